This is an optimization exercise on Yosys and OpenROAD, whose aim is small area and a short achievable clock period, not a production implementation.
At most, simulation tests tie the RTL to the original design; equivalence was not proved.
The runs stand in the order in which they began. Some may have run side by side, so a run need not build on the results above it, and the first need not be the original design.
Some runs may be left out. An edit can pass the tests and still lose a function that they never use.
No functional check of the RTL was part of runs 1, 4 and 6 to 11.

==> design.v <==
module n_bit_pipo #(
    parameter N = 8
) (
    input clk, clr_n, load,
    input [N-1:0] d,
    output reg [N-1:0] q
);
    always @(posedge clk or negedge clr_n) begin
        if(!clr_n)
            q <= 'b0;
        else if(load)
            q <= d;
        else
            q <= q;
    end
endmodule
module n_bit_adder 
#(
    parameter N = 8
) 
(
    input[N-1:0] a,b,
    input cin,
    output reg [N-1:0] sum,
    output reg cout
);
    always @(a or b or cin) begin
        {cout,sum} = a + b + cin;
    end
endmodule
module n_bit_array_mul 
#(
    parameter N = 32
)
(
    input[N-1:0] data_in,
    input clk, clr_n, load_a, load_b,
    output [2*N-1:0] product,
    output done
);
    wire[N-1:0] a,b;
    n_bit_pipo #(.N(N))  pipo_a (.clk(clk), .clr_n(clr_n), .load(load_a), .d(data_in), .q(a)),
                pipo_b(.clk(clk), .clr_n(clr_n), .load(load_b), .d(data_in), .q(b));
    assign done = 1'b1;
    wire[(N+1)*N-1:0] partial_prod;
    wire[2*N-1:0] product_d;
    n_bit_pipo #(.N(2*N))  pipo_out(.clk(clk), .clr_n(clr_n), .load(done), .d(product_d), .q(product));
    function [N-1:0] f_partial_product(input[N-1:0] a, input b);
        f_partial_product = b?a:{N{1'b0}};
    endfunction
    assign partial_prod[N:0] = {1'b0, f_partial_product(a, b[0])};
    assign product_d[0] = partial_prod[0];
    genvar gi;
    generate
        for (gi = 1; gi < N; gi = gi + 1) begin : gen_partial_prod
            n_bit_adder #(.N(N)) row_adder (
                .a(f_partial_product(a, b[gi])),
                .b(partial_prod[(N+1)*gi-1:(N+1)*(gi-1)+1]),
                .cin(1'b0),
                .sum(partial_prod[(N+1)*gi+N-1:(N+1)*gi]),
                .cout(partial_prod[(N+1)*gi+N])
            );
            assign product_d[gi] = partial_prod[(N+1)*gi];
        end
    endgenerate
    assign product_d[2*N-1:N] = partial_prod[(N+1)*N-1:(N+1)*(N-1)+1];
endmodule
==> run.sh <==
#!/bin/bash
# synth_recipe.tcl (not shown) runs the flow's synth.tcl, then flattens the netlist and writes it again
# the make line also repeats each setting of config.mk as NAME=value (left out here)
make -C /OpenROAD-flow-scripts/flow DESIGN_CONFIG=/design/flow/config.mk WORK_HOME=/design/flow/orfs CLKGATE_MAP_FILE= SYNTH_SCRIPT=/design/flow/synth_recipe.tcl finish
==> config.mk <==
export PLATFORM = sky130hd
export DESIGN_NAME = n_bit_array_mul
export DESIGN_NICKNAME = n_bit_array_mul
export VERILOG_FILES = /design/flow/design.v
export SDC_FILE = /design/flow/constraint.sdc
export NUM_CORES = 4
export LEC_CHECK = 0
export CAP_MARGIN = 20
export CORE_MARGIN = 2
export CORE_UTILIZATION = 40
export SLEW_MARGIN = 20
==> constraint.sdc <==
create_clock -name core_clock -period 38.0 [get_ports {clk}]
set_input_delay 7.6000 -clock core_clock [delete_from_list [all_inputs] [get_ports {clk}]]
set_output_delay 7.6000 -clock core_clock [all_outputs]
set_load 0.01 [all_outputs]
==> summary.txt, run 1 <==
Logic synthesis
  – Mux contribution to synthesized area: 1.327%
  – Largest family of logic cells by synthesized area: compound AO/OA/AOI/OAI gates
  – Synth Cell Area: 0.05590 sq mm
  – Top-area cell type share of the netlist area: 22.18%
  – Netlist cell types: 85
  – Compound-cell area share of the yosys netlist: 27.75%
  – Number of enable flip-flop cells after synthesis: 0
  – Ranking of synthesized cells by area: ha_1 (22%), and2_1 (11%), xnor2_1 (9.8%)
  – Top cells by count, synth: and2_1 (1023), ha_1 (991), a21oi_1 (766)
  – Ys flop type: dfrtp_1
  – Adder-cell share of the synthesized area: 23.29%
  – Synth warn: 4
  – Simple-Gate Fraction of Synth Area: 24.74%
  – XOR/XNOR Fraction of Synth Area: 13.55%
  – Post-synthesis sequential area ratio: 5.730%
  – Mean Syn Cell Area: 7.382 sq um
  – Fraction of registers with async set/reset: 100.0%
  – Yosys reg bits: 128
  – Largest area contributor in the netlist: ha_1
  – Syn Nets: 8630
  – Most frequent cell after synthesis: and2_1
  – Post-Synthesis Cells: 7572

Worst setup path
  – Slowest stage delay, CP: 540 ps
  – CP dominant cell by count: ha_1
  – Worst-path fanout max: 10
  – Class of the most critical setup path: flip-flop to flip-flop
  – Worst setup SP type: flip-flop
  – CP max stage cell: dfrtp_2
  – Worst Path Required: 38460 ps
  – CP Capture Type: flip-flop
  – Worst Path Arrival: 36610 ps
  – Worst R2R Path Depth: 178

Global route
  – Initial antenna violation count: 8
  – Vias in the first global route: 50481
  – GRT Util Overall: 22.05%
  – Global-route wire length before repair: 260100 um
  – Gr ovfl total: 0
  – Largest net degree at the start of global routing: 48

Layout
  – Layout cells sized above 1: 8.050%
  – P&R area growth vs syn: 10.23%
  – Finished Layout Cells: 9544
  – Layout Nets: 8710
  – Fill cells: 14453
  – Finished Cell Area: 0.06162 sq mm
  – Register Area: 0.003213 sq mm
  – Area of the multi-input gates: 0.05193 sq mm

Timing
  – Final min period: 36160 ps
  – Skew final: 25.81 ps
  – Max transition margin: 30.61%
  – Final hold vios: 0
  – Fin crit share: 95.15%
  – FMAX: 27.66 MHz
  – # setup viols final: 0
  – Worst-Margin Slew: 1041 ps
  – Final Slew Violations: 0

Clocking
  – CTS Root Cell: clkbuf_16
  – H-tree Lvls: 4
  – CTS clk-pin slew, worst paths: 70 ps
  – CTS tree: yes
  – Num CTS Buffers: 17
  – CTS Buffer Depth: 2
  – CTS sink count: 128
  – Clock Latency Late Sink: 550 ps

Detailed routing
  – 1st-iter DRT viols: 3065
  – DRC viols: 0
  – DRT antenna net count: 0
  – DRT Pass-1 Iters: 6
  – Total Routed Length: 162700 um
  – Wire per inst: 17.04 um
  – Vias/cell: 5.640
  – Via count: 53824

Flow run
  – Maxcap violations: 0

Place
  – Area post-placement: 0.05904 sq mm
  – IO buf count: 99
  – Final GP Congestion: 0.8865
  – Placed Instances: 9406
  – Dpl hpwl: 126900 um

Floorplanning
  – Chip width: 377.8 um
  – Starting Density: 40.16%
  – # rows: 137
  – Die Height: 377.8 um
  – Ports: 101
  – DIE AREA: 0.1428 sq mm
  – CORE AREA: 0.1392 sq mm

Status
  – Status: complete, no violations

Min path
  – HP Class: flip-flop to flip-flop
  – Hold Path Stages: 1
## flip-flops by register name, summed over array words and instances, names as in the netlist
signal,flops
pipo_a.q,32
pipo_b.q,32
pipo_out.q,64
## per-layer routing
metal  track usage, %  up-vias  share of wire [%]
met5                0        -                  0
li1                 -    27317                  -
met3            1.971      196                3.4
met4            5.194        0                2.3
met2            36.57      936                 45
met1            30.64    25375                 49
## layout make-up
type	count	share of cell area [%]
diodes	3	0.01218
clock buffers	18	0.6965
clock inverters	14	0.1909
inverters	305	1.858
multi-input cells	6908	84.28
flip-flops and latches	128	5.215
well taps	1876	3.809
repair buffers	292	3.941
## critical path, delay by kind of cell (launching register included)
kind	cells	cell delay (ps)
XOR/XNOR	27	4000
multiplexers	1	350
flip-flops	1	540
buffers and inverters	5	610
AND/OR/NAND/NOR	46	7650
adder cells (fa/ha/maj)	31	10200
AO/OA/AOI/OAI	68	12690
## what timing repair did
action | 4_1_cts | 5_1_grt
buffers inserted | 0 | 103
setup endpoints to repair | 6 | 17
resized for setup | 7 | 311
pin swaps | 0 | 124
hold buffers | 0 | 0
## kinds of logic after synthesis
logic type,Yosys count
and+or+nand+nor,2553
muxes,66
AOI/OAI and AO/OA,2401
buffers and inverters,536
other,1
DFF,128
xor gates and xnor gates,865
adders and majority gates,1022
## through the flow
stage	util [%]	hold WS [ps]	setup slack (ps)	setup TNS, ps
global placement	42.41	493.8	347.0	0
global route	44.26	524.7	-264.4	-1031
finish	44.27	509.7	1843	0
detailed placement	42.41	497.4	-311.6	-952.8
CTS	42.82	512.7	21.18	0
floorplan	-	526.2	3133	0
## cell usage in the layout, fill, tap and decap left out, drive strengths merged, types with 126 or more instances in the layout
master,count
a21o,489
a21oi,767
and2,1023
buf,196
dfrtp,128
ha,991
inv,313
nand2,367
nand3,129
nor2,436
nor2b,126
o21a,132
o21ai,387
xnor2,624
xor2,241
## final timing paths
path,start,to,slack (ps)
max,pipo_a.q[4]$_DFFE_PN0P_,pipo_out.q[60]$_DFF_PN0_,1840
min,pipo_b.q[5]$_DFFE_PN0P_,pipo_b.q[5]$_DFFE_PN0P_,510
max reg2reg,pipo_a.q[4]$_DFFE_PN0P_,pipo_out.q[60]$_DFF_PN0_,1840
min reg2reg,pipo_b.q[5]$_DFFE_PN0P_,pipo_b.q[5]$_DFFE_PN0P_,510
max in group asynchronous,clr_n,pipo_a.q[2]$_DFFE_PN0P_,29200
min in group asynchronous,clr_n,pipo_out.q[61]$_DFF_PN0_,7000
Power of run 1 is left out: the tool's default activity adds up to more than one toggle a clock period on the data nets, which glitch-free logic cannot reach.
==> run 2: changes to the inputs <==
==> design.v (replaced) <==
module n_bit_pipo #(
    parameter N = 8
) (
    input clk, clr_n, load,
    input [N-1:0] d,
    output reg [N-1:0] q
);
    always @(posedge clk or negedge clr_n) begin
        if(!clr_n)
            q <= 'b0;
        else if(load)
            q <= d;
        else
            q <= q;
    end
endmodule
module n_bit_adder
#(
    parameter N = 8
)
(
    input[N-1:0] a,b,
    input cin,
    output reg [N-1:0] sum,
    output reg cout
);
    always @(a or b or cin) begin
        {cout,sum} = a + b + cin;
    end
endmodule
module mul_fa (
    input a, b, c,
    output s, co
);
    assign s = a ^ b ^ c;
    assign co = (a & b) | (a & c) | (b & c);
endmodule
module mul_ha (
    input a, b,
    output s, co
);
    assign s = a ^ b;
    assign co = a & b;
endmodule
module mul_ha1 (
    input a, b,
    output s, co
);
    assign s = ~(a ^ b);
    assign co = a | b;
endmodule
module mul_and (
    input a, b,
    output y
);
    assign y = a & b;
endmodule
module booth_enc (
    input b2, b1, b0,
    output one, two, neg
);
    assign one = b1 ^ b0;
    assign two = (b2 & ~b1 & ~b0) | (~b2 & b1 & b0);
    assign neg = b2;
endmodule
module booth_enc0 (
    input b1, b0,
    output one, two, neg
);
    assign one = b0;
    assign two = b1 & ~b0;
    assign neg = b1;
endmodule
module booth_sel (
    input a, am1, one, two, neg,
    output pp
);
    assign pp = ((one & a) | (two & am1)) ^ neg;
endmodule
module booth_sel0 (
    input a, one, neg,
    output pp
);
    assign pp = (one & a) ^ neg;
endmodule
module booth_selt (
    input am1, two, neg,
    output pp
);
    assign pp = (two & am1) ^ neg;
endmodule
module booth_row (
    input [31:0] a,
    input one, two, neg,
    output [32:0] pp
);
    wire [33:0] ax = {1'b0, a, 1'b0};
    assign pp = (({33{one}} & ax[33:1]) | ({33{two}} & ax[32:0])) ^ {33{neg}};
endmodule
module prefix_g (
    input gh, ph, gl,
    output g
);
    assign g = gh | (ph & gl);
endmodule
module mul_final_add (
    input [63:0] a, b,
    output [63:0] s
);
    wire g0_0, p0_0, g0_1, p0_1, g0_2, p0_2, g0_3, p0_3, g0_4, p0_4, g0_5, p0_5, g0_6, p0_6, g0_7, p0_7, g0_8, p0_8, g0_9, p0_9, g0_10, p0_10, g0_11, p0_11, g0_12, p0_12, g0_13, p0_13, g0_14, p0_14, g0_15, p0_15, g0_16, p0_16, g0_17, p0_17, g0_18, p0_18, g0_19, p0_19, g0_20, p0_20, g0_21, p0_21, g0_22, p0_22, g0_23, p0_23, g0_24, p0_24, g0_25, p0_25, g0_26, p0_26, g0_27, p0_27, g0_28, p0_28, g0_29, p0_29, g0_30, p0_30, g0_31, p0_31, g0_32, p0_32, g0_33, p0_33, g0_34, p0_34, g0_35, p0_35, g0_36, p0_36, g0_37, p0_37, g0_38, p0_38, g0_39, p0_39, g0_40, p0_40, g0_41, p0_41, g0_42, p0_42, g0_43, p0_43, g0_44, p0_44, g0_45, p0_45, g0_46, p0_46, g0_47, p0_47, g0_48, p0_48, g0_49, p0_49, g0_50, p0_50, g0_51, p0_51, g0_52, p0_52, g0_53, p0_53, g0_54, p0_54, g0_55, p0_55, g0_56, p0_56, g0_57, p0_57, g0_58, p0_58, g0_59, p0_59, g0_60, p0_60, g0_61, p0_61, g0_62, p0_62, g0_63, p0_63, g1_1, p1_1, g1_3, p1_3, g1_5, p1_5, g1_7, p1_7, g1_9, p1_9, g1_11, p1_11, g1_13, p1_13, g1_15, p1_15, g1_17, p1_17, g1_19, p1_19, g1_21, p1_21, g1_23, p1_23, g1_25, p1_25, g1_27, p1_27, g1_29, p1_29, g1_31, p1_31, g1_33, p1_33, g1_35, p1_35, g1_37, p1_37, g1_39, p1_39, g1_41, p1_41, g1_43, p1_43, g1_45, p1_45, g1_47, p1_47, g1_49, p1_49, g1_51, p1_51, g1_53, p1_53, g1_55, p1_55, g1_57, p1_57, g1_59, p1_59, g1_61, p1_61, g1_63, p1_63, g2_3, p2_3, g2_7, p2_7, g2_11, p2_11, g2_15, p2_15, g2_19, p2_19, g2_23, p2_23, g2_27, p2_27, g2_31, p2_31, g2_35, p2_35, g2_39, p2_39, g2_43, p2_43, g2_47, p2_47, g2_51, p2_51, g2_55, p2_55, g2_59, p2_59, g2_63, p2_63, g3_7, p3_7, g3_15, p3_15, g3_23, p3_23, g3_31, p3_31, g3_39, p3_39, g3_47, p3_47, g3_55, p3_55, g3_63, p3_63, g4_15, p4_15, g4_31, p4_31, g4_47, p4_47, g4_63, p4_63, g5_31, p5_31, g5_63, p5_63, g6_63, p6_63, g7_47, p7_47, g8_23, p8_23, g8_39, p8_39, g8_55, p8_55, g9_11, p9_11, g9_19, p9_19, g9_27, p9_27, g9_35, p9_35, g9_43, p9_43, g9_51, p9_51, g9_59, p9_59, g10_5, p10_5, g10_9, p10_9, g10_13, p10_13, g10_17, p10_17, g10_21, p10_21, g10_25, p10_25, g10_29, p10_29, g10_33, p10_33, g10_37, p10_37, g10_41, p10_41, g10_45, p10_45, g10_49, p10_49, g10_53, p10_53, g10_57, p10_57, g10_61, p10_61, g11_2, p11_2, g11_4, p11_4, g11_6, p11_6, g11_8, p11_8, g11_10, p11_10, g11_12, p11_12, g11_14, p11_14, g11_16, p11_16, g11_18, p11_18, g11_20, p11_20, g11_22, p11_22, g11_24, p11_24, g11_26, p11_26, g11_28, p11_28, g11_30, p11_30, g11_32, p11_32, g11_34, p11_34, g11_36, p11_36, g11_38, p11_38, g11_40, p11_40, g11_42, p11_42, g11_44, p11_44, g11_46, p11_46, g11_48, p11_48, g11_50, p11_50, g11_52, p11_52, g11_54, p11_54, g11_56, p11_56, g11_58, p11_58, g11_60, p11_60, g11_62, p11_62;
    assign g0_0 = a[0] & b[0];
    assign p0_0 = a[0] ^ b[0];
    assign g0_1 = a[1] & b[1];
    assign p0_1 = a[1] ^ b[1];
    assign g0_2 = a[2] & b[2];
    assign p0_2 = a[2] ^ b[2];
    assign g0_3 = a[3] & b[3];
    assign p0_3 = a[3] ^ b[3];
    assign g0_4 = a[4] & b[4];
    assign p0_4 = a[4] ^ b[4];
    assign g0_5 = a[5] & b[5];
    assign p0_5 = a[5] ^ b[5];
    assign g0_6 = a[6] & b[6];
    assign p0_6 = a[6] ^ b[6];
    assign g0_7 = a[7] & b[7];
    assign p0_7 = a[7] ^ b[7];
    assign g0_8 = a[8] & b[8];
    assign p0_8 = a[8] ^ b[8];
    assign g0_9 = a[9] & b[9];
    assign p0_9 = a[9] ^ b[9];
    assign g0_10 = a[10] & b[10];
    assign p0_10 = a[10] ^ b[10];
    assign g0_11 = a[11] & b[11];
    assign p0_11 = a[11] ^ b[11];
    assign g0_12 = a[12] & b[12];
    assign p0_12 = a[12] ^ b[12];
    assign g0_13 = a[13] & b[13];
    assign p0_13 = a[13] ^ b[13];
    assign g0_14 = a[14] & b[14];
    assign p0_14 = a[14] ^ b[14];
    assign g0_15 = a[15] & b[15];
    assign p0_15 = a[15] ^ b[15];
    assign g0_16 = a[16] & b[16];
    assign p0_16 = a[16] ^ b[16];
    assign g0_17 = a[17] & b[17];
    assign p0_17 = a[17] ^ b[17];
    assign g0_18 = a[18] & b[18];
    assign p0_18 = a[18] ^ b[18];
    assign g0_19 = a[19] & b[19];
    assign p0_19 = a[19] ^ b[19];
    assign g0_20 = a[20] & b[20];
    assign p0_20 = a[20] ^ b[20];
    assign g0_21 = a[21] & b[21];
    assign p0_21 = a[21] ^ b[21];
    assign g0_22 = a[22] & b[22];
    assign p0_22 = a[22] ^ b[22];
    assign g0_23 = a[23] & b[23];
    assign p0_23 = a[23] ^ b[23];
    assign g0_24 = a[24] & b[24];
    assign p0_24 = a[24] ^ b[24];
    assign g0_25 = a[25] & b[25];
    assign p0_25 = a[25] ^ b[25];
    assign g0_26 = a[26] & b[26];
    assign p0_26 = a[26] ^ b[26];
    assign g0_27 = a[27] & b[27];
    assign p0_27 = a[27] ^ b[27];
    assign g0_28 = a[28] & b[28];
    assign p0_28 = a[28] ^ b[28];
    assign g0_29 = a[29] & b[29];
    assign p0_29 = a[29] ^ b[29];
    assign g0_30 = a[30] & b[30];
    assign p0_30 = a[30] ^ b[30];
    assign g0_31 = a[31] & b[31];
    assign p0_31 = a[31] ^ b[31];
    assign g0_32 = a[32] & b[32];
    assign p0_32 = a[32] ^ b[32];
    assign g0_33 = a[33] & b[33];
    assign p0_33 = a[33] ^ b[33];
    assign g0_34 = a[34] & b[34];
    assign p0_34 = a[34] ^ b[34];
    assign g0_35 = a[35] & b[35];
    assign p0_35 = a[35] ^ b[35];
    assign g0_36 = a[36] & b[36];
    assign p0_36 = a[36] ^ b[36];
    assign g0_37 = a[37] & b[37];
    assign p0_37 = a[37] ^ b[37];
    assign g0_38 = a[38] & b[38];
    assign p0_38 = a[38] ^ b[38];
    assign g0_39 = a[39] & b[39];
    assign p0_39 = a[39] ^ b[39];
    assign g0_40 = a[40] & b[40];
    assign p0_40 = a[40] ^ b[40];
    assign g0_41 = a[41] & b[41];
    assign p0_41 = a[41] ^ b[41];
    assign g0_42 = a[42] & b[42];
    assign p0_42 = a[42] ^ b[42];
    assign g0_43 = a[43] & b[43];
    assign p0_43 = a[43] ^ b[43];
    assign g0_44 = a[44] & b[44];
    assign p0_44 = a[44] ^ b[44];
    assign g0_45 = a[45] & b[45];
    assign p0_45 = a[45] ^ b[45];
    assign g0_46 = a[46] & b[46];
    assign p0_46 = a[46] ^ b[46];
    assign g0_47 = a[47] & b[47];
    assign p0_47 = a[47] ^ b[47];
    assign g0_48 = a[48] & b[48];
    assign p0_48 = a[48] ^ b[48];
    assign g0_49 = a[49] & b[49];
    assign p0_49 = a[49] ^ b[49];
    assign g0_50 = a[50] & b[50];
    assign p0_50 = a[50] ^ b[50];
    assign g0_51 = a[51] & b[51];
    assign p0_51 = a[51] ^ b[51];
    assign g0_52 = a[52] & b[52];
    assign p0_52 = a[52] ^ b[52];
    assign g0_53 = a[53] & b[53];
    assign p0_53 = a[53] ^ b[53];
    assign g0_54 = a[54] & b[54];
    assign p0_54 = a[54] ^ b[54];
    assign g0_55 = a[55] & b[55];
    assign p0_55 = a[55] ^ b[55];
    assign g0_56 = a[56] & b[56];
    assign p0_56 = a[56] ^ b[56];
    assign g0_57 = a[57] & b[57];
    assign p0_57 = a[57] ^ b[57];
    assign g0_58 = a[58] & b[58];
    assign p0_58 = a[58] ^ b[58];
    assign g0_59 = a[59] & b[59];
    assign p0_59 = a[59] ^ b[59];
    assign g0_60 = a[60] & b[60];
    assign p0_60 = a[60] ^ b[60];
    assign g0_61 = a[61] & b[61];
    assign p0_61 = a[61] ^ b[61];
    assign g0_62 = a[62] & b[62];
    assign p0_62 = a[62] ^ b[62];
    assign g0_63 = a[63] & b[63];
    assign p0_63 = a[63] ^ b[63];
    assign g1_1 = g0_1 | (p0_1 & g0_0);
    assign p1_1 = p0_1 & p0_0;
    assign g1_3 = g0_3 | (p0_3 & g0_2);
    assign p1_3 = p0_3 & p0_2;
    assign g1_5 = g0_5 | (p0_5 & g0_4);
    assign p1_5 = p0_5 & p0_4;
    assign g1_7 = g0_7 | (p0_7 & g0_6);
    assign p1_7 = p0_7 & p0_6;
    assign g1_9 = g0_9 | (p0_9 & g0_8);
    assign p1_9 = p0_9 & p0_8;
    assign g1_11 = g0_11 | (p0_11 & g0_10);
    assign p1_11 = p0_11 & p0_10;
    assign g1_13 = g0_13 | (p0_13 & g0_12);
    assign p1_13 = p0_13 & p0_12;
    assign g1_15 = g0_15 | (p0_15 & g0_14);
    assign p1_15 = p0_15 & p0_14;
    assign g1_17 = g0_17 | (p0_17 & g0_16);
    assign p1_17 = p0_17 & p0_16;
    assign g1_19 = g0_19 | (p0_19 & g0_18);
    assign p1_19 = p0_19 & p0_18;
    assign g1_21 = g0_21 | (p0_21 & g0_20);
    assign p1_21 = p0_21 & p0_20;
    assign g1_23 = g0_23 | (p0_23 & g0_22);
    assign p1_23 = p0_23 & p0_22;
    assign g1_25 = g0_25 | (p0_25 & g0_24);
    assign p1_25 = p0_25 & p0_24;
    assign g1_27 = g0_27 | (p0_27 & g0_26);
    assign p1_27 = p0_27 & p0_26;
    assign g1_29 = g0_29 | (p0_29 & g0_28);
    assign p1_29 = p0_29 & p0_28;
    assign g1_31 = g0_31 | (p0_31 & g0_30);
    assign p1_31 = p0_31 & p0_30;
    assign g1_33 = g0_33 | (p0_33 & g0_32);
    assign p1_33 = p0_33 & p0_32;
    assign g1_35 = g0_35 | (p0_35 & g0_34);
    assign p1_35 = p0_35 & p0_34;
    assign g1_37 = g0_37 | (p0_37 & g0_36);
    assign p1_37 = p0_37 & p0_36;
    assign g1_39 = g0_39 | (p0_39 & g0_38);
    assign p1_39 = p0_39 & p0_38;
    assign g1_41 = g0_41 | (p0_41 & g0_40);
    assign p1_41 = p0_41 & p0_40;
    assign g1_43 = g0_43 | (p0_43 & g0_42);
    assign p1_43 = p0_43 & p0_42;
    assign g1_45 = g0_45 | (p0_45 & g0_44);
    assign p1_45 = p0_45 & p0_44;
    assign g1_47 = g0_47 | (p0_47 & g0_46);
    assign p1_47 = p0_47 & p0_46;
    assign g1_49 = g0_49 | (p0_49 & g0_48);
    assign p1_49 = p0_49 & p0_48;
    assign g1_51 = g0_51 | (p0_51 & g0_50);
    assign p1_51 = p0_51 & p0_50;
    assign g1_53 = g0_53 | (p0_53 & g0_52);
    assign p1_53 = p0_53 & p0_52;
    assign g1_55 = g0_55 | (p0_55 & g0_54);
    assign p1_55 = p0_55 & p0_54;
    assign g1_57 = g0_57 | (p0_57 & g0_56);
    assign p1_57 = p0_57 & p0_56;
    assign g1_59 = g0_59 | (p0_59 & g0_58);
    assign p1_59 = p0_59 & p0_58;
    assign g1_61 = g0_61 | (p0_61 & g0_60);
    assign p1_61 = p0_61 & p0_60;
    assign g1_63 = g0_63 | (p0_63 & g0_62);
    assign p1_63 = p0_63 & p0_62;
    assign g2_3 = g1_3 | (p1_3 & g1_1);
    assign p2_3 = p1_3 & p1_1;
    assign g2_7 = g1_7 | (p1_7 & g1_5);
    assign p2_7 = p1_7 & p1_5;
    assign g2_11 = g1_11 | (p1_11 & g1_9);
    assign p2_11 = p1_11 & p1_9;
    assign g2_15 = g1_15 | (p1_15 & g1_13);
    assign p2_15 = p1_15 & p1_13;
    assign g2_19 = g1_19 | (p1_19 & g1_17);
    assign p2_19 = p1_19 & p1_17;
    assign g2_23 = g1_23 | (p1_23 & g1_21);
    assign p2_23 = p1_23 & p1_21;
    assign g2_27 = g1_27 | (p1_27 & g1_25);
    assign p2_27 = p1_27 & p1_25;
    assign g2_31 = g1_31 | (p1_31 & g1_29);
    assign p2_31 = p1_31 & p1_29;
    assign g2_35 = g1_35 | (p1_35 & g1_33);
    assign p2_35 = p1_35 & p1_33;
    assign g2_39 = g1_39 | (p1_39 & g1_37);
    assign p2_39 = p1_39 & p1_37;
    assign g2_43 = g1_43 | (p1_43 & g1_41);
    assign p2_43 = p1_43 & p1_41;
    assign g2_47 = g1_47 | (p1_47 & g1_45);
    assign p2_47 = p1_47 & p1_45;
    assign g2_51 = g1_51 | (p1_51 & g1_49);
    assign p2_51 = p1_51 & p1_49;
    assign g2_55 = g1_55 | (p1_55 & g1_53);
    assign p2_55 = p1_55 & p1_53;
    assign g2_59 = g1_59 | (p1_59 & g1_57);
    assign p2_59 = p1_59 & p1_57;
    assign g2_63 = g1_63 | (p1_63 & g1_61);
    assign p2_63 = p1_63 & p1_61;
    assign g3_7 = g2_7 | (p2_7 & g2_3);
    assign p3_7 = p2_7 & p2_3;
    assign g3_15 = g2_15 | (p2_15 & g2_11);
    assign p3_15 = p2_15 & p2_11;
    assign g3_23 = g2_23 | (p2_23 & g2_19);
    assign p3_23 = p2_23 & p2_19;
    assign g3_31 = g2_31 | (p2_31 & g2_27);
    assign p3_31 = p2_31 & p2_27;
    assign g3_39 = g2_39 | (p2_39 & g2_35);
    assign p3_39 = p2_39 & p2_35;
    assign g3_47 = g2_47 | (p2_47 & g2_43);
    assign p3_47 = p2_47 & p2_43;
    assign g3_55 = g2_55 | (p2_55 & g2_51);
    assign p3_55 = p2_55 & p2_51;
    assign g3_63 = g2_63 | (p2_63 & g2_59);
    assign p3_63 = p2_63 & p2_59;
    assign g4_15 = g3_15 | (p3_15 & g3_7);
    assign p4_15 = p3_15 & p3_7;
    assign g4_31 = g3_31 | (p3_31 & g3_23);
    assign p4_31 = p3_31 & p3_23;
    assign g4_47 = g3_47 | (p3_47 & g3_39);
    assign p4_47 = p3_47 & p3_39;
    assign g4_63 = g3_63 | (p3_63 & g3_55);
    assign p4_63 = p3_63 & p3_55;
    assign g5_31 = g4_31 | (p4_31 & g4_15);
    assign p5_31 = p4_31 & p4_15;
    assign g5_63 = g4_63 | (p4_63 & g4_47);
    assign p5_63 = p4_63 & p4_47;
    assign g6_63 = g5_63 | (p5_63 & g5_31);
    assign p6_63 = p5_63 & p5_31;
    assign g7_47 = g4_47 | (p4_47 & g5_31);
    assign p7_47 = p4_47 & p5_31;
    assign g8_23 = g3_23 | (p3_23 & g4_15);
    assign p8_23 = p3_23 & p4_15;
    assign g8_39 = g3_39 | (p3_39 & g5_31);
    assign p8_39 = p3_39 & p5_31;
    assign g8_55 = g3_55 | (p3_55 & g7_47);
    assign p8_55 = p3_55 & p7_47;
    assign g9_11 = g2_11 | (p2_11 & g3_7);
    assign p9_11 = p2_11 & p3_7;
    assign g9_19 = g2_19 | (p2_19 & g4_15);
    assign p9_19 = p2_19 & p4_15;
    assign g9_27 = g2_27 | (p2_27 & g8_23);
    assign p9_27 = p2_27 & p8_23;
    assign g9_35 = g2_35 | (p2_35 & g5_31);
    assign p9_35 = p2_35 & p5_31;
    assign g9_43 = g2_43 | (p2_43 & g8_39);
    assign p9_43 = p2_43 & p8_39;
    assign g9_51 = g2_51 | (p2_51 & g7_47);
    assign p9_51 = p2_51 & p7_47;
    assign g9_59 = g2_59 | (p2_59 & g8_55);
    assign p9_59 = p2_59 & p8_55;
    assign g10_5 = g1_5 | (p1_5 & g2_3);
    assign p10_5 = p1_5 & p2_3;
    assign g10_9 = g1_9 | (p1_9 & g3_7);
    assign p10_9 = p1_9 & p3_7;
    assign g10_13 = g1_13 | (p1_13 & g9_11);
    assign p10_13 = p1_13 & p9_11;
    assign g10_17 = g1_17 | (p1_17 & g4_15);
    assign p10_17 = p1_17 & p4_15;
    assign g10_21 = g1_21 | (p1_21 & g9_19);
    assign p10_21 = p1_21 & p9_19;
    assign g10_25 = g1_25 | (p1_25 & g8_23);
    assign p10_25 = p1_25 & p8_23;
    assign g10_29 = g1_29 | (p1_29 & g9_27);
    assign p10_29 = p1_29 & p9_27;
    assign g10_33 = g1_33 | (p1_33 & g5_31);
    assign p10_33 = p1_33 & p5_31;
    assign g10_37 = g1_37 | (p1_37 & g9_35);
    assign p10_37 = p1_37 & p9_35;
    assign g10_41 = g1_41 | (p1_41 & g8_39);
    assign p10_41 = p1_41 & p8_39;
    assign g10_45 = g1_45 | (p1_45 & g9_43);
    assign p10_45 = p1_45 & p9_43;
    assign g10_49 = g1_49 | (p1_49 & g7_47);
    assign p10_49 = p1_49 & p7_47;
    assign g10_53 = g1_53 | (p1_53 & g9_51);
    assign p10_53 = p1_53 & p9_51;
    assign g10_57 = g1_57 | (p1_57 & g8_55);
    assign p10_57 = p1_57 & p8_55;
    assign g10_61 = g1_61 | (p1_61 & g9_59);
    assign p10_61 = p1_61 & p9_59;
    assign g11_2 = g0_2 | (p0_2 & g1_1);
    assign p11_2 = p0_2 & p1_1;
    assign g11_4 = g0_4 | (p0_4 & g2_3);
    assign p11_4 = p0_4 & p2_3;
    assign g11_6 = g0_6 | (p0_6 & g10_5);
    assign p11_6 = p0_6 & p10_5;
    assign g11_8 = g0_8 | (p0_8 & g3_7);
    assign p11_8 = p0_8 & p3_7;
    assign g11_10 = g0_10 | (p0_10 & g10_9);
    assign p11_10 = p0_10 & p10_9;
    assign g11_12 = g0_12 | (p0_12 & g9_11);
    assign p11_12 = p0_12 & p9_11;
    assign g11_14 = g0_14 | (p0_14 & g10_13);
    assign p11_14 = p0_14 & p10_13;
    assign g11_16 = g0_16 | (p0_16 & g4_15);
    assign p11_16 = p0_16 & p4_15;
    assign g11_18 = g0_18 | (p0_18 & g10_17);
    assign p11_18 = p0_18 & p10_17;
    assign g11_20 = g0_20 | (p0_20 & g9_19);
    assign p11_20 = p0_20 & p9_19;
    assign g11_22 = g0_22 | (p0_22 & g10_21);
    assign p11_22 = p0_22 & p10_21;
    assign g11_24 = g0_24 | (p0_24 & g8_23);
    assign p11_24 = p0_24 & p8_23;
    assign g11_26 = g0_26 | (p0_26 & g10_25);
    assign p11_26 = p0_26 & p10_25;
    assign g11_28 = g0_28 | (p0_28 & g9_27);
    assign p11_28 = p0_28 & p9_27;
    assign g11_30 = g0_30 | (p0_30 & g10_29);
    assign p11_30 = p0_30 & p10_29;
    assign g11_32 = g0_32 | (p0_32 & g5_31);
    assign p11_32 = p0_32 & p5_31;
    assign g11_34 = g0_34 | (p0_34 & g10_33);
    assign p11_34 = p0_34 & p10_33;
    assign g11_36 = g0_36 | (p0_36 & g9_35);
    assign p11_36 = p0_36 & p9_35;
    assign g11_38 = g0_38 | (p0_38 & g10_37);
    assign p11_38 = p0_38 & p10_37;
    assign g11_40 = g0_40 | (p0_40 & g8_39);
    assign p11_40 = p0_40 & p8_39;
    assign g11_42 = g0_42 | (p0_42 & g10_41);
    assign p11_42 = p0_42 & p10_41;
    assign g11_44 = g0_44 | (p0_44 & g9_43);
    assign p11_44 = p0_44 & p9_43;
    assign g11_46 = g0_46 | (p0_46 & g10_45);
    assign p11_46 = p0_46 & p10_45;
    assign g11_48 = g0_48 | (p0_48 & g7_47);
    assign p11_48 = p0_48 & p7_47;
    assign g11_50 = g0_50 | (p0_50 & g10_49);
    assign p11_50 = p0_50 & p10_49;
    assign g11_52 = g0_52 | (p0_52 & g9_51);
    assign p11_52 = p0_52 & p9_51;
    assign g11_54 = g0_54 | (p0_54 & g10_53);
    assign p11_54 = p0_54 & p10_53;
    assign g11_56 = g0_56 | (p0_56 & g8_55);
    assign p11_56 = p0_56 & p8_55;
    assign g11_58 = g0_58 | (p0_58 & g10_57);
    assign p11_58 = p0_58 & p10_57;
    assign g11_60 = g0_60 | (p0_60 & g9_59);
    assign p11_60 = p0_60 & p9_59;
    assign g11_62 = g0_62 | (p0_62 & g10_61);
    assign p11_62 = p0_62 & p10_61;
    assign s[0] = p0_0;
    assign s[1] = p0_1 ^ g0_0;
    assign s[2] = p0_2 ^ g1_1;
    assign s[3] = p0_3 ^ g11_2;
    assign s[4] = p0_4 ^ g2_3;
    assign s[5] = p0_5 ^ g11_4;
    assign s[6] = p0_6 ^ g10_5;
    assign s[7] = p0_7 ^ g11_6;
    assign s[8] = p0_8 ^ g3_7;
    assign s[9] = p0_9 ^ g11_8;
    assign s[10] = p0_10 ^ g10_9;
    assign s[11] = p0_11 ^ g11_10;
    assign s[12] = p0_12 ^ g9_11;
    assign s[13] = p0_13 ^ g11_12;
    assign s[14] = p0_14 ^ g10_13;
    assign s[15] = p0_15 ^ g11_14;
    assign s[16] = p0_16 ^ g4_15;
    assign s[17] = p0_17 ^ g11_16;
    assign s[18] = p0_18 ^ g10_17;
    assign s[19] = p0_19 ^ g11_18;
    assign s[20] = p0_20 ^ g9_19;
    assign s[21] = p0_21 ^ g11_20;
    assign s[22] = p0_22 ^ g10_21;
    assign s[23] = p0_23 ^ g11_22;
    assign s[24] = p0_24 ^ g8_23;
    assign s[25] = p0_25 ^ g11_24;
    assign s[26] = p0_26 ^ g10_25;
    assign s[27] = p0_27 ^ g11_26;
    assign s[28] = p0_28 ^ g9_27;
    assign s[29] = p0_29 ^ g11_28;
    assign s[30] = p0_30 ^ g10_29;
    assign s[31] = p0_31 ^ g11_30;
    assign s[32] = p0_32 ^ g5_31;
    assign s[33] = p0_33 ^ g11_32;
    assign s[34] = p0_34 ^ g10_33;
    assign s[35] = p0_35 ^ g11_34;
    assign s[36] = p0_36 ^ g9_35;
    assign s[37] = p0_37 ^ g11_36;
    assign s[38] = p0_38 ^ g10_37;
    assign s[39] = p0_39 ^ g11_38;
    assign s[40] = p0_40 ^ g8_39;
    assign s[41] = p0_41 ^ g11_40;
    assign s[42] = p0_42 ^ g10_41;
    assign s[43] = p0_43 ^ g11_42;
    assign s[44] = p0_44 ^ g9_43;
    assign s[45] = p0_45 ^ g11_44;
    assign s[46] = p0_46 ^ g10_45;
    assign s[47] = p0_47 ^ g11_46;
    assign s[48] = p0_48 ^ g7_47;
    assign s[49] = p0_49 ^ g11_48;
    assign s[50] = p0_50 ^ g10_49;
    assign s[51] = p0_51 ^ g11_50;
    assign s[52] = p0_52 ^ g9_51;
    assign s[53] = p0_53 ^ g11_52;
    assign s[54] = p0_54 ^ g10_53;
    assign s[55] = p0_55 ^ g11_54;
    assign s[56] = p0_56 ^ g8_55;
    assign s[57] = p0_57 ^ g11_56;
    assign s[58] = p0_58 ^ g10_57;
    assign s[59] = p0_59 ^ g11_58;
    assign s[60] = p0_60 ^ g9_59;
    assign s[61] = p0_61 ^ g11_60;
    assign s[62] = p0_62 ^ g10_61;
    assign s[63] = p0_63 ^ g11_62;
endmodule
module n_bit_array_mul
#(
    parameter N = 32
)
(
    input[N-1:0] data_in,
    input clk, clr_n, load_a, load_b,
    output [2*N-1:0] product,
    output done
);
    reg [N-1:0] a_q, b_q;
    reg [2*N-1:0] p_q;
    wire [2*N-1:0] product_d;
    always @(posedge clk or negedge clr_n) begin
        if (!clr_n) begin
            a_q <= {N{1'b0}};
            b_q <= {N{1'b0}};
            p_q <= {(2*N){1'b0}};
        end else begin
            if (load_a) a_q <= data_in;
            if (load_b) b_q <= data_in;
            p_q <= product_d;
        end
    end
    assign product = p_q;
    assign done = 1'b1;
    wire [15:0] b_one, b_two, b_neg;
    wire [15:0] b_negn = ~b_neg;
    wire ppl_0, ppl_1, ppl_2, ppl_3, ppl_4, ppl_5, ppl_6, ppl_7, ppl_8, ppl_9, ppl_10, ppl_11, ppl_12, ppl_13, ppl_14, ppl_15, ppl_16, ppl_17, ppl_18, ppl_19, ppl_20, ppl_21, ppl_22, ppl_23, ppl_24, ppl_25, ppl_26, ppl_27, ppl_28, ppl_29, ppl_30, ppl_31, s1, c2, s3, c4, s5, c6, s7, c8, s9, c10, s11, c12, s13, c14, s15, c16, s17, c18, s19, c20, s21, c22, s23, c24, s25, c26, s27, c28, s29, c30, s31, c32, s33, c34, s35, c36, s37, c38, s39, c40, s41, c42, s43, c44, s45, c46, s47, c48, s49, c50, s51, c52, s53, c54, s55, c56, s57, c58, s59, c60, s61, c62, s63, c64, s65, c66, s67, c68, s69, c70, s71, c72, s73, c74, s75, c76, s77, c78, s79, c80, s81, c82, s83, c84, s85, c86, s87, c88, s89, c90, s91, c92, s93, c94, s95, c96, s97, c98, s99, c100, s101, c102, s103, c104, s105, c106, s107, c108, s109, c110, s111, c112, s113, c114, s115, c116, s117, c118, s119, c120, s121, c122, s123, c124, s125, c126, s127, c128, s129, c130, s131, c132, s133, c134, s135, c136, s137, c138, s139, c140, s141, c142, s143, c144, s145, c146, s147, c148, s149, c150, s151, c152, s153, c154, s155, c156, s157, c158, s159, c160, s161, c162, s163, c164, s165, c166, s167, c168, s169, c170, s171, c172, s173, c174, s175, c176, s177, c178, s179, c180, s181, c182, s183, c184, s185, c186, s187, c188, s189, c190, s191, c192, s193, c194, s195, c196, s197, c198, s199, c200, s201, c202, s203, c204, s205, c206, s207, c208, s209, c210, s211, c212, s213, c214, s215, c216, s217, c218, s219, c220, s221, c222, s223, c224, s225, c226, s227, c228, s229, c230, s231, c232, s233, c234, s235, c236, s237, c238, s239, c240, s241, c242, s243, c244, s245, c246, s247, c248, s249, c250, s251, c252, s253, c254, s255, c256, s257, c258, s259, c260, s261, c262, s263, c264, s265, c266, s267, c268, s269, c270, s271, c272, s273, c274, s275, c276, s277, c278, s279, c280, s281, c282, s283, c284, s285, c286, s287, c288, s289, c290, s291, c292, s293, c294, s295, c296, s297, c298, s299, c300, s301, c302, s303, c304, s305, c306, s307, c308, s309, c310, s311, c312, s313, c314, s315, c316, s317, c318, s319, c320, s321, c322, s323, c324, s325, c326, s327, c328, s329, c330, s331, c332, s333, c334, s335, c336, s337, c338, s339, c340, s341, c342, s343, c344, s345, c346, s347, c348, s349, c350, s351, c352, s353, c354, s355, c356, s357, c358, s359, c360, s361, c362, s363, c364, s365, c366, s367, c368, s369, c370, s371, c372, s373, c374, s375, c376, s377, c378, s379, c380, s381, c382, s383, c384, s385, c386, s387, c388, s389, c390, s391, c392, s393, c394, s395, c396, s397, c398, s399, c400, s401, c402, s403, c404, s405, c406, s407, c408, s409, c410, s411, c412, s413, c414, s415, c416, s417, c418, s419, c420, s421, c422, s423, c424, s425, c426, s427, c428, s429, c430, s431, c432, s433, c434, s435, c436, s437, c438, s439, c440, s441, c442, s443, c444, s445, c446, s447, c448, s449, c450, s451, c452, s453, c454, s455, c456, s457, c458, s459, c460, s461, c462, s463, c464, s465, c466, s467, c468, s469, c470, s471, c472, s473, c474, s475, c476, s477, c478, s479, c480, s481, c482, s483, c484, s485, c486, s487, c488, s489, c490, s491, c492, s493, c494, s495, c496, s497, c498, s499, c500, s501, c502, s503, c504, s505, c506, s507, c508, s509, c510, s511, c512, s513, c514, s515, c516, s517, c518, s519, c520, s521, c522, s523, c524, s525, c526, s527, c528, s529, c530, s531, c532, s533, c534, s535, c536, s537, c538, s539, c540, s541, c542, s543, c544, s545, c546, s547, c548, s549, c550, s551, c552, s553, c554, s555, c556, s557, c558, s559, c560, s561, c562, s563, c564, s565, c566, s567, c568, s569, c570, s571, c572, s573, c574, s575, c576, s577, c578, s579, c580, s581, c582, s583, c584, s585, c586, s587, c588, s589, c590, s591, c592, s593, c594, s595, c596, s597, c598, s599, c600, s601, c602, s603, c604, s605, c606, s607, c608, s609, c610, s611, c612, s613, c614, s615, c616, s617, c618, s619, c620, s621, c622, s623, c624, s625, c626, s627, c628, s629, c630, s631, c632, s633, c634, s635, c636, s637, c638, s639, c640, s641, c642, s643, c644, s645, c646, s647, c648, s649, c650, s651, c652, s653, c654, s655, c656, s657, c658, s659, c660, s661, c662, s663, c664, s665, c666, s667, c668, s669, c670, s671, c672, s673, c674, s675, c676, s677, c678, s679, c680, s681, c682, s683, c684, s685, c686, s687, c688, s689, c690, s691, c692, s693, c694, s695, c696, s697, c698, s699, c700, s701, c702, s703, c704, s705, c706, s707, c708, s709, c710, s711, c712, s713, c714, s715, c716, s717, c718, s719, c720, s721, c722, s723, c724, s725, c726, s727, c728, s729, c730, s731, c732, s733, c734, s735, c736, s737, c738, s739, c740, s741, c742, s743, c744, s745, c746, s747, c748, s749, c750, s751, c752, s753, c754, s755, c756, s757, c758, s759, c760, s761, c762, s763, c764, s765, c766, s767, c768, s769, c770, s771, c772, s773, c774, s775, c776, s777, c778, s779, c780, s781, c782, s783, c784, s785, c786, s787, c788, s789, c790, s791, c792, s793, c794, s795, c796, s797, c798, s799, c800, s801, c802, s803, c804, s805, c806, s807, c808, s809, c810, s811, c812, s813, c814, s815, c816, s817, c818, s819, c820, s821, c822, s823, c824, s825, c826, s827, c828, s829, c830, s831, c832, s833, c834, s835, c836, s837, c838, s839, c840, s841, c842, s843, c844, s845, c846, s847, c848, s849, c850, s851, c852, s853, c854, s855, c856, s857, c858, s859, c860, s861, c862, s863, c864, s865, c866, s867, c868, s869, c870, s871, c872, s873, c874, s875, c876, s877, c878, s879, c880, s881, c882, s883, c884, s885, c886, s887, c888, s889, c890, s891, c892, s893, c894, s895, c896, s897, c898, s899, c900, s901, c902, s903, c904, s905, c906, s907, c908, s909, c910, s911, c912, s913, c914, s915, c916, s917, c918, s919, c920, s921, c922, s923, c924, s925, c926, s927, c928, s929, c930, s931, c932, s933, c934, s935, c936, s937, c938, s939, c940, s941, c942, s943, c944, s945, c946, s947, c948, s949, c950, s951, c952, s953, c954, s955, c956, s957, c958, s959, c960, s961, c962, s963, c964, s965, c966, s967, c968, s969, c970, s971, c972, s973, c974, s975, c976, s977, c978, s979, c980, s981, c982, s983, c984, s985, c986, s987, c988, s989, c990, s991, c992, s993, c994, s995, c996, s997, c998, s999, c1000, s1001, c1002, s1003, c1004, s1005, c1006, s1007, c1008, s1009, c1010, s1011, c1012, s1013, c1014, s1015, c1016, s1017, c1018, s1019, c1020, s1021, c1022, s1023, c1024, s1025, c1026, s1027, c1028, s1029, c1030, s1031, c1032, s1033, c1034, s1035, c1036, s1037, c1038, s1039, c1040, s1041, c1042, s1043, c1044, s1045, c1046, s1047, c1048, s1049, c1050, s1051, c1052;
    booth_enc0 u_enc0 (.b1(b_q[1]), .b0(b_q[0]), .one(b_one[0]), .two(b_two[0]), .neg(b_neg[0]));
    wire [32:0] pp0;
    booth_row u_row0 (.a(a_q), .one(b_one[0]), .two(b_two[0]), .neg(b_neg[0]), .pp(pp0));
    booth_enc u_enc1 (.b2(b_q[3]), .b1(b_q[2]), .b0(b_q[1]), .one(b_one[1]), .two(b_two[1]), .neg(b_neg[1]));
    wire [32:0] pp1;
    booth_row u_row1 (.a(a_q), .one(b_one[1]), .two(b_two[1]), .neg(b_neg[1]), .pp(pp1));
    booth_enc u_enc2 (.b2(b_q[5]), .b1(b_q[4]), .b0(b_q[3]), .one(b_one[2]), .two(b_two[2]), .neg(b_neg[2]));
    wire [32:0] pp2;
    booth_row u_row2 (.a(a_q), .one(b_one[2]), .two(b_two[2]), .neg(b_neg[2]), .pp(pp2));
    booth_enc u_enc3 (.b2(b_q[7]), .b1(b_q[6]), .b0(b_q[5]), .one(b_one[3]), .two(b_two[3]), .neg(b_neg[3]));
    wire [32:0] pp3;
    booth_row u_row3 (.a(a_q), .one(b_one[3]), .two(b_two[3]), .neg(b_neg[3]), .pp(pp3));
    booth_enc u_enc4 (.b2(b_q[9]), .b1(b_q[8]), .b0(b_q[7]), .one(b_one[4]), .two(b_two[4]), .neg(b_neg[4]));
    wire [32:0] pp4;
    booth_row u_row4 (.a(a_q), .one(b_one[4]), .two(b_two[4]), .neg(b_neg[4]), .pp(pp4));
    booth_enc u_enc5 (.b2(b_q[11]), .b1(b_q[10]), .b0(b_q[9]), .one(b_one[5]), .two(b_two[5]), .neg(b_neg[5]));
    wire [32:0] pp5;
    booth_row u_row5 (.a(a_q), .one(b_one[5]), .two(b_two[5]), .neg(b_neg[5]), .pp(pp5));
    booth_enc u_enc6 (.b2(b_q[13]), .b1(b_q[12]), .b0(b_q[11]), .one(b_one[6]), .two(b_two[6]), .neg(b_neg[6]));
    wire [32:0] pp6;
    booth_row u_row6 (.a(a_q), .one(b_one[6]), .two(b_two[6]), .neg(b_neg[6]), .pp(pp6));
    booth_enc u_enc7 (.b2(b_q[15]), .b1(b_q[14]), .b0(b_q[13]), .one(b_one[7]), .two(b_two[7]), .neg(b_neg[7]));
    wire [32:0] pp7;
    booth_row u_row7 (.a(a_q), .one(b_one[7]), .two(b_two[7]), .neg(b_neg[7]), .pp(pp7));
    booth_enc u_enc8 (.b2(b_q[17]), .b1(b_q[16]), .b0(b_q[15]), .one(b_one[8]), .two(b_two[8]), .neg(b_neg[8]));
    wire [32:0] pp8;
    booth_row u_row8 (.a(a_q), .one(b_one[8]), .two(b_two[8]), .neg(b_neg[8]), .pp(pp8));
    booth_enc u_enc9 (.b2(b_q[19]), .b1(b_q[18]), .b0(b_q[17]), .one(b_one[9]), .two(b_two[9]), .neg(b_neg[9]));
    wire [32:0] pp9;
    booth_row u_row9 (.a(a_q), .one(b_one[9]), .two(b_two[9]), .neg(b_neg[9]), .pp(pp9));
    booth_enc u_enc10 (.b2(b_q[21]), .b1(b_q[20]), .b0(b_q[19]), .one(b_one[10]), .two(b_two[10]), .neg(b_neg[10]));
    wire [32:0] pp10;
    booth_row u_row10 (.a(a_q), .one(b_one[10]), .two(b_two[10]), .neg(b_neg[10]), .pp(pp10));
    booth_enc u_enc11 (.b2(b_q[23]), .b1(b_q[22]), .b0(b_q[21]), .one(b_one[11]), .two(b_two[11]), .neg(b_neg[11]));
    wire [32:0] pp11;
    booth_row u_row11 (.a(a_q), .one(b_one[11]), .two(b_two[11]), .neg(b_neg[11]), .pp(pp11));
    booth_enc u_enc12 (.b2(b_q[25]), .b1(b_q[24]), .b0(b_q[23]), .one(b_one[12]), .two(b_two[12]), .neg(b_neg[12]));
    wire [32:0] pp12;
    booth_row u_row12 (.a(a_q), .one(b_one[12]), .two(b_two[12]), .neg(b_neg[12]), .pp(pp12));
    booth_enc u_enc13 (.b2(b_q[27]), .b1(b_q[26]), .b0(b_q[25]), .one(b_one[13]), .two(b_two[13]), .neg(b_neg[13]));
    wire [32:0] pp13;
    booth_row u_row13 (.a(a_q), .one(b_one[13]), .two(b_two[13]), .neg(b_neg[13]), .pp(pp13));
    booth_enc u_enc14 (.b2(b_q[29]), .b1(b_q[28]), .b0(b_q[27]), .one(b_one[14]), .two(b_two[14]), .neg(b_neg[14]));
    wire [32:0] pp14;
    booth_row u_row14 (.a(a_q), .one(b_one[14]), .two(b_two[14]), .neg(b_neg[14]), .pp(pp14));
    booth_enc u_enc15 (.b2(b_q[31]), .b1(b_q[30]), .b0(b_q[29]), .one(b_one[15]), .two(b_two[15]), .neg(b_neg[15]));
    wire [32:0] pp15;
    booth_row u_row15 (.a(a_q), .one(b_one[15]), .two(b_two[15]), .neg(b_neg[15]), .pp(pp15));
    mul_and u_ppl0 (.a(a_q[0]), .b(b_q[31]), .y(ppl_0));
    mul_and u_ppl1 (.a(a_q[1]), .b(b_q[31]), .y(ppl_1));
    mul_and u_ppl2 (.a(a_q[2]), .b(b_q[31]), .y(ppl_2));
    mul_and u_ppl3 (.a(a_q[3]), .b(b_q[31]), .y(ppl_3));
    mul_and u_ppl4 (.a(a_q[4]), .b(b_q[31]), .y(ppl_4));
    mul_and u_ppl5 (.a(a_q[5]), .b(b_q[31]), .y(ppl_5));
    mul_and u_ppl6 (.a(a_q[6]), .b(b_q[31]), .y(ppl_6));
    mul_and u_ppl7 (.a(a_q[7]), .b(b_q[31]), .y(ppl_7));
    mul_and u_ppl8 (.a(a_q[8]), .b(b_q[31]), .y(ppl_8));
    mul_and u_ppl9 (.a(a_q[9]), .b(b_q[31]), .y(ppl_9));
    mul_and u_ppl10 (.a(a_q[10]), .b(b_q[31]), .y(ppl_10));
    mul_and u_ppl11 (.a(a_q[11]), .b(b_q[31]), .y(ppl_11));
    mul_and u_ppl12 (.a(a_q[12]), .b(b_q[31]), .y(ppl_12));
    mul_and u_ppl13 (.a(a_q[13]), .b(b_q[31]), .y(ppl_13));
    mul_and u_ppl14 (.a(a_q[14]), .b(b_q[31]), .y(ppl_14));
    mul_and u_ppl15 (.a(a_q[15]), .b(b_q[31]), .y(ppl_15));
    mul_and u_ppl16 (.a(a_q[16]), .b(b_q[31]), .y(ppl_16));
    mul_and u_ppl17 (.a(a_q[17]), .b(b_q[31]), .y(ppl_17));
    mul_and u_ppl18 (.a(a_q[18]), .b(b_q[31]), .y(ppl_18));
    mul_and u_ppl19 (.a(a_q[19]), .b(b_q[31]), .y(ppl_19));
    mul_and u_ppl20 (.a(a_q[20]), .b(b_q[31]), .y(ppl_20));
    mul_and u_ppl21 (.a(a_q[21]), .b(b_q[31]), .y(ppl_21));
    mul_and u_ppl22 (.a(a_q[22]), .b(b_q[31]), .y(ppl_22));
    mul_and u_ppl23 (.a(a_q[23]), .b(b_q[31]), .y(ppl_23));
    mul_and u_ppl24 (.a(a_q[24]), .b(b_q[31]), .y(ppl_24));
    mul_and u_ppl25 (.a(a_q[25]), .b(b_q[31]), .y(ppl_25));
    mul_and u_ppl26 (.a(a_q[26]), .b(b_q[31]), .y(ppl_26));
    mul_and u_ppl27 (.a(a_q[27]), .b(b_q[31]), .y(ppl_27));
    mul_and u_ppl28 (.a(a_q[28]), .b(b_q[31]), .y(ppl_28));
    mul_and u_ppl29 (.a(a_q[29]), .b(b_q[31]), .y(ppl_29));
    mul_and u_ppl30 (.a(a_q[30]), .b(b_q[31]), .y(ppl_30));
    mul_and u_ppl31 (.a(a_q[31]), .b(b_q[31]), .y(ppl_31));
    mul_ha1 u_s1 (.a(b_negn[0]), .b(ppl_1), .s(s1), .co(c2));
    mul_ha1 u_s3 (.a(ppl_2), .b(pp1[32]), .s(s3), .co(c4));
    mul_ha1 u_s5 (.a(ppl_4), .b(pp2[32]), .s(s5), .co(c6));
    mul_ha1 u_s7 (.a(ppl_6), .b(pp3[32]), .s(s7), .co(c8));
    mul_ha1 u_s9 (.a(ppl_8), .b(pp4[32]), .s(s9), .co(c10));
    mul_ha1 u_s11 (.a(ppl_10), .b(pp5[32]), .s(s11), .co(c12));
    mul_ha1 u_s13 (.a(ppl_12), .b(pp6[32]), .s(s13), .co(c14));
    mul_ha1 u_s15 (.a(ppl_14), .b(pp7[32]), .s(s15), .co(c16));
    mul_ha1 u_s17 (.a(ppl_16), .b(pp8[32]), .s(s17), .co(c18));
    mul_ha1 u_s19 (.a(ppl_18), .b(pp9[32]), .s(s19), .co(c20));
    mul_ha1 u_s21 (.a(ppl_20), .b(pp10[32]), .s(s21), .co(c22));
    mul_ha1 u_s23 (.a(ppl_22), .b(pp11[32]), .s(s23), .co(c24));
    mul_ha1 u_s25 (.a(ppl_24), .b(pp12[32]), .s(s25), .co(c26));
    mul_ha1 u_s27 (.a(ppl_26), .b(pp13[32]), .s(s27), .co(c28));
    mul_ha1 u_s29 (.a(ppl_28), .b(pp14[32]), .s(s29), .co(c30));
    mul_ha1 u_s31 (.a(ppl_30), .b(pp15[32]), .s(s31), .co(c32));
    mul_ha u_s33 (.a(b_neg[12]), .b(pp0[24]), .s(s33), .co(c34));
    mul_ha u_s35 (.a(pp0[25]), .b(pp1[23]), .s(s35), .co(c36));
    mul_fa u_s37 (.a(b_neg[13]), .b(pp0[26]), .c(pp1[24]), .s(s37), .co(c38));
    mul_ha u_s39 (.a(pp2[22]), .b(pp3[20]), .s(s39), .co(c40));
    mul_fa u_s41 (.a(pp0[27]), .b(pp1[25]), .c(pp2[23]), .s(s41), .co(c42));
    mul_ha u_s43 (.a(pp3[21]), .b(pp4[19]), .s(s43), .co(c44));
    mul_fa u_s45 (.a(b_neg[14]), .b(pp0[28]), .c(pp1[26]), .s(s45), .co(c46));
    mul_fa u_s47 (.a(pp2[24]), .b(pp3[22]), .c(pp4[20]), .s(s47), .co(c48));
    mul_ha u_s49 (.a(pp5[18]), .b(pp6[16]), .s(s49), .co(c50));
    mul_fa u_s51 (.a(pp0[29]), .b(pp1[27]), .c(pp2[25]), .s(s51), .co(c52));
    mul_fa u_s53 (.a(pp3[23]), .b(pp4[21]), .c(pp5[19]), .s(s53), .co(c54));
    mul_ha u_s55 (.a(pp6[17]), .b(pp7[15]), .s(s55), .co(c56));
    mul_fa u_s57 (.a(b_neg[15]), .b(pp0[30]), .c(pp1[28]), .s(s57), .co(c58));
    mul_fa u_s59 (.a(pp2[26]), .b(pp3[24]), .c(pp4[22]), .s(s59), .co(c60));
    mul_fa u_s61 (.a(pp5[20]), .b(pp6[18]), .c(pp7[16]), .s(s61), .co(c62));
    mul_ha u_s63 (.a(pp8[14]), .b(pp9[12]), .s(s63), .co(c64));
    mul_fa u_s65 (.a(pp0[31]), .b(pp1[29]), .c(pp2[27]), .s(s65), .co(c66));
    mul_fa u_s67 (.a(pp3[25]), .b(pp4[23]), .c(pp5[21]), .s(s67), .co(c68));
    mul_fa u_s69 (.a(pp6[19]), .b(pp7[17]), .c(pp8[15]), .s(s69), .co(c70));
    mul_ha u_s71 (.a(pp9[13]), .b(pp10[11]), .s(s71), .co(c72));
    mul_fa u_s73 (.a(ppl_0), .b(pp0[32]), .c(pp1[30]), .s(s73), .co(c74));
    mul_fa u_s75 (.a(pp2[28]), .b(pp3[26]), .c(pp4[24]), .s(s75), .co(c76));
    mul_fa u_s77 (.a(pp5[22]), .b(pp6[20]), .c(pp7[18]), .s(s77), .co(c78));
    mul_fa u_s79 (.a(pp8[16]), .b(pp9[14]), .c(pp10[12]), .s(s79), .co(c80));
    mul_fa u_s81 (.a(pp1[31]), .b(pp2[29]), .c(pp3[27]), .s(s81), .co(c82));
    mul_fa u_s83 (.a(pp4[25]), .b(pp5[23]), .c(pp6[21]), .s(s83), .co(c84));
    mul_fa u_s85 (.a(pp7[19]), .b(pp8[17]), .c(pp9[15]), .s(s85), .co(c86));
    mul_ha u_s87 (.a(pp10[13]), .b(pp11[11]), .s(s87), .co(c88));
    mul_fa u_s89 (.a(pp2[30]), .b(pp3[28]), .c(pp4[26]), .s(s89), .co(c90));
    mul_fa u_s91 (.a(pp5[24]), .b(pp6[22]), .c(pp7[20]), .s(s91), .co(c92));
    mul_fa u_s93 (.a(pp8[18]), .b(pp9[16]), .c(pp10[14]), .s(s93), .co(c94));
    mul_ha u_s95 (.a(pp11[12]), .b(pp12[10]), .s(s95), .co(c96));
    mul_fa u_s97 (.a(b_negn[1]), .b(ppl_3), .c(pp2[31]), .s(s97), .co(c98));
    mul_fa u_s99 (.a(pp3[29]), .b(pp4[27]), .c(pp5[25]), .s(s99), .co(c100));
    mul_fa u_s101 (.a(pp6[23]), .b(pp7[21]), .c(pp8[19]), .s(s101), .co(c102));
    mul_fa u_s103 (.a(pp9[17]), .b(pp10[15]), .c(pp11[13]), .s(s103), .co(c104));
    mul_fa u_s105 (.a(pp3[30]), .b(pp4[28]), .c(pp5[26]), .s(s105), .co(c106));
    mul_fa u_s107 (.a(pp6[24]), .b(pp7[22]), .c(pp8[20]), .s(s107), .co(c108));
    mul_ha u_s109 (.a(pp9[18]), .b(pp10[16]), .s(s109), .co(c110));
    mul_fa u_s111 (.a(b_negn[2]), .b(ppl_5), .c(pp3[31]), .s(s111), .co(c112));
    mul_fa u_s113 (.a(pp4[29]), .b(pp5[27]), .c(pp6[25]), .s(s113), .co(c114));
    mul_fa u_s115 (.a(pp7[23]), .b(pp8[21]), .c(pp9[19]), .s(s115), .co(c116));
    mul_fa u_s117 (.a(pp4[30]), .b(pp5[28]), .c(pp6[26]), .s(s117), .co(c118));
    mul_ha u_s119 (.a(pp7[24]), .b(pp8[22]), .s(s119), .co(c120));
    mul_fa u_s121 (.a(b_negn[3]), .b(ppl_7), .c(pp4[31]), .s(s121), .co(c122));
    mul_fa u_s123 (.a(pp5[29]), .b(pp6[27]), .c(pp7[25]), .s(s123), .co(c124));
    mul_ha u_s125 (.a(pp5[30]), .b(pp6[28]), .s(s125), .co(c126));
    mul_fa u_s127 (.a(b_negn[4]), .b(ppl_9), .c(pp5[31]), .s(s127), .co(c128));
    mul_ha u_s129 (.a(b_neg[8]), .b(pp0[16]), .s(s129), .co(c130));
    mul_ha u_s131 (.a(pp0[17]), .b(pp1[15]), .s(s131), .co(c132));
    mul_fa u_s133 (.a(b_neg[9]), .b(pp0[18]), .c(pp1[16]), .s(s133), .co(c134));
    mul_ha u_s135 (.a(pp2[14]), .b(pp3[12]), .s(s135), .co(c136));
    mul_fa u_s137 (.a(pp0[19]), .b(pp1[17]), .c(pp2[15]), .s(s137), .co(c138));
    mul_ha u_s139 (.a(pp3[13]), .b(pp4[11]), .s(s139), .co(c140));
    mul_fa u_s141 (.a(b_neg[10]), .b(pp0[20]), .c(pp1[18]), .s(s141), .co(c142));
    mul_fa u_s143 (.a(pp2[16]), .b(pp3[14]), .c(pp4[12]), .s(s143), .co(c144));
    mul_ha u_s145 (.a(pp5[10]), .b(pp6[8]), .s(s145), .co(c146));
    mul_fa u_s147 (.a(pp0[21]), .b(pp1[19]), .c(pp2[17]), .s(s147), .co(c148));
    mul_fa u_s149 (.a(pp3[15]), .b(pp4[13]), .c(pp5[11]), .s(s149), .co(c150));
    mul_ha u_s151 (.a(pp6[9]), .b(pp7[7]), .s(s151), .co(c152));
    mul_fa u_s153 (.a(b_neg[11]), .b(pp0[22]), .c(pp1[20]), .s(s153), .co(c154));
    mul_fa u_s155 (.a(pp2[18]), .b(pp3[16]), .c(pp4[14]), .s(s155), .co(c156));
    mul_fa u_s157 (.a(pp5[12]), .b(pp6[10]), .c(pp7[8]), .s(s157), .co(c158));
    mul_ha u_s159 (.a(pp8[6]), .b(pp9[4]), .s(s159), .co(c160));
    mul_fa u_s161 (.a(pp0[23]), .b(pp1[21]), .c(pp2[19]), .s(s161), .co(c162));
    mul_fa u_s163 (.a(pp3[17]), .b(pp4[15]), .c(pp5[13]), .s(s163), .co(c164));
    mul_fa u_s165 (.a(pp6[11]), .b(pp7[9]), .c(pp8[7]), .s(s165), .co(c166));
    mul_ha u_s167 (.a(pp9[5]), .b(pp10[3]), .s(s167), .co(c168));
    mul_fa u_s169 (.a(pp1[22]), .b(pp2[20]), .c(pp3[18]), .s(s169), .co(c170));
    mul_fa u_s171 (.a(pp4[16]), .b(pp5[14]), .c(pp6[12]), .s(s171), .co(c172));
    mul_fa u_s173 (.a(pp7[10]), .b(pp8[8]), .c(pp9[6]), .s(s173), .co(c174));
    mul_fa u_s175 (.a(pp10[4]), .b(pp11[2]), .c(pp12[0]), .s(s175), .co(c176));
    mul_fa u_s177 (.a(pp2[21]), .b(pp3[19]), .c(pp4[17]), .s(s177), .co(c178));
    mul_fa u_s179 (.a(pp5[15]), .b(pp6[13]), .c(pp7[11]), .s(s179), .co(c180));
    mul_fa u_s181 (.a(pp8[9]), .b(pp9[7]), .c(pp10[5]), .s(s181), .co(c182));
    mul_fa u_s183 (.a(pp11[3]), .b(pp12[1]), .c(c34), .s(s183), .co(c184));
    mul_fa u_s185 (.a(pp4[18]), .b(pp5[16]), .c(pp6[14]), .s(s185), .co(c186));
    mul_fa u_s187 (.a(pp7[12]), .b(pp8[10]), .c(pp9[8]), .s(s187), .co(c188));
    mul_fa u_s189 (.a(pp10[6]), .b(pp11[4]), .c(pp12[2]), .s(s189), .co(c190));
    mul_fa u_s191 (.a(pp13[0]), .b(c36), .c(s39), .s(s191), .co(c192));
    mul_fa u_s193 (.a(pp5[17]), .b(pp6[15]), .c(pp7[13]), .s(s193), .co(c194));
    mul_fa u_s195 (.a(pp8[11]), .b(pp9[9]), .c(pp10[7]), .s(s195), .co(c196));
    mul_fa u_s197 (.a(pp11[5]), .b(pp12[3]), .c(pp13[1]), .s(s197), .co(c198));
    mul_fa u_s199 (.a(c40), .b(s43), .c(c38), .s(s199), .co(c200));
    mul_fa u_s201 (.a(pp7[14]), .b(pp8[12]), .c(pp9[10]), .s(s201), .co(c202));
    mul_fa u_s203 (.a(pp10[8]), .b(pp11[6]), .c(pp12[4]), .s(s203), .co(c204));
    mul_fa u_s205 (.a(pp13[2]), .b(pp14[0]), .c(c44), .s(s205), .co(c206));
    mul_fa u_s207 (.a(s49), .b(c42), .c(s45), .s(s207), .co(c208));
    mul_fa u_s209 (.a(pp8[13]), .b(pp9[11]), .c(pp10[9]), .s(s209), .co(c210));
    mul_fa u_s211 (.a(pp11[7]), .b(pp12[5]), .c(pp13[3]), .s(s211), .co(c212));
    mul_fa u_s213 (.a(pp14[1]), .b(c50), .c(s55), .s(s213), .co(c214));
    mul_fa u_s215 (.a(c46), .b(c48), .c(s51), .s(s215), .co(c216));
    mul_fa u_s217 (.a(pp10[10]), .b(pp11[8]), .c(pp12[6]), .s(s217), .co(c218));
    mul_fa u_s219 (.a(pp13[4]), .b(pp14[2]), .c(pp15[0]), .s(s219), .co(c220));
    mul_fa u_s221 (.a(c56), .b(s63), .c(c52), .s(s221), .co(c222));
    mul_fa u_s223 (.a(c54), .b(s57), .c(s59), .s(s223), .co(c224));
    mul_fa u_s225 (.a(pp11[9]), .b(pp12[7]), .c(pp13[5]), .s(s225), .co(c226));
    mul_fa u_s227 (.a(pp14[3]), .b(pp15[1]), .c(c64), .s(s227), .co(c228));
    mul_fa u_s229 (.a(s71), .b(c58), .c(c60), .s(s229), .co(c230));
    mul_fa u_s231 (.a(c62), .b(s65), .c(s67), .s(s231), .co(c232));
    mul_fa u_s233 (.a(pp11[10]), .b(pp12[8]), .c(pp13[6]), .s(s233), .co(c234));
    mul_fa u_s235 (.a(pp14[4]), .b(pp15[2]), .c(c72), .s(s235), .co(c236));
    mul_fa u_s237 (.a(c66), .b(c68), .c(c70), .s(s237), .co(c238));
    mul_fa u_s239 (.a(s73), .b(s75), .c(s77), .s(s239), .co(c240));
    mul_fa u_s241 (.a(pp12[9]), .b(pp13[7]), .c(pp14[5]), .s(s241), .co(c242));
    mul_fa u_s243 (.a(pp15[3]), .b(s1), .c(s87), .s(s243), .co(c244));
    mul_fa u_s245 (.a(c74), .b(c76), .c(c78), .s(s245), .co(c246));
    mul_fa u_s247 (.a(c80), .b(s81), .c(s83), .s(s247), .co(c248));
    mul_fa u_s249 (.a(pp13[8]), .b(pp14[6]), .c(pp15[4]), .s(s249), .co(c250));
    mul_fa u_s251 (.a(c2), .b(c88), .c(s95), .s(s251), .co(c252));
    mul_fa u_s253 (.a(s3), .b(c82), .c(c84), .s(s253), .co(c254));
    mul_fa u_s255 (.a(c86), .b(s89), .c(s91), .s(s255), .co(c256));
    mul_fa u_s257 (.a(pp12[11]), .b(pp13[9]), .c(pp14[7]), .s(s257), .co(c258));
    mul_fa u_s259 (.a(pp15[5]), .b(c96), .c(c4), .s(s259), .co(c260));
    mul_fa u_s261 (.a(c90), .b(c92), .c(c94), .s(s261), .co(c262));
    mul_fa u_s263 (.a(s97), .b(s99), .c(s101), .s(s263), .co(c264));
    mul_fa u_s265 (.a(pp11[14]), .b(pp12[12]), .c(pp13[10]), .s(s265), .co(c266));
    mul_fa u_s267 (.a(pp14[8]), .b(pp15[6]), .c(s109), .s(s267), .co(c268));
    mul_fa u_s269 (.a(s5), .b(c98), .c(c100), .s(s269), .co(c270));
    mul_fa u_s271 (.a(c102), .b(c104), .c(s105), .s(s271), .co(c272));
    mul_fa u_s273 (.a(pp10[17]), .b(pp11[15]), .c(pp12[13]), .s(s273), .co(c274));
    mul_fa u_s275 (.a(pp13[11]), .b(pp14[9]), .c(pp15[7]), .s(s275), .co(c276));
    mul_fa u_s277 (.a(c110), .b(c6), .c(c106), .s(s277), .co(c278));
    mul_fa u_s279 (.a(c108), .b(s111), .c(s113), .s(s279), .co(c280));
    mul_fa u_s281 (.a(pp9[20]), .b(pp10[18]), .c(pp11[16]), .s(s281), .co(c282));
    mul_fa u_s283 (.a(pp12[14]), .b(pp13[12]), .c(pp14[10]), .s(s283), .co(c284));
    mul_fa u_s285 (.a(pp15[8]), .b(s119), .c(s7), .s(s285), .co(c286));
    mul_fa u_s287 (.a(c112), .b(c114), .c(c116), .s(s287), .co(c288));
    mul_fa u_s289 (.a(pp8[23]), .b(pp9[21]), .c(pp10[19]), .s(s289), .co(c290));
    mul_fa u_s291 (.a(pp11[17]), .b(pp12[15]), .c(pp13[13]), .s(s291), .co(c292));
    mul_fa u_s293 (.a(pp14[11]), .b(pp15[9]), .c(c120), .s(s293), .co(c294));
    mul_fa u_s295 (.a(c8), .b(c118), .c(s121), .s(s295), .co(c296));
    mul_fa u_s297 (.a(pp7[26]), .b(pp8[24]), .c(pp9[22]), .s(s297), .co(c298));
    mul_fa u_s299 (.a(pp10[20]), .b(pp11[18]), .c(pp12[16]), .s(s299), .co(c300));
    mul_fa u_s301 (.a(pp13[14]), .b(pp14[12]), .c(pp15[10]), .s(s301), .co(c302));
    mul_fa u_s303 (.a(s125), .b(s9), .c(c122), .s(s303), .co(c304));
    mul_fa u_s305 (.a(pp6[29]), .b(pp7[27]), .c(pp8[25]), .s(s305), .co(c306));
    mul_fa u_s307 (.a(pp9[23]), .b(pp10[21]), .c(pp11[19]), .s(s307), .co(c308));
    mul_fa u_s309 (.a(pp12[17]), .b(pp13[15]), .c(pp14[13]), .s(s309), .co(c310));
    mul_fa u_s311 (.a(pp15[11]), .b(c126), .c(c10), .s(s311), .co(c312));
    mul_fa u_s313 (.a(pp6[30]), .b(pp7[28]), .c(pp8[26]), .s(s313), .co(c314));
    mul_fa u_s315 (.a(pp9[24]), .b(pp10[22]), .c(pp11[20]), .s(s315), .co(c316));
    mul_fa u_s317 (.a(pp12[18]), .b(pp13[16]), .c(pp14[14]), .s(s317), .co(c318));
    mul_ha u_s319 (.a(pp15[12]), .b(s11), .s(s319), .co(c320));
    mul_fa u_s321 (.a(b_negn[5]), .b(ppl_11), .c(pp6[31]), .s(s321), .co(c322));
    mul_fa u_s323 (.a(pp7[29]), .b(pp8[27]), .c(pp9[25]), .s(s323), .co(c324));
    mul_fa u_s325 (.a(pp10[23]), .b(pp11[21]), .c(pp12[19]), .s(s325), .co(c326));
    mul_fa u_s327 (.a(pp13[17]), .b(pp14[15]), .c(pp15[13]), .s(s327), .co(c328));
    mul_fa u_s329 (.a(pp7[30]), .b(pp8[28]), .c(pp9[26]), .s(s329), .co(c330));
    mul_fa u_s331 (.a(pp10[24]), .b(pp11[22]), .c(pp12[20]), .s(s331), .co(c332));
    mul_ha u_s333 (.a(pp13[18]), .b(pp14[16]), .s(s333), .co(c334));
    mul_fa u_s335 (.a(b_negn[6]), .b(ppl_13), .c(pp7[31]), .s(s335), .co(c336));
    mul_fa u_s337 (.a(pp8[29]), .b(pp9[27]), .c(pp10[25]), .s(s337), .co(c338));
    mul_fa u_s339 (.a(pp11[23]), .b(pp12[21]), .c(pp13[19]), .s(s339), .co(c340));
    mul_fa u_s341 (.a(pp8[30]), .b(pp9[28]), .c(pp10[26]), .s(s341), .co(c342));
    mul_ha u_s343 (.a(pp11[24]), .b(pp12[22]), .s(s343), .co(c344));
    mul_fa u_s345 (.a(b_negn[7]), .b(ppl_15), .c(pp8[31]), .s(s345), .co(c346));
    mul_fa u_s347 (.a(pp9[29]), .b(pp10[27]), .c(pp11[25]), .s(s347), .co(c348));
    mul_ha u_s349 (.a(pp9[30]), .b(pp10[28]), .s(s349), .co(c350));
    mul_fa u_s351 (.a(b_negn[8]), .b(ppl_17), .c(pp9[31]), .s(s351), .co(c352));
    mul_ha u_s353 (.a(b_neg[5]), .b(pp0[10]), .s(s353), .co(c354));
    mul_ha u_s355 (.a(pp0[11]), .b(pp1[9]), .s(s355), .co(c356));
    mul_fa u_s357 (.a(b_neg[6]), .b(pp0[12]), .c(pp1[10]), .s(s357), .co(c358));
    mul_ha u_s359 (.a(pp2[8]), .b(pp3[6]), .s(s359), .co(c360));
    mul_fa u_s361 (.a(pp0[13]), .b(pp1[11]), .c(pp2[9]), .s(s361), .co(c362));
    mul_ha u_s363 (.a(pp3[7]), .b(pp4[5]), .s(s363), .co(c364));
    mul_fa u_s365 (.a(b_neg[7]), .b(pp0[14]), .c(pp1[12]), .s(s365), .co(c366));
    mul_fa u_s367 (.a(pp2[10]), .b(pp3[8]), .c(pp4[6]), .s(s367), .co(c368));
    mul_ha u_s369 (.a(pp5[4]), .b(pp6[2]), .s(s369), .co(c370));
    mul_fa u_s371 (.a(pp0[15]), .b(pp1[13]), .c(pp2[11]), .s(s371), .co(c372));
    mul_fa u_s373 (.a(pp3[9]), .b(pp4[7]), .c(pp5[5]), .s(s373), .co(c374));
    mul_ha u_s375 (.a(pp6[3]), .b(pp7[1]), .s(s375), .co(c376));
    mul_fa u_s377 (.a(pp1[14]), .b(pp2[12]), .c(pp3[10]), .s(s377), .co(c378));
    mul_fa u_s379 (.a(pp4[8]), .b(pp5[6]), .c(pp6[4]), .s(s379), .co(c380));
    mul_fa u_s381 (.a(pp7[2]), .b(pp8[0]), .c(s129), .s(s381), .co(c382));
    mul_fa u_s383 (.a(pp2[13]), .b(pp3[11]), .c(pp4[9]), .s(s383), .co(c384));
    mul_fa u_s385 (.a(pp5[7]), .b(pp6[5]), .c(pp7[3]), .s(s385), .co(c386));
    mul_fa u_s387 (.a(pp8[1]), .b(c130), .c(s131), .s(s387), .co(c388));
    mul_fa u_s389 (.a(pp4[10]), .b(pp5[8]), .c(pp6[6]), .s(s389), .co(c390));
    mul_fa u_s391 (.a(pp7[4]), .b(pp8[2]), .c(pp9[0]), .s(s391), .co(c392));
    mul_fa u_s393 (.a(c132), .b(s135), .c(s133), .s(s393), .co(c394));
    mul_fa u_s395 (.a(pp5[9]), .b(pp6[7]), .c(pp7[5]), .s(s395), .co(c396));
    mul_fa u_s397 (.a(pp8[3]), .b(pp9[1]), .c(c136), .s(s397), .co(c398));
    mul_fa u_s399 (.a(s139), .b(c134), .c(s137), .s(s399), .co(c400));
    mul_fa u_s401 (.a(pp7[6]), .b(pp8[4]), .c(pp9[2]), .s(s401), .co(c402));
    mul_fa u_s403 (.a(pp10[0]), .b(c140), .c(s145), .s(s403), .co(c404));
    mul_fa u_s405 (.a(c138), .b(s141), .c(s143), .s(s405), .co(c406));
    mul_fa u_s407 (.a(pp8[5]), .b(pp9[3]), .c(pp10[1]), .s(s407), .co(c408));
    mul_fa u_s409 (.a(c146), .b(s151), .c(c142), .s(s409), .co(c410));
    mul_fa u_s411 (.a(c144), .b(s147), .c(s149), .s(s411), .co(c412));
    mul_fa u_s413 (.a(pp10[2]), .b(pp11[0]), .c(c152), .s(s413), .co(c414));
    mul_fa u_s415 (.a(s159), .b(c148), .c(c150), .s(s415), .co(c416));
    mul_fa u_s417 (.a(s153), .b(s155), .c(s157), .s(s417), .co(c418));
    mul_fa u_s419 (.a(pp11[1]), .b(c160), .c(s167), .s(s419), .co(c420));
    mul_fa u_s421 (.a(c154), .b(c156), .c(c158), .s(s421), .co(c422));
    mul_fa u_s423 (.a(s161), .b(s163), .c(s165), .s(s423), .co(c424));
    mul_fa u_s425 (.a(c168), .b(s33), .c(c162), .s(s425), .co(c426));
    mul_fa u_s427 (.a(c164), .b(c166), .c(s169), .s(s427), .co(c428));
    mul_fa u_s429 (.a(s171), .b(s173), .c(s175), .s(s429), .co(c430));
    mul_fa u_s431 (.a(s35), .b(c170), .c(c172), .s(s431), .co(c432));
    mul_fa u_s433 (.a(c174), .b(c176), .c(s177), .s(s433), .co(c434));
    mul_fa u_s435 (.a(s179), .b(s181), .c(s183), .s(s435), .co(c436));
    mul_fa u_s437 (.a(c178), .b(c180), .c(c182), .s(s437), .co(c438));
    mul_fa u_s439 (.a(s185), .b(s187), .c(s189), .s(s439), .co(c440));
    mul_fa u_s441 (.a(s37), .b(c184), .c(s191), .s(s441), .co(c442));
    mul_fa u_s443 (.a(c186), .b(c188), .c(c190), .s(s443), .co(c444));
    mul_fa u_s445 (.a(s193), .b(s195), .c(s197), .s(s445), .co(c446));
    mul_fa u_s447 (.a(s41), .b(c192), .c(s199), .s(s447), .co(c448));
    mul_fa u_s449 (.a(c194), .b(c196), .c(c198), .s(s449), .co(c450));
    mul_fa u_s451 (.a(s201), .b(s203), .c(s47), .s(s451), .co(c452));
    mul_fa u_s453 (.a(c200), .b(s205), .c(s207), .s(s453), .co(c454));
    mul_fa u_s455 (.a(c202), .b(c204), .c(s209), .s(s455), .co(c456));
    mul_fa u_s457 (.a(s211), .b(s53), .c(c206), .s(s457), .co(c458));
    mul_fa u_s459 (.a(s213), .b(c208), .c(s215), .s(s459), .co(c460));
    mul_fa u_s461 (.a(c210), .b(c212), .c(s217), .s(s461), .co(c462));
    mul_fa u_s463 (.a(s219), .b(s61), .c(c214), .s(s463), .co(c464));
    mul_fa u_s465 (.a(c216), .b(s221), .c(s223), .s(s465), .co(c466));
    mul_fa u_s467 (.a(c218), .b(c220), .c(s225), .s(s467), .co(c468));
    mul_fa u_s469 (.a(s69), .b(c222), .c(s227), .s(s469), .co(c470));
    mul_fa u_s471 (.a(c224), .b(s229), .c(s231), .s(s471), .co(c472));
    mul_fa u_s473 (.a(c226), .b(s233), .c(s79), .s(s473), .co(c474));
    mul_fa u_s475 (.a(c228), .b(c230), .c(s235), .s(s475), .co(c476));
    mul_fa u_s477 (.a(c232), .b(s237), .c(s239), .s(s477), .co(c478));
    mul_fa u_s479 (.a(c234), .b(s241), .c(s85), .s(s479), .co(c480));
    mul_fa u_s481 (.a(c236), .b(c238), .c(s243), .s(s481), .co(c482));
    mul_fa u_s483 (.a(c240), .b(s245), .c(s247), .s(s483), .co(c484));
    mul_fa u_s485 (.a(c242), .b(s249), .c(s93), .s(s485), .co(c486));
    mul_fa u_s487 (.a(c244), .b(c246), .c(s251), .s(s487), .co(c488));
    mul_fa u_s489 (.a(c248), .b(s253), .c(s255), .s(s489), .co(c490));
    mul_fa u_s491 (.a(c250), .b(s257), .c(s103), .s(s491), .co(c492));
    mul_fa u_s493 (.a(c252), .b(c254), .c(s259), .s(s493), .co(c494));
    mul_fa u_s495 (.a(c256), .b(s261), .c(s263), .s(s495), .co(c496));
    mul_fa u_s497 (.a(c258), .b(s265), .c(s107), .s(s497), .co(c498));
    mul_fa u_s499 (.a(c260), .b(c262), .c(s267), .s(s499), .co(c500));
    mul_fa u_s501 (.a(c264), .b(s269), .c(s271), .s(s501), .co(c502));
    mul_fa u_s503 (.a(c266), .b(s273), .c(s275), .s(s503), .co(c504));
    mul_fa u_s505 (.a(s115), .b(c268), .c(c270), .s(s505), .co(c506));
    mul_fa u_s507 (.a(c272), .b(s277), .c(s279), .s(s507), .co(c508));
    mul_fa u_s509 (.a(c274), .b(c276), .c(s281), .s(s509), .co(c510));
    mul_fa u_s511 (.a(s283), .b(s117), .c(c278), .s(s511), .co(c512));
    mul_fa u_s513 (.a(s285), .b(c280), .c(s287), .s(s513), .co(c514));
    mul_fa u_s515 (.a(c282), .b(c284), .c(s289), .s(s515), .co(c516));
    mul_fa u_s517 (.a(s291), .b(s123), .c(c286), .s(s517), .co(c518));
    mul_fa u_s519 (.a(c288), .b(s293), .c(s295), .s(s519), .co(c520));
    mul_fa u_s521 (.a(c290), .b(c292), .c(c124), .s(s521), .co(c522));
    mul_fa u_s523 (.a(s297), .b(s299), .c(s301), .s(s523), .co(c524));
    mul_fa u_s525 (.a(c294), .b(c296), .c(s303), .s(s525), .co(c526));
    mul_fa u_s527 (.a(c298), .b(c300), .c(c302), .s(s527), .co(c528));
    mul_fa u_s529 (.a(s305), .b(s307), .c(s309), .s(s529), .co(c530));
    mul_fa u_s531 (.a(s127), .b(c304), .c(s311), .s(s531), .co(c532));
    mul_fa u_s533 (.a(c306), .b(c308), .c(c310), .s(s533), .co(c534));
    mul_fa u_s535 (.a(c128), .b(s313), .c(s315), .s(s535), .co(c536));
    mul_fa u_s537 (.a(s317), .b(c312), .c(s319), .s(s537), .co(c538));
    mul_fa u_s539 (.a(c12), .b(c314), .c(c316), .s(s539), .co(c540));
    mul_fa u_s541 (.a(c318), .b(s321), .c(s323), .s(s541), .co(c542));
    mul_fa u_s543 (.a(s325), .b(s327), .c(c320), .s(s543), .co(c544));
    mul_fa u_s545 (.a(pp15[14]), .b(s333), .c(s13), .s(s545), .co(c546));
    mul_fa u_s547 (.a(c322), .b(c324), .c(c326), .s(s547), .co(c548));
    mul_fa u_s549 (.a(c328), .b(s329), .c(s331), .s(s549), .co(c550));
    mul_fa u_s551 (.a(pp14[17]), .b(pp15[15]), .c(c334), .s(s551), .co(c552));
    mul_fa u_s553 (.a(c14), .b(c330), .c(c332), .s(s553), .co(c554));
    mul_fa u_s555 (.a(s335), .b(s337), .c(s339), .s(s555), .co(c556));
    mul_fa u_s557 (.a(pp13[20]), .b(pp14[18]), .c(pp15[16]), .s(s557), .co(c558));
    mul_fa u_s559 (.a(s343), .b(s15), .c(c336), .s(s559), .co(c560));
    mul_fa u_s561 (.a(c338), .b(c340), .c(s341), .s(s561), .co(c562));
    mul_fa u_s563 (.a(pp12[23]), .b(pp13[21]), .c(pp14[19]), .s(s563), .co(c564));
    mul_fa u_s565 (.a(pp15[17]), .b(c344), .c(c16), .s(s565), .co(c566));
    mul_fa u_s567 (.a(c342), .b(s345), .c(s347), .s(s567), .co(c568));
    mul_fa u_s569 (.a(pp11[26]), .b(pp12[24]), .c(pp13[22]), .s(s569), .co(c570));
    mul_fa u_s571 (.a(pp14[20]), .b(pp15[18]), .c(s349), .s(s571), .co(c572));
    mul_fa u_s573 (.a(s17), .b(c346), .c(c348), .s(s573), .co(c574));
    mul_fa u_s575 (.a(pp10[29]), .b(pp11[27]), .c(pp12[25]), .s(s575), .co(c576));
    mul_fa u_s577 (.a(pp13[23]), .b(pp14[21]), .c(pp15[19]), .s(s577), .co(c578));
    mul_fa u_s579 (.a(c350), .b(c18), .c(s351), .s(s579), .co(c580));
    mul_fa u_s581 (.a(pp10[30]), .b(pp11[28]), .c(pp12[26]), .s(s581), .co(c582));
    mul_fa u_s583 (.a(pp13[24]), .b(pp14[22]), .c(pp15[20]), .s(s583), .co(c584));
    mul_ha u_s585 (.a(s19), .b(c352), .s(s585), .co(c586));
    mul_fa u_s587 (.a(b_negn[9]), .b(ppl_19), .c(pp10[31]), .s(s587), .co(c588));
    mul_fa u_s589 (.a(pp11[29]), .b(pp12[27]), .c(pp13[25]), .s(s589), .co(c590));
    mul_fa u_s591 (.a(pp14[23]), .b(pp15[21]), .c(c20), .s(s591), .co(c592));
    mul_fa u_s593 (.a(pp11[30]), .b(pp12[28]), .c(pp13[26]), .s(s593), .co(c594));
    mul_ha u_s595 (.a(pp14[24]), .b(pp15[22]), .s(s595), .co(c596));
    mul_fa u_s597 (.a(b_negn[10]), .b(ppl_21), .c(pp11[31]), .s(s597), .co(c598));
    mul_fa u_s599 (.a(pp12[29]), .b(pp13[27]), .c(pp14[25]), .s(s599), .co(c600));
    mul_ha u_s601 (.a(pp12[30]), .b(pp13[28]), .s(s601), .co(c602));
    mul_fa u_s603 (.a(b_negn[11]), .b(ppl_23), .c(pp12[31]), .s(s603), .co(c604));
    mul_ha u_s605 (.a(b_neg[3]), .b(pp0[6]), .s(s605), .co(c606));
    mul_ha u_s607 (.a(pp0[7]), .b(pp1[5]), .s(s607), .co(c608));
    mul_fa u_s609 (.a(b_neg[4]), .b(pp0[8]), .c(pp1[6]), .s(s609), .co(c610));
    mul_ha u_s611 (.a(pp2[4]), .b(pp3[2]), .s(s611), .co(c612));
    mul_fa u_s613 (.a(pp0[9]), .b(pp1[7]), .c(pp2[5]), .s(s613), .co(c614));
    mul_ha u_s615 (.a(pp3[3]), .b(pp4[1]), .s(s615), .co(c616));
    mul_fa u_s617 (.a(pp1[8]), .b(pp2[6]), .c(pp3[4]), .s(s617), .co(c618));
    mul_fa u_s619 (.a(pp4[2]), .b(pp5[0]), .c(s353), .s(s619), .co(c620));
    mul_fa u_s621 (.a(pp2[7]), .b(pp3[5]), .c(pp4[3]), .s(s621), .co(c622));
    mul_fa u_s623 (.a(pp5[1]), .b(c354), .c(s355), .s(s623), .co(c624));
    mul_fa u_s625 (.a(pp4[4]), .b(pp5[2]), .c(pp6[0]), .s(s625), .co(c626));
    mul_fa u_s627 (.a(c356), .b(s359), .c(s357), .s(s627), .co(c628));
    mul_fa u_s629 (.a(pp5[3]), .b(pp6[1]), .c(c360), .s(s629), .co(c630));
    mul_fa u_s631 (.a(s363), .b(c358), .c(s361), .s(s631), .co(c632));
    mul_fa u_s633 (.a(pp7[0]), .b(c364), .c(s369), .s(s633), .co(c634));
    mul_fa u_s635 (.a(c362), .b(s365), .c(s367), .s(s635), .co(c636));
    mul_fa u_s637 (.a(c370), .b(s375), .c(c366), .s(s637), .co(c638));
    mul_fa u_s639 (.a(c368), .b(s371), .c(s373), .s(s639), .co(c640));
    mul_fa u_s641 (.a(c376), .b(c372), .c(c374), .s(s641), .co(c642));
    mul_fa u_s643 (.a(s377), .b(s379), .c(s381), .s(s643), .co(c644));
    mul_fa u_s645 (.a(c378), .b(c380), .c(s383), .s(s645), .co(c646));
    mul_fa u_s647 (.a(s385), .b(c382), .c(s387), .s(s647), .co(c648));
    mul_fa u_s649 (.a(c384), .b(c386), .c(s389), .s(s649), .co(c650));
    mul_fa u_s651 (.a(s391), .b(c388), .c(s393), .s(s651), .co(c652));
    mul_fa u_s653 (.a(c390), .b(c392), .c(s395), .s(s653), .co(c654));
    mul_fa u_s655 (.a(s397), .b(c394), .c(s399), .s(s655), .co(c656));
    mul_fa u_s657 (.a(c396), .b(s401), .c(c398), .s(s657), .co(c658));
    mul_fa u_s659 (.a(s403), .b(c400), .c(s405), .s(s659), .co(c660));
    mul_fa u_s661 (.a(c402), .b(s407), .c(c404), .s(s661), .co(c662));
    mul_fa u_s663 (.a(c406), .b(s409), .c(s411), .s(s663), .co(c664));
    mul_fa u_s665 (.a(c408), .b(c410), .c(s413), .s(s665), .co(c666));
    mul_fa u_s667 (.a(c412), .b(s415), .c(s417), .s(s667), .co(c668));
    mul_fa u_s669 (.a(c414), .b(c416), .c(s419), .s(s669), .co(c670));
    mul_fa u_s671 (.a(c418), .b(s421), .c(s423), .s(s671), .co(c672));
    mul_fa u_s673 (.a(c420), .b(c422), .c(c424), .s(s673), .co(c674));
    mul_fa u_s675 (.a(s425), .b(s427), .c(s429), .s(s675), .co(c676));
    mul_fa u_s677 (.a(c426), .b(c428), .c(c430), .s(s677), .co(c678));
    mul_fa u_s679 (.a(s431), .b(s433), .c(s435), .s(s679), .co(c680));
    mul_fa u_s681 (.a(c432), .b(c434), .c(s437), .s(s681), .co(c682));
    mul_fa u_s683 (.a(s439), .b(c436), .c(s441), .s(s683), .co(c684));
    mul_fa u_s685 (.a(c438), .b(c440), .c(s443), .s(s685), .co(c686));
    mul_fa u_s687 (.a(s445), .b(c442), .c(s447), .s(s687), .co(c688));
    mul_fa u_s689 (.a(c444), .b(c446), .c(s449), .s(s689), .co(c690));
    mul_fa u_s691 (.a(s451), .b(c448), .c(s453), .s(s691), .co(c692));
    mul_fa u_s693 (.a(c450), .b(c452), .c(s455), .s(s693), .co(c694));
    mul_fa u_s695 (.a(s457), .b(c454), .c(s459), .s(s695), .co(c696));
    mul_fa u_s697 (.a(c456), .b(s461), .c(c458), .s(s697), .co(c698));
    mul_fa u_s699 (.a(s463), .b(c460), .c(s465), .s(s699), .co(c700));
    mul_fa u_s701 (.a(c462), .b(s467), .c(c464), .s(s701), .co(c702));
    mul_fa u_s703 (.a(s469), .b(c466), .c(s471), .s(s703), .co(c704));
    mul_fa u_s705 (.a(c468), .b(s473), .c(c470), .s(s705), .co(c706));
    mul_fa u_s707 (.a(s475), .b(c472), .c(s477), .s(s707), .co(c708));
    mul_fa u_s709 (.a(c474), .b(s479), .c(c476), .s(s709), .co(c710));
    mul_fa u_s711 (.a(s481), .b(c478), .c(s483), .s(s711), .co(c712));
    mul_fa u_s713 (.a(c480), .b(s485), .c(c482), .s(s713), .co(c714));
    mul_fa u_s715 (.a(s487), .b(c484), .c(s489), .s(s715), .co(c716));
    mul_fa u_s717 (.a(c486), .b(s491), .c(c488), .s(s717), .co(c718));
    mul_fa u_s719 (.a(s493), .b(c490), .c(s495), .s(s719), .co(c720));
    mul_fa u_s721 (.a(c492), .b(s497), .c(c494), .s(s721), .co(c722));
    mul_fa u_s723 (.a(s499), .b(c496), .c(s501), .s(s723), .co(c724));
    mul_fa u_s725 (.a(c498), .b(s503), .c(c500), .s(s725), .co(c726));
    mul_fa u_s727 (.a(s505), .b(c502), .c(s507), .s(s727), .co(c728));
    mul_fa u_s729 (.a(c504), .b(s509), .c(c506), .s(s729), .co(c730));
    mul_fa u_s731 (.a(s511), .b(c508), .c(s513), .s(s731), .co(c732));
    mul_fa u_s733 (.a(c510), .b(s515), .c(c512), .s(s733), .co(c734));
    mul_fa u_s735 (.a(s517), .b(c514), .c(s519), .s(s735), .co(c736));
    mul_fa u_s737 (.a(c516), .b(s521), .c(s523), .s(s737), .co(c738));
    mul_fa u_s739 (.a(c518), .b(c520), .c(s525), .s(s739), .co(c740));
    mul_fa u_s741 (.a(c522), .b(c524), .c(s527), .s(s741), .co(c742));
    mul_fa u_s743 (.a(s529), .b(c526), .c(s531), .s(s743), .co(c744));
    mul_fa u_s745 (.a(c528), .b(c530), .c(s533), .s(s745), .co(c746));
    mul_fa u_s747 (.a(s535), .b(c532), .c(s537), .s(s747), .co(c748));
    mul_fa u_s749 (.a(c534), .b(c536), .c(s539), .s(s749), .co(c750));
    mul_fa u_s751 (.a(s541), .b(c538), .c(s543), .s(s751), .co(c752));
    mul_fa u_s753 (.a(c540), .b(s545), .c(c542), .s(s753), .co(c754));
    mul_fa u_s755 (.a(s547), .b(c544), .c(s549), .s(s755), .co(c756));
    mul_fa u_s757 (.a(c546), .b(c548), .c(s551), .s(s757), .co(c758));
    mul_fa u_s759 (.a(c550), .b(s553), .c(s555), .s(s759), .co(c760));
    mul_fa u_s761 (.a(s557), .b(c552), .c(c554), .s(s761), .co(c762));
    mul_fa u_s763 (.a(c556), .b(s559), .c(s561), .s(s763), .co(c764));
    mul_fa u_s765 (.a(c558), .b(s563), .c(c560), .s(s765), .co(c766));
    mul_fa u_s767 (.a(s565), .b(c562), .c(s567), .s(s767), .co(c768));
    mul_fa u_s769 (.a(c564), .b(s569), .c(c566), .s(s769), .co(c770));
    mul_fa u_s771 (.a(s571), .b(c568), .c(s573), .s(s771), .co(c772));
    mul_fa u_s773 (.a(c570), .b(s575), .c(s577), .s(s773), .co(c774));
    mul_fa u_s775 (.a(c572), .b(c574), .c(s579), .s(s775), .co(c776));
    mul_fa u_s777 (.a(c576), .b(c578), .c(s581), .s(s777), .co(c778));
    mul_fa u_s779 (.a(s583), .b(s585), .c(c580), .s(s779), .co(c780));
    mul_fa u_s781 (.a(c582), .b(c584), .c(s587), .s(s781), .co(c782));
    mul_fa u_s783 (.a(s589), .b(c586), .c(s591), .s(s783), .co(c784));
    mul_fa u_s785 (.a(s595), .b(s21), .c(c588), .s(s785), .co(c786));
    mul_fa u_s787 (.a(c590), .b(s593), .c(c592), .s(s787), .co(c788));
    mul_fa u_s789 (.a(pp15[23]), .b(c596), .c(c22), .s(s789), .co(c790));
    mul_fa u_s791 (.a(c594), .b(s597), .c(s599), .s(s791), .co(c792));
    mul_fa u_s793 (.a(pp14[26]), .b(pp15[24]), .c(s601), .s(s793), .co(c794));
    mul_fa u_s795 (.a(s23), .b(c598), .c(c600), .s(s795), .co(c796));
    mul_fa u_s797 (.a(pp13[29]), .b(pp14[27]), .c(pp15[25]), .s(s797), .co(c798));
    mul_fa u_s799 (.a(c602), .b(c24), .c(s603), .s(s799), .co(c800));
    mul_fa u_s801 (.a(pp13[30]), .b(pp14[28]), .c(pp15[26]), .s(s801), .co(c802));
    mul_ha u_s803 (.a(s25), .b(c604), .s(s803), .co(c804));
    mul_fa u_s805 (.a(b_negn[12]), .b(ppl_25), .c(pp13[31]), .s(s805), .co(c806));
    mul_fa u_s807 (.a(pp14[29]), .b(pp15[27]), .c(c26), .s(s807), .co(c808));
    mul_ha u_s809 (.a(pp14[30]), .b(pp15[28]), .s(s809), .co(c810));
    mul_fa u_s811 (.a(b_negn[13]), .b(ppl_27), .c(pp14[31]), .s(s811), .co(c812));
    mul_ha u_s813 (.a(b_neg[2]), .b(pp0[4]), .s(s813), .co(c814));
    mul_ha u_s815 (.a(pp0[5]), .b(pp1[3]), .s(s815), .co(c816));
    mul_fa u_s817 (.a(pp1[4]), .b(pp2[2]), .c(pp3[0]), .s(s817), .co(c818));
    mul_fa u_s819 (.a(pp2[3]), .b(pp3[1]), .c(c606), .s(s819), .co(c820));
    mul_fa u_s821 (.a(pp4[0]), .b(c608), .c(s611), .s(s821), .co(c822));
    mul_fa u_s823 (.a(c612), .b(s615), .c(c610), .s(s823), .co(c824));
    mul_fa u_s825 (.a(c616), .b(c614), .c(s617), .s(s825), .co(c826));
    mul_fa u_s827 (.a(c618), .b(s621), .c(c620), .s(s827), .co(c828));
    mul_fa u_s829 (.a(c622), .b(s625), .c(c624), .s(s829), .co(c830));
    mul_fa u_s831 (.a(c626), .b(s629), .c(c628), .s(s831), .co(c832));
    mul_fa u_s833 (.a(c630), .b(s633), .c(c632), .s(s833), .co(c834));
    mul_fa u_s835 (.a(c634), .b(c636), .c(s637), .s(s835), .co(c836));
    mul_fa u_s837 (.a(c638), .b(c640), .c(s641), .s(s837), .co(c838));
    mul_fa u_s839 (.a(c642), .b(s645), .c(c644), .s(s839), .co(c840));
    mul_fa u_s841 (.a(c646), .b(s649), .c(c648), .s(s841), .co(c842));
    mul_fa u_s843 (.a(c650), .b(s653), .c(c652), .s(s843), .co(c844));
    mul_fa u_s845 (.a(c654), .b(s657), .c(c656), .s(s845), .co(c846));
    mul_fa u_s847 (.a(c658), .b(s661), .c(c660), .s(s847), .co(c848));
    mul_fa u_s849 (.a(c662), .b(s665), .c(c664), .s(s849), .co(c850));
    mul_fa u_s851 (.a(c666), .b(s669), .c(c668), .s(s851), .co(c852));
    mul_fa u_s853 (.a(c670), .b(s673), .c(c672), .s(s853), .co(c854));
    mul_fa u_s855 (.a(c674), .b(s677), .c(c676), .s(s855), .co(c856));
    mul_fa u_s857 (.a(c678), .b(s681), .c(c680), .s(s857), .co(c858));
    mul_fa u_s859 (.a(c682), .b(s685), .c(c684), .s(s859), .co(c860));
    mul_fa u_s861 (.a(c686), .b(s689), .c(c688), .s(s861), .co(c862));
    mul_fa u_s863 (.a(c690), .b(s693), .c(c692), .s(s863), .co(c864));
    mul_fa u_s865 (.a(c694), .b(s697), .c(c696), .s(s865), .co(c866));
    mul_fa u_s867 (.a(c698), .b(s701), .c(c700), .s(s867), .co(c868));
    mul_fa u_s869 (.a(c702), .b(s705), .c(c704), .s(s869), .co(c870));
    mul_fa u_s871 (.a(c706), .b(s709), .c(c708), .s(s871), .co(c872));
    mul_fa u_s873 (.a(c710), .b(s713), .c(c712), .s(s873), .co(c874));
    mul_fa u_s875 (.a(c714), .b(s717), .c(c716), .s(s875), .co(c876));
    mul_fa u_s877 (.a(c718), .b(s721), .c(c720), .s(s877), .co(c878));
    mul_fa u_s879 (.a(c722), .b(s725), .c(c724), .s(s879), .co(c880));
    mul_fa u_s881 (.a(c726), .b(s729), .c(c728), .s(s881), .co(c882));
    mul_fa u_s883 (.a(c730), .b(s733), .c(c732), .s(s883), .co(c884));
    mul_fa u_s885 (.a(s737), .b(c734), .c(c736), .s(s885), .co(c886));
    mul_fa u_s887 (.a(c738), .b(s741), .c(c740), .s(s887), .co(c888));
    mul_fa u_s889 (.a(c742), .b(s745), .c(c744), .s(s889), .co(c890));
    mul_fa u_s891 (.a(c746), .b(s749), .c(c748), .s(s891), .co(c892));
    mul_fa u_s893 (.a(c750), .b(s753), .c(s755), .s(s893), .co(c894));
    mul_fa u_s895 (.a(c754), .b(s757), .c(c756), .s(s895), .co(c896));
    mul_fa u_s897 (.a(c758), .b(s761), .c(c760), .s(s897), .co(c898));
    mul_fa u_s899 (.a(c762), .b(s765), .c(c764), .s(s899), .co(c900));
    mul_fa u_s901 (.a(c766), .b(s769), .c(c768), .s(s901), .co(c902));
    mul_fa u_s903 (.a(s773), .b(c770), .c(c772), .s(s903), .co(c904));
    mul_fa u_s905 (.a(c774), .b(s777), .c(s779), .s(s905), .co(c906));
    mul_fa u_s907 (.a(c778), .b(s781), .c(c780), .s(s907), .co(c908));
    mul_fa u_s909 (.a(c782), .b(s785), .c(c784), .s(s909), .co(c910));
    mul_fa u_s911 (.a(c786), .b(s789), .c(s791), .s(s911), .co(c912));
    mul_fa u_s913 (.a(c790), .b(s793), .c(c792), .s(s913), .co(c914));
    mul_fa u_s915 (.a(s797), .b(c794), .c(c796), .s(s915), .co(c916));
    mul_fa u_s917 (.a(c798), .b(s801), .c(s803), .s(s917), .co(c918));
    mul_fa u_s919 (.a(c802), .b(s805), .c(c804), .s(s919), .co(c920));
    mul_fa u_s921 (.a(s809), .b(s27), .c(c806), .s(s921), .co(c922));
    mul_fa u_s923 (.a(pp15[29]), .b(c810), .c(c28), .s(s923), .co(c924));
    mul_ha u_s925 (.a(pp15[30]), .b(s29), .s(s925), .co(c926));
    mul_fa u_s927 (.a(b_negn[14]), .b(ppl_29), .c(pp15[31]), .s(s927), .co(c928));
    mul_ha u_s929 (.a(b_neg[1]), .b(pp0[2]), .s(s929), .co(c930));
    mul_ha u_s931 (.a(pp0[3]), .b(pp1[1]), .s(s931), .co(c932));
    mul_fa u_s933 (.a(pp1[2]), .b(pp2[0]), .c(s813), .s(s933), .co(c934));
    mul_fa u_s935 (.a(pp2[1]), .b(c814), .c(s815), .s(s935), .co(c936));
    mul_fa u_s937 (.a(c816), .b(s605), .c(s817), .s(s937), .co(c938));
    mul_fa u_s939 (.a(s607), .b(c818), .c(s819), .s(s939), .co(c940));
    mul_fa u_s941 (.a(s609), .b(c820), .c(s821), .s(s941), .co(c942));
    mul_fa u_s943 (.a(s613), .b(c822), .c(s823), .s(s943), .co(c944));
    mul_fa u_s945 (.a(c824), .b(s619), .c(s825), .s(s945), .co(c946));
    mul_fa u_s947 (.a(s623), .b(c826), .c(s827), .s(s947), .co(c948));
    mul_fa u_s949 (.a(s627), .b(c828), .c(s829), .s(s949), .co(c950));
    mul_fa u_s951 (.a(s631), .b(c830), .c(s831), .s(s951), .co(c952));
    mul_fa u_s953 (.a(s635), .b(c832), .c(s833), .s(s953), .co(c954));
    mul_fa u_s955 (.a(s639), .b(c834), .c(s835), .s(s955), .co(c956));
    mul_fa u_s957 (.a(c836), .b(s643), .c(s837), .s(s957), .co(c958));
    mul_fa u_s959 (.a(c838), .b(s647), .c(s839), .s(s959), .co(c960));
    mul_fa u_s961 (.a(s651), .b(c840), .c(s841), .s(s961), .co(c962));
    mul_fa u_s963 (.a(s655), .b(c842), .c(s843), .s(s963), .co(c964));
    mul_fa u_s965 (.a(s659), .b(c844), .c(s845), .s(s965), .co(c966));
    mul_fa u_s967 (.a(s663), .b(c846), .c(s847), .s(s967), .co(c968));
    mul_fa u_s969 (.a(s667), .b(c848), .c(s849), .s(s969), .co(c970));
    mul_fa u_s971 (.a(s671), .b(c850), .c(s851), .s(s971), .co(c972));
    mul_fa u_s973 (.a(s675), .b(c852), .c(s853), .s(s973), .co(c974));
    mul_fa u_s975 (.a(c854), .b(s679), .c(s855), .s(s975), .co(c976));
    mul_fa u_s977 (.a(c856), .b(s683), .c(s857), .s(s977), .co(c978));
    mul_fa u_s979 (.a(s687), .b(c858), .c(s859), .s(s979), .co(c980));
    mul_fa u_s981 (.a(s691), .b(c860), .c(s861), .s(s981), .co(c982));
    mul_fa u_s983 (.a(s695), .b(c862), .c(s863), .s(s983), .co(c984));
    mul_fa u_s985 (.a(s699), .b(c864), .c(s865), .s(s985), .co(c986));
    mul_fa u_s987 (.a(s703), .b(c866), .c(s867), .s(s987), .co(c988));
    mul_fa u_s989 (.a(s707), .b(c868), .c(s869), .s(s989), .co(c990));
    mul_fa u_s991 (.a(s711), .b(c870), .c(s871), .s(s991), .co(c992));
    mul_fa u_s993 (.a(s715), .b(c872), .c(s873), .s(s993), .co(c994));
    mul_fa u_s995 (.a(s719), .b(c874), .c(s875), .s(s995), .co(c996));
    mul_fa u_s997 (.a(s723), .b(c876), .c(s877), .s(s997), .co(c998));
    mul_fa u_s999 (.a(s727), .b(c878), .c(s879), .s(s999), .co(c1000));
    mul_fa u_s1001 (.a(s731), .b(c880), .c(s881), .s(s1001), .co(c1002));
    mul_fa u_s1003 (.a(s735), .b(c882), .c(s883), .s(s1003), .co(c1004));
    mul_fa u_s1005 (.a(s739), .b(c884), .c(s885), .s(s1005), .co(c1006));
    mul_fa u_s1007 (.a(s743), .b(c886), .c(s887), .s(s1007), .co(c1008));
    mul_fa u_s1009 (.a(s747), .b(c888), .c(s889), .s(s1009), .co(c1010));
    mul_fa u_s1011 (.a(s751), .b(c890), .c(s891), .s(s1011), .co(c1012));
    mul_fa u_s1013 (.a(c752), .b(c892), .c(s893), .s(s1013), .co(c1014));
    mul_fa u_s1015 (.a(s759), .b(c894), .c(s895), .s(s1015), .co(c1016));
    mul_fa u_s1017 (.a(s763), .b(c896), .c(s897), .s(s1017), .co(c1018));
    mul_fa u_s1019 (.a(s767), .b(c898), .c(s899), .s(s1019), .co(c1020));
    mul_fa u_s1021 (.a(s771), .b(c900), .c(s901), .s(s1021), .co(c1022));
    mul_fa u_s1023 (.a(s775), .b(c902), .c(s903), .s(s1023), .co(c1024));
    mul_fa u_s1025 (.a(c776), .b(c904), .c(s905), .s(s1025), .co(c1026));
    mul_fa u_s1027 (.a(s783), .b(c906), .c(s907), .s(s1027), .co(c1028));
    mul_fa u_s1029 (.a(s787), .b(s909), .c(c908), .s(s1029), .co(c1030));
    mul_fa u_s1031 (.a(c788), .b(s911), .c(c910), .s(s1031), .co(c1032));
    mul_fa u_s1033 (.a(s795), .b(s913), .c(c912), .s(s1033), .co(c1034));
    mul_fa u_s1035 (.a(s799), .b(c914), .c(s915), .s(s1035), .co(c1036));
    mul_fa u_s1037 (.a(c800), .b(c916), .c(s917), .s(s1037), .co(c1038));
    mul_fa u_s1039 (.a(s807), .b(c918), .c(s919), .s(s1039), .co(c1040));
    mul_fa u_s1041 (.a(c808), .b(s921), .c(c920), .s(s1041), .co(c1042));
    mul_fa u_s1043 (.a(s811), .b(c922), .c(s923), .s(s1043), .co(c1044));
    mul_fa u_s1045 (.a(c812), .b(c924), .c(s925), .s(s1045), .co(c1046));
    mul_fa u_s1047 (.a(c30), .b(s927), .c(c926), .s(s1047), .co(c1048));
    mul_ha u_s1049 (.a(s31), .b(c928), .s(s1049), .co(c1050));
    mul_fa u_s1051 (.a(b_negn[15]), .b(ppl_31), .c(c32), .s(s1051), .co(c1052));
    wire [2*N-1:0] row_a = {c1050, c1048, c1046, c1044, c1042, c1040, c1038, c1036, c1034, c1032, c1030, c1028, c1026, c1024, c1022, c1020, c1018, c1016, c1014, c1012, c1010, c1008, c1006, c1004, c1002, c1000, c998, c996, c994, c992, c990, c988, c986, c984, c982, c980, c978, c976, c974, c972, c970, c968, c966, c964, c962, c960, c958, c956, c954, c952, c950, c948, c946, c944, c942, c940, c938, c936, c934, c932, c930, s929, pp0[1], b_neg[0]};
    wire [2*N-1:0] row_b = {s1051, s1049, s1047, s1045, s1043, s1041, s1039, s1037, s1035, s1033, s1031, s1029, s1027, s1025, s1023, s1021, s1019, s1017, s1015, s1013, s1011, s1009, s1007, s1005, s1003, s1001, s999, s997, s995, s993, s991, s989, s987, s985, s983, s981, s979, s977, s975, s973, s971, s969, s967, s965, s963, s961, s959, s957, s955, s953, s951, s949, s947, s945, s943, s941, s939, s937, s935, s933, s931, pp1[0], 1'b0, pp0[0]};
    mul_final_add u_final (.a(row_a[2*N-1:0]), .b(row_b[2*N-1:0]), .s(product_d[2*N-1:0]));
endmodule
--- a/config.mk
+++ b/config.mk
@@ -9,3 +9,4 @@
 export CORE_MARGIN = 2
 export CORE_UTILIZATION = 40
 export SLEW_MARGIN = 20
+export SYNTH_HIERARCHICAL = 1
==> run 2 against run 1 <==
  * Utilization fell by 0.94 points
  * Die area fell by 50%
  * Non-clock buffer count fell by 126
  * Critical endpoint is now product[49]
  * Largest cell class unchanged
  * Final area fell by 52%
  * Clock skew rose by 4.5 ps
  * Synthesized area fell by 50%
  * Still clean on timing, DRC and antenna
  * Register-to-register slack improved by 27000 ps
  * Sequential cell count did not move
  * First-iteration DRC count fell by 16%
  * Hold slack improved by 9.2 ps
  * Final cell count fell by 65%
  * Via count fell by 61%
==> summary.txt, run 2 <==
Clocking
  – CTS tree: yes
  – H-tree Lvls: 4 (unchanged)
  – Resize count post-CTS: 0 (-7)
  – Clock Latency Late Sink: 520 ps (-30 ps)
  – Post-CTS Hold Fix Bufs: 0 (unchanged)
  – CTS sink count: 128 (unchanged)
  – Setup Fix Bufs, Post-CTS: 0 (unchanged)
  – CTS Root Cell: clkbuf_16
  – CTS Buffer Depth: 2 (unchanged)
  – CTS clk-pin slew, worst paths: 80 ps (about the same)
  – Num CTS Buffers: 17 (unchanged)

Global route
  – Vias in the first global route: 23198 (-54%)
  – Largest net degree at the start of global routing: 76 (+58%)
  – Global-route wire length before repair: 142700 um (-45%)
  – GRT Util Overall: 26.76% (+4.7 points)
  – Initial antenna violation count: 0 (-8)
  – Gr ovfl total: 0 (unchanged)

Logic synthesis
  – Synth warn: 7 (+3)
  – Yosys reg bits: 128 (unchanged)
  – Ranking of synthesized cells by area: fa_1 (36%), xnor2_1 (17%), a22oi_1 (13%)
  – Largest area contributor in the netlist: fa_1
  – Fraction of registers with async set/reset: 100.0% (unchanged)
  – Post-Synthesis Cells: 2445 (-68%)
  – Top-area cell type share of the netlist area: 35.64% (+13 points)
  – Netlist cell types: 50 (-41%)
  – Most frequent cell after synthesis: xnor2_1
  – Syn Nets: 3100 (-64%)
  – Mean Syn Cell Area: 11.39 sq um (+54%)
  – Synth Cell Area: 0.02786 sq mm (-50%)
  – Post-synthesis sequential area ratio: 11.50% (+5.8 points)
  – Top cells by count, synth: xnor2_1 (538), a22oi_1 (496), fa_1 (496)
  – Number of enable flip-flop cells after synthesis: 0 (unchanged)
  – Ys flop type: dfrtp_1

Timing
  – Fin crit share: 23.75% (-71 points)
  – Final hold vios: 0 (unchanged)
  – Final min period: 9027 ps (-27130 ps)
  – FMAX: 110.8 MHz (+300%)
  – Worst-Margin Slew: 1274 ps (+233.3 ps)
  – Final Slew Violations: 0 (unchanged)
  – RSZ-0062 raised after global routing: false
  – Skew final: 30.31 ps (+4.502 ps)
  – # setup viols final: 0 (unchanged)
  – Max transition margin: 15.06% (-16 points)
  – Setup_tns: 0 ps (unchanged)

Place
  – Final GP Congestion: 0.8601 (-3.0%)
  – Dpl hpwl: 57930 um (-54%)
  – IO buf count: 99 (unchanged)
  – Area post-placement: 0.02918 sq mm (-51%)

Floorplanning
  – Chip width: 267.9 um (-29%)
  – Starting Density: 40.47% (+0.31 points)
  – Die Height: 267.9 um (-29%)
  – DIE AREA: 0.07177 sq mm (-50%)
  – Ports: 101 (unchanged)
  – # rows: 96 (-30%)
  – CORE AREA: 0.06883 sq mm (-51%)

Worst setup path
  – Worst setup SP type: flip-flop
  – CP bufs+invs: 1 (-4)
  – Class of the most critical setup path: flip-flop to output pin
  – Worst-path fanout max: 1 (-9)
  – CP Capture Type: output pin
  – CP max stage cell: clkdlybuf4s50_1
  – Slowest stage delay, CP: 550 ps (about the same)
  – Top cell family by delay on the critical path: buffers and inverters
  – Worst Path Required: 30400 ps (-8060 ps)
  – Cell Chain, Critical Path: clkdlybuf4s50_1
  – Worst Path Arrival: 1430 ps (-35180 ps)

Detailed routing
  – Met2 wire len: 44660 um (-39%)
  – Highest routed layer: met4
  – DRT antenna net count: 0 (unchanged)
  – Vias/cell: 6.184 (+9.7%)
  – DRC viols: 0 (unchanged)
  – WL met1: 34520 um (-57%)
  – DRT Pass-1 Iters: 6 (unchanged)
  – Via count: 20946 (-61%)
  – Total Routed Length: 93340 um (-43%)
  – 1st-iter DRT viols: 2567 (-16%)
  – Wire per inst: 27.56 um (+62%)
  – Met3 wire length: 9160 um (+65%)

Status
  – Status: complete, no violations

Layout
  – Inserted Diodes: 0 (-3)
  – P&R area growth vs syn: 7.043%
  – Layout cells sized above 1: 9.487% (+1.4 points)
  – Finished Cell Area: 0.02982 sq mm (-52%)
  – Largest regs: p_q (64), a_q (32), b_q (32)
  – Commonest cells after routing, fill and taps aside: xnor2_1 (538), fa_1 (496), a22oi_1 (496)
  – Most common cell after layout, fill and taps aside: xnor2_1
  – Layout Nets: 3098 (-64%)
  – Max FFs per register: 64 (unchanged)
  – Largest register by flop count: p_q
  – Fin util: 43.32% (-0.94 points)

Flow run
  – Maxcap violations: 0 (unchanged)

Min path
  – HP Class: flip-flop to flip-flop
## run 2: cell count changes after synthesis, sizes merged, moves of 296 or more
| cell | change |
|---|---|
| a22oi | +493 |
| nand2 | -296 |
| a21oi | -737 |
| fa | +465 |
| nor2 | -424 |
| ha | -868 |
| and2 | -987 |
| a21o | -478 |
| o21ai | -364 |
## run 2: final cells by class
cell class,count,area [sq um]
inverter,115,431.7
tap,931,1165
fill,6417,39010
sequential,128,3248
timing repair buffer,166,1485
clock buffer,17,425.4
multi-input combinational,2015,22850
clock inverter,15,214.0
## run 2: path summary, 6_finish.rpt
path                               startpoint                   to  slack (ps)  cells past startpoint
max                         p_q[49]$_DFF_PN0_          product[49]       28970                      1
min in group asynchronous               clr_n    p_q[21]$_DFF_PN0_        7040                      1
min reg2reg                a_q[9]$_DFFE_PN0P_   a_q[9]$_DFFE_PN0P_         520                      1
max in group asynchronous               clr_n  b_q[19]$_DFFE_PN0P_       29430                      2
max reg2reg                b_q[9]$_DFFE_PN0P_    p_q[63]$_DFF_PN0_       29310                     23
min                        a_q[9]$_DFFE_PN0P_   a_q[9]$_DFFE_PN0P_         520                      1
## run 2: modules after synthesis (local to each module, per instance), a selection
module / area (sq um) / copies in the design / cells / flip-flops and latches
booth_enc: 38.79 / 15 / 5 / 0
booth_enc0: 28.78 / 1 / 3 / 0
booth_row: 606.8 / 16 / 76 / 0
mul_and: 6.256 / 32 / 1 / 0
mul_final_add: 2665 / 1 / 310 / 0
mul_ha: 12.51 / 46 / 1 / 0
mul_ha1: 27.53 / 16 / 5 / 0
n_bit_array_mul: 4367 / 1 / 219 / 128
## run 2: kinds of logic (layout without fill, tap and decap cells)
group | after synthesis | in the layout | synth area share (%)
flip-flops | 128 | 128 | 11.50
multiplexers | 64 | 64 | 3.396
AND/OR/NAND/NOR | 160 | 160 | 2.906
XOR/XNOR | 575 | 575 | 18.08
other | 2 | 2 | 0.02696
buffers and inverters | 302 | 313 | 7.029
adder cells (fa/ha/maj) | 619 | 619 | 41.17
AO/OA/AOI/OAI | 595 | 595 | 15.90
## run 2: metrics by stage
stage,hold slack (ps),setup WS [ps],cells
2_1_floorplan,537.5,29730,2445
4_1_cts,521.5,28920,3387
3_5_place_dp,504.0,28720,3355
6_report,518.9,28970,3387
5_1_grt,535.3,28920,3387
3_3_place_gp,503.5,28830,3355
## run 2: per-layer routing
| metal | vias to the layer above | track usage (%) |
|---|---|---|
| met5 | - | 0 |
| met4 | 0 | 14.87 |
| met3 | 318 | 7.147 |
| met2 | 1353 | 43.28 |
| met1 | 10887 | 32.49 |
| li1 | 8388 | - |
Power of run 2 is left out for the same reason.
==> run 3: changes to the inputs <==
--- a/config.mk
+++ b/config.mk
@@ -7,6 +7,6 @@
 export LEC_CHECK = 0
 export CAP_MARGIN = 20
 export CORE_MARGIN = 2
-export CORE_UTILIZATION = 40
+export CORE_UTILIZATION = 65
 export SLEW_MARGIN = 20
 export SYNTH_HIERARCHICAL = 1
==> run 3 against run 2 <==
  * Setup slack better by 41 ps
  * Sequential share of layout area rose by 0.12 points
  * Hold slack got worse by 2.1 ps
  * Clock skew is 14 ps lower
  * Via count rose by 1.7%
  * Final cell count decreased by 11%
  * Final area fell by 1.5%
==> summary.txt, run 3 <==
Status
  – Status: complete, no violations

Logic synthesis
  – Synth Cell Area: 0.02786 sq mm (unchanged)
  – Adder-cell share of the synthesized area: 41.17% (unchanged)
  – Ranking of synthesized cells by area: fa_1 (36%), xnor2_1 (17%), a22oi_1 (13%)
  – Most frequent cell after synthesis: xnor2_1
  – Largest area contributor in the netlist: fa_1
  – Fraction of registers with async set/reset: 100.0% (unchanged)
  – Mean Syn Cell Area: 11.39 sq um (unchanged)
  – Compound-cell area share of the yosys netlist: 15.90% (unchanged)
  – Simple-Gate Fraction of Synth Area: 2.906% (unchanged)
  – Synth warn: 7 (unchanged)
  – Syn Nets: 3100 (unchanged)
  – Netlist cell types: 50 (unchanged)
  – Yosys reg bits: 128 (unchanged)
  – Mux contribution to synthesized area: 3.396% (unchanged)
  – Top-area cell type share of the netlist area: 35.64% (unchanged)
  – Top cells by count, synth: xnor2_1 (538), a22oi_1 (496), fa_1 (496)
  – Largest family of logic cells by synthesized area: adder cells
  – Ys flop type: dfrtp_1
  – Number of enable flip-flop cells after synthesis: 0 (unchanged)
  – XOR/XNOR Fraction of Synth Area: 18.08% (unchanged)
  – Post-synthesis sequential area ratio: 11.50% (unchanged)
  – Post-Synthesis Cells: 2445 (unchanged)

Clocking
  – Setup Fix Bufs, Post-CTS: 0 (unchanged)
  – Clock Latency Late Sink: 490 ps (-30 ps)
  – Resize count post-CTS: 0 (unchanged)
  – H-tree Lvls: 4 (unchanged)
  – CTS Buffer Depth: 2 (unchanged)
  – CTS Root Cell: clkbuf_16
  – CTS tree: yes
  – CTS clk-pin slew, worst paths: 70 ps (about the same)
  – Post-CTS Hold Fix Bufs: 0 (unchanged)
  – Num CTS Buffers: 17 (unchanged)
  – CTS sink count: 128 (unchanged)

Floorplanning
  – Ports: 101 (unchanged)
  – CORE AREA: 0.04213 sq mm (-39%)
  – # rows: 75 (-22%)
  – DIE AREA: 0.04453 sq mm (-38%)
  – Die Height: 211.0 um (-21%)
  – Starting Density: 66.11% (+26 points)
  – Chip width: 211.0 um (-21%)

Global route
  – Largest net degree at the start of global routing: 66 (-13%)
  – Gr ovfl total: 0 (unchanged)
  – Vias in the first global route: 23140 (-0.25%)
  – Initial antenna violation count: 1 (+1)
  – Global-route wire length before repair: 138800 um (-2.7%)
  – GRT Util Overall: 42.12% (+15 points)

Layout
  – Layout Nets: 3111 (+0.42%)
  – Largest register by flop count: p_q
  – Fill cells: 3160 (-51%)
  – Finished Cell Area: 0.02936 sq mm (-1.5%)
  – Layout cells sized above 1: 9.599% (+0.11 points)
  – P&R area growth vs syn: 5.385%
  – Max FFs per register: 64 (unchanged)
  – Commonest cells after routing, fill and taps aside: xnor2_1 (538), fa_1 (496), a22oi_1 (496)
  – Most common cell after layout, fill and taps aside: xnor2_1
  – Area of the multi-input gates: 0.02281 sq mm (-0.18%)
  – Largest regs: p_q (64), a_q (32), b_q (32)
  – Register Area: 0.003232 sq mm (-0.50%)

Detailed routing
  – DRT Pass-1 Iters: 9 (+3)
  – Total Routed Length: 89920 um (-3.7%)
  – 1st-iter DRT viols: 2933 (+14%)
  – Vias/cell: 7.077 (+14%)
  – DRT antenna net count: 0 (unchanged)
  – DRC viols: 0 (unchanged)
  – Via count: 21301 (+1.7%)
  – Wire per inst: 29.87 um (+8.4%)

Timing
  – Skew final: 16.47 ps (-13.85 ps)
  – Final hold vios: 0 (unchanged)
  – Setup_tns: 0 ps (unchanged)
  – Worst-Margin Slew: 1216 ps (-57.82 ps)
  – Max transition margin: 18.91% (+3.9 points)
  – RSZ-0062 raised after global routing: false
  – Fin crit share: 23.65% (-0.11 points)
  – Final Slew Violations: 0 (unchanged)
  – FMAX: 111.3 MHz (+0.46%)
  – Final min period: 8986 ps (-41.00 ps)
  – # setup viols final: 0 (unchanged)

Worst setup path
  – Worst Path Arrival: 1390 ps (-40 ps)
  – Class of the most critical setup path: flip-flop to output pin
  – CP Capture Type: output pin
  – Cell Chain, Critical Path: clkdlybuf4s50_1
  – CP bufs+invs: 1 (unchanged)
  – Worst-path fanout max: 1 (unchanged)
  – CP max stage cell: clkdlybuf4s50_1
  – Top cell family by delay on the critical path: buffers and inverters
  – Slowest stage delay, CP: 540 ps (about the same)
  – Worst setup SP type: flip-flop
  – Worst Path Required: 30400 ps (about the same)

Place
  – IO buf count: 99 (unchanged)
  – Final GP Congestion: 0.9077 (+5.5%)
  – Area post-placement: 0.02873 sq mm (-1.5%)
  – Dpl hpwl: 55560 um (-4.1%)

Flow run
  – Maxcap violations: 0 (unchanged)

Min path
  – HP Class: flip-flop to flip-flop
[run 3: cell counts after synthesis]
Identical to the previous run, type by type.
[run 3: cells by family (layout without fill, tap and decap cells)]
family | Yosys count | after routing
compound gates | 595 | 595
xor+xnor | 575 | 575
fa+ha+maj | 619 | 619
buf+inv | 302 | 326
flops | 128 | 128
mux | 64 | 64
other cells | 2 | 4
simple gates | 160 | 160
[run 3: stage by stage]
step	hold slack, ps	worst slack [ps]	utilization, %	instances
final	516.8	29010	69.67	3010
after global routing	524.7	28940	69.66	3008
after CTS	515.6	28970	69.66	3008
after detailed placement	495.5	28930	68.18	2976
after global placement	500.8	29000	68.18	2976
after floorplan	537.5	29730	-	2445
[run 3: path summary, 6_finish.rpt]
path,slack [ps],from,endpoint,depth (start not counted)
max in group asynchronous,29540,clr_n,a_q[22]$_DFFE_PN0P_,2
min reg2reg,520,a_q[5]$_DFFE_PN0P_,a_q[5]$_DFFE_PN0P_,1
min in group asynchronous,7130,clr_n,p_q[23]$_DFF_PN0_,1
min,520,a_q[5]$_DFFE_PN0P_,a_q[5]$_DFFE_PN0P_,1
max,29010,p_q[53]$_DFF_PN0_,product[53],1
max reg2reg,29260,b_q[7]$_DFFE_PN0P_,p_q[63]$_DFF_PN0_,23
[run 3: metal layers]
metal,GRT usage (%),routed length [um],share of wire (%)
met1,53.44,32790,36
met2,64.79,40880,45
met3,10.79,10480,12
met4,26.40,5772,6.4
met5,0.3337,0,0
[run 3: per-module statistics from Yosys, one instance, submodules excluded]
module | times used | flip-flops and latches | cells inside | area (sq um)
mul_ha | 46 | 0 | 1 | 12.51
n_bit_array_mul | 1 | 128 | 219 | 4367
mul_and | 32 | 0 | 1 | 6.256
mul_ha1 | 16 | 0 | 5 | 27.53
booth_enc0 | 1 | 0 | 3 | 28.78
booth_enc | 15 | 0 | 5 | 38.79
booth_row | 16 | 0 | 76 | 606.8
mul_fa | 464 | 0 | 1 | 20.02
mul_final_add | 1 | 0 | 310 | 2665
[run 3: cell type report]
class	count	share of cell area, %
timing repair buffer	179	5.400
sequential	128	11.01
tap	539	2.297
clock buffer	19	1.543
antenna	2	0.01705
clock inverter	13	0.5711
multi-input combinational	2015	77.69
inverter	115	1.470
Power of run 3 is left out for the same reason.
==> run 4: changes to the inputs <==
--- a/design.v
+++ b/design.v
@@ -107,7 +107,7 @@
     input [63:0] a, b,
     output [63:0] s
 );
-    wire g0_0, p0_0, g0_1, p0_1, g0_2, p0_2, g0_3, p0_3, g0_4, p0_4, g0_5, p0_5, g0_6, p0_6, g0_7, p0_7, g0_8, p0_8, g0_9, p0_9, g0_10, p0_10, g0_11, p0_11, g0_12, p0_12, g0_13, p0_13, g0_14, p0_14, g0_15, p0_15, g0_16, p0_16, g0_17, p0_17, g0_18, p0_18, g0_19, p0_19, g0_20, p0_20, g0_21, p0_21, g0_22, p0_22, g0_23, p0_23, g0_24, p0_24, g0_25, p0_25, g0_26, p0_26, g0_27, p0_27, g0_28, p0_28, g0_29, p0_29, g0_30, p0_30, g0_31, p0_31, g0_32, p0_32, g0_33, p0_33, g0_34, p0_34, g0_35, p0_35, g0_36, p0_36, g0_37, p0_37, g0_38, p0_38, g0_39, p0_39, g0_40, p0_40, g0_41, p0_41, g0_42, p0_42, g0_43, p0_43, g0_44, p0_44, g0_45, p0_45, g0_46, p0_46, g0_47, p0_47, g0_48, p0_48, g0_49, p0_49, g0_50, p0_50, g0_51, p0_51, g0_52, p0_52, g0_53, p0_53, g0_54, p0_54, g0_55, p0_55, g0_56, p0_56, g0_57, p0_57, g0_58, p0_58, g0_59, p0_59, g0_60, p0_60, g0_61, p0_61, g0_62, p0_62, g0_63, p0_63, g1_1, p1_1, g1_3, p1_3, g1_5, p1_5, g1_7, p1_7, g1_9, p1_9, g1_11, p1_11, g1_13, p1_13, g1_15, p1_15, g1_17, p1_17, g1_19, p1_19, g1_21, p1_21, g1_23, p1_23, g1_25, p1_25, g1_27, p1_27, g1_29, p1_29, g1_31, p1_31, g1_33, p1_33, g1_35, p1_35, g1_37, p1_37, g1_39, p1_39, g1_41, p1_41, g1_43, p1_43, g1_45, p1_45, g1_47, p1_47, g1_49, p1_49, g1_51, p1_51, g1_53, p1_53, g1_55, p1_55, g1_57, p1_57, g1_59, p1_59, g1_61, p1_61, g1_63, p1_63, g2_3, p2_3, g2_7, p2_7, g2_11, p2_11, g2_15, p2_15, g2_19, p2_19, g2_23, p2_23, g2_27, p2_27, g2_31, p2_31, g2_35, p2_35, g2_39, p2_39, g2_43, p2_43, g2_47, p2_47, g2_51, p2_51, g2_55, p2_55, g2_59, p2_59, g2_63, p2_63, g3_7, p3_7, g3_15, p3_15, g3_23, p3_23, g3_31, p3_31, g3_39, p3_39, g3_47, p3_47, g3_55, p3_55, g3_63, p3_63, g4_15, p4_15, g4_31, p4_31, g4_47, p4_47, g4_63, p4_63, g5_31, p5_31, g5_63, p5_63, g6_63, p6_63, g7_47, p7_47, g8_23, p8_23, g8_39, p8_39, g8_55, p8_55, g9_11, p9_11, g9_19, p9_19, g9_27, p9_27, g9_35, p9_35, g9_43, p9_43, g9_51, p9_51, g9_59, p9_59, g10_5, p10_5, g10_9, p10_9, g10_13, p10_13, g10_17, p10_17, g10_21, p10_21, g10_25, p10_25, g10_29, p10_29, g10_33, p10_33, g10_37, p10_37, g10_41, p10_41, g10_45, p10_45, g10_49, p10_49, g10_53, p10_53, g10_57, p10_57, g10_61, p10_61, g11_2, p11_2, g11_4, p11_4, g11_6, p11_6, g11_8, p11_8, g11_10, p11_10, g11_12, p11_12, g11_14, p11_14, g11_16, p11_16, g11_18, p11_18, g11_20, p11_20, g11_22, p11_22, g11_24, p11_24, g11_26, p11_26, g11_28, p11_28, g11_30, p11_30, g11_32, p11_32, g11_34, p11_34, g11_36, p11_36, g11_38, p11_38, g11_40, p11_40, g11_42, p11_42, g11_44, p11_44, g11_46, p11_46, g11_48, p11_48, g11_50, p11_50, g11_52, p11_52, g11_54, p11_54, g11_56, p11_56, g11_58, p11_58, g11_60, p11_60, g11_62, p11_62;
+    wire g0_0, p0_0, g0_1, p0_1, g0_2, p0_2, g0_3, p0_3, g0_4, p0_4, g0_5, p0_5, g0_6, p0_6, g0_7, p0_7, g0_8, p0_8, g0_9, p0_9, g0_10, p0_10, g0_11, p0_11, g0_12, p0_12, g0_13, p0_13, g0_14, p0_14, g0_15, p0_15, g0_16, p0_16, g0_17, p0_17, g0_18, p0_18, g0_19, p0_19, g0_20, p0_20, g0_21, p0_21, g0_22, p0_22, g0_23, p0_23, g0_24, p0_24, g0_25, p0_25, g0_26, p0_26, g0_27, p0_27, g0_28, p0_28, g0_29, p0_29, g0_30, p0_30, g0_31, p0_31, g0_32, p0_32, g0_33, p0_33, g0_34, p0_34, g0_35, p0_35, g0_36, p0_36, g0_37, p0_37, g0_38, p0_38, g0_39, p0_39, g0_40, p0_40, g0_41, p0_41, g0_42, p0_42, g0_43, p0_43, g0_44, p0_44, g0_45, p0_45, g0_46, p0_46, g0_47, p0_47, g0_48, p0_48, g0_49, p0_49, g0_50, p0_50, g0_51, p0_51, g0_52, p0_52, g0_53, p0_53, g0_54, p0_54, g0_55, p0_55, g0_56, p0_56, g0_57, p0_57, g0_58, p0_58, g0_59, p0_59, g0_60, p0_60, g0_61, p0_61, g0_62, p0_62, g0_63, p0_63, g1_1, g1_3, p1_3, g1_5, p1_5, g1_7, p1_7, g1_9, p1_9, g1_11, p1_11, g1_13, p1_13, g1_15, p1_15, g1_17, p1_17, g1_19, p1_19, g1_21, p1_21, g1_23, p1_23, g1_25, p1_25, g1_27, p1_27, g1_29, p1_29, g1_31, p1_31, g1_33, p1_33, g1_35, p1_35, g1_37, p1_37, g1_39, p1_39, g1_41, p1_41, g1_43, p1_43, g1_45, p1_45, g1_47, p1_47, g1_49, p1_49, g1_51, p1_51, g1_53, p1_53, g1_55, p1_55, g1_57, p1_57, g1_59, p1_59, g1_61, p1_61, g1_63, p1_63, g2_2, g2_3, g2_6, p2_6, g2_7, p2_7, g2_10, p2_10, g2_11, p2_11, g2_14, p2_14, g2_15, p2_15, g2_18, p2_18, g2_19, p2_19, g2_22, p2_22, g2_23, p2_23, g2_26, p2_26, g2_27, p2_27, g2_30, p2_30, g2_31, p2_31, g2_34, p2_34, g2_35, p2_35, g2_38, p2_38, g2_39, p2_39, g2_42, p2_42, g2_43, p2_43, g2_46, p2_46, g2_47, p2_47, g2_50, p2_50, g2_51, p2_51, g2_54, p2_54, g2_55, p2_55, g2_58, p2_58, g2_59, p2_59, g2_62, p2_62, g2_63, p2_63, g3_4, g3_5, g3_6, g3_7, g3_12, p3_12, g3_13, p3_13, g3_14, p3_14, g3_15, p3_15, g3_20, p3_20, g3_21, p3_21, g3_22, p3_22, g3_23, p3_23, g3_28, p3_28, g3_29, p3_29, g3_30, p3_30, g3_31, p3_31, g3_36, p3_36, g3_37, p3_37, g3_38, p3_38, g3_39, p3_39, g3_44, p3_44, g3_45, p3_45, g3_46, p3_46, g3_47, p3_47, g3_52, p3_52, g3_53, p3_53, g3_54, p3_54, g3_55, p3_55, g3_60, p3_60, g3_61, p3_61, g3_62, p3_62, g3_63, p3_63, g4_8, g4_9, g4_10, g4_11, g4_12, g4_13, g4_14, g4_15, g4_24, p4_24, g4_25, p4_25, g4_26, p4_26, g4_27, p4_27, g4_28, p4_28, g4_29, p4_29, g4_30, p4_30, g4_31, p4_31, g4_40, p4_40, g4_41, p4_41, g4_42, p4_42, g4_43, p4_43, g4_44, p4_44, g4_45, p4_45, g4_46, p4_46, g4_47, p4_47, g4_56, p4_56, g4_57, p4_57, g4_58, p4_58, g4_59, p4_59, g4_60, p4_60, g4_61, p4_61, g4_62, p4_62, g4_63, p4_63, g5_16, g5_17, g5_18, g5_19, g5_20, g5_21, g5_22, g5_23, g5_24, g5_25, g5_26, g5_27, g5_28, g5_29, g5_30, g5_31, g5_48, p5_48, g5_49, p5_49, g5_50, p5_50, g5_51, p5_51, g5_52, p5_52, g5_53, p5_53, g5_54, p5_54, g5_55, p5_55, g5_56, p5_56, g5_57, p5_57, g5_58, p5_58, g5_59, p5_59, g5_60, p5_60, g5_61, p5_61, g5_62, p5_62, g5_63, p5_63, g6_32, g6_33, g6_34, g6_35, g6_36, g6_37, g6_38, g6_39, g6_40, g6_41, g6_42, g6_43, g6_44, g6_45, g6_46, g6_47, g6_48, g6_49, g6_50, g6_51, g6_52, g6_53, g6_54, g6_55, g6_56, g6_57, g6_58, g6_59, g6_60, g6_61, g6_62, g6_63;
     assign g0_0 = a[0] & b[0];
     assign p0_0 = a[0] ^ b[0];
     assign g0_1 = a[1] & b[1];
@@ -237,7 +237,6 @@
     assign g0_63 = a[63] & b[63];
     assign p0_63 = a[63] ^ b[63];
     assign g1_1 = g0_1 | (p0_1 & g0_0);
-    assign p1_1 = p0_1 & p0_0;
     assign g1_3 = g0_3 | (p0_3 & g0_2);
     assign p1_3 = p0_3 & p0_2;
     assign g1_5 = g0_5 | (p0_5 & g0_4);
@@ -300,246 +299,328 @@
     assign p1_61 = p0_61 & p0_60;
     assign g1_63 = g0_63 | (p0_63 & g0_62);
     assign p1_63 = p0_63 & p0_62;
+    assign g2_2 = g0_2 | (p0_2 & g1_1);
     assign g2_3 = g1_3 | (p1_3 & g1_1);
-    assign p2_3 = p1_3 & p1_1;
+    assign g2_6 = g0_6 | (p0_6 & g1_5);
+    assign p2_6 = p0_6 & p1_5;
     assign g2_7 = g1_7 | (p1_7 & g1_5);
     assign p2_7 = p1_7 & p1_5;
+    assign g2_10 = g0_10 | (p0_10 & g1_9);
+    assign p2_10 = p0_10 & p1_9;
     assign g2_11 = g1_11 | (p1_11 & g1_9);
     assign p2_11 = p1_11 & p1_9;
+    assign g2_14 = g0_14 | (p0_14 & g1_13);
+    assign p2_14 = p0_14 & p1_13;
     assign g2_15 = g1_15 | (p1_15 & g1_13);
     assign p2_15 = p1_15 & p1_13;
+    assign g2_18 = g0_18 | (p0_18 & g1_17);
+    assign p2_18 = p0_18 & p1_17;
     assign g2_19 = g1_19 | (p1_19 & g1_17);
     assign p2_19 = p1_19 & p1_17;
+    assign g2_22 = g0_22 | (p0_22 & g1_21);
+    assign p2_22 = p0_22 & p1_21;
     assign g2_23 = g1_23 | (p1_23 & g1_21);
     assign p2_23 = p1_23 & p1_21;
+    assign g2_26 = g0_26 | (p0_26 & g1_25);
+    assign p2_26 = p0_26 & p1_25;
     assign g2_27 = g1_27 | (p1_27 & g1_25);
     assign p2_27 = p1_27 & p1_25;
+    assign g2_30 = g0_30 | (p0_30 & g1_29);
+    assign p2_30 = p0_30 & p1_29;
     assign g2_31 = g1_31 | (p1_31 & g1_29);
     assign p2_31 = p1_31 & p1_29;
+    assign g2_34 = g0_34 | (p0_34 & g1_33);
+    assign p2_34 = p0_34 & p1_33;
     assign g2_35 = g1_35 | (p1_35 & g1_33);
     assign p2_35 = p1_35 & p1_33;
+    assign g2_38 = g0_38 | (p0_38 & g1_37);
+    assign p2_38 = p0_38 & p1_37;
     assign g2_39 = g1_39 | (p1_39 & g1_37);
     assign p2_39 = p1_39 & p1_37;
+    assign g2_42 = g0_42 | (p0_42 & g1_41);
+    assign p2_42 = p0_42 & p1_41;
     assign g2_43 = g1_43 | (p1_43 & g1_41);
     assign p2_43 = p1_43 & p1_41;
+    assign g2_46 = g0_46 | (p0_46 & g1_45);
+    assign p2_46 = p0_46 & p1_45;
     assign g2_47 = g1_47 | (p1_47 & g1_45);
     assign p2_47 = p1_47 & p1_45;
+    assign g2_50 = g0_50 | (p0_50 & g1_49);
+    assign p2_50 = p0_50 & p1_49;
     assign g2_51 = g1_51 | (p1_51 & g1_49);
     assign p2_51 = p1_51 & p1_49;
+    assign g2_54 = g0_54 | (p0_54 & g1_53);
+    assign p2_54 = p0_54 & p1_53;
     assign g2_55 = g1_55 | (p1_55 & g1_53);
     assign p2_55 = p1_55 & p1_53;
+    assign g2_58 = g0_58 | (p0_58 & g1_57);
+    assign p2_58 = p0_58 & p1_57;
     assign g2_59 = g1_59 | (p1_59 & g1_57);
     assign p2_59 = p1_59 & p1_57;
+    assign g2_62 = g0_62 | (p0_62 & g1_61);
+    assign p2_62 = p0_62 & p1_61;
     assign g2_63 = g1_63 | (p1_63 & g1_61);
     assign p2_63 = p1_63 & p1_61;
+    assign g3_4 = g0_4 | (p0_4 & g2_3);
+    assign g3_5 = g1_5 | (p1_5 & g2_3);
+    assign g3_6 = g2_6 | (p2_6 & g2_3);
     assign g3_7 = g2_7 | (p2_7 & g2_3);
-    assign p3_7 = p2_7 & p2_3;
+    assign g3_12 = g0_12 | (p0_12 & g2_11);
+    assign p3_12 = p0_12 & p2_11;
+    assign g3_13 = g1_13 | (p1_13 & g2_11);
+    assign p3_13 = p1_13 & p2_11;
+    assign g3_14 = g2_14 | (p2_14 & g2_11);
+    assign p3_14 = p2_14 & p2_11;
     assign g3_15 = g2_15 | (p2_15 & g2_11);
     assign p3_15 = p2_15 & p2_11;
+    assign g3_20 = g0_20 | (p0_20 & g2_19);
+    assign p3_20 = p0_20 & p2_19;
+    assign g3_21 = g1_21 | (p1_21 & g2_19);
+    assign p3_21 = p1_21 & p2_19;
+    assign g3_22 = g2_22 | (p2_22 & g2_19);
+    assign p3_22 = p2_22 & p2_19;
     assign g3_23 = g2_23 | (p2_23 & g2_19);
     assign p3_23 = p2_23 & p2_19;
+    assign g3_28 = g0_28 | (p0_28 & g2_27);
+    assign p3_28 = p0_28 & p2_27;
+    assign g3_29 = g1_29 | (p1_29 & g2_27);
+    assign p3_29 = p1_29 & p2_27;
+    assign g3_30 = g2_30 | (p2_30 & g2_27);
+    assign p3_30 = p2_30 & p2_27;
     assign g3_31 = g2_31 | (p2_31 & g2_27);
     assign p3_31 = p2_31 & p2_27;
+    assign g3_36 = g0_36 | (p0_36 & g2_35);
+    assign p3_36 = p0_36 & p2_35;
+    assign g3_37 = g1_37 | (p1_37 & g2_35);
+    assign p3_37 = p1_37 & p2_35;
+    assign g3_38 = g2_38 | (p2_38 & g2_35);
+    assign p3_38 = p2_38 & p2_35;
     assign g3_39 = g2_39 | (p2_39 & g2_35);
     assign p3_39 = p2_39 & p2_35;
+    assign g3_44 = g0_44 | (p0_44 & g2_43);
+    assign p3_44 = p0_44 & p2_43;
+    assign g3_45 = g1_45 | (p1_45 & g2_43);
+    assign p3_45 = p1_45 & p2_43;
+    assign g3_46 = g2_46 | (p2_46 & g2_43);
+    assign p3_46 = p2_46 & p2_43;
     assign g3_47 = g2_47 | (p2_47 & g2_43);
     assign p3_47 = p2_47 & p2_43;
+    assign g3_52 = g0_52 | (p0_52 & g2_51);
+    assign p3_52 = p0_52 & p2_51;
+    assign g3_53 = g1_53 | (p1_53 & g2_51);
+    assign p3_53 = p1_53 & p2_51;
+    assign g3_54 = g2_54 | (p2_54 & g2_51);
+    assign p3_54 = p2_54 & p2_51;
     assign g3_55 = g2_55 | (p2_55 & g2_51);
     assign p3_55 = p2_55 & p2_51;
+    assign g3_60 = g0_60 | (p0_60 & g2_59);
+    assign p3_60 = p0_60 & p2_59;
+    assign g3_61 = g1_61 | (p1_61 & g2_59);
+    assign p3_61 = p1_61 & p2_59;
+    assign g3_62 = g2_62 | (p2_62 & g2_59);
+    assign p3_62 = p2_62 & p2_59;
     assign g3_63 = g2_63 | (p2_63 & g2_59);
     assign p3_63 = p2_63 & p2_59;
+    assign g4_8 = g0_8 | (p0_8 & g3_7);
+    assign g4_9 = g1_9 | (p1_9 & g3_7);
+    assign g4_10 = g2_10 | (p2_10 & g3_7);
+    assign g4_11 = g2_11 | (p2_11 & g3_7);
+    assign g4_12 = g3_12 | (p3_12 & g3_7);
+    assign g4_13 = g3_13 | (p3_13 & g3_7);
+    assign g4_14 = g3_14 | (p3_14 & g3_7);
     assign g4_15 = g3_15 | (p3_15 & g3_7);
-    assign p4_15 = p3_15 & p3_7;
+    assign g4_24 = g0_24 | (p0_24 & g3_23);
+    assign p4_24 = p0_24 & p3_23;
+    assign g4_25 = g1_25 | (p1_25 & g3_23);
+    assign p4_25 = p1_25 & p3_23;
+    assign g4_26 = g2_26 | (p2_26 & g3_23);
+    assign p4_26 = p2_26 & p3_23;
+    assign g4_27 = g2_27 | (p2_27 & g3_23);
+    assign p4_27 = p2_27 & p3_23;
+    assign g4_28 = g3_28 | (p3_28 & g3_23);
+    assign p4_28 = p3_28 & p3_23;
+    assign g4_29 = g3_29 | (p3_29 & g3_23);
+    assign p4_29 = p3_29 & p3_23;
+    assign g4_30 = g3_30 | (p3_30 & g3_23);
+    assign p4_30 = p3_30 & p3_23;
     assign g4_31 = g3_31 | (p3_31 & g3_23);
     assign p4_31 = p3_31 & p3_23;
+    assign g4_40 = g0_40 | (p0_40 & g3_39);
+    assign p4_40 = p0_40 & p3_39;
+    assign g4_41 = g1_41 | (p1_41 & g3_39);
+    assign p4_41 = p1_41 & p3_39;
+    assign g4_42 = g2_42 | (p2_42 & g3_39);
+    assign p4_42 = p2_42 & p3_39;
+    assign g4_43 = g2_43 | (p2_43 & g3_39);
+    assign p4_43 = p2_43 & p3_39;
+    assign g4_44 = g3_44 | (p3_44 & g3_39);
+    assign p4_44 = p3_44 & p3_39;
+    assign g4_45 = g3_45 | (p3_45 & g3_39);
+    assign p4_45 = p3_45 & p3_39;
+    assign g4_46 = g3_46 | (p3_46 & g3_39);
+    assign p4_46 = p3_46 & p3_39;
     assign g4_47 = g3_47 | (p3_47 & g3_39);
     assign p4_47 = p3_47 & p3_39;
+    assign g4_56 = g0_56 | (p0_56 & g3_55);
+    assign p4_56 = p0_56 & p3_55;
+    assign g4_57 = g1_57 | (p1_57 & g3_55);
+    assign p4_57 = p1_57 & p3_55;
+    assign g4_58 = g2_58 | (p2_58 & g3_55);
+    assign p4_58 = p2_58 & p3_55;
+    assign g4_59 = g2_59 | (p2_59 & g3_55);
+    assign p4_59 = p2_59 & p3_55;
+    assign g4_60 = g3_60 | (p3_60 & g3_55);
+    assign p4_60 = p3_60 & p3_55;
+    assign g4_61 = g3_61 | (p3_61 & g3_55);
+    assign p4_61 = p3_61 & p3_55;
+    assign g4_62 = g3_62 | (p3_62 & g3_55);
+    assign p4_62 = p3_62 & p3_55;
     assign g4_63 = g3_63 | (p3_63 & g3_55);
     assign p4_63 = p3_63 & p3_55;
+    assign g5_16 = g0_16 | (p0_16 & g4_15);
+    assign g5_17 = g1_17 | (p1_17 & g4_15);
+    assign g5_18 = g2_18 | (p2_18 & g4_15);
+    assign g5_19 = g2_19 | (p2_19 & g4_15);
+    assign g5_20 = g3_20 | (p3_20 & g4_15);
+    assign g5_21 = g3_21 | (p3_21 & g4_15);
+    assign g5_22 = g3_22 | (p3_22 & g4_15);
+    assign g5_23 = g3_23 | (p3_23 & g4_15);
+    assign g5_24 = g4_24 | (p4_24 & g4_15);
+    assign g5_25 = g4_25 | (p4_25 & g4_15);
+    assign g5_26 = g4_26 | (p4_26 & g4_15);
+    assign g5_27 = g4_27 | (p4_27 & g4_15);
+    assign g5_28 = g4_28 | (p4_28 & g4_15);
+    assign g5_29 = g4_29 | (p4_29 & g4_15);
+    assign g5_30 = g4_30 | (p4_30 & g4_15);
     assign g5_31 = g4_31 | (p4_31 & g4_15);
-    assign p5_31 = p4_31 & p4_15;
+    assign g5_48 = g0_48 | (p0_48 & g4_47);
+    assign p5_48 = p0_48 & p4_47;
+    assign g5_49 = g1_49 | (p1_49 & g4_47);
+    assign p5_49 = p1_49 & p4_47;
+    assign g5_50 = g2_50 | (p2_50 & g4_47);
+    assign p5_50 = p2_50 & p4_47;
+    assign g5_51 = g2_51 | (p2_51 & g4_47);
+    assign p5_51 = p2_51 & p4_47;
+    assign g5_52 = g3_52 | (p3_52 & g4_47);
+    assign p5_52 = p3_52 & p4_47;
+    assign g5_53 = g3_53 | (p3_53 & g4_47);
+    assign p5_53 = p3_53 & p4_47;
+    assign g5_54 = g3_54 | (p3_54 & g4_47);
+    assign p5_54 = p3_54 & p4_47;
+    assign g5_55 = g3_55 | (p3_55 & g4_47);
+    assign p5_55 = p3_55 & p4_47;
+    assign g5_56 = g4_56 | (p4_56 & g4_47);
+    assign p5_56 = p4_56 & p4_47;
+    assign g5_57 = g4_57 | (p4_57 & g4_47);
+    assign p5_57 = p4_57 & p4_47;
+    assign g5_58 = g4_58 | (p4_58 & g4_47);
+    assign p5_58 = p4_58 & p4_47;
+    assign g5_59 = g4_59 | (p4_59 & g4_47);
+    assign p5_59 = p4_59 & p4_47;
+    assign g5_60 = g4_60 | (p4_60 & g4_47);
+    assign p5_60 = p4_60 & p4_47;
+    assign g5_61 = g4_61 | (p4_61 & g4_47);
+    assign p5_61 = p4_61 & p4_47;
+    assign g5_62 = g4_62 | (p4_62 & g4_47);
+    assign p5_62 = p4_62 & p4_47;
     assign g5_63 = g4_63 | (p4_63 & g4_47);
     assign p5_63 = p4_63 & p4_47;
+    assign g6_32 = g0_32 | (p0_32 & g5_31);
+    assign g6_33 = g1_33 | (p1_33 & g5_31);
+    assign g6_34 = g2_34 | (p2_34 & g5_31);
+    assign g6_35 = g2_35 | (p2_35 & g5_31);
+    assign g6_36 = g3_36 | (p3_36 & g5_31);
+    assign g6_37 = g3_37 | (p3_37 & g5_31);
+    assign g6_38 = g3_38 | (p3_38 & g5_31);
+    assign g6_39 = g3_39 | (p3_39 & g5_31);
+    assign g6_40 = g4_40 | (p4_40 & g5_31);
+    assign g6_41 = g4_41 | (p4_41 & g5_31);
+    assign g6_42 = g4_42 | (p4_42 & g5_31);
+    assign g6_43 = g4_43 | (p4_43 & g5_31);
+    assign g6_44 = g4_44 | (p4_44 & g5_31);
+    assign g6_45 = g4_45 | (p4_45 & g5_31);
+    assign g6_46 = g4_46 | (p4_46 & g5_31);
+    assign g6_47 = g4_47 | (p4_47 & g5_31);
+    assign g6_48 = g5_48 | (p5_48 & g5_31);
+    assign g6_49 = g5_49 | (p5_49 & g5_31);
+    assign g6_50 = g5_50 | (p5_50 & g5_31);
+    assign g6_51 = g5_51 | (p5_51 & g5_31);
+    assign g6_52 = g5_52 | (p5_52 & g5_31);
+    assign g6_53 = g5_53 | (p5_53 & g5_31);
+    assign g6_54 = g5_54 | (p5_54 & g5_31);
+    assign g6_55 = g5_55 | (p5_55 & g5_31);
+    assign g6_56 = g5_56 | (p5_56 & g5_31);
+    assign g6_57 = g5_57 | (p5_57 & g5_31);
+    assign g6_58 = g5_58 | (p5_58 & g5_31);
+    assign g6_59 = g5_59 | (p5_59 & g5_31);
+    assign g6_60 = g5_60 | (p5_60 & g5_31);
+    assign g6_61 = g5_61 | (p5_61 & g5_31);
+    assign g6_62 = g5_62 | (p5_62 & g5_31);
     assign g6_63 = g5_63 | (p5_63 & g5_31);
-    assign p6_63 = p5_63 & p5_31;
-    assign g7_47 = g4_47 | (p4_47 & g5_31);
-    assign p7_47 = p4_47 & p5_31;
-    assign g8_23 = g3_23 | (p3_23 & g4_15);
-    assign p8_23 = p3_23 & p4_15;
-    assign g8_39 = g3_39 | (p3_39 & g5_31);
-    assign p8_39 = p3_39 & p5_31;
-    assign g8_55 = g3_55 | (p3_55 & g7_47);
-    assign p8_55 = p3_55 & p7_47;
-    assign g9_11 = g2_11 | (p2_11 & g3_7);
-    assign p9_11 = p2_11 & p3_7;
-    assign g9_19 = g2_19 | (p2_19 & g4_15);
-    assign p9_19 = p2_19 & p4_15;
-    assign g9_27 = g2_27 | (p2_27 & g8_23);
-    assign p9_27 = p2_27 & p8_23;
-    assign g9_35 = g2_35 | (p2_35 & g5_31);
-    assign p9_35 = p2_35 & p5_31;
-    assign g9_43 = g2_43 | (p2_43 & g8_39);
-    assign p9_43 = p2_43 & p8_39;
-    assign g9_51 = g2_51 | (p2_51 & g7_47);
-    assign p9_51 = p2_51 & p7_47;
-    assign g9_59 = g2_59 | (p2_59 & g8_55);
-    assign p9_59 = p2_59 & p8_55;
-    assign g10_5 = g1_5 | (p1_5 & g2_3);
-    assign p10_5 = p1_5 & p2_3;
-    assign g10_9 = g1_9 | (p1_9 & g3_7);
-    assign p10_9 = p1_9 & p3_7;
-    assign g10_13 = g1_13 | (p1_13 & g9_11);
-    assign p10_13 = p1_13 & p9_11;
-    assign g10_17 = g1_17 | (p1_17 & g4_15);
-    assign p10_17 = p1_17 & p4_15;
-    assign g10_21 = g1_21 | (p1_21 & g9_19);
-    assign p10_21 = p1_21 & p9_19;
-    assign g10_25 = g1_25 | (p1_25 & g8_23);
-    assign p10_25 = p1_25 & p8_23;
-    assign g10_29 = g1_29 | (p1_29 & g9_27);
-    assign p10_29 = p1_29 & p9_27;
-    assign g10_33 = g1_33 | (p1_33 & g5_31);
-    assign p10_33 = p1_33 & p5_31;
-    assign g10_37 = g1_37 | (p1_37 & g9_35);
-    assign p10_37 = p1_37 & p9_35;
-    assign g10_41 = g1_41 | (p1_41 & g8_39);
-    assign p10_41 = p1_41 & p8_39;
-    assign g10_45 = g1_45 | (p1_45 & g9_43);
-    assign p10_45 = p1_45 & p9_43;
-    assign g10_49 = g1_49 | (p1_49 & g7_47);
-    assign p10_49 = p1_49 & p7_47;
-    assign g10_53 = g1_53 | (p1_53 & g9_51);
-    assign p10_53 = p1_53 & p9_51;
-    assign g10_57 = g1_57 | (p1_57 & g8_55);
-    assign p10_57 = p1_57 & p8_55;
-    assign g10_61 = g1_61 | (p1_61 & g9_59);
-    assign p10_61 = p1_61 & p9_59;
-    assign g11_2 = g0_2 | (p0_2 & g1_1);
-    assign p11_2 = p0_2 & p1_1;
-    assign g11_4 = g0_4 | (p0_4 & g2_3);
-    assign p11_4 = p0_4 & p2_3;
-    assign g11_6 = g0_6 | (p0_6 & g10_5);
-    assign p11_6 = p0_6 & p10_5;
-    assign g11_8 = g0_8 | (p0_8 & g3_7);
-    assign p11_8 = p0_8 & p3_7;
-    assign g11_10 = g0_10 | (p0_10 & g10_9);
-    assign p11_10 = p0_10 & p10_9;
-    assign g11_12 = g0_12 | (p0_12 & g9_11);
-    assign p11_12 = p0_12 & p9_11;
-    assign g11_14 = g0_14 | (p0_14 & g10_13);
-    assign p11_14 = p0_14 & p10_13;
-    assign g11_16 = g0_16 | (p0_16 & g4_15);
-    assign p11_16 = p0_16 & p4_15;
-    assign g11_18 = g0_18 | (p0_18 & g10_17);
-    assign p11_18 = p0_18 & p10_17;
-    assign g11_20 = g0_20 | (p0_20 & g9_19);
-    assign p11_20 = p0_20 & p9_19;
-    assign g11_22 = g0_22 | (p0_22 & g10_21);
-    assign p11_22 = p0_22 & p10_21;
-    assign g11_24 = g0_24 | (p0_24 & g8_23);
-    assign p11_24 = p0_24 & p8_23;
-    assign g11_26 = g0_26 | (p0_26 & g10_25);
-    assign p11_26 = p0_26 & p10_25;
-    assign g11_28 = g0_28 | (p0_28 & g9_27);
-    assign p11_28 = p0_28 & p9_27;
-    assign g11_30 = g0_30 | (p0_30 & g10_29);
-    assign p11_30 = p0_30 & p10_29;
-    assign g11_32 = g0_32 | (p0_32 & g5_31);
-    assign p11_32 = p0_32 & p5_31;
-    assign g11_34 = g0_34 | (p0_34 & g10_33);
-    assign p11_34 = p0_34 & p10_33;
-    assign g11_36 = g0_36 | (p0_36 & g9_35);
-    assign p11_36 = p0_36 & p9_35;
-    assign g11_38 = g0_38 | (p0_38 & g10_37);
-    assign p11_38 = p0_38 & p10_37;
-    assign g11_40 = g0_40 | (p0_40 & g8_39);
-    assign p11_40 = p0_40 & p8_39;
-    assign g11_42 = g0_42 | (p0_42 & g10_41);
-    assign p11_42 = p0_42 & p10_41;
-    assign g11_44 = g0_44 | (p0_44 & g9_43);
-    assign p11_44 = p0_44 & p9_43;
-    assign g11_46 = g0_46 | (p0_46 & g10_45);
-    assign p11_46 = p0_46 & p10_45;
-    assign g11_48 = g0_48 | (p0_48 & g7_47);
-    assign p11_48 = p0_48 & p7_47;
-    assign g11_50 = g0_50 | (p0_50 & g10_49);
-    assign p11_50 = p0_50 & p10_49;
-    assign g11_52 = g0_52 | (p0_52 & g9_51);
-    assign p11_52 = p0_52 & p9_51;
-    assign g11_54 = g0_54 | (p0_54 & g10_53);
-    assign p11_54 = p0_54 & p10_53;
-    assign g11_56 = g0_56 | (p0_56 & g8_55);
-    assign p11_56 = p0_56 & p8_55;
-    assign g11_58 = g0_58 | (p0_58 & g10_57);
-    assign p11_58 = p0_58 & p10_57;
-    assign g11_60 = g0_60 | (p0_60 & g9_59);
-    assign p11_60 = p0_60 & p9_59;
-    assign g11_62 = g0_62 | (p0_62 & g10_61);
-    assign p11_62 = p0_62 & p10_61;
     assign s[0] = p0_0;
     assign s[1] = p0_1 ^ g0_0;
     assign s[2] = p0_2 ^ g1_1;
-    assign s[3] = p0_3 ^ g11_2;
+    assign s[3] = p0_3 ^ g2_2;
     assign s[4] = p0_4 ^ g2_3;
-    assign s[5] = p0_5 ^ g11_4;
-    assign s[6] = p0_6 ^ g10_5;
-    assign s[7] = p0_7 ^ g11_6;
+    assign s[5] = p0_5 ^ g3_4;
+    assign s[6] = p0_6 ^ g3_5;
+    assign s[7] = p0_7 ^ g3_6;
     assign s[8] = p0_8 ^ g3_7;
-    assign s[9] = p0_9 ^ g11_8;
-    assign s[10] = p0_10 ^ g10_9;
-    assign s[11] = p0_11 ^ g11_10;
-    assign s[12] = p0_12 ^ g9_11;
-    assign s[13] = p0_13 ^ g11_12;
-    assign s[14] = p0_14 ^ g10_13;
-    assign s[15] = p0_15 ^ g11_14;
+    assign s[9] = p0_9 ^ g4_8;
+    assign s[10] = p0_10 ^ g4_9;
+    assign s[11] = p0_11 ^ g4_10;
+    assign s[12] = p0_12 ^ g4_11;
+    assign s[13] = p0_13 ^ g4_12;
+    assign s[14] = p0_14 ^ g4_13;
+    assign s[15] = p0_15 ^ g4_14;
     assign s[16] = p0_16 ^ g4_15;
-    assign s[17] = p0_17 ^ g11_16;
-    assign s[18] = p0_18 ^ g10_17;
-    assign s[19] = p0_19 ^ g11_18;
-    assign s[20] = p0_20 ^ g9_19;
-    assign s[21] = p0_21 ^ g11_20;
-    assign s[22] = p0_22 ^ g10_21;
-    assign s[23] = p0_23 ^ g11_22;
-    assign s[24] = p0_24 ^ g8_23;
-    assign s[25] = p0_25 ^ g11_24;
-    assign s[26] = p0_26 ^ g10_25;
-    assign s[27] = p0_27 ^ g11_26;
-    assign s[28] = p0_28 ^ g9_27;
-    assign s[29] = p0_29 ^ g11_28;
-    assign s[30] = p0_30 ^ g10_29;
-    assign s[31] = p0_31 ^ g11_30;
+    assign s[17] = p0_17 ^ g5_16;
+    assign s[18] = p0_18 ^ g5_17;
+    assign s[19] = p0_19 ^ g5_18;
+    assign s[20] = p0_20 ^ g5_19;
+    assign s[21] = p0_21 ^ g5_20;
+    assign s[22] = p0_22 ^ g5_21;
+    assign s[23] = p0_23 ^ g5_22;
+    assign s[24] = p0_24 ^ g5_23;
+    assign s[25] = p0_25 ^ g5_24;
+    assign s[26] = p0_26 ^ g5_25;
+    assign s[27] = p0_27 ^ g5_26;
+    assign s[28] = p0_28 ^ g5_27;
+    assign s[29] = p0_29 ^ g5_28;
+    assign s[30] = p0_30 ^ g5_29;
+    assign s[31] = p0_31 ^ g5_30;
     assign s[32] = p0_32 ^ g5_31;
-    assign s[33] = p0_33 ^ g11_32;
-    assign s[34] = p0_34 ^ g10_33;
-    assign s[35] = p0_35 ^ g11_34;
-    assign s[36] = p0_36 ^ g9_35;
-    assign s[37] = p0_37 ^ g11_36;
-    assign s[38] = p0_38 ^ g10_37;
-    assign s[39] = p0_39 ^ g11_38;
-    assign s[40] = p0_40 ^ g8_39;
-    assign s[41] = p0_41 ^ g11_40;
-    assign s[42] = p0_42 ^ g10_41;
-    assign s[43] = p0_43 ^ g11_42;
-    assign s[44] = p0_44 ^ g9_43;
-    assign s[45] = p0_45 ^ g11_44;
-    assign s[46] = p0_46 ^ g10_45;
-    assign s[47] = p0_47 ^ g11_46;
-    assign s[48] = p0_48 ^ g7_47;
-    assign s[49] = p0_49 ^ g11_48;
-    assign s[50] = p0_50 ^ g10_49;
-    assign s[51] = p0_51 ^ g11_50;
-    assign s[52] = p0_52 ^ g9_51;
-    assign s[53] = p0_53 ^ g11_52;
-    assign s[54] = p0_54 ^ g10_53;
-    assign s[55] = p0_55 ^ g11_54;
-    assign s[56] = p0_56 ^ g8_55;
-    assign s[57] = p0_57 ^ g11_56;
-    assign s[58] = p0_58 ^ g10_57;
-    assign s[59] = p0_59 ^ g11_58;
-    assign s[60] = p0_60 ^ g9_59;
-    assign s[61] = p0_61 ^ g11_60;
-    assign s[62] = p0_62 ^ g10_61;
-    assign s[63] = p0_63 ^ g11_62;
+    assign s[33] = p0_33 ^ g6_32;
+    assign s[34] = p0_34 ^ g6_33;
+    assign s[35] = p0_35 ^ g6_34;
+    assign s[36] = p0_36 ^ g6_35;
+    assign s[37] = p0_37 ^ g6_36;
+    assign s[38] = p0_38 ^ g6_37;
+    assign s[39] = p0_39 ^ g6_38;
+    assign s[40] = p0_40 ^ g6_39;
+    assign s[41] = p0_41 ^ g6_40;
+    assign s[42] = p0_42 ^ g6_41;
+    assign s[43] = p0_43 ^ g6_42;
+    assign s[44] = p0_44 ^ g6_43;
+    assign s[45] = p0_45 ^ g6_44;
+    assign s[46] = p0_46 ^ g6_45;
+    assign s[47] = p0_47 ^ g6_46;
+    assign s[48] = p0_48 ^ g6_47;
+    assign s[49] = p0_49 ^ g6_48;
+    assign s[50] = p0_50 ^ g6_49;
+    assign s[51] = p0_51 ^ g6_50;
+    assign s[52] = p0_52 ^ g6_51;
+    assign s[53] = p0_53 ^ g6_52;
+    assign s[54] = p0_54 ^ g6_53;
+    assign s[55] = p0_55 ^ g6_54;
+    assign s[56] = p0_56 ^ g6_55;
+    assign s[57] = p0_57 ^ g6_56;
+    assign s[58] = p0_58 ^ g6_57;
+    assign s[59] = p0_59 ^ g6_58;
+    assign s[60] = p0_60 ^ g6_59;
+    assign s[61] = p0_61 ^ g6_60;
+    assign s[62] = p0_62 ^ g6_61;
+    assign s[63] = p0_63 ^ g6_62;
 endmodule
 module n_bit_array_mul
 #(
==> flow/run.sh (new file) <==
#!/bin/bash
# Layout flow: the standard flow (standard.sh, unchanged synthesis and
# steps) with one difference: the buffers that placement puts on every input
# and output port are sky130_fd_sc_hd__buf_1 cells instead of the delay-cell
# buffers buffer_ports picks by default.  Each tool's full output stays in
# ORFS's own logs under orfs/logs/; this script's output goes to flow.log.
set -o pipefail
export BUFFER_PORTS_ARGS="-buffer_cell sky130_fd_sc_hd__buf_1"
bash standard.sh > flow.log 2>&1
==> standard.sh (new file) <==
#!/bin/bash
# synth_recipe.tcl (not shown) runs the flow's synth.tcl, then flattens the netlist and writes it again
# the make line also repeats each setting of config.mk as NAME=value (left out here)
make -C /OpenROAD-flow-scripts/flow DESIGN_CONFIG=/design/flow/config.mk WORK_HOME=/design/flow/orfs CLKGATE_MAP_FILE= SYNTH_SCRIPT=/design/flow/synth_recipe.tcl "${@:-finish}"
--- a/config.mk
+++ b/config.mk
@@ -7,6 +7,6 @@
 export LEC_CHECK = 0
 export CAP_MARGIN = 20
 export CORE_MARGIN = 2
-export CORE_UTILIZATION = 65
+export CORE_UTILIZATION = 45
 export SLEW_MARGIN = 20
 export SYNTH_HIERARCHICAL = 1
removed: run.sh
==> run 4 against run 3 <==
  * Setup slack improved by 19 ps
  * Utilization decreased by 22 points
  * Largest cell class unchanged
  * Synthesized area increased by 0.16%
  * Still clean
  * First-iteration DRC count is 24% lower
  * Global-route usage decreased by 13 points
  * Sequential cell count unchanged
==> summary.txt, run 4 <==
Worst setup path
  – Reg-to-reg setup timing slack: 29030 ps (-230 ps)
  – CP dominant cell by count: fa_1
  – R2R Path End: p_q[55]$_DFF_PN0_
  – Worst Path Arrival: 9380 ps (+7990 ps)
  – CP max stage cell: dfrtp_2
  – Worst Path Required: 38420 ps (+8020 ps)
  – Cell Chain, Critical Path: buf_4 -> nand2_1 -> o22ai_4 -> buf_4 -> a22oi_1 -> xnor2_1 -> ha_1 -> fa_1 -> fa_1 -> fa_1 -> fa_1 -> fa_1 -> ha_1 -> nand2_1 -> nor3_2 -> nand3_1 -> a211oi_1 -> o31ai_2 -> nor2_1 -> a21oi_1 -> o21bai_1 -> xor2_1
  – Worst Setup SP: b_q[17]$_DFFE_PN0P_
  – CP Capture Type: flip-flop
  – Slowest stage delay, CP: 930 ps (+390 ps)
  – Worst R2R Start: b_q[17]$_DFFE_PN0P_
  – Class of the most critical setup path: flip-flop to flip-flop
  – Worst-path fanout max: 32 (+31)
  – Worst setup SP type: flip-flop
  – Worst R2R Path Depth: 22 (-4.3%)

Min path
  – HP Start: a_q[27]$_DFFE_PN0P_
  – HP Class: flip-flop to flip-flop
  – Hold endpoint: a_q[27]$_DFFE_PN0P_
  – Hold Path Stages: 1 (unchanged)

Layout
  – Layout cells sized above 1: 10.13% (+0.53 points)
  – Commonest cells after routing, fill and taps aside: xnor2_1 (562), a22oi_1 (496), fa_1 (470)
  – Largest register by flop count: p_q
  – P&R area growth vs syn: 4.323%
  – Most common cell after layout, fill and taps aside: xnor2_1
  – Max FFs per register: 64 (unchanged)
  – Largest regs: p_q (64), a_q (32), b_q (32)
  – Inserted Diodes: 0 (-2)
  – Fill cells: 5654 (+79%)
  – Layout Nets: 3124 (+0.42%)

Flow run
  – Maxcap violations: 0 (unchanged)

Detailed routing
  – Vias/cell: 6.439 (-9.0%)
  – Via count: 21228 (-0.34%)
  – DRC viols: 0 (unchanged)
  – DRT antenna net count: 0 (unchanged)
  – Total Routed Length: 91630 um (+1.9%)
  – Wire per inst: 27.79 um (-7.0%)
  – 1st-iter DRT viols: 2225 (-24%)
  – DRT Pass-1 Iters: 6 (-3)

Floorplanning
  – CORE AREA: 0.06148 sq mm (+46%)
  – DIE AREA: 0.06401 sq mm (+44%)
  – Starting Density: 45.38% (-21 points)
  – Ports: 101 (unchanged)
  – Die Height: 253.0 um (+20%)
  – # rows: 91 (+21%)
  – Chip width: 253.0 um (+20%)

Logic synthesis
  – Ranking of synthesized cells by area: fa_1 (34%), xnor2_1 (18%), a22oi_1 (13%)
  – Ys flop type: dfrtp_1
  – Number of enable flip-flop cells after synthesis: 0 (unchanged)
  – Top cells by count, synth: xnor2_1 (562), a22oi_1 (496), fa_1 (470)
  – Fraction of registers with async set/reset: 100.0% (unchanged)
  – Syn Nets: 3120 (+0.65%)
  – Post-synthesis sequential area ratio: 11.48% (-0.019 points)
  – Synth warn: 7 (unchanged)
  – Most frequent cell after synthesis: xnor2_1
  – Largest area contributor in the netlist: fa_1
  – Synth Cell Area: 0.02790 sq mm (+0.16%)
  – Netlist cell types: 65 (+30%)
  – Top-area cell type share of the netlist area: 33.72% (-1.9 points)
  – Mean Syn Cell Area: 11.21 sq um (-1.6%)
  – Post-Synthesis Cells: 2490 (+1.8%)
  – Yosys reg bits: 128 (unchanged)

Timing
  – Max transition margin: 30.03% (+11 points)
  – FMAX: 111.5 MHz (+0.22%)
  – Skew final: 14.78 ps (-1.690 ps)
  – Final hold vios: 0 (unchanged)
  – Worst-Margin Slew: 1050 ps (-166.8 ps)
  – Final Slew Violations: 0 (unchanged)
  – Setup_tns: 0 ps (unchanged)
  – Fin crit share: 23.60% (-0.051 points)
  – # setup viols final: 0 (unchanged)
  – Final min period: 8966 ps (-19.40 ps)
  – RSZ-0062 raised after global routing: false

Clocking
  – CTS tree: yes
  – CTS clk-pin slew, worst paths: 70 ps (about the same)
  – H-tree Lvls: 4 (unchanged)
  – Resize count post-CTS: 0 (unchanged)
  – CTS sink count: 128 (unchanged)
  – CTS Root Cell: clkbuf_16
  – CTS Buffer Depth: 2 (unchanged)
  – Post-CTS Hold Fix Bufs: 0 (unchanged)
  – Setup Fix Bufs, Post-CTS: 0 (unchanged)
  – Num CTS Buffers: 17 (unchanged)
  – Clock Latency Late Sink: 500 ps (about the same)

Global route
  – Gr ovfl total: 0 (unchanged)
  – Vias in the first global route: 23425 (+1.2%)
  – Global-route wire length before repair: 140600 um (+1.3%)
  – Largest net degree at the start of global routing: 78 (+18%)
  – Initial antenna violation count: 2 (+1)
  – GRT Util Overall: 29.34% (-13 points)

Place
  – IO buf count: 99 (unchanged)
  – Final GP Congestion: 0.9107 (+0.33%)
  – Dpl hpwl: 57730 um (+3.9%)

Status
  – Status: complete, no violations
run 4: cell count changes after synthesis, moves of 4 or more:
cell	delta
fa_1	-26
xnor2_1	+24
nor2_1	+13
nor3_1	+8
nand3_1	+7
nand2_1	-6
a21oi_1	+5
a211oi_2	+4
a21o_1	-4
and3_1	+4
xor2_1	-4
run 4: metal layers:
| layer | track usage [%] | up-vias | routed length, um |
|---|---|---|---|
| met5 | 0 | - | 8 |
| met4 | 15.11 | 2 | 4396 |
| met3 | 8.008 | 292 | 9974 |
| met2 | 45.91 | 1431 | 41680 |
| met1 | 37.26 | 10903 | 35560 |
| li1 | - | 8600 | - |
run 4: worst max path at each step:
stage                                to
finish                p_q[55]$_DFF_PN0_
global route        b_q[21]$_DFFE_PN0P_
CTS                 b_q[21]$_DFFE_PN0P_
floorplan           a_q[30]$_DFFE_PN0P_
global placement    b_q[21]$_DFFE_PN0P_
detailed placement  b_q[21]$_DFFE_PN0P_
run 4: Yosys stat by module (local to each module, per instance):
module	area, sq um	times used	flops+latches
mul_fa	20.02	464	0
booth_enc	38.79	15	0
n_bit_array_mul	4367	1	128
mul_ha1	27.53	16	0
mul_ha	12.51	46	0
mul_and	6.256	32	0
booth_enc0	28.78	1	0
booth_row	606.8	16	0
mul_final_add	2710	1	0
run 4: critical path: cells and delay by family (launching register included):
kind	cells	cell delay, ps
adder cells (fa/ha/maj)	7	3070
AO/OA/AOI/OAI	6	1840
AND/OR/NAND/NOR	5	1660
buffers and inverters	2	990
XOR/XNOR	2	370
flip-flops	1	930
run 4: cells by family after synthesis:
family	Yosys count	share of synthesized area (%)
AOI/OAI and AO/OA	617	16.77
xor gates and xnor gates	595	18.68
adders and majority gates	594	39.28
buffers and inverters	306	7.076
DFF	128	11.48
muxes	64	3.390
other	2	0.02692
and+or+nand+nor	184	3.296
run 4: layout make-up:
class | instances | area (sq um) | area share (%)
clock buffers | 18 | 429.2 | 1.474
clock inverters | 14 | 152.6 | 0.5244
inverters | 118 | 442.9 | 1.522
multi-input cells | 2056 | 22920 | 78.73
flip-flops and latches | 128 | 3246 | 11.15
well taps | 790 | 988.4 | 3.396
repair buffers | 173 | 933.4 | 3.207
run 4: per-stage QoR:
stage	hold WS (ps)	utilization (%)	cells	setup WS [ps]	area (sq um)
after floorplan	537.5	-	2490	29730	27900
after global placement	499.6	46.40	3265	28580	28530
after detailed placement	502.7	46.40	3265	28500	28530
after CTS	519.2	47.34	3297	29050	29110
after global routing	536.5	47.34	3297	28830	29110
final	514.7	47.34	3297	29030	29110
Power of run 4 is left out for the same reason.
==> run 5: changes to the inputs <==
==> design.v: back to that of run 2 <==
==> flow/run.sh (replaced) <==
#!/bin/bash
# Layout flow: the standard flow (standard.sh, unchanged synthesis and
# steps) with one difference: the buffers that placement puts on every input
# and output port are sky130_fd_sc_hd__buf_2 cells instead of the delay-cell
# buffers buffer_ports picks by default.  Each tool's full output stays in
# ORFS's own logs under orfs/logs/; this script's output goes to flow.log.
set -o pipefail
export BUFFER_PORTS_ARGS="-buffer_cell sky130_fd_sc_hd__buf_2"
bash standard.sh > flow.log 2>&1
--- a/config.mk
+++ b/config.mk
@@ -7,6 +7,6 @@
 export LEC_CHECK = 0
 export CAP_MARGIN = 20
 export CORE_MARGIN = 2
-export CORE_UTILIZATION = 45
+export CORE_UTILIZATION = 65
 export SLEW_MARGIN = 20
 export SYNTH_HIERARCHICAL = 1
==> run 5 against run 4 <==
  * Critical path depth shrank 21
  * Register-to-register slack gained 390 ps
  * Hold slack gained 3.3 ps
  * Maximum frequency grew 4.3%
  * Critical path type is now flip-flop to output pin
==> summary.txt, run 5 <==
Status
  – Status: complete, no violations

Timing
  – Skew final: 17.03 ps (+2.250 ps)
  – # setup viols final: 0 (unchanged)
  – Max transition margin: 24.83% (-5.2 points)
  – Final Slew Violations: 0 (unchanged)
  – Final hold vios: 0 (unchanged)
  – Final min period: 8596 ps (-370.6 ps)
  – Setup_tns: 0 ps (unchanged)
  – Fin crit share: 22.62% (-0.98 points)
  – Hold WS: 518.0 ps (+3.294 ps)
  – Worst-Margin Slew: 1128 ps (+78.07 ps)
  – FMAX: 116.3 MHz (+4.3%)
  – RSZ-0062 raised after global routing: false

Worst setup path
  – Worst-path fanout max: 1 (-97%)
  – R2R Path End: p_q[63]$_DFF_PN0_
  – CP max stage cell: dfrtp_1
  – Worst setup SP type: flip-flop
  – Top cell family by delay on the critical path: flip-flops
  – Class of the most critical setup path: flip-flop to output pin
  – Worst Path Arrival: 1000 ps (-8380 ps)
  – Reg-to-reg setup timing slack: 29420 ps (+390 ps)
  – CP Capture Type: output pin
  – Worst Path Required: 30400 ps (-8020 ps)
  – Slowest stage delay, CP: 370 ps (-560 ps)
  – Cell Chain, Critical Path: buf_2
  – Worst R2R Start: b_q[21]$_DFFE_PN0P_
  – Worst R2R Path Depth: 24 (+9.1%)
  – CP bufs+invs: 1 (-1)

Place
  – Dpl hpwl: 56580 um (-2.0%)
  – Final GP Congestion: 0.8822 (-3.1%)
  – IO buf count: 99 (unchanged)

Layout
  – Layout Nets: 3113 (-0.35%)
  – Largest register by flop count: p_q
  – P&R area growth vs syn: 3.575%
  – Largest regs: p_q (64), a_q (32), b_q (32)
  – Max FFs per register: 64 (unchanged)
  – Area of the multi-input gates: 0.02282 sq mm (-0.42%)
  – Register Area: 0.003229 sq mm (-0.50%)
  – Inserted Diodes: 0 (unchanged)
  – Fill cells: 3265 (-42%)
  – Commonest cells after routing, fill and taps aside: xnor2_1 (538), fa_1 (496), a22oi_1 (496)
  – Most common cell after layout, fill and taps aside: xnor2_1
  – Layout cells sized above 1: 13.44% (+3.3 points)

Global route
  – Vias in the first global route: 23326 (-0.42%)
  – GRT Util Overall: 41.69% (+12 points)
  – Global-route wire length before repair: 138100 um (-1.7%)
  – Gr ovfl total: 0 (unchanged)
  – Largest net degree at the start of global routing: 82 (+5.1%)
  – Initial antenna violation count: 0 (-2)

Min path
  – Hold Path Stages: 1 (unchanged)
  – Hold endpoint: a_q[5]$_DFFE_PN0P_
  – HP Start: a_q[5]$_DFFE_PN0P_
  – HP Class: flip-flop to flip-flop

Detailed routing
  – DRT antenna net count: 0 (unchanged)
  – Via count: 21475 (+1.2%)
  – 1st-iter DRT viols: 2750 (+24%)
  – DRC viols: 0 (unchanged)
  – Vias/cell: 7.135 (+11%)
  – Wire per inst: 29.69 um (+6.8%)
  – Total Routed Length: 89360 um (-2.5%)
  – DRT Pass-1 Iters: 7 (+1)

Logic synthesis
  – Ys flop type: dfrtp_1
  – Top-area cell type share of the netlist area: 35.64% (+1.9 points)
  – Post-Synthesis Cells: 2445 (-1.8%)
  – Top cells by count, synth: xnor2_1 (538), a22oi_1 (496), fa_1 (496)
  – Synth warn: 7 (unchanged)
  – Netlist cell types: 50 (-23%)
  – Most frequent cell after synthesis: xnor2_1
  – Syn Nets: 3100 (-0.64%)
  – Fraction of registers with async set/reset: 100.0% (unchanged)
  – Ranking of synthesized cells by area: fa_1 (36%), xnor2_1 (17%), a22oi_1 (13%)
  – Mean Syn Cell Area: 11.39 sq um (+1.7%)
  – Yosys reg bits: 128 (unchanged)
  – Largest area contributor in the netlist: fa_1
  – Number of enable flip-flop cells after synthesis: 0 (unchanged)
  – Synth Cell Area: 0.02786 sq mm (-0.16%)
  – Post-synthesis sequential area ratio: 11.50% (+0.019 points)

Floorplanning
  – Die Height: 211.0 um (-17%)
  – # rows: 75 (-18%)
  – Ports: 101 (unchanged)
  – DIE AREA: 0.04453 sq mm (-30%)
  – Starting Density: 66.11% (+21 points)
  – Chip width: 211.0 um (-17%)
  – CORE AREA: 0.04213 sq mm (-31%)

Clocking
  – CTS Buffer Depth: 2 (unchanged)
  – H-tree Lvls: 4 (unchanged)
  – Post-CTS Hold Fix Bufs: 0 (unchanged)
  – CTS sink count: 128 (unchanged)
  – CTS tree: yes
  – Resize count post-CTS: 0 (unchanged)
  – Num CTS Buffers: 17 (unchanged)
  – CTS clk-pin slew, worst paths: 80 ps (about the same)
  – CTS Root Cell: clkbuf_16
  – Setup Fix Bufs, Post-CTS: 0 (unchanged)
  – Clock Latency Late Sink: 490 ps (about the same)

Flow run
  – Maxcap violations: 0 (unchanged)
## run 5: logic make-up (layout without fill, tap and decap cells)
family / count (synthesis) / in the layout / share of synthesized area, %
simple gates: 160 / 160 / 2.906
flops: 128 / 128 / 11.50
fa+ha+maj: 619 / 619 / 41.17
compound gates: 595 / 595 / 15.90
mux: 64 / 64 / 3.396
buf+inv: 302 / 328 / 7.029
xor+xnor: 575 / 575 / 18.08
other cells: 2 / 2 / 0.02696
## run 5: final cells by class
cell class | instances | share of cell area (%)
sequential | 128 | 11.19
multi-input combinational | 2015 | 79.09
timing repair buffer | 181 | 3.872
clock buffer | 18 | 1.487
inverter | 115 | 1.496
tap | 539 | 2.337
clock inverter | 14 | 0.5247
## run 5: worst max-delay path by stage
stage,end,cells past startpoint,slack [ps],start
2_1_floorplan,a_q[30]$_DFFE_PN0P_,3,29730,load_a
3_3_place_gp,b_q[0]$_DFFE_PN0P_,2,29020,load_b
3_5_place_dp,b_q[0]$_DFFE_PN0P_,2,29000,load_b
4_1_cts,product[43],1,29380,p_q[43]$_DFF_PN0_
5_1_grt,p_q[63]$_DFF_PN0_,24,29210,b_q[1]$_DFFE_PN0P_
6_report,product[43],1,29400,p_q[43]$_DFF_PN0_
## run 5: routing by layer
layer / part of all wire, % / track usage (%) / routed length, um / vias to the layer above
met5: 0 / 0 / 0 / -
met4: 7.0 / 25.04 / 6214 / 0
met3: 12 / 11.08 / 10700 / 472
met2: 45 / 63.77 / 40350 / 1692
met1: 36 / 53.44 / 32090 / 10887
li1: - / - / - / 8424
## run 5: Yosys stat by module, one instance, submodules excluded
module | cell area [sq um] | copies in the design | cells
booth_row | 606.8 | 16 | 76
booth_enc | 38.79 | 15 | 5
n_bit_array_mul | 4367 | 1 | 219
mul_fa | 20.02 | 464 | 1
mul_ha | 12.51 | 46 | 1
booth_enc0 | 28.78 | 1 | 3
mul_ha1 | 27.53 | 16 | 5
mul_and | 6.256 | 32 | 1
mul_final_add | 2665 | 1 | 310
## run 5: metrics by stage
stage / area (sq um) / util (%) / setup WS [ps] / std cells
floorplan: 27860 / - / 29730 / 2445
global placement: 28270 / 67.10 / 29020 / 2978
detailed placement: 28270 / 67.10 / 29000 / 2978
CTS: 28850 / 68.48 / 29380 / 3010
global route: 28850 / 68.48 / 29210 / 3010
finish: 28850 / 68.48 / 29400 / 3010
Power of run 5 is left out for the same reason.
==> run 6: changes to the inputs <==
--- a/design.v
+++ b/design.v
@@ -103,443 +103,374 @@
 );
     assign g = gh | (ph & gl);
 endmodule
+module mul_aoi21 (
+    input a, b, c,
+    output y
+);
+    assign y = ~(c | (a & b));
+endmodule
+module mul_inv (
+    input a,
+    output y
+);
+    assign y = ~a;
+endmodule
+module mul_nand2 (
+    input a, b,
+    output y
+);
+    assign y = ~(a & b);
+endmodule
+module mul_nor2 (
+    input a, b,
+    output y
+);
+    assign y = ~(a | b);
+endmodule
+module mul_oai21 (
+    input a, b, c,
+    output y
+);
+    assign y = ~(c & (a | b));
+endmodule
+module mul_xnor2 (
+    input a, b,
+    output y
+);
+    assign y = ~(a ^ b);
+endmodule
+module mul_xor2 (
+    input a, b,
+    output y
+);
+    assign y = a ^ b;
+endmodule
 module mul_final_add (
     input [63:0] a, b,
     output [63:0] s
 );
-    wire g0_0, p0_0, g0_1, p0_1, g0_2, p0_2, g0_3, p0_3, g0_4, p0_4, g0_5, p0_5, g0_6, p0_6, g0_7, p0_7, g0_8, p0_8, g0_9, p0_9, g0_10, p0_10, g0_11, p0_11, g0_12, p0_12, g0_13, p0_13, g0_14, p0_14, g0_15, p0_15, g0_16, p0_16, g0_17, p0_17, g0_18, p0_18, g0_19, p0_19, g0_20, p0_20, g0_21, p0_21, g0_22, p0_22, g0_23, p0_23, g0_24, p0_24, g0_25, p0_25, g0_26, p0_26, g0_27, p0_27, g0_28, p0_28, g0_29, p0_29, g0_30, p0_30, g0_31, p0_31, g0_32, p0_32, g0_33, p0_33, g0_34, p0_34, g0_35, p0_35, g0_36, p0_36, g0_37, p0_37, g0_38, p0_38, g0_39, p0_39, g0_40, p0_40, g0_41, p0_41, g0_42, p0_42, g0_43, p0_43, g0_44, p0_44, g0_45, p0_45, g0_46, p0_46, g0_47, p0_47, g0_48, p0_48, g0_49, p0_49, g0_50, p0_50, g0_51, p0_51, g0_52, p0_52, g0_53, p0_53, g0_54, p0_54, g0_55, p0_55, g0_56, p0_56, g0_57, p0_57, g0_58, p0_58, g0_59, p0_59, g0_60, p0_60, g0_61, p0_61, g0_62, p0_62, g0_63, p0_63, g1_1, p1_1, g1_3, p1_3, g1_5, p1_5, g1_7, p1_7, g1_9, p1_9, g1_11, p1_11, g1_13, p1_13, g1_15, p1_15, g1_17, p1_17, g1_19, p1_19, g1_21, p1_21, g1_23, p1_23, g1_25, p1_25, g1_27, p1_27, g1_29, p1_29, g1_31, p1_31, g1_33, p1_33, g1_35, p1_35, g1_37, p1_37, g1_39, p1_39, g1_41, p1_41, g1_43, p1_43, g1_45, p1_45, g1_47, p1_47, g1_49, p1_49, g1_51, p1_51, g1_53, p1_53, g1_55, p1_55, g1_57, p1_57, g1_59, p1_59, g1_61, p1_61, g1_63, p1_63, g2_3, p2_3, g2_7, p2_7, g2_11, p2_11, g2_15, p2_15, g2_19, p2_19, g2_23, p2_23, g2_27, p2_27, g2_31, p2_31, g2_35, p2_35, g2_39, p2_39, g2_43, p2_43, g2_47, p2_47, g2_51, p2_51, g2_55, p2_55, g2_59, p2_59, g2_63, p2_63, g3_7, p3_7, g3_15, p3_15, g3_23, p3_23, g3_31, p3_31, g3_39, p3_39, g3_47, p3_47, g3_55, p3_55, g3_63, p3_63, g4_15, p4_15, g4_31, p4_31, g4_47, p4_47, g4_63, p4_63, g5_31, p5_31, g5_63, p5_63, g6_63, p6_63, g7_47, p7_47, g8_23, p8_23, g8_39, p8_39, g8_55, p8_55, g9_11, p9_11, g9_19, p9_19, g9_27, p9_27, g9_35, p9_35, g9_43, p9_43, g9_51, p9_51, g9_59, p9_59, g10_5, p10_5, g10_9, p10_9, g10_13, p10_13, g10_17, p10_17, g10_21, p10_21, g10_25, p10_25, g10_29, p10_29, g10_33, p10_33, g10_37, p10_37, g10_41, p10_41, g10_45, p10_45, g10_49, p10_49, g10_53, p10_53, g10_57, p10_57, g10_61, p10_61, g11_2, p11_2, g11_4, p11_4, g11_6, p11_6, g11_8, p11_8, g11_10, p11_10, g11_12, p11_12, g11_14, p11_14, g11_16, p11_16, g11_18, p11_18, g11_20, p11_20, g11_22, p11_22, g11_24, p11_24, g11_26, p11_26, g11_28, p11_28, g11_30, p11_30, g11_32, p11_32, g11_34, p11_34, g11_36, p11_36, g11_38, p11_38, g11_40, p11_40, g11_42, p11_42, g11_44, p11_44, g11_46, p11_46, g11_48, p11_48, g11_50, p11_50, g11_52, p11_52, g11_54, p11_54, g11_56, p11_56, g11_58, p11_58, g11_60, p11_60, g11_62, p11_62;
-    assign g0_0 = a[0] & b[0];
-    assign p0_0 = a[0] ^ b[0];
-    assign g0_1 = a[1] & b[1];
-    assign p0_1 = a[1] ^ b[1];
-    assign g0_2 = a[2] & b[2];
-    assign p0_2 = a[2] ^ b[2];
-    assign g0_3 = a[3] & b[3];
-    assign p0_3 = a[3] ^ b[3];
-    assign g0_4 = a[4] & b[4];
-    assign p0_4 = a[4] ^ b[4];
-    assign g0_5 = a[5] & b[5];
-    assign p0_5 = a[5] ^ b[5];
-    assign g0_6 = a[6] & b[6];
-    assign p0_6 = a[6] ^ b[6];
-    assign g0_7 = a[7] & b[7];
-    assign p0_7 = a[7] ^ b[7];
-    assign g0_8 = a[8] & b[8];
-    assign p0_8 = a[8] ^ b[8];
-    assign g0_9 = a[9] & b[9];
-    assign p0_9 = a[9] ^ b[9];
-    assign g0_10 = a[10] & b[10];
-    assign p0_10 = a[10] ^ b[10];
-    assign g0_11 = a[11] & b[11];
-    assign p0_11 = a[11] ^ b[11];
-    assign g0_12 = a[12] & b[12];
-    assign p0_12 = a[12] ^ b[12];
-    assign g0_13 = a[13] & b[13];
-    assign p0_13 = a[13] ^ b[13];
-    assign g0_14 = a[14] & b[14];
-    assign p0_14 = a[14] ^ b[14];
-    assign g0_15 = a[15] & b[15];
-    assign p0_15 = a[15] ^ b[15];
-    assign g0_16 = a[16] & b[16];
-    assign p0_16 = a[16] ^ b[16];
-    assign g0_17 = a[17] & b[17];
-    assign p0_17 = a[17] ^ b[17];
-    assign g0_18 = a[18] & b[18];
-    assign p0_18 = a[18] ^ b[18];
-    assign g0_19 = a[19] & b[19];
-    assign p0_19 = a[19] ^ b[19];
-    assign g0_20 = a[20] & b[20];
-    assign p0_20 = a[20] ^ b[20];
-    assign g0_21 = a[21] & b[21];
-    assign p0_21 = a[21] ^ b[21];
-    assign g0_22 = a[22] & b[22];
-    assign p0_22 = a[22] ^ b[22];
-    assign g0_23 = a[23] & b[23];
-    assign p0_23 = a[23] ^ b[23];
-    assign g0_24 = a[24] & b[24];
-    assign p0_24 = a[24] ^ b[24];
-    assign g0_25 = a[25] & b[25];
-    assign p0_25 = a[25] ^ b[25];
-    assign g0_26 = a[26] & b[26];
-    assign p0_26 = a[26] ^ b[26];
-    assign g0_27 = a[27] & b[27];
-    assign p0_27 = a[27] ^ b[27];
-    assign g0_28 = a[28] & b[28];
-    assign p0_28 = a[28] ^ b[28];
-    assign g0_29 = a[29] & b[29];
-    assign p0_29 = a[29] ^ b[29];
-    assign g0_30 = a[30] & b[30];
-    assign p0_30 = a[30] ^ b[30];
-    assign g0_31 = a[31] & b[31];
-    assign p0_31 = a[31] ^ b[31];
-    assign g0_32 = a[32] & b[32];
-    assign p0_32 = a[32] ^ b[32];
-    assign g0_33 = a[33] & b[33];
-    assign p0_33 = a[33] ^ b[33];
-    assign g0_34 = a[34] & b[34];
-    assign p0_34 = a[34] ^ b[34];
-    assign g0_35 = a[35] & b[35];
-    assign p0_35 = a[35] ^ b[35];
-    assign g0_36 = a[36] & b[36];
-    assign p0_36 = a[36] ^ b[36];
-    assign g0_37 = a[37] & b[37];
-    assign p0_37 = a[37] ^ b[37];
-    assign g0_38 = a[38] & b[38];
-    assign p0_38 = a[38] ^ b[38];
-    assign g0_39 = a[39] & b[39];
-    assign p0_39 = a[39] ^ b[39];
-    assign g0_40 = a[40] & b[40];
-    assign p0_40 = a[40] ^ b[40];
-    assign g0_41 = a[41] & b[41];
-    assign p0_41 = a[41] ^ b[41];
-    assign g0_42 = a[42] & b[42];
-    assign p0_42 = a[42] ^ b[42];
-    assign g0_43 = a[43] & b[43];
-    assign p0_43 = a[43] ^ b[43];
-    assign g0_44 = a[44] & b[44];
-    assign p0_44 = a[44] ^ b[44];
-    assign g0_45 = a[45] & b[45];
-    assign p0_45 = a[45] ^ b[45];
-    assign g0_46 = a[46] & b[46];
-    assign p0_46 = a[46] ^ b[46];
-    assign g0_47 = a[47] & b[47];
-    assign p0_47 = a[47] ^ b[47];
-    assign g0_48 = a[48] & b[48];
-    assign p0_48 = a[48] ^ b[48];
-    assign g0_49 = a[49] & b[49];
-    assign p0_49 = a[49] ^ b[49];
-    assign g0_50 = a[50] & b[50];
-    assign p0_50 = a[50] ^ b[50];
-    assign g0_51 = a[51] & b[51];
-    assign p0_51 = a[51] ^ b[51];
-    assign g0_52 = a[52] & b[52];
-    assign p0_52 = a[52] ^ b[52];
-    assign g0_53 = a[53] & b[53];
-    assign p0_53 = a[53] ^ b[53];
-    assign g0_54 = a[54] & b[54];
-    assign p0_54 = a[54] ^ b[54];
-    assign g0_55 = a[55] & b[55];
-    assign p0_55 = a[55] ^ b[55];
-    assign g0_56 = a[56] & b[56];
-    assign p0_56 = a[56] ^ b[56];
-    assign g0_57 = a[57] & b[57];
-    assign p0_57 = a[57] ^ b[57];
-    assign g0_58 = a[58] & b[58];
-    assign p0_58 = a[58] ^ b[58];
-    assign g0_59 = a[59] & b[59];
-    assign p0_59 = a[59] ^ b[59];
-    assign g0_60 = a[60] & b[60];
-    assign p0_60 = a[60] ^ b[60];
-    assign g0_61 = a[61] & b[61];
-    assign p0_61 = a[61] ^ b[61];
-    assign g0_62 = a[62] & b[62];
-    assign p0_62 = a[62] ^ b[62];
-    assign g0_63 = a[63] & b[63];
-    assign p0_63 = a[63] ^ b[63];
-    assign g1_1 = g0_1 | (p0_1 & g0_0);
-    assign p1_1 = p0_1 & p0_0;
-    assign g1_3 = g0_3 | (p0_3 & g0_2);
-    assign p1_3 = p0_3 & p0_2;
-    assign g1_5 = g0_5 | (p0_5 & g0_4);
-    assign p1_5 = p0_5 & p0_4;
-    assign g1_7 = g0_7 | (p0_7 & g0_6);
-    assign p1_7 = p0_7 & p0_6;
-    assign g1_9 = g0_9 | (p0_9 & g0_8);
-    assign p1_9 = p0_9 & p0_8;
-    assign g1_11 = g0_11 | (p0_11 & g0_10);
-    assign p1_11 = p0_11 & p0_10;
-    assign g1_13 = g0_13 | (p0_13 & g0_12);
-    assign p1_13 = p0_13 & p0_12;
-    assign g1_15 = g0_15 | (p0_15 & g0_14);
-    assign p1_15 = p0_15 & p0_14;
-    assign g1_17 = g0_17 | (p0_17 & g0_16);
-    assign p1_17 = p0_17 & p0_16;
-    assign g1_19 = g0_19 | (p0_19 & g0_18);
-    assign p1_19 = p0_19 & p0_18;
-    assign g1_21 = g0_21 | (p0_21 & g0_20);
-    assign p1_21 = p0_21 & p0_20;
-    assign g1_23 = g0_23 | (p0_23 & g0_22);
-    assign p1_23 = p0_23 & p0_22;
-    assign g1_25 = g0_25 | (p0_25 & g0_24);
-    assign p1_25 = p0_25 & p0_24;
-    assign g1_27 = g0_27 | (p0_27 & g0_26);
-    assign p1_27 = p0_27 & p0_26;
-    assign g1_29 = g0_29 | (p0_29 & g0_28);
-    assign p1_29 = p0_29 & p0_28;
-    assign g1_31 = g0_31 | (p0_31 & g0_30);
-    assign p1_31 = p0_31 & p0_30;
-    assign g1_33 = g0_33 | (p0_33 & g0_32);
-    assign p1_33 = p0_33 & p0_32;
-    assign g1_35 = g0_35 | (p0_35 & g0_34);
-    assign p1_35 = p0_35 & p0_34;
-    assign g1_37 = g0_37 | (p0_37 & g0_36);
-    assign p1_37 = p0_37 & p0_36;
-    assign g1_39 = g0_39 | (p0_39 & g0_38);
-    assign p1_39 = p0_39 & p0_38;
-    assign g1_41 = g0_41 | (p0_41 & g0_40);
-    assign p1_41 = p0_41 & p0_40;
-    assign g1_43 = g0_43 | (p0_43 & g0_42);
-    assign p1_43 = p0_43 & p0_42;
-    assign g1_45 = g0_45 | (p0_45 & g0_44);
-    assign p1_45 = p0_45 & p0_44;
-    assign g1_47 = g0_47 | (p0_47 & g0_46);
-    assign p1_47 = p0_47 & p0_46;
-    assign g1_49 = g0_49 | (p0_49 & g0_48);
-    assign p1_49 = p0_49 & p0_48;
-    assign g1_51 = g0_51 | (p0_51 & g0_50);
-    assign p1_51 = p0_51 & p0_50;
-    assign g1_53 = g0_53 | (p0_53 & g0_52);
-    assign p1_53 = p0_53 & p0_52;
-    assign g1_55 = g0_55 | (p0_55 & g0_54);
-    assign p1_55 = p0_55 & p0_54;
-    assign g1_57 = g0_57 | (p0_57 & g0_56);
-    assign p1_57 = p0_57 & p0_56;
-    assign g1_59 = g0_59 | (p0_59 & g0_58);
-    assign p1_59 = p0_59 & p0_58;
-    assign g1_61 = g0_61 | (p0_61 & g0_60);
-    assign p1_61 = p0_61 & p0_60;
-    assign g1_63 = g0_63 | (p0_63 & g0_62);
-    assign p1_63 = p0_63 & p0_62;
-    assign g2_3 = g1_3 | (p1_3 & g1_1);
-    assign p2_3 = p1_3 & p1_1;
-    assign g2_7 = g1_7 | (p1_7 & g1_5);
-    assign p2_7 = p1_7 & p1_5;
-    assign g2_11 = g1_11 | (p1_11 & g1_9);
-    assign p2_11 = p1_11 & p1_9;
-    assign g2_15 = g1_15 | (p1_15 & g1_13);
-    assign p2_15 = p1_15 & p1_13;
-    assign g2_19 = g1_19 | (p1_19 & g1_17);
-    assign p2_19 = p1_19 & p1_17;
-    assign g2_23 = g1_23 | (p1_23 & g1_21);
-    assign p2_23 = p1_23 & p1_21;
-    assign g2_27 = g1_27 | (p1_27 & g1_25);
-    assign p2_27 = p1_27 & p1_25;
-    assign g2_31 = g1_31 | (p1_31 & g1_29);
-    assign p2_31 = p1_31 & p1_29;
-    assign g2_35 = g1_35 | (p1_35 & g1_33);
-    assign p2_35 = p1_35 & p1_33;
-    assign g2_39 = g1_39 | (p1_39 & g1_37);
-    assign p2_39 = p1_39 & p1_37;
-    assign g2_43 = g1_43 | (p1_43 & g1_41);
-    assign p2_43 = p1_43 & p1_41;
-    assign g2_47 = g1_47 | (p1_47 & g1_45);
-    assign p2_47 = p1_47 & p1_45;
-    assign g2_51 = g1_51 | (p1_51 & g1_49);
-    assign p2_51 = p1_51 & p1_49;
-    assign g2_55 = g1_55 | (p1_55 & g1_53);
-    assign p2_55 = p1_55 & p1_53;
-    assign g2_59 = g1_59 | (p1_59 & g1_57);
-    assign p2_59 = p1_59 & p1_57;
-    assign g2_63 = g1_63 | (p1_63 & g1_61);
-    assign p2_63 = p1_63 & p1_61;
-    assign g3_7 = g2_7 | (p2_7 & g2_3);
-    assign p3_7 = p2_7 & p2_3;
-    assign g3_15 = g2_15 | (p2_15 & g2_11);
-    assign p3_15 = p2_15 & p2_11;
-    assign g3_23 = g2_23 | (p2_23 & g2_19);
-    assign p3_23 = p2_23 & p2_19;
-    assign g3_31 = g2_31 | (p2_31 & g2_27);
-    assign p3_31 = p2_31 & p2_27;
-    assign g3_39 = g2_39 | (p2_39 & g2_35);
-    assign p3_39 = p2_39 & p2_35;
-    assign g3_47 = g2_47 | (p2_47 & g2_43);
-    assign p3_47 = p2_47 & p2_43;
-    assign g3_55 = g2_55 | (p2_55 & g2_51);
-    assign p3_55 = p2_55 & p2_51;
-    assign g3_63 = g2_63 | (p2_63 & g2_59);
-    assign p3_63 = p2_63 & p2_59;
-    assign g4_15 = g3_15 | (p3_15 & g3_7);
-    assign p4_15 = p3_15 & p3_7;
-    assign g4_31 = g3_31 | (p3_31 & g3_23);
-    assign p4_31 = p3_31 & p3_23;
-    assign g4_47 = g3_47 | (p3_47 & g3_39);
-    assign p4_47 = p3_47 & p3_39;
-    assign g4_63 = g3_63 | (p3_63 & g3_55);
-    assign p4_63 = p3_63 & p3_55;
-    assign g5_31 = g4_31 | (p4_31 & g4_15);
-    assign p5_31 = p4_31 & p4_15;
-    assign g5_63 = g4_63 | (p4_63 & g4_47);
-    assign p5_63 = p4_63 & p4_47;
-    assign g6_63 = g5_63 | (p5_63 & g5_31);
-    assign p6_63 = p5_63 & p5_31;
-    assign g7_47 = g4_47 | (p4_47 & g5_31);
-    assign p7_47 = p4_47 & p5_31;
-    assign g8_23 = g3_23 | (p3_23 & g4_15);
-    assign p8_23 = p3_23 & p4_15;
-    assign g8_39 = g3_39 | (p3_39 & g5_31);
-    assign p8_39 = p3_39 & p5_31;
-    assign g8_55 = g3_55 | (p3_55 & g7_47);
-    assign p8_55 = p3_55 & p7_47;
-    assign g9_11 = g2_11 | (p2_11 & g3_7);
-    assign p9_11 = p2_11 & p3_7;
-    assign g9_19 = g2_19 | (p2_19 & g4_15);
-    assign p9_19 = p2_19 & p4_15;
-    assign g9_27 = g2_27 | (p2_27 & g8_23);
-    assign p9_27 = p2_27 & p8_23;
-    assign g9_35 = g2_35 | (p2_35 & g5_31);
-    assign p9_35 = p2_35 & p5_31;
-    assign g9_43 = g2_43 | (p2_43 & g8_39);
-    assign p9_43 = p2_43 & p8_39;
-    assign g9_51 = g2_51 | (p2_51 & g7_47);
-    assign p9_51 = p2_51 & p7_47;
-    assign g9_59 = g2_59 | (p2_59 & g8_55);
-    assign p9_59 = p2_59 & p8_55;
-    assign g10_5 = g1_5 | (p1_5 & g2_3);
-    assign p10_5 = p1_5 & p2_3;
-    assign g10_9 = g1_9 | (p1_9 & g3_7);
-    assign p10_9 = p1_9 & p3_7;
-    assign g10_13 = g1_13 | (p1_13 & g9_11);
-    assign p10_13 = p1_13 & p9_11;
-    assign g10_17 = g1_17 | (p1_17 & g4_15);
-    assign p10_17 = p1_17 & p4_15;
-    assign g10_21 = g1_21 | (p1_21 & g9_19);
-    assign p10_21 = p1_21 & p9_19;
-    assign g10_25 = g1_25 | (p1_25 & g8_23);
-    assign p10_25 = p1_25 & p8_23;
-    assign g10_29 = g1_29 | (p1_29 & g9_27);
-    assign p10_29 = p1_29 & p9_27;
-    assign g10_33 = g1_33 | (p1_33 & g5_31);
-    assign p10_33 = p1_33 & p5_31;
-    assign g10_37 = g1_37 | (p1_37 & g9_35);
-    assign p10_37 = p1_37 & p9_35;
-    assign g10_41 = g1_41 | (p1_41 & g8_39);
-    assign p10_41 = p1_41 & p8_39;
-    assign g10_45 = g1_45 | (p1_45 & g9_43);
-    assign p10_45 = p1_45 & p9_43;
-    assign g10_49 = g1_49 | (p1_49 & g7_47);
-    assign p10_49 = p1_49 & p7_47;
-    assign g10_53 = g1_53 | (p1_53 & g9_51);
-    assign p10_53 = p1_53 & p9_51;
-    assign g10_57 = g1_57 | (p1_57 & g8_55);
-    assign p10_57 = p1_57 & p8_55;
-    assign g10_61 = g1_61 | (p1_61 & g9_59);
-    assign p10_61 = p1_61 & p9_59;
-    assign g11_2 = g0_2 | (p0_2 & g1_1);
-    assign p11_2 = p0_2 & p1_1;
-    assign g11_4 = g0_4 | (p0_4 & g2_3);
-    assign p11_4 = p0_4 & p2_3;
-    assign g11_6 = g0_6 | (p0_6 & g10_5);
-    assign p11_6 = p0_6 & p10_5;
-    assign g11_8 = g0_8 | (p0_8 & g3_7);
-    assign p11_8 = p0_8 & p3_7;
-    assign g11_10 = g0_10 | (p0_10 & g10_9);
-    assign p11_10 = p0_10 & p10_9;
-    assign g11_12 = g0_12 | (p0_12 & g9_11);
-    assign p11_12 = p0_12 & p9_11;
-    assign g11_14 = g0_14 | (p0_14 & g10_13);
-    assign p11_14 = p0_14 & p10_13;
-    assign g11_16 = g0_16 | (p0_16 & g4_15);
-    assign p11_16 = p0_16 & p4_15;
-    assign g11_18 = g0_18 | (p0_18 & g10_17);
-    assign p11_18 = p0_18 & p10_17;
-    assign g11_20 = g0_20 | (p0_20 & g9_19);
-    assign p11_20 = p0_20 & p9_19;
-    assign g11_22 = g0_22 | (p0_22 & g10_21);
-    assign p11_22 = p0_22 & p10_21;
-    assign g11_24 = g0_24 | (p0_24 & g8_23);
-    assign p11_24 = p0_24 & p8_23;
-    assign g11_26 = g0_26 | (p0_26 & g10_25);
-    assign p11_26 = p0_26 & p10_25;
-    assign g11_28 = g0_28 | (p0_28 & g9_27);
-    assign p11_28 = p0_28 & p9_27;
-    assign g11_30 = g0_30 | (p0_30 & g10_29);
-    assign p11_30 = p0_30 & p10_29;
-    assign g11_32 = g0_32 | (p0_32 & g5_31);
-    assign p11_32 = p0_32 & p5_31;
-    assign g11_34 = g0_34 | (p0_34 & g10_33);
-    assign p11_34 = p0_34 & p10_33;
-    assign g11_36 = g0_36 | (p0_36 & g9_35);
-    assign p11_36 = p0_36 & p9_35;
-    assign g11_38 = g0_38 | (p0_38 & g10_37);
-    assign p11_38 = p0_38 & p10_37;
-    assign g11_40 = g0_40 | (p0_40 & g8_39);
-    assign p11_40 = p0_40 & p8_39;
-    assign g11_42 = g0_42 | (p0_42 & g10_41);
-    assign p11_42 = p0_42 & p10_41;
-    assign g11_44 = g0_44 | (p0_44 & g9_43);
-    assign p11_44 = p0_44 & p9_43;
-    assign g11_46 = g0_46 | (p0_46 & g10_45);
-    assign p11_46 = p0_46 & p10_45;
-    assign g11_48 = g0_48 | (p0_48 & g7_47);
-    assign p11_48 = p0_48 & p7_47;
-    assign g11_50 = g0_50 | (p0_50 & g10_49);
-    assign p11_50 = p0_50 & p10_49;
-    assign g11_52 = g0_52 | (p0_52 & g9_51);
-    assign p11_52 = p0_52 & p9_51;
-    assign g11_54 = g0_54 | (p0_54 & g10_53);
-    assign p11_54 = p0_54 & p10_53;
-    assign g11_56 = g0_56 | (p0_56 & g8_55);
-    assign p11_56 = p0_56 & p8_55;
-    assign g11_58 = g0_58 | (p0_58 & g10_57);
-    assign p11_58 = p0_58 & p10_57;
-    assign g11_60 = g0_60 | (p0_60 & g9_59);
-    assign p11_60 = p0_60 & p9_59;
-    assign g11_62 = g0_62 | (p0_62 & g10_61);
-    assign p11_62 = p0_62 & p10_61;
-    assign s[0] = p0_0;
-    assign s[1] = p0_1 ^ g0_0;
-    assign s[2] = p0_2 ^ g1_1;
-    assign s[3] = p0_3 ^ g11_2;
-    assign s[4] = p0_4 ^ g2_3;
-    assign s[5] = p0_5 ^ g11_4;
-    assign s[6] = p0_6 ^ g10_5;
-    assign s[7] = p0_7 ^ g11_6;
-    assign s[8] = p0_8 ^ g3_7;
-    assign s[9] = p0_9 ^ g11_8;
-    assign s[10] = p0_10 ^ g10_9;
-    assign s[11] = p0_11 ^ g11_10;
-    assign s[12] = p0_12 ^ g9_11;
-    assign s[13] = p0_13 ^ g11_12;
-    assign s[14] = p0_14 ^ g10_13;
-    assign s[15] = p0_15 ^ g11_14;
-    assign s[16] = p0_16 ^ g4_15;
-    assign s[17] = p0_17 ^ g11_16;
-    assign s[18] = p0_18 ^ g10_17;
-    assign s[19] = p0_19 ^ g11_18;
-    assign s[20] = p0_20 ^ g9_19;
-    assign s[21] = p0_21 ^ g11_20;
-    assign s[22] = p0_22 ^ g10_21;
-    assign s[23] = p0_23 ^ g11_22;
-    assign s[24] = p0_24 ^ g8_23;
-    assign s[25] = p0_25 ^ g11_24;
-    assign s[26] = p0_26 ^ g10_25;
-    assign s[27] = p0_27 ^ g11_26;
-    assign s[28] = p0_28 ^ g9_27;
-    assign s[29] = p0_29 ^ g11_28;
-    assign s[30] = p0_30 ^ g10_29;
-    assign s[31] = p0_31 ^ g11_30;
-    assign s[32] = p0_32 ^ g5_31;
-    assign s[33] = p0_33 ^ g11_32;
-    assign s[34] = p0_34 ^ g10_33;
-    assign s[35] = p0_35 ^ g11_34;
-    assign s[36] = p0_36 ^ g9_35;
-    assign s[37] = p0_37 ^ g11_36;
-    assign s[38] = p0_38 ^ g10_37;
-    assign s[39] = p0_39 ^ g11_38;
-    assign s[40] = p0_40 ^ g8_39;
-    assign s[41] = p0_41 ^ g11_40;
-    assign s[42] = p0_42 ^ g10_41;
-    assign s[43] = p0_43 ^ g11_42;
-    assign s[44] = p0_44 ^ g9_43;
-    assign s[45] = p0_45 ^ g11_44;
-    assign s[46] = p0_46 ^ g10_45;
-    assign s[47] = p0_47 ^ g11_46;
-    assign s[48] = p0_48 ^ g7_47;
-    assign s[49] = p0_49 ^ g11_48;
-    assign s[50] = p0_50 ^ g10_49;
-    assign s[51] = p0_51 ^ g11_50;
-    assign s[52] = p0_52 ^ g9_51;
-    assign s[53] = p0_53 ^ g11_52;
-    assign s[54] = p0_54 ^ g10_53;
-    assign s[55] = p0_55 ^ g11_54;
-    assign s[56] = p0_56 ^ g8_55;
-    assign s[57] = p0_57 ^ g11_56;
-    assign s[58] = p0_58 ^ g10_57;
-    assign s[59] = p0_59 ^ g11_58;
-    assign s[60] = p0_60 ^ g9_59;
-    assign s[61] = p0_61 ^ g11_60;
-    assign s[62] = p0_62 ^ g10_61;
-    assign s[63] = p0_63 ^ g11_62;
+    wire g1, p2, g3, p4, g5, p6, g7, p8, g9, p10, g11, p12, g13, p14, g15, p16, g17, p18, g19, p20, g21, p22, g23, p24, g25, p26, g27, p28, g29, p30, g31, p32, g33, p34, g35, p36, g37, p38, g39, p40, g41, p42, g43, p44, g45, p46, g47, p48, g49, p50, g51, p52, g53, p54, g55, p56, g57, p58, g59, p60, g61, p62, g63, p64, g65, p66, g67, p68, g69, p70, g71, p72, g73, p74, g75, p76, g77, p78, g79, p80, g81, p82, g83, p84, g85, p86, g87, p88, g89, p90, g91, p92, g93, p94, g95, p96, g97, p98, g99, p100, g101, p102, g103, p104, g105, p106, g107, p108, g109, p110, g111, p112, g113, p114, g115, p116, g117, p118, g119, p120, g121, p122, g123, p124, g125, p126, g127, p128, g129, g130, p131, g132, p133, g134, p135, g136, p137, g138, p139, g140, p141, g142, p143, g144, p145, g146, p147, g148, p149, g150, p151, g152, p153, g154, p155, g156, p157, g158, p159, g160, p161, g162, p163, g164, p165, g166, p167, g168, p169, g170, p171, g172, p173, g174, p175, g176, p177, g178, p179, g180, p181, g182, p183, g184, p185, g186, p187, g188, p189, g190, p191, g192, g193, p194, g195, p196, g197, p198, g199, p200, g201, p202, g203, p204, g205, p206, g207, p208, g209, p210, g211, p212, g213, p214, g215, p216, g217, p218, g219, p220, g221, p222, g223, g224, p225, g226, p227, g228, p229, g230, p231, g232, p233, g234, p235, g236, p237, g238, g239, p240, g241, p242, g243, p244, g245, g246, p247, g248, n249, g250, n251, g252, g253, g254, n255, g256, g257, g258, g259, g260, n261, g262, g263, n264, g265, g266, g267, g268, g269, n270, g271, g272, g273, g274, n275, g276, g277, g278, g279, n280, g281, g282, n283, g284, g285, g286, g287, g288, n289, g290, g291, g292, g293, n294, g295, g296, g297, g298, n299, g300, g301, g302, g303, n304, g305, g306, g307, g308, n309, g310, g311, g312, g313, n314, g315, g316, g317, g318, n319, g320, g321;
+    mul_ha u_pg0 (.a(a[0]), .b(b[0]), .s(p2), .co(g1));
+    mul_ha u_pg1 (.a(a[1]), .b(b[1]), .s(p4), .co(g3));
+    mul_ha u_pg2 (.a(a[2]), .b(b[2]), .s(p6), .co(g5));
+    mul_ha u_pg3 (.a(a[3]), .b(b[3]), .s(p8), .co(g7));
+    mul_ha u_pg4 (.a(a[4]), .b(b[4]), .s(p10), .co(g9));
+    mul_ha u_pg5 (.a(a[5]), .b(b[5]), .s(p12), .co(g11));
+    mul_ha u_pg6 (.a(a[6]), .b(b[6]), .s(p14), .co(g13));
+    mul_ha u_pg7 (.a(a[7]), .b(b[7]), .s(p16), .co(g15));
+    mul_ha u_pg8 (.a(a[8]), .b(b[8]), .s(p18), .co(g17));
+    mul_ha u_pg9 (.a(a[9]), .b(b[9]), .s(p20), .co(g19));
+    mul_ha u_pg10 (.a(a[10]), .b(b[10]), .s(p22), .co(g21));
+    mul_ha u_pg11 (.a(a[11]), .b(b[11]), .s(p24), .co(g23));
+    mul_ha u_pg12 (.a(a[12]), .b(b[12]), .s(p26), .co(g25));
+    mul_ha u_pg13 (.a(a[13]), .b(b[13]), .s(p28), .co(g27));
+    mul_ha u_pg14 (.a(a[14]), .b(b[14]), .s(p30), .co(g29));
+    mul_ha u_pg15 (.a(a[15]), .b(b[15]), .s(p32), .co(g31));
+    mul_ha u_pg16 (.a(a[16]), .b(b[16]), .s(p34), .co(g33));
+    mul_ha u_pg17 (.a(a[17]), .b(b[17]), .s(p36), .co(g35));
+    mul_ha u_pg18 (.a(a[18]), .b(b[18]), .s(p38), .co(g37));
+    mul_ha u_pg19 (.a(a[19]), .b(b[19]), .s(p40), .co(g39));
+    mul_ha u_pg20 (.a(a[20]), .b(b[20]), .s(p42), .co(g41));
+    mul_ha u_pg21 (.a(a[21]), .b(b[21]), .s(p44), .co(g43));
+    mul_ha u_pg22 (.a(a[22]), .b(b[22]), .s(p46), .co(g45));
+    mul_ha u_pg23 (.a(a[23]), .b(b[23]), .s(p48), .co(g47));
+    mul_ha u_pg24 (.a(a[24]), .b(b[24]), .s(p50), .co(g49));
+    mul_ha u_pg25 (.a(a[25]), .b(b[25]), .s(p52), .co(g51));
+    mul_ha u_pg26 (.a(a[26]), .b(b[26]), .s(p54), .co(g53));
+    mul_ha u_pg27 (.a(a[27]), .b(b[27]), .s(p56), .co(g55));
+    mul_ha u_pg28 (.a(a[28]), .b(b[28]), .s(p58), .co(g57));
+    mul_ha u_pg29 (.a(a[29]), .b(b[29]), .s(p60), .co(g59));
+    mul_ha u_pg30 (.a(a[30]), .b(b[30]), .s(p62), .co(g61));
+    mul_ha u_pg31 (.a(a[31]), .b(b[31]), .s(p64), .co(g63));
+    mul_ha u_pg32 (.a(a[32]), .b(b[32]), .s(p66), .co(g65));
+    mul_ha u_pg33 (.a(a[33]), .b(b[33]), .s(p68), .co(g67));
+    mul_ha u_pg34 (.a(a[34]), .b(b[34]), .s(p70), .co(g69));
+    mul_ha u_pg35 (.a(a[35]), .b(b[35]), .s(p72), .co(g71));
+    mul_ha u_pg36 (.a(a[36]), .b(b[36]), .s(p74), .co(g73));
+    mul_ha u_pg37 (.a(a[37]), .b(b[37]), .s(p76), .co(g75));
+    mul_ha u_pg38 (.a(a[38]), .b(b[38]), .s(p78), .co(g77));
+    mul_ha u_pg39 (.a(a[39]), .b(b[39]), .s(p80), .co(g79));
+    mul_ha u_pg40 (.a(a[40]), .b(b[40]), .s(p82), .co(g81));
+    mul_ha u_pg41 (.a(a[41]), .b(b[41]), .s(p84), .co(g83));
+    mul_ha u_pg42 (.a(a[42]), .b(b[42]), .s(p86), .co(g85));
+    mul_ha u_pg43 (.a(a[43]), .b(b[43]), .s(p88), .co(g87));
+    mul_ha u_pg44 (.a(a[44]), .b(b[44]), .s(p90), .co(g89));
+    mul_ha u_pg45 (.a(a[45]), .b(b[45]), .s(p92), .co(g91));
+    mul_ha u_pg46 (.a(a[46]), .b(b[46]), .s(p94), .co(g93));
+    mul_ha u_pg47 (.a(a[47]), .b(b[47]), .s(p96), .co(g95));
+    mul_ha u_pg48 (.a(a[48]), .b(b[48]), .s(p98), .co(g97));
+    mul_ha u_pg49 (.a(a[49]), .b(b[49]), .s(p100), .co(g99));
+    mul_ha u_pg50 (.a(a[50]), .b(b[50]), .s(p102), .co(g101));
+    mul_ha u_pg51 (.a(a[51]), .b(b[51]), .s(p104), .co(g103));
+    mul_ha u_pg52 (.a(a[52]), .b(b[52]), .s(p106), .co(g105));
+    mul_ha u_pg53 (.a(a[53]), .b(b[53]), .s(p108), .co(g107));
+    mul_ha u_pg54 (.a(a[54]), .b(b[54]), .s(p110), .co(g109));
+    mul_ha u_pg55 (.a(a[55]), .b(b[55]), .s(p112), .co(g111));
+    mul_ha u_pg56 (.a(a[56]), .b(b[56]), .s(p114), .co(g113));
+    mul_ha u_pg57 (.a(a[57]), .b(b[57]), .s(p116), .co(g115));
+    mul_ha u_pg58 (.a(a[58]), .b(b[58]), .s(p118), .co(g117));
+    mul_ha u_pg59 (.a(a[59]), .b(b[59]), .s(p120), .co(g119));
+    mul_ha u_pg60 (.a(a[60]), .b(b[60]), .s(p122), .co(g121));
+    mul_ha u_pg61 (.a(a[61]), .b(b[61]), .s(p124), .co(g123));
+    mul_ha u_pg62 (.a(a[62]), .b(b[62]), .s(p126), .co(g125));
+    mul_ha u_pg63 (.a(a[63]), .b(b[63]), .s(p128), .co(g127));
+    mul_aoi21 u_g129 (.a(p4), .b(g1), .c(g3), .y(g129));
+    mul_aoi21 u_g130 (.a(p8), .b(g5), .c(g7), .y(g130));
+    mul_nand2 u_p131 (.a(p8), .b(p6), .y(p131));
+    mul_aoi21 u_g132 (.a(p12), .b(g9), .c(g11), .y(g132));
+    mul_nand2 u_p133 (.a(p12), .b(p10), .y(p133));
+    mul_aoi21 u_g134 (.a(p16), .b(g13), .c(g15), .y(g134));
+    mul_nand2 u_p135 (.a(p16), .b(p14), .y(p135));
+    mul_aoi21 u_g136 (.a(p20), .b(g17), .c(g19), .y(g136));
+    mul_nand2 u_p137 (.a(p20), .b(p18), .y(p137));
+    mul_aoi21 u_g138 (.a(p24), .b(g21), .c(g23), .y(g138));
+    mul_nand2 u_p139 (.a(p24), .b(p22), .y(p139));
+    mul_aoi21 u_g140 (.a(p28), .b(g25), .c(g27), .y(g140));
+    mul_nand2 u_p141 (.a(p28), .b(p26), .y(p141));
+    mul_aoi21 u_g142 (.a(p32), .b(g29), .c(g31), .y(g142));
+    mul_nand2 u_p143 (.a(p32), .b(p30), .y(p143));
+    mul_aoi21 u_g144 (.a(p36), .b(g33), .c(g35), .y(g144));
+    mul_nand2 u_p145 (.a(p36), .b(p34), .y(p145));
+    mul_aoi21 u_g146 (.a(p40), .b(g37), .c(g39), .y(g146));
+    mul_nand2 u_p147 (.a(p40), .b(p38), .y(p147));
+    mul_aoi21 u_g148 (.a(p44), .b(g41), .c(g43), .y(g148));
+    mul_nand2 u_p149 (.a(p44), .b(p42), .y(p149));
+    mul_aoi21 u_g150 (.a(p48), .b(g45), .c(g47), .y(g150));
+    mul_nand2 u_p151 (.a(p48), .b(p46), .y(p151));
+    mul_aoi21 u_g152 (.a(p52), .b(g49), .c(g51), .y(g152));
+    mul_nand2 u_p153 (.a(p52), .b(p50), .y(p153));
+    mul_aoi21 u_g154 (.a(p56), .b(g53), .c(g55), .y(g154));
+    mul_nand2 u_p155 (.a(p56), .b(p54), .y(p155));
+    mul_aoi21 u_g156 (.a(p60), .b(g57), .c(g59), .y(g156));
+    mul_nand2 u_p157 (.a(p60), .b(p58), .y(p157));
+    mul_aoi21 u_g158 (.a(p64), .b(g61), .c(g63), .y(g158));
+    mul_nand2 u_p159 (.a(p64), .b(p62), .y(p159));
+    mul_aoi21 u_g160 (.a(p68), .b(g65), .c(g67), .y(g160));
+    mul_nand2 u_p161 (.a(p68), .b(p66), .y(p161));
+    mul_aoi21 u_g162 (.a(p72), .b(g69), .c(g71), .y(g162));
+    mul_nand2 u_p163 (.a(p72), .b(p70), .y(p163));
+    mul_aoi21 u_g164 (.a(p76), .b(g73), .c(g75), .y(g164));
+    mul_nand2 u_p165 (.a(p76), .b(p74), .y(p165));
+    mul_aoi21 u_g166 (.a(p80), .b(g77), .c(g79), .y(g166));
+    mul_nand2 u_p167 (.a(p80), .b(p78), .y(p167));
+    mul_aoi21 u_g168 (.a(p84), .b(g81), .c(g83), .y(g168));
+    mul_nand2 u_p169 (.a(p84), .b(p82), .y(p169));
+    mul_aoi21 u_g170 (.a(p88), .b(g85), .c(g87), .y(g170));
+    mul_nand2 u_p171 (.a(p88), .b(p86), .y(p171));
+    mul_aoi21 u_g172 (.a(p92), .b(g89), .c(g91), .y(g172));
+    mul_nand2 u_p173 (.a(p92), .b(p90), .y(p173));
+    mul_aoi21 u_g174 (.a(p96), .b(g93), .c(g95), .y(g174));
+    mul_nand2 u_p175 (.a(p96), .b(p94), .y(p175));
+    mul_aoi21 u_g176 (.a(p100), .b(g97), .c(g99), .y(g176));
+    mul_nand2 u_p177 (.a(p100), .b(p98), .y(p177));
+    mul_aoi21 u_g178 (.a(p104), .b(g101), .c(g103), .y(g178));
+    mul_nand2 u_p179 (.a(p104), .b(p102), .y(p179));
+    mul_aoi21 u_g180 (.a(p108), .b(g105), .c(g107), .y(g180));
+    mul_nand2 u_p181 (.a(p108), .b(p106), .y(p181));
+    mul_aoi21 u_g182 (.a(p112), .b(g109), .c(g111), .y(g182));
+    mul_nand2 u_p183 (.a(p112), .b(p110), .y(p183));
+    mul_aoi21 u_g184 (.a(p116), .b(g113), .c(g115), .y(g184));
+    mul_nand2 u_p185 (.a(p116), .b(p114), .y(p185));
+    mul_aoi21 u_g186 (.a(p120), .b(g117), .c(g119), .y(g186));
+    mul_nand2 u_p187 (.a(p120), .b(p118), .y(p187));
+    mul_aoi21 u_g188 (.a(p124), .b(g121), .c(g123), .y(g188));
+    mul_nand2 u_p189 (.a(p124), .b(p122), .y(p189));
+    mul_aoi21 u_g190 (.a(p128), .b(g125), .c(g127), .y(g190));
+    mul_nand2 u_p191 (.a(p128), .b(p126), .y(p191));
+    mul_oai21 u_g192 (.a(p131), .b(g129), .c(g130), .y(g192));
+    mul_oai21 u_g193 (.a(p135), .b(g132), .c(g134), .y(g193));
+    mul_nor2 u_p194 (.a(p135), .b(p133), .y(p194));
+    mul_oai21 u_g195 (.a(p139), .b(g136), .c(g138), .y(g195));
+    mul_nor2 u_p196 (.a(p139), .b(p137), .y(p196));
+    mul_oai21 u_g197 (.a(p143), .b(g140), .c(g142), .y(g197));
+    mul_nor2 u_p198 (.a(p143), .b(p141), .y(p198));
+    mul_oai21 u_g199 (.a(p147), .b(g144), .c(g146), .y(g199));
+    mul_nor2 u_p200 (.a(p147), .b(p145), .y(p200));
+    mul_oai21 u_g201 (.a(p151), .b(g148), .c(g150), .y(g201));
+    mul_nor2 u_p202 (.a(p151), .b(p149), .y(p202));
+    mul_oai21 u_g203 (.a(p155), .b(g152), .c(g154), .y(g203));
+    mul_nor2 u_p204 (.a(p155), .b(p153), .y(p204));
+    mul_oai21 u_g205 (.a(p159), .b(g156), .c(g158), .y(g205));
+    mul_nor2 u_p206 (.a(p159), .b(p157), .y(p206));
+    mul_oai21 u_g207 (.a(p163), .b(g160), .c(g162), .y(g207));
+    mul_nor2 u_p208 (.a(p163), .b(p161), .y(p208));
+    mul_oai21 u_g209 (.a(p167), .b(g164), .c(g166), .y(g209));
+    mul_nor2 u_p210 (.a(p167), .b(p165), .y(p210));
+    mul_oai21 u_g211 (.a(p171), .b(g168), .c(g170), .y(g211));
+    mul_nor2 u_p212 (.a(p171), .b(p169), .y(p212));
+    mul_oai21 u_g213 (.a(p175), .b(g172), .c(g174), .y(g213));
+    mul_nor2 u_p214 (.a(p175), .b(p173), .y(p214));
+    mul_oai21 u_g215 (.a(p179), .b(g176), .c(g178), .y(g215));
+    mul_nor2 u_p216 (.a(p179), .b(p177), .y(p216));
+    mul_oai21 u_g217 (.a(p183), .b(g180), .c(g182), .y(g217));
+    mul_nor2 u_p218 (.a(p183), .b(p181), .y(p218));
+    mul_oai21 u_g219 (.a(p187), .b(g184), .c(g186), .y(g219));
+    mul_nor2 u_p220 (.a(p187), .b(p185), .y(p220));
+    mul_oai21 u_g221 (.a(p191), .b(g188), .c(g190), .y(g221));
+    mul_nor2 u_p222 (.a(p191), .b(p189), .y(p222));
+    mul_aoi21 u_g223 (.a(p194), .b(g192), .c(g193), .y(g223));
+    mul_aoi21 u_g224 (.a(p198), .b(g195), .c(g197), .y(g224));
+    mul_nand2 u_p225 (.a(p198), .b(p196), .y(p225));
+    mul_aoi21 u_g226 (.a(p202), .b(g199), .c(g201), .y(g226));
+    mul_nand2 u_p227 (.a(p202), .b(p200), .y(p227));
+    mul_aoi21 u_g228 (.a(p206), .b(g203), .c(g205), .y(g228));
+    mul_nand2 u_p229 (.a(p206), .b(p204), .y(p229));
+    mul_aoi21 u_g230 (.a(p210), .b(g207), .c(g209), .y(g230));
+    mul_nand2 u_p231 (.a(p210), .b(p208), .y(p231));
+    mul_aoi21 u_g232 (.a(p214), .b(g211), .c(g213), .y(g232));
+    mul_nand2 u_p233 (.a(p214), .b(p212), .y(p233));
+    mul_aoi21 u_g234 (.a(p218), .b(g215), .c(g217), .y(g234));
+    mul_nand2 u_p235 (.a(p218), .b(p216), .y(p235));
+    mul_aoi21 u_g236 (.a(p222), .b(g219), .c(g221), .y(g236));
+    mul_nand2 u_p237 (.a(p222), .b(p220), .y(p237));
+    mul_oai21 u_g238 (.a(p225), .b(g223), .c(g224), .y(g238));
+    mul_oai21 u_g239 (.a(p229), .b(g226), .c(g228), .y(g239));
+    mul_nor2 u_p240 (.a(p229), .b(p227), .y(p240));
+    mul_oai21 u_g241 (.a(p233), .b(g230), .c(g232), .y(g241));
+    mul_nor2 u_p242 (.a(p233), .b(p231), .y(p242));
+    mul_oai21 u_g243 (.a(p237), .b(g234), .c(g236), .y(g243));
+    mul_nor2 u_p244 (.a(p237), .b(p235), .y(p244));
+    mul_aoi21 u_g245 (.a(p240), .b(g238), .c(g239), .y(g245));
+    mul_aoi21 u_g246 (.a(p244), .b(g241), .c(g243), .y(g246));
+    mul_nand2 u_p247 (.a(p244), .b(p242), .y(p247));
+    mul_oai21 u_g248 (.a(p247), .b(g245), .c(g246), .y(g248));
+    mul_inv u_n249 (.a(g245), .y(n249));
+    mul_aoi21 u_g250 (.a(p242), .b(n249), .c(g241), .y(g250));
+    mul_inv u_n251 (.a(g238), .y(n251));
+    mul_oai21 u_g252 (.a(p227), .b(n251), .c(g226), .y(g252));
+    mul_oai21 u_g253 (.a(p231), .b(g245), .c(g230), .y(g253));
+    mul_oai21 u_g254 (.a(p235), .b(g250), .c(g234), .y(g254));
+    mul_inv u_n255 (.a(g223), .y(n255));
+    mul_aoi21 u_g256 (.a(p196), .b(n255), .c(g195), .y(g256));
+    mul_aoi21 u_g257 (.a(p200), .b(g238), .c(g199), .y(g257));
+    mul_aoi21 u_g258 (.a(p204), .b(g252), .c(g203), .y(g258));
+    mul_aoi21 u_g259 (.a(p208), .b(n249), .c(g207), .y(g259));
+    mul_aoi21 u_g260 (.a(p212), .b(g253), .c(g211), .y(g260));
+    mul_inv u_n261 (.a(g250), .y(n261));
+    mul_aoi21 u_g262 (.a(p216), .b(n261), .c(g215), .y(g262));
+    mul_aoi21 u_g263 (.a(p220), .b(g254), .c(g219), .y(g263));
+    mul_inv u_n264 (.a(g192), .y(n264));
+    mul_oai21 u_g265 (.a(p133), .b(n264), .c(g132), .y(g265));
+    mul_oai21 u_g266 (.a(p137), .b(g223), .c(g136), .y(g266));
+    mul_oai21 u_g267 (.a(p141), .b(g256), .c(g140), .y(g267));
+    mul_oai21 u_g268 (.a(p145), .b(n251), .c(g144), .y(g268));
+    mul_oai21 u_g269 (.a(p149), .b(g257), .c(g148), .y(g269));
+    mul_inv u_n270 (.a(g252), .y(n270));
+    mul_oai21 u_g271 (.a(p153), .b(n270), .c(g152), .y(g271));
+    mul_oai21 u_g272 (.a(p157), .b(g258), .c(g156), .y(g272));
+    mul_oai21 u_g273 (.a(p161), .b(g245), .c(g160), .y(g273));
+    mul_oai21 u_g274 (.a(p165), .b(g259), .c(g164), .y(g274));
+    mul_inv u_n275 (.a(g253), .y(n275));
+    mul_oai21 u_g276 (.a(p169), .b(n275), .c(g168), .y(g276));
+    mul_oai21 u_g277 (.a(p173), .b(g260), .c(g172), .y(g277));
+    mul_oai21 u_g278 (.a(p177), .b(g250), .c(g176), .y(g278));
+    mul_oai21 u_g279 (.a(p181), .b(g262), .c(g180), .y(g279));
+    mul_inv u_n280 (.a(g254), .y(n280));
+    mul_oai21 u_g281 (.a(p185), .b(n280), .c(g184), .y(g281));
+    mul_oai21 u_g282 (.a(p189), .b(g263), .c(g188), .y(g282));
+    mul_inv u_n283 (.a(g129), .y(n283));
+    mul_aoi21 u_g284 (.a(p6), .b(n283), .c(g5), .y(g284));
+    mul_aoi21 u_g285 (.a(p10), .b(g192), .c(g9), .y(g285));
+    mul_aoi21 u_g286 (.a(p14), .b(g265), .c(g13), .y(g286));
+    mul_aoi21 u_g287 (.a(p18), .b(n255), .c(g17), .y(g287));
+    mul_aoi21 u_g288 (.a(p22), .b(g266), .c(g21), .y(g288));
+    mul_inv u_n289 (.a(g256), .y(n289));
+    mul_aoi21 u_g290 (.a(p26), .b(n289), .c(g25), .y(g290));
+    mul_aoi21 u_g291 (.a(p30), .b(g267), .c(g29), .y(g291));
+    mul_aoi21 u_g292 (.a(p34), .b(g238), .c(g33), .y(g292));
+    mul_aoi21 u_g293 (.a(p38), .b(g268), .c(g37), .y(g293));
+    mul_inv u_n294 (.a(g257), .y(n294));
+    mul_aoi21 u_g295 (.a(p42), .b(n294), .c(g41), .y(g295));
+    mul_aoi21 u_g296 (.a(p46), .b(g269), .c(g45), .y(g296));
+    mul_aoi21 u_g297 (.a(p50), .b(g252), .c(g49), .y(g297));
+    mul_aoi21 u_g298 (.a(p54), .b(g271), .c(g53), .y(g298));
+    mul_inv u_n299 (.a(g258), .y(n299));
+    mul_aoi21 u_g300 (.a(p58), .b(n299), .c(g57), .y(g300));
+    mul_aoi21 u_g301 (.a(p62), .b(g272), .c(g61), .y(g301));
+    mul_aoi21 u_g302 (.a(p66), .b(n249), .c(g65), .y(g302));
+    mul_aoi21 u_g303 (.a(p70), .b(g273), .c(g69), .y(g303));
+    mul_inv u_n304 (.a(g259), .y(n304));
+    mul_aoi21 u_g305 (.a(p74), .b(n304), .c(g73), .y(g305));
+    mul_aoi21 u_g306 (.a(p78), .b(g274), .c(g77), .y(g306));
+    mul_aoi21 u_g307 (.a(p82), .b(g253), .c(g81), .y(g307));
+    mul_aoi21 u_g308 (.a(p86), .b(g276), .c(g85), .y(g308));
+    mul_inv u_n309 (.a(g260), .y(n309));
+    mul_aoi21 u_g310 (.a(p90), .b(n309), .c(g89), .y(g310));
+    mul_aoi21 u_g311 (.a(p94), .b(g277), .c(g93), .y(g311));
+    mul_aoi21 u_g312 (.a(p98), .b(n261), .c(g97), .y(g312));
+    mul_aoi21 u_g313 (.a(p102), .b(g278), .c(g101), .y(g313));
+    mul_inv u_n314 (.a(g262), .y(n314));
+    mul_aoi21 u_g315 (.a(p106), .b(n314), .c(g105), .y(g315));
+    mul_aoi21 u_g316 (.a(p110), .b(g279), .c(g109), .y(g316));
+    mul_aoi21 u_g317 (.a(p114), .b(g254), .c(g113), .y(g317));
+    mul_aoi21 u_g318 (.a(p118), .b(g281), .c(g117), .y(g318));
+    mul_inv u_n319 (.a(g263), .y(n319));
+    mul_aoi21 u_g320 (.a(p122), .b(n319), .c(g121), .y(g320));
+    mul_aoi21 u_g321 (.a(p126), .b(g282), .c(g125), .y(g321));
+    assign s[0] = p2;
+    mul_xor2 u_s1 (.a(p4), .b(g1), .y(s[1]));
+    mul_xnor2 u_s2 (.a(p6), .b(g129), .y(s[2]));
+    mul_xnor2 u_s3 (.a(p8), .b(g284), .y(s[3]));
+    mul_xor2 u_s4 (.a(p10), .b(g192), .y(s[4]));
+    mul_xnor2 u_s5 (.a(p12), .b(g285), .y(s[5]));
+    mul_xor2 u_s6 (.a(p14), .b(g265), .y(s[6]));
+    mul_xnor2 u_s7 (.a(p16), .b(g286), .y(s[7]));
+    mul_xnor2 u_s8 (.a(p18), .b(g223), .y(s[8]));
+    mul_xnor2 u_s9 (.a(p20), .b(g287), .y(s[9]));
+    mul_xor2 u_s10 (.a(p22), .b(g266), .y(s[10]));
+    mul_xnor2 u_s11 (.a(p24), .b(g288), .y(s[11]));
+    mul_xnor2 u_s12 (.a(p26), .b(g256), .y(s[12]));
+    mul_xnor2 u_s13 (.a(p28), .b(g290), .y(s[13]));
+    mul_xor2 u_s14 (.a(p30), .b(g267), .y(s[14]));
+    mul_xnor2 u_s15 (.a(p32), .b(g291), .y(s[15]));
+    mul_xor2 u_s16 (.a(p34), .b(g238), .y(s[16]));
+    mul_xnor2 u_s17 (.a(p36), .b(g292), .y(s[17]));
+    mul_xor2 u_s18 (.a(p38), .b(g268), .y(s[18]));
+    mul_xnor2 u_s19 (.a(p40), .b(g293), .y(s[19]));
+    mul_xnor2 u_s20 (.a(p42), .b(g257), .y(s[20]));
+    mul_xnor2 u_s21 (.a(p44), .b(g295), .y(s[21]));
+    mul_xor2 u_s22 (.a(p46), .b(g269), .y(s[22]));
+    mul_xnor2 u_s23 (.a(p48), .b(g296), .y(s[23]));
+    mul_xor2 u_s24 (.a(p50), .b(g252), .y(s[24]));
+    mul_xnor2 u_s25 (.a(p52), .b(g297), .y(s[25]));
+    mul_xor2 u_s26 (.a(p54), .b(g271), .y(s[26]));
+    mul_xnor2 u_s27 (.a(p56), .b(g298), .y(s[27]));
+    mul_xnor2 u_s28 (.a(p58), .b(g258), .y(s[28]));
+    mul_xnor2 u_s29 (.a(p60), .b(g300), .y(s[29]));
+    mul_xor2 u_s30 (.a(p62), .b(g272), .y(s[30]));
+    mul_xnor2 u_s31 (.a(p64), .b(g301), .y(s[31]));
+    mul_xnor2 u_s32 (.a(p66), .b(g245), .y(s[32]));
+    mul_xnor2 u_s33 (.a(p68), .b(g302), .y(s[33]));
+    mul_xor2 u_s34 (.a(p70), .b(g273), .y(s[34]));
+    mul_xnor2 u_s35 (.a(p72), .b(g303), .y(s[35]));
+    mul_xnor2 u_s36 (.a(p74), .b(g259), .y(s[36]));
+    mul_xnor2 u_s37 (.a(p76), .b(g305), .y(s[37]));
+    mul_xor2 u_s38 (.a(p78), .b(g274), .y(s[38]));
+    mul_xnor2 u_s39 (.a(p80), .b(g306), .y(s[39]));
+    mul_xor2 u_s40 (.a(p82), .b(g253), .y(s[40]));
+    mul_xnor2 u_s41 (.a(p84), .b(g307), .y(s[41]));
+    mul_xor2 u_s42 (.a(p86), .b(g276), .y(s[42]));
+    mul_xnor2 u_s43 (.a(p88), .b(g308), .y(s[43]));
+    mul_xnor2 u_s44 (.a(p90), .b(g260), .y(s[44]));
+    mul_xnor2 u_s45 (.a(p92), .b(g310), .y(s[45]));
+    mul_xor2 u_s46 (.a(p94), .b(g277), .y(s[46]));
+    mul_xnor2 u_s47 (.a(p96), .b(g311), .y(s[47]));
+    mul_xnor2 u_s48 (.a(p98), .b(g250), .y(s[48]));
+    mul_xnor2 u_s49 (.a(p100), .b(g312), .y(s[49]));
+    mul_xor2 u_s50 (.a(p102), .b(g278), .y(s[50]));
+    mul_xnor2 u_s51 (.a(p104), .b(g313), .y(s[51]));
+    mul_xnor2 u_s52 (.a(p106), .b(g262), .y(s[52]));
+    mul_xnor2 u_s53 (.a(p108), .b(g315), .y(s[53]));
+    mul_xor2 u_s54 (.a(p110), .b(g279), .y(s[54]));
+    mul_xnor2 u_s55 (.a(p112), .b(g316), .y(s[55]));
+    mul_xor2 u_s56 (.a(p114), .b(g254), .y(s[56]));
+    mul_xnor2 u_s57 (.a(p116), .b(g317), .y(s[57]));
+    mul_xor2 u_s58 (.a(p118), .b(g281), .y(s[58]));
+    mul_xnor2 u_s59 (.a(p120), .b(g318), .y(s[59]));
+    mul_xnor2 u_s60 (.a(p122), .b(g263), .y(s[60]));
+    mul_xnor2 u_s61 (.a(p124), .b(g320), .y(s[61]));
+    mul_xor2 u_s62 (.a(p126), .b(g282), .y(s[62]));
+    mul_xnor2 u_s63 (.a(p128), .b(g321), .y(s[63]));
 endmodule
 module n_bit_array_mul
 #(
==> flow/run.sh (replaced) <==
#!/bin/bash
# Layout flow: the standard flow (standard.sh: the standard synthesis and
# the ORFS steps, unchanged) with three layout choices of its own:
#  1. after synthesis, the a21oi_2 and mux2_4 cells that ABC sized up are set
#     back to their _1 size (same function and pins);
#  2. the buffers that placement puts on every port are buf_2 cells instead of
#     the delay-cell buffers that buffer_ports picks by default;
#  3. the port buffers of load_a, load_b and clr_n, which fan out to many
#     registers, are then made buf_8.
# Each step's full output goes to a log file of its own in this folder; ORFS
# also keeps its per-step logs under orfs/logs/.
set -euo pipefail
R=$PWD/orfs/results/$FLOW_PLATFORM/n_bit_array_mul/base
export BUFFER_PORTS_ARGS="-buffer_cell sky130_fd_sc_hd__buf_2"
bash standard.sh $R/1_2_yosys.v > flow_1_synth.log 2>&1
sed -i -e 's/sky130_fd_sc_hd__a21oi_2 /sky130_fd_sc_hd__a21oi_1 /' \
       -e 's/sky130_fd_sc_hd__mux2_4 /sky130_fd_sc_hd__mux2_1 /' $R/1_2_yosys.v
bash standard.sh $R/3_3_place_gp.odb > flow_2_place.log 2>&1
PORTS_ODB=$R/3_3_place_gp.odb openroad -no_init -exit flow/ports.tcl > flow_3_ports.log 2>&1
bash standard.sh > flow_4_finish.log 2>&1
==> flow/ports.tcl (new file) <==
# Give the input ports with a large fanout (operand loads, clear) a stronger
# port buffer than the other ports.  Runs on the global placement result,
# before the placement resizer and detailed placement.
set odb $::env(PORTS_ODB)
read_db $odb
set block [ord::get_db_block]
set big [[ord::get_db] findMaster sky130_fd_sc_hd__buf_8]
foreach p {load_a load_b clr_n} {
  set net [[$block findBTerm $p] getNet]
  foreach it [$net getITerms] {
    set inst [$it getInst]
    if {[string match "sky130_fd_sc_hd__buf_*" [[$inst getMaster] getName]]} {
      puts "port $p: [$inst getName] [[$inst getMaster] getName] -> sky130_fd_sc_hd__buf_8"
      $inst swapMaster $big
    }
  }
}
write_db $odb
--- a/config.mk
+++ b/config.mk
@@ -7,6 +7,6 @@
 export LEC_CHECK = 0
 export CAP_MARGIN = 20
 export CORE_MARGIN = 2
-export CORE_UTILIZATION = 65
+export CORE_UTILIZATION = 50
 export SLEW_MARGIN = 20
 export SYNTH_HIERARCHICAL = 1
==> run 6 against run 5 <==
  * Synthesized area fell by 2.5%
  * Non-clock buffer count rose by 4
  * Sequential cell count did not move
  * Die area rose by 26%
  * Final cell count rose by 5.3%
  * Final area fell by 1.6%
  * Critical path depth did not move
  * Global-route usage fell by 9.6 points
  * Critical path type unchanged
  * Highest routed layer is now met5
==> summary.txt, run 6 <==
Status
  – Status: complete, no violations

Min path
  – Hold Path Stages: 1 (unchanged)
  – Hold endpoint: a_q[12]$_DFFE_PN0P_
  – HP Class: flip-flop to flip-flop
  – HP Start: a_q[12]$_DFFE_PN0P_

Worst setup path
  – Worst Path Arrival: 1030 ps (+30 ps)
  – CP max stage cell: dfrtp_1
  – Slowest stage delay, CP: 400 ps (+30 ps)
  – Worst Path Required: 30400 ps (about the same)
  – CP Capture Type: output pin
  – R2R Path End: p_q[63]$_DFF_PN0_
  – Top cell family by delay on the critical path: flip-flops
  – Cell Chain, Critical Path: buf_2
  – Reg-to-reg setup timing slack: 29440 ps (+20 ps)
  – Worst-path fanout max: 1 (unchanged)
  – Class of the most critical setup path: flip-flop to output pin
  – Worst R2R Path Depth: 24 (unchanged)
  – CP bufs+invs: 1 (unchanged)
  – Worst setup SP type: flip-flop
  – Worst R2R Start: b_q[13]$_DFFE_PN0P_

Clocking
  – H-tree Lvls: 4 (unchanged)
  – CTS sink count: 128 (unchanged)
  – Num CTS Buffers: 17 (unchanged)
  – Setup Fix Bufs, Post-CTS: 0 (unchanged)
  – CTS Buffer Depth: 2 (unchanged)
  – CTS tree: yes
  – CTS Root Cell: clkbuf_16
  – Clock Latency Late Sink: 490 ps (about the same)
  – CTS clk-pin slew, worst paths: 70 ps (about the same)
  – Resize count post-CTS: 0 (unchanged)
  – Post-CTS Hold Fix Bufs: 0 (unchanged)

Detailed routing
  – DRT Pass-1 Iters: 6 (-1)
  – WL met1: 33690 um (+5.0%)
  – Total Routed Length: 87080 um (-2.5%)
  – 1st-iter DRT viols: 2306 (-16%)
  – Wire per inst: 27.46 um (-7.5%)
  – Via count: 20466 (-4.7%)
  – Vias/cell: 6.454 (-9.5%)
  – DRT antenna net count: 0 (unchanged)
  – Met3 wire length: 7544 um (-30%)
  – Met2 wire len: 41100 um (+1.9%)
  – DRC viols: 0 (unchanged)
  – Highest routed layer: met5

Layout
  – P&R area growth vs syn: 4.571%
  – Fill cells: 4756 (+46%)
  – Inserted Diodes: 0 (unchanged)
  – Most common cell after layout, fill and taps aside: xnor2_1
  – Largest register by flop count: p_q
  – Layout cells sized above 1: 10.99% (-2.4 points)
  – Max FFs per register: 64 (unchanged)
  – Layout Nets: 3088 (-0.80%)
  – Commonest cells after routing, fill and taps aside: xnor2_1 (570), a22oi_1 (496), fa_1 (464)
  – Area of the multi-input gates: 0.02218 sq mm (-2.8%)
  – Register Area: 0.003228 sq mm (about the same)
  – Largest regs: p_q (64), a_q (32), b_q (32)

Logic synthesis
  – Synth warn: 7 (unchanged)
  – Mean Syn Cell Area: 11.11 sq um (-2.5%)
  – Synth Cell Area: 0.02715 sq mm (-2.5%)
  – Syn Nets: 3071 (-0.94%)
  – Post-Synthesis Cells: 2445 (unchanged)

Timing
  – Fin worst setup slack: 29370 ps (-31.70 ps)
  – Worst-Margin Slew: 1173 ps (+45.71 ps)
  – Final Slew Violations: 0 (unchanged)
  – Final min period: 8628 ps (+31.70 ps)
  – # setup viols final: 0 (unchanged)
  – RSZ-0062 raised after global routing: false
  – Final hold vios: 0 (unchanged)
  – Fin crit share: 22.70% (+0.083 points)
  – Setup_tns: 0 ps (unchanged)
  – Skew final: 20.02 ps (+2.988 ps)
  – Max transition margin: 21.78% (-3.0 points)
  – FMAX: 115.9 MHz (-0.37%)

Global route
  – GRT Util Overall: 32.09% (-9.6 points)
  – Initial antenna violation count: 1 (+1)
  – Gr ovfl total: 0 (unchanged)
  – Global-route wire length before repair: 135200 um (-2.1%)
  – Largest net degree at the start of global routing: 80 (-2.4%)
  – Vias in the first global route: 21728 (-6.9%)

Floorplanning
  – # rows: 85 (+13%)
  – Starting Density: 50.56% (-16 points)
  – Ports: 101 (unchanged)
  – Die Height: 237.0 um (+12%)
  – DIE AREA: 0.05619 sq mm (+26%)
  – CORE AREA: 0.05371 sq mm (+27%)
  – Chip width: 237.0 um (+12%)

Place
  – Final GP Congestion: 0.9014 (+2.2%)
  – Dpl hpwl: 59200 um (+4.6%)
  – Place WS: 28890 ps (-113.9 ps)
  – IO buf count: 99 (unchanged)

Flow run
  – Maxcap violations: 0 (unchanged)
==> run 6: stage by stage <==
step           cells  hold slack, ps  cell area (sq um)  utilization [%]
2_1_floorplan   2445           514.3              27150                -
3_3_place_gp    3139           524.2              27790            51.74
3_5_place_dp    3139           527.2              27810            51.79
4_1_cts         3171           541.7              28390            52.86
5_1_grt         3171           558.3              28390            52.87
6_report        3171           537.8              28390            52.87
==> run 6: cell type report <==
type | count | area share, %
Clock buffer | 18 | 1.547
Clock inverter | 14 | 0.4847
Inverter | 96 | 1.269
Multi-Input combinational cell | 2034 | 78.13
Sequential cell | 128 | 11.37
Tap cell | 696 | 3.067
Timing Repair Buffer | 185 | 4.138
==> run 6: worst max-delay path by stage <==
| stage | startpoint | to | slack (ps) | cells past startpoint |
|---|---|---|---|---|
| floorplan | load_a | a_q[10]$_DFFE_PN0P_ | 29730 | 3 |
| global placement | clr_n | b_q[19]$_DFFE_PN0P_ | 28850 | 2 |
| detailed placement | clr_n | b_q[19]$_DFFE_PN0P_ | 28890 | 2 |
| CTS | b_q[17]$_DFFE_PN0P_ | p_q[63]$_DFF_PN0_ | 29300 | 25 |
| global route | b_q[11]$_DFFE_PN0P_ | p_q[63]$_DFF_PN0_ | 28880 | 25 |
| finish | p_q[49]$_DFF_PN0_ | product[49] | 29370 | 1 |
==> run 6: routing by layer <==
metal | track usage, % | vias up
met3 | 6.668 | 265
met4 | 16.63 | 2
met2 | 51.23 | 1211
met1 | 41.35 | 10551
met5 | 0 | -
li1 | - | 8437
Power of run 6 is left out for the same reason.
==> run 7: changes to the inputs <==
--- a/design.v
+++ b/design.v
@@ -149,7 +149,7 @@
     input [63:0] a, b,
     output [63:0] s
 );
-    wire g1, p2, g3, p4, g5, p6, g7, p8, g9, p10, g11, p12, g13, p14, g15, p16, g17, p18, g19, p20, g21, p22, g23, p24, g25, p26, g27, p28, g29, p30, g31, p32, g33, p34, g35, p36, g37, p38, g39, p40, g41, p42, g43, p44, g45, p46, g47, p48, g49, p50, g51, p52, g53, p54, g55, p56, g57, p58, g59, p60, g61, p62, g63, p64, g65, p66, g67, p68, g69, p70, g71, p72, g73, p74, g75, p76, g77, p78, g79, p80, g81, p82, g83, p84, g85, p86, g87, p88, g89, p90, g91, p92, g93, p94, g95, p96, g97, p98, g99, p100, g101, p102, g103, p104, g105, p106, g107, p108, g109, p110, g111, p112, g113, p114, g115, p116, g117, p118, g119, p120, g121, p122, g123, p124, g125, p126, g127, p128, g129, g130, p131, g132, p133, g134, p135, g136, p137, g138, p139, g140, p141, g142, p143, g144, p145, g146, p147, g148, p149, g150, p151, g152, p153, g154, p155, g156, p157, g158, p159, g160, p161, g162, p163, g164, p165, g166, p167, g168, p169, g170, p171, g172, p173, g174, p175, g176, p177, g178, p179, g180, p181, g182, p183, g184, p185, g186, p187, g188, p189, g190, p191, g192, g193, p194, g195, p196, g197, p198, g199, p200, g201, p202, g203, p204, g205, p206, g207, p208, g209, p210, g211, p212, g213, p214, g215, p216, g217, p218, g219, p220, g221, p222, g223, g224, p225, g226, p227, g228, p229, g230, p231, g232, p233, g234, p235, g236, p237, g238, g239, p240, g241, p242, g243, p244, g245, g246, p247, g248, n249, g250, n251, g252, g253, g254, n255, g256, g257, g258, g259, g260, n261, g262, g263, n264, g265, g266, g267, g268, g269, n270, g271, g272, g273, g274, n275, g276, g277, g278, g279, n280, g281, g282, n283, g284, g285, g286, g287, g288, n289, g290, g291, g292, g293, n294, g295, g296, g297, g298, n299, g300, g301, g302, g303, n304, g305, g306, g307, g308, n309, g310, g311, g312, g313, n314, g315, g316, g317, g318, n319, g320, g321;
+    wire g1, p2, g3, p4, g5, p6, g7, p8, g9, p10, g11, p12, g13, p14, g15, p16, g17, p18, g19, p20, g21, p22, g23, p24, g25, p26, g27, p28, g29, p30, g31, p32, g33, p34, g35, p36, g37, p38, g39, p40, g41, p42, g43, p44, g45, p46, g47, p48, g49, p50, g51, p52, g53, p54, g55, p56, g57, p58, g59, p60, g61, p62, g63, p64, g65, p66, g67, p68, g69, p70, g71, p72, g73, p74, g75, p76, g77, p78, g79, p80, g81, p82, g83, p84, g85, p86, g87, p88, g89, p90, g91, p92, g93, p94, g95, p96, g97, p98, g99, p100, g101, p102, g103, p104, g105, p106, g107, p108, g109, p110, g111, p112, g113, p114, g115, p116, g117, p118, g119, p120, g121, p122, g123, p124, g125, p126, g127, p128, g129, g130, p131, g132, p133, g134, p135, g136, p137, g138, p139, g140, p141, g142, p143, g144, p145, g146, p147, g148, p149, g150, p151, g152, p153, g154, p155, g156, p157, g158, p159, g160, p161, g162, p163, g164, p165, g166, p167, g168, p169, g170, p171, g172, p173, g174, p175, g176, p177, g178, p179, g180, p181, g182, p183, g184, p185, g186, p187, g188, p189, g190, p191, g192, g193, p194, g195, p196, g197, p198, g199, p200, g201, p202, g203, p204, g205, p206, g207, p208, g209, p210, g211, p212, g213, p214, g215, p216, g217, p218, g219, p220, g221, p222, g223, p224, g225, p226, g227, p228, g229, p230, g231, p232, g233, p234, g235, p236, g237, p238, g239, p240, g241, p242, g243, p244, g245, p246, g247, p248, g249, p250, g251, p252, n253, g254, g255, g256, p257, g258, p259, g260, p261, g262, p263, g264, p265, g266, p267, g268, p269, g270, p271, g272, p273, g274, p275, g276, p277, g278, p279, g280, p281, g282, p283, g284, p285, g286, p287, g288, p289, g290, p291, g292, p293, g294, p295, g296, p297, g298, p299, g300, p301, g302, p303, g304, p305, g306, p307, g308, p309, g310, p311, g312, n313, g314, g315, g316, g317, p318, g319, p320, g321, p322, g323, p324, g325, p326, g327, p328, g329, p330, g331, p332, g333, p334, g335, p336, g337, p338, g339, p340, g341, p342, g343, p344, g345, p346, g347, p348, g349, p350, g351, p352, g353, p354, g355, p356, g357, p358, g359, p360, g361, p362, g363, p364, g365, g366, n367, g368, n369, g370, g371, g372, g373, g374, g375, p376, g377, p378, g379, p380, g381, p382, g383, p384, g385, p386, g387, p388, g389, p390, g391, p392, g393, p394, g395, p396, g397, p398, g399, p400, g401, p402, g403, p404, g405, p406, g407, g408, g409, g410, n411, g412, n413, g414, n415, g416, n417, g418, g419, g420, g421, g422, g423, g424, g425, g426, g427, g428, g429, g430, g431, g432, g433, g434, n435, g436, n437, g438, n439, g440, n441, g442, n443, g444, n445, g446, n447, g448, n449, g450, g451, g452, g453, g454, g455, g456, g457, g458, g459, g460, g461, g462, g463, g464, g465;
     mul_ha u_pg0 (.a(a[0]), .b(b[0]), .s(p2), .co(g1));
     mul_ha u_pg1 (.a(a[1]), .b(b[1]), .s(p4), .co(g3));
     mul_ha u_pg2 (.a(a[2]), .b(b[2]), .s(p6), .co(g5));
@@ -278,199 +278,343 @@
     mul_aoi21 u_g190 (.a(p128), .b(g125), .c(g127), .y(g190));
     mul_nand2 u_p191 (.a(p128), .b(p126), .y(p191));
     mul_oai21 u_g192 (.a(p131), .b(g129), .c(g130), .y(g192));
-    mul_oai21 u_g193 (.a(p135), .b(g132), .c(g134), .y(g193));
-    mul_nor2 u_p194 (.a(p135), .b(p133), .y(p194));
-    mul_oai21 u_g195 (.a(p139), .b(g136), .c(g138), .y(g195));
-    mul_nor2 u_p196 (.a(p139), .b(p137), .y(p196));
-    mul_oai21 u_g197 (.a(p143), .b(g140), .c(g142), .y(g197));
-    mul_nor2 u_p198 (.a(p143), .b(p141), .y(p198));
-    mul_oai21 u_g199 (.a(p147), .b(g144), .c(g146), .y(g199));
-    mul_nor2 u_p200 (.a(p147), .b(p145), .y(p200));
-    mul_oai21 u_g201 (.a(p151), .b(g148), .c(g150), .y(g201));
-    mul_nor2 u_p202 (.a(p151), .b(p149), .y(p202));
-    mul_oai21 u_g203 (.a(p155), .b(g152), .c(g154), .y(g203));
-    mul_nor2 u_p204 (.a(p155), .b(p153), .y(p204));
-    mul_oai21 u_g205 (.a(p159), .b(g156), .c(g158), .y(g205));
-    mul_nor2 u_p206 (.a(p159), .b(p157), .y(p206));
-    mul_oai21 u_g207 (.a(p163), .b(g160), .c(g162), .y(g207));
-    mul_nor2 u_p208 (.a(p163), .b(p161), .y(p208));
-    mul_oai21 u_g209 (.a(p167), .b(g164), .c(g166), .y(g209));
-    mul_nor2 u_p210 (.a(p167), .b(p165), .y(p210));
-    mul_oai21 u_g211 (.a(p171), .b(g168), .c(g170), .y(g211));
-    mul_nor2 u_p212 (.a(p171), .b(p169), .y(p212));
-    mul_oai21 u_g213 (.a(p175), .b(g172), .c(g174), .y(g213));
-    mul_nor2 u_p214 (.a(p175), .b(p173), .y(p214));
-    mul_oai21 u_g215 (.a(p179), .b(g176), .c(g178), .y(g215));
-    mul_nor2 u_p216 (.a(p179), .b(p177), .y(p216));
-    mul_oai21 u_g217 (.a(p183), .b(g180), .c(g182), .y(g217));
-    mul_nor2 u_p218 (.a(p183), .b(p181), .y(p218));
-    mul_oai21 u_g219 (.a(p187), .b(g184), .c(g186), .y(g219));
-    mul_nor2 u_p220 (.a(p187), .b(p185), .y(p220));
-    mul_oai21 u_g221 (.a(p191), .b(g188), .c(g190), .y(g221));
-    mul_nor2 u_p222 (.a(p191), .b(p189), .y(p222));
-    mul_aoi21 u_g223 (.a(p194), .b(g192), .c(g193), .y(g223));
-    mul_aoi21 u_g224 (.a(p198), .b(g195), .c(g197), .y(g224));
-    mul_nand2 u_p225 (.a(p198), .b(p196), .y(p225));
-    mul_aoi21 u_g226 (.a(p202), .b(g199), .c(g201), .y(g226));
-    mul_nand2 u_p227 (.a(p202), .b(p200), .y(p227));
-    mul_aoi21 u_g228 (.a(p206), .b(g203), .c(g205), .y(g228));
-    mul_nand2 u_p229 (.a(p206), .b(p204), .y(p229));
-    mul_aoi21 u_g230 (.a(p210), .b(g207), .c(g209), .y(g230));
-    mul_nand2 u_p231 (.a(p210), .b(p208), .y(p231));
-    mul_aoi21 u_g232 (.a(p214), .b(g211), .c(g213), .y(g232));
-    mul_nand2 u_p233 (.a(p214), .b(p212), .y(p233));
-    mul_aoi21 u_g234 (.a(p218), .b(g215), .c(g217), .y(g234));
-    mul_nand2 u_p235 (.a(p218), .b(p216), .y(p235));
-    mul_aoi21 u_g236 (.a(p222), .b(g219), .c(g221), .y(g236));
-    mul_nand2 u_p237 (.a(p222), .b(p220), .y(p237));
-    mul_oai21 u_g238 (.a(p225), .b(g223), .c(g224), .y(g238));
-    mul_oai21 u_g239 (.a(p229), .b(g226), .c(g228), .y(g239));
-    mul_nor2 u_p240 (.a(p229), .b(p227), .y(p240));
-    mul_oai21 u_g241 (.a(p233), .b(g230), .c(g232), .y(g241));
-    mul_nor2 u_p242 (.a(p233), .b(p231), .y(p242));
-    mul_oai21 u_g243 (.a(p237), .b(g234), .c(g236), .y(g243));
-    mul_nor2 u_p244 (.a(p237), .b(p235), .y(p244));
-    mul_aoi21 u_g245 (.a(p240), .b(g238), .c(g239), .y(g245));
-    mul_aoi21 u_g246 (.a(p244), .b(g241), .c(g243), .y(g246));
-    mul_nand2 u_p247 (.a(p244), .b(p242), .y(p247));
-    mul_oai21 u_g248 (.a(p247), .b(g245), .c(g246), .y(g248));
-    mul_inv u_n249 (.a(g245), .y(n249));
-    mul_aoi21 u_g250 (.a(p242), .b(n249), .c(g241), .y(g250));
-    mul_inv u_n251 (.a(g238), .y(n251));
-    mul_oai21 u_g252 (.a(p227), .b(n251), .c(g226), .y(g252));
-    mul_oai21 u_g253 (.a(p231), .b(g245), .c(g230), .y(g253));
-    mul_oai21 u_g254 (.a(p235), .b(g250), .c(g234), .y(g254));
-    mul_inv u_n255 (.a(g223), .y(n255));
-    mul_aoi21 u_g256 (.a(p196), .b(n255), .c(g195), .y(g256));
-    mul_aoi21 u_g257 (.a(p200), .b(g238), .c(g199), .y(g257));
-    mul_aoi21 u_g258 (.a(p204), .b(g252), .c(g203), .y(g258));
-    mul_aoi21 u_g259 (.a(p208), .b(n249), .c(g207), .y(g259));
-    mul_aoi21 u_g260 (.a(p212), .b(g253), .c(g211), .y(g260));
-    mul_inv u_n261 (.a(g250), .y(n261));
-    mul_aoi21 u_g262 (.a(p216), .b(n261), .c(g215), .y(g262));
-    mul_aoi21 u_g263 (.a(p220), .b(g254), .c(g219), .y(g263));
-    mul_inv u_n264 (.a(g192), .y(n264));
-    mul_oai21 u_g265 (.a(p133), .b(n264), .c(g132), .y(g265));
-    mul_oai21 u_g266 (.a(p137), .b(g223), .c(g136), .y(g266));
-    mul_oai21 u_g267 (.a(p141), .b(g256), .c(g140), .y(g267));
-    mul_oai21 u_g268 (.a(p145), .b(n251), .c(g144), .y(g268));
-    mul_oai21 u_g269 (.a(p149), .b(g257), .c(g148), .y(g269));
-    mul_inv u_n270 (.a(g252), .y(n270));
-    mul_oai21 u_g271 (.a(p153), .b(n270), .c(g152), .y(g271));
-    mul_oai21 u_g272 (.a(p157), .b(g258), .c(g156), .y(g272));
-    mul_oai21 u_g273 (.a(p161), .b(g245), .c(g160), .y(g273));
-    mul_oai21 u_g274 (.a(p165), .b(g259), .c(g164), .y(g274));
-    mul_inv u_n275 (.a(g253), .y(n275));
-    mul_oai21 u_g276 (.a(p169), .b(n275), .c(g168), .y(g276));
-    mul_oai21 u_g277 (.a(p173), .b(g260), .c(g172), .y(g277));
-    mul_oai21 u_g278 (.a(p177), .b(g250), .c(g176), .y(g278));
-    mul_oai21 u_g279 (.a(p181), .b(g262), .c(g180), .y(g279));
-    mul_inv u_n280 (.a(g254), .y(n280));
-    mul_oai21 u_g281 (.a(p185), .b(n280), .c(g184), .y(g281));
-    mul_oai21 u_g282 (.a(p189), .b(g263), .c(g188), .y(g282));
-    mul_inv u_n283 (.a(g129), .y(n283));
-    mul_aoi21 u_g284 (.a(p6), .b(n283), .c(g5), .y(g284));
-    mul_aoi21 u_g285 (.a(p10), .b(g192), .c(g9), .y(g285));
-    mul_aoi21 u_g286 (.a(p14), .b(g265), .c(g13), .y(g286));
-    mul_aoi21 u_g287 (.a(p18), .b(n255), .c(g17), .y(g287));
-    mul_aoi21 u_g288 (.a(p22), .b(g266), .c(g21), .y(g288));
-    mul_inv u_n289 (.a(g256), .y(n289));
-    mul_aoi21 u_g290 (.a(p26), .b(n289), .c(g25), .y(g290));
-    mul_aoi21 u_g291 (.a(p30), .b(g267), .c(g29), .y(g291));
-    mul_aoi21 u_g292 (.a(p34), .b(g238), .c(g33), .y(g292));
-    mul_aoi21 u_g293 (.a(p38), .b(g268), .c(g37), .y(g293));
-    mul_inv u_n294 (.a(g257), .y(n294));
-    mul_aoi21 u_g295 (.a(p42), .b(n294), .c(g41), .y(g295));
-    mul_aoi21 u_g296 (.a(p46), .b(g269), .c(g45), .y(g296));
-    mul_aoi21 u_g297 (.a(p50), .b(g252), .c(g49), .y(g297));
-    mul_aoi21 u_g298 (.a(p54), .b(g271), .c(g53), .y(g298));
-    mul_inv u_n299 (.a(g258), .y(n299));
-    mul_aoi21 u_g300 (.a(p58), .b(n299), .c(g57), .y(g300));
-    mul_aoi21 u_g301 (.a(p62), .b(g272), .c(g61), .y(g301));
-    mul_aoi21 u_g302 (.a(p66), .b(n249), .c(g65), .y(g302));
-    mul_aoi21 u_g303 (.a(p70), .b(g273), .c(g69), .y(g303));
-    mul_inv u_n304 (.a(g259), .y(n304));
-    mul_aoi21 u_g305 (.a(p74), .b(n304), .c(g73), .y(g305));
-    mul_aoi21 u_g306 (.a(p78), .b(g274), .c(g77), .y(g306));
-    mul_aoi21 u_g307 (.a(p82), .b(g253), .c(g81), .y(g307));
-    mul_aoi21 u_g308 (.a(p86), .b(g276), .c(g85), .y(g308));
-    mul_inv u_n309 (.a(g260), .y(n309));
-    mul_aoi21 u_g310 (.a(p90), .b(n309), .c(g89), .y(g310));
-    mul_aoi21 u_g311 (.a(p94), .b(g277), .c(g93), .y(g311));
-    mul_aoi21 u_g312 (.a(p98), .b(n261), .c(g97), .y(g312));
-    mul_aoi21 u_g313 (.a(p102), .b(g278), .c(g101), .y(g313));
-    mul_inv u_n314 (.a(g262), .y(n314));
-    mul_aoi21 u_g315 (.a(p106), .b(n314), .c(g105), .y(g315));
-    mul_aoi21 u_g316 (.a(p110), .b(g279), .c(g109), .y(g316));
-    mul_aoi21 u_g317 (.a(p114), .b(g254), .c(g113), .y(g317));
-    mul_aoi21 u_g318 (.a(p118), .b(g281), .c(g117), .y(g318));
-    mul_inv u_n319 (.a(g263), .y(n319));
-    mul_aoi21 u_g320 (.a(p122), .b(n319), .c(g121), .y(g320));
-    mul_aoi21 u_g321 (.a(p126), .b(g282), .c(g125), .y(g321));
+    mul_oai21 u_g193 (.a(p133), .b(g130), .c(g132), .y(g193));
+    mul_nor2 u_p194 (.a(p133), .b(p131), .y(p194));
+    mul_oai21 u_g195 (.a(p135), .b(g132), .c(g134), .y(g195));
+    mul_nor2 u_p196 (.a(p135), .b(p133), .y(p196));
+    mul_oai21 u_g197 (.a(p137), .b(g134), .c(g136), .y(g197));
+    mul_nor2 u_p198 (.a(p137), .b(p135), .y(p198));
+    mul_oai21 u_g199 (.a(p139), .b(g136), .c(g138), .y(g199));
+    mul_nor2 u_p200 (.a(p139), .b(p137), .y(p200));
+    mul_oai21 u_g201 (.a(p141), .b(g138), .c(g140), .y(g201));
+    mul_nor2 u_p202 (.a(p141), .b(p139), .y(p202));
+    mul_oai21 u_g203 (.a(p143), .b(g140), .c(g142), .y(g203));
+    mul_nor2 u_p204 (.a(p143), .b(p141), .y(p204));
+    mul_oai21 u_g205 (.a(p145), .b(g142), .c(g144), .y(g205));
+    mul_nor2 u_p206 (.a(p145), .b(p143), .y(p206));
+    mul_oai21 u_g207 (.a(p147), .b(g144), .c(g146), .y(g207));
+    mul_nor2 u_p208 (.a(p147), .b(p145), .y(p208));
+    mul_oai21 u_g209 (.a(p149), .b(g146), .c(g148), .y(g209));
+    mul_nor2 u_p210 (.a(p149), .b(p147), .y(p210));
+    mul_oai21 u_g211 (.a(p151), .b(g148), .c(g150), .y(g211));
+    mul_nor2 u_p212 (.a(p151), .b(p149), .y(p212));
+    mul_oai21 u_g213 (.a(p153), .b(g150), .c(g152), .y(g213));
+    mul_nor2 u_p214 (.a(p153), .b(p151), .y(p214));
+    mul_oai21 u_g215 (.a(p155), .b(g152), .c(g154), .y(g215));
+    mul_nor2 u_p216 (.a(p155), .b(p153), .y(p216));
+    mul_oai21 u_g217 (.a(p157), .b(g154), .c(g156), .y(g217));
+    mul_nor2 u_p218 (.a(p157), .b(p155), .y(p218));
+    mul_oai21 u_g219 (.a(p159), .b(g156), .c(g158), .y(g219));
+    mul_nor2 u_p220 (.a(p159), .b(p157), .y(p220));
+    mul_oai21 u_g221 (.a(p161), .b(g158), .c(g160), .y(g221));
+    mul_nor2 u_p222 (.a(p161), .b(p159), .y(p222));
+    mul_oai21 u_g223 (.a(p163), .b(g160), .c(g162), .y(g223));
+    mul_nor2 u_p224 (.a(p163), .b(p161), .y(p224));
+    mul_oai21 u_g225 (.a(p165), .b(g162), .c(g164), .y(g225));
+    mul_nor2 u_p226 (.a(p165), .b(p163), .y(p226));
+    mul_oai21 u_g227 (.a(p167), .b(g164), .c(g166), .y(g227));
+    mul_nor2 u_p228 (.a(p167), .b(p165), .y(p228));
+    mul_oai21 u_g229 (.a(p169), .b(g166), .c(g168), .y(g229));
+    mul_nor2 u_p230 (.a(p169), .b(p167), .y(p230));
+    mul_oai21 u_g231 (.a(p171), .b(g168), .c(g170), .y(g231));
+    mul_nor2 u_p232 (.a(p171), .b(p169), .y(p232));
+    mul_oai21 u_g233 (.a(p173), .b(g170), .c(g172), .y(g233));
+    mul_nor2 u_p234 (.a(p173), .b(p171), .y(p234));
+    mul_oai21 u_g235 (.a(p175), .b(g172), .c(g174), .y(g235));
+    mul_nor2 u_p236 (.a(p175), .b(p173), .y(p236));
+    mul_oai21 u_g237 (.a(p177), .b(g174), .c(g176), .y(g237));
+    mul_nor2 u_p238 (.a(p177), .b(p175), .y(p238));
+    mul_oai21 u_g239 (.a(p179), .b(g176), .c(g178), .y(g239));
+    mul_nor2 u_p240 (.a(p179), .b(p177), .y(p240));
+    mul_oai21 u_g241 (.a(p181), .b(g178), .c(g180), .y(g241));
+    mul_nor2 u_p242 (.a(p181), .b(p179), .y(p242));
+    mul_oai21 u_g243 (.a(p183), .b(g180), .c(g182), .y(g243));
+    mul_nor2 u_p244 (.a(p183), .b(p181), .y(p244));
+    mul_oai21 u_g245 (.a(p185), .b(g182), .c(g184), .y(g245));
+    mul_nor2 u_p246 (.a(p185), .b(p183), .y(p246));
+    mul_oai21 u_g247 (.a(p187), .b(g184), .c(g186), .y(g247));
+    mul_nor2 u_p248 (.a(p187), .b(p185), .y(p248));
+    mul_oai21 u_g249 (.a(p189), .b(g186), .c(g188), .y(g249));
+    mul_nor2 u_p250 (.a(p189), .b(p187), .y(p250));
+    mul_oai21 u_g251 (.a(p191), .b(g188), .c(g190), .y(g251));
+    mul_nor2 u_p252 (.a(p191), .b(p189), .y(p252));
+    mul_inv u_n253 (.a(g129), .y(n253));
+    mul_aoi21 u_g254 (.a(p194), .b(n253), .c(g193), .y(g254));
+    mul_aoi21 u_g255 (.a(p196), .b(g192), .c(g195), .y(g255));
+    mul_aoi21 u_g256 (.a(p198), .b(g193), .c(g197), .y(g256));
+    mul_nand2 u_p257 (.a(p198), .b(p194), .y(p257));
+    mul_aoi21 u_g258 (.a(p200), .b(g195), .c(g199), .y(g258));
+    mul_nand2 u_p259 (.a(p200), .b(p196), .y(p259));
+    mul_aoi21 u_g260 (.a(p202), .b(g197), .c(g201), .y(g260));
+    mul_nand2 u_p261 (.a(p202), .b(p198), .y(p261));
+    mul_aoi21 u_g262 (.a(p204), .b(g199), .c(g203), .y(g262));
+    mul_nand2 u_p263 (.a(p204), .b(p200), .y(p263));
+    mul_aoi21 u_g264 (.a(p206), .b(g201), .c(g205), .y(g264));
+    mul_nand2 u_p265 (.a(p206), .b(p202), .y(p265));
+    mul_aoi21 u_g266 (.a(p208), .b(g203), .c(g207), .y(g266));
+    mul_nand2 u_p267 (.a(p208), .b(p204), .y(p267));
+    mul_aoi21 u_g268 (.a(p210), .b(g205), .c(g209), .y(g268));
+    mul_nand2 u_p269 (.a(p210), .b(p206), .y(p269));
+    mul_aoi21 u_g270 (.a(p212), .b(g207), .c(g211), .y(g270));
+    mul_nand2 u_p271 (.a(p212), .b(p208), .y(p271));
+    mul_aoi21 u_g272 (.a(p214), .b(g209), .c(g213), .y(g272));
+    mul_nand2 u_p273 (.a(p214), .b(p210), .y(p273));
+    mul_aoi21 u_g274 (.a(p216), .b(g211), .c(g215), .y(g274));
+    mul_nand2 u_p275 (.a(p216), .b(p212), .y(p275));
+    mul_aoi21 u_g276 (.a(p218), .b(g213), .c(g217), .y(g276));
+    mul_nand2 u_p277 (.a(p218), .b(p214), .y(p277));
+    mul_aoi21 u_g278 (.a(p220), .b(g215), .c(g219), .y(g278));
+    mul_nand2 u_p279 (.a(p220), .b(p216), .y(p279));
+    mul_aoi21 u_g280 (.a(p222), .b(g217), .c(g221), .y(g280));
+    mul_nand2 u_p281 (.a(p222), .b(p218), .y(p281));
+    mul_aoi21 u_g282 (.a(p224), .b(g219), .c(g223), .y(g282));
+    mul_nand2 u_p283 (.a(p224), .b(p220), .y(p283));
+    mul_aoi21 u_g284 (.a(p226), .b(g221), .c(g225), .y(g284));
+    mul_nand2 u_p285 (.a(p226), .b(p222), .y(p285));
+    mul_aoi21 u_g286 (.a(p228), .b(g223), .c(g227), .y(g286));
+    mul_nand2 u_p287 (.a(p228), .b(p224), .y(p287));
+    mul_aoi21 u_g288 (.a(p230), .b(g225), .c(g229), .y(g288));
+    mul_nand2 u_p289 (.a(p230), .b(p226), .y(p289));
+    mul_aoi21 u_g290 (.a(p232), .b(g227), .c(g231), .y(g290));
+    mul_nand2 u_p291 (.a(p232), .b(p228), .y(p291));
+    mul_aoi21 u_g292 (.a(p234), .b(g229), .c(g233), .y(g292));
+    mul_nand2 u_p293 (.a(p234), .b(p230), .y(p293));
+    mul_aoi21 u_g294 (.a(p236), .b(g231), .c(g235), .y(g294));
+    mul_nand2 u_p295 (.a(p236), .b(p232), .y(p295));
+    mul_aoi21 u_g296 (.a(p238), .b(g233), .c(g237), .y(g296));
+    mul_nand2 u_p297 (.a(p238), .b(p234), .y(p297));
+    mul_aoi21 u_g298 (.a(p240), .b(g235), .c(g239), .y(g298));
+    mul_nand2 u_p299 (.a(p240), .b(p236), .y(p299));
+    mul_aoi21 u_g300 (.a(p242), .b(g237), .c(g241), .y(g300));
+    mul_nand2 u_p301 (.a(p242), .b(p238), .y(p301));
+    mul_aoi21 u_g302 (.a(p244), .b(g239), .c(g243), .y(g302));
+    mul_nand2 u_p303 (.a(p244), .b(p240), .y(p303));
+    mul_aoi21 u_g304 (.a(p246), .b(g241), .c(g245), .y(g304));
+    mul_nand2 u_p305 (.a(p246), .b(p242), .y(p305));
+    mul_aoi21 u_g306 (.a(p248), .b(g243), .c(g247), .y(g306));
+    mul_nand2 u_p307 (.a(p248), .b(p244), .y(p307));
+    mul_aoi21 u_g308 (.a(p250), .b(g245), .c(g249), .y(g308));
+    mul_nand2 u_p309 (.a(p250), .b(p246), .y(p309));
+    mul_aoi21 u_g310 (.a(p252), .b(g247), .c(g251), .y(g310));
+    mul_nand2 u_p311 (.a(p252), .b(p248), .y(p311));
+    mul_oai21 u_g312 (.a(p257), .b(g129), .c(g256), .y(g312));
+    mul_inv u_n313 (.a(g192), .y(n313));
+    mul_oai21 u_g314 (.a(p259), .b(n313), .c(g258), .y(g314));
+    mul_oai21 u_g315 (.a(p261), .b(g254), .c(g260), .y(g315));
+    mul_oai21 u_g316 (.a(p263), .b(g255), .c(g262), .y(g316));
+    mul_oai21 u_g317 (.a(p265), .b(g256), .c(g264), .y(g317));
+    mul_nor2 u_p318 (.a(p265), .b(p257), .y(p318));
+    mul_oai21 u_g319 (.a(p267), .b(g258), .c(g266), .y(g319));
+    mul_nor2 u_p320 (.a(p267), .b(p259), .y(p320));
+    mul_oai21 u_g321 (.a(p269), .b(g260), .c(g268), .y(g321));
+    mul_nor2 u_p322 (.a(p269), .b(p261), .y(p322));
+    mul_oai21 u_g323 (.a(p271), .b(g262), .c(g270), .y(g323));
+    mul_nor2 u_p324 (.a(p271), .b(p263), .y(p324));
+    mul_oai21 u_g325 (.a(p273), .b(g264), .c(g272), .y(g325));
+    mul_nor2 u_p326 (.a(p273), .b(p265), .y(p326));
+    mul_oai21 u_g327 (.a(p275), .b(g266), .c(g274), .y(g327));
+    mul_nor2 u_p328 (.a(p275), .b(p267), .y(p328));
+    mul_oai21 u_g329 (.a(p277), .b(g268), .c(g276), .y(g329));
+    mul_nor2 u_p330 (.a(p277), .b(p269), .y(p330));
+    mul_oai21 u_g331 (.a(p279), .b(g270), .c(g278), .y(g331));
+    mul_nor2 u_p332 (.a(p279), .b(p271), .y(p332));
+    mul_oai21 u_g333 (.a(p281), .b(g272), .c(g280), .y(g333));
+    mul_nor2 u_p334 (.a(p281), .b(p273), .y(p334));
+    mul_oai21 u_g335 (.a(p283), .b(g274), .c(g282), .y(g335));
+    mul_nor2 u_p336 (.a(p283), .b(p275), .y(p336));
+    mul_oai21 u_g337 (.a(p285), .b(g276), .c(g284), .y(g337));
+    mul_nor2 u_p338 (.a(p285), .b(p277), .y(p338));
+    mul_oai21 u_g339 (.a(p287), .b(g278), .c(g286), .y(g339));
+    mul_nor2 u_p340 (.a(p287), .b(p279), .y(p340));
+    mul_oai21 u_g341 (.a(p289), .b(g280), .c(g288), .y(g341));
+    mul_nor2 u_p342 (.a(p289), .b(p281), .y(p342));
+    mul_oai21 u_g343 (.a(p291), .b(g282), .c(g290), .y(g343));
+    mul_nor2 u_p344 (.a(p291), .b(p283), .y(p344));
+    mul_oai21 u_g345 (.a(p293), .b(g284), .c(g292), .y(g345));
+    mul_nor2 u_p346 (.a(p293), .b(p285), .y(p346));
+    mul_oai21 u_g347 (.a(p295), .b(g286), .c(g294), .y(g347));
+    mul_nor2 u_p348 (.a(p295), .b(p287), .y(p348));
+    mul_oai21 u_g349 (.a(p297), .b(g288), .c(g296), .y(g349));
+    mul_nor2 u_p350 (.a(p297), .b(p289), .y(p350));
+    mul_oai21 u_g351 (.a(p299), .b(g290), .c(g298), .y(g351));
+    mul_nor2 u_p352 (.a(p299), .b(p291), .y(p352));
+    mul_oai21 u_g353 (.a(p301), .b(g292), .c(g300), .y(g353));
+    mul_nor2 u_p354 (.a(p301), .b(p293), .y(p354));
+    mul_oai21 u_g355 (.a(p303), .b(g294), .c(g302), .y(g355));
+    mul_nor2 u_p356 (.a(p303), .b(p295), .y(p356));
+    mul_oai21 u_g357 (.a(p305), .b(g296), .c(g304), .y(g357));
+    mul_nor2 u_p358 (.a(p305), .b(p297), .y(p358));
+    mul_oai21 u_g359 (.a(p307), .b(g298), .c(g306), .y(g359));
+    mul_nor2 u_p360 (.a(p307), .b(p299), .y(p360));
+    mul_oai21 u_g361 (.a(p309), .b(g300), .c(g308), .y(g361));
+    mul_nor2 u_p362 (.a(p309), .b(p301), .y(p362));
+    mul_oai21 u_g363 (.a(p311), .b(g302), .c(g310), .y(g363));
+    mul_nor2 u_p364 (.a(p311), .b(p303), .y(p364));
+    mul_aoi21 u_g365 (.a(p318), .b(n253), .c(g317), .y(g365));
+    mul_aoi21 u_g366 (.a(p320), .b(g192), .c(g319), .y(g366));
+    mul_inv u_n367 (.a(g254), .y(n367));
+    mul_aoi21 u_g368 (.a(p322), .b(n367), .c(g321), .y(g368));
+    mul_inv u_n369 (.a(g255), .y(n369));
+    mul_aoi21 u_g370 (.a(p324), .b(n369), .c(g323), .y(g370));
+    mul_aoi21 u_g371 (.a(p326), .b(g312), .c(g325), .y(g371));
+    mul_aoi21 u_g372 (.a(p328), .b(g314), .c(g327), .y(g372));
+    mul_aoi21 u_g373 (.a(p330), .b(g315), .c(g329), .y(g373));
+    mul_aoi21 u_g374 (.a(p332), .b(g316), .c(g331), .y(g374));
+    mul_aoi21 u_g375 (.a(p334), .b(g317), .c(g333), .y(g375));
+    mul_nand2 u_p376 (.a(p334), .b(p318), .y(p376));
+    mul_aoi21 u_g377 (.a(p336), .b(g319), .c(g335), .y(g377));
+    mul_nand2 u_p378 (.a(p336), .b(p320), .y(p378));
+    mul_aoi21 u_g379 (.a(p338), .b(g321), .c(g337), .y(g379));
+    mul_nand2 u_p380 (.a(p338), .b(p322), .y(p380));
+    mul_aoi21 u_g381 (.a(p340), .b(g323), .c(g339), .y(g381));
+    mul_nand2 u_p382 (.a(p340), .b(p324), .y(p382));
+    mul_aoi21 u_g383 (.a(p342), .b(g325), .c(g341), .y(g383));
+    mul_nand2 u_p384 (.a(p342), .b(p326), .y(p384));
+    mul_aoi21 u_g385 (.a(p344), .b(g327), .c(g343), .y(g385));
+    mul_nand2 u_p386 (.a(p344), .b(p328), .y(p386));
+    mul_aoi21 u_g387 (.a(p346), .b(g329), .c(g345), .y(g387));
+    mul_nand2 u_p388 (.a(p346), .b(p330), .y(p388));
+    mul_aoi21 u_g389 (.a(p348), .b(g331), .c(g347), .y(g389));
+    mul_nand2 u_p390 (.a(p348), .b(p332), .y(p390));
+    mul_aoi21 u_g391 (.a(p350), .b(g333), .c(g349), .y(g391));
+    mul_nand2 u_p392 (.a(p350), .b(p334), .y(p392));
+    mul_aoi21 u_g393 (.a(p352), .b(g335), .c(g351), .y(g393));
+    mul_nand2 u_p394 (.a(p352), .b(p336), .y(p394));
+    mul_aoi21 u_g395 (.a(p354), .b(g337), .c(g353), .y(g395));
+    mul_nand2 u_p396 (.a(p354), .b(p338), .y(p396));
+    mul_aoi21 u_g397 (.a(p356), .b(g339), .c(g355), .y(g397));
+    mul_nand2 u_p398 (.a(p356), .b(p340), .y(p398));
+    mul_aoi21 u_g399 (.a(p358), .b(g341), .c(g357), .y(g399));
+    mul_nand2 u_p400 (.a(p358), .b(p342), .y(p400));
+    mul_aoi21 u_g401 (.a(p360), .b(g343), .c(g359), .y(g401));
+    mul_nand2 u_p402 (.a(p360), .b(p344), .y(p402));
+    mul_aoi21 u_g403 (.a(p362), .b(g345), .c(g361), .y(g403));
+    mul_nand2 u_p404 (.a(p362), .b(p346), .y(p404));
+    mul_aoi21 u_g405 (.a(p364), .b(g347), .c(g363), .y(g405));
+    mul_nand2 u_p406 (.a(p364), .b(p348), .y(p406));
+    mul_oai21 u_g407 (.a(p376), .b(g129), .c(g375), .y(g407));
+    mul_oai21 u_g408 (.a(p378), .b(n313), .c(g377), .y(g408));
+    mul_oai21 u_g409 (.a(p380), .b(g254), .c(g379), .y(g409));
+    mul_oai21 u_g410 (.a(p382), .b(g255), .c(g381), .y(g410));
+    mul_inv u_n411 (.a(g312), .y(n411));
+    mul_oai21 u_g412 (.a(p384), .b(n411), .c(g383), .y(g412));
+    mul_inv u_n413 (.a(g314), .y(n413));
+    mul_oai21 u_g414 (.a(p386), .b(n413), .c(g385), .y(g414));
+    mul_inv u_n415 (.a(g315), .y(n415));
+    mul_oai21 u_g416 (.a(p388), .b(n415), .c(g387), .y(g416));
+    mul_inv u_n417 (.a(g316), .y(n417));
+    mul_oai21 u_g418 (.a(p390), .b(n417), .c(g389), .y(g418));
+    mul_oai21 u_g419 (.a(p392), .b(g365), .c(g391), .y(g419));
+    mul_oai21 u_g420 (.a(p394), .b(g366), .c(g393), .y(g420));
+    mul_oai21 u_g421 (.a(p396), .b(g368), .c(g395), .y(g421));
+    mul_oai21 u_g422 (.a(p398), .b(g370), .c(g397), .y(g422));
+    mul_oai21 u_g423 (.a(p400), .b(g371), .c(g399), .y(g423));
+    mul_oai21 u_g424 (.a(p402), .b(g372), .c(g401), .y(g424));
+    mul_oai21 u_g425 (.a(p404), .b(g373), .c(g403), .y(g425));
+    mul_oai21 u_g426 (.a(p406), .b(g374), .c(g405), .y(g426));
+    mul_aoi21 u_g427 (.a(p6), .b(n253), .c(g5), .y(g427));
+    mul_aoi21 u_g428 (.a(p10), .b(g192), .c(g9), .y(g428));
+    mul_aoi21 u_g429 (.a(p14), .b(n367), .c(g13), .y(g429));
+    mul_aoi21 u_g430 (.a(p18), .b(n369), .c(g17), .y(g430));
+    mul_aoi21 u_g431 (.a(p22), .b(g312), .c(g21), .y(g431));
+    mul_aoi21 u_g432 (.a(p26), .b(g314), .c(g25), .y(g432));
+    mul_aoi21 u_g433 (.a(p30), .b(g315), .c(g29), .y(g433));
+    mul_aoi21 u_g434 (.a(p34), .b(g316), .c(g33), .y(g434));
+    mul_inv u_n435 (.a(g365), .y(n435));
+    mul_aoi21 u_g436 (.a(p38), .b(n435), .c(g37), .y(g436));
+    mul_inv u_n437 (.a(g366), .y(n437));
+    mul_aoi21 u_g438 (.a(p42), .b(n437), .c(g41), .y(g438));
+    mul_inv u_n439 (.a(g368), .y(n439));
+    mul_aoi21 u_g440 (.a(p46), .b(n439), .c(g45), .y(g440));
+    mul_inv u_n441 (.a(g370), .y(n441));
+    mul_aoi21 u_g442 (.a(p50), .b(n441), .c(g49), .y(g442));
+    mul_inv u_n443 (.a(g371), .y(n443));
+    mul_aoi21 u_g444 (.a(p54), .b(n443), .c(g53), .y(g444));
+    mul_inv u_n445 (.a(g372), .y(n445));
+    mul_aoi21 u_g446 (.a(p58), .b(n445), .c(g57), .y(g446));
+    mul_inv u_n447 (.a(g373), .y(n447));
+    mul_aoi21 u_g448 (.a(p62), .b(n447), .c(g61), .y(g448));
+    mul_inv u_n449 (.a(g374), .y(n449));
+    mul_aoi21 u_g450 (.a(p66), .b(n449), .c(g65), .y(g450));
+    mul_aoi21 u_g451 (.a(p70), .b(g407), .c(g69), .y(g451));
+    mul_aoi21 u_g452 (.a(p74), .b(g408), .c(g73), .y(g452));
+    mul_aoi21 u_g453 (.a(p78), .b(g409), .c(g77), .y(g453));
+    mul_aoi21 u_g454 (.a(p82), .b(g410), .c(g81), .y(g454));
+    mul_aoi21 u_g455 (.a(p86), .b(g412), .c(g85), .y(g455));
+    mul_aoi21 u_g456 (.a(p90), .b(g414), .c(g89), .y(g456));
+    mul_aoi21 u_g457 (.a(p94), .b(g416), .c(g93), .y(g457));
+    mul_aoi21 u_g458 (.a(p98), .b(g418), .c(g97), .y(g458));
+    mul_aoi21 u_g459 (.a(p102), .b(g419), .c(g101), .y(g459));
+    mul_aoi21 u_g460 (.a(p106), .b(g420), .c(g105), .y(g460));
+    mul_aoi21 u_g461 (.a(p110), .b(g421), .c(g109), .y(g461));
+    mul_aoi21 u_g462 (.a(p114), .b(g422), .c(g113), .y(g462));
+    mul_aoi21 u_g463 (.a(p118), .b(g423), .c(g117), .y(g463));
+    mul_aoi21 u_g464 (.a(p122), .b(g424), .c(g121), .y(g464));
+    mul_aoi21 u_g465 (.a(p126), .b(g425), .c(g125), .y(g465));
     assign s[0] = p2;
     mul_xor2 u_s1 (.a(p4), .b(g1), .y(s[1]));
     mul_xnor2 u_s2 (.a(p6), .b(g129), .y(s[2]));
-    mul_xnor2 u_s3 (.a(p8), .b(g284), .y(s[3]));
+    mul_xnor2 u_s3 (.a(p8), .b(g427), .y(s[3]));
     mul_xor2 u_s4 (.a(p10), .b(g192), .y(s[4]));
-    mul_xnor2 u_s5 (.a(p12), .b(g285), .y(s[5]));
-    mul_xor2 u_s6 (.a(p14), .b(g265), .y(s[6]));
-    mul_xnor2 u_s7 (.a(p16), .b(g286), .y(s[7]));
-    mul_xnor2 u_s8 (.a(p18), .b(g223), .y(s[8]));
-    mul_xnor2 u_s9 (.a(p20), .b(g287), .y(s[9]));
-    mul_xor2 u_s10 (.a(p22), .b(g266), .y(s[10]));
-    mul_xnor2 u_s11 (.a(p24), .b(g288), .y(s[11]));
-    mul_xnor2 u_s12 (.a(p26), .b(g256), .y(s[12]));
-    mul_xnor2 u_s13 (.a(p28), .b(g290), .y(s[13]));
-    mul_xor2 u_s14 (.a(p30), .b(g267), .y(s[14]));
-    mul_xnor2 u_s15 (.a(p32), .b(g291), .y(s[15]));
-    mul_xor2 u_s16 (.a(p34), .b(g238), .y(s[16]));
-    mul_xnor2 u_s17 (.a(p36), .b(g292), .y(s[17]));
-    mul_xor2 u_s18 (.a(p38), .b(g268), .y(s[18]));
-    mul_xnor2 u_s19 (.a(p40), .b(g293), .y(s[19]));
-    mul_xnor2 u_s20 (.a(p42), .b(g257), .y(s[20]));
-    mul_xnor2 u_s21 (.a(p44), .b(g295), .y(s[21]));
-    mul_xor2 u_s22 (.a(p46), .b(g269), .y(s[22]));
-    mul_xnor2 u_s23 (.a(p48), .b(g296), .y(s[23]));
-    mul_xor2 u_s24 (.a(p50), .b(g252), .y(s[24]));
-    mul_xnor2 u_s25 (.a(p52), .b(g297), .y(s[25]));
-    mul_xor2 u_s26 (.a(p54), .b(g271), .y(s[26]));
-    mul_xnor2 u_s27 (.a(p56), .b(g298), .y(s[27]));
-    mul_xnor2 u_s28 (.a(p58), .b(g258), .y(s[28]));
-    mul_xnor2 u_s29 (.a(p60), .b(g300), .y(s[29]));
-    mul_xor2 u_s30 (.a(p62), .b(g272), .y(s[30]));
-    mul_xnor2 u_s31 (.a(p64), .b(g301), .y(s[31]));
-    mul_xnor2 u_s32 (.a(p66), .b(g245), .y(s[32]));
-    mul_xnor2 u_s33 (.a(p68), .b(g302), .y(s[33]));
-    mul_xor2 u_s34 (.a(p70), .b(g273), .y(s[34]));
-    mul_xnor2 u_s35 (.a(p72), .b(g303), .y(s[35]));
-    mul_xnor2 u_s36 (.a(p74), .b(g259), .y(s[36]));
-    mul_xnor2 u_s37 (.a(p76), .b(g305), .y(s[37]));
-    mul_xor2 u_s38 (.a(p78), .b(g274), .y(s[38]));
-    mul_xnor2 u_s39 (.a(p80), .b(g306), .y(s[39]));
-    mul_xor2 u_s40 (.a(p82), .b(g253), .y(s[40]));
-    mul_xnor2 u_s41 (.a(p84), .b(g307), .y(s[41]));
-    mul_xor2 u_s42 (.a(p86), .b(g276), .y(s[42]));
-    mul_xnor2 u_s43 (.a(p88), .b(g308), .y(s[43]));
-    mul_xnor2 u_s44 (.a(p90), .b(g260), .y(s[44]));
-    mul_xnor2 u_s45 (.a(p92), .b(g310), .y(s[45]));
-    mul_xor2 u_s46 (.a(p94), .b(g277), .y(s[46]));
-    mul_xnor2 u_s47 (.a(p96), .b(g311), .y(s[47]));
-    mul_xnor2 u_s48 (.a(p98), .b(g250), .y(s[48]));
-    mul_xnor2 u_s49 (.a(p100), .b(g312), .y(s[49]));
-    mul_xor2 u_s50 (.a(p102), .b(g278), .y(s[50]));
-    mul_xnor2 u_s51 (.a(p104), .b(g313), .y(s[51]));
-    mul_xnor2 u_s52 (.a(p106), .b(g262), .y(s[52]));
-    mul_xnor2 u_s53 (.a(p108), .b(g315), .y(s[53]));
-    mul_xor2 u_s54 (.a(p110), .b(g279), .y(s[54]));
-    mul_xnor2 u_s55 (.a(p112), .b(g316), .y(s[55]));
-    mul_xor2 u_s56 (.a(p114), .b(g254), .y(s[56]));
-    mul_xnor2 u_s57 (.a(p116), .b(g317), .y(s[57]));
-    mul_xor2 u_s58 (.a(p118), .b(g281), .y(s[58]));
-    mul_xnor2 u_s59 (.a(p120), .b(g318), .y(s[59]));
-    mul_xnor2 u_s60 (.a(p122), .b(g263), .y(s[60]));
-    mul_xnor2 u_s61 (.a(p124), .b(g320), .y(s[61]));
-    mul_xor2 u_s62 (.a(p126), .b(g282), .y(s[62]));
-    mul_xnor2 u_s63 (.a(p128), .b(g321), .y(s[63]));
+    mul_xnor2 u_s5 (.a(p12), .b(g428), .y(s[5]));
+    mul_xnor2 u_s6 (.a(p14), .b(g254), .y(s[6]));
+    mul_xnor2 u_s7 (.a(p16), .b(g429), .y(s[7]));
+    mul_xnor2 u_s8 (.a(p18), .b(g255), .y(s[8]));
+    mul_xnor2 u_s9 (.a(p20), .b(g430), .y(s[9]));
+    mul_xor2 u_s10 (.a(p22), .b(g312), .y(s[10]));
+    mul_xnor2 u_s11 (.a(p24), .b(g431), .y(s[11]));
+    mul_xor2 u_s12 (.a(p26), .b(g314), .y(s[12]));
+    mul_xnor2 u_s13 (.a(p28), .b(g432), .y(s[13]));
+    mul_xor2 u_s14 (.a(p30), .b(g315), .y(s[14]));
+    mul_xnor2 u_s15 (.a(p32), .b(g433), .y(s[15]));
+    mul_xor2 u_s16 (.a(p34), .b(g316), .y(s[16]));
+    mul_xnor2 u_s17 (.a(p36), .b(g434), .y(s[17]));
+    mul_xnor2 u_s18 (.a(p38), .b(g365), .y(s[18]));
+    mul_xnor2 u_s19 (.a(p40), .b(g436), .y(s[19]));
+    mul_xnor2 u_s20 (.a(p42), .b(g366), .y(s[20]));
+    mul_xnor2 u_s21 (.a(p44), .b(g438), .y(s[21]));
+    mul_xnor2 u_s22 (.a(p46), .b(g368), .y(s[22]));
+    mul_xnor2 u_s23 (.a(p48), .b(g440), .y(s[23]));
+    mul_xnor2 u_s24 (.a(p50), .b(g370), .y(s[24]));
+    mul_xnor2 u_s25 (.a(p52), .b(g442), .y(s[25]));
+    mul_xnor2 u_s26 (.a(p54), .b(g371), .y(s[26]));
+    mul_xnor2 u_s27 (.a(p56), .b(g444), .y(s[27]));
+    mul_xnor2 u_s28 (.a(p58), .b(g372), .y(s[28]));
+    mul_xnor2 u_s29 (.a(p60), .b(g446), .y(s[29]));
+    mul_xnor2 u_s30 (.a(p62), .b(g373), .y(s[30]));
+    mul_xnor2 u_s31 (.a(p64), .b(g448), .y(s[31]));
+    mul_xnor2 u_s32 (.a(p66), .b(g374), .y(s[32]));
+    mul_xnor2 u_s33 (.a(p68), .b(g450), .y(s[33]));
+    mul_xor2 u_s34 (.a(p70), .b(g407), .y(s[34]));
+    mul_xnor2 u_s35 (.a(p72), .b(g451), .y(s[35]));
+    mul_xor2 u_s36 (.a(p74), .b(g408), .y(s[36]));
+    mul_xnor2 u_s37 (.a(p76), .b(g452), .y(s[37]));
+    mul_xor2 u_s38 (.a(p78), .b(g409), .y(s[38]));
+    mul_xnor2 u_s39 (.a(p80), .b(g453), .y(s[39]));
+    mul_xor2 u_s40 (.a(p82), .b(g410), .y(s[40]));
+    mul_xnor2 u_s41 (.a(p84), .b(g454), .y(s[41]));
+    mul_xor2 u_s42 (.a(p86), .b(g412), .y(s[42]));
+    mul_xnor2 u_s43 (.a(p88), .b(g455), .y(s[43]));
+    mul_xor2 u_s44 (.a(p90), .b(g414), .y(s[44]));
+    mul_xnor2 u_s45 (.a(p92), .b(g456), .y(s[45]));
+    mul_xor2 u_s46 (.a(p94), .b(g416), .y(s[46]));
+    mul_xnor2 u_s47 (.a(p96), .b(g457), .y(s[47]));
+    mul_xor2 u_s48 (.a(p98), .b(g418), .y(s[48]));
+    mul_xnor2 u_s49 (.a(p100), .b(g458), .y(s[49]));
+    mul_xor2 u_s50 (.a(p102), .b(g419), .y(s[50]));
+    mul_xnor2 u_s51 (.a(p104), .b(g459), .y(s[51]));
+    mul_xor2 u_s52 (.a(p106), .b(g420), .y(s[52]));
+    mul_xnor2 u_s53 (.a(p108), .b(g460), .y(s[53]));
+    mul_xor2 u_s54 (.a(p110), .b(g421), .y(s[54]));
+    mul_xnor2 u_s55 (.a(p112), .b(g461), .y(s[55]));
+    mul_xor2 u_s56 (.a(p114), .b(g422), .y(s[56]));
+    mul_xnor2 u_s57 (.a(p116), .b(g462), .y(s[57]));
+    mul_xor2 u_s58 (.a(p118), .b(g423), .y(s[58]));
+    mul_xnor2 u_s59 (.a(p120), .b(g463), .y(s[59]));
+    mul_xor2 u_s60 (.a(p122), .b(g424), .y(s[60]));
+    mul_xnor2 u_s61 (.a(p124), .b(g464), .y(s[61]));
+    mul_xor2 u_s62 (.a(p126), .b(g425), .y(s[62]));
+    mul_xnor2 u_s63 (.a(p128), .b(g465), .y(s[63]));
 endmodule
 module n_bit_array_mul
 #(
==> flow/run.sh (replaced) <==
#!/bin/bash
# Layout flow: the standard flow (standard.sh: the standard synthesis and
# the ORFS steps, unchanged) with these layout choices of its own:
#  1. the buffers that placement puts on every port are buf_2 cells instead
#     of the delay-cell buffers that buffer_ports picks by default;
#  2. after global placement (flow/resize.tcl): cells that synthesis sized up
#     but that drive at most two loads go back to their _1 size, and the port
#     buffers of load_a, load_b and clr_n (large fanout) become buf_8.
# Each step's full output goes to a log file of its own in this folder; ORFS
# also keeps its per-step logs under orfs/logs/.
set -euo pipefail
R=$PWD/orfs/results/$FLOW_PLATFORM/n_bit_array_mul/base
export BUFFER_PORTS_ARGS="-buffer_cell sky130_fd_sc_hd__buf_2"
bash standard.sh $R/3_3_place_gp.odb > flow_1_to_global_place.log 2>&1
RESIZE_ODB=$R/3_3_place_gp.odb openroad -no_init -exit flow/resize.tcl > flow_2_resize.log 2>&1
bash standard.sh > flow_3_finish.log 2>&1
==> flow/resize.tcl (new file) <==
# Layout choices applied to the global placement result, before the
# placement resizer (repair_design) and detailed placement:
#  - cells that synthesis sized up but that drive at most two loads are set
#    back to their _1 size (same function, same pins);
#  - the port buffers of load_a, load_b and clr_n, which fan out to many
#    registers, are made buf_8.
set odb $::env(RESIZE_ODB)
read_db $odb
set db [ord::get_db]
set block [ord::get_db_block]
set small [dict create \
  sky130_fd_sc_hd__a21oi_2 sky130_fd_sc_hd__a21oi_1 \
  sky130_fd_sc_hd__mux2_4 sky130_fd_sc_hd__mux2_1 \
  sky130_fd_sc_hd__mux2_2 sky130_fd_sc_hd__mux2_1]
set n 0
foreach inst [$block getInsts] {
  set m [[$inst getMaster] getName]
  if {![dict exists $small $m]} { continue }
  set fo 0
  foreach it [$inst getITerms] {
    if {[$it isOutputSignal]} {
      set net [$it getNet]
      if {$net ne "NULL"} {
        set fo [expr {[llength [$net getITerms]] - 1 + [llength [$net getBTerms]]}]
      }
    }
  }
  if {$fo <= 2} {
    $inst swapMaster [$db findMaster [dict get $small $m]]
    incr n
  }
}
puts "resized $n cells down"
set big [$db findMaster sky130_fd_sc_hd__buf_8]
foreach p {load_a load_b clr_n} {
  set net [[$block findBTerm $p] getNet]
  foreach it [$net getITerms] {
    set inst [$it getInst]
    if {[string match "sky130_fd_sc_hd__buf_*" [[$inst getMaster] getName]]} {
      puts "port $p: [$inst getName] [[$inst getMaster] getName] -> sky130_fd_sc_hd__buf_8"
      $inst swapMaster $big
    }
  }
}
write_db $odb
removed: flow/ports.tcl
==> run 7 against run 6 <==
  * Count of clock-buffer cells in the layout is 2 higher
  * Die area increased by 4.6%
  * Wire length rose by 20%
  * Utilization is 1.1 points lower
  * Critical path type unchanged
  * Global-route usage rose by 3.1 points
  * Sequential share of layout area down 0.24 points
  * Final area increased by 2.6%
  * Synthesized area increased by 4.7%
  * Non-clock buffer count down 4
  * Critical path depth unchanged
  * Still clean
  * Setup slack worse by 39 ps
  * Largest cell class unchanged
  * Via count up 11%
==> summary.txt, run 7 <==
Status
  – Status: complete, no violations

Layout
  – Finished Cell Area: 0.02912 sq mm (+2.6%)
  – Layout cells sized above 1: 10.44% (-0.55 points)
  – Most common cell after layout, fill and taps aside: xnor2_1
  – Largest register by flop count: p_q
  – Largest regs: p_q (64), a_q (32), b_q (32)
  – Inserted Diodes: 0 (unchanged)
  – P&R area growth vs syn: 2.398%
  – Layout Nets: 3228 (+4.5%)
  – Max FFs per register: 64 (unchanged)
  – Commonest cells after routing, fill and taps aside: xnor2_1 (570), a22oi_1 (496), fa_1 (464)

Logic synthesis
  – Top cells by count, synth: xnor2_1 (570), a22oi_1 (496), fa_1 (464)
  – Post-Synthesis Cells: 2589 (+5.9%)
  – Ys flop type: dfrtp_1
  – Number of enable flip-flop cells after synthesis: 0
  – Mean Syn Cell Area: 10.98 sq um (-1.1%)
  – Post-synthesis sequential area ratio: 11.26%
  – Largest area contributor in the netlist: fa_1
  – Synth Cell Area: 0.02844 sq mm (+4.7%)
  – Fraction of registers with async set/reset: 100.0%
  – Ranking of synthesized cells by area: fa_1 (33%), xnor2_1 (18%), a22oi_1 (13%)
  – Netlist cell types: 23
  – Yosys reg bits: 128
  – Most frequent cell after synthesis: xnor2_1
  – Synth warn: 7 (unchanged)
  – Syn Nets: 3215 (+4.7%)
  – Top-area cell type share of the netlist area: 32.67%

Worst setup path
  – Class of the most critical setup path: flip-flop to output pin
  – Top cell family by delay on the critical path: flip-flops
  – Cell Chain, Critical Path: buf_2
  – Worst Path Required: 30400 ps (about the same)
  – Slowest stage delay, CP: 440 ps (+40 ps)
  – CP bufs+invs: 1 (unchanged)
  – Worst Path Arrival: 1070 ps (+40 ps)
  – CP max stage cell: dfrtp_1
  – Worst-path fanout max: 1 (unchanged)
  – Worst setup SP type: flip-flop
  – CP Capture Type: output pin

Timing
  – Fin crit share: 22.81% (+0.10 points)
  – Fin worst setup slack: 29330 ps (-38.80 ps)
  – Final Slew Violations: 0 (unchanged)
  – Max transition margin: 32.18% (+10 points)
  – Worst-Margin Slew: 1017 ps (-156.0 ps)
  – Setup_tns: 0 ps (unchanged)
  – FMAX: 115.4 MHz (-0.45%)
  – RSZ-0062 raised after global routing: false
  – Skew final: 21.63 ps (+1.615 ps)
  – Hold WS: 489.9 ps (-47.90 ps)
  – # setup viols final: 0 (unchanged)
  – Final min period: 8666 ps (+38.80 ps)
  – Final hold vios: 0 (unchanged)

Global route
  – GRT Util Overall: 35.16% (+3.1 points)
  – Global-route wire length before repair: 154900 um (+15%)
  – Gr ovfl total: 0 (unchanged)
  – Initial antenna violation count: 4 (+3)
  – Vias in the first global route: 24209 (+11%)
  – Largest net degree at the start of global routing: 75 (-6.3%)

Floorplanning
  – Ports: 101 (unchanged)
  – Chip width: 242.5 um (+2.3%)
  – Die Height: 242.5 um (+2.3%)
  – DIE AREA: 0.05880 sq mm (+4.6%)
  – # rows: 87 (+2.4%)
  – CORE AREA: 0.05628 sq mm (+4.8%)
  – Starting Density: 50.53% (about the same)

Clocking
  – Clock Latency Late Sink: 450 ps (-40 ps)
  – CTS tree: yes
  – Num CTS Buffers: 17 (unchanged)
  – CTS sink count: 128 (unchanged)
  – Setup Fix Bufs, Post-CTS: 0 (unchanged)
  – CTS Root Cell: clkbuf_16
  – Resize count post-CTS: 0 (unchanged)
  – Post-CTS Hold Fix Bufs: 0 (unchanged)
  – CTS Buffer Depth: 2 (unchanged)
  – H-tree Lvls: 4 (unchanged)
  – CTS clk-pin slew, worst paths: 80 ps (about the same)

Detailed routing
  – DRT Pass-1 Iters: 8 (+2)
  – 1st-iter DRT viols: 3071 (+33%)
  – DRC viols: 0 (unchanged)
  – Via count: 22798 (+11%)
  – Vias/cell: 6.763 (+4.8%)
  – Wire per inst: 30.88 um (+12%)
  – Total Routed Length: 104100 um (+20%)
  – DRT antenna net count: 0 (unchanged)

Place
  – Place WS: 28960 ps (+67.70 ps)
  – IO buf count: 99 (unchanged)
  – Area post-placement: 0.02856 sq mm (+2.7%)
  – Final GP Congestion: 0.9643 (+7.0%)
  – Dpl hpwl: 65260 um (+10%)

Min path
  – HP Class: flip-flop to flip-flop

Flow run
  – Maxcap violations: 0 (unchanged)
## run 7: metal layers
metal	vias up	share of wire, %	wire (um)	track usage, %
li1	8942	-	-	-
met1	11598	37	38770	45.66
met2	1849	45	46530	54.31
met3	407	13	13490	10.50
met4	2	5.1	5291	15.76
met5	-	0.012	12	0
## run 7: cell families after synthesis
| kind of cell | Yosys count | share of synthesized area (%) |
|---|---|---|
| AO/OA/AOI/OAI | 697 | 18.53 |
| XOR/XNOR | 606 | 18.67 |
| adder cells (fa/ha/maj) | 590 | 38.21 |
| buffers and inverters | 283 | 6.635 |
| AND/OR/NAND/NOR | 219 | 3.340 |
| flip-flops | 128 | 11.26 |
| multiplexers | 64 | 3.326 |
| other | 2 | 0.02641 |
## run 7: final timing paths
| check | from | endpoint | slack [ps] | depth (start not counted) |
|---|---|---|---|---|
| worst min-delay path | a_q[13]$_DFFE_PN0P_ | a_q[13]$_DFFE_PN0P_ | 490 | 1 |
| min in group asynchronous | clr_n | a_q[3]$_DFFE_PN0P_ | 7080 | 1 |
| max in group asynchronous | clr_n | b_q[9]$_DFFE_PN0P_ | 29500 | 2 |
| worst max-delay path | p_q[34]$_DFF_PN0_ | product[34] | 29330 | 1 |
| worst max register to register | b_q[21]$_DFFE_PN0P_ | p_q[43]$_DFF_PN0_ | 30070 | 21 |
| worst min register to register | a_q[13]$_DFFE_PN0P_ | a_q[13]$_DFFE_PN0P_ | 490 | 1 |
## run 7: layout make-up
class	instances	area (sq um)
clock buffer	20	446.7
inverter	96	360.3
tap	756	945.9
timing repair buffer	181	1141
multi-input combinational	2178	22870
clock inverter	12	112.6
sequential	128	3242
fill	5071	27160
## run 7: through the flow
stage	utilization [%]	cells
floorplan	-	2589
global placement	51.80	3339
detailed placement	50.75	3339
CTS	51.74	3371
global route	51.74	3371
finish	51.74	3371
## run 7: Yosys stat by module (local to each module, per instance), a selection
module | copies in the design | flops+latches
booth_enc | 15 | 0
booth_enc0 | 1 | 0
mul_ha1 | 16 | 0
mul_xnor2 | 42 | 0
mul_final_add | 1 | 0
mul_and | 32 | 0
mul_inv | 16 | 0
mul_nor2 | 52 | 0
Power of run 7 is left out for the same reason.
==> run 8: changes to the inputs <==
==> design.v: back to that of run 6 <==
==> run 8 against run 7 <==
  * Clock skew decreased by 8.9 ps
  * Utilization up 0.26 points
  * Largest cell class unchanged
  * Non-clock buffer count increased by 2
  * Sequential cell count did not move
==> summary.txt, run 8 <==
Status
  – Status: complete, no violations

Layout
  – Commonest cells after routing, fill and taps aside: xnor2_1 (570), a22oi_1 (496), fa_1 (464)
  – P&R area growth vs syn: 3.125%
  – Max FFs per register: 64 (unchanged)
  – Inserted Diodes: 0 (unchanged)
  – Area of the multi-input gates: 0.02226 sq mm (-2.7%)
  – Register Area: 0.003246 sq mm (+0.12%)
  – Fill cells: 4864 (-4.1%)
  – Finished Layout Cells: 3176 (-5.8%)
  – Largest register by flop count: p_q
  – Layout Nets: 3086 (-4.4%)
  – Largest regs: p_q (64), a_q (32), b_q (32)
  – Layout cells sized above 1: 11.57% (+1.1 points)
  – Most common cell after layout, fill and taps aside: xnor2_1

Global route
  – Largest net degree at the start of global routing: 75 (unchanged)
  – Global-route wire length before repair: 136100 um (-12%)
  – GRT Util Overall: 31.58% (-3.6 points)
  – Vias in the first global route: 22774 (-5.9%)
  – Initial antenna violation count: 1 (-3)
  – Gr ovfl total: 0 (unchanged)

Logic synthesis
  – Top cells by count, synth: xnor2_1 (570), a22oi_1 (496), fa_1 (464)
  – Largest area contributor in the netlist: fa_1
  – Netlist cell types: 23 (unchanged)
  – Synth Cell Area: 0.02767 sq mm (-2.7%)
  – Number of enable flip-flop cells after synthesis: 0 (unchanged)
  – Largest family of logic cells by synthesized area: adder cells
  – Yosys reg bits: 128 (unchanged)
  – Most frequent cell after synthesis: xnor2_1
  – Synth warn: 7 (unchanged)
  – XOR/XNOR Fraction of Synth Area: 19.18% (+0.52 points)
  – Mux contribution to synthesized area: 3.418% (+0.092 points)
  – Simple-Gate Fraction of Synth Area: 2.455% (-0.88 points)
  – Fraction of registers with async set/reset: 100.0% (unchanged)
  – Compound-cell area share of the yosys netlist: 17.26% (-1.3 points)
  – Top-area cell type share of the netlist area: 33.57% (+0.90 points)
  – Adder-cell share of the synthesized area: 39.27% (+1.1 points)
  – Post-Synthesis Cells: 2445 (-5.6%)
  – Post-synthesis sequential area ratio: 11.58% (+0.31 points)
  – Mean Syn Cell Area: 11.32 sq um (+3.0%)
  – Ys flop type: dfrtp_1
  – Ranking of synthesized cells by area: fa_1 (34%), xnor2_1 (18%), a22oi_1 (13%)
  – Syn Nets: 3071 (-4.5%)

Worst setup path
  – Worst Path Arrival: 1000 ps (-70 ps)
  – Slowest stage delay, CP: 380 ps (-60 ps)
  – CP bufs+invs: 1 (unchanged)
  – CP max stage cell: dfrtp_1
  – Class of the most critical setup path: flip-flop to output pin
  – CP Capture Type: output pin
  – Worst setup SP type: flip-flop
  – Worst-path fanout max: 1 (unchanged)
  – Top cell family by delay on the critical path: flip-flops
  – Worst Path Required: 30400 ps (about the same)
  – Cell Chain, Critical Path: buf_2

Detailed routing
  – Total Routed Length: 87630 um (-16%)
  – Vias/cell: 6.559 (-3.0%)
  – DRT antenna net count: 0 (unchanged)
  – DRT Pass-1 Iters: 8 (unchanged)
  – DRC viols: 0 (unchanged)
  – Via count: 20832 (-8.6%)
  – Wire per inst: 27.59 um (-11%)
  – 1st-iter DRT viols: 2803 (-8.7%)

Place
  – IO buf count: 99 (unchanged)
  – Placed Instances: 3145 (-5.8%)
  – Dpl hpwl: 55930 um (-14%)
  – Final GP Congestion: 0.8848 (-8.2%)
  – Place WS: 29040 ps (+80.20 ps)

Clocking
  – Num CTS Buffers: 17 (unchanged)
  – CTS Buffer Depth: 2 (unchanged)
  – Resize count post-CTS: 0 (unchanged)
  – CTS Root Cell: clkbuf_16
  – Setup Fix Bufs, Post-CTS: 0 (unchanged)
  – Post-CTS Hold Fix Bufs: 0 (unchanged)
  – Clock Latency Late Sink: 490 ps (+40 ps)
  – CTS tree: yes
  – CTS clk-pin slew, worst paths: 60 ps (-20 ps)
  – CTS sink count: 128 (unchanged)
  – H-tree Lvls: 4 (unchanged)

Timing
  – RSZ-0062 raised after global routing: false
  – FMAX: 116.2 MHz (+0.74%)
  – Final min period: 8603 ps (-63.80 ps)
  – Worst-Margin Slew: 1021 ps (+3.429 ps)
  – Hold WS: 590.9 ps (+101.0 ps)
  – Setup_tns: 0 ps (unchanged)
  – Skew final: 12.75 ps (-8.883 ps)
  – Final Slew Violations: 0 (unchanged)
  – Final hold vios: 0 (unchanged)
  – # setup viols final: 0 (unchanged)
  – Fin worst setup slack: 29400 ps (+63.80 ps)
  – Fin crit share: 22.64% (-0.17 points)
  – Max transition margin: 31.95% (-0.23 points)

Floorplanning
  – Starting Density: 50.42% (-0.11 points)
  – Die Height: 239.2 um (-1.3%)
  – Chip width: 239.2 um (-1.3%)
  – CORE AREA: 0.05488 sq mm (-2.5%)
  – DIE AREA: 0.05724 sq mm (-2.7%)
  – # rows: 86 (-1.1%)
  – Ports: 101 (unchanged)

Flow run
  – Maxcap violations: 0 (unchanged)

Min path
  – HP Class: flip-flop to flip-flop
-- run 8: cell count changes in the layout (fill, tap and decap cells not counted), sizes merged, moves of 4 or more --
cell / delta
nor2: -36
nand2: -36
clkinvlp: -4
o21ai: -36
a21oi: -36
-- run 8: cell type report --
type	count	share of cell area, %
Tap cell	704	3.087
Timing Repair Buffer	183	4.052
Clock buffer	17	1.491
Multi-Input combinational cell	2034	78.01
Inverter	96	1.263
Clock inverter	14	0.7191
Sequential cell	128	11.37
-- run 8: metal layers --
layer / wire length, um / vias to the layer above / GRT usage, % / share of wire (%)
met5: 0 / - / 0 / 0
met4: 4262 / 0 / 14.94 / 4.9
met3: 8063 / 332 / 6.880 / 9.2
met2: 41260 / 1311 / 51.78 / 47
met1: 34050 / 10757 / 39.82 / 39
li1: - / 8432 / - / -
-- run 8: through the flow --
step / instance area, sq um / utilization [%]
3_3_place_gp: 28360 / 51.67
4_1_cts: 28530 / 52.00
2_1_floorplan: 27670 / -
6_report: 28530 / 52.00
3_5_place_dp: 27900 / 50.85
5_1_grt: 28530 / 52.00
-- run 8: kinds of logic (layout without fill, tap and decap cells) --
family	Yosys count	in the layout
buffers and inverters	283	310
AOI/OAI and AO/OA	625	625
xor gates and xnor gates	606	606
DFF	128	128
and+or+nand+nor	147	147
other	2	2
muxes	64	64
adders and majority gates	590	590
-- run 8: final timing paths --
| path | startpoint | end | slack [ps] | depth (start not counted) |
|---|---|---|---|---|
| setup / recovery | p_q[55]$_DFF_PN0_ | product[55] | 29400 | 1 |
| hold / removal | b_q[30]$_DFFE_PN0P_ | b_q[30]$_DFFE_PN0P_ | 590 | 1 |
| setup reg to reg | b_q[5]$_DFFE_PN0P_ | p_q[63]$_DFF_PN0_ | 29890 | 25 |
| hold reg to reg | b_q[30]$_DFFE_PN0P_ | b_q[30]$_DFFE_PN0P_ | 590 | 1 |
| max in group asynchronous | clr_n | b_q[21]$_DFFE_PN0P_ | 29700 | 2 |
| min in group asynchronous | clr_n | p_q[8]$_DFF_PN0_ | 7080 | 1 |
-- run 8: modules after synthesis (local to each module, per instance), a selection --
| module | cell area [sq um] | times used |
|---|---|---|
| mul_fa | 20.02 | 464 |
| mul_final_add | 7.507 | 1 |
| mul_xor2 | 8.758 | 21 |
| booth_row | 606.8 | 16 |
| mul_oai21 | 5.005 | 36 |
| mul_nor2 | 3.754 | 16 |
| mul_inv | 3.754 | 16 |
| mul_ha1 | 27.53 | 16 |
| n_bit_array_mul | 4367 | 1 |
| mul_and | 6.256 | 32 |
| mul_xnor2 | 8.758 | 42 |
| mul_aoi21 | 8.758 | 78 |
| booth_enc0 | 28.78 | 1 |
| booth_enc | 38.79 | 15 |
| mul_ha | 12.51 | 110 |
Power of run 8 is left out for the same reason.
==> run 9: changes to the inputs <==
--- a/flow/run.sh
+++ b/flow/run.sh
@@ -5,7 +5,9 @@
 #     of the delay-cell buffers that buffer_ports picks by default;
 #  2. after global placement (flow/resize.tcl): cells that synthesis sized up
 #     but that drive at most two loads go back to their _1 size, and the port
-#     buffers of load_a, load_b and clr_n (large fanout) become buf_8.
+#     buffers of load_a, load_b and clr_n (large fanout) become buf_8;
+#  3. after the placement resizer (flow/resize2.tcl): the buffers of the
+#     clr_n tree that drive more than 16 loads become buf_16.
 # Each step's full output goes to a log file of its own in this folder; ORFS
 # also keeps its per-step logs under orfs/logs/.
 set -euo pipefail
@@ -13,4 +15,6 @@
 export BUFFER_PORTS_ARGS="-buffer_cell sky130_fd_sc_hd__buf_2"
 bash standard.sh $R/3_3_place_gp.odb > flow_1_to_global_place.log 2>&1
 RESIZE_ODB=$R/3_3_place_gp.odb openroad -no_init -exit flow/resize.tcl > flow_2_resize.log 2>&1
-bash standard.sh > flow_3_finish.log 2>&1
+bash standard.sh $R/3_4_place_resized.odb > flow_3_place_resize.log 2>&1
+RESIZE_ODB=$R/3_4_place_resized.odb openroad -no_init -exit flow/resize2.tcl > flow_4_resize_clear.log 2>&1
+bash standard.sh > flow_5_finish.log 2>&1
==> flow/resize2.tcl (new file) <==
# Layout choice applied after the placement resizer, before detailed
# placement: the buffers of the clear (clr_n) tree that drive 16 or more
# loads become buf_16, so the clear reaches all registers sooner.
set odb $::env(RESIZE_ODB)
read_db $odb
set db [ord::get_db]
set block [ord::get_db_block]
set big [$db findMaster sky130_fd_sc_hd__buf_16]
set todo [list [[$block findBTerm clr_n] getNet]]
while {[llength $todo]} {
  set net [lindex $todo 0]
  set todo [lrange $todo 1 end]
  foreach it [$net getITerms] {
    if {![$it isInputSignal]} { continue }
    set inst [$it getInst]
    set m [[$inst getMaster] getName]
    if {![string match "sky130_fd_sc_hd__buf_*" $m]} { continue }
    foreach ot [$inst getITerms] {
      if {[$ot isOutputSignal] && [$ot getNet] ne "NULL"} {
        set onet [$ot getNet]
        set fo [llength [$onet getITerms]]
        if {$fo > 16} {
          puts "clr_n tree: [$inst getName] $m fanout [expr {$fo - 1}] -> sky130_fd_sc_hd__buf_16"
          $inst swapMaster $big
        }
        lappend todo $onet
      }
    }
  }
}
write_db $odb
==> run 9 against run 8 <==
  * Still clean
  * Final cell count about the same
  * First-iteration DRC count fell by 4.4%
  * Synthesized cell count did not move
  * Critical path depth is the same
  * Utilization hardly changed
  * Critical endpoint is now product[28]
==> summary.txt, run 9 <==
Flow run
  – Maxcap violations: 0 (unchanged)

Clocking
  – CTS clk-pin slew, worst paths: 80 ps (+20 ps)
  – Clock Latency Late Sink: 500 ps (about the same)
  – Post-CTS Hold Fix Bufs: 0 (unchanged)
  – CTS sink count: 128 (unchanged)
  – CTS tree: yes
  – Resize count post-CTS: 0 (unchanged)
  – CTS Root Cell: clkbuf_16
  – Setup Fix Bufs, Post-CTS: 0 (unchanged)
  – H-tree Lvls: 4 (unchanged)
  – CTS Buffer Depth: 2 (unchanged)
  – Num CTS Buffers: 17 (unchanged)

Floorplanning
  – Ports: 101 (unchanged)
  – CORE AREA: 0.05488 sq mm (unchanged)
  – Die Height: 239.2 um (unchanged)
  – DIE AREA: 0.05724 sq mm (unchanged)
  – Chip width: 239.2 um (unchanged)
  – Starting Density: 50.42% (unchanged)
  – # rows: 86 (unchanged)

Logic synthesis
  – Syn Nets: 3071 (unchanged)
  – Post-Synthesis Cells: 2445 (unchanged)
  – Synth Cell Area: 0.02767 sq mm (unchanged)
  – Ranking of synthesized cells by area: fa_1 (34%), xnor2_1 (18%), a22oi_1 (13%)
  – Synth warn: 7 (unchanged)
  – Netlist cell types: 23 (unchanged)
  – Top cells by count, synth: xnor2_1 (570), a22oi_1 (496), fa_1 (464)
  – Number of enable flip-flop cells after synthesis: 0 (unchanged)
  – Mean Syn Cell Area: 11.32 sq um (unchanged)
  – Largest area contributor in the netlist: fa_1
  – Fraction of registers with async set/reset: 100.0% (unchanged)
  – Top-area cell type share of the netlist area: 33.57% (unchanged)
  – Yosys reg bits: 128 (unchanged)
  – Post-synthesis sequential area ratio: 11.58% (unchanged)
  – Most frequent cell after synthesis: xnor2_1
  – Ys flop type: dfrtp_1

Place
  – Final GP Congestion: 0.8848 (unchanged)
  – IO buf count: 99 (unchanged)
  – Dpl hpwl: 55930 um (about the same)

Timing
  – Setup_tns: 0 ps (unchanged)
  – Final Slew Violations: 0 (unchanged)
  – Max transition margin: 29.29% (-2.7 points)
  – # setup viols final: 0 (unchanged)
  – Skew final: 20.11 ps (+7.360 ps)
  – RSZ-0062 raised after global routing: false
  – Worst-Margin Slew: 1061 ps (+39.91 ps)
  – Final hold vios: 0 (unchanged)
  – Fin crit share: 22.65% (about the same)
  – Final min period: 8606 ps (+3.700 ps)
  – FMAX: 116.2 MHz (about the same)

Layout
  – Layout Nets: 3086 (unchanged)
  – Area of the multi-input gates: 0.02226 sq mm (unchanged)
  – Inserted Diodes: 0 (unchanged)
  – Layout cells sized above 1: 11.61% (+0.036 points)
  – Fill cells: 4908 (+0.90%)
  – Largest register by flop count: p_q
  – Commonest cells after routing, fill and taps aside: xnor2_1 (570), a22oi_1 (496), fa_1 (464)
  – Largest regs: p_q (64), a_q (32), b_q (32)
  – Most common cell after layout, fill and taps aside: xnor2_1
  – Register Area: 0.003246 sq mm (unchanged)
  – Max FFs per register: 64 (unchanged)
  – P&R area growth vs syn: 3.080% (about the same)

Detailed routing
  – DRC viols: 0 (unchanged)
  – Via count: 20882 (+0.24%)
  – DRT antenna net count: 0 (unchanged)
  – Vias/cell: 6.573 (+0.21%)
  – Wire per inst: 27.80 um (+0.75%)
  – 1st-iter DRT viols: 2679 (-4.4%)
  – DRT Pass-1 Iters: 6 (-2)
  – Total Routed Length: 88320 um (+0.78%)

Global route
  – Gr ovfl total: 0 (unchanged)
  – Vias in the first global route: 22773 (-0.0044%)
  – GRT Util Overall: 31.94% (+0.36 points)
  – Largest net degree at the start of global routing: 75 (unchanged)
  – Initial antenna violation count: 1 (unchanged)
  – Global-route wire length before repair: 136900 um (+0.61%)

Worst setup path
  – CP bufs+invs: 1 (unchanged)
  – Top cell family by delay on the critical path: flip-flops
  – Worst-path fanout max: 1 (unchanged)
  – Worst Path Arrival: 1010 ps (about the same)
  – Cell Chain, Critical Path: buf_2
  – Worst setup SP type: flip-flop
  – CP max stage cell: dfrtp_1
  – Slowest stage delay, CP: 370 ps (about the same)
  – Worst Path Required: 30400 ps (about the same)
  – CP Capture Type: output pin
  – Worst R2R Path Depth: 25 (unchanged)
  – Worst Setup SP: p_q[28]$_DFF_PN0_
  – Class of the most critical setup path: flip-flop to output pin
  – Reg-to-reg setup timing slack: 29930 ps (+40 ps)
  – Worst R2R Start: b_q[5]$_DFFE_PN0P_
  – R2R Path End: p_q[63]$_DFF_PN0_

Min path
  – Hold Path Stages: 1 (unchanged)
  – HP Start: b_q[7]$_DFFE_PN0P_
  – Hold endpoint: b_q[7]$_DFFE_PN0P_
  – HP Class: flip-flop to flip-flop

Status
  – Status: complete, no violations
-- run 9: cell types whose count changed in the layout (fill, tap and decap cells not counted), moves of 2 or more --
| cell | change |
|---|---|
| inv_6 | +3 |
| buf_16 | +2 |
| bufinv_16 | -3 |
| clkinv_4 | -2 |
| clkinvlp_4 | +3 |
-- run 9: metrics by stage --
step	cell area [sq um]	worst slack [ps]	hold slack, ps	instances	utilization, %
6_report	28520	29390	595.4	3177	51.97
3_3_place_gp	28360	28990	590.3	3145	51.67
5_1_grt	28520	29350	620.3	3177	51.97
3_5_place_dp	27940	29290	582.0	3145	50.91
4_1_cts	28520	29360	598.1	3177	51.97
2_1_floorplan	27670	29730	537.5	2445	-
-- run 9: worst max path at each step --
stage / to / slack [ps] / depth (start not counted)
after floorplan: a_q[30]$_DFFE_PN0P_ / 29730 / 3
final: product[28] / 29390 / 1
after global placement: b_q[21]$_DFFE_PN0P_ / 28990 / 2
after CTS: product[41] / 29360 / 1
after detailed placement: b_q[13]$_DFFE_PN0P_ / 29290 / 3
after global routing: product[47] / 29350 / 1
-- run 9: cell type report --
type | instances | area share, %
multi-input combinational | 2034 | 78.05
clock buffer | 18 | 1.540
clock inverter | 14 | 0.5132
inverter | 96 | 1.263
sequential | 128 | 11.38
tap | 704 | 3.088
timing repair buffer | 183 | 4.167
-- run 9: cells by family (layout without fill, tap and decap cells) --
| logic type | count (synthesis) | after routing | share of synthesized area, % |
|---|---|---|---|
| fa+ha+maj | 590 | 590 | 39.27 |
| flops | 128 | 128 | 11.58 |
| other cells | 2 | 2 | 0.02714 |
| xor+xnor | 606 | 606 | 19.18 |
| buf+inv | 283 | 311 | 6.819 |
| mux | 64 | 64 | 3.418 |
| simple gates | 147 | 147 | 2.455 |
| compound gates | 625 | 625 | 17.26 |
-- run 9: Yosys stat by module, one instance, submodules excluded, a selection --
module | times used | flops+latches | cells | area [sq um]
n_bit_array_mul | 1 | 128 | 219 | 4367
booth_row | 16 | 0 | 76 | 606.8
mul_and | 32 | 0 | 1 | 6.256
mul_ha | 110 | 0 | 1 | 12.51
booth_enc0 | 1 | 0 | 3 | 28.78
mul_ha1 | 16 | 0 | 5 | 27.53
mul_nand2 | 36 | 0 | 1 | 3.754
mul_xnor2 | 42 | 0 | 1 | 8.758
mul_fa | 464 | 0 | 1 | 20.02
-- run 9: per-layer routing --
metal	share of wire [%]	track usage, %
met1	38	40.30
met2	47	51.98
met3	9.9	6.903
met4	4.5	16.00
met5	0	0
Power of run 9 is left out for the same reason.
==> run 10: changes to the inputs <==
--- a/config.mk
+++ b/config.mk
@@ -8,5 +8,6 @@
 export CAP_MARGIN = 20
 export CORE_MARGIN = 2
 export CORE_UTILIZATION = 50
+export CTS_BUF_LIST = sky130_fd_sc_hd__clkbuf_8
 export SLEW_MARGIN = 20
 export SYNTH_HIERARCHICAL = 1
==> run 10 against run 9 <==
  * Setup slack worse by 77 ps
  * Critical endpoint is now product[41]
  * Hold slack better by 5.5 ps
  * Synthesized area did not move
  * Sequential share of layout area up 0.076 points
  * Die area unchanged
  * Still clean on timing, DRC and antenna
  * Non-clock buffer count stayed put
  * Global-route usage shrank 0.10 points
  * First-iteration DRC count is 1.0% higher
==> summary.txt, run 10 <==
Worst setup path
  – Slowest stage delay, CP: 380 ps (about the same)
  – Worst Path Required: 30400 ps (about the same)
  – Cell Chain, Critical Path: buf_2
  – Worst setup SP type: flip-flop
  – Worst-path fanout max: 1 (unchanged)
  – Worst Path Arrival: 1080 ps (+70 ps)
  – Class of the most critical setup path: flip-flop to output pin
  – CP bufs+invs: 1 (unchanged)
  – CP max stage cell: dfrtp_1
  – CP Capture Type: output pin
  – Top cell family by delay on the critical path: flip-flops

Timing
  – FMAX: 115.2 MHz (-0.89%)
  – Fin crit share: 22.85% (+0.20 points)
  – Skew final: 34.00 ps (+13.89 ps)
  – Final min period: 8683 ps (+76.80 ps)
  – Final Slew Violations: 0 (unchanged)
  – Setup_tns: 0 ps (unchanged)
  – Final hold vios: 0 (unchanged)
  – RSZ-0062 raised after global routing: false
  – Worst-Margin Slew: 1065 ps (+4.450 ps)
  – Max transition margin: 28.99% (-0.30 points)
  – # setup viols final: 0 (unchanged)

Clocking
  – CTS clk-pin slew, worst paths: 120 ps (+40 ps)
  – Setup Fix Bufs, Post-CTS: 0 (unchanged)
  – Clock Latency Late Sink: 570 ps (+70 ps)
  – Post-CTS Hold Fix Bufs: 0 (unchanged)
  – CTS tree: yes
  – Num CTS Buffers: 17 (unchanged)
  – CTS sink count: 128 (unchanged)
  – CTS Root Cell: clkbuf_8
  – Resize count post-CTS: 0 (unchanged)
  – H-tree Lvls: 4 (unchanged)
  – CTS Buffer Depth: 2 (unchanged)

Logic synthesis
  – Post-synthesis sequential area ratio: 11.58% (unchanged)
  – Mean Syn Cell Area: 11.32 sq um (unchanged)
  – Top-area cell type share of the netlist area: 33.57% (unchanged)
  – Yosys reg bits: 128 (unchanged)
  – Post-Synthesis Cells: 2445 (unchanged)
  – Synth warn: 7 (unchanged)
  – Number of enable flip-flop cells after synthesis: 0 (unchanged)
  – Ranking of synthesized cells by area: fa_1 (34%), xnor2_1 (18%), a22oi_1 (13%)
  – Synth Cell Area: 0.02767 sq mm (unchanged)
  – Ys flop type: dfrtp_1
  – Top cells by count, synth: xnor2_1 (570), a22oi_1 (496), fa_1 (464)
  – Netlist cell types: 23 (unchanged)
  – Fraction of registers with async set/reset: 100.0% (unchanged)
  – Syn Nets: 3071 (unchanged)
  – Most frequent cell after synthesis: xnor2_1
  – Largest area contributor in the netlist: fa_1

Global route
  – GRT Util Overall: 31.84% (-0.10 points)
  – Initial antenna violation count: 2 (+1)
  – Gr ovfl total: 0 (unchanged)
  – Vias in the first global route: 22760 (-0.057%)
  – Global-route wire length before repair: 136700 um (-0.16%)
  – Largest net degree at the start of global routing: 75 (unchanged)

Detailed routing
  – Wire per inst: 27.77 um (-0.11%)
  – DRT antenna net count: 0 (unchanged)
  – DRC viols: 0 (unchanged)
  – DRT Pass-1 Iters: 6 (unchanged)
  – Via count: 21059 (+0.85%)
  – Vias/cell: 6.626 (+0.82%)
  – 1st-iter DRT viols: 2707 (+1.0%)
  – Total Routed Length: 88250 um (about the same)

Floorplanning
  – DIE AREA: 0.05724 sq mm (unchanged)
  – Die Height: 239.2 um (unchanged)
  – Starting Density: 50.42% (unchanged)
  – Ports: 101 (unchanged)
  – # rows: 86 (unchanged)
  – Chip width: 239.2 um (unchanged)
  – CORE AREA: 0.05488 sq mm (unchanged)

Layout
  – Largest regs: p_q (64), a_q (32), b_q (32)
  – Largest register by flop count: p_q
  – Max FFs per register: 64 (unchanged)
  – Layout cells sized above 1: 11.61% (unchanged)
  – Layout Nets: 3086 (unchanged)
  – Commonest cells after routing, fill and taps aside: xnor2_1 (570), a22oi_1 (496), fa_1 (464)
  – Most common cell after layout, fill and taps aside: xnor2_1
  – P&R area growth vs syn: 2.396%

Place
  – Dpl hpwl: 55930 um (unchanged)
  – IO buf count: 99 (unchanged)
  – Final GP Congestion: 0.8848 (unchanged)

Flow run
  – Maxcap violations: 0 (unchanged)

Min path
  – HP Class: flip-flop to flip-flop

Status
  – Status: complete, no violations
-- run 10: cell counts after synthesis --
Identical to the previous run, type by type.
-- run 10: final cells by class --
| class | instances | area, sq um |
|---|---|---|
| Inverter | 96 | 360.3 |
| Tap cell | 704 | 880.8 |
| Sequential cell | 128 | 3246 |
| Clock inverter | 14 | 146.4 |
| Fill cell | 4924 | 26540 |
| Antenna cell | 1 | 2.502 |
| Clock buffer | 18 | 247.7 |
| Timing Repair Buffer | 183 | 1189 |
| Multi-Input combinational cell | 2034 | 22260 |
-- run 10: routing by layer --
| layer | up-vias | GRT usage, % | share of wire (%) |
|---|---|---|---|
| li1 | 8438 | - | - |
| met1 | 10866 | 40.20 | 38 |
| met2 | 1430 | 52.22 | 47 |
| met3 | 325 | 6.269 | 10 |
| met4 | 0 | 16.02 | 4.8 |
| met5 | - | 0 | 0 |
-- run 10: per-stage QoR --
stage / area [sq um] / instances / hold WS, ps / utilization, % / setup WS [ps]
2_1_floorplan: 27670 / 2445 / 537.5 / - / 29730
3_3_place_gp: 28360 / 3145 / 590.3 / 51.67 / 28990
3_5_place_dp: 27940 / 3145 / 582.0 / 50.91 / 29290
4_1_cts: 28330 / 3177 / 603.7 / 51.63 / 29260
5_1_grt: 28330 / 3178 / 627.3 / 51.63 / 29270
6_report: 28330 / 3178 / 600.9 / 51.63 / 29320
-- run 10: path summary, 6_finish.rpt --
kind / startpoint / to / slack (ps) / depth (start not counted)
max: p_q[41]$_DFF_PN0_ / product[41] / 29320 / 1
min: b_q[30]$_DFFE_PN0P_ / b_q[30]$_DFFE_PN0P_ / 600 / 1
max reg2reg: b_q[5]$_DFFE_PN0P_ / p_q[63]$_DFF_PN0_ / 29880 / 25
min reg2reg: b_q[30]$_DFFE_PN0P_ / b_q[30]$_DFFE_PN0P_ / 600 / 1
max in group asynchronous: clr_n / b_q[25]$_DFFE_PN0P_ / 30410 / 2
min in group asynchronous: clr_n / p_q[8]$_DFF_PN0_ / 6940 / 1
-- run 10: Yosys stat by module (local to each module, per instance), a selection --
module / cells / area, sq um
booth_enc: 5 / 38.79
booth_row: 76 / 606.8
mul_and: 1 / 6.256
mul_final_add: 1 / 7.507
mul_ha1: 5 / 27.53
mul_inv: 1 / 3.754
mul_nand2: 1 / 3.754
mul_nor2: 1 / 3.754
mul_oai21: 1 / 5.005
mul_xor2: 1 / 8.758
n_bit_array_mul: 219 / 4367
-- run 10: kinds of logic after synthesis --
kind of cell	Yosys count	synth area share, %
and+or+nand+nor	147	2.455
AOI/OAI and AO/OA	625	17.26
other	2	0.02714
muxes	64	3.418
buffers and inverters	283	6.819
adders and majority gates	590	39.27
DFF	128	11.58
xor gates and xnor gates	606	19.18
Power of run 10 is left out for the same reason.
==> run 11: changes to the inputs <==
--- a/flow/run.sh
+++ b/flow/run.sh
@@ -8,11 +8,14 @@
 #     buffers of load_a, load_b and clr_n (large fanout) become buf_8;
 #  3. after the placement resizer (flow/resize2.tcl): the buffers of the
 #     clr_n tree that drive more than 16 loads become buf_16.
+#  4. clock tree synthesis runs with its usual options plus
+#     -dont_use_dummy_load (no extra load cells on the clock tree).
 # Each step's full output goes to a log file of its own in this folder; ORFS
 # also keeps its per-step logs under orfs/logs/.
 set -euo pipefail
 R=$PWD/orfs/results/$FLOW_PLATFORM/n_bit_array_mul/base
 export BUFFER_PORTS_ARGS="-buffer_cell sky130_fd_sc_hd__buf_2"
+export CTS_ARGS="-sink_clustering_enable -repair_clock_nets -dont_use_dummy_load"
 bash standard.sh $R/3_3_place_gp.odb > flow_1_to_global_place.log 2>&1
 RESIZE_ODB=$R/3_3_place_gp.odb openroad -no_init -exit flow/resize.tcl > flow_2_resize.log 2>&1
 bash standard.sh $R/3_4_place_resized.odb > flow_3_place_resize.log 2>&1
--- a/config.mk
+++ b/config.mk
@@ -8,6 +8,5 @@
 export CAP_MARGIN = 20
 export CORE_MARGIN = 2
 export CORE_UTILIZATION = 50
-export CTS_BUF_LIST = sky130_fd_sc_hd__clkbuf_8
 export SLEW_MARGIN = 20
 export SYNTH_HIERARCHICAL = 1
==> run 11 against run 10 <==
  * Non-clock buffer count unchanged
  * Global-route usage rose by 0.074 points
  * Via count decreased by 0.82%
  * Synthesized cell count is the same
  * Sequential share of layout area about the same
  * Clock skew decreased by 7.9 ps
==> summary.txt, run 11 <==
Floorplanning
  – DIE AREA: 0.05724 sq mm (unchanged)
  – Chip width: 239.2 um (unchanged)
  – Die Height: 239.2 um (unchanged)
  – Starting Density: 50.42% (unchanged)
  – # rows: 86 (unchanged)
  – CORE AREA: 0.05488 sq mm (unchanged)
  – Ports: 101 (unchanged)

Detailed routing
  – DRT antenna net count: 0 (unchanged)
  – 1st-iter DRT viols: 2712 (+0.18%)
  – Via count: 20886 (-0.82%)
  – DRC viols: 0 (unchanged)
  – DRT Pass-1 Iters: 6 (unchanged)
  – Wire per inst: 27.86 um (+0.35%)
  – Vias/cell: 6.605 (-0.32%)
  – Total Routed Length: 88110 um (-0.16%)

Layout
  – Layout cells sized above 1: 11.07% (-0.54 points)
  – Inserted Diodes: 0 (-1)
  – Layout Nets: 3086 (unchanged)
  – Largest register by flop count: p_q
  – Most common cell after layout, fill and taps aside: xnor2_1
  – P&R area growth vs syn: 2.501%
  – Max FFs per register: 64 (unchanged)
  – Largest regs: p_q (64), a_q (32), b_q (32)
  – Fill cells: 4914 (-0.20%)
  – Commonest cells after routing, fill and taps aside: xnor2_1 (570), a22oi_1 (496), fa_1 (464)

Logic synthesis
  – Syn Nets: 3071 (unchanged)
  – Synth Cell Area: 0.02767 sq mm (unchanged)
  – Post-synthesis sequential area ratio: 11.58% (unchanged)
  – Top-area cell type share of the netlist area: 33.57% (unchanged)
  – Ys flop type: dfrtp_1
  – Netlist cell types: 23 (unchanged)
  – Largest area contributor in the netlist: fa_1
  – Most frequent cell after synthesis: xnor2_1
  – Number of enable flip-flop cells after synthesis: 0 (unchanged)
  – Post-Synthesis Cells: 2445 (unchanged)
  – Top cells by count, synth: xnor2_1 (570), a22oi_1 (496), fa_1 (464)
  – Mean Syn Cell Area: 11.32 sq um (unchanged)
  – Fraction of registers with async set/reset: 100.0% (unchanged)
  – Ranking of synthesized cells by area: fa_1 (34%), xnor2_1 (18%), a22oi_1 (13%)
  – Synth warn: 7 (unchanged)
  – Yosys reg bits: 128 (unchanged)

Timing
  – Final min period: 8599 ps (-84.10 ps)
  – Max transition margin: 28.28% (-0.71 points)
  – # setup viols final: 0 (unchanged)
  – Fin crit share: 22.63% (-0.22 points)
  – FMAX: 116.3 MHz (+0.98%)
  – Worst-Margin Slew: 1076 ps (+10.65 ps)
  – RSZ-0062 raised after global routing: false
  – Final Slew Violations: 0 (unchanged)
  – Final hold vios: 0 (unchanged)
  – Setup_tns: 0 ps (unchanged)
  – Skew final: 26.05 ps (-7.948 ps)

Worst setup path
  – Worst R2R Start: b_q[5]$_DFFE_PN0P_
  – Class of the most critical setup path: flip-flop to output pin
  – Worst Setup SP: p_q[28]$_DFF_PN0_
  – Worst setup SP type: flip-flop
  – Slowest stage delay, CP: 370 ps (about the same)
  – R2R Path End: p_q[63]$_DFF_PN0_
  – Worst R2R Path Depth: 25 (unchanged)
  – CP Capture Type: output pin
  – Reg-to-reg setup timing slack: 29900 ps (+20 ps)
  – CP max stage cell: dfrtp_1
  – Worst Path Required: 30400 ps (about the same)
  – Worst-path fanout max: 1 (unchanged)
  – Worst Path Arrival: 1000 ps (-80 ps)
  – Cell Chain, Critical Path: buf_2
  – Top cell family by delay on the critical path: flip-flops
  – CP bufs+invs: 1 (unchanged)

Min path
  – HP Class: flip-flop to flip-flop
  – HP Start: b_q[7]$_DFFE_PN0P_
  – Hold Path Stages: 1 (unchanged)
  – Hold endpoint: b_q[7]$_DFFE_PN0P_

Clocking
  – CTS clk-pin slew, worst paths: 70 ps (-50 ps)
  – CTS tree: yes
  – H-tree Lvls: 4 (unchanged)
  – Post-CTS Hold Fix Bufs: 0 (unchanged)
  – Setup Fix Bufs, Post-CTS: 0 (unchanged)
  – CTS Buffer Depth: 2 (unchanged)
  – CTS sink count: 128 (unchanged)
  – Resize count post-CTS: 0 (unchanged)
  – CTS Root Cell: clkbuf_16
  – Clock Latency Late Sink: 500 ps (-70 ps)
  – Num CTS Buffers: 17 (unchanged)

Global route
  – Gr ovfl total: 0 (unchanged)
  – Largest net degree at the start of global routing: 75 (unchanged)
  – Vias in the first global route: 22760 (unchanged)
  – GRT Util Overall: 31.91% (+0.074 points)
  – Initial antenna violation count: 1 (-1)
  – Global-route wire length before repair: 136700 um (about the same)

Place
  – IO buf count: 99 (unchanged)
  – Final GP Congestion: 0.8848 (unchanged)
  – Dpl hpwl: 55930 um (unchanged)

Flow run
  – Maxcap violations: 0 (unchanged)

Status
  – Status: complete, no violations
## run 11: cell counts after synthesis
Identical to the previous run, type by type.
## run 11: area by class of cell
class / instances / area (sq um) / share of cell area (%)
clock buffer: 17 / 425.4 / 1.500
inverter: 96 / 360.3 / 1.271
multi-input combinational: 2034 / 22260 / 78.49
sequential: 128 / 3246 / 11.44
tap: 704 / 880.8 / 3.106
timing repair buffer: 183 / 1189 / 4.191
## run 11: worst max path at each step
| stage | to | depth (start not counted) | slack (ps) |
|---|---|---|---|
| after floorplan | a_q[30]$_DFFE_PN0P_ | 3 | 29730 |
| after global placement | b_q[21]$_DFFE_PN0P_ | 2 | 28990 |
| after detailed placement | b_q[13]$_DFFE_PN0P_ | 3 | 29290 |
| after CTS | product[28] | 1 | 29370 |
| after global routing | product[1] | 1 | 29360 |
| final | product[28] | 1 | 29400 |
## run 11: through the flow
step / area, sq um / hold slack, ps / instances / utilization, % / setup WS [ps]
after floorplan: 27670 / 537.5 / 2445 / - / 29730
after global placement: 28360 / 590.3 / 3145 / 51.67 / 28990
after detailed placement: 27940 / 582.0 / 3145 / 50.91 / 29290
after CTS: 28360 / 596.5 / 3162 / 51.68 / 29370
after global routing: 28360 / 618.0 / 3162 / 51.68 / 29360
final: 28360 / 593.1 / 3162 / 51.68 / 29400
## run 11: layer usage
metal	up-vias	share of wire, %	global-route usage [%]	routed length [um]
li1	8412	-	-	-
met1	10857	39	40.24	34100
met2	1320	47	51.97	41700
met3	297	9.3	6.880	8165
met4	0	4.7	15.98	4147
met5	-	0	0	0
## run 11: Yosys stat by module (local to each module, per instance), excerpt
| module | cells | cell area [sq um] |
|---|---|---|
| mul_ha1 | 5 | 27.53 |
| mul_nor2 | 1 | 3.754 |
| mul_ha | 1 | 12.51 |
| mul_fa | 1 | 20.02 |
| n_bit_array_mul | 219 | 4367 |
| mul_final_add | 1 | 7.507 |
| mul_and | 1 | 6.256 |
## run 11: kinds of logic (layout without fill, tap and decap cells)
logic type,count (synthesis),count (layout),synth area share (%)
xor+xnor,606,606,19.18
simple gates,147,147,2.455
flops,128,128,11.58
compound gates,625,625,17.26
fa+ha+maj,590,590,39.27
mux,64,64,3.418
other cells,2,2,0.02714
buf+inv,283,296,6.819
Power of run 11 is left out for the same reason.
--- run 12: outline of the changes from run 11 ---
design.v: 1113 -> 1111 lines; modules unchanged: 21
  n_bit_array_mul: edited, 639 -> 637 lines, shown in part
==> module n_bit_array_mul as of run 12, first 28 of 637 lines <==
module n_bit_array_mul
#(
    parameter N = 32
)
(
    input[N-1:0] data_in,
    input clk, clr_n, load_a, load_b,
    output [2*N-1:0] product,
    output done
);
    reg [N-1:0] a_q, b_q;
    reg [2*N-1:0] p_q;
    wire [2*N-1:0] product_d;
    always @(posedge clk or negedge clr_n) begin
        if (!clr_n) begin
            a_q <= {N{1'b0}};
            b_q <= {N{1'b0}};
            p_q <= {(2*N){1'b0}};
        end else begin
            if (load_a) a_q <= data_in;
            if (load_b) b_q <= data_in;
            p_q <= product_d;
        end
    end
    assign product = p_q;
    assign done = 1'b1;
    wire [15:0] b_one, b_two, b_neg;
    wire [15:0] b_negn = ~b_neg;
==> run 12 against run 11 <==
  * Still clean
  * First-iteration DRC count shrank 19%
  * Wire length down 2.9%
  * Critical path depth unchanged
  * Sequential cell count unchanged
  * Via count shrank 3.5%
  * Sequential share of layout area up 0.066 points
  * Global-route usage decreased by 0.56 points
  * Non-clock buffer count increased by 4
  * Critical endpoint is now product[55]
==> summary.txt, run 12 <==
Clocking
  – CTS sink count: 128 (unchanged)
  – CTS tree: yes
  – Resize count post-CTS: 0 (unchanged)
  – Post-CTS Hold Fix Bufs: 0 (unchanged)
  – Clock Latency Late Sink: 510 ps (about the same)
  – CTS clk-pin slew, worst paths: 50 ps (-20 ps)
  – H-tree Lvls: 4 (unchanged)
  – CTS Buffer Depth: 2 (unchanged)
  – CTS Root Cell: clkbuf_16
  – Setup Fix Bufs, Post-CTS: 0 (unchanged)
  – Num CTS Buffers: 17 (unchanged)

Layout
  – Inserted Diodes: 0 (unchanged)
  – Layout cells sized above 1: 11.35% (+0.29 points)
  – Most common cell after layout, fill and taps aside: xnor2_1
  – Max FFs per register: 64 (unchanged)
  – Layout Nets: 3008 (-2.5%)
  – Largest register by flop count: p_q
  – Commonest cells after routing, fill and taps aside: xnor2_1 (570), a22oi_1 (496), fa_1 (480)
  – P&R area growth vs syn: 2.666%
  – Finished Cell Area: 0.02813 sq mm (-0.81%)
  – Largest regs: p_q (64), a_q (32), b_q (32)
  – Fin util: 52.07% (+0.39 points)

Worst setup path
  – Top cell family by delay on the critical path: flip-flops
  – Worst Path Arrival: 1030 ps (+30 ps)
  – CP bufs+invs: 1 (unchanged)
  – CP max stage cell: dfrtp_1
  – Cell Chain, Critical Path: buf_2
  – Worst-path fanout max: 1 (unchanged)
  – Slowest stage delay, CP: 400 ps (+30 ps)
  – Worst setup SP type: flip-flop
  – Class of the most critical setup path: flip-flop to output pin
  – CP Capture Type: output pin
  – Worst Path Required: 30400 ps (about the same)

Timing
  – FMAX: 115.9 MHz (-0.35%)
  – Max transition margin: 25.76% (-2.5 points)
  – Worst-Margin Slew: 1106 ps (+30.42 ps)
  – Setup_tns: 0 ps (unchanged)
  – Fin crit share: 22.71% (+0.081 points)
  – Final Slew Violations: 0 (unchanged)
  – # setup viols final: 0 (unchanged)
  – RSZ-0062 raised after global routing: false
  – Final hold vios: 0 (unchanged)
  – Skew final: 35.49 ps (+9.441 ps)
  – Final min period: 8630 ps (+30.60 ps)

Place
  – Area post-placement: 0.02771 sq mm (-0.82%)
  – IO buf count: 99 (unchanged)
  – Dpl hpwl: 55520 um (-0.73%)
  – Final GP Congestion: 0.8693 (-1.8%)

Logic synthesis
  – Netlist cell types: 23 (unchanged)
  – Synth warn: 7 (unchanged)
  – Most frequent cell after synthesis: xnor2_1
  – Fraction of registers with async set/reset: 100.0% (unchanged)
  – Syn Nets: 2989 (-2.7%)
  – Post-Synthesis Cells: 2379 (-2.7%)
  – Number of enable flip-flop cells after synthesis: 0 (unchanged)
  – Largest area contributor in the netlist: fa_1
  – Yosys reg bits: 128 (unchanged)
  – Top-area cell type share of the netlist area: 35.07% (+1.5 points)
  – Ranking of synthesized cells by area: fa_1 (35%), xnor2_1 (18%), a22oi_1 (14%)
  – Post-synthesis sequential area ratio: 11.69% (+0.11 points)
  – Mean Syn Cell Area: 11.52 sq um (+1.8%)
  – Synth Cell Area: 0.02740 sq mm (-0.97%)
  – Ys flop type: dfrtp_1
  – Top cells by count, synth: xnor2_1 (570), a22oi_1 (496), fa_1 (480)

Status
  – Status: complete, no violations

Detailed routing
  – DRC viols: 0 (unchanged)
  – DRT Pass-1 Iters: 6 (unchanged)
  – 1st-iter DRT viols: 2204 (-19%)
  – Wire per inst: 27.67 um (-0.70%)
  – Via count: 20147 (-3.5%)
  – DRT antenna net count: 0 (unchanged)
  – Total Routed Length: 85550 um (-2.9%)
  – Vias/cell: 6.516 (-1.4%)

Flow run
  – Maxcap violations: 0 (unchanged)

Global route
  – Largest net degree at the start of global routing: 77 (+2.7%)
  – GRT Util Overall: 31.36% (-0.56 points)
  – Initial antenna violation count: 0 (-1)
  – Gr ovfl total: 0 (unchanged)
  – Vias in the first global route: 22202 (-2.5%)
  – Global-route wire length before repair: 133600 um (-2.3%)

Min path
  – HP Class: flip-flop to flip-flop

Floorplanning
  – DIE AREA: 0.05669 sq mm (-0.95%)
  – Chip width: 238.1 um (-0.48%)
  – Ports: 101 (unchanged)
  – # rows: 85 (-1.2%)
  – Starting Density: 50.72% (+0.30 points)
  – CORE AREA: 0.05403 sq mm (-1.6%)
  – Die Height: 238.1 um (-0.48%)
==> run 12: area by class of cell <==
cell class | instances | area, sq um
tap | 696 | 870.8
inverter | 46 | 172.7
clock buffer | 17 | 425.4
multi-input combinational | 2018 | 22210
sequential | 128 | 3238
fill | 4818 | 25890
timing repair buffer | 187 | 1219
==> run 12: cells by family (layout without fill, tap and decap cells) <==
family	count (synthesis)	count (layout)	share of synthesized area [%]
other cells	2	2	0.02741
fa+ha+maj	574	574	39.36
simple gates	147	147	2.479
mux	64	64	3.452
buf+inv	233	250	6.201
xor+xnor	606	606	19.37
flops	128	128	11.69
compound gates	625	625	17.42
==> run 12: path summary, 6_finish.rpt <==
path,from,slack [ps],to,cells after the start
max in group asynchronous,clr_n,30360,b_q[29]$_DFFE_PN0P_,2
min in group asynchronous,clr_n,6980,p_q[6]$_DFF_PN0_,1
worst max-delay path,p_q[55]$_DFF_PN0_,29370,product[55],1
worst min-delay path,a_q[11]$_DFFE_PN0P_,490,a_q[11]$_DFFE_PN0P_,1
worst max register to register,b_q[15]$_DFFE_PN0P_,29800,p_q[63]$_DFF_PN0_,25
worst min register to register,a_q[11]$_DFFE_PN0P_,490,a_q[11]$_DFFE_PN0P_,1
==> run 12: routing by layer <==
metal / wire, um / GRT usage (%) / up-vias
li1: - / - / 8249
met1: 33580 / 40.99 / 10400
met2: 40300 / 50.31 / 1232
met3: 8105 / 6.282 / 266
met4: 3563 / 14.73 / 0
met5: 0 / 0 / -
==> run 12: through the flow <==
stage	std cells	worst slack (ps)	hold WS, ps
3_5_place_dp	3075	29320	483.5
6_report	3092	29370	491.6
4_1_cts	3092	29310	496.8
2_1_floorplan	2379	29730	537.5
3_3_place_gp	3075	29010	501.2
5_1_grt	3092	29340	507.3
==> run 12: Yosys stat by module, one instance, submodules excluded, a selection <==
module     flops+latches  cell area [sq um]  copies in the design  cells inside
mul_oai21              0              5.005                    36             1
mul_nor2               0              3.754                    16             1
mul_ha                 0              12.51                    94             1
mul_aoi21              0              8.758                    78             1
mul_xor2               0              8.758                    21             1
mul_inv                0              3.754                    16             1
booth_row              0              606.8                    16            76
mul_nand2              0              3.754                    36             1
mul_and                0              6.256                    32             1
Power of run 12 is left out for the same reason.
==> run 13: changes to the inputs <==
--- a/flow/run.sh
+++ b/flow/run.sh
@@ -4,7 +4,8 @@
 #  1. the buffers that placement puts on every port are buf_2 cells instead
 #     of the delay-cell buffers that buffer_ports picks by default;
 #  2. after global placement (flow/resize.tcl): cells that synthesis sized up
-#     but that drive at most two loads go back to their _1 size, and the port
+#     but that drive at most two loads (and the Booth encoder cells) go back
+#     to their _1 size, and the port
 #     buffers of load_a, load_b and clr_n (large fanout) become buf_8;
 #  3. after the placement resizer (flow/resize2.tcl): the buffers of the
 #     clr_n tree that drive more than 16 loads become buf_16.
@@ -15,7 +16,7 @@
 set -euo pipefail
 R=$PWD/orfs/results/$FLOW_PLATFORM/n_bit_array_mul/base
 export BUFFER_PORTS_ARGS="-buffer_cell sky130_fd_sc_hd__buf_2"
-export CTS_ARGS="-sink_clustering_enable -repair_clock_nets -dont_use_dummy_load"
+export CTS_ARGS="-sink_clustering_enable -repair_clock_nets -dont_use_dummy_load -sink_clustering_size 32 -sink_clustering_max_diameter 120"
 bash standard.sh $R/3_3_place_gp.odb > flow_1_to_global_place.log 2>&1
 RESIZE_ODB=$R/3_3_place_gp.odb openroad -no_init -exit flow/resize.tcl > flow_2_resize.log 2>&1
 bash standard.sh $R/3_4_place_resized.odb > flow_3_place_resize.log 2>&1
--- a/flow/resize.tcl
+++ b/flow/resize.tcl
@@ -1,7 +1,8 @@
 # Layout choices applied to the global placement result, before the
 # placement resizer (repair_design) and detailed placement:
-#  - cells that synthesis sized up but that drive at most two loads are set
-#    back to their _1 size (same function, same pins);
+#  - cells that synthesis sized up but that drive at most two loads, and the
+#    Booth encoder cells whatever their load, are set back to their _1 size
+#    (same function, same pins);
 #  - the port buffers of load_a, load_b and clr_n, which fan out to many
 #    registers, are made buf_8.
 set odb $::env(RESIZE_ODB)
@@ -11,7 +12,16 @@
 set small [dict create \
   sky130_fd_sc_hd__a21oi_2 sky130_fd_sc_hd__a21oi_1 \
   sky130_fd_sc_hd__mux2_4 sky130_fd_sc_hd__mux2_1 \
-  sky130_fd_sc_hd__mux2_2 sky130_fd_sc_hd__mux2_1]
+  sky130_fd_sc_hd__mux2_2 sky130_fd_sc_hd__mux2_1 \
+  sky130_fd_sc_hd__xor2_2 sky130_fd_sc_hd__xor2_1 \
+  sky130_fd_sc_hd__xor2_4 sky130_fd_sc_hd__xor2_1 \
+  sky130_fd_sc_hd__o22ai_2 sky130_fd_sc_hd__o22ai_1 \
+  sky130_fd_sc_hd__o22ai_4 sky130_fd_sc_hd__o22ai_1 \
+  sky130_fd_sc_hd__nor2b_4 sky130_fd_sc_hd__nor2b_1]
+# cells that go back to _1 whatever their fanout: the placement resizer
+# buffers their nets as needed
+set always [list sky130_fd_sc_hd__xor2_2 sky130_fd_sc_hd__xor2_4 \
+  sky130_fd_sc_hd__o22ai_2 sky130_fd_sc_hd__o22ai_4 sky130_fd_sc_hd__nor2b_4]
 set n 0
 foreach inst [$block getInsts] {
   set m [[$inst getMaster] getName]
@@ -25,7 +35,7 @@
       }
     }
   }
-  if {$fo <= 2} {
+  if {$fo <= 2 || [lsearch $always $m] >= 0} {
     $inst swapMaster [$db findMaster [dict get $small $m]]
     incr n
   }
==> run 13 against run 12 <==
  * Synthesized area is the same
  * Clock skew decreased by 7.3 ps
  * Synthesized cell count unchanged
  * Maximum frequency is essentially flat
  * Die area unchanged
  * Critical path type unchanged
  * Highest routed layer unchanged
==> summary.txt, run 13 <==
Clocking
  – CTS tree: yes
  – Setup Fix Bufs, Post-CTS: 0 (unchanged)
  – Resize count post-CTS: 0 (unchanged)
  – CTS sink count: 128 (unchanged)
  – Num CTS Buffers: 17 (unchanged)
  – Clock Latency Late Sink: 490 ps (-20 ps)
  – Post-CTS Hold Fix Bufs: 0 (unchanged)
  – H-tree Lvls: 4 (unchanged)
  – CTS Buffer Depth: 2 (unchanged)
  – CTS clk-pin slew, worst paths: 50 ps (about the same)
  – CTS Root Cell: clkbuf_16

Detailed routing
  – DRT antenna net count: 0 (unchanged)
  – DRC viols: 0 (unchanged)
  – Via count: 20119 (-0.14%)
  – Wire per inst: 27.64 um (about the same)
  – 1st-iter DRT viols: 2086 (-5.4%)
  – Vias/cell: 6.505 (-0.17%)
  – DRT Pass-1 Iters: 7 (+1)
  – Total Routed Length: 85510 um (about the same)

Worst setup path
  – Worst-path fanout max: 1 (unchanged)
  – Worst setup SP type: flip-flop
  – Reg-to-reg setup timing slack: 29740 ps (-60 ps)
  – CP max stage cell: dfrtp_1
  – Class of the most critical setup path: flip-flop to output pin
  – Top cell family by delay on the critical path: flip-flops
  – Slowest stage delay, CP: 400 ps (about the same)
  – R2R Path End: p_q[63]$_DFF_PN0_
  – Worst Path Arrival: 1020 ps (about the same)
  – CP bufs+invs: 1 (unchanged)
  – Worst Path Required: 30400 ps (about the same)
  – Worst R2R Start: b_q[3]$_DFFE_PN0P_
  – Worst R2R Path Depth: 25 (unchanged)
  – CP Capture Type: output pin
  – Cell Chain, Critical Path: buf_2

Timing
  – Max transition margin: 26.48% (+0.72 points)
  – FMAX: 116.0 MHz (about the same)
  – Final Slew Violations: 0 (unchanged)
  – Final min period: 8621 ps (-8.500 ps)
  – Worst-Margin Slew: 1095 ps (-10.70 ps)
  – Setup_tns: 0 ps (unchanged)
  – Final hold vios: 0 (unchanged)
  – RSZ-0062 raised after global routing: false
  – Skew final: 28.20 ps (-7.285 ps)
  – Fin crit share: 22.69% (about the same)
  – # setup viols final: 0 (unchanged)

Floorplanning
  – DIE AREA: 0.05669 sq mm (unchanged)
  – Die Height: 238.1 um (unchanged)
  – Chip width: 238.1 um (unchanged)
  – # rows: 85 (unchanged)
  – Starting Density: 50.72% (unchanged)
  – Ports: 101 (unchanged)
  – CORE AREA: 0.05403 sq mm (unchanged)

Logic synthesis
  – Syn Nets: 2989 (unchanged)
  – Fraction of registers with async set/reset: 100.0% (unchanged)
  – Netlist cell types: 23 (unchanged)
  – Synth warn: 7 (unchanged)
  – Ranking of synthesized cells by area: fa_1 (35%), xnor2_1 (18%), a22oi_1 (14%)
  – Number of enable flip-flop cells after synthesis: 0 (unchanged)
  – Largest area contributor in the netlist: fa_1
  – Most frequent cell after synthesis: xnor2_1
  – Ys flop type: dfrtp_1
  – Post-Synthesis Cells: 2379 (unchanged)
  – Yosys reg bits: 128 (unchanged)
  – Post-synthesis sequential area ratio: 11.69% (unchanged)
  – Mean Syn Cell Area: 11.52 sq um (unchanged)
  – Top-area cell type share of the netlist area: 35.07% (unchanged)
  – Top cells by count, synth: xnor2_1 (570), a22oi_1 (496), fa_1 (480)
  – Synth Cell Area: 0.02740 sq mm (unchanged)

Min path
  – Hold endpoint: a_q[14]$_DFFE_PN0P_
  – Hold Path Stages: 1 (unchanged)
  – HP Start: a_q[14]$_DFFE_PN0P_
  – HP Class: flip-flop to flip-flop

Place
  – IO buf count: 99 (unchanged)
  – Final GP Congestion: 0.8693 (unchanged)
  – Dpl hpwl: 55650 um (+0.24%)

Global route
  – GRT Util Overall: 31.27% (-0.082 points)
  – Global-route wire length before repair: 133500 um (about the same)
  – Initial antenna violation count: 0 (unchanged)
  – Largest net degree at the start of global routing: 77 (unchanged)
  – Vias in the first global route: 22056 (-0.66%)
  – Gr ovfl total: 0 (unchanged)

Layout
  – Commonest cells after routing, fill and taps aside: xnor2_1 (570), a22oi_1 (496), fa_1 (480)
  – Largest regs: p_q (64), a_q (32), b_q (32)
  – Largest register by flop count: p_q
  – Max FFs per register: 64 (unchanged)
  – Layout Nets: 3009 (+0.033%)
  – P&R area growth vs syn: 1.690%
  – Layout cells sized above 1: 10.14% (-1.2 points)
  – Most common cell after layout, fill and taps aside: xnor2_1
  – Inserted Diodes: 0 (unchanged)

Flow run
  – Maxcap violations: 0 (unchanged)

Status
  – Status: complete, no violations
[run 13: cell counts after synthesis]
No cell type changed its count.
[run 13: how the worst max path moves through the flow]
stage / from / to / cells after the start
floorplan: load_a / a_q[30]$_DFFE_PN0P_ / 3
global placement: clr_n / b_q[23]$_DFFE_PN0P_ / 2
detailed placement: load_b / b_q[24]$_DFFE_PN0P_ / 3
CTS: p_q[53]$_DFF_PN0_ / product[53] / 1
global route: p_q[53]$_DFF_PN0_ / product[53] / 1
finish: p_q[55]$_DFF_PN0_ / product[55] / 1
[run 13: logic make-up (layout without fill, tap and decap cells)]
| kind of cell | after synthesis | after routing | synth area share (%) |
|---|---|---|---|
| AOI/OAI and AO/OA | 625 | 625 | 17.42 |
| xor gates and xnor gates | 606 | 606 | 19.37 |
| adders and majority gates | 574 | 574 | 39.36 |
| buffers and inverters | 233 | 251 | 6.201 |
| DFF | 128 | 128 | 11.69 |
| muxes | 64 | 64 | 3.452 |
| other | 2 | 2 | 0.02741 |
| and+or+nand+nor | 147 | 147 | 2.479 |
[run 13: final cells by class]
cell class,count,area [sq um]
multi-input combinational,2018,21930
timing repair buffer,188,1230
tap,696,870.8
clock buffer,17,425.4
fill,4892,26160
inverter,46,172.7
sequential,128,3238
[run 13: stage by stage]
step	instances	cell area [sq um]	hold WS, ps	util (%)	setup WS (ps)
final	3093	27870	490.7	51.58	29380
after detailed placement	3076	27440	483.5	50.79	29320
after floorplan	2379	27400	537.5	-	29730
after global routing	3093	27870	507.3	51.58	29340
after global placement	3075	28130	501.2	52.06	29010
after CTS	3093	27870	497.7	51.58	29320
[run 13: per-module statistics from Yosys, one instance, submodules excluded]
module	cells inside	flops+latches	area, sq um
mul_nand2	1	0	3.754
mul_inv	1	0	3.754
mul_oai21	1	0	5.005
mul_nor2	1	0	3.754
mul_aoi21	1	0	8.758
n_bit_array_mul	233	128	4419
mul_xor2	1	0	8.758
booth_enc	5	0	38.79
mul_and	1	0	6.256
mul_xnor2	1	0	8.758
mul_final_add	1	0	7.507
booth_enc0	3	0	28.78
mul_fa	1	0	20.02
mul_ha	1	0	12.51
booth_row	76	0	606.8
[run 13: metal layers]
metal | share of wire, % | global-route usage [%] | wire, um
met1 | 39 | 40.04 | 33410
met2 | 48 | 50.61 | 40680
met3 | 9.7 | 7.381 | 8269
met4 | 3.7 | 14.03 | 3138
met5 | 0 | 0 | 0
Power of run 13 is left out for the same reason.
==> run 14: changes to the inputs <==
--- a/flow/run.sh
+++ b/flow/run.sh
@@ -16,7 +16,7 @@
 set -euo pipefail
 R=$PWD/orfs/results/$FLOW_PLATFORM/n_bit_array_mul/base
 export BUFFER_PORTS_ARGS="-buffer_cell sky130_fd_sc_hd__buf_2"
-export CTS_ARGS="-sink_clustering_enable -repair_clock_nets -dont_use_dummy_load -sink_clustering_size 32 -sink_clustering_max_diameter 120"
+export CTS_ARGS="-sink_clustering_enable -repair_clock_nets -dont_use_dummy_load"
 bash standard.sh $R/3_3_place_gp.odb > flow_1_to_global_place.log 2>&1
 RESIZE_ODB=$R/3_3_place_gp.odb openroad -no_init -exit flow/resize.tcl > flow_2_resize.log 2>&1
 bash standard.sh $R/3_4_place_resized.odb > flow_3_place_resize.log 2>&1
==> run 14 against run 13 <==
  * Still clean
  * Setup slack unchanged
  * Via count unchanged
  * Critical path depth unchanged
  * Count of clock-buffer cells in the layout unchanged
==> summary.txt, run 14 <==
Worst setup path
  – Worst Setup SP: p_q[55]$_DFF_PN0_
  – CP max stage cell: dfrtp_1
  – CP Depth: 1 (unchanged)
  – CP bufs+invs: 1 (unchanged)
  – Top cell family by delay on the critical path: flip-flops
  – Reg-to-reg setup timing slack: 29740 ps (about the same)
  – Critical Path End: product[55]
  – Cell Chain, Critical Path: buf_2
  – Worst R2R Start: b_q[3]$_DFFE_PN0P_
  – Slowest stage delay, CP: 400 ps (about the same)
  – Worst Path Arrival: 1020 ps (about the same)
  – Worst setup SP type: flip-flop
  – Worst Path Required: 30400 ps (about the same)
  – Worst R2R Path Depth: 25 (unchanged)
  – R2R Path End: p_q[63]$_DFF_PN0_
  – Worst-path fanout max: 1 (unchanged)
  – CP Capture Type: output pin
  – Class of the most critical setup path: flip-flop to output pin

Place
  – Final GP Congestion: 0.8693 (unchanged)
  – IO buf count: 99 (unchanged)
  – Place WS: 29320 ps (unchanged)
  – Dpl hpwl: 55650 um (unchanged)

Clocking
  – Post-CTS Hold Fix Bufs: 0 (unchanged)
  – Setup Fix Bufs, Post-CTS: 0 (unchanged)
  – Resize count post-CTS: 0 (unchanged)
  – CTS sink count: 128 (unchanged)
  – CTS tree: yes
  – CTS Root Cell: clkbuf_16
  – Num CTS Buffers: 17 (unchanged)
  – CTS Buffer Depth: 2 (unchanged)
  – H-tree Lvls: 4 (unchanged)
  – CTS clk-pin slew, worst paths: 50 ps (about the same)
  – Clock Latency Late Sink: 490 ps (about the same)

Timing
  – Skew final: 28.20 ps (unchanged)
  – Setup_tns: 0 ps (unchanged)
  – RSZ-0062 raised after global routing: false
  – FMAX: 116.0 MHz (unchanged)
  – Final hold vios: 0 (unchanged)
  – Max transition margin: 26.48% (unchanged)
  – Final Slew Violations: 0 (unchanged)
  – Fin worst setup slack: 29380 ps (unchanged)
  – Fin crit share: 22.69% (unchanged)
  – Final min period: 8621 ps (unchanged)
  – Worst-Margin Slew: 1095 ps (unchanged)
  – # setup viols final: 0 (unchanged)

Global route
  – Global-route wire length before repair: 133500 um (unchanged)
  – GRT Util Overall: 31.27% (unchanged)
  – Initial antenna violation count: 0 (unchanged)
  – Gr ovfl total: 0 (unchanged)
  – Vias in the first global route: 22056 (unchanged)
  – Largest net degree at the start of global routing: 77 (unchanged)

Detailed routing
  – Via count: 20119 (unchanged)
  – Vias/cell: 6.505 (unchanged)
  – Wire per inst: 27.64 um (unchanged)
  – DRT antenna net count: 0 (unchanged)
  – DRC viols: 0 (unchanged)
  – 1st-iter DRT viols: 2086 (unchanged)
  – Total Routed Length: 85510 um (unchanged)
  – DRT Pass-1 Iters: 7 (unchanged)

Logic synthesis
  – Syn Nets: 2989 (unchanged)
  – Top-area cell type share of the netlist area: 35.07% (unchanged)
  – Top cells by count, synth: xnor2_1 (570), a22oi_1 (496), fa_1 (480)
  – Ranking of synthesized cells by area: fa_1 (35%), xnor2_1 (18%), a22oi_1 (14%)
  – Yosys reg bits: 128 (unchanged)
  – Number of enable flip-flop cells after synthesis: 0 (unchanged)
  – Most frequent cell after synthesis: xnor2_1
  – Mean Syn Cell Area: 11.52 sq um (unchanged)
  – Fraction of registers with async set/reset: 100.0% (unchanged)
  – Largest area contributor in the netlist: fa_1
  – Post-synthesis sequential area ratio: 11.69% (unchanged)
  – Netlist cell types: 23 (unchanged)
  – Post-Synthesis Cells: 2379 (unchanged)
  – Synth warn: 7 (unchanged)
  – Synth Cell Area: 0.02740 sq mm (unchanged)
  – Ys flop type: dfrtp_1

Flow run
  – Maxcap violations: 0 (unchanged)

Floorplanning
  – CORE AREA: 0.05403 sq mm (unchanged)
  – Ports: 101 (unchanged)
  – Chip width: 238.1 um (unchanged)
  – Die Height: 238.1 um (unchanged)
  – # rows: 85 (unchanged)
  – DIE AREA: 0.05669 sq mm (unchanged)
  – Starting Density: 50.72% (unchanged)

Layout
  – Largest register by flop count: p_q
  – Layout Nets: 3009 (unchanged)
  – P&R area growth vs syn: 1.690% (unchanged)
  – Inserted Diodes: 0 (unchanged)
  – Commonest cells after routing, fill and taps aside: xnor2_1 (570), a22oi_1 (496), fa_1 (480)
  – Most common cell after layout, fill and taps aside: xnor2_1
  – Fill cells: 4892 (unchanged)
  – Layout cells sized above 1: 10.14% (unchanged)
  – Largest regs: p_q (64), a_q (32), b_q (32)
  – Max FFs per register: 64 (unchanged)

Min path
  – HP Start: a_q[14]$_DFFE_PN0P_
  – HP Class: flip-flop to flip-flop

Status
  – Status: complete, no violations
run 14: logic make-up (layout without fill, tap and decap cells):
| kind of cell | Yosys count | in the layout | share of synthesized area [%] |
|---|---|---|---|
| AND/OR/NAND/NOR | 147 | 147 | 2.479 |
| flip-flops | 128 | 128 | 11.69 |
| XOR/XNOR | 606 | 606 | 19.37 |
| adder cells (fa/ha/maj) | 574 | 574 | 39.36 |
| buffers and inverters | 233 | 251 | 6.201 |
| other | 2 | 2 | 0.02741 |
| multiplexers | 64 | 64 | 3.452 |
| AO/OA/AOI/OAI | 625 | 625 | 17.42 |
run 14: area by class of cell:
type,instances,area [sq um],share of cell area (%)
sequential,128,3238,11.62
multi-input combinational,2018,21930,78.69
timing repair buffer,188,1230,4.414
inverter,46,172.7,0.6196
clock buffer,17,425.4,1.527
tap,696,870.8,3.125
run 14: worst min path at each step:
stage,slack (ps),depth (start not counted),to
6_report,490,1,a_q[14]$_DFFE_PN0P_
5_1_grt,510,1,b_q[3]$_DFFE_PN0P_
4_1_cts,500,1,a_q[14]$_DFFE_PN0P_
3_5_place_dp,480,1,b_q[3]$_DFFE_PN0P_
3_3_place_gp,500,1,b_q[3]$_DFFE_PN0P_
2_1_floorplan,540,1,b_q[10]$_DFFE_PN0P_
run 14: per-module statistics from Yosys, one instance, submodules excluded:
module | cell area, sq um | cells inside
mul_nand2 | 3.754 | 1
mul_oai21 | 5.005 | 1
booth_enc0 | 28.78 | 3
mul_nor2 | 3.754 | 1
mul_inv | 3.754 | 1
n_bit_array_mul | 4419 | 233
mul_fa | 20.02 | 1
mul_ha | 12.51 | 1
mul_final_add | 7.507 | 1
mul_and | 6.256 | 1
mul_aoi21 | 8.758 | 1
booth_enc | 38.79 | 5
mul_xnor2 | 8.758 | 1
mul_xor2 | 8.758 | 1
booth_row | 606.8 | 76
run 14: per-layer routing:
metal / up-vias / routed length [um] / GRT usage (%) / part of all wire (%)
met4: 0 / 3138 / 14.03 / 3.7
met5: - / 0 / 0 / 0
met2: 1215 / 40680 / 50.61 / 48
li1: 8254 / - / - / -
met3: 206 / 8269 / 7.381 / 9.7
met1: 10444 / 33410 / 40.04 / 39
run 14: stage by stage:
| stage | cells | area (sq um) | hold WS (ps) | utilization (%) |
|---|---|---|---|---|
| CTS | 3093 | 27870 | 497.7 | 51.58 |
| finish | 3093 | 27870 | 490.7 | 51.58 |
| detailed placement | 3076 | 27440 | 483.5 | 50.79 |
| global placement | 3075 | 28130 | 501.2 | 52.06 |
| global route | 3093 | 27870 | 507.3 | 51.58 |
| floorplan | 2379 | 27400 | 537.5 | - |
Power of run 14 is left out for the same reason.
==> run 15: changes to the inputs <==
--- a/config.mk
+++ b/config.mk
@@ -5,8 +5,8 @@
 export SDC_FILE = /design/flow/constraint.sdc
 export NUM_CORES = 4
 export LEC_CHECK = 0
-export CAP_MARGIN = 20
+export CAP_MARGIN = 0
 export CORE_MARGIN = 2
 export CORE_UTILIZATION = 50
-export SLEW_MARGIN = 20
+export SLEW_MARGIN = 0
 export SYNTH_HIERARCHICAL = 1
==> run 15 against run 14 <==
  * Non-clock buffer count fell by 1
  * Critical path depth did not move
  * Synthesized area did not move
  * Register-to-register slack barely moved
  * Sequential cell count did not move
  * First-iteration DRC count rose by 0.43%
  * Setup slack improved by 2.5 ps
  * Hold slack got worse by 6.0 ps
  * Sequential share of layout area barely moved
==> summary.txt, run 15 <==
Layout
  – Layout cells sized above 1: 10.10% (-0.038 points)
  – Max FFs per register: 64 (unchanged)
  – Finished Cell Area: 0.02785 sq mm (about the same)
  – Commonest cells after routing, fill and taps aside: xnor2_1 (570), a22oi_1 (496), fa_1 (480)
  – P&R area growth vs syn: 1.648% (about the same)
  – Most common cell after layout, fill and taps aside: xnor2_1
  – Largest register by flop count: p_q
  – Largest regs: p_q (64), a_q (32), b_q (32)
  – Layout Nets: 3008 (-0.033%)
  – Inserted Diodes: 0 (unchanged)

Global route
  – Gr ovfl total: 0 (unchanged)
  – Largest net degree at the start of global routing: 77 (unchanged)
  – Vias in the first global route: 22213 (+0.71%)
  – Initial antenna violation count: 0 (unchanged)
  – GRT Util Overall: 31.18% (-0.095 points)
  – Global-route wire length before repair: 133100 um (-0.27%)

Worst setup path
  – Worst Path Required: 30400 ps (about the same)
  – Top cell family by delay on the critical path: flip-flops
  – Reg-to-reg setup timing slack: 29740 ps (about the same)
  – CP bufs+invs: 1 (unchanged)
  – CP Capture Type: output pin
  – R2R Path End: p_q[63]$_DFF_PN0_
  – Worst R2R Start: b_q[3]$_DFFE_PN0P_
  – Worst Path Arrival: 1020 ps (about the same)
  – Cell Chain, Critical Path: buf_2
  – CP max stage cell: dfrtp_1
  – Slowest stage delay, CP: 400 ps (about the same)
  – Worst setup SP type: flip-flop
  – Class of the most critical setup path: flip-flop to output pin
  – Worst-path fanout max: 1 (unchanged)
  – Worst R2R Path Depth: 25 (unchanged)

Logic synthesis
  – Ys flop type: dfrtp_1
  – Fraction of registers with async set/reset: 100.0% (unchanged)
  – Mean Syn Cell Area: 11.52 sq um (unchanged)
  – Ranking of synthesized cells by area: fa_1 (35%), xnor2_1 (18%), a22oi_1 (14%)
  – Synth Cell Area: 0.02740 sq mm (unchanged)
  – Syn Nets: 2989 (unchanged)
  – Number of enable flip-flop cells after synthesis: 0 (unchanged)
  – Post-synthesis sequential area ratio: 11.69% (unchanged)
  – Top-area cell type share of the netlist area: 35.07% (unchanged)
  – Netlist cell types: 23 (unchanged)
  – Synth warn: 7 (unchanged)
  – Most frequent cell after synthesis: xnor2_1
  – Yosys reg bits: 128 (unchanged)
  – Post-Synthesis Cells: 2379 (unchanged)
  – Top cells by count, synth: xnor2_1 (570), a22oi_1 (496), fa_1 (480)
  – Largest area contributor in the netlist: fa_1

Timing
  – RSZ-0062 raised after global routing: false
  – Worst-Margin Slew: 1053 ps (-42.17 ps)
  – Max transition margin: 29.78% (+3.3 points)
  – Skew final: 30.54 ps (+2.339 ps)
  – Final Slew Violations: 0 (unchanged)
  – # setup viols final: 0 (unchanged)
  – Final hold vios: 0 (unchanged)
  – Fin crit share: 22.68% (about the same)
  – Setup_tns: 0 ps (unchanged)
  – FMAX: 116.0 MHz (about the same)
  – Final min period: 8619 ps (-2.500 ps)

Clocking
  – CTS clk-pin slew, worst paths: 50 ps (about the same)
  – Num CTS Buffers: 17 (unchanged)
  – CTS Buffer Depth: 2 (unchanged)
  – CTS sink count: 128 (unchanged)
  – CTS Root Cell: clkbuf_16
  – Post-CTS Hold Fix Bufs: 0 (unchanged)
  – Resize count post-CTS: 0 (unchanged)
  – Setup Fix Bufs, Post-CTS: 0 (unchanged)
  – CTS tree: yes
  – Clock Latency Late Sink: 490 ps (about the same)
  – H-tree Lvls: 4 (unchanged)

Floorplanning
  – Starting Density: 50.72% (unchanged)
  – DIE AREA: 0.05669 sq mm (unchanged)
  – Chip width: 238.1 um (unchanged)
  – Ports: 101 (unchanged)
  – # rows: 85 (unchanged)
  – Die Height: 238.1 um (unchanged)
  – CORE AREA: 0.05403 sq mm (unchanged)

Place
  – Area post-placement: 0.02743 sq mm (about the same)
  – Final GP Congestion: 0.8693 (unchanged)
  – Dpl hpwl: 55560 um (-0.17%)
  – IO buf count: 99 (unchanged)

Detailed routing
  – Via count: 20134 (+0.075%)
  – Vias/cell: 6.512 (+0.11%)
  – DRT antenna net count: 0 (unchanged)
  – DRC viols: 0 (unchanged)
  – 1st-iter DRT viols: 2095 (+0.43%)
  – Wire per inst: 27.60 um (-0.16%)
  – DRT Pass-1 Iters: 6 (-1)
  – Total Routed Length: 85340 um (-0.19%)

Status
  – Status: complete, no violations

Min path
  – HP Start: a_q[14]$_DFFE_PN0P_
  – Hold endpoint: a_q[14]$_DFFE_PN0P_
  – HP Class: flip-flop to flip-flop
  – Hold Path Stages: 1 (unchanged)

Flow run
  – Maxcap violations: 0 (unchanged)
-- run 15: cell counts after synthesis --
Identical to the previous run, type by type.
-- run 15: worst max path at each step --
| stage | start | to | slack, ps | cells after the start |
|---|---|---|---|---|
| floorplan | load_a | a_q[30]$_DFFE_PN0P_ | 29730 | 3 |
| global placement | clr_n | b_q[23]$_DFFE_PN0P_ | 29010 | 2 |
| detailed placement | load_b | b_q[24]$_DFFE_PN0P_ | 29320 | 3 |
| CTS | p_q[53]$_DFF_PN0_ | product[53] | 29320 | 1 |
| global route | b_q[3]$_DFFE_PN0P_ | p_q[63]$_DFF_PN0_ | 29290 | 25 |
| finish | p_q[55]$_DFF_PN0_ | product[55] | 29380 | 1 |
-- run 15: layout make-up --
cell class	count	area (sq um)
Inverter	46	172.7
Sequential cell	128	3238
Tap cell	696	870.8
Timing Repair Buffer	187	1219
Multi-Input combinational cell	2018	21930
Fill cell	4884	26170
Clock buffer	17	425.4
-- run 15: per-module statistics from Yosys (local to each module, per instance), a selection --
module           cells  cell area (sq um)  flops+latches  copies in the design
mul_xor2             1              8.758              0                    21
mul_nor2             1              3.754              0                    16
mul_nand2            1              3.754              0                    36
mul_inv              1              3.754              0                    16
mul_xnor2            1              8.758              0                    42
n_bit_array_mul    233               4419            128                     1
mul_ha               1              12.51              0                    94
booth_row           76              606.8              0                    16
mul_final_add        1              7.507              0                     1
mul_aoi21            1              8.758              0                    78
mul_oai21            1              5.005              0                    36
mul_and              1              6.256              0                    32
mul_fa               1              20.02              0                   480
-- run 15: kinds of logic (layout without fill, tap and decap cells) --
family	count (synthesis)	in the layout	share of synthesized area, %
fa+ha+maj	574	574	39.36
flops	128	128	11.69
simple gates	147	147	2.479
mux	64	64	3.452
xor+xnor	606	606	19.37
buf+inv	233	250	6.201
compound gates	625	625	17.42
other cells	2	2	0.02741
-- run 15: layer usage --
layer / routed length [um] / track usage (%) / share of wire, % / vias to the layer above
met5: 0 / 0 / 0 / -
met2: 40420 / 49.86 / 47 / 1283
met1: 33230 / 40.25 / 39 / 10379
met4: 3393 / 15.34 / 4.0 / 0
met3: 8296 / 6.802 / 9.7 / 220
li1: - / - / - / 8252
-- run 15: stage by stage --
stage | setup slack (ps) | hold WS [ps] | cells | utilization, %
2_1_floorplan | 29730 | 537.5 | 2379 | -
3_3_place_gp | 29010 | 501.2 | 3075 | 52.06
3_5_place_dp | 29320 | 478.4 | 3075 | 50.77
4_1_cts | 29320 | 489.7 | 3092 | 51.56
5_1_grt | 29290 | 507.3 | 3092 | 51.56
6_report | 29380 | 484.7 | 3092 | 51.56
Power of run 15 is left out for the same reason.
==> run 16: changes to the inputs <==
--- a/config.mk
+++ b/config.mk
@@ -5,8 +5,8 @@
 export SDC_FILE = /design/flow/constraint.sdc
 export NUM_CORES = 4
 export LEC_CHECK = 0
-export CAP_MARGIN = 0
+export CAP_MARGIN = 20
 export CORE_MARGIN = 2
-export CORE_UTILIZATION = 50
-export SLEW_MARGIN = 0
+export CORE_UTILIZATION = 70
+export SLEW_MARGIN = 20
 export SYNTH_HIERARCHICAL = 1
==> run 16 against run 15 <==
  * Still clean
  * Count of clock-buffer cells in the layout stayed put
  * Wire length fell by 3.8%
  * Maximum frequency is 0.45% higher
  * Hold slack hardly changed
  * Final cell count shrank 5.7%
  * Critical path depth unchanged
  * First-iteration DRC count is 25% higher
  * Setup slack improved by 39 ps
  * Register-to-register slack improved by 50 ps
  * Synthesized area stayed put
==> summary.txt, run 16 <==
Status
  – Status: complete, no violations

Clocking
  – CTS Buffer Depth: 2 (unchanged)
  – Post-CTS Hold Fix Bufs: 0 (unchanged)
  – CTS sink count: 128 (unchanged)
  – Resize count post-CTS: 0 (unchanged)
  – H-tree Lvls: 4 (unchanged)
  – Setup Fix Bufs, Post-CTS: 0 (unchanged)
  – CTS tree: yes
  – CTS Root Cell: clkbuf_16
  – Num CTS Buffers: 17 (unchanged)
  – Clock Latency Late Sink: 480 ps (about the same)
  – CTS clk-pin slew, worst paths: 60 ps (about the same)

Logic synthesis
  – Number of enable flip-flop cells after synthesis: 0 (unchanged)
  – Post-synthesis sequential area ratio: 11.69% (unchanged)
  – Top cells by count, synth: xnor2_1 (570), a22oi_1 (496), fa_1 (480)
  – Ys flop type: dfrtp_1
  – Ranking of synthesized cells by area: fa_1 (35%), xnor2_1 (18%), a22oi_1 (14%)
  – Netlist cell types: 23 (unchanged)
  – Yosys reg bits: 128 (unchanged)
  – Fraction of registers with async set/reset: 100.0% (unchanged)
  – Mean Syn Cell Area: 11.52 sq um (unchanged)
  – Syn Nets: 2989 (unchanged)
  – Top-area cell type share of the netlist area: 35.07% (unchanged)
  – Synth warn: 7 (unchanged)
  – Most frequent cell after synthesis: xnor2_1
  – Synth Cell Area: 0.02740 sq mm (unchanged)
  – Largest area contributor in the netlist: fa_1
  – Post-Synthesis Cells: 2379 (unchanged)

Layout
  – Max FFs per register: 64 (unchanged)
  – Largest register by flop count: p_q
  – Inserted Diodes: 0 (unchanged)
  – Layout Nets: 3010 (+0.066%)
  – Largest regs: p_q (64), a_q (32), b_q (32)
  – Layout cells sized above 1: 10.01% (-0.092 points)
  – Most common cell after layout, fill and taps aside: xnor2_1
  – P&R area growth vs syn: 0.8768%
  – Commonest cells after routing, fill and taps aside: xnor2_1 (570), a22oi_1 (496), fa_1 (480)

Timing
  – Final hold vios: 0 (unchanged)
  – Setup_tns: 0 ps (unchanged)
  – Final Slew Violations: 0 (unchanged)
  – Max transition margin: 42.73% (+13 points)
  – Final min period: 8580 ps (-38.90 ps)
  – # setup viols final: 0 (unchanged)
  – FMAX: 116.6 MHz (+0.45%)
  – Worst-Margin Slew: 859.0 ps (-194.2 ps)
  – Fin crit share: 22.58% (-0.10 points)
  – RSZ-0062 raised after global routing: false
  – Skew final: 29.22 ps (-1.323 ps)

Detailed routing
  – Via count: 20696 (+2.8%)
  – DRC viols: 0 (unchanged)
  – DRT antenna net count: 0 (unchanged)
  – Total Routed Length: 82110 um (-3.8%)
  – Wire per inst: 28.16 um (+2.0%)
  – 1st-iter DRT viols: 2624 (+25%)
  – Vias/cell: 7.097 (+9.0%)
  – DRT Pass-1 Iters: 7 (+1)

Flow run
  – Maxcap violations: 0 (unchanged)

Floorplanning
  – Starting Density: 70.90% (+20 points)
  – CORE AREA: 0.03865 sq mm (-28%)
  – Die Height: 201.9 um (-15%)
  – # rows: 72 (-15%)
  – Chip width: 201.9 um (-15%)
  – Ports: 101 (unchanged)
  – DIE AREA: 0.04075 sq mm (-28%)

Global route
  – Global-route wire length before repair: 129900 um (-2.5%)
  – GRT Util Overall: 42.01% (+11 points)
  – Gr ovfl total: 0 (unchanged)
  – Vias in the first global route: 22760 (+2.5%)
  – Initial antenna violation count: 0 (unchanged)
  – Largest net degree at the start of global routing: 68 (-12%)

Min path
  – HP Class: flip-flop to flip-flop

Place
  – Dpl hpwl: 52820 um (-4.9%)
  – Final GP Congestion: 0.9613 (+11%)
  – IO buf count: 99 (unchanged)

Worst setup path
  – Cell Chain, Critical Path: buf_2
  – Slowest stage delay, CP: 370 ps (-30 ps)
  – Top cell family by delay on the critical path: flip-flops
  – CP bufs+invs: 1 (unchanged)
  – Worst-path fanout max: 1 (unchanged)
  – Worst Path Required: 30400 ps (about the same)
  – Worst Path Arrival: 980 ps (-40 ps)
  – Class of the most critical setup path: flip-flop to output pin
  – CP Capture Type: output pin
  – Worst setup SP type: flip-flop
  – CP max stage cell: dfrtp_1
run 16: cell counts after synthesis:
Identical to the previous run, type by type.
run 16: layout make-up:
class	instances	area [sq um]
multi-input combinational	2018	21930
fill	2899	11000
sequential	128	3231
timing repair buffer	189	1237
tap	518	648.1
clock buffer	17	425.4
inverter	46	172.7
run 16: routing by layer:
| layer | global-route usage (%) | vias up | wire length, um |
|---|---|---|---|
| li1 | - | 8276 | - |
| met1 | 53.15 | 10342 | 28980 |
| met2 | 66.22 | 1658 | 38200 |
| met3 | 9.981 | 420 | 9758 |
| met4 | 25.00 | 0 | 5170 |
| met5 | 0 | - | 0 |
run 16: cell families after synthesis:
family	after synthesis	share of synthesized area [%]
AO/OA/AOI/OAI	625	17.42
XOR/XNOR	606	19.37
other	2	0.02741
flip-flops	128	11.69
adder cells (fa/ha/maj)	574	39.36
AND/OR/NAND/NOR	147	2.479
buffers and inverters	233	6.201
multiplexers	64	3.452
run 16: final timing paths:
kind	start	to	slack, ps	depth (start not counted)
min in group asynchronous	clr_n	p_q[7]$_DFF_PN0_	7000	1
min	a_q[17]$_DFFE_PN0P_	a_q[17]$_DFFE_PN0P_	490	1
min reg2reg	a_q[17]$_DFFE_PN0P_	a_q[17]$_DFFE_PN0P_	490	1
max in group asynchronous	clr_n	a_q[19]$_DFFE_PN0P_	30340	2
max	p_q[11]$_DFF_PN0_	product[11]	29420	1
max reg2reg	b_q[5]$_DFFE_PN0P_	p_q[63]$_DFF_PN0_	29790	25
run 16: per-module statistics from Yosys, one instance, submodules excluded, a selection:
module           cell area (sq um)  cells  times used  flops+latches
mul_nand2                    3.754      1          36              0
booth_enc                    38.79      5          15              0
booth_enc0                   28.78      3           1              0
n_bit_array_mul               4419    233           1            128
mul_oai21                    5.005      1          36              0
mul_fa                       20.02      1         480              0
mul_final_add                7.507      1           1              0
mul_inv                      3.754      1          16              0
mul_xor2                     8.758      1          21              0
mul_and                      6.256      1          32              0
run 16: through the flow:
stage	setup WS (ps)	area [sq um]	utilization (%)	hold slack (ps)	std cells
after floorplan	29730	27400	-	537.5	2379
after global placement	29040	27860	72.10	493.4	2898
after detailed placement	29340	27220	70.43	476.2	2899
after CTS	29390	27640	71.53	487.5	2916
after global routing	29340	27640	71.53	503.5	2916
final	29420	27640	71.53	485.1	2916
Power of run 16 is left out for the same reason.
==> run 17: changes to the inputs <==
--- a/config.mk
+++ b/config.mk
@@ -7,6 +7,6 @@
 export LEC_CHECK = 0
 export CAP_MARGIN = 20
 export CORE_MARGIN = 2
-export CORE_UTILIZATION = 70
+export CORE_UTILIZATION = 80
 export SLEW_MARGIN = 20
 export SYNTH_HIERARCHICAL = 1
==> run 17 against run 16 <==
  * Still clean
  * Count of clock-buffer cells in the layout did not move
  * Final cell count fell by 2.6%
  * Register-to-register slack lost 110 ps
  * Global-route usage up 5.6 points
  * Clock skew decreased by 4.2 ps
  * First-iteration DRC count rose by 27%
  * Sequential share of layout area rose by 0.059 points
  * Maximum frequency barely moved
  * Synthesized area unchanged
  * Critical path type unchanged
  * Critical endpoint is now product[54]
  * Largest cell class unchanged
  * Highest routed layer unchanged
==> summary.txt, run 17 <==
Timing
  – Final hold vios: 0 (unchanged)
  – Final Slew Violations: 0 (unchanged)
  – # setup viols final: 0 (unchanged)
  – FMAX: 116.5 MHz (about the same)
  – Worst-Margin Slew: 1039 ps (+179.8 ps)
  – RSZ-0062 raised after global routing: false
  – Setup_tns: 0 ps (unchanged)
  – Fin crit share: 22.58% (about the same)
  – Skew final: 24.99 ps (-4.225 ps)
  – Hold WS: 485.1 ps (-0.02000 ps)
  – Max transition margin: 30.74% (-12 points)
  – Final min period: 8581 ps (+1.400 ps)

Clocking
  – H-tree Lvls: 4 (unchanged)
  – CTS Root Cell: clkbuf_16
  – Post-CTS Hold Fix Bufs: 0 (unchanged)
  – CTS tree: yes
  – Clock Latency Late Sink: 460 ps (-20 ps)
  – Resize count post-CTS: 0 (unchanged)
  – CTS clk-pin slew, worst paths: 50 ps (about the same)
  – CTS sink count: 128 (unchanged)
  – Setup Fix Bufs, Post-CTS: 0 (unchanged)
  – Num CTS Buffers: 17 (unchanged)
  – CTS Buffer Depth: 2 (unchanged)

Worst setup path
  – Cell Chain, Critical Path: buf_2
  – CP bufs+invs: 1 (unchanged)
  – Worst Setup SP: p_q[54]$_DFF_PN0_
  – Slowest stage delay, CP: 390 ps (+20 ps)
  – Worst R2R Path Depth: 25 (unchanged)
  – Worst setup SP type: flip-flop
  – R2R Path End: p_q[63]$_DFF_PN0_
  – CP Capture Type: output pin
  – CP Depth: 1 (unchanged)
  – Worst Path Arrival: 980 ps (about the same)
  – Worst-path fanout max: 1 (unchanged)
  – Worst R2R Start: b_q[5]$_DFFE_PN0P_
  – Reg-to-reg setup timing slack: 29680 ps (-110 ps)
  – Class of the most critical setup path: flip-flop to output pin
  – Critical Path End: product[54]
  – Worst Path Required: 30400 ps (about the same)
  – CP max stage cell: dfrtp_1
  – Top cell family by delay on the critical path: flip-flops

Layout
  – Most common cell after layout, fill and taps aside: xnor2_1
  – Layout cells sized above 1: 9.824% (-0.18 points)
  – Largest regs: p_q (64), a_q (32), b_q (32)
  – Fill cells: 2082 (-28%)
  – Layout Nets: 3004 (-0.20%)
  – Commonest cells after routing, fill and taps aside: xnor2_1 (570), a22oi_1 (496), fa_1 (480)
  – Finished Layout Cells: 2841 (-2.6%)
  – P&R area growth vs syn: 0.4064%
  – Max FFs per register: 64 (unchanged)
  – Largest register by flop count: p_q

Floorplanning
  – Chip width: 189.1 um (-6.3%)
  – # rows: 67 (-6.9%)
  – Ports: 101 (unchanged)
  – Die Height: 189.1 um (-6.3%)
  – DIE AREA: 0.03575 sq mm (-12%)
  – CORE AREA: 0.03362 sq mm (-13%)
  – Starting Density: 81.52% (+11 points)

Logic synthesis
  – Fraction of registers with async set/reset: 100.0% (unchanged)
  – Synth warn: 7 (unchanged)
  – Ys flop type: dfrtp_1
  – Post-synthesis sequential area ratio: 11.69% (unchanged)
  – Number of enable flip-flop cells after synthesis: 0 (unchanged)
  – Most frequent cell after synthesis: xnor2_1
  – Mean Syn Cell Area: 11.52 sq um (unchanged)
  – Post-Synthesis Cells: 2379 (unchanged)
  – Syn Nets: 2989 (unchanged)
  – Yosys reg bits: 128 (unchanged)
  – Ranking of synthesized cells by area: fa_1 (35%), xnor2_1 (18%), a22oi_1 (14%)
  – Netlist cell types: 23 (unchanged)
  – Top cells by count, synth: xnor2_1 (570), a22oi_1 (496), fa_1 (480)
  – Synth Cell Area: 0.02740 sq mm (unchanged)
  – Largest area contributor in the netlist: fa_1
  – Top-area cell type share of the netlist area: 35.07% (unchanged)

Min path
  – Hold Path Stages: 1 (unchanged)
  – HP Class: flip-flop to flip-flop
  – HP Start: a_q[16]$_DFFE_PN0P_

Place
  – Placed Instances: 2823 (-2.6%)
  – Final GP Congestion: 0.9691 (+0.81%)
  – IO buf count: 99 (unchanged)
  – Dpl hpwl: 52300 um (-0.99%)

Flow run
  – Maxcap violations: 0 (unchanged)

Global route
  – GRT Util Overall: 47.62% (+5.6 points)
  – Largest net degree at the start of global routing: 68 (unchanged)
  – Gr ovfl total: 0 (unchanged)
  – Initial antenna violation count: 0 (unchanged)
  – Vias in the first global route: 23586 (+3.6%)
  – Global-route wire length before repair: 129200 um (-0.54%)

Detailed routing
  – Wire per inst: 28.90 um (+2.6%)
  – DRC viols: 0 (unchanged)
  – Total Routed Length: 82100 um (about the same)
  – Via count: 21592 (+4.3%)
  – Vias/cell: 7.600 (+7.1%)
  – 1st-iter DRT viols: 3338 (+27%)
  – DRT Pass-1 Iters: 9 (+2)
  – DRT antenna net count: 0 (unchanged)

Status
  – Status: complete, no violations
## run 17: cell counts after synthesis
No cell type changed its count.
## run 17: Yosys stat by module, one instance, submodules excluded
module / cells / flops+latches / area [sq um] / copies in the design
n_bit_array_mul: 233 / 128 / 4419 / 1
booth_row: 76 / 0 / 606.8 / 16
booth_enc: 5 / 0 / 38.79 / 15
booth_enc0: 3 / 0 / 28.78 / 1
mul_fa: 1 / 0 / 20.02 / 480
mul_ha: 1 / 0 / 12.51 / 94
mul_aoi21: 1 / 0 / 8.758 / 78
mul_xnor2: 1 / 0 / 8.758 / 42
mul_xor2: 1 / 0 / 8.758 / 21
mul_final_add: 1 / 0 / 7.507 / 1
mul_and: 1 / 0 / 6.256 / 32
mul_oai21: 1 / 0 / 5.005 / 36
mul_inv: 1 / 0 / 3.754 / 16
mul_nand2: 1 / 0 / 3.754 / 36
mul_nor2: 1 / 0 / 3.754 / 16
## run 17: cell families (layout without fill, tap and decap cells)
| logic type | count (synthesis) | after routing | synth area share (%) |
|---|---|---|---|
| mux | 64 | 64 | 3.452 |
| flops | 128 | 128 | 11.69 |
| fa+ha+maj | 574 | 574 | 39.36 |
| buf+inv | 233 | 246 | 6.201 |
| xor+xnor | 606 | 606 | 19.37 |
| other cells | 2 | 3 | 0.02741 |
| simple gates | 147 | 147 | 2.479 |
| compound gates | 625 | 625 | 17.42 |
## run 17: worst min-delay path by stage
stage and endpoint:
2_1_floorplan b_q[10]$_DFFE_PN0P_, 3_3_place_gp a_q[0]$_DFFE_PN0P_, 3_5_place_dp a_q[16]$_DFFE_PN0P_, 4_1_cts a_q[16]$_DFFE_PN0P_, 5_1_grt a_q[14]$_DFFE_PN0P_, 6_report a_q[16]$_DFFE_PN0P_
## run 17: per-stage QoR
step           util, %  instance area (sq um)  setup WS [ps]
4_1_cts          81.84                  27510          29400
6_report         81.85                  27510          29420
3_3_place_gp     82.59                  27760          28990
3_5_place_dp     80.57                  27090          29590
5_1_grt          81.84                  27510          29400
2_1_floorplan        -                  27400          29730
## run 17: cell type report
type	instances	area [sq um]	area share, %
multi-input cells	2018	21930	79.70
flip-flops and latches	128	3232	11.75
repair buffers	183	1192	4.334
well taps	448	560.5	2.037
clock buffers	17	425.4	1.546
inverters	46	172.7	0.6276
diodes	1	2.502	0.009095
## run 17: routing by layer
metal  routed length, um  track usage (%)
met2               37220            74.06
met4                6086            30.74
met3               11560            14.48
met5                   0                0
met1               27240            58.12
Power of run 17 is left out for the same reason.

[separate check: timing with driven ports]
Ports are ideal in the flow. The routed layouts listed here were re-timed in OpenROAD.
Step 1: set_driving_cell puts a clkbuf_16 on clk and a buf_2 on each other input, an assumption about the parent block.
Step 2 also shifts input and output timing later by t, the mid clock arrival at the registers, as if the neighbouring blocks saw the same clock.
Three values: ideal ports, drivers, drivers and shift; two values: the first two.
| run | t (ns) | setup slack, ns | worst slew at a driven data input, ns | cell pins on the clock port's net |
|---|---|---|---|---|
| run 1 | 0.615 | 1.843 / 1.843 / 1.843 | 0.10 | 1 |
| run 2 | 0.566 | 28.973 / 28.911 / 28.882 | 0.07 | 1 |
| run 3 | 0.546 | 29.014 / 28.951 / 28.980 | 0.09 | 1 |
| run 4 | 0.550 | 29.034 / 29.034 / 28.681 | 0.13 | 1 |
| run 5 | 0.540 | 29.404 / 29.345 / 28.997 | 0.04 | 1 |
| run 6 | 0.542 | 29.373 / 29.310 / 29.291 | 0.06 | 1 |
| run 7 | 0.499 | 29.334 / 29.278 / 29.002 | 0.06 | 1 |
| run 8 | 0.544 | 29.397 / 29.335 / 29.164 | 0.05 | 1 |
| run 9 | 0.554 | 29.394 / 29.330 / 29.232 | 0.09 | 1 |
| run 10 | 0.615 | 29.317 / 29.255 / 29.248 | 0.09 | 1 |
| run 11 | 0.547 | 29.401 / 29.337 / 29.242 | 0.09 | 1 |
| run 12 | 0.552 | 29.371 / 29.306 / 29.280 | 0.09 | 1 |
| run 13 | 0.544 | 29.379 / 29.315 / 29.275 | 0.09 | 1 |
| run 14 | 0.544 | 29.379 / 29.315 / 29.275 | 0.09 | 1 |
| run 15 | 0.540 | 29.382 / 29.320 / 29.280 | 0.09 | 1 |
| run 16 | 0.521 | 29.420 / 29.363 / 29.300 | 0.09 | 1 |
| run 17 | 0.504 | 29.419 / 29.360 / 29.534 | 0.09 | 1 |
After both steps setup and hold are still met in every run listed. For run 5, which loses most, drivers alone change the setup slack by -0.059 ns; drivers and shift together by -0.407 ns. The worst setup slack also covers recovery checks on asynchronous resets.
